What follows belongs to an exercise in optimizing a design on an open flow for small area and a short achievable clock period; a production flow would make more cautious choices. At most, simulation tests tie the RTL to the original design; equivalence was not proved. The runs stand in the order in which they began. Some may have run side by side, so a run need not build on the results above it, and the first need not be the original design. Some runs may be left out. An edit can pass the tests and still lose a function that they never use. Function not checked in runs 6 to 8, 10, 11, 22, 33 and 34: the RTL went through the layout flow alone. The flow treats the clock pin as an ideal source. Dropping or thinning the clock tree relies on that and would not hold on a real chip. Power and IR drop assume default switching activity.

--- flow/design.v ---
`timescale 1ns / 1ps
module BMU(
    input cx0,
    input cx1,
    output reg [1:0] bm0,
    output reg [1:0] bm1,
    output reg [1:0] bm2,
    output reg [1:0] bm3,
    output reg [1:0] bm4,
    output reg [1:0] bm5,
    output reg [1:0] bm6,
    output reg [1:0] bm7
    );
	 always@ (cx0 or cx1)
	 begin
	    if (cx0==0 && cx1==0)
		 begin
			bm0 <= 2'd0;  
			bm1 <= 2'd2;  
	   	bm2 <= 2'd2;  
	    	bm3 <= 2'd0;  
	    	bm4 <= 2'd1;  
	    	bm5 <= 2'd1;  
	    	bm6 <= 2'd1;  
	    	bm7 <= 2'd1;  
	    end
	    else if (cx0==0 && cx1==1)
	    begin
	      bm0 <= 2'd1;  
	    	bm1 <= 2'd1;  
	   	bm2 <= 2'd1;  
	    	bm3 <= 2'd1;  
	    	bm4 <= 2'd2;  
	    	bm5 <= 2'd0;  
	    	bm6 <= 2'd0;  
	    	bm7 <= 2'd2;  
	    end
	    else if (cx0==1 && cx1==0)
	    begin
	      bm0 <= 2'd1;  
	    	bm1 <= 2'd1;  
	   	bm2 <= 2'd1;  
	    	bm3 <= 2'd1;  
	    	bm4 <= 2'd0;  
	    	bm5 <= 2'd2;  
	    	bm6 <= 2'd2;  
	    	bm7 <= 2'd0;  
	    end
	    else  
	    begin
	      bm0 <= 2'd2;  
	    	bm1 <= 2'd0;  
	   	bm2 <= 2'd0;  
	    	bm3 <= 2'd2;  
	    	bm4 <= 2'd1;  
	    	bm5 <= 2'd1;  
	    	bm6 <= 2'd1;  
	    	bm7 <= 2'd1;  
	    end
	 end
endmodule
`timescale 1ns / 1ps
module ACS(
    input [3:0] pm1,		 
    input [1:0] bm1,		 
    input [3:0] pm2,		 
    input [1:0] bm2,		 
    output reg [3:0] npm,	 
    output reg d				 
    );
	 reg [3:0] sum1;		 
	 reg [3:0] sum2;		 
	 reg [4:0] temp1;		 
	 reg [4:0] temp2;		 
	 parameter max_value = 4'd15;
	 always @ (pm1 or bm1)
	 begin
		temp1 = pm1 + bm1;
		if(temp1 > max_value)
		begin
			sum1 = max_value;
		end
		else
		begin
			sum1 = pm1 + bm1;
		end
	end
	always @ (pm2 or bm2)
	 begin
		temp2 = pm2 + bm2;
		if(temp2 > max_value)
		begin
			sum2 = max_value;
		end
		else
		begin
			sum2 = pm2 + bm2;
		end
	end
	always @ (sum1 or sum2)
	begin
		if(sum1 <= sum2)
		begin
			d = 1'b0;		 
		end
		else
		begin
			d = 1'b1;		 
		end
	end
	always @ (d or sum1 or sum2)
	begin
		if(d)
		begin
			npm = sum2;		 
		end
		else
		begin
			npm = sum1;		 
		end
	end
endmodule
`timescale 1ns / 1ps
module PMSM(
    input [3:0] npm0,
    input [3:0] npm1,
    input [3:0] npm2,
    input [3:0]npm3,
    input clk,
    input reset,
    output reg [3:0] pm0,
    output reg [3:0] pm1,
    output reg [3:0] pm2,
    output reg [3:0] pm3
    );
	 reg [3:0] 	npm0norm, npm1norm, npm2norm, npm3norm;
	 parameter saturating_value = 4'd15;
	 always @ (npm0 or npm1 or npm2 or npm3)
	 begin
	   if ((npm0 <= npm1)&&(npm0 <= npm2)&&(npm0 <= npm3))
	     begin
	       npm0norm <= 0;
	       npm1norm <= npm1-npm0;
	       npm2norm <= npm2-npm0;
	       npm3norm <= npm3-npm0;
	     end
	   else if ((npm1 <= npm0)&&(npm1 <= npm2)&&(npm1 <= npm3))
	     begin
	       npm0norm <= npm0-npm1;
	       npm1norm <= 0;
	       npm2norm <= npm2-npm1;
	       npm3norm <= npm3-npm1;
	     end
	   else if ((npm2 <= npm0)&&(npm2 <= npm1)&&(npm2 <= npm3))
	     begin
	       npm0norm <= npm0-npm2;
	       npm1norm <= npm1-npm2;
	       npm2norm <= 0;
	       npm3norm <= npm3-npm2;
	     end
	   else  
	     begin
	       npm0norm <= npm0-npm3;
	       npm1norm <= npm1-npm3;
	       npm2norm <= npm2-npm3;
	       npm3norm <= 0;
	     end
	 end
	 always @ (posedge clk)
	 begin
		if (reset)
		  begin
		    pm0 <= 4'd0;
		    pm1 <= saturating_value;
		    pm2 <= saturating_value;
		    pm3 <= saturating_value;
		  end
		else
		  begin
		    pm0 <= npm0norm;
		    pm1 <= npm1norm;
		    pm2 <= npm2norm;
		    pm3 <= npm3norm;
		  end
	 end
endmodule
`timescale 1ns / 1ps
module SPDu(
    input in0,
    input in1,
    input in2,
    input in3,
    input d0,
    input d1,
    input d2,
    input d3,
    input clk,
    input reset,
    output reg out0,
    output reg out1,
    output reg out2,
    output reg out3
    );
	 reg   	w0, w1, w2, w3;
	 always @ (d0 or d1 or d2 or d3 or in0 or in1 or in2 or in3)
	 begin
		w0  <= d0?in1:in0;  
		w1  <= d1?in3:in2;  
		w2  <= d2?in1:in0;  
		w3  <= d3?in3:in2;  
	 end
   always @ (posedge clk)
	 begin
		if (reset)
		  begin
		    out0 <= 1'b0;
		    out1 <= 1'b0;
		    out2 <= 1'b0;
		    out3 <= 1'b0;
		  end
		else
		  begin
		    out0 <= w0;
		    out1 <= w1;
		    out2 <= w2;
		    out3 <= w3;
		  end
	 end
endmodule
`timescale 1ns / 1ps
module Selector(
    input [3:0] pm0,
    input [3:0] pm1,
    input [3:0] pm2,
    input [3:0] pm3,
    output reg d0,
    output reg d1
    );
	 reg[1:0] int0, int1;
	 reg[3:0] pm_int0, pm_int1;
	 always @ (pm0 or pm1 or pm2 or pm3)
	 begin
		int0 = (pm0<=pm1)? 2'd0 : 2'd1;  
		int1 = (pm2<=pm3)? 2'd2 : 2'd3;  
		pm_int0 = (pm0<=pm1)? pm0 : pm1;  
		pm_int1 = (pm2<=pm3)? pm2 : pm3;  
		{d1,d0} = (pm_int0<=pm_int1)? int0 : int1;  
	 end
endmodule
`timescale 1ns / 1ps
module Mux(
    input in0,
    input in1,
    input in2,
    input in3,
    input d0,
    input d1,
    output reg out
    );
	 reg temp1, temp2;
    always@(in0 or in1 or in2 or in3 or d0 or d1)
      begin
        temp1 = d0?in1:in0;
        temp2 = d0?in3:in2;
        out =  d1?temp2:temp1;     
      end
endmodule
`timescale 1ns / 1ps
module SPD(
    input d0,
    input d1,
    input d2,
    input d3,
    input [3:0] pm0,
    input [3:0] pm1,
    input [3:0] pm2,
    input [3:0] pm3,
    input clk,
    input reset,
    output wire out
    );
    wire 	Selectord0, Selectord1;
    wire 	SPDu0out0, SPDu0out1, SPDu0out2, SPDu0out3;
    wire 	SPDu1out0, SPDu1out1, SPDu1out2, SPDu1out3;
    wire 	SPDu2out0, SPDu2out1, SPDu2out2, SPDu2out3;
    wire 	SPDu3out0, SPDu3out1, SPDu3out2, SPDu3out3;
    wire 	SPDu4out0, SPDu4out1, SPDu4out2, SPDu4out3;
    wire 	SPDu5out0, SPDu5out1, SPDu5out2, SPDu5out3;
    wire 	SPDu6out0, SPDu6out1, SPDu6out2, SPDu6out3;
    wire 	SPDu7out0, SPDu7out1, SPDu7out2, SPDu7out3;
    wire 	SPDu8out0, SPDu8out1, SPDu8out2, SPDu8out3;
    wire 	SPDu9out0, SPDu9out1, SPDu9out2, SPDu9out3;
    wire 	SPDu10out0, SPDu10out1, SPDu10out2, SPDu10out3;
    wire 	SPDu11out0, SPDu11out1, SPDu11out2, SPDu11out3;
    wire 	SPDu12out0, SPDu12out1, SPDu12out2, SPDu12out3;
    wire 	SPDu13out0, SPDu13out1, SPDu13out2, SPDu13out3;
    wire 	SPDu14out0, SPDu14out1, SPDu14out2, SPDu14out3;
    SPDu SPDu0(1'b0, 
    	      1'b0, 
   	      1'b1, 
   	      1'b1, d0, d1, d2, d3, clk, reset,
    	SPDu0out0, 
    	SPDu0out1, 
    	SPDu0out2, 
    	SPDu0out3);
    SPDu SPDu1(SPDu0out0, 
   	      SPDu0out1, 
   	      SPDu0out2, 
   	      SPDu0out3, d0, d1, d2, d3, clk, reset,
    	SPDu1out0, 
    	SPDu1out1, 
    	SPDu1out2, 
    	SPDu1out3);
    SPDu SPDu2(SPDu1out0, 
    	      SPDu1out1, 
   	      SPDu1out2, 
   	      SPDu1out3, d0, d1, d2, d3, clk, reset,
    	SPDu2out0, 
    	SPDu2out1, 
    	SPDu2out2, 
    	SPDu2out3);
    SPDu SPDu3(SPDu2out0, 
   	      SPDu2out1, 
   	      SPDu2out2, 
   	      SPDu2out3, d0, d1, d2, d3, clk, reset,
    	SPDu3out0, 
    	SPDu3out1, 
    	SPDu3out2, 
    	SPDu3out3);
    SPDu SPDu4(SPDu3out0, 
   	      SPDu3out1, 
   	      SPDu3out2, 
   	      SPDu3out3, d0, d1, d2, d3, clk, reset,
    	SPDu4out0, 
    	SPDu4out1, 
    	SPDu4out2, 
    	SPDu4out3);
    SPDu SPDu5(SPDu4out0, 
   	      SPDu4out1, 
   	      SPDu4out2, 
   	      SPDu4out3, d0, d1, d2, d3, clk, reset,
    	SPDu5out0, 
    	SPDu5out1, 
    	SPDu5out2, 
    	SPDu5out3);
    SPDu SPDu6(SPDu5out0, 
   	      SPDu5out1, 
   	      SPDu5out2, 
   	      SPDu5out3, d0, d1, d2, d3, clk, reset,
    	SPDu6out0, 
    	SPDu6out1, 
    	SPDu6out2, 
    	SPDu6out3);
    SPDu SPDu7(SPDu6out0, 
   	      SPDu6out1, 
   	      SPDu6out2, 
   	      SPDu6out3, d0, d1, d2, d3, clk, reset,
    	SPDu7out0, 
    	SPDu7out1, 
    	SPDu7out2, 
    	SPDu7out3);
    SPDu SPDu8(SPDu7out0, 
   	      SPDu7out1, 
   	      SPDu7out2, 
   	      SPDu7out3, d0, d1, d2, d3, clk, reset,
    	SPDu8out0, 
    	SPDu8out1, 
    	SPDu8out2, 
    	SPDu8out3);
    SPDu SPDu9(SPDu8out0, 
   	      SPDu8out1, 
   	      SPDu8out2, 
   	      SPDu8out3, d0, d1, d2, d3, clk, reset,
    	SPDu9out0, 
    	SPDu9out1, 
    	SPDu9out2, 
    	SPDu9out3);
    SPDu SPDu10(SPDu9out0, 
   	       SPDu9out1, 
   	       SPDu9out2, 
   	       SPDu9out3, d0, d1, d2, d3, clk, reset,
    	SPDu10out0, 
    	SPDu10out1, 
    	SPDu10out2, 
    	SPDu10out3);
    SPDu SPDu11(SPDu10out0, 
   	       SPDu10out1, 
   	       SPDu10out2, 
   	       SPDu10out3, d0, d1, d2, d3, clk, reset,
    	SPDu11out0, 
    	SPDu11out1, 
    	SPDu11out2, 
    	SPDu11out3);
    SPDu SPDu12(SPDu11out0, 
   	       SPDu11out1, 
   	       SPDu11out2, 
   	       SPDu11out3, d0, d1, d2, d3, clk, reset,
    	SPDu12out0, 
    	SPDu12out1, 
    	SPDu12out2, 
    	SPDu12out3);
    SPDu SPDu13(SPDu12out0, 
    	       SPDu12out1, 
   	       SPDu12out2, 
   	       SPDu12out3, d0, d1, d2, d3, clk, reset,
    	SPDu13out0, 
    	SPDu13out1, 
    	SPDu13out2, 
    	SPDu13out3);
    SPDu SPDu14(SPDu13out0, 
   	       SPDu13out1, 
   	       SPDu13out2, 
   	       SPDu13out3, d0, d1, d2, d3, clk, reset,
    	SPDu14out0, 
    	SPDu14out1, 
    	SPDu14out2, 
    	SPDu14out3);
    Selector Selector1 (pm0, pm1, pm2, pm3, Selectord0, Selectord1);
    Mux Mux1 (SPDu14out0, SPDu14out1, SPDu14out2, SPDu14out3,
	         Selectord0, Selectord1, out);
endmodule
`timescale 1ns / 1ps
module Viterbi_Decoder(
		input [1:0] encoded_signal,
		input clk,
		input reset,
		output wire decoded_signal
	);
	wire [1:0] bm0, bm1, bm2, bm3,
				  bm4, bm5, bm6, bm7;
	wire d0, d1, d2, d3;
	wire [3:0] new_pm0, new_pm1, new_pm2, new_pm3;
	wire [3:0] pm0, pm1, pm2, pm3;
	BMU bm (encoded_signal[0], encoded_signal[1],
		bm0, bm1, bm2, bm3,
		bm4, bm5, bm6, bm7);
	ACS acs0(pm0, bm0, pm1, bm2, new_pm0, d0);
	ACS acs1(pm2, bm4, pm3, bm6, new_pm1, d1);
	ACS acs2(pm0, bm1, pm1, bm3, new_pm2, d2);
	ACS acs3(pm2, bm5, pm3, bm7, new_pm3, d3);
	PMSM path_metric_sm (new_pm0, new_pm1, new_pm2, new_pm3, clk, reset,
		pm0, pm1, pm2, pm3);
	SPD survivor_path_dec (d0, d1, d2, d3, pm0, pm1, pm2, pm3,
		clk, reset, decoded_signal);
endmodule
--- flow/run.sh ---
#!/bin/bash
# synth_recipe.tcl (not shown) runs the flow's synth.tcl, then flattens the netlist and writes it again
# the make line also repeats each setting of config.mk as NAME=value (left out here)
make -C /OpenROAD-flow-scripts/flow DESIGN_CONFIG=/design/flow/config.mk WORK_HOME=/design/flow/orfs CLKGATE_MAP_FILE= SYNTH_SCRIPT=/design/flow/synth_recipe.tcl finish
--- flow/config.mk ---
export PLATFORM = sky130hd
export DESIGN_NAME = Viterbi_Decoder
export DESIGN_NICKNAME = Viterbi_Decoder
export VERILOG_FILES = /design/flow/design.v
export SDC_FILE = /design/flow/constraint.sdc
export NUM_CORES = 4
export LEC_CHECK = 0
export CAP_MARGIN = 20
export CORE_MARGIN = 2
export CORE_UTILIZATION = 40
export SLEW_MARGIN = 20
--- flow/constraint.sdc ---
create_clock -name core_clock -period 10.0 [get_ports {clk}]
set_input_delay 2.0000 -clock core_clock [delete_from_list [all_inputs] [get_ports {clk}]]
set_output_delay 2.0000 -clock core_clock [all_outputs]
set_load 0.01 [all_outputs]
==> results.toml, run 1 <==
[critical_path]
slowest_delay_ps = 570
critPathMaxFanout = 23
crit_arrival_ps = 8400
endpoint_kind = "flop"
cp.required_ps = 10230
startpoint_type = "input pin"
criticalPathCategory = "input pin to flop"
worst_path_max_delay_cell = "clkdlybuf4s50_1"

[detailed_routing]
drt_iter0_drc = 347
wl_per_cell_microns = 16.9
drc = 0
wl_mm = 16.0
firstDrtPassIters = 6
route.antenna.remaining_nets = 0
vias = 5366
vias_per_cell = 5.64

[clock_tree]
cts_num_sinks = 73
root_buffer = "clkbuf_16"
clock_latency_ps = 340
cts-buffers-inserted = 9
clk_pin_slew_worst_paths_ps = 60
ctsHoldBuffers = 0
htree_levels = 3
cts_tree = "done"
cts_buffer_depth = 2
cts_setup_buffers = 0
post_cts_resized = 0

[grt]
grt_pass1_vias = 5243
grt_max_degree = 60
grt_pass1_wl_mm = 26.4
grt_usage_pct = 19.9
antenna_found_initial = 0
grt_overflow = 0

[die]
ios = 5
start_util_pct = 41.1
core.rowCount = 45
dieWidth_microns = 129
dieArea_sq_mm = 0.0166
core-area_sq_mm = 0.0152
chipHeight_microns = 129

[timing]
relSlewSlack_pct = 46.9
final_max_slew_viol_count = 0
finalHoldViolCount = 0
worstMarginPinSlew_ps = 792
finalCritPeriodShare_pct = 81.7
setup_violations = 0
fin_crit_ps = 8170
rsz0062_at_grt = "no"
setup_ws_ps = 1830
finClkSkew_ps = 7.96
tns_ps = 0
fmax_mhz = 122

[synth]
avgSynthCellArea_sq_um = 8.15
synth_async_sr_flop_share_pct = 0
ys_ff_latch = 73
ys_warn_count = 6
netlist_area_sq_mm = 0.00624
synth-edff-count = 0
ys_types = 73
synthCells = 766
ys_seq_area_share_pct = 23.4
syn-num-nets = 852
synth_ff_type = "dfxtp_1"

[cells_and_area]
num-nets-final = 844
final_area_sq_mm = 0.00676
layout_commonest_cell = "nor2_1"
layout_common_cells = "nor2_1, ha_1, nand2_1"
area_delta_synth_final_pct = 8.21
drive_above_1_share_pct = 8.26
n_antenna_cell = 0

[run_status]
status = "complete, no violations"

[place]
gp_congestion = 1.00
pre_cts_ws_ps = 1520
place_area_sq_mm = 0.00643
place_hpwl_mm = 12.4
port_buffers = 4

[worst_hold_path]
hold_class = "flop to flop"

[job]
maxCapViolCount = 0
[path summary, 6_finish.rpt]
| check | start | endpoint | slack, ps | cells past startpoint |
|---|---|---|---|---|
| max reg2reg | path_metric_sm.pm2[1] | path_metric_sm.pm1[2] | 4220 | 25 |
| max | encoded_signal[1] | path_metric_sm.pm1[2] | 1830 | 29 |
| min | survivor_path_dec.SPDu2.out2 | survivor_path_dec.SPDu3.out3 | 460 | 2 |
| min reg2reg | survivor_path_dec.SPDu2.out2 | survivor_path_dec.SPDu3.out3 | 460 | 2 |
[layer usage]
metal	wire [microns]	vias to the layer above	global-route usage, %
met2	7320	126	32.5
met1	7690	2541	26.4
met4	431	0	7.93
li1	-	2671	-
met3	595	28	3.16
met5	0	-	0
[per-stage QoR]
stage	utilization, %	hold slack [ps]	instances
final	44.5	457	951
after global routing	44.5	485	951
after CTS	44.5	457	951
after detailed placement	42.3	450	935
after global placement	42.3	441	935
after floorplan	-	436	766
[synth_stat cells, drive strengths merged, types with 13 or more instances]
cell type   n  share of area (%)
buf        14                1.6
clkbuf     18                1.1
a21o       13                1.6
nor2       90                5.4
o21ai      47                3.8
nand3      24                2.0
a21oi      54                4.4
xor2       16                2.2
mux2i      59                9.5
dfxtp      73                 23
xnor2      23                3.2
inv        47                2.8
ha         77                 15
nand2      74                4.4
[flip-flops by register name (all words and copies together) (netlist names), 4 cells and up]
name / count
path_metric_sm.pm3: 4
path_metric_sm.pm2: 4
path_metric_sm.pm0: 4
path_metric_sm.pm1: 4
[final cells by class]
cell class	count	area (sq um)
inverter	49	189
tap	188	235
fill	1502	8440
clock buffer	9	225
timing repair buffer	13	103
clock inverter	7	103
sequential	73	1460
multi-input combinational	612	4440
[critical path: cells and delay by family]
family                     cells  cell delay [ps]
AOI/OAI and AO/OA             11             2380
adders and majority gates      6             1780
buffers and inverters          8             1500
muxes                          2              410
and+or+nand+nor                2              290
[logic make-up (layout without fill, tap and decap cells)]
group	count (synthesis)	in the layout	share of synthesized area [%]
simple gates	236	236	16.9
compound gates	181	181	19.3
fa+ha+maj	87	87	17.8
buf+inv	81	78	5.73
flops	73	73	23.4
mux	69	69	11.3
xor+xnor	39	39	5.47
Power of run 1 is left out: the tool's default activity adds up to more than one toggle a clock period on the data nets, which glitch-free logic cannot reach.
==> run 2: changes to the inputs <==
==> flow/design.v (replaced) <==
module Viterbi_Decoder(
    input [1:0] encoded_signal,
    input clk,
    input reset,
    output wire decoded_signal
);
  reg  [11:0] pm;
  reg  [3:0]  dr;
  reg  [1:0]  qr;
  reg  [3:0]  cnt;
  reg  [3:0]  b1;
  reg  [47:0] re;       
  wire [11:0] pmn;
  wire [3:0]  dn;
  wire [1:0]  qn;
  alogic L (.z(pm), .s(encoded_signal), .zn(pmn), .d(dn), .q(qn));
  function [3:0] sel(input [3:0] d, input [3:0] c);
    sel = {d[3] ? c[3] : c[2], d[2] ? c[1] : c[0], d[1] ? c[3] : c[2], d[0] ? c[1] : c[0]};
  endfunction
  always @(posedge clk) begin
    if (reset) begin
      pm  <= {3'd7, 3'd7, 3'd7, 3'd0};
      cnt <= 4'd0;
    end else begin
      pm  <= pmn;
      if (cnt != 4'd15) cnt <= cnt + 4'd1;
    end
    dr <= dn;
    qr <= qn;
    b1 <= dr;
    re <= {sel(dr, re[43:40]), sel(dr, re[39:36]), sel(dr, re[35:32]), sel(dr, re[31:28]),
           sel(dr, re[27:24]), sel(dr, re[23:20]), sel(dr, re[19:16]), sel(dr, re[15:12]),
           sel(dr, re[11:8]),  sel(dr, re[7:4]),   sel(dr, re[3:0]),   sel(dr, b1)};
  end
  wire [3:0] last = re[47:44];
  assign decoded_signal = (cnt == 4'd15) & last[qr];
endmodule
module alogic(input [11:0] z, input [1:0] s, output [11:0] zn, output [3:0] d, output [1:0] q);
  wire [2:0] p0=z[2:0], p1=z[5:3], p2=z[8:6], p3=z[11:9];
  wire c0=s[0], c1=s[1];
  wire [1:0] b00 = {c0&c1, c0^c1};
  wire [1:0] b11 = {~c0&~c1, c0^c1};
  wire [1:0] b10 = {~c0&c1, ~(c0^c1)};
  wire [1:0] b01 = {c0&~c1, ~(c0^c1)};
  function [2:0] sadd(input [2:0] p, input [1:0] b);
    reg [3:0] t; begin t = p + b; sadd = t[3] ? 3'd7 : t[2:0]; end
  endfunction
  wire [2:0] s00=sadd(p0,b00), s01=sadd(p1,b11);  
  wire [2:0] s20=sadd(p0,b11), s21=sadd(p1,b00);  
  wire [2:0] s10=sadd(p2,b10), s11=sadd(p3,b01);  
  wire [2:0] s30=sadd(p2,b01), s31=sadd(p3,b10);  
  assign d[0] = s00 > s01; assign d[2] = s20 > s21; assign d[1] = s10 > s11; assign d[3] = s30 > s31;
  wire [2:0] n0 = d[0]?s01:s00, n1 = d[1]?s11:s10, n2 = d[2]?s21:s20, n3 = d[3]?s31:s30;
  wire l01 = n0<=n1, l23 = n2<=n3;
  wire [2:0] m01 = l01?n0:n1, m23 = l23?n2:n3;
  wire lo = m01<=m23;
  wire [2:0] m = lo?m01:m23;
  wire [1:0] amin = lo ? {1'b0, ~l01} : {1'b1, ~l23};
  assign zn = {n3-m, n2-m, n1-m, n0-m};
  assign q = {amin[0], d[amin]};
endmodule
==> results.toml, run 2 <==
[die]
ios = 5
dieArea_sq_mm = 0.0114
core.rowCount = 37
chipHeight_microns = 107
start_util_pct = 41.1
core-area_sq_mm = 0.0103
dieWidth_microns = 107

[synth]
synth_ff_type = "dfxtp_1"
netlist_area_sq_mm = 0.00422
synth_async_sr_flop_share_pct = 0
synth_most_common_cell = "dfxtp_1"
syn-num-nets = 451
synth_area_leaders = "dfxtp_1, mux2_2, ha_1, xnor2_1, inv_1"
synthCells = 401
synth_commonest_cells = "dfxtp_1, mux2_2, ha_1"
yosysTopAreaCellShare_pct = 35.1
ys_warn_count = 2
ys_seq_area_share_pct = 35.1
ys_types = 60
synth.largest_area_cell = "dfxtp_1"
ys_ff_latch = 74
avgSynthCellArea_sq_um = 10.5
synth-edff-count = 0

[grt]
grt_overflow = 0
grt_max_degree = 15
grt_pass1_wl_mm = 13.1
antenna_found_initial = 0
grt_pass1_vias = 2763
grt_usage_pct = 14.6

[place]
place_area_sq_mm = 0.00437
gp_congestion = 0.886
port_buffers = 4
placed_cells = 529
place_hpwl_mm = 5.91

[detailed_routing]
vias = 2770
wl_per_cell_microns = 14.1
firstDrtPassIters = 4
vias_per_cell = 5.08
wl_mm = 7.71
drc = 0
drt_iter0_drc = 50
route.antenna.remaining_nets = 0

[timing]
final_max_slew_viol_count = 0
relSlewSlack_pct = 53.9
fin_crit_ps = 9150
tns_ps = 0
finClkSkew_ps = 9.10
finalHoldViolCount = 0
rsz0062_at_grt = "no"
setup_violations = 0
worstMarginPinSlew_ps = 691
finalCritPeriodShare_pct = 91.5
fmax_mhz = 109

[run_status]
status = "complete, no violations"

[critical_path]
criticalPathCategory = "input pin to flop"
critPathMaxFanout = 13
reg2reg_slack_ps = 3400
crit_arrival_ps = 9370
worst_path_max_delay_cell = "ha_1"
cpMostUsedCell = "ha_1"
cp.required_ps = 10230
endpoint_kind = "flop"
slowest_delay_ps = 600
startpoint_type = "input pin"
reg2reg_depth = 28

[clock_tree]
clk_pin_slew_worst_paths_ps = 80
ctsHoldBuffers = 0
cts-buffers-inserted = 9
cts_num_sinks = 74
post_cts_resized = 0
cts_setup_buffers = 0
cts_buffer_depth = 2
clock_latency_ps = 350
root_buffer = "clkbuf_8"
htree_levels = 3
cts_tree = "done"

[cells_and_area]
final_area_sq_mm = 0.00460
layout_commonest_cell = "dfxtp_1"
final_util_pct = 44.8
n_antenna_cell = 0
drive_above_1_share_pct = 24.0
reg_top3 = "re x48, pm x12"
fillers = 998
top_register = "re"
area_delta_synth_final_pct = 9.05
largest_reg_flops = 48
layout_common_cells = "dfxtp_1, mux2_2, ha_1"
num-nets-final = 454
layout.cells.non_filler = 545

[worst_hold_path]
holdPathStages = 1
hold_class = "flop to flop"

[job]
maxCapViolCount = 0
[run 2: metal layers]
| layer | wire, microns | vias up | global-route usage (%) |
|---|---|---|---|
| li1 | - | 1412 | - |
| met1 | 3930 | 1316 | 19.3 |
| met2 | 3490 | 28 | 23.2 |
| met3 | 174 | 14 | 3.77 |
| met4 | 113 | 0 | 4.92 |
| met5 | 0 | - | 0 |
[run 2: final cells by class]
cell class | count | area [sq um] | share of cell area (%)
flip-flops and latches | 74 | 1480 | 32.2
repair buffers | 4 | 40.0 | 0.870
clock buffers | 10 | 138 | 2.99
clock inverters | 6 | 95.1 | 2.07
multi-input cells | 279 | 2540 | 55.2
well taps | 136 | 170 | 3.70
inverters | 36 | 135 | 2.94
[run 2: cell families after synthesis]
| group | after synthesis | synth area share [%] |
|---|---|---|
| AOI/OAI and AO/OA | 75 | 13.9 |
| DFF | 74 | 35.1 |
| and+or+nand+nor | 70 | 8.54 |
| muxes | 63 | 17.4 |
| buffers and inverters | 48 | 4.66 |
| adders and majority gates | 46 | 14.4 |
| xor gates and xnor gates | 25 | 5.99 |
[run 2: per-stage QoR]
| step | setup slack [ps] | hold slack (ps) |
|---|---|---|
| after floorplan | 2320 | 372 |
| after global placement | 782 | 457 |
| after detailed placement | 568 | 463 |
| after CTS | 876 | 482 |
| after global routing | 108 | 497 |
| final | 851 | 483 |
[run 2: final timing paths]
kind                                   startpoint     end
worst max-delay path            encoded_signal[0]   pm[5]
worst min-delay path                       re[13]  re[16]
worst max register to register              pm[7]   pm[5]
worst min register to register             re[13]  re[16]
[run 2: worst max-delay path: cells and delay by family]
kind	cells	cell delay, ps
adders and majority gates	7	2440
AOI/OAI and AO/OA	12	2430
buffers and inverters	6	1150
and+or+nand+nor	5	740
muxes	1	390
xor gates and xnor gates	1	220
Power of run 2 is left out for the same reason.
==> run 3: changes to the inputs <==
==> flow/design.v (replaced) <==
module Viterbi_Decoder(
    input [1:0] encoded_signal,
    input clk,
    input reset,
    output wire decoded_signal
);
  reg  [6:0]  pm;       
  reg  [3:0]  dr;
  reg  [1:0]  qr;
  reg  [3:0]  cnt;
  reg  [3:0]  b1;
  reg  [47:0] re;       
  wire [6:0]  pmn;
  wire [3:0]  dn;
  wire [1:0]  qn;
  pmlogic L (.t(pm[0]), .e(pm[3:1]), .f(pm[6:4]), .c0(encoded_signal[0]), .c1(encoded_signal[1]),
             .tn(pmn[0]), .en(pmn[3:1]), .fn(pmn[6:4]), .d(dn), .q(qn));
  function [3:0] sel(input [3:0] d, input [3:0] c);
    sel = {d[3] ? c[3] : c[2], d[2] ? c[1] : c[0], d[1] ? c[3] : c[2], d[0] ? c[1] : c[0]};
  endfunction
  always @(posedge clk) begin
    if (reset) begin
      pm  <= {3'd0, 3'b101, 1'b0};    
      cnt <= 4'd0;
    end else begin
      pm  <= pmn;
      if (cnt != 4'd15) cnt <= cnt + 4'd1;
    end
    dr <= dn;
    qr <= qn;
    b1 <= dr;
    re <= {sel(dr, re[43:40]), sel(dr, re[39:36]), sel(dr, re[35:32]), sel(dr, re[31:28]),
           sel(dr, re[27:24]), sel(dr, re[23:20]), sel(dr, re[19:16]), sel(dr, re[15:12]),
           sel(dr, re[11:8]),  sel(dr, re[7:4]),   sel(dr, re[3:0]),   sel(dr, b1)};
  end
  wire [3:0] last = re[47:44];
  assign decoded_signal = (cnt == 4'd15) & last[qr];
endmodule
module pmlogic(
    input t,
    input signed [2:0] e,
    input signed [2:0] f,
    input c0,
    input c1,
    output tn,
    output signed [2:0] en,
    output signed [2:0] fn,
    output [3:0] d,
    output [1:0] q
);
  wire xact = ~(c0 ^ c1);
  wire signed [2:0] act = xact ? e : f;
  wire signed [2:0] pas = xact ? f : e;
  wire signed [2:0] Pv = (act == 3'sd3) ? 3'sd2 : act;
  wire signed [2:0] Qv = (act < -3'sd1) ? act + 3'sd2 : 3'sd0;
  wire signed [2:0] Mv = pas[2] ? pas : 3'sd0;
  wire dA = t ? (act < -3'sd2) : (act == 3'sd3);
  wire dB = t ? (act < 3'sd2) : (act > -3'sd2);
  wire dm = t ? pas[2] : (pas > 3'sd0);
  wire signed [2:0] A = t ? Qv : Pv;
  wire signed [2:0] B = t ? Pv : Qv;
  wire signed [2:0] u = c1 ? B : A;
  wire signed [2:0] v = c1 ? A : B;
  wire du = c1 ? dB : dA;
  wire dv = c1 ? dA : dB;
  wire signed [2:0] cn = Mv + 3'sd1;
  assign en = u - cn;
  assign fn = v - cn;
  assign tn = c0 ^ c1;
  assign d = xact ? {dm, dv, dm, du} : {dv, dm, du, dm};
  reg [1:0] am;
  always @* begin
    if (!tn) am = (!(en > 3'sd0) && !(en > fn)) ? 2'd0 : (!fn[2] ? 2'd1 : 2'd2);
    else     am = (!en[2] && !fn[2]) ? 2'd0 : (!(en > fn) ? 2'd1 : 2'd3);
  end
  assign q = {am[0], d[am]};
endmodule
==> results.toml, run 3 <==
[timing]
worstMarginPinSlew_ps = 630
setup_violations = 0
finalCritPeriodShare_pct = 71.7
fmax_mhz = 139
finalHoldViolCount = 0
relSlewSlack_pct = 57.9
fin_crit_ps = 7170
rsz0062_at_grt = "no"
setup_ws_ps = 2830
tns_ps = 0
final_max_slew_viol_count = 0
finClkSkew_ps = 8.18

[synth]
synth-edff-count = 0
synth_commonest_cells = "dfxtp_1, mux2_2, nor2_1"
synth_ff_type = "dfxtp_1"
ys_seq_area_share_pct = 47.3
synth_area_leaders = "dfxtp_1, mux2_2, ha_1, nor2_1, mux2i_1"
netlist_area_sq_mm = 0.00292
yosysTopAreaCellShare_pct = 47.3
ys_types = 47
synth.largest_area_cell = "dfxtp_1"
synth_most_common_cell = "dfxtp_1"
synth_async_sr_flop_share_pct = 0
ys_ff_latch = 69
ys_warn_count = 2
avgSynthCellArea_sq_um = 11.2
synthCells = 261
syn-num-nets = 276

[worst_hold_path]
hold_class = "flop to flop"
holdPathStages = 1
min_from = "re[8]"
hold_end = "re[12]"

[detailed_routing]
drc = 0
wl_mm = 4.67
vias_per_cell = 4.86
firstDrtPassIters = 4
vias = 1788
drt_iter0_drc = 54
route.antenna.remaining_nets = 0
wl_per_cell_microns = 12.7

[clock_tree]
cts_tree = "done"
clk_pin_slew_worst_paths_ps = 70
cts_setup_buffers = 0
htree_levels = 3
cts_num_sinks = 69
cts_buffer_depth = 2
root_buffer = "clkbuf_8"
clock_latency_ps = 330
post_cts_resized = 0
cts-buffers-inserted = 9
ctsHoldBuffers = 0

[critical_path]
reg2reg_slack_ps = 5460
reg2reg_depth = 21
endpoint_kind = "flop"
criticalPathCategory = "input pin to flop"
critPathMaxFanout = 13
reg2reg_from = "pm[2]"
startpoint_type = "input pin"
r2r-end = "qr[0]"
cp.required_ps = 10250
crit_arrival_ps = 7420

[place]
gp_congestion = 0.787
place_area_sq_mm = 0.00303
place_hpwl_mm = 3.18
port_buffers = 4
pre_cts_ws_ps = 2560

[grt]
use_met1_pct = 18.0
grt_usage_pct = 13.7
grt_busiest_layer = "met2"
use_met2_pct = 20.2
grt_pass1_vias = 1679
grt_overflow = 0
use_met3_pct = 5.26
grt_pass1_wl_mm = 8.11
grt_max_degree = 15
antenna_found_initial = 0

[cells_and_area]
n_antenna_cell = 0
layout_commonest_cell = "dfxtp_1"
reg_top3 = "re x48, pm x7"
final_util_pct = 45.4
final_area_sq_mm = 0.00326
layout_common_cells = "dfxtp_1, mux2_2, nor2_1"
drive_above_1_share_pct = 28.3
largest_reg_flops = 48
num-nets-final = 279
area_delta_synth_final_pct = 11.6
top_register = "re"

[die]
core-area_sq_mm = 0.00718
dieArea_sq_mm = 0.00800
ios = 5
core.rowCount = 31
dieWidth_microns = 89.5
start_util_pct = 40.7
chipHeight_microns = 89.5

[run_status]
status = "complete, no violations"

[job]
maxCapViolCount = 0
-- run 3: changes by cell type after synthesis, moves of 4 or more --
cell,change
o21ai_0,-12
nand2_1,-24
ha_1,-33
nor2b_1,-4
inv_1,-21
nor2_1,+11
dfxtp_1,-5
a21oi_1,-8
xnor2_1,-10
-- run 3: worst max-delay path: stages --
cell,delay (ps)
clkdlybuf4s50_1,780
xor2_2,560
mux2i_1,380
nor2_1,120
ha_1,300
xnor2_1,210
nor2_1,60
a211o_1,280
ha_1,170
inv_1,60
fa_1,170
xor2_1,380
o21a_1,180
o21ai_0,70
o211ai_1,270
inv_1,120
ha_1,230
o311ai_0,330
o21ai_0,140
inv_1,110
a311o_1,210
a21oi_1,90
a211oi_2,190
-- run 3: through the flow --
| stage | instances | hold WS [ps] |
|---|---|---|
| after floorplan | 261 | 372 |
| after global placement | 352 | 459 |
| after detailed placement | 352 | 463 |
| after CTS | 368 | 482 |
| after global routing | 368 | 497 |
| final | 368 | 479 |
-- run 3: worst max-delay path by stage --
stage	end	startpoint	slack, ps
after floorplan	qr[0]	encoded_signal[0]	3870
after global placement	qr[0]	encoded_signal[1]	2700
after detailed placement	qr[0]	encoded_signal[1]	2560
after CTS	qr[0]	encoded_signal[1]	2910
after global routing	qr[0]	encoded_signal[1]	2380
final	qr[0]	encoded_signal[1]	2830
-- run 3: cell type report --
class	instances	area, sq um
clock buffer	11	151
inverter	12	45.0
fill	694	3920
timing repair buffer	4	40.0
tap	99	124
clock inverter	5	81.3
multi-input combinational	168	1440
sequential	69	1380
-- run 3: cell families (layout without fill, tap and decap cells) --
group / Yosys count / after routing / share of synthesized area, %
XOR/XNOR: 11 / 11 / 4.20
AO/OA/AOI/OAI: 35 / 35 / 8.22
buffers and inverters: 24 / 32 / 3.51
flip-flops: 69 / 69 / 47.3
multiplexers: 59 / 59 / 23.0
adder cells (fa/ha/maj): 12 / 12 / 5.57
AND/OR/NAND/NOR: 51 / 51 / 8.18
-- run 3: per-layer routing --
metal,vias to the layer above,part of all wire [%]
li1,914,-
met1,842,49
met2,21,45
met3,11,4.0
met4,0,2.2
met5,-,0
Power of run 3 is not shown: the default activity estimate is doubtful for this run.
==> run 4: changes to the inputs <==
==> flow/design.v (replaced) <==
module Viterbi_Decoder(
    input [1:0] encoded_signal,
    input clk,
    input reset,
    output wire decoded_signal
);
  reg        t;
  reg [2:0]  e, f;
  reg [3:0]  dr;        
  reg [3:0]  b1;        
  reg [43:0] re;        
  reg [3:0]  cnt;       
  reg        dec;
  function [3:0] sel(input [3:0] d, input [3:0] c);
    sel = {d[3] ? c[3] : c[2], d[2] ? c[1] : c[0], d[1] ? c[3] : c[2], d[0] ? c[1] : c[0]};
  endfunction
  wire [12:0] X;
  assign X[0] = (t & f[2]) | (~t & ~e[2] & ~f[2]) | (t & e[2]) | (~t & ~e[2] & f[0]) | (~e[1] & ~e[0] & ~f[2]);
  assign X[1] = (f[2] & ~f[1]) | (~e[2] & f[2] & ~f[0]) | (~t & f[2] & ~f[0]) | (t & ~e[2] & e[0] & f[2]);
  assign X[2] = (t & e[2]) | (~t & ~e[2] & e[0] & ~f[2]) | (~t & ~e[2] & e[1]) | (t & f[2] & ~f[0]);
  assign X[3] = (f[2] & ~f[1]) | (~e[2] & f[2] & ~f[0]) | (t & f[2] & ~f[0]) | (~t & ~e[2] & e[0] & f[2]);
  assign X[4] = (t & f[2]) | (~t & ~f[2] & f[0]) | (~t & ~f[2] & f[1]);
  assign X[5] = (~e[2] & ~e[1]) | (e[2] & e[1] & e[0]) | (t & e[2]) | (~t & ~e[2]);
  assign X[6] = (t & e[2] & ~e[1]) | (~t & ~e[2] & e[1] & e[0]);
  assign X[7] = (~e[0] & ~f[0]) | (~t & ~e[2] & ~f[2]) | (t & e[0] & f[2] & f[0]) | (~e[0] & ~f[2]) | (~t & e[1] & ~f[2]) | (~e[2] & e[1]) | (~t & f[2] & ~f[0]) | (e[2] & ~e[1] & f[1]);
  assign X[8] = (~t & ~f[2]) | (~t & ~f[1]) | (~t & e[2] & ~e[1]) | (~e[1] & ~e[0] & ~f[2]) | (e[2] & e[0] & ~f[2]) | (t & e[1] & f[1] & f[0]);
  assign X[9] = (~t & ~f[2]) | (e[2] & ~e[1]) | (e[2] & ~f[2]) | (~e[1] & ~e[0] & ~f[2]) | (t & e[2] & f[1] & f[0]);
  assign X[10] = (t & ~f[2]) | (~e[0] & ~f[0]) | (~t & e[0] & f[2] & f[0]) | (~e[0] & ~f[2]) | (~e[2] & e[1]) | (t & ~f[0]) | (e[2] & ~e[1] & f[1]);
  assign X[11] = (t & ~f[2]) | (~e[1] & ~e[0] & ~f[1]) | (~t & e[1] & f[1] & f[0]) | (e[2] & e[1] & e[0] & ~f[2]) | (t & ~f[1]) | (t & e[2] & ~e[1]);
  assign X[12] = (t & ~f[2]) | (e[2] & ~e[1]) | (e[2] & ~f[2]) | (~e[1] & ~e[0] & ~f[2]) | (~t & e[2] & f[1] & f[0]);
  wire [12:0] Y;
  assign Y[0] = (t & f[2]) | (~t & ~e[2] & ~f[2]) | (t & ~f[1] & ~f[0]) | (t & e[2]);
  assign Y[1] = (~e[2]) | (e[1] & e[0] & f[2]);
  assign Y[2] = (t & f[2]) | (~t & ~e[2] & ~f[2] & f[0]) | (t & e[2]) | (~t & ~f[2] & f[1]);
  assign Y[3] = (~e[2]) | (e[1] & e[0] & f[2]);
  assign Y[4] = (t & e[2]) | (~t & ~e[2] & e[0]) | (~t & ~e[2] & e[1]);
  assign Y[5] = (~f[2] & ~f[1]) | (f[2] & f[1] & f[0]) | (t & f[2]) | (~t & ~f[2]);
  assign Y[6] = (t & f[2] & ~f[1]) | (~t & ~f[2] & f[1] & f[0]);
  assign Y[7] = (~t & ~e[2]) | (~e[0] & ~f[0]) | (t & e[2] & e[0] & f[0]) | (~e[2] & ~f[0]) | (~f[2] & f[1]) | (~t & ~e[0]) | (f[2] & ~f[1]);
  assign Y[8] = (~t & ~e[1]) | (~t & ~e[2]) | (~t & f[2] & ~f[1]) | (~e[1] & ~f[1] & ~f[0]) | (~e[2] & f[2] & f[0]) | (t & e[1] & e[0] & f[1]);
  assign Y[9] = (~t & ~e[2]) | (~e[2] & f[2]) | (f[2] & ~f[1]) | (~e[2] & ~f[1] & ~f[0]) | (t & e[1] & e[0] & f[2]);
  assign Y[10] = (t & ~e[2]) | (~e[0] & ~f[0]) | (~t & e[2] & e[0] & f[0]) | (~e[2] & ~f[0]) | (t & ~e[0]) | (~f[2] & f[1]) | (f[2] & ~f[1]);
  assign Y[11] = (t & ~e[2]) | (~e[1] & ~f[1] & ~f[0]) | (~e[2] & f[2] & f[0]) | (~t & e[1] & e[0] & f[1]) | (t & ~e[1]) | (t & f[2] & ~f[1]);
  assign Y[12] = (t & ~e[2]) | (~e[2] & f[2]) | (f[2] & ~f[1]) | (~e[2] & ~f[1] & ~f[0]) | (~t & e[1] & e[0] & f[2]);
  wire [3:0]  s13 = sel(dr, re[43:40]);
  wire o00 = s13[X[3:2]];
  wire o11 = s13[X[1:0]];
  wire o10 = s13[Y[3:2]];
  wire o01 = s13[Y[1:0]];
  wire c0 = encoded_signal[0];
  wire c1 = encoded_signal[1];
  reg [2:0] en, fn;
  reg [3:0] dn;
  reg       on;
  always @* begin
    case ({c1, c0})
      2'b00: begin en = X[12:10]; fn = X[9:7];   dn = {X[4], X[5], X[4], X[6]}; on = o00; end
      2'b11: begin en = X[9:7];   fn = X[12:10]; dn = {X[4], X[6], X[4], X[5]}; on = o11; end
      2'b01: begin en = Y[12:10]; fn = Y[9:7];   dn = {Y[5], Y[4], Y[6], Y[4]}; on = o10; end
      default: begin en = Y[9:7]; fn = Y[12:10]; dn = {Y[6], Y[4], Y[5], Y[4]}; on = o01; end
    endcase
  end
  always @(posedge clk) begin
    if (reset) begin
      t   <= 1'b0;
      e   <= 3'b101;    
      f   <= 3'b000;
      cnt <= 4'd0;
    end else begin
      t   <= c0 ^ c1;
      e   <= en;
      f   <= fn;
      if (cnt != 4'd15) cnt <= cnt + 4'd1;
    end
    dr  <= dn;
    b1  <= dr;
    re  <= {sel(dr, re[39:36]), sel(dr, re[35:32]), sel(dr, re[31:28]), sel(dr, re[27:24]),
            sel(dr, re[23:20]), sel(dr, re[19:16]), sel(dr, re[15:12]), sel(dr, re[11:8]),
            sel(dr, re[7:4]),   sel(dr, re[3:0]),   sel(dr, b1)};
    dec <= ~reset & (cnt[3:1] == 3'b111) & on;
  end
  assign decoded_signal = dec;
endmodule
==> results.toml, run 4 <==
[die]
core-area_sq_mm = 0.00725
core.rowCount = 31
chipHeight_microns = 90.6
dieArea_sq_mm = 0.00821
dieWidth_microns = 90.6
ios = 5
start_util_pct = 41.4

[synth]
synth.largest_area_cell = "dfxtp_1"
synthCells = 302
synth_commonest_cells = "dfxtp_1, mux2_2, nand2_1"
synth_async_sr_flop_share_pct = 0
avgSynthCellArea_sq_um = 9.94
ys_seq_area_share_pct = 42.7
yosysTopAreaCellShare_pct = 42.7
synth_area_leaders = "dfxtp_1, mux2_2, nand2_1, o21ai_0, mux2i_1"
synth-edff-count = 0
synth_ff_type = "dfxtp_1"
ys_ff_latch = 64
ys_types = 58
synth_most_common_cell = "dfxtp_1"
ys_warn_count = 1
netlist_area_sq_mm = 0.00300
syn-num-nets = 311

[grt]
grt_max_degree = 29
grt_usage_pct = 14.9
grt_pass1_wl_mm = 9.76
grt_pass1_vias = 2069
grt_overflow = 0
antenna_found_initial = 0

[worst_hold_path]
min_from = "b1[1]"
hold_class = "flop to flop"
holdPathStages = 1
hold_end = "re[0]"

[cells_and_area]
layout_commonest_cell = "dfxtp_1"
area_delta_synth_final_pct = 8.21
num-nets-final = 304
final_area_sq_mm = 0.00325
drive_above_1_share_pct = 22.7
top_register = "re"
largest_reg_flops = 44
fillers = 715
n_antenna_cell = 0
layout_common_cells = "dfxtp_1, mux2_2, nand2_1"

[timing]
finalCritPeriodShare_pct = 39.8
relSlewSlack_pct = 38.4
setup_violations = 0
setup_ws_ps = 6020
finalHoldViolCount = 0
finClkSkew_ps = 8.51
worstMarginPinSlew_ps = 922
fin_crit_ps = 3980
final_max_slew_viol_count = 0
tns_ps = 0
rsz0062_at_grt = "no"
fmax_mhz = 251

[critical_path]
cp.required_ps = 10220
endpoint_kind = "flop"
reg2reg_slack_ps = 7740
criticalPathCategory = "input pin to flop"
reg2reg_from = "t"
crit_arrival_ps = 4190
reg2reg_depth = 6
startpoint_type = "input pin"
r2r-end = "dec"
critPathMaxFanout = 17

[clock_tree]
post_cts_resized = 0
root_buffer = "clkbuf_8"
ctsHoldBuffers = 0
cts-buffers-inserted = 9
cts_num_sinks = 64
clock_latency_ps = 330
clk_pin_slew_worst_paths_ps = 70
cts_buffer_depth = 2
htree_levels = 3
cts_tree = "done"
cts_setup_buffers = 0

[detailed_routing]
wl_per_cell_microns = 14.6
drc = 0
vias = 2148
wl_mm = 5.84
drt_iter0_drc = 88
firstDrtPassIters = 5
route.antenna.remaining_nets = 0
vias_per_cell = 5.38

[place]
pre_cts_ws_ps = 5690
gp_congestion = 0.887
place_area_sq_mm = 0.00304
place_hpwl_mm = 3.88
port_buffers = 4

[job]
maxCapViolCount = 0

[run_status]
status = "complete, no violations"

[pwr]
power_leakage_nw = 1.25
power_density_mw_per_mm2 = 249
total_power_w = 0.000809
ir_drop_mv = 0.0904
==> run 4: power by group <==
group          switching (W)  leakage, nW  internal (W)
Sequential         0.0000684        0.534      0.000343
Clock              0.0000933        0.104      0.000140
Combinational      0.0000613        0.617      0.000102
==> run 4: kinds of logic after synthesis <==
group,share of synthesized area (%)
XOR/XNOR,1.17
multiplexers,19.2
AND/OR/NAND/NOR,11.7
AO/OA/AOI/OAI,17.5
adder cells (fa/ha/maj),2.08
buffers and inverters,5.71
flip-flops,42.7
==> run 4: area by class of cell <==
cell class / count / area [sq um] / area share [%]
multi-input combinational: 205 / 1550 / 47.7
sequential: 64 / 1280 / 39.4
clock buffer: 11 / 131 / 4.04
tap: 99 / 124 / 3.81
clock inverter: 5 / 81.3 / 2.50
inverter: 11 / 41.3 / 1.27
timing repair buffer: 4 / 40.0 / 1.23
==> run 4: how the worst max path moves through the flow <==
| stage | startpoint | to | cells after the start |
|---|---|---|---|
| floorplan | encoded_signal[0] | dec | 9 |
| global placement | encoded_signal[0] | dec | 9 |
| detailed placement | encoded_signal[0] | dec | 9 |
| global route | encoded_signal[0] | dec | 9 |
| finish | encoded_signal[0] | dec | 9 |
| CTS | encoded_signal[0] | dec | 9 |
==> run 4: critical path: stages <==
cell	delay (ps)
clkdlybuf4s50_1	510
inv_1	70
ha_1	390
nand2b_1	260
a211oi_2	230
a21oi_1	100
and2_4	170
mux2i_1	110
a311o_1	350
==> run 4: per-layer routing <==
metal | track usage [%] | up-vias | wire, microns
li1 | - | 1088 | -
met1 | 18.1 | 986 | 2680
met2 | 24.5 | 59 | 2740
met3 | 3.67 | 15 | 276
met4 | 7.82 | 0 | 145
met5 | 0 | - | 0
==> run 4: metrics by stage <==
stage               cells  hold slack [ps]  util (%)
finish                399              476      44.8
floorplan             302              379         -
CTS                   399              476      44.8
global placement      383              458      41.8
detailed placement    383              464      41.8
global route          399              489      44.8
==> run 5: changes to the inputs <==
--- a/flow/design.v
+++ b/flow/design.v
@@ -4,16 +4,12 @@
     input reset,
     output wire decoded_signal
 );
-  reg        t;
+  reg        t, tp;
   reg [2:0]  e, f;
   reg [3:0]  dr;        
-  reg [3:0]  b1;        
-  reg [43:0] re;        
+  reg [35:0] re;        
   reg [3:0]  cnt;       
   reg        dec;
-  function [3:0] sel(input [3:0] d, input [3:0] c);
-    sel = {d[3] ? c[3] : c[2], d[2] ? c[1] : c[0], d[1] ? c[3] : c[2], d[0] ? c[1] : c[0]};
-  endfunction
   wire [12:0] X;
   assign X[0] = (t & f[2]) | (~t & ~e[2] & ~f[2]) | (t & e[2]) | (~t & ~e[2] & f[0]) | (~e[1] & ~e[0] & ~f[2]);
   assign X[1] = (f[2] & ~f[1]) | (~e[2] & f[2] & ~f[0]) | (~t & f[2] & ~f[0]) | (t & ~e[2] & e[0] & f[2]);
@@ -42,24 +38,39 @@
   assign Y[10] = (t & ~e[2]) | (~e[0] & ~f[0]) | (~t & e[2] & e[0] & f[0]) | (~e[2] & ~f[0]) | (t & ~e[0]) | (~f[2] & f[1]) | (f[2] & ~f[1]);
   assign Y[11] = (t & ~e[2]) | (~e[1] & ~f[1] & ~f[0]) | (~e[2] & f[2] & f[0]) | (~t & e[1] & e[0] & f[1]) | (t & ~e[1]) | (t & f[2] & ~f[1]);
   assign Y[12] = (t & ~e[2]) | (~e[2] & f[2]) | (f[2] & ~f[1]) | (~e[2] & ~f[1] & ~f[0]) | (~t & e[1] & e[0] & f[2]);
-  wire [3:0]  s13 = sel(dr, re[43:40]);
+  wire g10 = ~dr[1] & tp;
+  wire g11 = dr[1] & ~tp;
+  wire g12 = ~(g10 | g11);
+  wire g20 = t ? (~dr[3] & tp) : ~dr[2];
+  wire g21 = t ? (dr[3] & ~tp) : dr[2];
+  wire g22 = ~(g20 | g21);
+  wire [32:0] ren;
+  genvar k;
+  generate
+    for (k = 0; k < 11; k = k + 1) begin : st
+      wire [2:0] s = re[3*k +: 3];
+      assign ren[3*k]     = ~(dr[0] ? s[1] : s[0]);
+      assign ren[3*k + 1] = ~((g10 & s[0]) | (g11 & s[1]) | (g12 & s[2]));
+      assign ren[3*k + 2] = ~((g20 & s[0]) | (g21 & s[1]) | (g22 & s[2]));
+    end
+  endgenerate
+  wire [2:0] s12 = ~re[35:33];
+  wire c2o = tp ? s12[0] : s12[2];    
+  wire c3o = tp ? s12[2] : s12[1];    
+  wire [3:0] s13 = {dr[3] ? c3o : c2o, dr[2] ? s12[1] : s12[0],
+                    dr[1] ? c3o : c2o, dr[0] ? s12[1] : s12[0]};
   wire o00 = s13[X[3:2]];
   wire o11 = s13[X[1:0]];
   wire o10 = s13[Y[3:2]];
   wire o01 = s13[Y[1:0]];
   wire c0 = encoded_signal[0];
   wire c1 = encoded_signal[1];
-  reg [2:0] en, fn;
-  reg [3:0] dn;
-  reg       on;
-  always @* begin
-    case ({c1, c0})
-      2'b00: begin en = X[12:10]; fn = X[9:7];   dn = {X[4], X[5], X[4], X[6]}; on = o00; end
-      2'b11: begin en = X[9:7];   fn = X[12:10]; dn = {X[4], X[6], X[4], X[5]}; on = o11; end
-      2'b01: begin en = Y[12:10]; fn = Y[9:7];   dn = {Y[5], Y[4], Y[6], Y[4]}; on = o10; end
-      default: begin en = Y[9:7]; fn = Y[12:10]; dn = {Y[6], Y[4], Y[5], Y[4]}; on = o01; end
-    endcase
-  end
+  wire [2:0] en = c1 ? (c0 ? X[9:7]   : Y[9:7])   : (c0 ? Y[12:10] : X[12:10]);
+  wire [2:0] fn = c1 ? (c0 ? X[12:10] : Y[12:10]) : (c0 ? Y[9:7]   : X[9:7]);
+  wire [3:0] dn = c1 ? (c0 ? {X[4], X[6], X[4], X[5]} : {Y[6], Y[4], Y[5], Y[4]})
+                     : (c0 ? {Y[5], Y[4], Y[6], Y[4]} : {X[4], X[5], X[4], X[6]});
+  wire       on = c1 ? (c0 ? o11 : o01) : (c0 ? o10 : o00);
+  wire [2:0] s1n = {t ? dr[3] : dr[2], dr[1], dr[0]};
   always @(posedge clk) begin
     if (reset) begin
       t   <= 1'b0;
@@ -72,11 +83,9 @@
       f   <= fn;
       if (cnt != 4'd15) cnt <= cnt + 4'd1;
     end
+    tp  <= t;
     dr  <= dn;
-    b1  <= dr;
-    re  <= {sel(dr, re[39:36]), sel(dr, re[35:32]), sel(dr, re[31:28]), sel(dr, re[27:24]),
-            sel(dr, re[23:20]), sel(dr, re[19:16]), sel(dr, re[15:12]), sel(dr, re[11:8]),
-            sel(dr, re[7:4]),   sel(dr, re[3:0]),   sel(dr, b1)};
+    re  <= {ren, s1n};
     dec <= ~reset & (cnt[3:1] == 3'b111) & on;
   end
   assign decoded_signal = dec;
==> results.toml, run 5 <==
[detailed_routing]
wl_mm = 5.60
firstDrtPassIters = 7
route.antenna.remaining_nets = 0
vias_per_cell = 6.07
wl_per_cell_microns = 15.4
drt_iter0_drc = 163
vias = 2210
drc = 0

[clock_tree]
ctsHoldBuffers = 0
cts-buffers-inserted = 5
cts_buffer_depth = 2
post_cts_resized = 0
cts_num_sinks = 53
root_buffer = "clkbuf_8"
clock_latency_ps = 300
cts_setup_buffers = 0
cts_tree = "done"
clk_pin_slew_worst_paths_ps = 90
htree_levels = 2

[cells_and_area]
drive_above_1_share_pct = 7.04
area_delta_synth_final_pct = 1.50
layout_commonest_cell = "dfxtp_1"
layout_common_cells = "dfxtp_1, nor2_1, a21oi_1"
reg_top3 = "re x36, cnt x4, dr x4"
top_register = "re"
largest_reg_flops = 36
layout.cells.non_filler = 364
n_antenna_cell = 0
num-nets-final = 290

[synth]
synth_compound_area_share_pct = 23.3
yosysTopAreaCellShare_pct = 38.5
synth_fa_ha_area_share_pct = 1.36
synth_most_common_cell = "dfxtp_1"
synth_async_sr_flop_share_pct = 0
yosys.area_share.simple_pct = 14.6
synth_commonest_cells = "dfxtp_1, nor2_1, a21oi_1"
syn-num-nets = 305
ys_ff_latch = 53
synth_top_family_by_area = "compound AO/OA/AOI/OAI gates"
netlist_area_sq_mm = 0.00276
synthCells = 298
ys_warn_count = 1
synth_xor_area_share_pct = 2.86
synth_ff_type = "dfxtp_1"
ys_seq_area_share_pct = 38.5
synth-edff-count = 0
avgSynthCellArea_sq_um = 9.25
synth.area.mux_share_pct = 11.5
ys_types = 53
synth.largest_area_cell = "dfxtp_1"
synth_area_leaders = "dfxtp_1, mux2i_1, nor2_1, mux4_2, a21oi_1"

[pwr]
total_power_w = 0.000810
power_leakage_nw = 1.09
ir_drop_mv = 0.0761
power_density_mw_per_mm2 = 289

[timing]
worstMarginPinSlew_ps = 898
rsz0062_at_grt = "no"
finClkSkew_ps = 3.07
finalCritPeriodShare_pct = 39.8
setup_violations = 0
final_max_slew_viol_count = 0
tns_ps = 0
relSlewSlack_pct = 40.0
fin_crit_ps = 3980
fmax_mhz = 251
finalHoldViolCount = 0

[worst_hold_path]
hold_class = "flop to flop"

[grt]
grt_usage_pct = 15.3
grt_max_degree = 27
grt_busiest_layer = "met2"
grt_pass1_wl_mm = 9.34
antenna_found_initial = 0
grt_pass1_vias = 1919
use_met3_pct = 3.03
grt_overflow = 0
use_met1_pct = 22.2
use_met2_pct = 22.6

[die]
dieWidth_microns = 87.0
core.rowCount = 30
core-area_sq_mm = 0.00672
chipHeight_microns = 87.0
ios = 5
start_util_pct = 41.0
dieArea_sq_mm = 0.00757

[place]
place_hpwl_mm = 3.56
gp_congestion = 0.805
placed_cells = 356
port_buffers = 4

[critical_path]
startpoint_type = "input pin"
cp.required_ps = 10190
crit_arrival_ps = 4170
endpoint_kind = "flop"
criticalPathCategory = "input pin to flop"
critPathMaxFanout = 20

[job]
maxCapViolCount = 0

[run_status]
status = "complete, no violations"
-- run 5: cell families after synthesis --
logic type / count (synthesis)
buffers and inverters: 34
AO/OA/AOI/OAI: 88
multiplexers: 24
XOR/XNOR: 9
flip-flops: 53
AND/OR/NAND/NOR: 87
adder cells (fa/ha/maj): 3
-- run 5: path summary, 6_finish.rpt --
| check | start | end | slack [ps] | cells past startpoint |
|---|---|---|---|---|
| setup reg to reg | t | re[32] | 7570 | 6 |
| hold / removal | dr[1] | re[1] | 430 | 0 |
| hold reg to reg | dr[1] | re[1] | 430 | 0 |
| setup / recovery | encoded_signal[1] | dec | 6020 | 7 |
-- run 5: critical path: stages --
cell and delay, ps:
clkdlybuf4s50_1 940, inv_1 320, a311o_1 390, o21ai_0 170, a21oi_1 60, a211oi_1 210, a211oi_1 70
-- run 5: cell type report --
class                   instances  area [sq um]
fillers                       679          3920
multi-input cells             211          1480
flip-flops and latches         53          1060
well taps                      80           100
clock buffers                   6          72.6
repair buffers                  5          47.5
inverters                       7          26.3
clock inverters                 2          13.8
-- run 5: per-layer routing --
metal	vias up	routed length, microns
li1	1079	-
met1	1072	2780
met2	54	2540
met3	5	226
met4	0	65
met5	-	0
-- run 5: report_power, final --
group | total (W) | switching (W) | internal (W)
combinational | 0.000280 | 0.000132 | 0.000148
clock | 0.000119 | 0.0000694 | 0.0000500
sequential | 0.000410 | 0.000105 | 0.000305
total | 0.000810 | 0.000307 | 0.000503
-- run 5: stage by stage --
step | worst slack, ps | utilization [%] | hold WS, ps | area (sq um)
2_1_floorplan | 6840 | - | 387 | 2760
3_3_place_gp | 5740 | 40.4 | 418 | 2710
3_5_place_dp | 5690 | 40.4 | 417 | 2710
4_1_cts | 6010 | 41.7 | 434 | 2800
5_1_grt | 5770 | 41.7 | 448 | 2800
6_report | 6020 | 41.7 | 432 | 2800
==> run 6: changes to the inputs <==
--- a/flow/design.v
+++ b/flow/design.v
@@ -75,7 +75,7 @@
     if (reset) begin
       t   <= 1'b0;
       e   <= 3'b101;    
-      f   <= 3'b000;
+      f   <= 3'b000;    
       cnt <= 4'd0;
     end else begin
       t   <= c0 ^ c1;
==> flow/flow/run.sh (new file) <==
#!/bin/bash
# The standard layout (standard.sh, unchanged synthesis), with two
# optimisation knobs: port buffers of a normal buffer cell instead of the
# delay cell buffer_ports picks by default, and a setup margin so that the
# resizer's repair works towards a shorter period than the 10 ns constraint.
# The constraints (constraint.sdc) are not changed.
set -euo pipefail
bash standard.sh \
  "BUFFER_PORTS_ARGS=-buffer_cell sky130_fd_sc_hd__buf_2" \
  SETUP_SLACK_MARGIN=${MARGIN:-7.0} \
  finish > make_finish.log 2>&1
==> flow/standard.sh (new file) <==
#!/bin/bash
# synth_recipe.tcl (not shown) runs the flow's synth.tcl, then flattens the netlist and writes it again
# the make line also repeats each setting of config.mk as NAME=value (left out here)
make -C /OpenROAD-flow-scripts/flow DESIGN_CONFIG=/design/flow/config.mk WORK_HOME=/design/flow/orfs CLKGATE_MAP_FILE= SYNTH_SCRIPT=/design/flow/synth_recipe.tcl "${@:-finish}"
removed: flow/run.sh
==> results.toml, run 6 <==
[synth]
netlist_area_sq_mm = 0.00276
synth-edff-count = 0
synth_area_leaders = "dfxtp_1, mux2i_1, nor2_1, mux4_2, a21oi_1"
synth_commonest_cells = "dfxtp_1, nor2_1, a21oi_1"
ys_seq_area_share_pct = 38.5
syn-num-nets = 305
ys_types = 53
synth_async_sr_flop_share_pct = 0
ys_ff_latch = 53
synth_ff_type = "dfxtp_1"
yosysTopAreaCellShare_pct = 38.5
synth_most_common_cell = "dfxtp_1"
synth.largest_area_cell = "dfxtp_1"
synthCells = 298
avgSynthCellArea_sq_um = 9.25
ys_warn_count = 1

[timing]
final_max_slew_viol_count = 0
finalHoldViolCount = 0
setup_ws_ps = 6990
worstMarginPinSlew_ps = 926
finClkSkew_ps = 7.85
setup_violations = 0
fin_crit_ps = 3010
finalCritPeriodShare_pct = 30.1
relSlewSlack_pct = 38.2
hold_ws_ps = 433
fmax_mhz = 332
rsz0062_at_grt = "yes"
tns_ps = 0

[pwr]
power_leakage_nw = 1.12
ir_drop_mv = 0.0831
power_density_mw_per_mm2 = 295

[job]
maxCapViolCount = 0

[cells_and_area]
num-nets-final = 290
drive_above_1_share_pct = 10.6
regArea_sq_mm = 0.00106
n_antenna_cell = 0
layout_commonest_cell = "dfxtp_1"
top_register = "re"
layout_common_cells = "dfxtp_1, nor2_1, a21oi_1"
largest_reg_flops = 36
final_area_sq_mm = 0.00286
fillers = 643
multi_input_area_sq_mm = 0.00150
area_delta_synth_final_pct = 3.68
reg_top3 = "re x36, cnt x4, dr x4"

[detailed_routing]
route.antenna.remaining_nets = 0
wl_per_cell_microns = 15.9
wl_mm = 5.77
drc = 0
vias = 2187
drt_iter0_drc = 165
vias_per_cell = 6.01
firstDrtPassIters = 6

[grt]
grt_pass1_vias = 1969
grt_max_degree = 27
grt_overflow = 0
antenna_found_initial = 0
grt_pass1_wl_mm = 9.73
grt_usage_pct = 16.0

[critical_path]
crit_arrival_ps = 3230
reg2reg_slack_ps = 7560
criticalPathCategory = "input pin to flop"
reg2reg_depth = 5
reg2reg_from = "t"
r2r-end = "re[8]"
critPathMaxFanout = 24
cp.required_ps = 10220
endpoint_kind = "flop"
startpoint_type = "input pin"

[place]
gp_congestion = 0.786
place_area_sq_mm = 0.00269
place_hpwl_mm = 3.66
port_buffers = 4
pre_cts_ws_ps = 6280

[worst_hold_path]
hold_end = "re[14]"
min_from = "re[11]"
hold_class = "flop to flop"
holdPathStages = 1

[clock_tree]
htree_levels = 2
cts_num_sinks = 53
cts-buffers-inserted = 5
cts_tree = "done"
root_buffer = "clkbuf_8"
clk_pin_slew_worst_paths_ps = 100
cts_buffer_depth = 2
clock_latency_ps = 300

[die]
dieWidth_microns = 87.0
core-area_sq_mm = 0.00672
ios = 5
core.rowCount = 30
chipHeight_microns = 87.0
dieArea_sq_mm = 0.00757
start_util_pct = 41.0

[run_status]
status = "complete, no violations"
-- run 6: how the worst max path moves through the flow --
stage	startpoint	endpoint	slack [ps]	cells after the start
6_report	encoded_signal[0]	dec	6990	6
2_1_floorplan	encoded_signal[1]	dec	6840	6
5_1_grt	encoded_signal[0]	dec	6930	6
3_3_place_gp	encoded_signal[1]	dec	6390	6
4_1_cts	encoded_signal[0]	dec	7000	6
3_5_place_dp	encoded_signal[1]	dec	6280	6
-- run 6: where the power goes --
group	leakage [nW]	internal (W)	switching, W	total, W
Clock	0.0585	0.0000751	0.0000709	0.000146
Combinational	0.611	0.000150	0.000136	0.000286
Sequential	0.445	0.000305	0.000107	0.000412
Total	1.12	0.000531	0.000313	0.000844
-- run 6: repair_timing --
action / CTS / global route
resized for setup: 4 / 8
endpoints found under the setup margin: 3 / 12
endpoints found under the hold margin: 0 / 0
buffers inserted: 1 / 0
hold buffers: 0 / 0
gates cloned: 0 / 0
pin swaps: 0 / 1
-- run 6: cells by family after synthesis --
logic type | after synthesis | synth area share, %
mux | 24 | 11.5
compound gates | 88 | 23.3
fa+ha+maj | 3 | 1.36
flops | 53 | 38.5
xor+xnor | 9 | 2.86
simple gates | 87 | 14.6
buf+inv | 34 | 7.94
-- run 6: layout make-up --
cell class | instances | share of cell area [%]
Multi-Input combinational cell | 211 | 52.5
Timing Repair Buffer | 5 | 1.84
Inverter | 7 | 1.05
Clock buffer | 5 | 2.41
Sequential cell | 53 | 37.2
Clock inverter | 3 | 1.53
Tap cell | 80 | 3.50
-- run 6: metal layers --
metal / GRT usage [%] / up-vias / share of wire [%]
met2: 23.9 / 54 / 46
met5: 0 / - / 0
li1: - / 1073 / -
met3: 3.13 / 2 / 4.6
met4: 4.83 / 0 / 0.62
met1: 23.1 / 1058 / 49
-- run 6: critical path: stages --
cell	delay, ps
buf_12	130
or3_4	330
o221a_4	270
o2bb2ai_2	130
mux2i_1	130
a211oi_1	230
-- run 6: through the flow --
step	util (%)	instances	power, W
2_1_floorplan	-	298	0.000647
3_3_place_gp	40.0	355	0.000693
3_5_place_dp	40.0	355	0.000693
4_1_cts	42.0	364	0.000842
5_1_grt	42.6	364	0.000902
6_report	42.6	364	0.000844
==> run 7: changes to the inputs <==
--- a/flow/flow/run.sh
+++ b/flow/flow/run.sh
@@ -7,5 +7,5 @@
 set -euo pipefail
 bash standard.sh \
   "BUFFER_PORTS_ARGS=-buffer_cell sky130_fd_sc_hd__buf_2" \
-  SETUP_SLACK_MARGIN=${MARGIN:-7.0} \
+  SETUP_SLACK_MARGIN=${MARGIN:-7.5} \
   finish > make_finish.log 2>&1
==> results.toml, run 7 <==
[grt]
antenna_found_initial = 0
grt_pass1_vias = 1974
grt_max_degree = 27
grt_pass1_wl_mm = 9.83
grt_usage_pct = 16.3
grt_overflow = 0

[clock_tree]
htree_levels = 2
cts_tree = "done"
cts_num_sinks = 53
root_buffer = "clkbuf_8"
clock_latency_ps = 310
clk_pin_slew_worst_paths_ps = 100
cts-buffers-inserted = 5
cts_buffer_depth = 2

[pwr]
total_power_w = 0.000830
power_leakage_nw = 1.17
ir_drop_mv = 0.128
power_density_mw_per_mm2 = 279

[detailed_routing]
drc = 0
wl_per_cell_microns = 16.0
vias_per_cell = 6.01
firstDrtPassIters = 9
wl_mm = 5.97
vias = 2249
route.antenna.remaining_nets = 0
drt_iter0_drc = 268

[synth]
synthCells = 298
synth_most_common_cell = "dfxtp_1"
synth_ff_type = "dfxtp_1"
netlist_area_sq_mm = 0.00276
synth_area_leaders = "dfxtp_1, mux2i_1, nor2_1, mux4_2, a21oi_1"
avgSynthCellArea_sq_um = 9.25
synth_async_sr_flop_share_pct = 0
ys_ff_latch = 53
ys_seq_area_share_pct = 38.5
synth-edff-count = 0
synth_commonest_cells = "dfxtp_1, nor2_1, a21oi_1"
ys_warn_count = 1
ys_types = 53
yosysTopAreaCellShare_pct = 38.5
synth.largest_area_cell = "dfxtp_1"
syn-num-nets = 305

[cells_and_area]
area_delta_synth_final_pct = 7.76
layout_common_cells = "dfxtp_1, nor2_1, a21oi_1"
n_antenna_cell = 0
multi_input_area_sq_mm = 0.00150
largest_reg_flops = 36
layout.cells.non_filler = 374
layout_commonest_cell = "dfxtp_1"
num-nets-final = 300
final_area_sq_mm = 0.00297
top_register = "re"
drive_above_1_share_pct = 14.3
fillers = 654
regArea_sq_mm = 0.00106
reg_top3 = "re x36, cnt x4, dr x4"

[place]
pre_cts_ws_ps = 6340
gp_congestion = 0.817
place_area_sq_mm = 0.00269
placed_cells = 355
port_buffers = 4
place_hpwl_mm = 3.62

[job]
maxCapViolCount = 0

[critical_path]
startpoint_type = "input pin"
reg2reg_depth = 6
r2r-end = "e[0]"
reg2reg_from = "e[2]"
reg2reg_slack_ps = 7770
crit_arrival_ps = 3190
critPathMaxFanout = 24
cp.required_ps = 10230
endpoint_kind = "flop"
criticalPathCategory = "input pin to flop"

[die]
dieWidth_microns = 87.0
chipHeight_microns = 87.0
dieArea_sq_mm = 0.00757
ios = 5
start_util_pct = 41.0
core-area_sq_mm = 0.00672
core.rowCount = 30

[timing]
fin_crit_ps = 2960
rsz0062_at_grt = "yes"
setup_violations = 0
relSlewSlack_pct = 40.2
worstMarginPinSlew_ps = 895
fmax_mhz = 338
finalHoldViolCount = 0
finClkSkew_ps = 9.46
finalCritPeriodShare_pct = 29.6
tns_ps = 0
setup_ws_ps = 7040
final_max_slew_viol_count = 0

[worst_hold_path]
holdPathStages = 1
min_from = "re[11]"
hold_class = "flop to flop"
hold_end = "re[14]"

[run_status]
status = "complete, no violations"
==> run 7: cell counts after synthesis <==
No cell type changed its count.
==> run 7: metrics by stage <==
step | hold slack [ps] | util, %
floorplan | 387 | -
global placement | 414 | 40.0
detailed placement | 419 | 40.0
CTS | 433 | 43.4
global route | 446 | 44.2
finish | 431 | 44.2
==> run 7: power by group <==
part / switching (W) / total [W] / internal [W]
sequential: 0.000108 / 0.000414 / 0.000305
combinational: 0.000137 / 0.000292 / 0.000156
clock: 0.0000732 / 0.000124 / 0.0000510
==> run 7: worst max path at each step <==
stage	start	endpoint	slack, ps	depth (start not counted)
2_1_floorplan	encoded_signal[1]	dec	6840	6
3_3_place_gp	encoded_signal[1]	dec	6380	6
3_5_place_dp	encoded_signal[1]	dec	6340	6
4_1_cts	encoded_signal[0]	dec	7030	6
5_1_grt	encoded_signal[0]	dec	6980	6
6_report	encoded_signal[0]	dec	7040	6
==> run 7: repair_timing <==
item,4_1_cts,5_1_grt
pin swaps,5,5
gates resized for setup,15,8
cloned,1,0
hold buffers,0,0
endpoints found under the hold margin,0,0
buffers inserted,6,4
endpoints found under the setup margin,24,21
==> run 7: worst max-delay path: stages <==
cell       delay, ps
buf_8            140
or3_1            320
o221a_4          270
o2bb2ai_2        130
mux2i_1          120
a211oi_1         190
==> run 7: cells by family after synthesis <==
kind of cell | after synthesis | synth area share, %
adders and majority gates | 3 | 1.36
xor gates and xnor gates | 9 | 2.86
muxes | 24 | 11.5
buffers and inverters | 34 | 7.94
and+or+nand+nor | 87 | 14.6
AOI/OAI and AO/OA | 88 | 23.3
DFF | 53 | 38.5
==> run 7: cell type report <==
type / count / area share (%)
multi-input cells: 211 / 50.4
flip-flops and latches: 53 / 35.7
inverters: 7 / 1.14
repair buffers: 15 / 6.15
clock inverters: 3 / 0.884
clock buffers: 5 / 2.32
well taps: 80 / 3.37
==> run 7: metal layers <==
metal	wire length, microns	vias up	track usage [%]
met5	0	-	0
met1	2870	1083	23.5
met3	297	4	3.22
met2	2760	72	24.8
met4	42	0	3.98
li1	-	1090	-
==> run 8: changes to the inputs <==
--- a/flow/flow/run.sh
+++ b/flow/flow/run.sh
@@ -7,5 +7,5 @@
 set -euo pipefail
 bash standard.sh \
   "BUFFER_PORTS_ARGS=-buffer_cell sky130_fd_sc_hd__buf_2" \
-  SETUP_SLACK_MARGIN=${MARGIN:-7.5} \
+  SETUP_SLACK_MARGIN=${MARGIN:-8.0} \
   finish > make_finish.log 2>&1
==> results.toml, run 8 <==
[synth]
ys_ff_latch = 53
synth.largest_area_cell = "dfxtp_1"
ys_seq_area_share_pct = 38.5
synth-edff-count = 0
synth_most_common_cell = "dfxtp_1"
netlist_area_sq_mm = 0.00276
yosysTopAreaCellShare_pct = 38.5
synth_area_leaders = "dfxtp_1, mux2i_1, nor2_1, mux4_2, a21oi_1"
yosys.area_share.simple_pct = 14.6
avgSynthCellArea_sq_um = 9.25
synth_async_sr_flop_share_pct = 0
synth_xor_area_share_pct = 2.86
synth_top_family_by_area = "compound AO/OA/AOI/OAI gates"
syn-num-nets = 305
synth_commonest_cells = "dfxtp_1, nor2_1, a21oi_1"
synth.area.mux_share_pct = 11.5
synth_ff_type = "dfxtp_1"
synthCells = 298
synth_compound_area_share_pct = 23.3
ys_types = 53
ys_warn_count = 1
synth_fa_ha_area_share_pct = 1.36

[cells_and_area]
largest_reg_flops = 36
reg_top3 = "re x36, cnt x4, dr x4"
final_area_sq_mm = 0.00315
top_register = "re"
fillers = 615
area_delta_synth_final_pct = 14.1
layout_commonest_cell = "dfxtp_1"
drive_above_1_share_pct = 19.4
num-nets-final = 305
n_antenna_cell = 0
layout_common_cells = "dfxtp_1, nor2_1, a21oi_1"

[pwr]
power_density_mw_per_mm2 = 271
total_power_w = 0.000853
power_leakage_nw = 1.23
p_sw_share_pct = 38.7
ir_drop_mv = 0.109
p_clk_share_pct = 14.6
pwr-share-seq_pct = 48.2
p_comb_share_pct = 37.2
power_switching_w = 0.000330
power.internal_w = 0.000523

[timing]
worstMarginPinSlew_ps = 896
relSlewSlack_pct = 40.2
rsz0062_at_grt = "yes"
setup_ws_ps = 7060
finalCritPeriodShare_pct = 29.4
fmax_mhz = 340
finalHoldViolCount = 0
hold_ws_ps = 431
finClkSkew_ps = 4.58
tns_ps = 0
setup_violations = 0
final_max_slew_viol_count = 0
fin_crit_ps = 2940

[critical_path]
slowest_delay_ps = 320
crit_arrival_ps = 3170
crit_cells = 6
crit_chain = "buf_16 -> or3_4 -> o221a_4 -> o2bb2ai_2 -> mux2i_1 -> a211oi_1"
reg2reg_depth = 6
reg2reg_from = "f[2]"
path_buf_inv = 1
r2r-end = "e[0]"
critPathMaxFanout = 12
critPathTopFamily = "compound AO/OA/AOI/OAI gates"
endpoint_kind = "flop"
startpoint_type = "input pin"
reg2reg_slack_ps = 7730
cp.required_ps = 10230
worst_path_max_delay_cell = "or3_4"
criticalPathCategory = "input pin to flop"

[grt]
grt_overflow = 0
grt_pass1_vias = 2047
grt_busiest_layer = "met2"
grt_pass1_wl_mm = 10.3
antenna_found_initial = 0
grt_usage_pct = 16.7
use_met3_pct = 3.03
use_met1_pct = 24.4
grt_max_degree = 27
use_met2_pct = 25.7

[clock_tree]
cts_num_sinks = 53
clk_pin_slew_worst_paths_ps = 100
cts-buffers-inserted = 5
cts_tree = "done"
cts_buffer_depth = 2
root_buffer = "clkbuf_8"
ctsHoldBuffers = 0
htree_levels = 2
clock_latency_ps = 310

[die]
ios = 5
start_util_pct = 41.0
dieWidth_microns = 87.0
dieArea_sq_mm = 0.00757
core-area_sq_mm = 0.00672
core.rowCount = 30
chipHeight_microns = 87.0

[worst_hold_path]
holdPathStages = 1
hold_class = "flop to flop"
hold_end = "re[26]"
min_from = "re[23]"

[detailed_routing]
vias = 2268
firstDrtPassIters = 7
route.antenna.remaining_nets = 0
vias_per_cell = 5.98
wl_mm = 6.21
drc = 0
wl_per_cell_microns = 16.4
drt_iter0_drc = 242

[place]
gp_congestion = 0.834
pre_cts_ws_ps = 6360
place_area_sq_mm = 0.00271
place_hpwl_mm = 3.76
port_buffers = 4

[run_status]
status = "complete, no violations"

[job]
maxCapViolCount = 0
-- run 8: cell counts after synthesis --
No cell type changed its count.
-- run 8: worst max path at each step --
stage | from | end | slack, ps
floorplan | encoded_signal[1] | dec | 6840
global placement | encoded_signal[1] | dec | 6380
detailed placement | encoded_signal[1] | dec | 6360
CTS | encoded_signal[0] | dec | 7060
global route | encoded_signal[0] | dec | 7020
finish | encoded_signal[0] | dec | 7060
-- run 8: final cells by class --
type                    count  area, sq um  area share [%]
flip-flops and latches     53         1060            33.7
inverters                   7         33.8            1.07
clock buffers               5         68.8            2.19
repair buffers             20          272            8.63
multi-input cells         211         1580            50.4
clock inverters             3         26.3           0.835
well taps                  80          100            3.18
-- run 8: logic make-up after synthesis --
family,Yosys count
xor gates and xnor gates,9
DFF,53
buffers and inverters,34
muxes,24
and+or+nand+nor,87
AOI/OAI and AO/OA,88
adders and majority gates,3
-- run 8: power groups by stage --
| stage | clock network, W | registers, W | logic (W) |
|---|---|---|---|
| 2_1_floorplan | 0 | 0.000359 | 0.000290 |
| 3_3_place_gp | 0 | 0.000412 | 0.000283 |
| 3_5_place_dp | 0 | 0.000412 | 0.000284 |
| 4_1_cts | 0.000128 | 0.000407 | 0.000300 |
| 5_1_grt | 0.000136 | 0.000427 | 0.000353 |
| 6_report | 0.000125 | 0.000411 | 0.000317 |
-- run 8: timing repair --
action                     4_1_cts  5_1_grt
cloned                           2        0
setup buffers                    4        9
setup endpoints to repair       28       24
pin swaps                        5        6
gates resized for setup         27       15
-- run 8: metal layers --
metal | wire, microns | part of all wire (%) | up-vias
met5 | 0 | 0 | -
met3 | 344 | 5.5 | 6
met2 | 2890 | 47 | 82
met1 | 2920 | 47 | 1071
li1 | - | - | 1109
met4 | 59 | 0.95 | 0
-- run 8: stage by stage --
step                utilization [%]  instances
CTS                            44.6        370
global placement               40.3        356
floorplan                         -        298
finish                         46.8        379
global route                   46.8        379
detailed placement             40.3        356
==> run 9: changes to the inputs <==
==> flow/design.v (replaced) <==
module Viterbi_Decoder(
    input [1:0] encoded_signal,
    input clk,
    input reset,
    output wire decoded_signal
);
  reg        t, tp;
  reg [2:0]  e, f;
  reg [2:0]  dr;        
  reg [35:0] re;        
  reg [3:0]  cnt;       
  reg        dec;
  wire [12:0] X, Y;
  vd_tables tables (.t(t), .e(e), .f(f), .X(X), .Y(Y));
  wire d0 = dr[0];
  wire d1 = dr[1];
  wire g10 = ~d1 & tp;
  wire g11 = d1 & ~tp;
  wire g12 = ~(g10 | g11);
  wire g20 = ~dr[2] & (tp | ~t);
  wire g21 = dr[2] & ~(tp & t);
  wire g22 = ~(g20 | g21);
  wire [35:0] ren;
  genvar k;
  generate
    for (k = 0; k < 12; k = k + 1) begin : st
      vd_col col (.s(re[3*k +: 3]), .d0(d0), .g10(g10), .g11(g11), .g12(g12),
                  .g20(g20), .g21(g21), .g22(g22), .n(ren[3*k +: 3]));
    end
  endgenerate
  wire [2:0] s13 = ren[35:33];
  wire o00, o11, o10, o01;
  vd_out outs (.s(s13), .i00(X[3:2]), .i11(X[1:0]), .i10(Y[3:2]), .i01(Y[1:0]),
               .o00(o00), .o11(o11), .o10(o10), .o01(o01));
  wire c0 = encoded_signal[0];
  wire c1 = encoded_signal[1];
  wire [2:0] en, fn, dn;
  wire       decn;
  vd_sel sel (.c0(c0), .c1(c1), .reset(reset), .v14(cnt[3:1] == 3'b111), .X(X), .Y(Y),
              .o00(o00), .o11(o11), .o10(o10), .o01(o01), .en(en), .fn(fn), .dn(dn), .decn(decn));
  always @(posedge clk) begin
    if (reset) begin
      t   <= 1'b0;
      e   <= 3'b101;    
      f   <= 3'b000;    
      cnt <= 4'd0;
    end else begin
      t   <= c0 ^ c1;
      e   <= en;
      f   <= fn;
      if (cnt != 4'd15) cnt <= cnt + 4'd1;
    end
    tp  <= t;
    dr  <= dn;
    re  <= {ren[32:0], dr};
    dec <= decn;
  end
  assign decoded_signal = dec;
endmodule
module vd_tables(
    input t,
    input [2:0] e,
    input [2:0] f,
    output [12:0] X,
    output [12:0] Y
);
  assign X[0] = (~t & ~e[2] & ~f[2]) | (t & e[2] & f[1]) | (t & e[2] & ~f[2]) | (~e[1] & ~e[0] & f[0]) | (~t & ~e[2] & f[0]) | (~e[1] & ~e[0] & ~f[2]);
  assign X[1] = (f[2] & ~f[1]) | (~e[2] & f[2] & ~f[0]) | (~t & f[2] & ~f[0]) | (t & ~e[2] & e[0] & f[2]);
  assign X[2] = (~t & ~e[2] & e[0] & ~f[2]) | (t & e[2] & ~f[2]) | (t & e[2] & f[1] & f[0]) | (~t & ~e[2] & e[1]);
  assign X[3] = (f[2] & ~f[1]) | (~e[2] & f[2] & ~f[0]) | (t & f[2] & ~f[0]) | (~t & ~e[2] & e[0] & f[2]);
  assign X[4] = (t & f[2]) | (~t & ~f[2] & f[0]) | (~t & ~f[2] & f[1]);
  assign X[5] = (~e[2] & ~e[1]) | (e[2] & e[1] & e[0]) | (t & e[2]) | (~t & ~e[2]);
  assign X[6] = (t & e[2] & ~e[1]) | (~t & ~e[2] & e[1] & e[0]);
  assign X[7] = (~e[0] & ~f[0]) | (~t & ~e[2] & ~f[2]) | (t & e[0] & f[2] & f[0]) | (~e[0] & ~f[2]) | (~t & e[1] & ~f[2]) | (~e[2] & e[1]) | (~t & f[2] & ~f[0]) | (e[2] & ~e[1] & f[1]);
  assign X[8] = (~t & ~f[2]) | (~t & ~f[1]) | (~t & e[2] & ~e[1]) | (~e[1] & ~e[0] & ~f[2]) | (e[2] & e[0] & ~f[2]) | (t & e[1] & f[1] & f[0]);
  assign X[9] = (~t & ~f[2]) | (e[2] & ~e[1]) | (e[2] & ~f[2]) | (~e[1] & ~e[0] & ~f[2]) | (t & e[2] & f[1] & f[0]);
  assign X[10] = (t & ~f[2]) | (~e[0] & ~f[0]) | (~t & e[0] & f[2] & f[0]) | (~e[0] & ~f[2]) | (~e[2] & e[1]) | (t & ~f[0]) | (e[2] & ~e[1] & f[1]);
  assign X[11] = (t & ~f[2]) | (~e[1] & ~e[0] & ~f[1]) | (~t & e[1] & f[1] & f[0]) | (e[2] & e[1] & e[0] & ~f[2]) | (t & ~f[1]) | (t & e[2] & ~e[1]);
  assign X[12] = (t & ~f[2]) | (e[2] & ~e[1]) | (e[2] & ~f[2]) | (~e[1] & ~e[0] & ~f[2]) | (~t & e[2] & f[1] & f[0]);
  assign Y[0] = (~t & ~e[2] & ~f[2]) | (t & e[2] & ~f[2]) | (t & e[2] & ~e[1]) | (t & e[2] & ~e[0]);
  assign Y[1] = (~e[2] & f[2]) | (e[1] & e[0] & f[2]) | (t & ~e[1] & ~f[1] & ~f[0]);
  assign Y[2] = (~t & ~e[2] & ~f[2] & f[0]) | (t & e[2] & ~f[2]) | (~t & ~f[2] & f[1]) | (t & e[2] & ~e[1]) | (t & e[2] & ~e[0]);
  assign Y[3] = (~e[2] & f[2]) | (e[1] & e[0] & f[2]) | (~t & ~e[2] & ~f[1] & ~f[0]);
  assign Y[4] = (t & e[2]) | (~t & ~e[2] & e[0]) | (~t & ~e[2] & e[1]);
  assign Y[5] = (~f[2] & ~f[1]) | (f[2] & f[1] & f[0]) | (t & f[2]) | (~t & ~f[2]);
  assign Y[6] = (t & f[2] & ~f[1]) | (~t & ~f[2] & f[1] & f[0]);
  assign Y[7] = (~t & ~e[2]) | (~e[0] & ~f[0]) | (t & e[2] & e[0] & f[0]) | (~e[2] & ~f[0]) | (~f[2] & f[1]) | (~t & ~e[0]) | (f[2] & ~f[1]);
  assign Y[8] = (~t & ~e[1]) | (~t & ~e[2]) | (~t & f[2] & ~f[1]) | (~e[1] & ~f[1] & ~f[0]) | (~e[2] & f[2] & f[0]) | (t & e[1] & e[0] & f[1]);
  assign Y[9] = (~t & ~e[2]) | (~e[2] & f[2]) | (f[2] & ~f[1]) | (~e[2] & ~f[1] & ~f[0]) | (t & e[1] & e[0] & f[2]);
  assign Y[10] = (t & ~e[2]) | (~e[0] & ~f[0]) | (~t & e[2] & e[0] & f[0]) | (~e[2] & ~f[0]) | (t & ~e[0]) | (~f[2] & f[1]) | (f[2] & ~f[1]);
  assign Y[11] = (t & ~e[2]) | (~e[1] & ~f[1] & ~f[0]) | (~e[2] & f[2] & f[0]) | (~t & e[1] & e[0] & f[1]) | (t & ~e[1]) | (t & f[2] & ~f[1]);
  assign Y[12] = (t & ~e[2]) | (~e[2] & f[2]) | (f[2] & ~f[1]) | (~e[2] & ~f[1] & ~f[0]) | (~t & e[1] & e[0] & f[2]);
endmodule
module vd_col(
    input [2:0] s,
    input d0, g10, g11, g12, g20, g21, g22,
    output [2:0] n
);
  assign n[0] = ~(d0 ? s[1] : s[0]);
  assign n[1] = ~((g10 & s[0]) | (g11 & s[1]) | (g12 & s[2]));
  assign n[2] = ~((g20 & s[0]) | (g21 & s[1]) | (g22 & s[2]));
endmodule
module vd_out(
    input [2:0] s,
    input [1:0] i00, i11, i10, i01,
    output o00, o11, o10, o01
);
  function pick(input [2:0] v, input [1:0] i);
    pick = i[1] ? v[2] : (i[0] ? v[1] : v[0]);
  endfunction
  assign o00 = pick(s, i00);
  assign o11 = pick(s, i11);
  assign o10 = pick(s, i10);
  assign o01 = pick(s, i01);
endmodule
module vd_sel(
    input c0, c1, reset, v14,
    input [12:0] X,
    input [12:0] Y,
    input o00, o11, o10, o01,
    output [2:0] en,
    output [2:0] fn,
    output [2:0] dn,
    output decn
);
  assign en = c1 ? (c0 ? X[9:7]   : Y[9:7])   : (c0 ? Y[12:10] : X[12:10]);
  assign fn = c1 ? (c0 ? X[12:10] : Y[12:10]) : (c0 ? Y[9:7]   : X[9:7]);
  assign dn = c1 ? (c0 ? {X[6], X[4], X[5]} : {Y[6], Y[5], Y[4]})
                 : (c0 ? {Y[5], Y[6], Y[4]} : {X[5], X[4], X[6]});
  wire on = c1 ? (c0 ? o11 : o01) : (c0 ? o10 : o00);
  assign decn = ~reset & v14 & on;
endmodule
--- a/flow/flow/run.sh
+++ b/flow/flow/run.sh
@@ -7,5 +7,5 @@
 set -euo pipefail
 bash standard.sh \
   "BUFFER_PORTS_ARGS=-buffer_cell sky130_fd_sc_hd__buf_2" \
-  SETUP_SLACK_MARGIN=${MARGIN:-8.0} \
+  SETUP_SLACK_MARGIN=${MARGIN:-7.0} \
   finish > make_finish.log 2>&1
--- a/flow/config.mk
+++ b/flow/config.mk
@@ -9,3 +9,5 @@
 export CORE_MARGIN = 2
 export CORE_UTILIZATION = 40
 export SLEW_MARGIN = 20
+export SYNTH_HIERARCHICAL = 1
+export SYNTH_MINIMUM_KEEP_SIZE = 0
==> results.toml, run 9 <==
[critical_path]
critPathTopFamily = "multiplexers"
criticalPathCategory = "input pin to flop"
critPathMaxFanout = 13
crit_arrival_ps = 3070
slowest_delay_ps = 520
endpoint_kind = "flop"
reg2reg_slack_ps = 7340
worst_path_max_delay_cell = "mux4_2"
startpoint_type = "input pin"
cp.required_ps = 10200
crit_chain = "clkbuf_4 -> mux4_2 -> or2_2"
path_buf_inv = 1

[die]
chipHeight_microns = 84.5
dieArea_sq_mm = 0.00713
core-area_sq_mm = 0.00631
core.rowCount = 29
ios = 5
start_util_pct = 41.0
dieWidth_microns = 84.5

[synth]
synth_most_common_cell = "dfxtp_1"
ys_ff_latch = 52
synth-edff-count = 0
synth.largest_area_cell = "dfxtp_1"
ys_warn_count = 8
netlist_area_sq_mm = 0.00259
synthCells = 254
synth_async_sr_flop_share_pct = 0
avgSynthCellArea_sq_um = 10.2
synth_ff_type = "dfxtp_1"
synth_commonest_cells = "dfxtp_1, a222oi_1, mux2i_1"
synth_area_leaders = "dfxtp_1, a222oi_1, mux2i_1, mux4_2, nand2_1"
syn-num-nets = 261
yosysTopAreaCellShare_pct = 40.2
ys_seq_area_share_pct = 40.2
ys_types = 51

[place]
gp_congestion = 0.844
port_buffers = 4
place_hpwl_mm = 3.51

[timing]
relSlewSlack_pct = 33.7
setup_violations = 0
finClkSkew_ps = 2.00
finalHoldViolCount = 0
tns_ps = 0
finalCritPeriodShare_pct = 28.7
fmax_mhz = 349
fin_crit_ps = 2870
hold_ws_ps = 382
rsz0062_at_grt = "no"
worstMarginPinSlew_ps = 994
final_max_slew_viol_count = 0

[pwr]
pwr-share-seq_pct = 48.8
power_density_mw_per_mm2 = 295
power_switching_w = 0.000302
p_comb_share_pct = 36.1
ir_drop_mv = 0.115
power_leakage_nw = 1.02
power.internal_w = 0.000501
p_clk_share_pct = 15.1
p_sw_share_pct = 37.6

[detailed_routing]
route.antenna.remaining_nets = 0
wl_per_cell_microns = 16.6
drt_iter0_drc = 255
drc = 0
vias = 2064
wl_mm = 5.50
firstDrtPassIters = 7
vias_per_cell = 6.24

[run_status]
status = "complete, no violations"

[clock_tree]
htree_levels = 2
cts_buffer_depth = 2
cts-buffers-inserted = 5
ctsHoldBuffers = 0
cts_num_sinks = 52
clock_latency_ps = 300
clk_pin_slew_worst_paths_ps = 100
root_buffer = "clkbuf_8"
cts_tree = "done"

[worst_hold_path]
hold_class = "flop to flop"

[job]
maxCapViolCount = 0

[grt]
grt_overflow = 0
grt_pass1_wl_mm = 9.67
antenna_found_initial = 0
grt_usage_pct = 16.3
grt_pass1_vias = 1981
grt_max_degree = 32

[cells_and_area]
area_delta_synth_final_pct = 4.83
largest_reg_flops = 36
drive_above_1_share_pct = 11.4
top_register = "re"
layout_common_cells = "dfxtp_1, a222oi_1, mux2i_1"
fillers = 642
layout_commonest_cell = "dfxtp_1"
reg_top3 = "re x36, cnt x4"
num-nets-final = 260
n_antenna_cell = 0
[run 9: cell types whose count changed after synthesis, sizes merged, moves of 5 or more]
cell    previous run  this run
a22o              12         3
nor2b              1         7
a21oi             24        11
a222oi            11        24
clkbuf             7         0
o21ai             10        15
nor2              36        12
nand2             24        19
buf               20        14
[run 9: modules after synthesis, one instance, submodules excluded]
module / cells / flip-flops and latches / area, sq um
vd_sel: 19 / 0 / 274
vd_col: 3 / 0 / 30.0
vd_out: 12 / 0 / 75.1
Viterbi_Decoder: 84 / 52 / 1270
vd_tables: 103 / 0 / 612
[run 9: cell families (layout without fill, tap and decap cells)]
| kind of cell | after synthesis | in the layout | share of synthesized area, % |
|---|---|---|---|
| compound gates | 79 | 79 | 23.7 |
| simple gates | 64 | 64 | 12.8 |
| flops | 52 | 52 | 40.2 |
| mux | 28 | 28 | 14.8 |
| buf+inv | 22 | 22 | 4.98 |
| xor+xnor | 6 | 6 | 2.03 |
| fa+ha+maj | 3 | 3 | 1.45 |
[run 9: final cells by class]
cell class                      instances  area (sq um)  share of cell area, %
Clock buffer                            5          68.8                   2.53
Clock inverter                          3          21.3                  0.783
Inverter                                8          30.0                   1.11
Multi-Input combinational cell        180          1420                   52.3
Sequential cell                        52          1040                   38.3
Tap cell                               77          96.3                   3.55
Timing Repair Buffer                    6          37.5                   1.38
[run 9: repair_timing]
action	in CTS	in global routing
hold endpoints to repair	0	0
setup buffers	0	0
resized for setup	0	1
endpoints found under the setup margin	0	2
[run 9: power by group through the flow]
stage	combinational (W)	sequential (W)	clock, W
detailed placement	0.000286	0.000394	0
CTS	0.000289	0.000390	0.000126
global route	0.000327	0.000408	0.000134
global placement	0.000284	0.000393	0
finish	0.000290	0.000391	0.000121
floorplan	0.000267	0.000351	0
[run 9: path summary, 6_finish.rpt]
kind | from | depth (start not counted) | to
setup / recovery | encoded_signal[0] | 3 | e[0]
setup reg to reg | t | 7 | dec
hold reg to reg | dr[1] | 0 | re[1]
hold / removal | dr[1] | 0 | re[1]
[run 9: worst reg2reg max path, delay by kind of cell (launching register included)]
kind	cells	cell delay, ps
flops	1	310
mux	1	450
simple gates	2	300
buf+inv	1	220
compound gates	3	1290
[run 9: through the flow]
stage	util, %	std cells	area [sq um]	total power (W)	setup slack, ps
after CTS	43.0	331	2710	0.000804	7040
after detailed placement	41.5	323	2620	0.000680	6700
after floorplan	-	254	2590	0.000618	7010
after global placement	41.5	323	2620	0.000677	6730
final	43.0	331	2720	0.000802	7130
after global routing	43.0	331	2720	0.000868	7100
[run 9: routing by layer]
metal	vias up	GRT usage (%)	part of all wire (%)	wire (microns)
met2	73	23.3	43	2350
met1	984	24.5	50	2750
li1	1000	-	-	-
met5	-	0	0	0
met4	0	5.05	1.2	66
met3	7	3.74	6.2	340
==> run 10: changes to the inputs <==
==> flow/design.v (replaced) <==
module Viterbi_Decoder(
    input [1:0] encoded_signal,
    input clk,
    input reset,
    output wire decoded_signal
);
  reg        t, tp;
  reg [2:0]  e, f;
  reg [2:0]  dr;        
  reg [35:0] re;        
  reg [3:0]  cnt;       
  reg        dec;
  wire [12:0] X, Y;
  vd_tables tables (.t(t), .e(e), .f(f), .X(X), .Y(Y));
  wire d0 = dr[0];
  wire d1 = dr[1];
  wire g10 = ~d1 & tp;
  wire g11 = d1 & ~tp;
  wire g12 = ~(g10 | g11);
  wire g20 = ~dr[2] & (tp | ~t);
  wire g21 = dr[2] & ~(tp & t);
  wire g22 = ~(g20 | g21);
  wire [35:0] ren;
  genvar k;
  generate
    for (k = 0; k < 12; k = k + 1) begin : st
      vd_col col (.s(re[3*k +: 3]), .d0(d0), .g10(g10), .g11(g11), .g12(g12),
                  .g20(g20), .g21(g21), .g22(g22), .n(ren[3*k +: 3]));
    end
  endgenerate
  wire [2:0] s13 = ren[35:33];
  wire o00, o11, o10, o01;
  vd_out outs (.s(s13), .i00(X[3:2]), .i11(X[1:0]), .i10(Y[3:2]), .i01(Y[1:0]),
               .o00(o00), .o11(o11), .o10(o10), .o01(o01));
  wire c0 = encoded_signal[0];
  wire c1 = encoded_signal[1];
  wire [2:0] en, fn, dn;
  wire       decn;
  vd_sel sel (.c0(c0), .c1(c1), .reset(reset), .v14(cnt[3:1] == 3'b111), .X(X), .Y(Y),
              .o00(o00), .o11(o11), .o10(o10), .o01(o01), .en(en), .fn(fn), .dn(dn), .decn(decn));
  always @(posedge clk) begin
    if (reset) begin
      t   <= 1'b0;
      e   <= 3'b101;    
      f   <= 3'b000;    
      cnt <= 4'd0;
    end else begin
      t   <= c0 ^ c1;
      e   <= en;
      f   <= fn;
      if (cnt != 4'd15) cnt <= cnt + 4'd1;
    end
    tp  <= t;
    dr  <= dn;
    re  <= {ren[32:0], dr};
    dec <= decn;
  end
  assign decoded_signal = dec;
endmodule
module vd_tables(
    input t,
    input [2:0] e,
    input [2:0] f,
    output [12:0] X,
    output [12:0] Y
);
  wire g_new_n34, g_new_n35, g_new_n36, g_new_n37, g_new_n38, g_new_n39, g_new_n40, g_new_n41, g_new_n42, g_new_n43, g_new_n44, g_new_n45, g_new_n46, g_new_n47, g_new_n49, g_new_n50, g_new_n51, g_new_n52, g_new_n53, g_new_n54, g_new_n56, g_new_n57, g_new_n58, g_new_n59, g_new_n60, g_new_n61, g_new_n63, g_new_n64, g_new_n65, g_new_n66, g_new_n68, g_new_n70, g_new_n71, g_new_n73, g_new_n74, g_new_n75, g_new_n76, g_new_n77, g_new_n80, g_new_n81, g_new_n82, g_new_n83, g_new_n85, g_new_n86, g_new_n87, g_new_n88, g_new_n89, g_new_n90, g_new_n92, g_new_n95, g_new_n96, g_new_n97, g_new_n98, g_new_n99, g_new_n100, g_new_n104, g_new_n105, g_new_n106, g_new_n108, g_new_n111, g_new_n112, g_new_n115, g_new_n116, g_new_n117, g_new_n119, g_new_n120, g_new_n121, g_new_n122, g_new_n124, g_new_n126, g_new_n127, g_new_n129;
  vc_inv_1 gg00 (.A(f[0]), .Y(g_new_n34));
  vc_inv_1 gg01 (.A(f[2]), .Y(g_new_n35));
  vc_nor2_1 gg02 (.A(f[1]), .B(g_new_n35), .Y(g_new_n36));
  vc_inv_1 gg03 (.A(g_new_n36), .Y(g_new_n37));
  vc_inv_1 gg04 (.A(t), .Y(g_new_n38));
  vc_inv_1 gg05 (.A(e[2]), .Y(g_new_n39));
  vc_nor2_1 gg06 (.A(g_new_n38), .B(g_new_n39), .Y(g_new_n40));
  vc_nand2_1 gg07 (.A(g_new_n37), .B(g_new_n40), .Y(g_new_n41));
  vc_nor2_1 gg08 (.A(e[0]), .B(e[1]), .Y(g_new_n42));
  vc_inv_1 gg09 (.A(g_new_n42), .Y(g_new_n43));
  vc_nor2_1 gg10 (.A(t), .B(e[2]), .Y(g_new_n44));
  vc_inv_1 gg11 (.A(g_new_n44), .Y(g_new_n45));
  vc_nand2_1 gg12 (.A(g_new_n41), .B(f[2]), .Y(g_new_n46));
  vc_inv_1 gg13 (.A(g_new_n46), .Y(g_new_n47));
  vc_a32oi_1 gg14 (.A1(g_new_n41), .A2(g_new_n43), .A3(g_new_n45), .B1(g_new_n47), .B2(g_new_n34), .Y(X[0]));
  vc_inv_1 gg15 (.A(e[0]), .Y(g_new_n49));
  vc_nor2_1 gg16 (.A(g_new_n38), .B(g_new_n49), .Y(g_new_n50));
  vc_inv_1 gg17 (.A(f[1]), .Y(g_new_n51));
  vc_nor2_1 gg18 (.A(g_new_n34), .B(g_new_n51), .Y(g_new_n52));
  vc_inv_1 gg19 (.A(g_new_n52), .Y(g_new_n53));
  vc_o21ai_0 gg20 (.A1(g_new_n50), .A2(g_new_n53), .B1(g_new_n47), .Y(g_new_n54));
  vc_inv_1 gg21 (.A(g_new_n54), .Y(X[1]));
  vc_nor2_1 gg22 (.A(g_new_n38), .B(g_new_n35), .Y(g_new_n56));
  vc_nor2_1 gg23 (.A(g_new_n39), .B(g_new_n51), .Y(g_new_n57));
  vc_nor2_1 gg24 (.A(g_new_n35), .B(g_new_n57), .Y(g_new_n58));
  vc_nor2_1 gg25 (.A(g_new_n56), .B(g_new_n58), .Y(g_new_n59));
  vc_nor2_1 gg26 (.A(t), .B(g_new_n49), .Y(g_new_n60));
  vc_nor2_1 gg27 (.A(g_new_n60), .B(g_new_n53), .Y(g_new_n61));
  vc_nor2_1 gg28 (.A(g_new_n61), .B(g_new_n59), .Y(X[3]));
  vc_inv_1 gg29 (.A(e[1]), .Y(g_new_n63));
  vc_nor2_1 gg30 (.A(e[2]), .B(g_new_n63), .Y(g_new_n64));
  vc_inv_1 gg31 (.A(g_new_n64), .Y(g_new_n65));
  vc_inv_1 gg32 (.A(g_new_n40), .Y(g_new_n66));
  vc_o21ai_0 gg33 (.A1(g_new_n42), .A2(g_new_n45), .B1(g_new_n66), .Y(Y[4]));
  vc_inv_1 gg34 (.A(Y[4]), .Y(g_new_n68));
  vc_a21oi_1 gg35 (.A1(X[3]), .A2(g_new_n65), .B1(g_new_n68), .Y(X[2]));
  vc_nor2_1 gg36 (.A(t), .B(f[2]), .Y(g_new_n70));
  vc_o21ai_0 gg37 (.A1(f[0]), .A2(f[1]), .B1(g_new_n70), .Y(g_new_n71));
  vc_o21ai_0 gg38 (.A1(g_new_n38), .A2(g_new_n35), .B1(g_new_n71), .Y(X[4]));
  vc_nor2_1 gg39 (.A(g_new_n44), .B(g_new_n40), .Y(g_new_n73));
  vc_nor2_1 gg40 (.A(g_new_n38), .B(g_new_n63), .Y(g_new_n74));
  vc_inv_1 gg41 (.A(g_new_n74), .Y(g_new_n75));
  vc_nor2_1 gg42 (.A(g_new_n49), .B(g_new_n63), .Y(g_new_n76));
  vc_o21ai_0 gg43 (.A1(t), .A2(g_new_n76), .B1(g_new_n75), .Y(g_new_n77));
  vc_nand2_1 gg44 (.A(g_new_n77), .B(g_new_n73), .Y(X[5]));
  vc_nor2_1 gg45 (.A(g_new_n77), .B(g_new_n68), .Y(X[6]));
  vc_nor2_1 gg46 (.A(g_new_n34), .B(g_new_n35), .Y(g_new_n80));
  vc_xor2_1 gg47 (.A(g_new_n60), .B(g_new_n80), .X(g_new_n81));
  vc_o211ai_1 gg48 (.A1(f[2]), .A2(X[5]), .B1(e[0]), .C1(g_new_n81), .Y(g_new_n82));
  vc_a21oi_1 gg49 (.A1(g_new_n57), .A2(g_new_n63), .B1(g_new_n64), .Y(g_new_n83));
  vc_o211ai_1 gg50 (.A1(e[0]), .A2(g_new_n80), .B1(g_new_n83), .C1(g_new_n82), .Y(X[7]));
  vc_inv_1 gg51 (.A(g_new_n76), .Y(g_new_n85));
  vc_a21oi_1 gg52 (.A1(g_new_n85), .A2(e[2]), .B1(g_new_n35), .Y(g_new_n86));
  vc_nor2_1 gg53 (.A(g_new_n49), .B(g_new_n39), .Y(g_new_n87));
  vc_inv_1 gg54 (.A(g_new_n87), .Y(g_new_n88));
  vc_a21oi_1 gg55 (.A1(g_new_n43), .A2(g_new_n88), .B1(g_new_n86), .Y(g_new_n89));
  vc_nor3_1 gg56 (.A(g_new_n36), .B(g_new_n70), .C(g_new_n89), .Y(g_new_n90));
  vc_o22ai_1 gg57 (.A1(g_new_n53), .A2(g_new_n75), .B1(g_new_n56), .B2(g_new_n90), .Y(X[8]));
  vc_nor2_1 gg58 (.A(g_new_n70), .B(g_new_n40), .Y(g_new_n92));
  vc_o21bai_1 gg59 (.A1(X[3]), .A2(g_new_n92), .B1_N(g_new_n89), .Y(X[9]));
  vc_nand2_1 gg60 (.A(g_new_n81), .B(g_new_n83), .Y(X[10]));
  vc_nor2_1 gg61 (.A(t), .B(g_new_n76), .Y(g_new_n95));
  vc_nor2_1 gg62 (.A(t), .B(g_new_n63), .Y(g_new_n96));
  vc_nor2_1 gg63 (.A(g_new_n51), .B(g_new_n96), .Y(g_new_n97));
  vc_nor3_1 gg64 (.A(t), .B(g_new_n42), .C(g_new_n52), .Y(g_new_n98));
  vc_nor2_1 gg65 (.A(g_new_n44), .B(g_new_n56), .Y(g_new_n99));
  vc_a21oi_1 gg66 (.A1(g_new_n54), .A2(g_new_n99), .B1(g_new_n89), .Y(g_new_n100));
  vc_o22ai_1 gg67 (.A1(g_new_n97), .A2(g_new_n98), .B1(g_new_n95), .B2(g_new_n100), .Y(X[11]));
  vc_inv_1 gg68 (.A(g_new_n100), .Y(X[12]));
  vc_nor2_1 gg69 (.A(g_new_n73), .B(g_new_n86), .Y(Y[0]));
  vc_inv_1 gg70 (.A(g_new_n86), .Y(g_new_n104));
  vc_nor3_1 gg71 (.A(e[1]), .B(f[0]), .C(f[1]), .Y(g_new_n105));
  vc_nand2_1 gg72 (.A(g_new_n105), .B(t), .Y(g_new_n106));
  vc_nand2_1 gg73 (.A(g_new_n104), .B(g_new_n106), .Y(Y[1]));
  vc_inv_1 gg74 (.A(g_new_n70), .Y(g_new_n108));
  vc_o41ai_1 gg75 (.A1(t), .A2(e[2]), .A3(f[0]), .A4(f[1]), .B1(g_new_n104), .Y(Y[3]));
  vc_o22ai_1 gg76 (.A1(g_new_n51), .A2(g_new_n108), .B1(g_new_n73), .B2(Y[3]), .Y(Y[2]));
  vc_nor2_1 gg77 (.A(t), .B(g_new_n52), .Y(g_new_n111));
  vc_nor2_1 gg78 (.A(f[2]), .B(g_new_n51), .Y(g_new_n112));
  vc_o21ai_0 gg79 (.A1(g_new_n112), .A2(g_new_n111), .B1(g_new_n108), .Y(Y[5]));
  vc_a21oi_1 gg80 (.A1(g_new_n108), .A2(g_new_n37), .B1(g_new_n111), .Y(Y[6]));
  vc_nor2_1 gg81 (.A(g_new_n36), .B(g_new_n112), .Y(g_new_n115));
  vc_nand3_1 gg82 (.A(g_new_n87), .B(t), .C(f[0]), .Y(g_new_n116));
  vc_o21ai_0 gg83 (.A1(g_new_n38), .A2(g_new_n34), .B1(g_new_n88), .Y(g_new_n117));
  vc_nand3_1 gg84 (.A(g_new_n117), .B(g_new_n115), .C(g_new_n116), .Y(Y[7]));
  vc_nor2_1 gg85 (.A(g_new_n51), .B(g_new_n85), .Y(g_new_n119));
  vc_a21oi_1 gg86 (.A1(g_new_n80), .A2(g_new_n39), .B1(g_new_n105), .Y(g_new_n120));
  vc_nand2_1 gg87 (.A(g_new_n120), .B(t), .Y(g_new_n121));
  vc_nor2_1 gg88 (.A(g_new_n119), .B(g_new_n121), .Y(g_new_n122));
  vc_a31oi_1 gg89 (.A1(e[2]), .A2(g_new_n37), .A3(g_new_n96), .B1(g_new_n122), .Y(Y[8]));
  vc_a31oi_1 gg90 (.A1(g_new_n39), .A2(g_new_n34), .A3(g_new_n51), .B1(g_new_n58), .Y(g_new_n124));
  vc_o21ai_0 gg91 (.A1(g_new_n99), .A2(g_new_n122), .B1(g_new_n124), .Y(Y[9]));
  vc_o21ai_0 gg92 (.A1(t), .A2(g_new_n34), .B1(g_new_n88), .Y(g_new_n126));
  vc_nand3_1 gg93 (.A(g_new_n87), .B(g_new_n38), .C(f[0]), .Y(g_new_n127));
  vc_nand3_1 gg94 (.A(g_new_n126), .B(g_new_n115), .C(g_new_n127), .Y(Y[10]));
  vc_nor2_1 gg95 (.A(t), .B(g_new_n119), .Y(g_new_n129));
  vc_a22oi_1 gg96 (.A1(g_new_n120), .A2(g_new_n129), .B1(X[0]), .B2(g_new_n74), .Y(Y[11]));
  vc_o31ai_1 gg97 (.A1(g_new_n40), .A2(g_new_n70), .A3(g_new_n95), .B1(g_new_n124), .Y(Y[12]));
endmodule
module vd_col(
    input [2:0] s,
    input d0, g10, g11, g12, g20, g21, g22,
    output [2:0] n
);
  assign n[0] = ~(d0 ? s[1] : s[0]);
  assign n[1] = ~((g10 & s[0]) | (g11 & s[1]) | (g12 & s[2]));
  assign n[2] = ~((g20 & s[0]) | (g21 & s[1]) | (g22 & s[2]));
endmodule
module vd_out(
    input [2:0] s,
    input [1:0] i00, i11, i10, i01,
    output o00, o11, o10, o01
);
  function pick(input [2:0] v, input [1:0] i);
    pick = i[1] ? v[2] : (i[0] ? v[1] : v[0]);
  endfunction
  assign o00 = pick(s, i00);
  assign o11 = pick(s, i11);
  assign o10 = pick(s, i10);
  assign o01 = pick(s, i01);
endmodule
module vd_sel(
    input c0, c1, reset, v14,
    input [12:0] X,
    input [12:0] Y,
    input o00, o11, o10, o01,
    output [2:0] en,
    output [2:0] fn,
    output [2:0] dn,
    output decn
);
  assign en = c1 ? (c0 ? X[9:7]   : Y[9:7])   : (c0 ? Y[12:10] : X[12:10]);
  assign fn = c1 ? (c0 ? X[12:10] : Y[12:10]) : (c0 ? Y[9:7]   : X[9:7]);
  assign dn = c1 ? (c0 ? {X[6], X[4], X[5]} : {Y[6], Y[5], Y[4]})
                 : (c0 ? {Y[5], Y[6], Y[4]} : {X[5], X[4], X[6]});
  wire on = c1 ? (c0 ? o11 : o01) : (c0 ? o10 : o00);
  assign decn = ~reset & v14 & on;
endmodule
module vc_a21oi_1(input A1, input A2, input B1, output Y);
  assign Y = (~A1&~B1) | (~A2&~B1);
endmodule
module vc_a22oi_1(input A1, input A2, input B1, input B2, output Y);
  assign Y = (~A1&~B1) | (~A1&~B2) | (~A2&~B1) | (~A2&~B2);
endmodule
module vc_a31oi_1(input A1, input A2, input A3, input B1, output Y);
  assign Y = (~A1&~B1) | (~A2&~B1) | (~A3&~B1);
endmodule
module vc_a32oi_1(input A1, input A2, input A3, input B1, input B2, output Y);
  assign Y = (~A1&~B1) | (~A1&~B2) | (~A2&~B1) | (~A3&~B1) | (~A2&~B2) | (~A3&~B2);
endmodule
module vc_inv_1(input A, output Y);
  assign Y = (~A);
endmodule
module vc_nand2_1(input A, input B, output Y);
  assign Y = (~A) | (~B);
endmodule
module vc_nand3_1(input A, input B, input C, output Y);
  assign Y = (~A) | (~B) | (~C);
endmodule
module vc_nor2_1(input A, input B, output Y);
  assign Y = (~A&~B);
endmodule
module vc_nor3_1(input A, input B, input C, output Y);
  assign Y = (~A&~B&~C);
endmodule
module vc_o211ai_1(input A1, input A2, input B1, input C1, output Y);
  assign Y = (~A1&~A2) | (~B1) | (~C1);
endmodule
module vc_o21ai_0(input A1, input A2, input B1, output Y);
  assign Y = (~A1&~A2) | (~B1);
endmodule
module vc_o21bai_1(input A1, input A2, input B1_N, output Y);
  assign Y = (~A1&~A2) | (B1_N);
endmodule
module vc_o22ai_1(input A1, input A2, input B1, input B2, output Y);
  assign Y = (~B1&~B2) | (~A1&~A2);
endmodule
module vc_o31ai_1(input A1, input A2, input A3, input B1, output Y);
  assign Y = (~A1&~A2&~A3) | (~B1);
endmodule
module vc_o41ai_1(input A1, input A2, input A3, input A4, input B1, output Y);
  assign Y = (~A1&~A2&~A3&~A4) | (~B1);
endmodule
module vc_xor2_1(input A, input B, output X);
  assign X = (A&~B) | (~A&B);
endmodule
--- a/flow/flow/run.sh
+++ b/flow/flow/run.sh
@@ -8,4 +8,5 @@
 bash standard.sh \
   "BUFFER_PORTS_ARGS=-buffer_cell sky130_fd_sc_hd__buf_2" \
   SETUP_SLACK_MARGIN=${MARGIN:-7.0} \
+  ABC_LOAD_IN_FF=1 \
   finish > make_finish.log 2>&1
--- a/flow/config.mk
+++ b/flow/config.mk
@@ -8,6 +8,8 @@
 export CAP_MARGIN = 20
 export CORE_MARGIN = 2
 export CORE_UTILIZATION = 40
+export CTS_CLUSTER_DIAMETER = 200
+export CTS_CLUSTER_SIZE = 64
 export SLEW_MARGIN = 20
 export SYNTH_HIERARCHICAL = 1
 export SYNTH_MINIMUM_KEEP_SIZE = 0
==> results.toml, run 10 <==
[clock_tree]
clock_latency_ps = 290
clk_pin_slew_worst_paths_ps = 80
ctsHoldBuffers = 0
cts_num_sinks = 52
htree_levels = 2
cts-buffers-inserted = 5
root_buffer = "clkbuf_8"
cts_tree = "done"
cts_buffer_depth = 2
cts_setup_buffers = 0

[cells_and_area]
fillers = 580
regArea_sq_mm = 0.00104
largest_reg_flops = 36
n_antenna_cell = 0
layout_commonest_cell = "dfxtp_1"
drive_above_1_share_pct = 8.91
top_register = "re"
reg_top3 = "re x36, cnt x4"
area_delta_synth_final_pct = 7.51
layout_common_cells = "dfxtp_1, nor2_1, inv_1"
num-nets-final = 265
multi_input_area_sq_mm = 0.00126

[synth]
ys_seq_area_share_pct = 43.1
ys_types = 38
syn-num-nets = 256
synth_ff_type = "dfxtp_1"
synth_most_common_cell = "dfxtp_1"
ys_warn_count = 8
netlist_area_sq_mm = 0.00242
synth-edff-count = 0
synth_async_sr_flop_share_pct = 0
ys_ff_latch = 52
synth_commonest_cells = "dfxtp_1, nor2_1, inv_1"
synthCells = 249
avgSynthCellArea_sq_um = 9.71
yosysTopAreaCellShare_pct = 43.1
synth_area_leaders = "dfxtp_1, a222oi_1, mux2i_1, mux4_2, nor2_1"
synth.largest_area_cell = "dfxtp_1"

[timing]
finClkSkew_ps = 5.52
fmax_mhz = 351
worstMarginPinSlew_ps = 1010
hold_ws_ps = 380
finalHoldViolCount = 0
final_max_slew_viol_count = 0
rsz0062_at_grt = "no"
tns_ps = 0
finalCritPeriodShare_pct = 28.5
fin_crit_ps = 2850
setup_violations = 0
relSlewSlack_pct = 32.4

[grt]
antenna_found_initial = 0
grt_max_degree = 20
grt_pass1_wl_mm = 8.54
grt_usage_pct = 16.5
grt_pass1_vias = 1750
grt_overflow = 0

[pwr]
ir_drop_mv = 0.110
power_density_mw_per_mm2 = 342
total_power_w = 0.000888
power_leakage_nw = 1.05

[detailed_routing]
met1_length_mm = 2.45
vias_per_cell = 5.95
wl_per_cell_microns = 15.5
wl_met2_mm = 2.34
dr_wl_met3_microns = 335
drc = 0
wl_mm = 5.17
vias = 1983
drt_iter0_drc = 205
route.antenna.remaining_nets = 0
firstDrtPassIters = 8
maxUsedRoutingLayer = "met4"

[place]
place_hpwl_mm = 3.70
gp_congestion = 0.958
port_buffers = 4

[run_status]
status = "complete, no violations"

[die]
start_util_pct = 41.1
core.rowCount = 28
core-area_sq_mm = 0.00589
dieWidth_microns = 81.7
ios = 5
chipHeight_microns = 81.7
dieArea_sq_mm = 0.00668

[critical_path]
criticalPathCategory = "input pin to flop"
endpoint_kind = "flop"
critPathMaxFanout = 13
crit_arrival_ps = 3030
startpoint_type = "input pin"
cp.required_ps = 10180

[job]
maxCapViolCount = 0

[worst_hold_path]
hold_class = "flop to flop"
==> run 10: metrics by stage <==
| step | util [%] | cells | setup WS (ps) | cell area [sq um] |
|---|---|---|---|---|
| floorplan | - | 249 | 7010 | 2420 |
| global placement | 42.8 | 326 | 6750 | 2520 |
| detailed placement | 42.8 | 326 | 6740 | 2520 |
| CTS | 44.1 | 333 | 7060 | 2590 |
| global route | 44.2 | 333 | 7100 | 2600 |
| finish | 44.2 | 333 | 7150 | 2600 |
==> run 10: what timing repair did <==
action | CTS | global route
setup endpoints to repair | 0 | 4
endpoints found under the hold margin | 0 | 0
resized for setup | 0 | 2
==> run 10: modules after synthesis (local to each module, per instance), excerpt <==
module / cells / cell area [sq um] / times used / flip-flops and latches
vc_a31oi_1: 1 / 6.26 / 2 / 0
vc_a32oi_1: 1 / 8.76 / 1 / 0
vc_nor2_1: 1 / 3.75 / 33 / 0
vc_nor3_1: 1 / 5.00 / 3 / 0
vd_out: 12 / 75.1 / 1 / 0
vd_sel: 19 / 274 / 1 / 0
==> run 10: kinds of logic (layout without fill, tap and decap cells) <==
kind of cell | after synthesis | after routing | synth area share [%]
xor+xnor | 4 | 4 | 1.45
compound gates | 63 | 63 | 19.6
flops | 52 | 52 | 43.1
mux | 28 | 28 | 15.9
buf+inv | 28 | 37 | 4.76
simple gates | 71 | 71 | 13.7
fa+ha+maj | 3 | 3 | 1.55
==> run 10: final timing paths <==
kind	from	end	slack, ps	cells after the start
worst min-delay path	dr[1]	re[1]	380	0
worst max register to register	t	dec	7300	10
worst min register to register	dr[1]	re[1]	380	0
worst max-delay path	encoded_signal[0]	e[2]	7150	3
==> run 10: layout make-up <==
class                      count  share of cell area (%)
timing repair buffer           5                    1.16
inverter                      25                    3.61
clock buffer                   6                    2.79
tap                           75                    3.61
clock inverter                 1                   0.193
sequential                    52                    40.1
multi-input combinational    169                    48.5
==> run 10: worst max-delay path, stage by stage <==
cell and delay (ps):
clkbuf_4 250, mux4_2 510, or2_2 270
==> run 10: power by group <==
part           switching, W  internal (W)  leakage, nW
logic              0.000206      0.000186        0.568
registers         0.0000835      0.000305        0.437
clock network     0.0000608     0.0000477       0.0410
==> run 10: routing by layer <==
layer  vias to the layer above  global-route usage (%)
met2                        72                    25.3
met1                       936                    23.8
met5                         -                       0
li1                        967                       -
met4                         0                    4.00
met3                         8                    3.52
==> run 11: changes to the inputs <==
--- a/flow/config.mk
+++ b/flow/config.mk
@@ -8,8 +8,6 @@
 export CAP_MARGIN = 20
 export CORE_MARGIN = 2
 export CORE_UTILIZATION = 40
-export CTS_CLUSTER_DIAMETER = 200
-export CTS_CLUSTER_SIZE = 64
 export SLEW_MARGIN = 20
 export SYNTH_HIERARCHICAL = 1
 export SYNTH_MINIMUM_KEEP_SIZE = 0
==> results.toml, run 11 <==
[run_status]
status = "complete, no violations"

[synth]
synth_compound_area_share_pct = 19.6
synth_fa_ha_area_share_pct = 1.55
synth_async_sr_flop_share_pct = 0
synth_xor_area_share_pct = 1.45
yosysTopAreaCellShare_pct = 43.1
ys_seq_area_share_pct = 43.1
synthCells = 249
synth.area.mux_share_pct = 15.9
synth_top_family_by_area = "compound AO/OA/AOI/OAI gates"
synth_area_leaders = "dfxtp_1, a222oi_1, mux2i_1, mux4_2, nor2_1"
syn-num-nets = 256
synth-edff-count = 0
synth.largest_area_cell = "dfxtp_1"
netlist_area_sq_mm = 0.00242
synth_ff_type = "dfxtp_1"
avgSynthCellArea_sq_um = 9.71
ys_types = 38
ys_ff_latch = 52
synth_commonest_cells = "dfxtp_1, nor2_1, inv_1"
synth_most_common_cell = "dfxtp_1"
yosys.area_share.simple_pct = 13.7
ys_warn_count = 8

[cells_and_area]
layout_common_cells = "dfxtp_1, nor2_1, inv_1"
largest_reg_flops = 36
layout.cells.non_filler = 333
num-nets-final = 265
drive_above_1_share_pct = 8.91
reg_top3 = "re x36, cnt x4"
n_antenna_cell = 0
area_delta_synth_final_pct = 7.51
layout_commonest_cell = "dfxtp_1"
top_register = "re"

[timing]
finClkSkew_ps = 5.52
setup_violations = 0
relSlewSlack_pct = 32.4
final_max_slew_viol_count = 0
worstMarginPinSlew_ps = 1010
hold_ws_ps = 380
tns_ps = 0
finalHoldViolCount = 0
finalCritPeriodShare_pct = 28.5
fin_crit_ps = 2850
rsz0062_at_grt = "no"
fmax_mhz = 351

[detailed_routing]
vias = 1983
drc = 0
vias_per_cell = 5.95
firstDrtPassIters = 8
drt_iter0_drc = 205
route.antenna.remaining_nets = 0
wl_mm = 5.17
wl_per_cell_microns = 15.5

[critical_path]
endpoint_kind = "flop"
worst_path_max_delay_cell = "mux4_2"
critPathTopFamily = "multiplexers"
startpoint_type = "input pin"
crit_arrival_ps = 3030
criticalPathCategory = "input pin to flop"
slowest_delay_ps = 510
cp.required_ps = 10180
crit_chain = "clkbuf_4 -> mux4_2 -> or2_2"
path_buf_inv = 1
critPathMaxFanout = 13

[die]
chipHeight_microns = 81.7
dieArea_sq_mm = 0.00668
ios = 5
core-area_sq_mm = 0.00589
core.rowCount = 28
start_util_pct = 41.1
dieWidth_microns = 81.7

[grt]
grt_max_degree = 20
grt_pass1_vias = 1750
grt_pass1_wl_mm = 8.54
antenna_found_initial = 0
grt_usage_pct = 16.5
grt_overflow = 0

[clock_tree]
cts_buffer_depth = 2
clock_latency_ps = 290
cts_num_sinks = 52
root_buffer = "clkbuf_8"
cts_tree = "done"
cts_setup_buffers = 0
cts-buffers-inserted = 5
clk_pin_slew_worst_paths_ps = 80
ctsHoldBuffers = 0
htree_levels = 2

[place]
place_hpwl_mm = 3.70
port_buffers = 4
placed_cells = 326
gp_congestion = 0.958

[worst_hold_path]
hold_class = "flop to flop"

[pwr]
total_power_w = 0.000888
ir_drop_mv = 0.110
power_leakage_nw = 1.05
power_density_mw_per_mm2 = 342

[job]
maxCapViolCount = 0
-- run 11: power by group --
group / internal (W) / switching (W) / leakage (nW)
Combinational: 0.000186 / 0.000206 / 0.568
Clock: 0.0000477 / 0.0000608 / 0.0410
Sequential: 0.000305 / 0.0000835 / 0.437
Total: 0.000538 / 0.000350 / 1.05
-- run 11: cell type report --
cell class,count,area [sq um]
clock buffer,6,72.6
clock inverter,1,5.00
fill,580,3290
inverter,25,93.8
multi-input combinational,169,1260
sequential,52,1040
tap,75,93.8
timing repair buffer,5,30.0
-- run 11: what timing repair did --
action / in CTS / in global routing
endpoints found under the setup margin: 0 / 4
gates resized for setup: 0 / 2
endpoints found under the hold margin: 0 / 0
-- run 11: cells by family after synthesis --
| logic type | after synthesis |
|---|---|
| and+or+nand+nor | 71 |
| AOI/OAI and AO/OA | 63 |
| DFF | 52 |
| buffers and inverters | 28 |
| muxes | 28 |
| xor gates and xnor gates | 4 |
| adders and majority gates | 3 |
-- run 11: worst paths after layout --
path                      from    end  slack, ps  depth (start not counted)
min reg2reg              dr[1]  re[1]        380                          0
min                      dr[1]  re[1]        380                          0
max          encoded_signal[0]   e[2]       7150                          3
max reg2reg                  t    dec       7300                         10
-- run 11: routing by layer --
layer | track usage (%) | up-vias | routed length [microns] | share of wire, %
met3 | 3.52 | 8 | 335 | 6.5
met5 | 0 | - | 0 | 0
met1 | 23.8 | 936 | 2450 | 47
li1 | - | 967 | - | -
met4 | 4.00 | 0 | 48 | 0.93
met2 | 25.3 | 72 | 2340 | 45
-- run 11: per-module statistics from Yosys, one instance, submodules excluded, a selection --
module	cell area, sq um	flip-flops and latches	copies in the design	cells inside
vd_col	30.0	0	12	3
vc_nor3_1	5.00	0	3	1
vc_o31ai_1	7.51	0	1	1
vc_o21bai_1	7.51	0	1	1
vc_o41ai_1	8.76	0	1	1
vc_a31oi_1	6.26	0	2	1
vc_o211ai_1	7.51	0	2	1
vc_o22ai_1	6.26	0	3	1
vc_a32oi_1	8.76	0	1	1
Viterbi_Decoder	1260	52	1	84
vd_out	75.1	0	1	12
vc_nor2_1	3.75	0	33	1
-- run 11: through the flow --
step	util (%)	setup slack [ps]	area, sq um
after CTS	44.1	7060	2590
after detailed placement	42.8	6740	2520
final	44.2	7150	2600
after global placement	42.8	6750	2520
after global routing	44.2	7100	2600
after floorplan	-	7010	2420
==> run 12: changes to the inputs <==
==> flow/design.v (replaced) <==
module Viterbi_Decoder(
    input [1:0] encoded_signal,
    input clk,
    input reset,
    output wire decoded_signal
);
  reg        t, tp;
  reg [2:0]  e, f;
  reg [2:0]  dr;        
  reg [35:0] re;        
  reg [3:0]  cnt;       
  reg        dec;
  wire [12:0] X, Y;
  vd_tables tables (.t(t), .e(e), .f(f), .X(X), .Y(Y));
  wire [3:0] cntn;
  wire nv14, g10, g11, g12, g20, g21, g22;
  vd_ctl ctl (.reset(reset), .cnt(cnt), .dr(dr), .t(t), .tp(tp), .cntn(cntn), .nv14(nv14),
              .g10(g10), .g11(g11), .g12(g12), .g20(g20), .g21(g21), .g22(g22));
  wire [35:0] ren;
  genvar k;
  generate
    for (k = 0; k < 12; k = k + 1) begin : st
      vd_col col (.s(re[3*k +: 3]), .d0(dr[0]), .g10(g10), .g11(g11), .g12(g12),
                  .g20(g20), .g21(g21), .g22(g22), .n(ren[3*k +: 3]));
    end
  endgenerate
  wire o00, o11, o10, o01;
  vd_out outs (.s(ren[35:33]), .i00(X[3:2]), .i11(X[1:0]), .i10(Y[3:2]), .i01(Y[1:0]),
               .o00(o00), .o11(o11), .o10(o10), .o01(o01));
  wire       tn, decn;
  wire [2:0] en, fn, dn;
  vd_sel sel (.c0(encoded_signal[0]), .c1(encoded_signal[1]), .reset(reset), .nv14(nv14),
              .X(X), .Y(Y), .o00(o00), .o11(o11), .o10(o10), .o01(o01),
              .tn(tn), .en(en), .fn(fn), .dn(dn), .decn(decn));
  always @(posedge clk) begin
    t   <= tn;     
    e   <= en;
    f   <= fn;
    cnt <= cntn;
    tp  <= t;
    dr  <= dn;
    re  <= {ren[32:0], dr};
    dec <= decn;
  end
  assign decoded_signal = dec;
endmodule
module vd_tables(
    input t,
    input [2:0] e,
    input [2:0] f,
    output [12:0] X,
    output [12:0] Y
);
  wire tb_new_n34, tb_new_n35, tb_new_n36, tb_new_n37, tb_new_n38, tb_new_n39, tb_new_n40, tb_new_n41, tb_new_n42, tb_new_n43, tb_new_n44, tb_new_n45, tb_new_n47, tb_new_n48, tb_new_n49, tb_new_n50, tb_new_n51, tb_new_n52, tb_new_n54, tb_new_n55, tb_new_n56, tb_new_n57, tb_new_n58, tb_new_n59, tb_new_n60, tb_new_n61, tb_new_n62, tb_new_n64, tb_new_n65, tb_new_n66, tb_new_n67, tb_new_n68, tb_new_n70, tb_new_n71, tb_new_n72, tb_new_n73, tb_new_n75, tb_new_n76, tb_new_n78, tb_new_n79, tb_new_n81, tb_new_n82, tb_new_n83, tb_new_n84, tb_new_n86, tb_new_n87, tb_new_n88, tb_new_n89, tb_new_n90, tb_new_n91, tb_new_n93, tb_new_n95, tb_new_n97, tb_new_n98, tb_new_n99, tb_new_n100, tb_new_n103, tb_new_n104, tb_new_n106, tb_new_n107, tb_new_n108, tb_new_n110, tb_new_n114, tb_new_n115, tb_new_n116, tb_new_n119, tb_new_n120, tb_new_n121, tb_new_n123, tb_new_n124, tb_new_n125;
  vc_inv_1 tbg00 (.A(f[0]), .Y(tb_new_n34));
  vc_inv_1 tbg01 (.A(f[2]), .Y(tb_new_n35));
  vc_nor2_1 tbg02 (.A(f[1]), .B(tb_new_n35), .Y(tb_new_n36));
  vc_inv_1 tbg03 (.A(t), .Y(tb_new_n37));
  vc_inv_1 tbg04 (.A(e[2]), .Y(tb_new_n38));
  vc_nor2_1 tbg05 (.A(tb_new_n37), .B(tb_new_n38), .Y(tb_new_n39));
  vc_inv_1 tbg06 (.A(tb_new_n39), .Y(tb_new_n40));
  vc_nor2_1 tbg07 (.A(tb_new_n36), .B(tb_new_n40), .Y(tb_new_n41));
  vc_nor2_1 tbg08 (.A(tb_new_n35), .B(tb_new_n41), .Y(tb_new_n42));
  vc_nor2_1 tbg09 (.A(t), .B(e[2]), .Y(tb_new_n43));
  vc_nor2_1 tbg10 (.A(e[0]), .B(e[1]), .Y(tb_new_n44));
  vc_nor3_1 tbg11 (.A(tb_new_n43), .B(tb_new_n44), .C(tb_new_n41), .Y(tb_new_n45));
  vc_a21oi_1 tbg12 (.A1(tb_new_n42), .A2(tb_new_n34), .B1(tb_new_n45), .Y(X[0]));
  vc_inv_1 tbg13 (.A(e[0]), .Y(tb_new_n47));
  vc_nor2_1 tbg14 (.A(tb_new_n37), .B(tb_new_n47), .Y(tb_new_n48));
  vc_inv_1 tbg15 (.A(f[1]), .Y(tb_new_n49));
  vc_nor2_1 tbg16 (.A(tb_new_n34), .B(tb_new_n49), .Y(tb_new_n50));
  vc_inv_1 tbg17 (.A(tb_new_n50), .Y(tb_new_n51));
  vc_o21ai_0 tbg18 (.A1(tb_new_n48), .A2(tb_new_n51), .B1(tb_new_n42), .Y(tb_new_n52));
  vc_inv_1 tbg19 (.A(tb_new_n52), .Y(X[1]));
  vc_inv_1 tbg20 (.A(tb_new_n36), .Y(tb_new_n54));
  vc_nor2_1 tbg21 (.A(t), .B(tb_new_n47), .Y(tb_new_n55));
  vc_nor2_1 tbg22 (.A(tb_new_n34), .B(tb_new_n35), .Y(tb_new_n56));
  vc_inv_1 tbg23 (.A(tb_new_n56), .Y(tb_new_n57));
  vc_nor2_1 tbg24 (.A(tb_new_n55), .B(tb_new_n57), .Y(tb_new_n58));
  vc_inv_1 tbg25 (.A(tb_new_n43), .Y(tb_new_n59));
  vc_nand2_1 tbg26 (.A(t), .B(f[2]), .Y(tb_new_n60));
  vc_nand2_1 tbg27 (.A(tb_new_n59), .B(tb_new_n60), .Y(tb_new_n61));
  vc_inv_1 tbg28 (.A(tb_new_n61), .Y(tb_new_n62));
  vc_o31ai_1 tbg29 (.A1(tb_new_n35), .A2(tb_new_n62), .A3(tb_new_n58), .B1(tb_new_n54), .Y(X[3]));
  vc_inv_1 tbg30 (.A(e[1]), .Y(tb_new_n64));
  vc_nor2_1 tbg31 (.A(e[2]), .B(tb_new_n64), .Y(tb_new_n65));
  vc_inv_1 tbg32 (.A(tb_new_n65), .Y(tb_new_n66));
  vc_inv_1 tbg33 (.A(tb_new_n44), .Y(tb_new_n67));
  vc_a21oi_1 tbg34 (.A1(tb_new_n67), .A2(tb_new_n43), .B1(tb_new_n39), .Y(tb_new_n68));
  vc_a21oi_1 tbg35 (.A1(X[3]), .A2(tb_new_n66), .B1(tb_new_n68), .Y(X[2]));
  vc_nor2_1 tbg36 (.A(f[0]), .B(f[1]), .Y(tb_new_n70));
  vc_inv_1 tbg37 (.A(tb_new_n70), .Y(tb_new_n71));
  vc_nor2_1 tbg38 (.A(t), .B(f[2]), .Y(tb_new_n72));
  vc_nand2_1 tbg39 (.A(tb_new_n71), .B(tb_new_n72), .Y(tb_new_n73));
  vc_nand2_1 tbg40 (.A(tb_new_n73), .B(tb_new_n60), .Y(X[4]));
  vc_nor2_1 tbg41 (.A(tb_new_n47), .B(tb_new_n64), .Y(tb_new_n75));
  vc_nor2_1 tbg42 (.A(t), .B(tb_new_n75), .Y(tb_new_n76));
  vc_o21ai_0 tbg43 (.A1(tb_new_n65), .A2(tb_new_n76), .B1(tb_new_n59), .Y(X[5]));
  vc_nor2_1 tbg44 (.A(e[1]), .B(tb_new_n38), .Y(tb_new_n78));
  vc_nor2_1 tbg45 (.A(tb_new_n43), .B(tb_new_n78), .Y(tb_new_n79));
  vc_nor2_1 tbg46 (.A(tb_new_n79), .B(tb_new_n76), .Y(X[6]));
  vc_inv_1 tbg47 (.A(tb_new_n48), .Y(tb_new_n81));
  vc_a21oi_1 tbg48 (.A1(tb_new_n78), .A2(f[1]), .B1(tb_new_n65), .Y(tb_new_n82));
  vc_nand2_1 tbg49 (.A(e[0]), .B(e[2]), .Y(tb_new_n83));
  vc_o311ai_0 tbg50 (.A1(e[1]), .A2(f[2]), .A3(tb_new_n83), .B1(tb_new_n81), .C1(tb_new_n57), .Y(tb_new_n84));
  vc_o211ai_1 tbg51 (.A1(tb_new_n81), .A2(tb_new_n57), .B1(tb_new_n82), .C1(tb_new_n84), .Y(X[7]));
  vc_a21oi_1 tbg52 (.A1(tb_new_n35), .A2(tb_new_n44), .B1(tb_new_n78), .Y(tb_new_n86));
  vc_inv_1 tbg53 (.A(tb_new_n86), .Y(tb_new_n87));
  vc_nand2_1 tbg54 (.A(tb_new_n83), .B(t), .Y(tb_new_n88));
  vc_inv_1 tbg55 (.A(tb_new_n88), .Y(tb_new_n89));
  vc_a21oi_1 tbg56 (.A1(f[1]), .A2(f[2]), .B1(tb_new_n89), .Y(tb_new_n90));
  vc_o21ai_0 tbg57 (.A1(tb_new_n87), .A2(tb_new_n90), .B1(tb_new_n60), .Y(tb_new_n91));
  vc_o31ai_1 tbg58 (.A1(tb_new_n37), .A2(tb_new_n64), .A3(tb_new_n51), .B1(tb_new_n91), .Y(X[8]));
  vc_nor2_1 tbg59 (.A(tb_new_n72), .B(tb_new_n39), .Y(tb_new_n93));
  vc_o21ai_0 tbg60 (.A1(tb_new_n93), .A2(X[3]), .B1(tb_new_n86), .Y(X[9]));
  vc_nor3_1 tbg61 (.A(t), .B(tb_new_n47), .C(tb_new_n56), .Y(tb_new_n95));
  vc_o21ai_0 tbg62 (.A1(tb_new_n95), .A2(tb_new_n58), .B1(tb_new_n82), .Y(X[10]));
  vc_nor3_1 tbg63 (.A(t), .B(tb_new_n44), .C(tb_new_n50), .Y(tb_new_n97));
  vc_nor2_1 tbg64 (.A(t), .B(tb_new_n64), .Y(tb_new_n98));
  vc_nor2_1 tbg65 (.A(tb_new_n49), .B(tb_new_n98), .Y(tb_new_n99));
  vc_a21oi_1 tbg66 (.A1(tb_new_n52), .A2(tb_new_n62), .B1(tb_new_n87), .Y(tb_new_n100));
  vc_o22ai_1 tbg67 (.A1(tb_new_n97), .A2(tb_new_n99), .B1(tb_new_n76), .B2(tb_new_n100), .Y(X[11]));
  vc_inv_1 tbg68 (.A(tb_new_n100), .Y(X[12]));
  vc_nor2_1 tbg69 (.A(tb_new_n38), .B(tb_new_n75), .Y(tb_new_n103));
  vc_nor2_1 tbg70 (.A(tb_new_n35), .B(tb_new_n103), .Y(tb_new_n104));
  vc_a21oi_1 tbg71 (.A1(tb_new_n40), .A2(tb_new_n59), .B1(tb_new_n104), .Y(Y[0]));
  vc_inv_1 tbg72 (.A(tb_new_n104), .Y(tb_new_n106));
  vc_nor2_1 tbg73 (.A(e[1]), .B(tb_new_n71), .Y(tb_new_n107));
  vc_nand2_1 tbg74 (.A(tb_new_n107), .B(t), .Y(tb_new_n108));
  vc_nand2_1 tbg75 (.A(tb_new_n106), .B(tb_new_n108), .Y(Y[1]));
  vc_nor2_1 tbg76 (.A(f[1]), .B(tb_new_n38), .Y(tb_new_n110));
  vc_o22ai_1 tbg77 (.A1(tb_new_n110), .A2(tb_new_n73), .B1(tb_new_n40), .B2(tb_new_n104), .Y(Y[2]));
  vc_o21ai_0 tbg78 (.A1(tb_new_n59), .A2(tb_new_n71), .B1(tb_new_n106), .Y(Y[3]));
  vc_inv_1 tbg79 (.A(tb_new_n68), .Y(Y[4]));
  vc_inv_1 tbg80 (.A(tb_new_n72), .Y(tb_new_n114));
  vc_nor2_1 tbg81 (.A(t), .B(tb_new_n50), .Y(tb_new_n115));
  vc_nor2_1 tbg82 (.A(f[2]), .B(tb_new_n49), .Y(tb_new_n116));
  vc_o21ai_0 tbg83 (.A1(tb_new_n116), .A2(tb_new_n115), .B1(tb_new_n114), .Y(Y[5]));
  vc_a21oi_1 tbg84 (.A1(tb_new_n114), .A2(tb_new_n54), .B1(tb_new_n115), .Y(Y[6]));
  vc_a31oi_1 tbg85 (.A1(tb_new_n55), .A2(e[2]), .A3(f[0]), .B1(tb_new_n89), .Y(tb_new_n119));
  vc_nand2_1 tbg86 (.A(tb_new_n119), .B(f[0]), .Y(tb_new_n120));
  vc_a211oi_1 tbg87 (.A1(tb_new_n34), .A2(tb_new_n83), .B1(tb_new_n36), .C1(tb_new_n116), .Y(tb_new_n121));
  vc_nand2_1 tbg88 (.A(tb_new_n120), .B(tb_new_n121), .Y(Y[7]));
  vc_o21ai_0 tbg89 (.A1(tb_new_n38), .A2(tb_new_n75), .B1(tb_new_n61), .Y(tb_new_n123));
  vc_a21oi_1 tbg90 (.A1(tb_new_n38), .A2(tb_new_n70), .B1(tb_new_n36), .Y(tb_new_n124));
  vc_a221oi_1 tbg91 (.A1(tb_new_n56), .A2(tb_new_n38), .B1(f[1]), .B2(tb_new_n75), .C1(tb_new_n107), .Y(tb_new_n125));
  vc_a32oi_1 tbg92 (.A1(tb_new_n98), .A2(tb_new_n123), .A3(tb_new_n124), .B1(tb_new_n125), .B2(t), .Y(Y[8]));
  vc_nand2_1 tbg93 (.A(tb_new_n123), .B(tb_new_n124), .Y(Y[9]));
  vc_nand2_1 tbg94 (.A(tb_new_n119), .B(tb_new_n121), .Y(Y[10]));
  vc_a22oi_1 tbg95 (.A1(e[1]), .A2(tb_new_n41), .B1(tb_new_n125), .B2(tb_new_n37), .Y(Y[11]));
  vc_o31ai_1 tbg96 (.A1(tb_new_n39), .A2(tb_new_n72), .A3(tb_new_n103), .B1(tb_new_n124), .Y(Y[12]));
endmodule
module vd_ctl(
    input reset,
    input [3:0] cnt,
    input [2:0] dr,
    input t, tp,
    output [3:0] cntn,
    output nv14,
    output g10, g11, g12, g20, g21, g22
);
  wire ct_new_n24, ct_new_n25, ct_new_n26, ct_new_n27, ct_new_n28, ct_new_n30, ct_new_n31, ct_new_n33, ct_new_n35, ct_new_n37;
  vc_nand3_1 ctg00 (.A(cnt[1]), .B(cnt[2]), .C(cnt[3]), .Y(nv14));
  vc_a21oi_1 ctg01 (.A1(nv14), .A2(cnt[0]), .B1(reset), .Y(cntn[0]));
  vc_nand2_1 ctg02 (.A(cnt[2]), .B(cnt[3]), .Y(ct_new_n24));
  vc_nand2_1 ctg03 (.A(cnt[0]), .B(cnt[1]), .Y(ct_new_n25));
  vc_inv_1 ctg04 (.A(ct_new_n25), .Y(ct_new_n26));
  vc_inv_1 ctg05 (.A(reset), .Y(ct_new_n27));
  vc_o21ai_0 ctg06 (.A1(cnt[0]), .A2(cnt[1]), .B1(ct_new_n27), .Y(ct_new_n28));
  vc_a21oi_1 ctg07 (.A1(ct_new_n26), .A2(ct_new_n24), .B1(ct_new_n28), .Y(cntn[1]));
  vc_inv_1 ctg08 (.A(cnt[3]), .Y(ct_new_n30));
  vc_o21ai_0 ctg09 (.A1(cnt[2]), .A2(ct_new_n26), .B1(ct_new_n27), .Y(ct_new_n31));
  vc_a31oi_1 ctg10 (.A1(cnt[2]), .A2(ct_new_n30), .A3(ct_new_n26), .B1(ct_new_n31), .Y(cntn[2]));
  vc_nand2_1 ctg11 (.A(ct_new_n26), .B(cnt[2]), .Y(ct_new_n33));
  vc_a21oi_1 ctg12 (.A1(ct_new_n33), .A2(ct_new_n30), .B1(reset), .Y(cntn[3]));
  vc_inv_1 ctg13 (.A(tp), .Y(ct_new_n35));
  vc_nor2_1 ctg14 (.A(dr[1]), .B(ct_new_n35), .Y(g10));
  vc_inv_1 ctg15 (.A(dr[1]), .Y(ct_new_n37));
  vc_nor2_1 ctg16 (.A(tp), .B(ct_new_n37), .Y(g11));
  vc_nor2_1 ctg17 (.A(g10), .B(g11), .Y(g12));
  vc_a21oi_1 ctg18 (.A1(ct_new_n35), .A2(t), .B1(dr[2]), .Y(g20));
  vc_a21boi_0 ctg19 (.A1(t), .A2(tp), .B1_N(dr[2]), .Y(g21));
  vc_nor2_1 ctg20 (.A(g21), .B(g20), .Y(g22));
endmodule
module vd_col(
    input [2:0] s,
    input d0, g10, g11, g12, g20, g21, g22,
    output [2:0] n
);
  assign n[0] = ~(d0 ? s[1] : s[0]);
  assign n[1] = ~((g10 & s[0]) | (g11 & s[1]) | (g12 & s[2]));
  assign n[2] = ~((g20 & s[0]) | (g21 & s[1]) | (g22 & s[2]));
endmodule
module vd_out(
    input [2:0] s,
    input [1:0] i00, i11, i10, i01,
    output o00, o11, o10, o01
);
  function pick(input [2:0] v, input [1:0] i);
    pick = i[1] ? v[2] : (i[0] ? v[1] : v[0]);
  endfunction
  assign o00 = pick(s, i00);
  assign o11 = pick(s, i11);
  assign o10 = pick(s, i10);
  assign o01 = pick(s, i01);
endmodule
module vd_sel(
    input c0, c1, reset, nv14,
    input [12:0] X,
    input [12:0] Y,
    input o00, o11, o10, o01,
    output tn,
    output [2:0] en,
    output [2:0] fn,
    output [2:0] dn,
    output decn
);
  wire s00, s01, s10, s11, nrst;    
  vc_nor3_1   u_s00 (.A(c0), .B(c1), .C(reset), .Y(s00));
  vc_nor3b_1  u_s01 (.A(c1), .B(reset), .C_N(c0), .Y(s01));
  vc_nor3b_1  u_s10 (.A(c0), .B(reset), .C_N(c1), .Y(s10));
  vc_and3b_1  u_s11 (.A_N(reset), .B(c0), .C(c1), .X(s11));
  vc_inv_1    u_nr (.A(reset), .Y(nrst));
  vc_or2_1    u_t (.A(s01), .B(s10), .X(tn));
  vd_sel4 #(.R(1)) u_e2 (s00, s01, s10, s11, nrst, {X[9],  Y[9],  Y[12], X[12]}, en[2]);
  vd_sel4 #(.R(0)) u_e1 (s00, s01, s10, s11, nrst, {X[8],  Y[8],  Y[11], X[11]}, en[1]);
  vd_sel4 #(.R(1)) u_e0 (s00, s01, s10, s11, nrst, {X[7],  Y[7],  Y[10], X[10]}, en[0]);
  vd_sel4 #(.R(0)) u_f2 (s00, s01, s10, s11, nrst, {X[12], Y[12], Y[9],  X[9]},  fn[2]);
  vd_sel4 #(.R(0)) u_f1 (s00, s01, s10, s11, nrst, {X[11], Y[11], Y[8],  X[8]},  fn[1]);
  vd_sel4 #(.R(0)) u_f0 (s00, s01, s10, s11, nrst, {X[10], Y[10], Y[7],  X[7]},  fn[0]);
  vd_sel4 #(.R(0))     u_d2 (s00, s01, s10, s11, nrst, {X[6],  Y[6],  Y[5],  X[5]},  dn[2]);
  vd_sel4 #(.R(0))     u_d1 (s00, s01, s10, s11, nrst, {X[4],  Y[5],  Y[6],  X[4]},  dn[1]);
  vd_sel4 #(.R(0))     u_d0 (s00, s01, s10, s11, nrst, {X[5],  Y[4],  Y[4],  X[6]},  dn[0]);
  wire p1, p2;
  vc_a22oi_1  u_o1 (.A1(s00), .A2(o00), .B1(s01), .B2(o10), .Y(p1));
  vc_a22oi_1  u_o2 (.A1(s10), .A2(o01), .B1(s11), .B2(o11), .Y(p2));
  vc_a21oi_1  u_dec (.A1(p1), .A2(p2), .B1(nv14), .Y(decn));
endmodule
module vd_sel4 #(parameter R = 0) (
    input s00, s01, s10, s11, nrst,
    input [3:0] d,
    output y
);
  wire p1, p2;
  vc_a22oi_1 u_p1 (.A1(s00), .A2(d[0]), .B1(s01), .B2(d[1]), .Y(p1));
  vc_a22oi_1 u_p2 (.A1(s10), .A2(d[2]), .B1(s11), .B2(d[3]), .Y(p2));
  generate
    if (R) begin : one
      vc_nand3_1 u_y (.A(p1), .B(p2), .C(nrst), .Y(y));
    end else begin : zero
      vc_nand2_1 u_y (.A(p1), .B(p2), .Y(y));
    end
  endgenerate
endmodule
module vc_a211oi_1(input A1, input A2, input B1, input C1, output Y);
  assign Y = (~A1&~B1&~C1) | (~A2&~B1&~C1);
endmodule
module vc_a21boi_0(input A1, input A2, input B1_N, output Y);
  assign Y = (~A1&B1_N) | (~A2&B1_N);
endmodule
module vc_a21oi_1(input A1, input A2, input B1, output Y);
  assign Y = (~A1&~B1) | (~A2&~B1);
endmodule
module vc_a221oi_1(input A1, input A2, input B1, input B2, input C1, output Y);
  assign Y = (~A1&~B1&~C1) | (~A1&~B2&~C1) | (~A2&~B1&~C1) | (~A2&~B2&~C1);
endmodule
module vc_a22oi_1(input A1, input A2, input B1, input B2, output Y);
  assign Y = (~A1&~B1) | (~A1&~B2) | (~A2&~B1) | (~A2&~B2);
endmodule
module vc_a31oi_1(input A1, input A2, input A3, input B1, output Y);
  assign Y = (~A1&~B1) | (~A2&~B1) | (~A3&~B1);
endmodule
module vc_a32oi_1(input A1, input A2, input A3, input B1, input B2, output Y);
  assign Y = (~A1&~B1) | (~A1&~B2) | (~A2&~B1) | (~A3&~B1) | (~A2&~B2) | (~A3&~B2);
endmodule
module vc_and3b_1(input A_N, input B, input C, output X);
  assign X = (~A_N&B&C);
endmodule
module vc_inv_1(input A, output Y);
  assign Y = (~A);
endmodule
module vc_nand2_1(input A, input B, output Y);
  assign Y = (~A) | (~B);
endmodule
module vc_nand3_1(input A, input B, input C, output Y);
  assign Y = (~A) | (~B) | (~C);
endmodule
module vc_nor2_1(input A, input B, output Y);
  assign Y = (~A&~B);
endmodule
module vc_nor3_1(input A, input B, input C, output Y);
  assign Y = (~A&~B&~C);
endmodule
module vc_nor3b_1(input A, input B, input C_N, output Y);
  assign Y = (~A&~B&C_N);
endmodule
module vc_o211ai_1(input A1, input A2, input B1, input C1, output Y);
  assign Y = (~A1&~A2) | (~B1) | (~C1);
endmodule
module vc_o21ai_0(input A1, input A2, input B1, output Y);
  assign Y = (~A1&~A2) | (~B1);
endmodule
module vc_o22ai_1(input A1, input A2, input B1, input B2, output Y);
  assign Y = (~B1&~B2) | (~A1&~A2);
endmodule
module vc_o311ai_0(input A1, input A2, input A3, input B1, input C1, output Y);
  assign Y = (~A1&~A2&~A3) | (~B1) | (~C1);
endmodule
module vc_o31ai_1(input A1, input A2, input A3, input B1, output Y);
  assign Y = (~A1&~A2&~A3) | (~B1);
endmodule
module vc_or2_1(input A, input B, output X);
  assign X = (A) | (B);
endmodule
==> results.toml, run 12 <==
[run_status]
status = "complete, no violations"

[critical_path]
endpoint_kind = "flop"
criticalPathCategory = "input pin to flop"
startpoint_type = "input pin"
slowest_delay_ps = 630
worst_path_max_delay_cell = "nor3b_2"
critPathMaxFanout = 11
cp.required_ps = 10250
crit_chain = "buf_2 -> nor3b_2 -> a22oi_1 -> a21oi_1"
reg2reg_depth = 10
crit_arrival_ps = 3150

[die]
chipHeight_microns = 78.8
core.rowCount = 27
dieArea_sq_mm = 0.00620
start_util_pct = 41.1
dieWidth_microns = 78.8
ios = 5
core-area_sq_mm = 0.00544

[clock_tree]
htree_levels = 2
clock_latency_ps = 310
cts_num_sinks = 52
ctsHoldBuffers = 0
cts_buffer_depth = 2
clk_pin_slew_worst_paths_ps = 100
cts-buffers-inserted = 5
cts_tree = "done"
root_buffer = "clkbuf_8"

[detailed_routing]
wl_per_cell_microns = 16.0
drt_iter0_drc = 194
maxUsedRoutingLayer = "met4"
met1_length_mm = 2.59
vias_per_cell = 6.02
dr_wl_met3_microns = 308
wl_mm = 5.52
firstDrtPassIters = 6
drc = 0
vias = 2071
wl_met2_mm = 2.57
route.antenna.remaining_nets = 0

[timing]
fmax_mhz = 345
finalHoldViolCount = 0
worstMarginPinSlew_ps = 749
fin_crit_ps = 2900
finClkSkew_ps = 5.47
tns_ps = 0
setup_violations = 0
final_max_slew_viol_count = 0
finalCritPeriodShare_pct = 29.0
rsz0062_at_grt = "no"
relSlewSlack_pct = 50.0

[grt]
grt_overflow = 0
antenna_found_initial = 0
grt_usage_pct = 19.5
grt_pass1_wl_mm = 9.54
grt_pass1_vias = 1973
grt_max_degree = 18

[pwr]
power_density_mw_per_mm2 = 250
pwr-share-seq_pct = 52.1
ir_drop_mv = 0.0870
power.internal_w = 0.000397
power_leakage_nw = 1.02
p_comb_share_pct = 28.0
p_clk_share_pct = 19.9
p_sw_share_pct = 36.3
power_switching_w = 0.000226

[worst_hold_path]
hold_class = "flop to flop"
holdPathStages = 0

[synth]
ys_types = 23
synth.largest_area_cell = "dfxtp_1"
synth_most_common_cell = "dfxtp_1"
synth-edff-count = 0
synth_ff_type = "dfxtp_1"
ys_warn_count = 8
ys_seq_area_share_pct = 46.6
netlist_area_sq_mm = 0.00224
syn-num-nets = 258
synth_async_sr_flop_share_pct = 0
synth_commonest_cells = "dfxtp_1, nor2_1, inv_1"
avgSynthCellArea_sq_um = 8.80
yosysTopAreaCellShare_pct = 46.6
synth_area_leaders = "dfxtp_1, a222oi_1, mux2i_1, a22oi_1, nor2_1"
ys_ff_latch = 52
synthCells = 254

[cells_and_area]
layout.cells.non_filler = 344
num-nets-final = 275
reg_top3 = "re x36, cnt x4"
area_delta_synth_final_pct = 11.6
layout_common_cells = "dfxtp_1, nor2_1, inv_1"
layout_commonest_cell = "dfxtp_1"
largest_reg_flops = 36
n_antenna_cell = 0
drive_above_1_share_pct = 7.72
top_register = "re"

[place]
port_buffers = 4
gp_congestion = 0.955
placed_cells = 336
place_hpwl_mm = 3.87

[job]
maxCapViolCount = 0
[run 12: cell count changes after synthesis, sizes merged, moves of 3 or more]
cell and delta:
nand2 +15, inv +5, xnor2 -3, mux2i -4
buf -3, ha -3, nor2 -3, a21oi +6
mux4 -8, nor2b -4, a22oi +20
[run 12: final timing paths]
path,start,to,slack [ps]
worst max-delay path,reset,dec,7100
worst min-delay path,dr[1],re[1],370
worst max register to register,t,dec,7510
worst min register to register,dr[1],re[1],370
[run 12: worst max-delay path: cells and delay by family]
family / cells / cell delay (ps)
AO/OA/AOI/OAI: 2 / 370
buffers and inverters: 1 / 150
AND/OR/NAND/NOR: 1 / 630
[run 12: cell type report]
cell class	instances	area, sq um
Tap cell	72	90.1
Inverter	30	113
Timing Repair Buffer	10	65.1
Clock inverter	3	21.3
Clock buffer	5	68.8
Multi-Input combinational cell	172	1100
Sequential cell	52	1040
Fill cell	528	2940
[run 12: stage by stage]
step                      utilization, %  power [W]  setup WS (ps)  area, sq um  hold slack, ps
after global placement              44.1   0.000500           6570         2400             363
final                               45.9   0.000624           7100         2500             375
after floorplan                        -   0.000445           7020         2250             346
after global routing                45.9   0.000665           7050         2500             391
after CTS                           45.9   0.000626           7110         2500             374
after detailed placement            44.1   0.000499           6550         2400             360
[run 12: per-layer routing]
metal,global-route usage (%),up-vias
met5,0,-
met4,5.09,0
met2,32.5,71
li1,-,992
met3,4.77,10
met1,25.2,998
[run 12: logic make-up (layout without fill, tap and decap cells)]
| logic type | Yosys count | after routing | share of synthesized area [%] |
|---|---|---|---|
| AND/OR/NAND/NOR | 69 | 69 | 12.6 |
| buffers and inverters | 30 | 48 | 5.04 |
| flip-flops | 52 | 52 | 46.6 |
| multiplexers | 16 | 16 | 7.16 |
| AO/OA/AOI/OAI | 87 | 87 | 28.6 |
[run 12: per-module statistics from Yosys (local to each module, per instance), a selection]
module           times used  cells  flops+latches
vc_a211oi_1               1      1              0
vc_a22oi_1               21      1              0
vc_inv_1                 30      1              0
vc_nand3_1                3      1              0
vc_a21boi_0               1      1              0
vd_out                    1     12              0
vc_o21ai_0               10      1              0
vc_nor3_1                 4      1              0
vc_o311ai_0               1      1              0
Viterbi_Decoder           1     52             52
vc_o31ai_1                3      1              0
vd_col                   12      3              0
vc_a31oi_1                2      1              0
vc_o22ai_1                2      1              0
vc_and3b_1                1      1              0
[run 12: what timing repair did]
action	in CTS	in global routing
resized for setup	1	0
setup buffers	0	0
hold endpoints to repair	0	0
endpoints found under the setup margin	10	0
[run 12: power groups by stage]
stage / sequential, W / clock [W] / combinational, W
after floorplan: 0.000313 / 0 / 0.000132
after global placement: 0.000328 / 0 / 0.000172
after detailed placement: 0.000327 / 0 / 0.000172
after CTS: 0.000324 / 0.000130 / 0.000173
after global routing: 0.000334 / 0.000136 / 0.000195
final: 0.000325 / 0.000124 / 0.000175
==> run 13: changes to the inputs <==
--- a/flow/flow/run.sh
+++ b/flow/flow/run.sh
@@ -9,4 +9,5 @@
   "BUFFER_PORTS_ARGS=-buffer_cell sky130_fd_sc_hd__buf_2" \
   SETUP_SLACK_MARGIN=${MARGIN:-7.0} \
   ABC_LOAD_IN_FF=1 \
+  "CTS_ARGS=-sink_clustering_enable -sink_clustering_size 60 -sink_clustering_max_diameter 500 -repair_clock_nets -buf_list sky130_fd_sc_hd__clkbuf_16 -root_buf sky130_fd_sc_hd__clkbuf_16" \
   finish > make_finish.log 2>&1
==> results.toml, run 13 <==
[clock_tree]
ctsHoldBuffers = 0
cts_setup_buffers = 0
cts_num_sinks = 52
post_cts_resized = 1
htree_levels = 2
cts_buffer_depth = 2
clk_pin_slew_worst_paths_ps = 70
cts_tree = "done"
root_buffer = "clkbuf_16"
clock_latency_ps = 290
cts-buffers-inserted = 5

[grt]
grt_max_degree = 18
grt_pass1_wl_mm = 9.55
grt_usage_pct = 19.6
antenna_found_initial = 0
grt_pass1_vias = 1970
grt_overflow = 0

[place]
place_hpwl_mm = 3.87
gp_congestion = 0.955
port_buffers = 4
placed_cells = 336
pre_cts_ws_ps = 6550

[synth]
ys_types = 23
synth_commonest_cells = "dfxtp_1, nor2_1, inv_1"
avgSynthCellArea_sq_um = 8.80
synth_ff_type = "dfxtp_1"
ys_warn_count = 8
ys_ff_latch = 52
synth_area_leaders = "dfxtp_1, a222oi_1, mux2i_1, a22oi_1, nor2_1"
yosysTopAreaCellShare_pct = 46.6
ys_seq_area_share_pct = 46.6
synth_most_common_cell = "dfxtp_1"
syn-num-nets = 258
synthCells = 254
synth_async_sr_flop_share_pct = 0
synth-edff-count = 0
netlist_area_sq_mm = 0.00224
synth.largest_area_cell = "dfxtp_1"

[timing]
rsz0062_at_grt = "no"
tns_ps = 0
finalCritPeriodShare_pct = 29.1
final_max_slew_viol_count = 0
setup_ws_ps = 7090
fin_crit_ps = 2910
finalHoldViolCount = 0
worstMarginPinSlew_ps = 748
setup_violations = 0
relSlewSlack_pct = 50.1
fmax_mhz = 343
finClkSkew_ps = 3.26

[detailed_routing]
wl_per_cell_microns = 16.1
wl_mm = 5.53
route.antenna.remaining_nets = 0
drc = 0
vias_per_cell = 6.03
firstDrtPassIters = 6
drt_iter0_drc = 192
met1_length_mm = 2.57
vias = 2076
maxUsedRoutingLayer = "met4"
dr_wl_met3_microns = 318
wl_met2_mm = 2.57

[die]
core.rowCount = 27
start_util_pct = 41.1
core-area_sq_mm = 0.00544
ios = 5
dieArea_sq_mm = 0.00620
dieWidth_microns = 78.8
chipHeight_microns = 78.8

[critical_path]
worst_path_max_delay_cell = "nor3b_2"
crit_cells = 4
crit_path_start = "reset"
startpoint_type = "input pin"
crit_chain = "buf_2 -> nor3b_2 -> a22oi_1 -> a21oi_1"
crit_arrival_ps = 3140
critPathMaxFanout = 11
slowest_delay_ps = 620
critPathTopFamily = "simple AND/OR/NAND/NOR gates"
reg2reg_depth = 10
crit_end = "dec"
reg2reg_slack_ps = 7510
criticalPathCategory = "input pin to flop"
path_buf_inv = 1
r2r-end = "dec"
reg2reg_from = "t"
endpoint_kind = "flop"
cp.required_ps = 10230

[cells_and_area]
regArea_sq_mm = 0.00104
num-nets-final = 275
multi_input_area_sq_mm = 0.00110
largest_reg_flops = 36
reg_top3 = "re x36, cnt x4"
area_delta_synth_final_pct = 14.2
layout_commonest_cell = "dfxtp_1"
fillers = 526
layout_common_cells = "dfxtp_1, nor2_1, inv_1"
final_util_pct = 46.9
drive_above_1_share_pct = 7.72
top_register = "re"
n_antenna_cell = 0
layout.cells.non_filler = 344

[pwr]
power_density_mw_per_mm2 = 263
power_leakage_nw = 1.04
ir_drop_mv = 0.108

[run_status]
status = "complete, no violations"

[worst_hold_path]
hold_class = "flop to flop"

[job]
maxCapViolCount = 0
-- run 13: cell count changes in the layout (fill, tap and decap cells not counted) --
cell	delta
clkbuf_16	+5
clkbuf_8	-5
-- run 13: metrics by stage --
step / area [sq um] / total power, W / hold slack (ps)
finish: 2550 / 0.000672 / 367
global placement: 2400 / 0.000500 / 363
detailed placement: 2400 / 0.000499 / 360
global route: 2550 / 0.000714 / 386
floorplan: 2250 / 0.000445 / 346
CTS: 2550 / 0.000675 / 370
-- run 13: layout make-up --
| class | instances | share of cell area, % |
|---|---|---|
| flip-flops and latches | 52 | 40.8 |
| clock buffers | 5 | 4.90 |
| repair buffers | 10 | 2.55 |
| multi-input cells | 172 | 43.0 |
| clock inverters | 3 | 0.833 |
| well taps | 72 | 3.53 |
| inverters | 30 | 4.41 |
-- run 13: how the worst min path moves through the flow --
stage / startpoint / cells after the start / end
detailed placement: dr[1] / 0 / re[1]
global route: dr[1] / 0 / re[1]
CTS: dr[1] / 0 / re[1]
global placement: dr[2] / 0 / re[2]
floorplan: dr[2] / 0 / re[2]
finish: dr[1] / 0 / re[1]
-- run 13: logic make-up (layout without fill, tap and decap cells) --
family | count (synthesis) | count (layout) | share of synthesized area (%)
flip-flops | 52 | 52 | 46.6
AO/OA/AOI/OAI | 87 | 87 | 28.6
multiplexers | 16 | 16 | 7.16
AND/OR/NAND/NOR | 69 | 69 | 12.6
buffers and inverters | 30 | 48 | 5.04
-- run 13: per-layer routing --
metal  track usage, %  vias to the layer above
met2             32.5                       73
met1             25.2                      992
li1                 -                      997
met4             5.61                        0
met5                0                        -
met3             4.77                       14
-- run 13: modules after synthesis (local to each module, per instance), a selection --
module | cells inside | area [sq um] | flops+latches | times used
Viterbi_Decoder | 52 | 1040 | 52 | 1
vc_a221oi_1 | 1 | 8.76 | 0 | 1
vc_o311ai_0 | 1 | 8.76 | 0 | 1
vc_a32oi_1 | 1 | 8.76 | 0 | 1
vc_a211oi_1 | 1 | 7.51 | 0 | 1
vc_o31ai_1 | 1 | 7.51 | 0 | 3
vc_o211ai_1 | 1 | 7.51 | 0 | 1
vc_a21boi_0 | 1 | 7.51 | 0 | 1
vc_nor3b_1 | 1 | 7.51 | 0 | 2
vc_o22ai_1 | 1 | 6.26 | 0 | 2
vc_or2_1 | 1 | 6.26 | 0 | 1
vc_nor3_1 | 1 | 5.00 | 0 | 4
vc_a21oi_1 | 1 | 5.00 | 0 | 15
vc_nand2_1 | 1 | 3.75 | 0 | 22
-- run 13: power breakdown --
part	switching [W]	total (W)	internal [W]
registers	0.0000522	0.000325	0.000273
clock network	0.0000784	0.000172	0.0000933
logic	0.000100	0.000175	0.0000751
==> run 14: changes to the inputs <==
--- a/flow/flow/run.sh
+++ b/flow/flow/run.sh
@@ -7,7 +7,6 @@
 set -euo pipefail
 bash standard.sh \
   "BUFFER_PORTS_ARGS=-buffer_cell sky130_fd_sc_hd__buf_2" \
-  SETUP_SLACK_MARGIN=${MARGIN:-7.0} \
+  SETUP_SLACK_MARGIN=${MARGIN:-7.2} \
   ABC_LOAD_IN_FF=1 \
-  "CTS_ARGS=-sink_clustering_enable -sink_clustering_size 60 -sink_clustering_max_diameter 500 -repair_clock_nets -buf_list sky130_fd_sc_hd__clkbuf_16 -root_buf sky130_fd_sc_hd__clkbuf_16" \
   finish > make_finish.log 2>&1
==> results.toml, run 14 <==
[cells_and_area]
largest_reg_flops = 36
area_delta_synth_final_pct = 12.1
layout_commonest_cell = "dfxtp_1"
n_antenna_cell = 0
top_register = "re"
layout_common_cells = "dfxtp_1, inv_1, nor2_1"
num-nets-final = 272
drive_above_1_share_pct = 8.18
final_area_sq_mm = 0.00251
reg_top3 = "re x36, cnt x4"
final_util_pct = 46.1

[timing]
finalCritPeriodShare_pct = 27.3
setup_ws_ps = 7270
rsz0062_at_grt = "no"
finalHoldViolCount = 0
fmax_mhz = 367
tns_ps = 0
finClkSkew_ps = 9.71
final_max_slew_viol_count = 0
setup_violations = 0
fin_crit_ps = 2730
relSlewSlack_pct = 43.3
hold_ws_ps = 380
worstMarginPinSlew_ps = 848

[die]
core-area_sq_mm = 0.00544
dieArea_sq_mm = 0.00620
start_util_pct = 41.1
core.rowCount = 27
dieWidth_microns = 78.8
chipHeight_microns = 78.8
ios = 5

[synth]
netlist_area_sq_mm = 0.00224
avgSynthCellArea_sq_um = 8.80
synth_area_leaders = "dfxtp_1, a222oi_1, mux2i_1, a22oi_1, nor2_1"
synth-edff-count = 0
synth_async_sr_flop_share_pct = 0
ys_types = 23
syn-num-nets = 258
ys_warn_count = 8
ys_seq_area_share_pct = 46.6
synth.largest_area_cell = "dfxtp_1"
yosysTopAreaCellShare_pct = 46.6
synthCells = 254
synth_most_common_cell = "dfxtp_1"
synth_commonest_cells = "dfxtp_1, nor2_1, inv_1"
synth_ff_type = "dfxtp_1"
ys_ff_latch = 52

[worst_hold_path]
hold_end = "re[2]"
min_from = "dr[2]"
hold_class = "flop to flop"
holdPathStages = 0

[critical_path]
reg2reg_slack_ps = 7530
slowest_delay_ps = 310
worst_path_max_delay_cell = "dfxtp_1"
critPathMaxFanout = 1
path_buf_inv = 1
r2r-end = "dec"
reg2reg_depth = 10
crit_chain = "buf_2"
criticalPathCategory = "flop to primary output"
endpoint_kind = "primary output"
startpoint_type = "flop"
critPathTopFamily = "flip-flops"
reg2reg_from = "t"
crit_arrival_ps = 730
cp.required_ps = 8000

[clock_tree]
cts-buffers-inserted = 5
cts_buffer_depth = 2
htree_levels = 2
cts_tree = "done"
ctsHoldBuffers = 0
clk_pin_slew_worst_paths_ps = 90
cts_num_sinks = 52
root_buffer = "clkbuf_8"
clock_latency_ps = 300

[detailed_routing]
vias = 2031
wl_mm = 5.22
wl_per_cell_microns = 15.3
firstDrtPassIters = 8
drc = 0
vias_per_cell = 5.96
drt_iter0_drc = 268
route.antenna.remaining_nets = 0

[grt]
grt_max_degree = 17
grt_overflow = 0
grt_usage_pct = 18.4
grt_pass1_vias = 1973
grt_pass1_wl_mm = 9.18
antenna_found_initial = 0

[pwr]
ir_drop_mv = 0.111
power_density_mw_per_mm2 = 246
power_leakage_nw = 1.01

[place]
port_buffers = 4
pre_cts_ws_ps = 6850
place_area_sq_mm = 0.00236
gp_congestion = 0.972
place_hpwl_mm = 3.69

[run_status]
status = "complete, no violations"

[job]
maxCapViolCount = 0
run 14: kinds of logic (layout without fill, tap and decap cells):
group	after synthesis	count (layout)	share of synthesized area, %
DFF	52	52	46.6
buffers and inverters	30	45	5.04
muxes	16	16	7.16
AOI/OAI and AO/OA	87	87	28.6
and+or+nand+nor	69	69	12.6
run 14: final cells by class:
class / instances / area, sq um
clock inverter: 2 / 16.3
tap: 72 / 90.1
sequential: 52 / 1040
multi-input combinational: 172 / 1130
inverter: 30 / 113
timing repair buffer: 7 / 42.5
fill: 531 / 2930
clock buffer: 6 / 72.6
run 14: Yosys stat by module (local to each module, per instance), excerpt:
module	times used	cell area, sq um	flops+latches	cells
vc_o21ai_0	10	5.00	0	1
vc_o31ai_1	3	7.51	0	1
vc_a32oi_1	1	8.76	0	1
vc_nor2_1	32	3.75	0	1
vc_nand2_1	22	3.75	0	1
vd_out	1	75.1	0	12
vc_nand3_1	3	5.00	0	1
vc_nor3_1	4	5.00	0	1
vc_a21oi_1	15	5.00	0	1
run 14: metal layers:
metal / vias up / track usage [%] / share of wire (%)
li1: 994 / - / -
met1: 954 / 23.9 / 44
met2: 73 / 31.0 / 47
met3: 10 / 3.41 / 6.1
met4: 0 / 5.61 / 2.0
met5: - / 0 / 0
run 14: metrics by stage:
| step | power (W) | std cells |
|---|---|---|
| 2_1_floorplan | 0.000445 | 254 |
| 5_1_grt | 0.000657 | 341 |
| 6_report | 0.000616 | 341 |
| 3_5_place_dp | 0.000494 | 330 |
| 4_1_cts | 0.000612 | 338 |
| 3_3_place_gp | 0.000493 | 330 |
run 14: timing repair:
action                     in CTS  in global routing
gates resized for setup         5                  3
buffers inserted                0                  3
setup endpoints to repair       1                  3
pin swaps                       0                  2
run 14: worst max-delay path by stage:
| stage | cells past startpoint | to | start |
|---|---|---|---|
| finish | 1 | decoded_signal | dec |
| global route | 1 | decoded_signal | dec |
| CTS | 8 | dec | dr[1] |
| detailed placement | 4 | dec | reset |
| global placement | 4 | dec | reset |
| floorplan | 3 | dec | reset |
run 14: power breakdown:
group          leakage, nW  total, W  switching, W  internal [W]
Combinational        0.532  0.000175      0.000101     0.0000745
Sequential           0.434  0.000324     0.0000512      0.000273
Clock               0.0414  0.000116     0.0000665     0.0000499
==> run 15: changes to the inputs <==
--- a/flow/flow/run.sh
+++ b/flow/flow/run.sh
@@ -7,6 +7,6 @@
 set -euo pipefail
 bash standard.sh \
   "BUFFER_PORTS_ARGS=-buffer_cell sky130_fd_sc_hd__buf_2" \
-  SETUP_SLACK_MARGIN=${MARGIN:-7.2} \
+  SETUP_SLACK_MARGIN=${MARGIN:-7.3} \
   ABC_LOAD_IN_FF=1 \
   finish > make_finish.log 2>&1
==> results.toml, run 15 <==
[clock_tree]
clock_latency_ps = 300
cts_tree = "done"
cts-buffers-inserted = 5
cts_buffer_depth = 2
ctsHoldBuffers = 0
htree_levels = 2
clk_pin_slew_worst_paths_ps = 90
root_buffer = "clkbuf_8"
cts_num_sinks = 52

[grt]
use_met3_pct = 3.07
grt_max_degree = 19
grt_overflow = 0
use_met2_pct = 29.5
grt_pass1_vias = 1951
use_met1_pct = 25.2
grt_pass1_wl_mm = 9.08
antenna_found_initial = 0
grt_busiest_layer = "met2"
grt_usage_pct = 18.2

[die]
core-area_sq_mm = 0.00544
chipHeight_microns = 78.8
start_util_pct = 41.1
core.rowCount = 27
ios = 5
dieArea_sq_mm = 0.00620
dieWidth_microns = 78.8

[synth]
ys_seq_area_share_pct = 46.6
ys_ff_latch = 52
synth_async_sr_flop_share_pct = 0
synth.area.mux_share_pct = 7.16
synth_fa_ha_area_share_pct = 0
avgSynthCellArea_sq_um = 8.80
synth_commonest_cells = "dfxtp_1, nor2_1, inv_1"
synth_xor_area_share_pct = 0
synth_compound_area_share_pct = 28.6
synthCells = 254
synth_area_leaders = "dfxtp_1, a222oi_1, mux2i_1, a22oi_1, nor2_1"
syn-num-nets = 258
synth.largest_area_cell = "dfxtp_1"
synth_ff_type = "dfxtp_1"
synth_most_common_cell = "dfxtp_1"
yosysTopAreaCellShare_pct = 46.6
synth-edff-count = 0
synth_top_family_by_area = "compound AO/OA/AOI/OAI gates"
ys_types = 23
yosys.area_share.simple_pct = 12.6
ys_warn_count = 8
netlist_area_sq_mm = 0.00224

[timing]
fmax_mhz = 367
finClkSkew_ps = 14.4
finalHoldViolCount = 0
worstMarginPinSlew_ps = 880
setup_violations = 0
hold_ws_ps = 390
tns_ps = 0
fin_crit_ps = 2730
relSlewSlack_pct = 41.1
rsz0062_at_grt = "yes"
final_max_slew_viol_count = 0
finalCritPeriodShare_pct = 27.3

[place]
port_buffers = 4
place_hpwl_mm = 3.71
placed_cells = 330
gp_congestion = 0.958

[detailed_routing]
vias_per_cell = 6.13
wl_per_cell_microns = 15.7
wl_mm = 5.36
drt_iter0_drc = 318
firstDrtPassIters = 7
drc = 0
vias = 2092
route.antenna.remaining_nets = 0

[cells_and_area]
reg_top3 = "re x36, cnt x4"
area_delta_synth_final_pct = 12.9
drive_above_1_share_pct = 9.67
largest_reg_flops = 36
layout.cells.non_filler = 341
layout_commonest_cell = "dfxtp_1"
n_antenna_cell = 0
layout_common_cells = "dfxtp_1, inv_1, nor2_1"
top_register = "re"
final_util_pct = 46.4
num-nets-final = 272

[pwr]
pwr-share-seq_pct = 52.2
p_clk_share_pct = 19.6
p_sw_share_pct = 36.1
power_switching_w = 0.000225
p_comb_share_pct = 28.3
power_leakage_nw = 1.01
power.internal_w = 0.000399
ir_drop_mv = 0.108
power_density_mw_per_mm2 = 247
total_power_w = 0.000623

[critical_path]
critPathMaxFanout = 1
cp.required_ps = 8000
critPathTopFamily = "flip-flops"
reg2reg_depth = 10
crit_path_start = "dec"
path_buf_inv = 1
startpoint_type = "flop"
reg2reg_slack_ps = 7580
r2r-end = "dec"
crit_end = "decoded_signal"
crit_cells = 1
reg2reg_from = "t"
crit_chain = "buf_6"
worst_path_max_delay_cell = "dfxtp_2"
criticalPathCategory = "flop to primary output"
slowest_delay_ps = 320
crit_arrival_ps = 730
endpoint_kind = "primary output"

[job]
maxCapViolCount = 0

[run_status]
status = "complete, no violations"

[worst_hold_path]
hold_class = "flop to flop"
==> run 15: cell types whose count changed in the layout (fill, tap and decap cells not counted) <==
cell / previous run / this run
buf_2: 4 / 3
dfxtp_1: 52 / 50
inv_8: 0 / 1
and3b_2: 0 / 1
dfxtp_2: 0 / 2
clkbuf_1: 1 / 0
and3b_1: 1 / 0
buf_6: 0 / 1
==> run 15: final cells by class <==
class,count,area (sq um)
Fill cell,539,2920
Multi-Input combinational cell,172,1130
Sequential cell,52,1040
Inverter,30,113
Tap cell,72,90.1
Clock buffer,5,68.8
Timing Repair Buffer,7,48.8
Clock inverter,3,27.5
==> run 15: timing repair <==
item | 4_1_cts | 5_1_grt
pin swaps | 0 | 3
cloned | 0 | 0
buffers inserted | 0 | 3
endpoints found under the setup margin | 2 | 3
resized for setup | 6 | 3
==> run 15: worst register-to-register path, stage by stage (launching register included) <==
cell,delay [ps]
dfxtp_2,430
nor2_1,260
inv_1,130
nand2_1,130
inv_1,60
o31ai_1,550
a21oi_1,180
mux2i_1,190
o21ai_1,80
a22oi_1,210
a21oi_1,90
==> run 15: worst min-delay path by stage <==
| stage | start | end | slack [ps] | cells after the start |
|---|---|---|---|---|
| after floorplan | dr[2] | re[2] | 350 | 0 |
| after global placement | dr[1] | re[1] | 360 | 0 |
| after detailed placement | dr[1] | re[1] | 370 | 0 |
| after CTS | dr[1] | re[1] | 390 | 0 |
| after global routing | dr[1] | re[1] | 400 | 0 |
| final | dr[1] | re[1] | 390 | 0 |
==> run 15: Yosys stat by module, one instance, submodules excluded, excerpt <==
module	flops+latches	copies in the design	area, sq um
vc_nor2_1	0	32	3.75
vc_a21boi_0	0	1	7.51
vc_a21oi_1	0	15	5.00
Viterbi_Decoder	52	1	1040
vd_col	0	12	30.0
vc_o21ai_0	0	10	5.00
vc_nor3b_1	0	2	7.51
vc_o211ai_1	0	1	7.51
vc_o31ai_1	0	3	7.51
==> run 15: through the flow <==
step           setup slack, ps  area, sq um
6_report                  7270         2520
4_1_cts                   7250         2500
2_1_floorplan             7330         2270
5_1_grt                   7220         2520
3_3_place_gp              7020         2380
3_5_place_dp              6990         2380
==> run 15: cell families (layout without fill, tap and decap cells) <==
| group | Yosys count | in the layout |
|---|---|---|
| compound gates | 87 | 87 |
| mux | 16 | 16 |
| flops | 52 | 52 |
| simple gates | 69 | 69 |
| buf+inv | 30 | 45 |
==> run 15: power groups by stage <==
stage / combinational [W] / clock, W / sequential (W)
floorplan: 0.000132 / 0 / 0.000313
global placement: 0.000169 / 0 / 0.000327
detailed placement: 0.000167 / 0 / 0.000327
CTS: 0.000169 / 0.000125 / 0.000323
global route: 0.000197 / 0.000137 / 0.000335
finish: 0.000176 / 0.000122 / 0.000325
==> run 15: per-layer routing <==
layer	share of wire (%)	up-vias
li1	-	990
met1	45	1006
met2	47	86
met3	6.0	10
met4	1.7	0
met5	0	-
==> run 16: changes to the inputs <==
==> flow/design.v (replaced) <==
module Viterbi_Decoder(
    input [1:0] encoded_signal,
    input clk,
    input reset,
    output wire decoded_signal
);
  reg        t, tp;
  reg [2:0]  e, f;
  reg [2:0]  dr;        
  reg [35:0] re;        
  reg [3:0]  cnt;       
  reg        dec;
  wire [12:0] X, Y;
  vd_tables tables (.t(t), .e(e), .f(f), .X(X), .Y(Y));
  wire [3:0] cntn;
  wire nv14, g10, g11, g12, g20, g21, g22;
  vd_ctl ctl (.reset(reset), .cnt(cnt), .dr(dr), .t(t), .tp(tp), .cntn(cntn), .nv14(nv14),
              .g10(g10), .g11(g11), .g12(g12), .g20(g20), .g21(g21), .g22(g22));
  wire [35:0] ren;
  genvar k;
  generate
    for (k = 0; k < 12; k = k + 1) begin : st
      vd_col col (.s(re[3*k +: 3]), .d0(dr[0]), .g10(g10), .g11(g11), .g12(g12),
                  .g20(g20), .g21(g21), .g22(g22), .n(ren[3*k +: 3]));
    end
  endgenerate
  wire o00, o11, o10, o01;
  vd_out outs (.s(ren[35:33]), .i00(X[3:2]), .i11(X[1:0]), .i10(Y[3:2]), .i01(Y[1:0]),
               .o00(o00), .o11(o11), .o10(o10), .o01(o01));
  wire       tn, decn;
  wire [2:0] en, fn, dn;
  vd_sel sel (.c0(encoded_signal[0]), .c1(encoded_signal[1]), .reset(reset), .nv14(nv14),
              .X(X), .Y(Y), .o00(o00), .o11(o11), .o10(o10), .o01(o01),
              .tn(tn), .en(en), .fn(fn), .dn(dn), .decn(decn));
  always @(posedge clk) begin
    t   <= tn;     
    e   <= en;
    f   <= fn;
    cnt <= cntn;
    tp  <= t;
    dr  <= dn;
    re  <= {ren[32:0], dr};
    dec <= decn;
  end
  assign decoded_signal = dec;
endmodule
module vd_tables(
    input t,
    input [2:0] e,
    input [2:0] f,
    output [12:0] X,
    output [12:0] Y
);
  wire tb_new_n34, tb_new_n35, tb_new_n36, tb_new_n37, tb_new_n38, tb_new_n39, tb_new_n40, tb_new_n41, tb_new_n42, tb_new_n43, tb_new_n44, tb_new_n45, tb_new_n47, tb_new_n48, tb_new_n49, tb_new_n51, tb_new_n52, tb_new_n54, tb_new_n55, tb_new_n56, tb_new_n57, tb_new_n58, tb_new_n59, tb_new_n60, tb_new_n61, tb_new_n63, tb_new_n64, tb_new_n66, tb_new_n67, tb_new_n69, tb_new_n71, tb_new_n72, tb_new_n73, tb_new_n75, tb_new_n76, tb_new_n77, tb_new_n78, tb_new_n79, tb_new_n80, tb_new_n81, tb_new_n83, tb_new_n84, tb_new_n86, tb_new_n87, tb_new_n88, tb_new_n90, tb_new_n91, tb_new_n92, tb_new_n93, tb_new_n94, tb_new_n95, tb_new_n97, tb_new_n100, tb_new_n102, tb_new_n103, tb_new_n108, tb_new_n110, tb_new_n111, tb_new_n112, tb_new_n113, tb_new_n116, tb_new_n118, tb_new_n120;
  vc_inv_1 tbg00 (.A(t), .Y(tb_new_n34));
  vc_inv_1 tbg01 (.A(e[2]), .Y(tb_new_n35));
  vc_nor3_1 tbg02 (.A(f[1]), .B(tb_new_n34), .C(tb_new_n35), .Y(tb_new_n36));
  vc_inv_1 tbg03 (.A(tb_new_n36), .Y(tb_new_n37));
  vc_inv_1 tbg04 (.A(e[0]), .Y(tb_new_n38));
  vc_inv_1 tbg05 (.A(f[2]), .Y(tb_new_n39));
  vc_nor2_1 tbg06 (.A(f[0]), .B(tb_new_n39), .Y(tb_new_n40));
  vc_inv_1 tbg07 (.A(tb_new_n40), .Y(tb_new_n41));
  vc_a21oi_1 tbg08 (.A1(tb_new_n41), .A2(tb_new_n35), .B1(tb_new_n38), .Y(tb_new_n42));
  vc_nor2_1 tbg09 (.A(e[0]), .B(tb_new_n35), .Y(tb_new_n43));
  vc_nor2_1 tbg10 (.A(t), .B(tb_new_n35), .Y(tb_new_n44));
  vc_nor2_1 tbg11 (.A(f[0]), .B(tb_new_n34), .Y(tb_new_n45));
  vc_o22ai_1 tbg12 (.A1(e[1]), .A2(tb_new_n43), .B1(tb_new_n44), .B2(tb_new_n45), .Y(X[5]));
  vc_nor2_1 tbg13 (.A(e[0]), .B(tb_new_n34), .Y(tb_new_n47));
  vc_inv_1 tbg14 (.A(tb_new_n47), .Y(tb_new_n48));
  vc_nand2_1 tbg15 (.A(X[5]), .B(tb_new_n48), .Y(tb_new_n49));
  vc_o21ai_0 tbg16 (.A1(tb_new_n42), .A2(tb_new_n49), .B1(tb_new_n37), .Y(X[0]));
  vc_inv_1 tbg17 (.A(f[0]), .Y(tb_new_n51));
  vc_nor2_1 tbg18 (.A(f[1]), .B(tb_new_n51), .Y(tb_new_n52));
  vc_a211oi_1 tbg19 (.A1(tb_new_n48), .A2(tb_new_n52), .B1(tb_new_n39), .C1(tb_new_n36), .Y(X[1]));
  vc_nor2_1 tbg20 (.A(t), .B(tb_new_n39), .Y(tb_new_n54));
  vc_inv_1 tbg21 (.A(tb_new_n54), .Y(tb_new_n55));
  vc_nor2_1 tbg22 (.A(e[0]), .B(tb_new_n55), .Y(tb_new_n56));
  vc_nor2_1 tbg23 (.A(tb_new_n40), .B(tb_new_n56), .Y(tb_new_n57));
  vc_inv_1 tbg24 (.A(tb_new_n44), .Y(tb_new_n58));
  vc_nand2_1 tbg25 (.A(tb_new_n35), .B(t), .Y(tb_new_n59));
  vc_nand2_1 tbg26 (.A(tb_new_n58), .B(tb_new_n59), .Y(tb_new_n60));
  vc_nor3_1 tbg27 (.A(t), .B(e[1]), .C(tb_new_n38), .Y(tb_new_n61));
  vc_nor2_1 tbg28 (.A(tb_new_n61), .B(tb_new_n60), .Y(Y[4]));
  vc_nand2_1 tbg29 (.A(tb_new_n57), .B(Y[4]), .Y(tb_new_n63));
  vc_nand3_1 tbg30 (.A(tb_new_n34), .B(e[0]), .C(e[1]), .Y(tb_new_n64));
  vc_nand2_1 tbg31 (.A(tb_new_n63), .B(tb_new_n64), .Y(X[2]));
  vc_inv_1 tbg32 (.A(f[1]), .Y(tb_new_n66));
  vc_nor2_1 tbg33 (.A(f[1]), .B(tb_new_n58), .Y(tb_new_n67));
  vc_o22ai_1 tbg34 (.A1(tb_new_n66), .A2(tb_new_n39), .B1(tb_new_n67), .B2(tb_new_n57), .Y(X[3]));
  vc_nor2_1 tbg35 (.A(f[2]), .B(tb_new_n34), .Y(tb_new_n69));
  vc_a211oi_1 tbg36 (.A1(tb_new_n52), .A2(tb_new_n34), .B1(tb_new_n54), .C1(tb_new_n69), .Y(X[4]));
  vc_inv_1 tbg37 (.A(e[1]), .Y(tb_new_n71));
  vc_nor2_1 tbg38 (.A(tb_new_n71), .B(tb_new_n39), .Y(tb_new_n72));
  vc_nand2_1 tbg39 (.A(tb_new_n72), .B(t), .Y(tb_new_n73));
  vc_o21ai_0 tbg40 (.A1(e[2]), .A2(tb_new_n64), .B1(tb_new_n73), .Y(X[6]));
  vc_nand2_1 tbg41 (.A(tb_new_n34), .B(e[1]), .Y(tb_new_n75));
  vc_inv_1 tbg42 (.A(tb_new_n69), .Y(tb_new_n76));
  vc_o21ai_0 tbg43 (.A1(tb_new_n36), .A2(tb_new_n41), .B1(tb_new_n76), .Y(tb_new_n77));
  vc_nor2_1 tbg44 (.A(e[2]), .B(f[2]), .Y(tb_new_n78));
  vc_inv_1 tbg45 (.A(tb_new_n78), .Y(tb_new_n79));
  vc_o21ai_0 tbg46 (.A1(t), .A2(tb_new_n51), .B1(tb_new_n79), .Y(tb_new_n80));
  vc_a21oi_1 tbg47 (.A1(tb_new_n80), .A2(tb_new_n71), .B1(tb_new_n56), .Y(tb_new_n81));
  vc_o221ai_1 tbg48 (.A1(f[0]), .A2(tb_new_n75), .B1(tb_new_n38), .B2(tb_new_n77), .C1(tb_new_n81), .Y(X[7]));
  vc_inv_1 tbg49 (.A(tb_new_n43), .Y(tb_new_n83));
  vc_a22oi_1 tbg50 (.A1(tb_new_n54), .A2(f[1]), .B1(tb_new_n72), .B2(t), .Y(tb_new_n84));
  vc_o21ai_0 tbg51 (.A1(tb_new_n83), .A2(tb_new_n76), .B1(tb_new_n84), .Y(X[8]));
  vc_nor2_1 tbg52 (.A(e[1]), .B(f[2]), .Y(tb_new_n86));
  vc_a21oi_1 tbg53 (.A1(e[0]), .A2(tb_new_n86), .B1(tb_new_n72), .Y(tb_new_n87));
  vc_nand2_1 tbg54 (.A(tb_new_n55), .B(tb_new_n59), .Y(tb_new_n88));
  vc_o21ai_0 tbg55 (.A1(tb_new_n45), .A2(tb_new_n88), .B1(tb_new_n87), .Y(X[9]));
  vc_inv_1 tbg56 (.A(tb_new_n67), .Y(tb_new_n90));
  vc_nand2_1 tbg57 (.A(tb_new_n61), .B(f[2]), .Y(tb_new_n91));
  vc_nor2_1 tbg58 (.A(tb_new_n78), .B(tb_new_n86), .Y(tb_new_n92));
  vc_a21oi_1 tbg59 (.A1(tb_new_n58), .A2(tb_new_n75), .B1(tb_new_n92), .Y(tb_new_n93));
  vc_inv_1 tbg60 (.A(tb_new_n93), .Y(tb_new_n94));
  vc_nand2_1 tbg61 (.A(tb_new_n57), .B(tb_new_n94), .Y(tb_new_n95));
  vc_o21ai_0 tbg62 (.A1(tb_new_n90), .A2(tb_new_n91), .B1(tb_new_n95), .Y(X[10]));
  vc_o211ai_1 tbg63 (.A1(t), .A2(e[1]), .B1(e[2]), .C1(tb_new_n37), .Y(tb_new_n97));
  vc_o21ai_0 tbg64 (.A1(tb_new_n83), .A2(tb_new_n94), .B1(tb_new_n97), .Y(X[11]));
  vc_o211ai_1 tbg65 (.A1(tb_new_n51), .A2(tb_new_n90), .B1(tb_new_n76), .C1(tb_new_n87), .Y(X[12]));
  vc_nor2_1 tbg66 (.A(tb_new_n39), .B(tb_new_n43), .Y(tb_new_n100));
  vc_nor2_1 tbg67 (.A(tb_new_n100), .B(tb_new_n60), .Y(Y[0]));
  vc_inv_1 tbg68 (.A(tb_new_n100), .Y(tb_new_n102));
  vc_nand2_1 tbg69 (.A(tb_new_n52), .B(tb_new_n35), .Y(tb_new_n103));
  vc_o21ai_0 tbg70 (.A1(tb_new_n34), .A2(tb_new_n103), .B1(tb_new_n102), .Y(Y[1]));
  vc_o21ai_0 tbg71 (.A1(t), .A2(tb_new_n103), .B1(tb_new_n102), .Y(Y[3]));
  vc_nor3_1 tbg72 (.A(tb_new_n67), .B(tb_new_n88), .C(Y[3]), .Y(Y[2]));
  vc_o22ai_1 tbg73 (.A1(f[1]), .A2(tb_new_n40), .B1(tb_new_n54), .B2(tb_new_n69), .Y(Y[5]));
  vc_nor2_1 tbg74 (.A(e[2]), .B(f[0]), .Y(tb_new_n108));
  vc_nor3_1 tbg75 (.A(tb_new_n66), .B(tb_new_n108), .C(tb_new_n60), .Y(Y[6]));
  vc_nor2_1 tbg76 (.A(e[0]), .B(tb_new_n90), .Y(tb_new_n110));
  vc_inv_1 tbg77 (.A(tb_new_n110), .Y(tb_new_n111));
  vc_o22ai_1 tbg78 (.A1(tb_new_n35), .A2(tb_new_n51), .B1(f[1]), .B2(tb_new_n79), .Y(tb_new_n112));
  vc_o21ai_0 tbg79 (.A1(tb_new_n34), .A2(tb_new_n112), .B1(tb_new_n111), .Y(tb_new_n113));
  vc_a21oi_1 tbg80 (.A1(tb_new_n47), .A2(X[8]), .B1(tb_new_n113), .Y(Y[7]));
  vc_o21ai_0 tbg81 (.A1(tb_new_n41), .A2(tb_new_n59), .B1(tb_new_n97), .Y(Y[8]));
  vc_a22oi_1 tbg82 (.A1(f[1]), .A2(f[2]), .B1(tb_new_n52), .B2(tb_new_n35), .Y(tb_new_n116));
  vc_o31ai_1 tbg83 (.A1(tb_new_n44), .A2(tb_new_n47), .A3(tb_new_n69), .B1(tb_new_n116), .Y(Y[9]));
  vc_o21ai_0 tbg84 (.A1(t), .A2(tb_new_n112), .B1(tb_new_n83), .Y(tb_new_n118));
  vc_o21ai_0 tbg85 (.A1(X[11]), .A2(tb_new_n111), .B1(tb_new_n118), .Y(Y[10]));
  vc_a21oi_1 tbg86 (.A1(tb_new_n108), .A2(tb_new_n34), .B1(tb_new_n39), .Y(tb_new_n120));
  vc_o31ai_1 tbg87 (.A1(tb_new_n78), .A2(tb_new_n86), .A3(tb_new_n120), .B1(tb_new_n84), .Y(Y[11]));
  vc_nand3_1 tbg88 (.A(tb_new_n116), .B(tb_new_n59), .C(tb_new_n91), .Y(Y[12]));
endmodule
module vd_ctl(
    input reset,
    input [3:0] cnt,
    input [2:0] dr,
    input t, tp,
    output [3:0] cntn,
    output nv14,
    output g10, g11, g12, g20, g21, g22
);
  wire ct_new_n24, ct_new_n25, ct_new_n26, ct_new_n27, ct_new_n28, ct_new_n30, ct_new_n31, ct_new_n33, ct_new_n35, ct_new_n37;
  vc_nand3_1 ctg00 (.A(cnt[1]), .B(cnt[2]), .C(cnt[3]), .Y(nv14));
  vc_a21oi_1 ctg01 (.A1(nv14), .A2(cnt[0]), .B1(reset), .Y(cntn[0]));
  vc_nand2_1 ctg02 (.A(cnt[2]), .B(cnt[3]), .Y(ct_new_n24));
  vc_nand2_1 ctg03 (.A(cnt[0]), .B(cnt[1]), .Y(ct_new_n25));
  vc_inv_1 ctg04 (.A(ct_new_n25), .Y(ct_new_n26));
  vc_inv_1 ctg05 (.A(reset), .Y(ct_new_n27));
  vc_o21ai_0 ctg06 (.A1(cnt[0]), .A2(cnt[1]), .B1(ct_new_n27), .Y(ct_new_n28));
  vc_a21oi_1 ctg07 (.A1(ct_new_n26), .A2(ct_new_n24), .B1(ct_new_n28), .Y(cntn[1]));
  vc_inv_1 ctg08 (.A(cnt[3]), .Y(ct_new_n30));
  vc_o21ai_0 ctg09 (.A1(cnt[2]), .A2(ct_new_n26), .B1(ct_new_n27), .Y(ct_new_n31));
  vc_a31oi_1 ctg10 (.A1(cnt[2]), .A2(ct_new_n30), .A3(ct_new_n26), .B1(ct_new_n31), .Y(cntn[2]));
  vc_nand2_1 ctg11 (.A(ct_new_n26), .B(cnt[2]), .Y(ct_new_n33));
  vc_a21oi_1 ctg12 (.A1(ct_new_n33), .A2(ct_new_n30), .B1(reset), .Y(cntn[3]));
  vc_inv_1 ctg13 (.A(tp), .Y(ct_new_n35));
  vc_nor2_1 ctg14 (.A(dr[1]), .B(ct_new_n35), .Y(g10));
  vc_inv_1 ctg15 (.A(dr[1]), .Y(ct_new_n37));
  vc_nor2_1 ctg16 (.A(tp), .B(ct_new_n37), .Y(g11));
  vc_nor2_1 ctg17 (.A(g10), .B(g11), .Y(g12));
  vc_a21oi_1 ctg18 (.A1(ct_new_n35), .A2(t), .B1(dr[2]), .Y(g20));
  vc_a21boi_0 ctg19 (.A1(t), .A2(tp), .B1_N(dr[2]), .Y(g21));
  vc_nor2_1 ctg20 (.A(g21), .B(g20), .Y(g22));
endmodule
module vd_col(
    input [2:0] s,
    input d0, g10, g11, g12, g20, g21, g22,
    output [2:0] n
);
  assign n[0] = ~(d0 ? s[1] : s[0]);
  assign n[1] = ~((g10 & s[0]) | (g11 & s[1]) | (g12 & s[2]));
  assign n[2] = ~((g20 & s[0]) | (g21 & s[1]) | (g22 & s[2]));
endmodule
module vd_out(
    input [2:0] s,
    input [1:0] i00, i11, i10, i01,
    output o00, o11, o10, o01
);
  function pick(input [2:0] v, input [1:0] i);
    pick = i[1] ? v[2] : (i[0] ? v[1] : v[0]);
  endfunction
  assign o00 = pick(s, i00);
  assign o11 = pick(s, i11);
  assign o10 = pick(s, i10);
  assign o01 = pick(s, i01);
endmodule
module vd_sel(
    input c0, c1, reset, nv14,
    input [12:0] X,
    input [12:0] Y,
    input o00, o11, o10, o01,
    output tn,
    output [2:0] en,
    output [2:0] fn,
    output [2:0] dn,
    output decn
);
  wire s00, s01, s10, s11, nrst;    
  vc_nor3_1   u_s00 (.A(c0), .B(c1), .C(reset), .Y(s00));
  vc_nor3b_1  u_s01 (.A(c1), .B(reset), .C_N(c0), .Y(s01));
  vc_nor3b_1  u_s10 (.A(c0), .B(reset), .C_N(c1), .Y(s10));
  vc_and3b_1  u_s11 (.A_N(reset), .B(c0), .C(c1), .X(s11));
  vc_inv_1    u_nr (.A(reset), .Y(nrst));
  vc_or2_1    u_t (.A(s01), .B(s10), .X(tn));
  vd_sel4 #(.R(1)) u_e2 (s00, s01, s10, s11, nrst, {X[9],  Y[9],  Y[12], X[12]}, en[2]);
  vd_sel4 #(.R(1)) u_e1 (s00, s01, s10, s11, nrst, {X[8],  Y[8],  Y[11], X[11]}, en[1]);
  vd_sel4 #(.R(0)) u_e0 (s00, s01, s10, s11, nrst, {X[7],  Y[7],  Y[10], X[10]}, en[0]);
  vd_sel4 #(.R(0)) u_f2 (s00, s01, s10, s11, nrst, {X[12], Y[12], Y[9],  X[9]},  fn[2]);
  vd_sel4 #(.R(0)) u_f1 (s00, s01, s10, s11, nrst, {X[11], Y[11], Y[8],  X[8]},  fn[1]);
  vd_sel4 #(.R(1)) u_f0 (s00, s01, s10, s11, nrst, {X[10], Y[10], Y[7],  X[7]},  fn[0]);
  vd_sel4 #(.R(0))     u_d2 (s00, s01, s10, s11, nrst, {X[6],  Y[6],  Y[5],  X[5]},  dn[2]);
  vd_sel4 #(.R(0))     u_d1 (s00, s01, s10, s11, nrst, {X[4],  Y[5],  Y[6],  X[4]},  dn[1]);
  vd_sel4 #(.R(0))     u_d0 (s00, s01, s10, s11, nrst, {X[5],  Y[4],  Y[4],  X[6]},  dn[0]);
  wire p1, p2;
  vc_a22oi_1  u_o1 (.A1(s00), .A2(o00), .B1(s01), .B2(o10), .Y(p1));
  vc_a22oi_1  u_o2 (.A1(s10), .A2(o01), .B1(s11), .B2(o11), .Y(p2));
  vc_a21oi_1  u_dec (.A1(p1), .A2(p2), .B1(nv14), .Y(decn));
endmodule
module vd_sel4 #(parameter R = 0) (
    input s00, s01, s10, s11, nrst,
    input [3:0] d,
    output y
);
  wire p1, p2;
  vc_a22oi_1 u_p1 (.A1(s00), .A2(d[0]), .B1(s01), .B2(d[1]), .Y(p1));
  vc_a22oi_1 u_p2 (.A1(s10), .A2(d[2]), .B1(s11), .B2(d[3]), .Y(p2));
  generate
    if (R) begin : one
      vc_nand3_1 u_y (.A(p1), .B(p2), .C(nrst), .Y(y));
    end else begin : zero
      vc_nand2_1 u_y (.A(p1), .B(p2), .Y(y));
    end
  endgenerate
endmodule
module vc_a211oi_1(input A1, input A2, input B1, input C1, output Y);
  assign Y = (~A1&~B1&~C1) | (~A2&~B1&~C1);
endmodule
module vc_a21boi_0(input A1, input A2, input B1_N, output Y);
  assign Y = (~A1&B1_N) | (~A2&B1_N);
endmodule
module vc_a21oi_1(input A1, input A2, input B1, output Y);
  assign Y = (~A1&~B1) | (~A2&~B1);
endmodule
module vc_a22oi_1(input A1, input A2, input B1, input B2, output Y);
  assign Y = (~A1&~B1) | (~A1&~B2) | (~A2&~B1) | (~A2&~B2);
endmodule
module vc_a31oi_1(input A1, input A2, input A3, input B1, output Y);
  assign Y = (~A1&~B1) | (~A2&~B1) | (~A3&~B1);
endmodule
module vc_and3b_1(input A_N, input B, input C, output X);
  assign X = (~A_N&B&C);
endmodule
module vc_inv_1(input A, output Y);
  assign Y = (~A);
endmodule
module vc_nand2_1(input A, input B, output Y);
  assign Y = (~A) | (~B);
endmodule
module vc_nand3_1(input A, input B, input C, output Y);
  assign Y = (~A) | (~B) | (~C);
endmodule
module vc_nor2_1(input A, input B, output Y);
  assign Y = (~A&~B);
endmodule
module vc_nor3_1(input A, input B, input C, output Y);
  assign Y = (~A&~B&~C);
endmodule
module vc_nor3b_1(input A, input B, input C_N, output Y);
  assign Y = (~A&~B&C_N);
endmodule
module vc_o211ai_1(input A1, input A2, input B1, input C1, output Y);
  assign Y = (~A1&~A2) | (~B1) | (~C1);
endmodule
module vc_o21ai_0(input A1, input A2, input B1, output Y);
  assign Y = (~A1&~A2) | (~B1);
endmodule
module vc_o221ai_1(input A1, input A2, input B1, input B2, input C1, output Y);
  assign Y = (~B1&~B2) | (~A1&~A2) | (~C1);
endmodule
module vc_o22ai_1(input A1, input A2, input B1, input B2, output Y);
  assign Y = (~B1&~B2) | (~A1&~A2);
endmodule
module vc_o31ai_1(input A1, input A2, input A3, input B1, output Y);
  assign Y = (~A1&~A2&~A3) | (~B1);
endmodule
module vc_or2_1(input A, input B, output X);
  assign X = (A) | (B);
endmodule
--- a/flow/flow/run.sh
+++ b/flow/flow/run.sh
@@ -7,6 +7,6 @@
 set -euo pipefail
 bash standard.sh \
   "BUFFER_PORTS_ARGS=-buffer_cell sky130_fd_sc_hd__buf_2" \
-  SETUP_SLACK_MARGIN=${MARGIN:-7.3} \
+  SETUP_SLACK_MARGIN=${MARGIN:-7.2} \
   ABC_LOAD_IN_FF=1 \
   finish > make_finish.log 2>&1
==> results.toml, run 16 <==
[cells_and_area]
n_antenna_cell = 0
reg_top3 = "re x36, cnt x4"
layout_commonest_cell = "dfxtp_1"
layout_common_cells = "dfxtp_1, inv_1, nand2_1, a222oi_1, a22oi_1"
top_register = "re"
num-nets-final = 263
final_util_pct = 46.4
area_delta_synth_final_pct = 13.9
largest_reg_flops = 36
drive_above_1_share_pct = 8.08

[critical_path]
path_buf_inv = 1
critPathTopFamily = "flip-flops"
worst_path_max_delay_cell = "dfxtp_1"
crit_cells = 1
crit_chain = "buf_2"
r2r-end = "dec"
slowest_delay_ps = 330
endpoint_kind = "primary output"
reg2reg_slack_ps = 7570
crit_arrival_ps = 750
critPathMaxFanout = 1
criticalPathCategory = "flop to primary output"
crit_path_start = "dec"
cp.required_ps = 8000
startpoint_type = "flop"
crit_end = "decoded_signal"
reg2reg_from = "t"
reg2reg_depth = 7

[synth]
synth_ff_type = "dfxtp_1"
netlist_area_sq_mm = 0.00221
ys_ff_latch = 52
synth_area_leaders = "dfxtp_1, a222oi_1, a22oi_1, mux2i_1, o21ai_1"
avgSynthCellArea_sq_um = 9.00
ys_seq_area_share_pct = 47.0
synthCells = 246
synth-edff-count = 0
synth_most_common_cell = "dfxtp_1"
synth.largest_area_cell = "dfxtp_1"
ys_warn_count = 8
synth_commonest_cells = "dfxtp_1, inv_1, a222oi_1, nand2_1, nor2_1"
ys_types = 21
synth_async_sr_flop_share_pct = 0
syn-num-nets = 250
yosysTopAreaCellShare_pct = 47.0

[run_status]
status = "complete, no violations"

[detailed_routing]
maxUsedRoutingLayer = "met4"
drc = 0
firstDrtPassIters = 7
met1_length_mm = 2.47
dr_wl_met3_microns = 372
route.antenna.remaining_nets = 0
vias = 2020
wl_met2_mm = 2.51
drt_iter0_drc = 236
wl_per_cell_microns = 16.5
vias_per_cell = 6.08
wl_mm = 5.47

[timing]
finalCritPeriodShare_pct = 27.5
relSlewSlack_pct = 38.7
worstMarginPinSlew_ps = 917
setup_violations = 0
finalHoldViolCount = 0
finClkSkew_ps = 10.3
fin_crit_ps = 2750
tns_ps = 0
final_max_slew_viol_count = 0
rsz0062_at_grt = "no"
fmax_mhz = 364

[job]
maxCapViolCount = 0

[die]
core.rowCount = 27
core-area_sq_mm = 0.00544
ios = 5
chipHeight_microns = 78.4
dieArea_sq_mm = 0.00614
start_util_pct = 40.7
dieWidth_microns = 78.4

[clock_tree]
ctsHoldBuffers = 0
cts_buffer_depth = 2
cts_tree = "done"
clock_latency_ps = 300
htree_levels = 2
clk_pin_slew_worst_paths_ps = 90
cts-buffers-inserted = 5
root_buffer = "clkbuf_8"
cts_num_sinks = 52

[pwr]
power_leakage_nw = 0.989
power_density_mw_per_mm2 = 257
ir_drop_mv = 0.112
total_power_w = 0.000649

[grt]
grt_pass1_wl_mm = 9.42
grt_usage_pct = 19.3
grt_pass1_vias = 1971
grt_overflow = 0
grt_max_degree = 18
antenna_found_initial = 0

[place]
gp_congestion = 0.974
place_hpwl_mm = 3.82
port_buffers = 4

[worst_hold_path]
hold_class = "flop to flop"
==> run 16: cell types whose count changed after synthesis, moves of 2 or more <==
cell     change
nor2_1       -8
o21ai_1      +6
inv_1        -5
a21oi_1      -4
nand3_1      +3
nand2_1      -2
o22ai_1      +2
==> run 16: layer usage <==
metal	vias up	GRT usage, %
met1	933	25.6
met5	-	0
met3	14	4.71
met2	100	30.4
met4	0	7.37
li1	973	-
==> run 16: worst min-delay path by stage <==
stage,depth (start not counted),end,start,slack (ps)
finish,0,re[2],dr[2],380
global route,0,re[2],dr[2],390
CTS,0,re[2],dr[2],380
detailed placement,0,re[2],dr[2],360
global placement,0,re[2],dr[2],360
floorplan,0,re[2],dr[2],350
==> run 16: per-module statistics from Yosys, one instance, submodules excluded, a selection <==
module	copies in the design	cells inside	flops+latches
vc_a211oi_1	2	1	0
vc_o221ai_1	1	1	0
Viterbi_Decoder	1	52	52
vc_nand2_1	20	1	0
vd_col	12	3	0
vc_nor3_1	5	1	0
vc_nand3_1	6	1	0
vc_o21ai_0	16	1	0
==> run 16: cells by family (layout without fill, tap and decap cells) <==
| logic type | after synthesis | in the layout | synth area share (%) |
|---|---|---|---|
| AO/OA/AOI/OAI | 90 | 90 | 29.5 |
| AND/OR/NAND/NOR | 63 | 63 | 12.0 |
| flip-flops | 52 | 52 | 47.0 |
| buffers and inverters | 25 | 39 | 4.24 |
| multiplexers | 16 | 16 | 7.24 |
==> run 16: where the power goes <==
group	switching, W	total (W)	internal [W]	leakage, nW
Clock	0.0000681	0.000169	0.000101	0.0687
Sequential	0.0000495	0.000319	0.000270	0.434
Combinational	0.0000919	0.000161	0.0000693	0.487
==> run 16: cell type report <==
| cell class | count | area, sq um |
|---|---|---|
| fill | 523 | 2920 |
| multi-input combinational | 169 | 1120 |
| sequential | 52 | 1040 |
| inverter | 25 | 93.8 |
| tap | 72 | 90.1 |
| clock buffer | 5 | 68.8 |
| clock inverter | 3 | 68.8 |
| timing repair buffer | 6 | 35.0 |
==> run 16: metrics by stage <==
step | hold slack (ps) | instance area, sq um | instances | setup slack (ps)
floorplan | 346 | 2230 | 246 | 7230
global placement | 356 | 2350 | 323 | 6890
detailed placement | 356 | 2350 | 323 | 6860
CTS | 379 | 2500 | 331 | 7210
global route | 391 | 2520 | 332 | 7220
finish | 378 | 2520 | 332 | 7250
==> run 16: what timing repair did <==
item	in CTS	in global routing
gates resized for setup	5	2
pin swaps	0	1
buffers inserted	0	1
cloned	0	0
setup endpoints to repair	1	10
==> run 17: changes to the inputs <==
--- a/flow/flow/run.sh
+++ b/flow/flow/run.sh
@@ -9,4 +9,5 @@
   "BUFFER_PORTS_ARGS=-buffer_cell sky130_fd_sc_hd__buf_2" \
   SETUP_SLACK_MARGIN=${MARGIN:-7.2} \
   ABC_LOAD_IN_FF=1 \
+  "CTS_ARGS=-sink_clustering_enable -sink_clustering_size 60 -sink_clustering_max_diameter 500 -sink_clustering_levels 1 -buf_list sky130_fd_sc_hd__clkbuf_8 -root_buf sky130_fd_sc_hd__clkbuf_8 -sink_buffer_max_cap_derate 1.0 -repair_clock_nets" \
   finish > make_finish.log 2>&1
==> results.toml, run 17 <==
[job]
maxCapViolCount = 0

[detailed_routing]
route.antenna.remaining_nets = 0
met1_length_mm = 2.47
vias_per_cell = 6.08
wl_mm = 5.47
firstDrtPassIters = 7
drc = 0
vias = 2020
wl_per_cell_microns = 16.5
drt_iter0_drc = 236
wl_met2_mm = 2.51
maxUsedRoutingLayer = "met4"
dr_wl_met3_microns = 372

[synth]
ys_warn_count = 8
synth_commonest_cells = "dfxtp_1, inv_1, a222oi_1, nand2_1, nor2_1"
avgSynthCellArea_sq_um = 9.00
synth_async_sr_flop_share_pct = 0
ys_seq_area_share_pct = 47.0
synth_most_common_cell = "dfxtp_1"
ys_ff_latch = 52
synth-edff-count = 0
synth_area_leaders = "dfxtp_1, a222oi_1, a22oi_1, mux2i_1, o21ai_1"
yosysTopAreaCellShare_pct = 47.0
syn-num-nets = 250
synth.largest_area_cell = "dfxtp_1"
synth_ff_type = "dfxtp_1"
netlist_area_sq_mm = 0.00221
synthCells = 246
ys_types = 21

[pwr]
p_clk_share_pct = 26.0
power_density_mw_per_mm2 = 257
power.internal_w = 0.000440
p_comb_share_pct = 24.8
total_power_w = 0.000649
ir_drop_mv = 0.112
p_sw_share_pct = 32.3
power_switching_w = 0.000210
pwr-share-seq_pct = 49.2
power_leakage_nw = 0.989

[clock_tree]
cts-buffers-inserted = 5
cts_tree = "done"
clk_pin_slew_worst_paths_ps = 90
cts_num_sinks = 52
root_buffer = "clkbuf_8"
cts_buffer_depth = 2
clock_latency_ps = 300
htree_levels = 2

[die]
dieArea_sq_mm = 0.00614
dieWidth_microns = 78.4
ios = 5
core.rowCount = 27
core-area_sq_mm = 0.00544
chipHeight_microns = 78.4
start_util_pct = 40.7

[timing]
rsz0062_at_grt = "no"
finalCritPeriodShare_pct = 27.5
fin_crit_ps = 2750
tns_ps = 0
fmax_mhz = 364
relSlewSlack_pct = 38.7
finalHoldViolCount = 0
finClkSkew_ps = 10.3
worstMarginPinSlew_ps = 917
setup_violations = 0
final_max_slew_viol_count = 0
hold_ws_ps = 378

[critical_path]
criticalPathCategory = "flop to primary output"
path_buf_inv = 1
startpoint_type = "flop"
slowest_delay_ps = 330
crit_arrival_ps = 750
critPathMaxFanout = 1
critPathTopFamily = "flip-flops"
endpoint_kind = "primary output"
crit_chain = "buf_2"
worst_path_max_delay_cell = "dfxtp_1"
cp.required_ps = 8000

[cells_and_area]
layout_commonest_cell = "dfxtp_1"
drive_above_1_share_pct = 8.08
n_antenna_cell = 0
num-nets-final = 263
reg_top3 = "re x36, cnt x4"
layout_common_cells = "dfxtp_1, inv_1, nand2_1, a222oi_1, a22oi_1"
largest_reg_flops = 36
area_delta_synth_final_pct = 13.9
top_register = "re"
final_area_sq_mm = 0.00252

[grt]
grt_overflow = 0
grt_pass1_vias = 1971
antenna_found_initial = 0
grt_max_degree = 18
grt_usage_pct = 19.3
grt_pass1_wl_mm = 9.42

[run_status]
status = "complete, no violations"

[place]
place_area_sq_mm = 0.00235
gp_congestion = 0.974
port_buffers = 4
place_hpwl_mm = 3.82

[worst_hold_path]
hold_class = "flop to flop"
run 17: cell counts after synthesis:
Identical to the previous run, type by type.
run 17: final cells by class:
class                   instances  area (sq um)
inverters                      25          93.8
repair buffers                  6          35.0
fillers                       523          2920
well taps                      72          90.1
clock inverters                 3          68.8
clock buffers                   5          68.8
multi-input cells             169          1120
flip-flops and latches         52          1040
run 17: final timing paths:
kind	from	end	depth (start not counted)	slack, ps
max	dec	decoded_signal	1	7250
min	dr[2]	re[2]	0	380
min reg2reg	dr[2]	re[2]	0	380
max reg2reg	t	dec	7	7570
run 17: repair_timing:
action | CTS | global route
buffers inserted | 0 | 1
gates cloned | 0 | 0
hold buffers | 0 | 0
pin swaps | 0 | 1
endpoints found under the setup margin | 1 | 10
gates resized for setup | 5 | 2
run 17: per-stage QoR:
| step | cells | util [%] | worst slack (ps) |
|---|---|---|---|
| after floorplan | 246 | - | 7230 |
| after global placement | 323 | 43.1 | 6890 |
| after detailed placement | 323 | 43.1 | 6860 |
| after CTS | 331 | 46.1 | 7210 |
| after global routing | 332 | 46.4 | 7220 |
| final | 332 | 46.4 | 7250 |
run 17: logic make-up (layout without fill, tap and decap cells):
kind of cell / after synthesis / count (layout) / synth area share [%]
AO/OA/AOI/OAI: 90 / 90 / 29.5
AND/OR/NAND/NOR: 63 / 63 / 12.0
flip-flops: 52 / 52 / 47.0
buffers and inverters: 25 / 39 / 4.24
multiplexers: 16 / 16 / 7.24
run 17: per-layer routing:
| metal | up-vias | global-route usage, % |
|---|---|---|
| met5 | - | 0 |
| met4 | 0 | 7.37 |
| met3 | 14 | 4.71 |
| met2 | 100 | 30.4 |
| met1 | 933 | 25.6 |
| li1 | 973 | - |
run 17: power by group through the flow:
stage | logic (W) | clock network, W | registers [W]
finish | 0.000161 | 0.000169 | 0.000319
global placement | 0.000157 | 0 | 0.000322
floorplan | 0.000119 | 0 | 0.000309
global route | 0.000179 | 0.000183 | 0.000327
detailed placement | 0.000153 | 0 | 0.000322
CTS | 0.000156 | 0.000172 | 0.000318
run 17: modules after synthesis, one instance, submodules excluded, a selection:
module           cells  flip-flops and latches  cell area [sq um]
Viterbi_Decoder     52                      52               1040
vc_a22oi_1           1                       0               7.51
vc_a31oi_1           1                       0               6.26
vc_inv_1             1                       0               3.75
vc_nand2_1           1                       0               3.75
vc_nor2_1            1                       0               3.75
vc_nor3_1            1                       0               5.00
vc_o211ai_1          1                       0               7.51
vc_o21ai_0           1                       0               5.00
vc_o22ai_1           1                       0               6.26
vc_o31ai_1           1                       0               7.51
vd_col               3                       0               30.0
vd_out              12                       0               75.1
run 17: worst register-to-register path: cells and delay by family, from the launching register on:
family / cells / cell delay, ps
AOI/OAI and AO/OA: 5 / 1530
and+or+nand+nor: 2 / 340
DFF: 1 / 480
==> run 18: changes to the inputs <==
--- a/flow/flow/run.sh
+++ b/flow/flow/run.sh
@@ -9,5 +9,5 @@
   "BUFFER_PORTS_ARGS=-buffer_cell sky130_fd_sc_hd__buf_2" \
   SETUP_SLACK_MARGIN=${MARGIN:-7.2} \
   ABC_LOAD_IN_FF=1 \
-  "CTS_ARGS=-sink_clustering_enable -sink_clustering_size 60 -sink_clustering_max_diameter 500 -sink_clustering_levels 1 -buf_list sky130_fd_sc_hd__clkbuf_8 -root_buf sky130_fd_sc_hd__clkbuf_8 -sink_buffer_max_cap_derate 1.0 -repair_clock_nets" \
+  "CTS_ARGS=-buf_list sky130_fd_sc_hd__clkbuf_16 -root_buf sky130_fd_sc_hd__clkbuf_16 -sink_buffer_max_cap_derate 1.0 -repair_clock_nets" \
   finish > make_finish.log 2>&1
==> results.toml, run 18 <==
[run_status]
status = "complete, no violations"

[clock_tree]
htree_levels = 2
clock_latency_ps = 280
ctsHoldBuffers = 0
cts_num_sinks = 52
clk_pin_slew_worst_paths_ps = 70
cts_buffer_depth = 2
root_buffer = "clkbuf_16"
cts-buffers-inserted = 5
cts_tree = "done"

[detailed_routing]
vias_per_cell = 6.08
vias = 2017
drc = 0
wl_mm = 5.43
drt_iter0_drc = 229
wl_per_cell_microns = 16.4
firstDrtPassIters = 8
route.antenna.remaining_nets = 0

[critical_path]
crit_cells = 1
endpoint_kind = "primary output"
worst_path_max_delay_cell = "dfxtp_1"
reg2reg_slack_ps = 7530
crit_chain = "buf_2"
startpoint_type = "flop"
critPathTopFamily = "flip-flops"
crit_arrival_ps = 720
reg2reg_depth = 7
slowest_delay_ps = 320
criticalPathCategory = "flop to primary output"
cp.required_ps = 8000
path_buf_inv = 1
reg2reg_from = "t"
critPathMaxFanout = 1
r2r-end = "dec"

[cells_and_area]
num-nets-final = 263
final_util_pct = 47.4
area_delta_synth_final_pct = 16.4
n_antenna_cell = 0
fillers = 518
layout.cells.non_filler = 332
reg_top3 = "re x36, cnt x4"
layout_common_cells = "dfxtp_1, inv_1, nand2_1, a222oi_1, a22oi_1"
drive_above_1_share_pct = 8.08
top_register = "re"
layout_commonest_cell = "dfxtp_1"
largest_reg_flops = 36

[place]
gp_congestion = 0.974
placed_cells = 323
place_hpwl_mm = 3.82
port_buffers = 4
pre_cts_ws_ps = 6860

[pwr]
power_leakage_nw = 1.01
p_comb_share_pct = 23.2
power_density_mw_per_mm2 = 270
power.internal_w = 0.000483
p_sw_share_pct = 30.6
pwr-share-seq_pct = 45.9
ir_drop_mv = 0.117
p_clk_share_pct = 30.9
power_switching_w = 0.000213

[synth]
yosysTopAreaCellShare_pct = 47.0
ys_seq_area_share_pct = 47.0
netlist_area_sq_mm = 0.00221
synth_ff_type = "dfxtp_1"
ys_types = 21
ys_warn_count = 8
avgSynthCellArea_sq_um = 9.00
synth_async_sr_flop_share_pct = 0
ys_ff_latch = 52
synthCells = 246
synth_commonest_cells = "dfxtp_1, inv_1, a222oi_1, nand2_1, nor2_1"
synth_area_leaders = "dfxtp_1, a222oi_1, a22oi_1, mux2i_1, o21ai_1"
synth_most_common_cell = "dfxtp_1"
synth.largest_area_cell = "dfxtp_1"
synth-edff-count = 0
syn-num-nets = 250

[die]
start_util_pct = 40.7
core.rowCount = 27
core-area_sq_mm = 0.00544
chipHeight_microns = 78.4
dieArea_sq_mm = 0.00614
dieWidth_microns = 78.4
ios = 5

[timing]
setup_violations = 0
setup_ws_ps = 7280
rsz0062_at_grt = "no"
finClkSkew_ps = 5.65
finalHoldViolCount = 0
finalCritPeriodShare_pct = 27.2
fmax_mhz = 368
relSlewSlack_pct = 40.8
final_max_slew_viol_count = 0
worstMarginPinSlew_ps = 885
tns_ps = 0
fin_crit_ps = 2720

[grt]
antenna_found_initial = 0
grt_pass1_wl_mm = 9.36
grt_busiest_layer = "met2"
use_met2_pct = 30.3
use_met1_pct = 25.7
grt_pass1_vias = 1943
grt_max_degree = 18
use_met3_pct = 4.60
grt_usage_pct = 19.0
grt_overflow = 0

[job]
maxCapViolCount = 0

[worst_hold_path]
hold_class = "flop to flop"
min_from = "dr[2]"
hold_end = "re[2]"
holdPathStages = 0
-- run 18: layout make-up --
class	instances	area (sq um)	area share (%)
multi-input combinational	169	1120	43.6
sequential	52	1040	40.4
clock buffer	5	125	4.85
inverter	25	93.8	3.64
tap	72	90.1	3.50
clock inverter	3	68.8	2.67
timing repair buffer	6	35.0	1.36
-- run 18: worst reg2reg max path, cell delays in order (launching register included) --
cell      delay [ps]
dfxtp_1          470
a21boi_2         620
nor2_2           250
a222oi_1         580
nand2_1          100
o21ai_1          120
a22oi_1          100
a21oi_1          160
-- run 18: worst max path at each step --
stage | slack [ps] | start | endpoint
after floorplan | 7230 | reset | dec
after global placement | 6890 | reset | dec
after detailed placement | 6860 | reset | dec
after CTS | 7270 | dec | decoded_signal
after global routing | 7210 | reset | dec
final | 7280 | dec | decoded_signal
-- run 18: what timing repair did --
item,in CTS,in global routing
setup endpoints to repair,1,1
pin swaps,0,1
gates resized for setup,6,1
buffers inserted,0,1
-- run 18: modules after synthesis, one instance, submodules excluded, a selection --
| module | flip-flops and latches | copies in the design | cell area [sq um] |
|---|---|---|---|
| vc_or2_1 | 0 | 1 | 6.26 |
| vc_nand2_1 | 0 | 20 | 3.75 |
| Viterbi_Decoder | 52 | 1 | 1040 |
| vc_and3b_1 | 0 | 1 | 8.76 |
| vc_o31ai_1 | 0 | 2 | 7.51 |
| vc_inv_1 | 0 | 25 | 3.75 |
| vc_a211oi_1 | 0 | 2 | 7.51 |
| vc_o211ai_1 | 0 | 2 | 7.51 |
| vc_o221ai_1 | 0 | 1 | 8.76 |
-- run 18: kinds of logic (layout without fill, tap and decap cells) --
kind of cell           Yosys count  count (layout)  synth area share [%]
muxes                           16              16                  7.24
and+or+nand+nor                 63              63                  12.0
buffers and inverters           25              39                  4.24
DFF                             52              52                  47.0
AOI/OAI and AO/OA               90              90                  29.5
-- run 18: power groups by stage --
stage,combinational [W],clock (W),sequential [W]
4_1_cts,0.000156,0.000219,0.000318
5_1_grt,0.000179,0.000232,0.000327
6_report,0.000161,0.000215,0.000319
2_1_floorplan,0.000119,0,0.000309
3_3_place_gp,0.000157,0,0.000322
3_5_place_dp,0.000153,0,0.000322
-- run 18: metrics by stage --
stage | hold slack, ps | area (sq um) | power, W
after floorplan | 346 | 2230 | 0.000428
after global placement | 356 | 2350 | 0.000479
after detailed placement | 356 | 2350 | 0.000476
after CTS | 365 | 2570 | 0.000694
after global routing | 376 | 2580 | 0.000737
final | 364 | 2580 | 0.000696
-- run 18: metal layers --
layer	wire (microns)	part of all wire [%]
met5	0	0
met4	135	2.5
met3	357	6.6
met2	2520	46
met1	2420	45
==> run 19: changes to the inputs <==
--- a/flow/flow/run.sh
+++ b/flow/flow/run.sh
@@ -7,7 +7,7 @@
 set -euo pipefail
 bash standard.sh \
   "BUFFER_PORTS_ARGS=-buffer_cell sky130_fd_sc_hd__buf_2" \
-  SETUP_SLACK_MARGIN=${MARGIN:-7.2} \
+  SETUP_SLACK_MARGIN=${MARGIN:-7.3} \
   ABC_LOAD_IN_FF=1 \
-  "CTS_ARGS=-buf_list sky130_fd_sc_hd__clkbuf_16 -root_buf sky130_fd_sc_hd__clkbuf_16 -sink_buffer_max_cap_derate 1.0 -repair_clock_nets" \
+  "CTS_ARGS=-sink_clustering_enable -repair_clock_nets -dont_use_dummy_load" \
   finish > make_finish.log 2>&1
==> results.toml, run 19 <==
[cells_and_area]
largest_reg_flops = 36
final_util_pct = 45.5
layout_commonest_cell = "dfxtp_1"
top_register = "re"
drive_above_1_share_pct = 8.11
area_delta_synth_final_pct = 11.8
reg_top3 = "re x36, cnt x4"
final_area_sq_mm = 0.00247
layout_common_cells = "dfxtp_1, inv_1, nand2_1, a222oi_1, a22oi_1"
num-nets-final = 265
n_antenna_cell = 0
fillers = 535

[detailed_routing]
vias = 2033
vias_per_cell = 6.14
wl_mm = 5.32
firstDrtPassIters = 6
drc = 0
route.antenna.remaining_nets = 0
wl_per_cell_microns = 16.1
drt_iter0_drc = 236

[job]
maxCapViolCount = 0

[pwr]
pwr-share-seq_pct = 55.0
p_sw_share_pct = 34.2
power.internal_w = 0.000383
p_comb_share_pct = 27.0
power_leakage_nw = 0.968
power_switching_w = 0.000199
p_clk_share_pct = 18.0
power_density_mw_per_mm2 = 235
ir_drop_mv = 0.0882

[place]
port_buffers = 4
place_area_sq_mm = 0.00237
gp_congestion = 0.967
place_hpwl_mm = 3.70

[clock_tree]
cts-buffers-inserted = 5
cts_tree = "done"
clk_pin_slew_worst_paths_ps = 80
clock_latency_ps = 300
htree_levels = 2
cts_num_sinks = 52
cts_buffer_depth = 2
root_buffer = "clkbuf_8"

[synth]
synth_compound_area_share_pct = 29.5
synth_fa_ha_area_share_pct = 0
synth.largest_area_cell = "dfxtp_1"
syn-num-nets = 250
synth_most_common_cell = "dfxtp_1"
avgSynthCellArea_sq_um = 9.00
netlist_area_sq_mm = 0.00221
synth_ff_type = "dfxtp_1"
synth_xor_area_share_pct = 0
synth.area.mux_share_pct = 7.24
ys_ff_latch = 52
synthCells = 246
synth_async_sr_flop_share_pct = 0
synth_area_leaders = "dfxtp_1, a222oi_1, a22oi_1, mux2i_1, o21ai_1"
synth-edff-count = 0
ys_types = 21
yosysTopAreaCellShare_pct = 47.0
synth_top_family_by_area = "compound AO/OA/AOI/OAI gates"
synth_commonest_cells = "dfxtp_1, inv_1, a222oi_1, nand2_1, nor2_1"
ys_seq_area_share_pct = 47.0
ys_warn_count = 8
yosys.area_share.simple_pct = 12.0

[grt]
grt_overflow = 0
antenna_found_initial = 0
grt_max_degree = 17
grt_pass1_wl_mm = 8.94
grt_pass1_vias = 1828
grt_usage_pct = 18.2

[die]
chipHeight_microns = 78.4
dieWidth_microns = 78.4
start_util_pct = 40.7
core-area_sq_mm = 0.00544
core.rowCount = 27
dieArea_sq_mm = 0.00614
ios = 5

[timing]
fin_crit_ps = 2720
finClkSkew_ps = 28.5
relSlewSlack_pct = 43.7
rsz0062_at_grt = "yes"
worstMarginPinSlew_ps = 841
hold_ws_ps = 351
final_max_slew_viol_count = 0
finalCritPeriodShare_pct = 27.2
fmax_mhz = 367
finalHoldViolCount = 0
tns_ps = 0
setup_violations = 0

[critical_path]
criticalPathCategory = "flop to primary output"
endpoint_kind = "primary output"
slowest_delay_ps = 330
crit_chain = "buf_6"
path_buf_inv = 1
worst_path_max_delay_cell = "dfxtp_2"
cp.required_ps = 8000
startpoint_type = "flop"
critPathTopFamily = "flip-flops"
crit_arrival_ps = 720
critPathMaxFanout = 1

[worst_hold_path]
hold_class = "flop to flop"

[run_status]
status = "complete, no violations"
run 19: layout make-up:
class / instances / area [sq um] / area share, %
Multi-Input combinational cell: 169 / 1120 / 45.3
Timing Repair Buffer: 8 / 58.8 / 2.38
Inverter: 25 / 93.8 / 3.79
Clock buffer: 5 / 68.8 / 2.78
Sequential cell: 52 / 1040 / 42.1
Tap cell: 72 / 90.1 / 3.64
run 19: per-stage QoR:
step                      worst slack, ps  total power (W)  cells
after floorplan                      7330         0.000428    246
after global placement               7000         0.000477    324
after detailed placement             6970         0.000476    324
after CTS                            7260         0.000583    331
after global routing                 7240         0.000620    331
final                                7280         0.000581    331
run 19: power by group through the flow:
stage / clock, W / combinational (W) / sequential (W)
5_1_grt: 0.000117 / 0.000175 / 0.000327
3_5_place_dp: 0 / 0.000153 / 0.000322
6_report: 0.000105 / 0.000157 / 0.000320
4_1_cts: 0.000109 / 0.000155 / 0.000318
2_1_floorplan: 0 / 0.000119 / 0.000309
3_3_place_gp: 0 / 0.000155 / 0.000322
run 19: Yosys stat by module, one instance, submodules excluded, excerpt:
module           copies in the design  cells inside
Viterbi_Decoder                     1            52
vc_o221ai_1                         1             1
vc_o211ai_1                         2             1
vc_a22oi_1                         22             1
vc_nor3b_1                          2             1
vc_a21boi_0                         1             1
vc_or2_1                            1             1
vc_o22ai_1                          4             1
vc_o21ai_0                         16             1
vc_nor3_1                           5             1
vc_inv_1                           25             1
vc_nand2_1                         20             1
run 19: kinds of logic (layout without fill, tap and decap cells):
logic type / after synthesis / in the layout
DFF: 52 / 52
and+or+nand+nor: 63 / 63
AOI/OAI and AO/OA: 90 / 90
muxes: 16 / 16
buffers and inverters: 25 / 38
run 19: routing by layer:
layer  vias to the layer above  wire length, microns  GRT usage [%]
li1                        978                     -              -
met1                       952                  2380           25.5
met2                        94                  2470           27.8
met3                         9                   394           4.37
met4                         0                    72           5.61
met5                         -                     0              0
run 19: what timing repair did:
item	4_1_cts	5_1_grt
hold buffers	0	0
setup buffers	2	0
setup endpoints to repair	2	6
pin swaps	1	1
gates resized for setup	4	3
run 19: path summary, 6_finish.rpt:
check,cells after the start,endpoint,from,slack [ps]
min,0,re[2],dr[2],350
max,1,decoded_signal,dec,7280
min reg2reg,0,re[2],dr[2],350
max reg2reg,8,dec,tp,7580
==> run 20: changes to the inputs <==
--- a/flow/flow/run.sh
+++ b/flow/flow/run.sh
@@ -7,7 +7,7 @@
 set -euo pipefail
 bash standard.sh \
   "BUFFER_PORTS_ARGS=-buffer_cell sky130_fd_sc_hd__buf_2" \
-  SETUP_SLACK_MARGIN=${MARGIN:-7.3} \
+  SETUP_SLACK_MARGIN=${MARGIN:-7.2} \
   ABC_LOAD_IN_FF=1 \
   "CTS_ARGS=-sink_clustering_enable -repair_clock_nets -dont_use_dummy_load" \
   finish > make_finish.log 2>&1
==> results.toml, run 20 <==
[timing]
setup_violations = 0
finClkSkew_ps = 29.5
tns_ps = 0
finalHoldViolCount = 0
final_max_slew_viol_count = 0
relSlewSlack_pct = 41.4
fin_crit_ps = 2720
rsz0062_at_grt = "no"
fmax_mhz = 368
finalCritPeriodShare_pct = 27.2
worstMarginPinSlew_ps = 875

[clock_tree]
clock_latency_ps = 300
ctsHoldBuffers = 0
cts_num_sinks = 52
htree_levels = 2
cts_tree = "done"
clk_pin_slew_worst_paths_ps = 80
cts-buffers-inserted = 5
cts_buffer_depth = 2
root_buffer = "clkbuf_8"

[synth]
netlist_area_sq_mm = 0.00221
ys_ff_latch = 52
ys_seq_area_share_pct = 47.0
synth_commonest_cells = "dfxtp_1, inv_1, a222oi_1, nand2_1, nor2_1"
yosysTopAreaCellShare_pct = 47.0
synth.largest_area_cell = "dfxtp_1"
syn-num-nets = 250
ys_types = 21
synth-edff-count = 0
synth_most_common_cell = "dfxtp_1"
synthCells = 246
ys_warn_count = 8
synth_area_leaders = "dfxtp_1, a222oi_1, a22oi_1, mux2i_1, o21ai_1"
avgSynthCellArea_sq_um = 9.00
synth_ff_type = "dfxtp_1"
synth_async_sr_flop_share_pct = 0

[pwr]
power_density_mw_per_mm2 = 237
ir_drop_mv = 0.0947
power_leakage_nw = 0.957

[critical_path]
cp.required_ps = 8000
startpoint_type = "flop"
crit_arrival_ps = 720
crit_chain = "buf_2"
critPathMaxFanout = 1
endpoint_kind = "primary output"
worst_path_max_delay_cell = "dfxtp_1"
critPathTopFamily = "flip-flops"
path_buf_inv = 1
criticalPathCategory = "flop to primary output"
slowest_delay_ps = 320

[place]
port_buffers = 4
place_area_sq_mm = 0.00235
gp_congestion = 0.974
place_hpwl_mm = 3.82

[grt]
grt_pass1_wl_mm = 9.23
grt_pass1_vias = 1935
grt_max_degree = 18
grt_overflow = 0
grt_usage_pct = 18.9
antenna_found_initial = 0

[detailed_routing]
vias_per_cell = 6.06
drt_iter0_drc = 229
wl_mm = 5.37
vias = 1994
wl_per_cell_microns = 16.3
firstDrtPassIters = 7
drc = 0
route.antenna.remaining_nets = 0

[die]
core-area_sq_mm = 0.00544
dieWidth_microns = 78.4
core.rowCount = 27
ios = 5
start_util_pct = 40.7
dieArea_sq_mm = 0.00614
chipHeight_microns = 78.4

[cells_and_area]
top_register = "re"
multi_input_area_sq_mm = 0.00112
final_area_sq_mm = 0.00245
regArea_sq_mm = 0.00104
num-nets-final = 263
layout_commonest_cell = "dfxtp_1"
drive_above_1_share_pct = 7.00
n_antenna_cell = 0
final_util_pct = 45.1
layout_common_cells = "dfxtp_1, inv_1, nand2_1, a222oi_1, a22oi_1"
reg_top3 = "re x36, cnt x4"
largest_reg_flops = 36
area_delta_synth_final_pct = 10.8
fillers = 532

[worst_hold_path]
hold_class = "flop to flop"

[run_status]
status = "complete, no violations"

[job]
maxCapViolCount = 0
==> run 20: cell counts after synthesis <==
Identical to the previous run, type by type.
==> run 20: worst paths after layout <==
path | start | endpoint | slack (ps) | depth (start not counted)
worst max register to register | t | dec | 7580 | 7
worst min-delay path | dr[2] | re[2] | 360 | 0
worst min register to register | dr[2] | re[2] | 360 | 0
worst max-delay path | dec | decoded_signal | 7280 | 1
==> run 20: final cells by class <==
class | count | area share, %
timing repair buffer | 6 | 1.43
inverter | 25 | 3.83
sequential | 52 | 42.4
clock buffer | 5 | 2.81
tap | 72 | 3.67
multi-input combinational | 169 | 45.8
==> run 20: cell families after synthesis <==
group                  synth area share, %
AOI/OAI and AO/OA                     29.5
and+or+nand+nor                       12.0
DFF                                   47.0
muxes                                 7.24
buffers and inverters                 4.24
==> run 20: modules after synthesis, one instance, submodules excluded, excerpt <==
module / copies in the design / area (sq um) / flip-flops and latches / cells inside
vc_nand3_1: 6 / 5.00 / 0 / 1
vd_out: 1 / 75.1 / 0 / 12
vc_o221ai_1: 1 / 8.76 / 0 / 1
Viterbi_Decoder: 1 / 1040 / 52 / 52
vc_a22oi_1: 22 / 7.51 / 0 / 1
vc_inv_1: 25 / 3.75 / 0 / 1
vc_o21ai_0: 16 / 5.00 / 0 / 1
vc_nor3_1: 5 / 5.00 / 0 / 1
vc_o22ai_1: 4 / 6.26 / 0 / 1
vc_o211ai_1: 2 / 7.51 / 0 / 1
vc_nand2_1: 20 / 3.75 / 0 / 1
vc_nor2_1: 24 / 3.75 / 0 / 1
vc_and3b_1: 1 / 8.76 / 0 / 1
vc_nor3b_1: 2 / 7.51 / 0 / 1
vd_col: 12 / 30.0 / 0 / 3
vc_a21oi_1: 11 / 5.00 / 0 / 1
==> run 20: where the power goes <==
group          switching (W)  leakage [nW]  total [W]  internal [W]
clock              0.0000580        0.0359   0.000103     0.0000452
combinational      0.0000910         0.487   0.000160     0.0000694
sequential         0.0000491         0.434   0.000319      0.000270
==> run 20: layer usage <==
metal  GRT usage (%)  routed length [microns]  vias to the layer above
li1                -                        -                      973
met5               0                        0                        -
met4            7.37                      108                        0
met1            25.1                     2430                      929
met2            29.6                     2490                       80
met3            4.71                      345                       12
==> run 20: through the flow <==
stage	worst slack, ps	cells	hold WS, ps	power, W
after detailed placement	6860	323	356	0.000476
final	7280	329	365	0.000582
after CTS	7260	328	367	0.000581
after global placement	6890	323	356	0.000479
after global routing	7210	329	378	0.000622
after floorplan	7230	246	346	0.000428
==> run 20: worst register-to-register path: stages (launching register included) <==
cell	delay [ps]
dfxtp_1	470
a21boi_2	620
nor2_2	250
a222oi_1	530
nand2_1	90
o21ai_1	120
a22oi_1	100
a21oi_1	160
==> run 20: timing repair <==
action / CTS / global route
resized for setup: 6 / 1
pin swaps: 0 / 1
buffers inserted: 0 / 1
setup endpoints to repair: 1 / 1
==> run 21: changes to the inputs <==
--- a/flow/flow/run.sh
+++ b/flow/flow/run.sh
@@ -6,6 +6,7 @@
 # The constraints (constraint.sdc) are not changed.
 set -euo pipefail
 bash standard.sh \
+  "POST_CTS_TCL=$PWD/flow/flat_clock.tcl" \
   "BUFFER_PORTS_ARGS=-buffer_cell sky130_fd_sc_hd__buf_2" \
   SETUP_SLACK_MARGIN=${MARGIN:-7.2} \
   ABC_LOAD_IN_FF=1 \
==> flow/flow/flat_clock.tcl (new file) <==
set block [ord::get_db_block]
set clkport_net [$block findNet clk]
set root ""
foreach it [$clkport_net getITerms] {
  if {[$it isInputSignal]} { set root [$it getInst] }
}
if {$root eq ""} { error "flat_clock: no root clock buffer" }
set rootin ""; set rootout ""
foreach it [$root getITerms] {
  if {[$it isInputSignal]} { set rootin $it }
  if {[$it isOutputSignal]} { set rootout [$it getNet] }
}
set leaves {}
set other 0
foreach it [$rootout getITerms] {
  set inst [$it getInst]
  if {$inst eq $root} continue
  if {[string match "sky130_fd_sc_hd__clkbuf*" [[$inst getMaster] getName]]} {
    lappend leaves $it
  } else {
    incr other
  }
}
puts "flat_clock: root [$root getName], [llength $leaves] leaf buffers, $other other sinks"
if {$other == 0 && [llength $leaves] > 0 && [llength $leaves] <= 4} {
  foreach it $leaves {
    $it disconnect
    $it connect $clkport_net
  }
  $rootin disconnect
  foreach it [$root getITerms] { if {[$it isOutputSignal]} { $it disconnect } }
  odb::dbInst_destroy $root
  odb::dbNet_destroy $rootout
  detailed_placement
  estimate_parasitics -placement
} else {
  puts "flat_clock: tree left as it is"
}
==> results.toml, run 21 <==
[critical_path]
critPathMaxFanout = 5
startpoint_type = "input pin"
crit_chain = "clkbuf_4 -> nor3b_4 -> buf_4 -> buf_4 -> a22oi_2 -> nand2_1"
cp.required_ps = 10030
slowest_delay_ps = 160
criticalPathCategory = "input pin to flop"
crit_arrival_ps = 2810
endpoint_kind = "flop"
cpMostUsedCell = "buf_4"
worst_path_max_delay_cell = "nor3b_4"

[synth]
netlist_area_sq_mm = 0.00221
ys_seq_area_share_pct = 47.0
synth.largest_area_cell = "dfxtp_1"
synth_ff_type = "dfxtp_1"
ys_types = 21
synth_async_sr_flop_share_pct = 0
synth_commonest_cells = "dfxtp_1, inv_1, a222oi_1, nand2_1, nor2_1"
ys_ff_latch = 52
synth_area_leaders = "dfxtp_1, a222oi_1, a22oi_1, mux2i_1, o21ai_1"
yosysTopAreaCellShare_pct = 47.0
avgSynthCellArea_sq_um = 9.00
synthCells = 246
synth-edff-count = 0
synth_most_common_cell = "dfxtp_1"
syn-num-nets = 250
ys_warn_count = 8

[timing]
relSlewSlack_pct = 39.8
rsz0062_at_grt = "no"
fin_crit_ps = 2780
hold_ws_ps = 365
setup_violations = 0
tns_ps = 0
finalCritPeriodShare_pct = 27.8
setup_ws_ps = 7220
finClkSkew_ps = 27.0
finalHoldViolCount = 0
worstMarginPinSlew_ps = 899
final_max_slew_viol_count = 0
fmax_mhz = 360

[detailed_routing]
drc = 0
wl_met2_mm = 2.66
vias = 2050
met1_length_mm = 2.46
drt_iter0_drc = 252
vias_per_cell = 6.10
firstDrtPassIters = 5
wl_per_cell_microns = 16.6
dr_wl_met3_microns = 332
wl_mm = 5.57
maxUsedRoutingLayer = "met4"
route.antenna.remaining_nets = 0

[grt]
grt_max_degree = 18
grt_pass1_vias = 1916
antenna_found_initial = 0
grt_pass1_wl_mm = 9.17
grt_usage_pct = 18.5
grt_overflow = 0

[place]
place_hpwl_mm = 3.82
placed_cells = 323
pre_cts_ws_ps = 6860
port_buffers = 4
gp_congestion = 0.974

[job]
maxCapViolCount = 0

[cells_and_area]
layout_common_cells = "dfxtp_1, inv_1, nand2_1, a222oi_1, nor2_1"
multi_input_area_sq_mm = 0.00114
layout.cells.non_filler = 336
num-nets-final = 270
n_antenna_cell = 0
reg_top3 = "re x36, cnt x4"
drive_above_1_share_pct = 10.2
layout_commonest_cell = "dfxtp_1"
regArea_sq_mm = 0.00104
fillers = 536
area_delta_synth_final_pct = 14.2
final_util_pct = 46.5
largest_reg_flops = 36
top_register = "re"

[pwr]
ir_drop_mv = 0.0977
power_leakage_nw = 0.999
p_clk_share_pct = 15.0
pwr-share-seq_pct = 56.3
power_switching_w = 0.000190
power.internal_w = 0.000376
p_sw_share_pct = 33.6
p_comb_share_pct = 28.7
power_density_mw_per_mm2 = 224

[die]
start_util_pct = 40.7
ios = 5
dieWidth_microns = 78.4
core.rowCount = 27
dieArea_sq_mm = 0.00614
core-area_sq_mm = 0.00544
chipHeight_microns = 78.4

[run_status]
status = "complete, no violations"

[worst_hold_path]
hold_class = "flop to flop"

[clock_tree]
clk_pin_slew_worst_paths_ps = 80
clock_latency_ps = 150
cts_num_sinks = 52
## run 21: per-stage QoR
| stage | power, W | cell area (sq um) |
|---|---|---|
| finish | 0.000566 | 2530 |
| global route | 0.000604 | 2530 |
| detailed placement | 0.000476 | 2350 |
| global placement | 0.000479 | 2350 |
| floorplan | 0.000428 | 2230 |
## run 21: layout make-up
class,instances,area share (%)
multi-input combinational,170,45.2
sequential,52,41.2
timing repair buffer,13,4.16
inverter,25,3.71
tap,72,3.56
clock buffer,4,2.18
## run 21: critical path: cells and delay by family
family | cells | cell delay (ps)
AO/OA/AOI/OAI | 1 | 140
buffers and inverters | 3 | 440
AND/OR/NAND/NOR | 2 | 230
## run 21: cells by family after synthesis
family	count (synthesis)	share of synthesized area, %
buffers and inverters	25	4.24
multiplexers	16	7.24
AO/OA/AOI/OAI	90	29.5
flip-flops	52	47.0
AND/OR/NAND/NOR	63	12.0
## run 21: per-module statistics from Yosys (local to each module, per instance), a selection
module           copies in the design  flops+latches
vc_o31ai_1                          2              0
vc_and3b_1                          1              0
vc_o22ai_1                          4              0
Viterbi_Decoder                     1             52
vc_inv_1                           25              0
vc_o21ai_0                         16              0
vc_a22oi_1                         22              0
vc_a211oi_1                         2              0
vc_a21oi_1                         11              0
vd_col                             12              0
vc_a31oi_1                          1              0
vc_o211ai_1                         2              0
vc_or2_1                            1              0
vc_nor3b_1                          2              0
vc_a21boi_0                         1              0
## run 21: path summary, 6_finish.rpt
check / start / to / slack (ps) / cells after the start
max: encoded_signal[0] / dr[2] / 7220 / 6
min reg2reg: dr[2] / re[2] / 360 / 0
min: dr[2] / re[2] / 360 / 0
max reg2reg: tp / dec / 7460 / 8
## run 21: layer usage
layer | vias up | track usage [%]
met5 | - | 0
met4 | 0 | 5.79
met3 | 15 | 4.02
met2 | 77 | 29.6
met1 | 971 | 25.1
li1 | 987 | -
## run 21: power by group through the flow
stage / logic (W) / clock network, W / registers, W
6_report: 0.000162 / 0.0000851 / 0.000319
3_3_place_gp: 0.000157 / 0 / 0.000322
2_1_floorplan: 0.000119 / 0 / 0.000309
3_5_place_dp: 0.000153 / 0 / 0.000322
5_1_grt: 0.000180 / 0.0000974 / 0.000326
==> run 22: changes to the inputs <==
==> flow/design.v (replaced) <==
module Viterbi_Decoder(
    input [1:0] encoded_signal,
    input clk,
    input reset,
    output wire decoded_signal
);
  reg        t, tp;
  reg [2:0]  e, f;
  reg [2:0]  dr;        
  reg [35:0] re;        
  reg [3:0]  cnt;       
  reg        dec;
  reg        rp;        
  wire [12:0] X, Y;
  vd_tables tables (.rp(rp), .t(t), .e(e), .f(f), .X(X), .Y(Y));
  wire [3:0] cntn;
  wire v14, g10, g11, g12, g20, g21, g22;
  vd_ctl ctl (.reset(reset), .cnt(cnt), .dr(dr), .t(t), .tp(tp), .cntn(cntn), .v14(v14),
              .g10(g10), .g11(g11), .g12(g12), .g20(g20), .g21(g21), .g22(g22));
  wire [35:0] ren;
  genvar k;
  generate
    for (k = 0; k < 12; k = k + 1) begin : st
      vd_col col (.s(re[3*k +: 3]), .d0(dr[0]), .g10(g10), .g11(g11), .g12(g12),
                  .g20(g20), .g21(g21), .g22(g22), .n(ren[3*k +: 3]));
    end
  endgenerate
  wire o00, o11, o10, o01;
  vd_out outs (.s(ren[35:33]), .i00(X[3:2]), .i11(X[1:0]), .i10(Y[3:2]), .i01(Y[1:0]),
               .o00(o00), .o11(o11), .o10(o10), .o01(o01));
  wire       tn, decn;
  wire [2:0] en, fn, dn;
  vd_sel sel (.c0(encoded_signal[0]), .c1(encoded_signal[1]), .reset(reset), .v14(v14),
              .X(X), .Y(Y), .o00(o00), .o11(o11), .o10(o10), .o01(o01),
              .tn(tn), .en(en), .fn(fn), .dn(dn), .decn(decn));
  always @(posedge clk) begin
    rp  <= reset;
    t   <= tn;     
    e   <= en;
    f   <= fn;
    cnt <= cntn;
    tp  <= t;
    dr  <= dn;
    re  <= {ren[32:0], dr};
    dec <= decn;
  end
  assign decoded_signal = dec;
endmodule
module vd_tables(
    input rp,
    input t,
    input [2:0] e,
    input [2:0] f,
    output [12:0] X,
    output [12:0] Y
);
  wire tb_new_n35, tb_new_n36, tb_new_n37, tb_new_n38, tb_new_n39, tb_new_n40, tb_new_n41, tb_new_n42, tb_new_n43, tb_new_n44, tb_new_n45, tb_new_n46, tb_new_n47, tb_new_n49, tb_new_n50, tb_new_n51, tb_new_n52, tb_new_n53, tb_new_n55, tb_new_n56, tb_new_n57, tb_new_n58, tb_new_n59, tb_new_n60, tb_new_n61, tb_new_n62, tb_new_n63, tb_new_n65, tb_new_n66, tb_new_n67, tb_new_n69, tb_new_n70, tb_new_n71, tb_new_n72, tb_new_n74, tb_new_n75, tb_new_n78, tb_new_n79, tb_new_n80, tb_new_n81, tb_new_n83, tb_new_n84, tb_new_n85, tb_new_n87, tb_new_n88, tb_new_n89, tb_new_n90, tb_new_n92, tb_new_n93, tb_new_n94, tb_new_n95, tb_new_n97, tb_new_n98, tb_new_n99, tb_new_n100, tb_new_n102, tb_new_n104, tb_new_n106, tb_new_n107, tb_new_n109, tb_new_n111, tb_new_n116, tb_new_n117, tb_new_n118, tb_new_n119, tb_new_n121, tb_new_n123, tb_new_n124, tb_new_n126, tb_new_n127, tb_new_n129;
  vc_inv_1 tbg00 (.A(t), .Y(tb_new_n35));
  vc_inv_1 tbg01 (.A(e[2]), .Y(tb_new_n36));
  vc_nor2_1 tbg02 (.A(tb_new_n35), .B(tb_new_n36), .Y(tb_new_n37));
  vc_inv_1 tbg03 (.A(tb_new_n37), .Y(tb_new_n38));
  vc_nor2_1 tbg04 (.A(f[1]), .B(tb_new_n38), .Y(tb_new_n39));
  vc_inv_1 tbg05 (.A(tb_new_n39), .Y(tb_new_n40));
  vc_inv_1 tbg06 (.A(e[0]), .Y(tb_new_n41));
  vc_inv_1 tbg07 (.A(f[2]), .Y(tb_new_n42));
  vc_nor2_1 tbg08 (.A(tb_new_n41), .B(tb_new_n42), .Y(tb_new_n43));
  vc_inv_1 tbg09 (.A(tb_new_n43), .Y(tb_new_n44));
  vc_nand2_1 tbg10 (.A(t), .B(e[1]), .Y(tb_new_n45));
  vc_a21oi_1 tbg11 (.A1(tb_new_n44), .A2(tb_new_n45), .B1(f[0]), .Y(tb_new_n46));
  vc_o21ai_0 tbg12 (.A1(e[0]), .A2(tb_new_n35), .B1(tb_new_n36), .Y(tb_new_n47));
  vc_o21ai_0 tbg13 (.A1(tb_new_n47), .A2(tb_new_n46), .B1(tb_new_n40), .Y(X[0]));
  vc_inv_1 tbg14 (.A(f[0]), .Y(tb_new_n49));
  vc_nor2_1 tbg15 (.A(f[1]), .B(tb_new_n49), .Y(tb_new_n50));
  vc_inv_1 tbg16 (.A(tb_new_n50), .Y(tb_new_n51));
  vc_nor2_1 tbg17 (.A(tb_new_n35), .B(tb_new_n43), .Y(tb_new_n52));
  vc_o21ai_0 tbg18 (.A1(tb_new_n51), .A2(tb_new_n52), .B1(f[2]), .Y(tb_new_n53));
  vc_nor2_1 tbg19 (.A(tb_new_n39), .B(tb_new_n53), .Y(X[1]));
  vc_nor2_1 tbg20 (.A(f[0]), .B(tb_new_n42), .Y(tb_new_n55));
  vc_nor2_1 tbg21 (.A(t), .B(tb_new_n43), .Y(tb_new_n56));
  vc_nor2_1 tbg22 (.A(tb_new_n55), .B(tb_new_n56), .Y(tb_new_n57));
  vc_nor2_1 tbg23 (.A(tb_new_n42), .B(tb_new_n57), .Y(tb_new_n58));
  vc_nor2_1 tbg24 (.A(t), .B(tb_new_n36), .Y(tb_new_n59));
  vc_nor2_1 tbg25 (.A(e[2]), .B(tb_new_n35), .Y(tb_new_n60));
  vc_nor2_1 tbg26 (.A(tb_new_n59), .B(tb_new_n60), .Y(tb_new_n61));
  vc_o21ai_0 tbg27 (.A1(t), .A2(tb_new_n41), .B1(tb_new_n61), .Y(tb_new_n62));
  vc_nand3_1 tbg28 (.A(tb_new_n35), .B(e[0]), .C(e[1]), .Y(tb_new_n63));
  vc_o21ai_0 tbg29 (.A1(tb_new_n62), .A2(tb_new_n58), .B1(tb_new_n63), .Y(X[2]));
  vc_inv_1 tbg30 (.A(f[1]), .Y(tb_new_n65));
  vc_inv_1 tbg31 (.A(tb_new_n59), .Y(tb_new_n66));
  vc_nand2_1 tbg32 (.A(tb_new_n58), .B(tb_new_n66), .Y(tb_new_n67));
  vc_o21ai_0 tbg33 (.A1(tb_new_n65), .A2(tb_new_n42), .B1(tb_new_n67), .Y(X[3]));
  vc_nor2_1 tbg34 (.A(t), .B(tb_new_n42), .Y(tb_new_n69));
  vc_inv_1 tbg35 (.A(tb_new_n69), .Y(tb_new_n70));
  vc_nor2_1 tbg36 (.A(t), .B(tb_new_n50), .Y(tb_new_n71));
  vc_o21ai_0 tbg37 (.A1(f[2]), .A2(tb_new_n71), .B1(tb_new_n70), .Y(tb_new_n72));
  vc_inv_1 tbg38 (.A(tb_new_n72), .Y(X[4]));
  vc_inv_1 tbg39 (.A(tb_new_n61), .Y(tb_new_n74));
  vc_nor2_1 tbg40 (.A(e[0]), .B(tb_new_n36), .Y(tb_new_n75));
  vc_o21ai_0 tbg41 (.A1(e[1]), .A2(tb_new_n75), .B1(tb_new_n74), .Y(X[5]));
  vc_o22ai_1 tbg42 (.A1(tb_new_n42), .A2(tb_new_n45), .B1(e[2]), .B2(tb_new_n63), .Y(X[6]));
  vc_a21oi_1 tbg43 (.A1(tb_new_n40), .A2(tb_new_n49), .B1(tb_new_n52), .Y(tb_new_n78));
  vc_inv_1 tbg44 (.A(e[1]), .Y(tb_new_n79));
  vc_nand2_1 tbg45 (.A(tb_new_n79), .B(f[2]), .Y(tb_new_n80));
  vc_a31oi_1 tbg46 (.A1(tb_new_n38), .A2(tb_new_n45), .A3(tb_new_n80), .B1(tb_new_n78), .Y(tb_new_n81));
  vc_nor2_1 tbg47 (.A(rp), .B(tb_new_n81), .Y(X[7]));
  vc_nor2_1 tbg48 (.A(tb_new_n42), .B(tb_new_n45), .Y(tb_new_n83));
  vc_a21oi_1 tbg49 (.A1(tb_new_n69), .A2(f[1]), .B1(tb_new_n83), .Y(tb_new_n84));
  vc_nand4_1 tbg50 (.A(tb_new_n80), .B(t), .C(tb_new_n41), .D(e[2]), .Y(tb_new_n85));
  vc_a21oi_1 tbg51 (.A1(tb_new_n84), .A2(tb_new_n85), .B1(rp), .Y(X[8]));
  vc_nand2_1 tbg52 (.A(tb_new_n36), .B(e[1]), .Y(tb_new_n87));
  vc_o21ai_0 tbg53 (.A1(f[2]), .A2(tb_new_n41), .B1(tb_new_n79), .Y(tb_new_n88));
  vc_a21oi_1 tbg54 (.A1(tb_new_n88), .A2(tb_new_n87), .B1(rp), .Y(tb_new_n89));
  vc_a21oi_1 tbg55 (.A1(e[2]), .A2(f[0]), .B1(tb_new_n35), .Y(tb_new_n90));
  vc_o21ai_0 tbg56 (.A1(tb_new_n69), .A2(tb_new_n90), .B1(tb_new_n89), .Y(X[9]));
  vc_nor2_1 tbg57 (.A(e[2]), .B(f[2]), .Y(tb_new_n92));
  vc_nor3_1 tbg58 (.A(f[1]), .B(tb_new_n66), .C(tb_new_n44), .Y(tb_new_n93));
  vc_o21ai_0 tbg59 (.A1(tb_new_n92), .A2(tb_new_n93), .B1(tb_new_n79), .Y(tb_new_n94));
  vc_nor2_1 tbg60 (.A(rp), .B(tb_new_n57), .Y(tb_new_n95));
  vc_nand2_1 tbg61 (.A(tb_new_n94), .B(tb_new_n95), .Y(X[10]));
  vc_inv_1 tbg62 (.A(rp), .Y(tb_new_n97));
  vc_o21ai_0 tbg63 (.A1(tb_new_n79), .A2(tb_new_n70), .B1(tb_new_n97), .Y(tb_new_n98));
  vc_a21oi_1 tbg64 (.A1(f[1]), .A2(tb_new_n37), .B1(tb_new_n98), .Y(tb_new_n99));
  vc_nand2_1 tbg65 (.A(tb_new_n35), .B(tb_new_n42), .Y(tb_new_n100));
  vc_o31ai_1 tbg66 (.A1(e[0]), .A2(tb_new_n36), .A3(tb_new_n100), .B1(tb_new_n99), .Y(X[11]));
  vc_nor2_1 tbg67 (.A(t), .B(e[2]), .Y(tb_new_n102));
  vc_o31ai_1 tbg68 (.A1(tb_new_n71), .A2(tb_new_n102), .A3(X[4]), .B1(tb_new_n89), .Y(X[12]));
  vc_nor2_1 tbg69 (.A(tb_new_n42), .B(tb_new_n75), .Y(tb_new_n104));
  vc_nor2_1 tbg70 (.A(tb_new_n104), .B(tb_new_n74), .Y(Y[0]));
  vc_inv_1 tbg71 (.A(tb_new_n104), .Y(tb_new_n106));
  vc_nand2_1 tbg72 (.A(tb_new_n50), .B(tb_new_n60), .Y(tb_new_n107));
  vc_nand2_1 tbg73 (.A(tb_new_n106), .B(tb_new_n107), .Y(Y[1]));
  vc_nand3_1 tbg74 (.A(tb_new_n35), .B(tb_new_n42), .C(f[1]), .Y(tb_new_n109));
  vc_o31ai_1 tbg75 (.A1(tb_new_n74), .A2(tb_new_n104), .A3(tb_new_n78), .B1(tb_new_n109), .Y(Y[2]));
  vc_nand2_1 tbg76 (.A(tb_new_n50), .B(tb_new_n102), .Y(tb_new_n111));
  vc_nand2_1 tbg77 (.A(tb_new_n106), .B(tb_new_n111), .Y(Y[3]));
  vc_o21ai_0 tbg78 (.A1(tb_new_n79), .A2(tb_new_n100), .B1(tb_new_n62), .Y(Y[4]));
  vc_o21ai_0 tbg79 (.A1(f[1]), .A2(tb_new_n55), .B1(tb_new_n72), .Y(Y[5]));
  vc_o22ai_1 tbg80 (.A1(tb_new_n49), .A2(tb_new_n109), .B1(tb_new_n65), .B2(tb_new_n38), .Y(Y[6]));
  vc_nand2_1 tbg81 (.A(tb_new_n92), .B(tb_new_n65), .Y(tb_new_n116));
  vc_nand3_1 tbg82 (.A(tb_new_n59), .B(tb_new_n41), .C(tb_new_n65), .Y(tb_new_n117));
  vc_a31oi_1 tbg83 (.A1(tb_new_n80), .A2(t), .A3(tb_new_n41), .B1(tb_new_n90), .Y(tb_new_n118));
  vc_nand2_1 tbg84 (.A(tb_new_n118), .B(tb_new_n117), .Y(tb_new_n119));
  vc_a21oi_1 tbg85 (.A1(tb_new_n119), .A2(tb_new_n116), .B1(rp), .Y(Y[7]));
  vc_nand2_1 tbg86 (.A(tb_new_n55), .B(tb_new_n60), .Y(tb_new_n121));
  vc_nand2_1 tbg87 (.A(tb_new_n99), .B(tb_new_n121), .Y(Y[8]));
  vc_o22ai_1 tbg88 (.A1(tb_new_n65), .A2(tb_new_n42), .B1(e[2]), .B2(tb_new_n51), .Y(tb_new_n123));
  vc_nand2_1 tbg89 (.A(tb_new_n123), .B(tb_new_n97), .Y(tb_new_n124));
  vc_o31ai_1 tbg90 (.A1(rp), .A2(tb_new_n59), .A3(tb_new_n52), .B1(tb_new_n124), .Y(Y[9]));
  vc_a21oi_1 tbg91 (.A1(e[2]), .A2(f[0]), .B1(t), .Y(tb_new_n126));
  vc_o21ai_0 tbg92 (.A1(tb_new_n126), .A2(tb_new_n75), .B1(tb_new_n116), .Y(tb_new_n127));
  vc_o2bb2ai_1 tbg93 (.A1_N(tb_new_n97), .A2_N(tb_new_n127), .B1(tb_new_n117), .B2(X[11]), .Y(Y[10]));
  vc_a21oi_1 tbg94 (.A1(tb_new_n55), .A2(tb_new_n102), .B1(rp), .Y(tb_new_n129));
  vc_nand2_1 tbg95 (.A(tb_new_n84), .B(tb_new_n129), .Y(Y[11]));
  vc_o31ai_1 tbg96 (.A1(tb_new_n37), .A2(tb_new_n56), .A3(tb_new_n98), .B1(tb_new_n124), .Y(Y[12]));
endmodule
module vd_ctl(
    input reset,
    input [3:0] cnt,
    input [2:0] dr,
    input t, tp,
    output [3:0] cntn,
    output v14,
    output g10, g11, g12, g20, g21, g22
);
  wire ct_new_n22, ct_new_n24, ct_new_n25, ct_new_n26, ct_new_n27, ct_new_n28, ct_new_n30, ct_new_n31, ct_new_n33, ct_new_n36, ct_new_n38;
  vc_nand3_1 ctg00 (.A(cnt[1]), .B(cnt[2]), .C(cnt[3]), .Y(ct_new_n22));
  vc_a21oi_1 ctg01 (.A1(ct_new_n22), .A2(cnt[0]), .B1(reset), .Y(cntn[0]));
  vc_nand2_1 ctg02 (.A(cnt[2]), .B(cnt[3]), .Y(ct_new_n24));
  vc_nand2_1 ctg03 (.A(cnt[0]), .B(cnt[1]), .Y(ct_new_n25));
  vc_inv_1 ctg04 (.A(ct_new_n25), .Y(ct_new_n26));
  vc_inv_1 ctg05 (.A(reset), .Y(ct_new_n27));
  vc_o21ai_0 ctg06 (.A1(cnt[0]), .A2(cnt[1]), .B1(ct_new_n27), .Y(ct_new_n28));
  vc_a21oi_1 ctg07 (.A1(ct_new_n26), .A2(ct_new_n24), .B1(ct_new_n28), .Y(cntn[1]));
  vc_inv_1 ctg08 (.A(cnt[3]), .Y(ct_new_n30));
  vc_o21ai_0 ctg09 (.A1(cnt[2]), .A2(ct_new_n26), .B1(ct_new_n27), .Y(ct_new_n31));
  vc_a31oi_1 ctg10 (.A1(cnt[2]), .A2(ct_new_n30), .A3(ct_new_n26), .B1(ct_new_n31), .Y(cntn[2]));
  vc_nand2_1 ctg11 (.A(ct_new_n26), .B(cnt[2]), .Y(ct_new_n33));
  vc_a21oi_1 ctg12 (.A1(ct_new_n33), .A2(ct_new_n30), .B1(reset), .Y(cntn[3]));
  vc_inv_1 ctg13 (.A(ct_new_n22), .Y(v14));
  vc_inv_1 ctg14 (.A(tp), .Y(ct_new_n36));
  vc_nor2_1 ctg15 (.A(dr[1]), .B(ct_new_n36), .Y(g10));
  vc_inv_1 ctg16 (.A(dr[1]), .Y(ct_new_n38));
  vc_nor2_1 ctg17 (.A(tp), .B(ct_new_n38), .Y(g11));
  vc_nor2_1 ctg18 (.A(g10), .B(g11), .Y(g12));
  vc_a21oi_1 ctg19 (.A1(ct_new_n36), .A2(t), .B1(dr[2]), .Y(g20));
  vc_a21boi_0 ctg20 (.A1(t), .A2(tp), .B1_N(dr[2]), .Y(g21));
  vc_nor2_1 ctg21 (.A(g21), .B(g20), .Y(g22));
endmodule
module vd_col(
    input [2:0] s,
    input d0, g10, g11, g12, g20, g21, g22,
    output [2:0] n
);
  assign n[0] = ~(d0 ? s[1] : s[0]);
  assign n[1] = ~((g10 & s[0]) | (g11 & s[1]) | (g12 & s[2]));
  assign n[2] = ~((g20 & s[0]) | (g21 & s[1]) | (g22 & s[2]));
endmodule
module vd_out(
    input [2:0] s,
    input [1:0] i00, i11, i10, i01,
    output o00, o11, o10, o01
);
  function pick(input [2:0] v, input [1:0] i);
    pick = i[1] ? v[2] : (i[0] ? v[1] : v[0]);
  endfunction
  assign o00 = pick(s, i00);
  assign o11 = pick(s, i11);
  assign o10 = pick(s, i10);
  assign o01 = pick(s, i01);
endmodule
module vd_sel(
    input c0, c1, reset, v14,
    input [12:0] X,
    input [12:0] Y,
    input o00, o11, o10, o01,
    output tn,
    output [2:0] en,
    output [2:0] fn,
    output [2:0] dn,
    output decn
);
  vc_xor2_1 u_t (.A(c0), .B(c1), .X(tn));
  vd_m4 u_e2 (c0, c1, X[12], Y[12], Y[9],  X[9],  en[2]);
  vd_m4 u_e1 (c0, c1, X[11], Y[11], Y[8],  X[8],  en[1]);
  vd_m4 u_e0 (c0, c1, X[10], Y[10], Y[7],  X[7],  en[0]);
  vd_m4 u_f2 (c0, c1, X[9],  Y[9],  Y[12], X[12], fn[2]);
  vd_m4 u_f1 (c0, c1, X[8],  Y[8],  Y[11], X[11], fn[1]);
  vd_m4 u_f0 (c0, c1, X[7],  Y[7],  Y[10], X[10], fn[0]);
  vd_m4 u_d2 (c0, c1, X[5],  Y[5],  Y[6],  X[6],  dn[2]);
  vd_m4 u_d1 (c0, c1, X[4],  Y[6],  Y[5],  X[4],  dn[1]);
  vd_m4 u_d0 (c0, c1, X[6],  Y[4],  Y[4],  X[5],  dn[0]);
  wire on;
  vd_m4 u_o  (c0, c1, o00,   o10,   o01,   o11,   on);
  vc_and3b_1 u_dec (.A_N(reset), .B(v14), .C(on), .X(decn));
endmodule
module vd_m4(input s0, input s1, input a0, input a1, input a2, input a3, output y);
  vc_mux4_2 u (.A0(a0), .A1(a1), .A2(a2), .A3(a3), .S0(s0), .S1(s1), .X(y));
endmodule
module vc_a21boi_0(input A1, input A2, input B1_N, output Y);
  assign Y = (~A1&B1_N) | (~A2&B1_N);
endmodule
module vc_a21oi_1(input A1, input A2, input B1, output Y);
  assign Y = (~A1&~B1) | (~A2&~B1);
endmodule
module vc_a31oi_1(input A1, input A2, input A3, input B1, output Y);
  assign Y = (~A1&~B1) | (~A2&~B1) | (~A3&~B1);
endmodule
module vc_and3b_1(input A_N, input B, input C, output X);
  assign X = (~A_N&B&C);
endmodule
module vc_inv_1(input A, output Y);
  assign Y = (~A);
endmodule
module vc_mux4_2(input A0, input A1, input A2, input A3, input S0, input S1, output X);
  assign X = (A0&~S0&~S1) | (A1&S0&~S1) | (A2&~S0&S1) | (A3&S0&S1);
endmodule
module vc_nand2_1(input A, input B, output Y);
  assign Y = (~A) | (~B);
endmodule
module vc_nand3_1(input A, input B, input C, output Y);
  assign Y = (~A) | (~B) | (~C);
endmodule
module vc_nand4_1(input A, input B, input C, input D, output Y);
  assign Y = (~A) | (~B) | (~C) | (~D);
endmodule
module vc_nor2_1(input A, input B, output Y);
  assign Y = (~A&~B);
endmodule
module vc_nor3_1(input A, input B, input C, output Y);
  assign Y = (~A&~B&~C);
endmodule
module vc_o21ai_0(input A1, input A2, input B1, output Y);
  assign Y = (~A1&~A2) | (~B1);
endmodule
module vc_o22ai_1(input A1, input A2, input B1, input B2, output Y);
  assign Y = (~B1&~B2) | (~A1&~A2);
endmodule
module vc_o2bb2ai_1(input A1_N, input A2_N, input B1, input B2, output Y);
  assign Y = (~B1&~B2) | (A1_N&A2_N);
endmodule
module vc_o31ai_1(input A1, input A2, input A3, input B1, output Y);
  assign Y = (~A1&~A2&~A3) | (~B1);
endmodule
module vc_xor2_1(input A, input B, output X);
  assign X = (A&~B) | (~A&B);
endmodule
==> results.toml, run 22 <==
[synth]
ys_types = 19
synth_most_common_cell = "dfxtp_1"
avgSynthCellArea_sq_um = 9.81
synthCells = 232
synth.area.mux_share_pct = 16.9
yosys.area_share.simple_pct = 10.0
ys_seq_area_share_pct = 46.6
netlist_area_sq_mm = 0.00228
synth_compound_area_share_pct = 22.3
ys_warn_count = 8
synth_top_family_by_area = "compound AO/OA/AOI/OAI gates"
syn-num-nets = 236
synth_async_sr_flop_share_pct = 0
synth_commonest_cells = "dfxtp_1, nor2_1, a222oi_1"
synth-edff-count = 0
synth_xor_area_share_pct = 0.385
synth_ff_type = "dfxtp_1"
ys_ff_latch = 53
synth.largest_area_cell = "dfxtp_1"
synth_area_leaders = "dfxtp_1, a222oi_1, mux4_2, mux2i_1, o21ai_1"
synth_fa_ha_area_share_pct = 0
yosysTopAreaCellShare_pct = 46.6

[place]
gp_congestion = 0.998
placed_cells = 308
pre_cts_ws_ps = 6790
port_buffers = 4
place_hpwl_mm = 3.41

[clock_tree]
clock_latency_ps = 150
cts_num_sinks = 53
clk_pin_slew_worst_paths_ps = 90

[detailed_routing]
wl_mm = 5.00
drt_iter0_drc = 238
drc = 0
route.antenna.remaining_nets = 0
vias_per_cell = 6.02
vias = 1877
wl_per_cell_microns = 16.0
firstDrtPassIters = 7

[pwr]
total_power_w = 0.000811
power_leakage_nw = 1.01
power_density_mw_per_mm2 = 328
ir_drop_mv = 0.112

[critical_path]
critPathTopFamily = "multiplexers"
critPathMaxFanout = 11
cp.required_ps = 10050
worst_path_max_delay_cell = "mux4_2"
reg2reg_depth = 11
path_buf_inv = 1
crit_arrival_ps = 2800
endpoint_kind = "flop"
slowest_delay_ps = 490
startpoint_type = "input pin"
crit_cells = 3
crit_chain = "buf_12 -> mux4_2 -> and3b_1"
criticalPathCategory = "input pin to flop"
reg2reg_slack_ps = 7430

[grt]
grt_overflow = 0
grt_pass1_wl_mm = 8.36
grt_pass1_vias = 1710
antenna_found_initial = 0
grt_max_degree = 17
grt_usage_pct = 16.7

[worst_hold_path]
holdPathStages = 0
hold_class = "flop to flop"

[timing]
finalHoldViolCount = 0
finalCritPeriodShare_pct = 27.5
relSlewSlack_pct = 44.7
finClkSkew_ps = 17.7
final_max_slew_viol_count = 0
fmax_mhz = 363
fin_crit_ps = 2750
worstMarginPinSlew_ps = 826
rsz0062_at_grt = "no"
setup_ws_ps = 7250
tns_ps = 0
setup_violations = 0

[cells_and_area]
layout_common_cells = "dfxtp_1, nor2_1, a222oi_1"
n_antenna_cell = 0
top_register = "re"
largest_reg_flops = 36
reg_top3 = "re x36, cnt x4"
layout.cells.non_filler = 312
num-nets-final = 246
drive_above_1_share_pct = 10.0
layout_commonest_cell = "dfxtp_1"
area_delta_synth_final_pct = 8.63

[die]
core-area_sq_mm = 0.00551
start_util_pct = 41.3
core.rowCount = 27
ios = 5
dieArea_sq_mm = 0.00631
dieWidth_microns = 79.4
chipHeight_microns = 79.4

[job]
maxCapViolCount = 0

[run_status]
status = "complete, no violations"
==> run 22: cell count changes after synthesis, moves of 2 or more <==
| cell | delta |
|---|---|
| o211ai_1 | -2 |
| a21oi_1 | +3 |
| nand3_1 | -2 |
| o31ai_1 | +3 |
| inv_1 | -2 |
| nor3b_1 | -2 |
| a22oi_1 | -22 |
| nor3_1 | -4 |
| a31oi_1 | +2 |
| mux4_2 | +10 |
| a211oi_1 | -2 |
| nor2_1 | +3 |
==> run 22: layout make-up <==
cell class / instances / area, sq um
multi-input cells: 156 / 1140
clock buffers: 4 / 55.1
well taps: 72 / 90.1
inverters: 23 / 86.3
repair buffers: 4 / 35.0
flip-flops and latches: 53 / 1060
fillers: 528 / 3030
==> run 22: power breakdown <==
part | switching [W] | internal [W] | leakage [nW] | total (W)
clock network | 0.0000539 | 0.0000368 | 0.0288 | 0.0000907
logic | 0.000171 | 0.000150 | 0.531 | 0.000321
registers | 0.0000884 | 0.000311 | 0.446 | 0.000399
==> run 22: metal layers <==
layer,vias up,part of all wire [%],track usage (%)
met5,-,0,0
met4,0,1.2,3.45
met3,10,7.5,3.51
met2,88,46,26.6
met1,869,45,23.4
li1,910,-,-
==> run 22: worst register-to-register path, cell delays in order (launching register included) <==
cell and delay [ps]:
dfxtp_1 530, inv_1 200, nor2_1 260, inv_1 120, nor2_1 150, inv_1 70
a21oi_1 210, o31ai_1 120, mux2i_1 150, o21ai_1 70, mux4_2 440, and3b_1 180
==> run 22: logic make-up after synthesis <==
family,count (synthesis)
AO/OA/AOI/OAI,72
XOR/XNOR,1
buffers and inverters,23
flip-flops,53
multiplexers,26
AND/OR/NAND/NOR,57
==> run 22: Yosys stat by module (local to each module, per instance), a selection <==
module / cell area [sq um] / flops+latches / copies in the design / cells inside
vc_mux4_2: 22.5 / 0 / 10 / 1
vc_a21oi_1: 5.00 / 0 / 14 / 1
vc_nor2_1: 3.75 / 0 / 27 / 1
vc_o31ai_1: 7.51 / 0 / 5 / 1
vc_xor2_1: 8.76 / 0 / 1 / 1
vd_col: 30.0 / 0 / 12 / 3
vc_nor3_1: 5.00 / 0 / 1 / 1
vc_inv_1: 3.75 / 0 / 23 / 1
vc_nand3_1: 5.00 / 0 / 4 / 1
Viterbi_Decoder: 1060 / 53 / 1 / 53
vc_a31oi_1: 6.26 / 0 / 3 / 1
vc_a21boi_0: 7.51 / 0 / 1 / 1
vd_out: 75.1 / 0 / 1 / 12
vc_nand4_1: 6.26 / 0 / 1 / 1
==> run 22: worst paths after layout <==
kind / start / to
worst max register to register: e[2] / dec
worst min-delay path: dr[2] / re[2]
worst max-delay path: encoded_signal[0] / dec
worst min register to register: dr[2] / re[2]
==> run 22: stage by stage <==
stage          hold WS [ps]  util (%)  area, sq um
5_1_grt                 387      44.9         2470
3_5_place_dp            354      43.3         2390
3_3_place_gp            354      43.3         2390
2_1_floorplan           346         -         2280
6_report                377      44.9         2470
==> run 23: changes to the inputs <==
==> flow/design.v (replaced) <==
module Viterbi_Decoder(
    input [1:0] encoded_signal,
    input clk,
    input reset,
    output wire decoded_signal
);
  reg        t, tp;      
  reg [2:0]  e, f;
  reg [2:0]  dr;        
  reg [35:0] re;        
  reg [3:0]  cnt;       
  reg        dec;
  wire [12:0] X, Y;
  vd_tables tables (.t(t), .e(e), .f(f), .X(X), .Y(Y));
  wire [3:0] cntn;
  wire nv14, g10, g11, g12, g20, g21, g22;
  vd_ctl ctl (.reset(reset), .cnt(cnt), .dr(dr), .t_s(t), .tp_s(tp), .cntn(cntn), .nv14(nv14),
              .g10(g10), .g11(g11), .g12(g12), .g20(g20), .g21(g21), .g22(g22));
  wire [35:0] ren;
  genvar k;
  generate
    for (k = 0; k < 12; k = k + 1) begin : st
      vd_col col (.s(re[3*k +: 3]), .d0(dr[0]), .g10(g10), .g11(g11), .g12(g12),
                  .g20(g20), .g21(g21), .g22(g22), .n(ren[3*k +: 3]));
    end
  endgenerate
  wire o00, o11, o10, o01;
  vd_out outs (.s(ren[35:33]), .i00(X[3:2]), .i11(X[1:0]), .i10(Y[3:2]), .i01(Y[1:0]),
               .o00(o00), .o11(o11), .o10(o10), .o01(o01));
  wire       tn, decn;
  wire [2:0] en, fn, dn;
  vd_sel sel (.c0(encoded_signal[0]), .c1(encoded_signal[1]), .reset(reset), .nv14(nv14),
              .X(X), .Y(Y), .o00(o00), .o11(o11), .o10(o10), .o01(o01),
              .tn(tn), .en(en), .fn(fn), .dn(dn), .decn(decn));
  always @(posedge clk) begin
    t   <= tn;     
    e   <= en;
    f   <= fn;
    cnt <= cntn;
    tp  <= t;
    dr  <= dn;
    re  <= {ren[32:0], dr};
    dec <= decn;
  end
  assign decoded_signal = dec;
endmodule
module vd_tables(
    input t,
    input [2:0] e,
    input [2:0] f,
    output [12:0] X,
    output [12:0] Y
);
  wire tb_new_n34, tb_new_n35, tb_new_n36, tb_new_n37, tb_new_n38, tb_new_n39, tb_new_n40, tb_new_n41, tb_new_n42, tb_new_n43, tb_new_n44, tb_new_n45, tb_new_n46, tb_new_n47, tb_new_n48, tb_new_n49, tb_new_n50, tb_new_n51, tb_new_n52, tb_new_n53, tb_new_n56, tb_new_n57, tb_new_n58, tb_new_n59, tb_new_n60, tb_new_n62, tb_new_n63, tb_new_n64, tb_new_n65, tb_new_n66, tb_new_n68, tb_new_n69, tb_new_n71, tb_new_n73, tb_new_n74, tb_new_n75, tb_new_n76, tb_new_n78, tb_new_n79, tb_new_n80, tb_new_n81, tb_new_n82, tb_new_n84, tb_new_n85, tb_new_n86, tb_new_n87, tb_new_n90, tb_new_n91, tb_new_n94, tb_new_n97, tb_new_n98, tb_new_n100, tb_new_n101, tb_new_n107, tb_new_n108, tb_new_n111, tb_new_n113, tb_new_n116;
  vc_inv_1 tbg00 (.A(e[2]), .Y(tb_new_n34));
  vc_nor2_1 tbg01 (.A(t), .B(tb_new_n34), .Y(tb_new_n35));
  vc_inv_1 tbg02 (.A(e[1]), .Y(tb_new_n36));
  vc_nor2_1 tbg03 (.A(t), .B(tb_new_n36), .Y(tb_new_n37));
  vc_inv_1 tbg04 (.A(f[1]), .Y(tb_new_n38));
  vc_nor2_1 tbg05 (.A(t), .B(e[2]), .Y(tb_new_n39));
  vc_inv_1 tbg06 (.A(t), .Y(tb_new_n40));
  vc_nor2_1 tbg07 (.A(tb_new_n40), .B(tb_new_n34), .Y(tb_new_n41));
  vc_nor2_1 tbg08 (.A(tb_new_n39), .B(tb_new_n41), .Y(tb_new_n42));
  vc_nor2_1 tbg09 (.A(tb_new_n38), .B(tb_new_n42), .Y(tb_new_n43));
  vc_o21ai_0 tbg10 (.A1(tb_new_n37), .A2(tb_new_n43), .B1(e[2]), .Y(tb_new_n44));
  vc_inv_1 tbg11 (.A(tb_new_n41), .Y(tb_new_n45));
  vc_inv_1 tbg12 (.A(e[0]), .Y(tb_new_n46));
  vc_inv_1 tbg13 (.A(f[0]), .Y(tb_new_n47));
  vc_o21ai_0 tbg14 (.A1(tb_new_n40), .A2(tb_new_n46), .B1(tb_new_n47), .Y(tb_new_n48));
  vc_nand2_1 tbg15 (.A(tb_new_n45), .B(tb_new_n48), .Y(tb_new_n49));
  vc_nand2_1 tbg16 (.A(tb_new_n44), .B(tb_new_n49), .Y(tb_new_n50));
  vc_inv_1 tbg17 (.A(f[2]), .Y(tb_new_n51));
  vc_nor2_1 tbg18 (.A(e[0]), .B(e[1]), .Y(tb_new_n52));
  vc_o21ai_0 tbg19 (.A1(tb_new_n40), .A2(tb_new_n52), .B1(tb_new_n51), .Y(tb_new_n53));
  vc_a21oi_1 tbg20 (.A1(tb_new_n50), .A2(tb_new_n53), .B1(tb_new_n35), .Y(X[0]));
  vc_o22ai_1 tbg21 (.A1(e[0]), .A2(tb_new_n38), .B1(tb_new_n51), .B2(tb_new_n49), .Y(X[1]));
  vc_nor2_1 tbg22 (.A(t), .B(tb_new_n46), .Y(tb_new_n56));
  vc_nor2_1 tbg23 (.A(e[2]), .B(f[2]), .Y(tb_new_n57));
  vc_nand2_1 tbg24 (.A(tb_new_n56), .B(tb_new_n57), .Y(tb_new_n58));
  vc_nand2_1 tbg25 (.A(tb_new_n37), .B(f[0]), .Y(tb_new_n59));
  vc_nor2_1 tbg26 (.A(tb_new_n47), .B(tb_new_n51), .Y(tb_new_n60));
  vc_o211ai_1 tbg27 (.A1(tb_new_n60), .A2(tb_new_n45), .B1(tb_new_n58), .C1(tb_new_n59), .Y(X[2]));
  vc_inv_1 tbg28 (.A(tb_new_n60), .Y(tb_new_n62));
  vc_o22ai_1 tbg29 (.A1(e[0]), .A2(tb_new_n38), .B1(tb_new_n35), .B2(tb_new_n62), .Y(tb_new_n63));
  vc_a21oi_1 tbg30 (.A1(f[2]), .A2(tb_new_n56), .B1(tb_new_n63), .Y(tb_new_n64));
  vc_nor2_1 tbg31 (.A(tb_new_n46), .B(tb_new_n34), .Y(tb_new_n65));
  vc_nand2_1 tbg32 (.A(t), .B(f[2]), .Y(tb_new_n66));
  vc_a21oi_1 tbg33 (.A1(tb_new_n65), .A2(tb_new_n66), .B1(tb_new_n64), .Y(X[3]));
  vc_nand2_1 tbg34 (.A(tb_new_n40), .B(tb_new_n51), .Y(tb_new_n68));
  vc_nor2_1 tbg35 (.A(f[0]), .B(f[1]), .Y(tb_new_n69));
  vc_o21ai_0 tbg36 (.A1(tb_new_n69), .A2(tb_new_n68), .B1(tb_new_n66), .Y(X[4]));
  vc_inv_1 tbg37 (.A(tb_new_n39), .Y(tb_new_n71));
  vc_o221ai_1 tbg38 (.A1(tb_new_n40), .A2(f[0]), .B1(e[1]), .B2(tb_new_n65), .C1(tb_new_n71), .Y(X[5]));
  vc_nor2_1 tbg39 (.A(t), .B(tb_new_n51), .Y(tb_new_n73));
  vc_nor2_1 tbg40 (.A(tb_new_n36), .B(tb_new_n73), .Y(tb_new_n74));
  vc_inv_1 tbg41 (.A(tb_new_n74), .Y(tb_new_n75));
  vc_nor3_1 tbg42 (.A(f[2]), .B(tb_new_n37), .C(tb_new_n56), .Y(tb_new_n76));
  vc_nor3_1 tbg43 (.A(tb_new_n56), .B(tb_new_n76), .C(tb_new_n75), .Y(X[6]));
  vc_o21ai_0 tbg44 (.A1(tb_new_n36), .A2(tb_new_n63), .B1(X[1]), .Y(tb_new_n78));
  vc_nand2_1 tbg45 (.A(tb_new_n74), .B(tb_new_n59), .Y(tb_new_n79));
  vc_nor2_1 tbg46 (.A(tb_new_n51), .B(tb_new_n65), .Y(tb_new_n80));
  vc_inv_1 tbg47 (.A(tb_new_n80), .Y(tb_new_n81));
  vc_nand2_1 tbg48 (.A(tb_new_n81), .B(tb_new_n41), .Y(tb_new_n82));
  vc_nand3_1 tbg49 (.A(tb_new_n78), .B(tb_new_n79), .C(tb_new_n82), .Y(X[7]));
  vc_nand2_1 tbg50 (.A(tb_new_n65), .B(tb_new_n66), .Y(tb_new_n84));
  vc_nand2_1 tbg51 (.A(e[1]), .B(f[2]), .Y(tb_new_n85));
  vc_nor2_1 tbg52 (.A(tb_new_n38), .B(tb_new_n51), .Y(tb_new_n86));
  vc_nor2_1 tbg53 (.A(t), .B(tb_new_n86), .Y(tb_new_n87));
  vc_a31oi_1 tbg54 (.A1(tb_new_n84), .A2(t), .A3(tb_new_n85), .B1(tb_new_n87), .Y(X[8]));
  vc_o211ai_1 tbg55 (.A1(f[0]), .A2(tb_new_n45), .B1(tb_new_n53), .C1(tb_new_n85), .Y(X[9]));
  vc_a21oi_1 tbg56 (.A1(e[1]), .A2(e[2]), .B1(f[2]), .Y(tb_new_n90));
  vc_nand2_1 tbg57 (.A(tb_new_n35), .B(tb_new_n90), .Y(tb_new_n91));
  vc_nand3_1 tbg58 (.A(tb_new_n64), .B(tb_new_n59), .C(tb_new_n91), .Y(X[10]));
  vc_o31ai_1 tbg59 (.A1(tb_new_n46), .A2(tb_new_n34), .A3(tb_new_n68), .B1(tb_new_n44), .Y(X[11]));
  vc_nand2_1 tbg60 (.A(tb_new_n35), .B(tb_new_n69), .Y(tb_new_n94));
  vc_nand3b_1 tbg61 (.A_N(tb_new_n76), .B(tb_new_n85), .C(tb_new_n94), .Y(X[12]));
  vc_nor2_1 tbg62 (.A(tb_new_n42), .B(tb_new_n80), .Y(Y[0]));
  vc_inv_1 tbg63 (.A(tb_new_n69), .Y(tb_new_n97));
  vc_nand2_1 tbg64 (.A(tb_new_n34), .B(t), .Y(tb_new_n98));
  vc_o21ai_0 tbg65 (.A1(tb_new_n98), .A2(tb_new_n97), .B1(tb_new_n81), .Y(Y[1]));
  vc_nor2_1 tbg66 (.A(e[2]), .B(tb_new_n47), .Y(tb_new_n100));
  vc_o21ai_0 tbg67 (.A1(f[1]), .A2(tb_new_n100), .B1(tb_new_n40), .Y(tb_new_n101));
  vc_o21ai_0 tbg68 (.A1(f[2]), .A2(tb_new_n101), .B1(tb_new_n82), .Y(Y[2]));
  vc_o21ai_0 tbg69 (.A1(tb_new_n71), .A2(tb_new_n97), .B1(tb_new_n81), .Y(Y[3]));
  vc_o21ai_0 tbg70 (.A1(tb_new_n52), .A2(tb_new_n71), .B1(tb_new_n45), .Y(Y[4]));
  vc_o21bai_1 tbg71 (.A1(f[1]), .A2(tb_new_n60), .B1_N(X[4]), .Y(Y[5]));
  vc_nor3_1 tbg72 (.A(tb_new_n38), .B(tb_new_n100), .C(tb_new_n42), .Y(Y[6]));
  vc_a22oi_1 tbg73 (.A1(tb_new_n57), .A2(tb_new_n38), .B1(e[2]), .B2(tb_new_n69), .Y(tb_new_n107));
  vc_nand2_1 tbg74 (.A(tb_new_n107), .B(t), .Y(tb_new_n108));
  vc_o221ai_1 tbg75 (.A1(tb_new_n36), .A2(f[0]), .B1(tb_new_n84), .B2(tb_new_n86), .C1(tb_new_n108), .Y(Y[7]));
  vc_o21ai_0 tbg76 (.A1(tb_new_n62), .A2(tb_new_n98), .B1(tb_new_n44), .Y(Y[8]));
  vc_a21oi_1 tbg77 (.A1(tb_new_n34), .A2(tb_new_n69), .B1(tb_new_n86), .Y(tb_new_n111));
  vc_o211ai_1 tbg78 (.A1(e[0]), .A2(tb_new_n66), .B1(tb_new_n71), .C1(tb_new_n111), .Y(Y[9]));
  vc_a22oi_1 tbg79 (.A1(e[1]), .A2(e[2]), .B1(tb_new_n107), .B2(tb_new_n40), .Y(tb_new_n113));
  vc_o31ai_1 tbg80 (.A1(tb_new_n46), .A2(tb_new_n34), .A3(tb_new_n73), .B1(tb_new_n113), .Y(Y[10]));
  vc_a21oi_1 tbg81 (.A1(tb_new_n75), .A2(tb_new_n101), .B1(tb_new_n90), .Y(Y[11]));
  vc_nand2_1 tbg82 (.A(tb_new_n73), .B(tb_new_n52), .Y(tb_new_n116));
  vc_nand3_1 tbg83 (.A(tb_new_n111), .B(tb_new_n98), .C(tb_new_n116), .Y(Y[12]));
endmodule
module vd_ctl(
    input reset,
    input [3:0] cnt,
    input [2:0] dr,
    input t_s, tp_s,
    output [3:0] cntn,
    output nv14,
    output g10, g11, g12, g20, g21, g22
);
  wire ct_new_n24, ct_new_n25, ct_new_n26, ct_new_n27, ct_new_n28, ct_new_n30, ct_new_n31, ct_new_n33, ct_new_n35, ct_new_n37;
  vc_nand3_1 ctg00 (.A(cnt[1]), .B(cnt[2]), .C(cnt[3]), .Y(nv14));
  vc_a21oi_1 ctg01 (.A1(nv14), .A2(cnt[0]), .B1(reset), .Y(cntn[0]));
  vc_nand2_1 ctg02 (.A(cnt[2]), .B(cnt[3]), .Y(ct_new_n24));
  vc_nand2_1 ctg03 (.A(cnt[0]), .B(cnt[1]), .Y(ct_new_n25));
  vc_inv_1 ctg04 (.A(ct_new_n25), .Y(ct_new_n26));
  vc_inv_1 ctg05 (.A(reset), .Y(ct_new_n27));
  vc_o21ai_0 ctg06 (.A1(cnt[0]), .A2(cnt[1]), .B1(ct_new_n27), .Y(ct_new_n28));
  vc_a21oi_1 ctg07 (.A1(ct_new_n26), .A2(ct_new_n24), .B1(ct_new_n28), .Y(cntn[1]));
  vc_inv_1 ctg08 (.A(cnt[3]), .Y(ct_new_n30));
  vc_o21ai_0 ctg09 (.A1(cnt[2]), .A2(ct_new_n26), .B1(ct_new_n27), .Y(ct_new_n31));
  vc_a31oi_1 ctg10 (.A1(cnt[2]), .A2(ct_new_n30), .A3(ct_new_n26), .B1(ct_new_n31), .Y(cntn[2]));
  vc_nand2_1 ctg11 (.A(ct_new_n26), .B(cnt[2]), .Y(ct_new_n33));
  vc_a21oi_1 ctg12 (.A1(ct_new_n33), .A2(ct_new_n30), .B1(reset), .Y(cntn[3]));
  vc_inv_1 ctg13 (.A(tp_s), .Y(ct_new_n35));
  vc_nor2_1 ctg14 (.A(dr[1]), .B(ct_new_n35), .Y(g10));
  vc_inv_1 ctg15 (.A(dr[1]), .Y(ct_new_n37));
  vc_nor2_1 ctg16 (.A(tp_s), .B(ct_new_n37), .Y(g11));
  vc_nor2_1 ctg17 (.A(g10), .B(g11), .Y(g12));
  vc_a21oi_1 ctg18 (.A1(ct_new_n35), .A2(t_s), .B1(dr[2]), .Y(g20));
  vc_a21boi_0 ctg19 (.A1(t_s), .A2(tp_s), .B1_N(dr[2]), .Y(g21));
  vc_nor2_1 ctg20 (.A(g21), .B(g20), .Y(g22));
endmodule
module vd_col(
    input [2:0] s,
    input d0, g10, g11, g12, g20, g21, g22,
    output [2:0] n
);
  assign n[0] = ~(d0 ? s[1] : s[0]);
  assign n[1] = ~((g10 & s[0]) | (g11 & s[1]) | (g12 & s[2]));
  assign n[2] = ~((g20 & s[0]) | (g21 & s[1]) | (g22 & s[2]));
endmodule
module vd_out(
    input [2:0] s,
    input [1:0] i00, i11, i10, i01,
    output o00, o11, o10, o01
);
  function pick(input [2:0] v, input [1:0] i);
    pick = i[1] ? v[2] : (i[0] ? v[1] : v[0]);
  endfunction
  assign o00 = pick(s, i00);
  assign o11 = pick(s, i11);
  assign o10 = pick(s, i10);
  assign o01 = pick(s, i01);
endmodule
module vd_sel(
    input c0, c1, reset, nv14,
    input [12:0] X,
    input [12:0] Y,
    input o00, o11, o10, o01,
    output tn,
    output [2:0] en,
    output [2:0] fn,
    output [2:0] dn,
    output decn
);
  wire s00, s01, s10, s11, nrst;    
  vc_nor3_1   u_s00 (.A(c0), .B(c1), .C(reset), .Y(s00));
  vc_nor3b_1  u_s01 (.A(c1), .B(reset), .C_N(c0), .Y(s01));
  vc_nor3b_1  u_s10 (.A(c0), .B(reset), .C_N(c1), .Y(s10));
  vc_and3b_1  u_s11 (.A_N(reset), .B(c0), .C(c1), .X(s11));
  vc_inv_1    u_nr (.A(reset), .Y(nrst));
  vc_or2_1    u_t (.A(s01), .B(s10), .X(tn));
  vd_sel4 #(.R(1)) u_e2 (s00, s01, s10, s11, nrst, {X[9],  Y[9],  Y[12], X[12]}, en[2]);
  vd_sel4 #(.R(1)) u_e1 (s00, s01, s10, s11, nrst, {X[8],  Y[8],  Y[11], X[11]}, en[1]);
  vd_sel4 #(.R(1)) u_e0 (s00, s01, s10, s11, nrst, {X[7],  Y[7],  Y[10], X[10]}, en[0]);
  vd_sel4 #(.R(0)) u_f2 (s00, s01, s10, s11, nrst, {X[12], Y[12], Y[9],  X[9]},  fn[2]);
  vd_sel4 #(.R(0)) u_f1 (s00, s01, s10, s11, nrst, {X[11], Y[11], Y[8],  X[8]},  fn[1]);
  vd_sel4 #(.R(0)) u_f0 (s00, s01, s10, s11, nrst, {X[10], Y[10], Y[7],  X[7]},  fn[0]);
  vd_sel4 #(.R(0))     u_d2 (s00, s01, s10, s11, nrst, {X[6],  Y[6],  Y[5],  X[5]},  dn[2]);
  vd_sel4 #(.R(0))     u_d1 (s00, s01, s10, s11, nrst, {X[4],  Y[5],  Y[6],  X[4]},  dn[1]);
  vd_sel4 #(.R(0))     u_d0 (s00, s01, s10, s11, nrst, {X[5],  Y[4],  Y[4],  X[6]},  dn[0]);
  wire p1, p2;
  vc_a22oi_1  u_o1 (.A1(s00), .A2(o00), .B1(s01), .B2(o10), .Y(p1));
  vc_a22oi_1  u_o2 (.A1(s10), .A2(o01), .B1(s11), .B2(o11), .Y(p2));
  vc_a21oi_1  u_dec (.A1(p1), .A2(p2), .B1(nv14), .Y(decn));
endmodule
module vd_sel4 #(parameter R = 0) (
    input s00, s01, s10, s11, nrst,
    input [3:0] d,
    output y
);
  wire p1, p2;
  vc_a22oi_1 u_p1 (.A1(s00), .A2(d[0]), .B1(s01), .B2(d[1]), .Y(p1));
  vc_a22oi_1 u_p2 (.A1(s10), .A2(d[2]), .B1(s11), .B2(d[3]), .Y(p2));
  generate
    if (R) begin : one
      vc_nand3_1 u_y (.A(p1), .B(p2), .C(nrst), .Y(y));
    end else begin : zero
      vc_nand2_1 u_y (.A(p1), .B(p2), .Y(y));
    end
  endgenerate
endmodule
module vc_a21boi_0(input A1, input A2, input B1_N, output Y);
  assign Y = (~A1&B1_N) | (~A2&B1_N);
endmodule
module vc_a21oi_1(input A1, input A2, input B1, output Y);
  assign Y = (~A1&~B1) | (~A2&~B1);
endmodule
module vc_a22oi_1(input A1, input A2, input B1, input B2, output Y);
  assign Y = (~A1&~B1) | (~A1&~B2) | (~A2&~B1) | (~A2&~B2);
endmodule
module vc_a31oi_1(input A1, input A2, input A3, input B1, output Y);
  assign Y = (~A1&~B1) | (~A2&~B1) | (~A3&~B1);
endmodule
module vc_and3b_1(input A_N, input B, input C, output X);
  assign X = (~A_N&B&C);
endmodule
module vc_inv_1(input A, output Y);
  assign Y = (~A);
endmodule
module vc_nand2_1(input A, input B, output Y);
  assign Y = (~A) | (~B);
endmodule
module vc_nand3_1(input A, input B, input C, output Y);
  assign Y = (~A) | (~B) | (~C);
endmodule
module vc_nand3b_1(input A_N, input B, input C, output Y);
  assign Y = (A_N) | (~B) | (~C);
endmodule
module vc_nor2_1(input A, input B, output Y);
  assign Y = (~A&~B);
endmodule
module vc_nor3_1(input A, input B, input C, output Y);
  assign Y = (~A&~B&~C);
endmodule
module vc_nor3b_1(input A, input B, input C_N, output Y);
  assign Y = (~A&~B&C_N);
endmodule
module vc_o211ai_1(input A1, input A2, input B1, input C1, output Y);
  assign Y = (~A1&~A2) | (~B1) | (~C1);
endmodule
module vc_o21ai_0(input A1, input A2, input B1, output Y);
  assign Y = (~A1&~A2) | (~B1);
endmodule
module vc_o21bai_1(input A1, input A2, input B1_N, output Y);
  assign Y = (~A1&~A2) | (B1_N);
endmodule
module vc_o221ai_1(input A1, input A2, input B1, input B2, input C1, output Y);
  assign Y = (~B1&~B2) | (~A1&~A2) | (~C1);
endmodule
module vc_o22ai_1(input A1, input A2, input B1, input B2, output Y);
  assign Y = (~B1&~B2) | (~A1&~A2);
endmodule
module vc_o31ai_1(input A1, input A2, input A3, input B1, output Y);
  assign Y = (~A1&~A2&~A3) | (~B1);
endmodule
module vc_or2_1(input A, input B, output X);
  assign X = (A) | (B);
endmodule
--- a/flow/flow/run.sh
+++ b/flow/flow/run.sh
@@ -6,7 +6,6 @@
 # The constraints (constraint.sdc) are not changed.
 set -euo pipefail
 bash standard.sh \
-  "POST_CTS_TCL=$PWD/flow/flat_clock.tcl" \
   "BUFFER_PORTS_ARGS=-buffer_cell sky130_fd_sc_hd__buf_2" \
   SETUP_SLACK_MARGIN=${MARGIN:-7.2} \
   ABC_LOAD_IN_FF=1 \
removed: flow/flow/flat_clock.tcl
==> results.toml, run 23 <==
[detailed_routing]
drc = 0
route.antenna.remaining_nets = 0
wl_per_cell_microns = 16.3
vias_per_cell = 6.13
wl_mm = 5.33
vias = 2004
drt_iter0_drc = 231
firstDrtPassIters = 8

[cells_and_area]
n_antenna_cell = 0
reg_top3 = "re x36, cnt x4"
layout_commonest_cell = "dfxtp_1"
regArea_sq_mm = 0.00104
largest_reg_flops = 36
num-nets-final = 263
layout_common_cells = "dfxtp_1, nand2_1, a222oi_1"
final_area_sq_mm = 0.00246
area_delta_synth_final_pct = 12.0
multi_input_area_sq_mm = 0.00112
fillers = 509
top_register = "re"
drive_above_1_share_pct = 7.39

[clock_tree]
clk_pin_slew_worst_paths_ps = 80
cts_setup_buffers = 0
cts_buffer_depth = 2
ctsHoldBuffers = 0
clock_latency_ps = 300
cts_tree = "done"
root_buffer = "clkbuf_8"
htree_levels = 2
cts_num_sinks = 52
cts-buffers-inserted = 5

[job]
maxCapViolCount = 0

[pwr]
p_sw_share_pct = 33.8
power_leakage_nw = 0.971
power_switching_w = 0.000196
power.internal_w = 0.000383
p_comb_share_pct = 27.2
power_density_mw_per_mm2 = 235
ir_drop_mv = 0.0855
pwr-share-seq_pct = 54.5
p_clk_share_pct = 18.3

[synth]
synth_commonest_cells = "dfxtp_1, nand2_1, a222oi_1"
yosys.area_share.simple_pct = 12.9
synth_most_common_cell = "dfxtp_1"
synth_fa_ha_area_share_pct = 0
synth_area_leaders = "dfxtp_1, a222oi_1, a22oi_1, mux2i_1, nand2_1"
synth_xor_area_share_pct = 0
synth.largest_area_cell = "dfxtp_1"
synth.area.mux_share_pct = 7.29
synth_async_sr_flop_share_pct = 0
synthCells = 241
syn-num-nets = 245
yosysTopAreaCellShare_pct = 47.4
synth_ff_type = "dfxtp_1"
ys_seq_area_share_pct = 47.4
ys_types = 22
synth-edff-count = 0
avgSynthCellArea_sq_um = 9.12
ys_ff_latch = 52
netlist_area_sq_mm = 0.00220
ys_warn_count = 8
synth_compound_area_share_pct = 29.2
synth_top_family_by_area = "compound AO/OA/AOI/OAI gates"

[timing]
finClkSkew_ps = 20.7
relSlewSlack_pct = 61.7
final_max_slew_viol_count = 0
finalCritPeriodShare_pct = 27.3
finalHoldViolCount = 0
tns_ps = 0
setup_violations = 0
fmax_mhz = 366
fin_crit_ps = 2730
rsz0062_at_grt = "no"
worstMarginPinSlew_ps = 575

[grt]
grt_pass1_wl_mm = 9.23
grt_usage_pct = 19.0
antenna_found_initial = 0
grt_max_degree = 17
grt_overflow = 0
grt_pass1_vias = 1900

[place]
gp_congestion = 0.982
place_area_sq_mm = 0.00237
place_hpwl_mm = 3.79
port_buffers = 4

[die]
core.rowCount = 26
dieWidth_microns = 78.1
core-area_sq_mm = 0.00520
chipHeight_microns = 78.1
dieArea_sq_mm = 0.00610
start_util_pct = 42.2
ios = 5

[critical_path]
cp.required_ps = 8000
path_buf_inv = 1
criticalPathCategory = "flop to primary output"
crit_chain = "buf_2"
endpoint_kind = "primary output"
reg2reg_from = "t"
critPathTopFamily = "flip-flops"
critPathMaxFanout = 1
crit_path_start = "dec"
startpoint_type = "flop"
slowest_delay_ps = 310
worst_path_max_delay_cell = "dfxtp_1"
crit_arrival_ps = 730

[run_status]
status = "complete, no violations"

[worst_hold_path]
min_from = "dr[2]"
hold_class = "flop to flop"
[run 23: changes by cell type after synthesis, moves of 4 or more]
cell,delta
a22oi_1,+22
nor2_1,-4
nand2_1,+5
inv_1,-4
o21ai_1,-4
mux4_2,-10
[run 23: cell families (layout without fill, tap and decap cells)]
logic type             count (synthesis)  after routing
AND/OR/NAND/NOR                       67             67
flip-flops                            52             52
buffers and inverters                 19             35
AO/OA/AOI/OAI                         87             87
multiplexers                          16             16
[run 23: cell type report]
type                    instances  share of cell area [%]
multi-input cells             170                    45.5
flip-flops and latches         52                    42.3
well taps                      70                    3.56
repair buffers                 11                    2.95
inverters                      19                    2.90
clock buffers                   5                    2.80
[run 23: final timing paths]
kind	end	slack, ps	depth (start not counted)
worst max-delay path	decoded_signal	7270	1
worst min-delay path	re[2]	370	0
worst max register to register	dec	7730	11
worst min register to register	re[2]	370	0
[run 23: per-module statistics from Yosys, one instance, submodules excluded, a selection]
module,area [sq um],flops+latches,cells
vc_a21oi_1,5.00,0,1
vc_o21ai_0,5.00,0,1
vc_o22ai_1,6.26,0,1
vc_o21bai_1,7.51,0,1
Viterbi_Decoder,1040,52,52
vd_col,30.0,0,3
vc_nand3b_1,7.51,0,1
vc_a21boi_0,7.51,0,1
vc_nor3_1,5.00,0,1
vc_nand3_1,5.00,0,1
vc_nor2_1,3.75,0,1
[run 23: repair_timing]
item / in CTS / in global routing
resized for setup: 1 / 2
endpoints found under the setup margin: 2 / 10
pin swaps: 0 / 0
[run 23: power groups by stage]
stage               clock (W)  combinational (W)  sequential, W
floorplan                   0           0.000115       0.000308
global placement            0           0.000155       0.000318
detailed placement          0           0.000155       0.000318
CTS                  0.000110           0.000156       0.000314
global route         0.000119           0.000175       0.000325
finish               0.000106           0.000157       0.000315
[run 23: metrics by stage]
stage          power, W  util, %  hold slack [ps]  worst slack [ps]  cells
2_1_floorplan  0.000424        -              346              7230    241
3_3_place_gp   0.000473     45.6              362              6880    322
3_5_place_dp   0.000473     45.6              366              6820    322
4_1_cts        0.000580     47.0              376              7210    327
5_1_grt        0.000618     47.3              379              7200    327
6_report       0.000579     47.3              374              7270    327
[run 23: routing by layer]
metal	share of wire, %	track usage [%]	vias up	routed length (microns)
met4	1.7	7.72	0	91
met2	46	31.6	100	2450
li1	-	-	975	-
met5	0	0	-	0
met1	45	24.7	920	2410
met3	7.1	3.10	9	377
==> run 24: changes to the inputs <==
--- a/flow/config.mk
+++ b/flow/config.mk
@@ -7,7 +7,7 @@
 export LEC_CHECK = 0
 export CAP_MARGIN = 20
 export CORE_MARGIN = 2
-export CORE_UTILIZATION = 40
+export CORE_UTILIZATION = 50
 export SLEW_MARGIN = 20
 export SYNTH_HIERARCHICAL = 1
 export SYNTH_MINIMUM_KEEP_SIZE = 0
==> results.toml, run 24 <==
[grt]
grt_overflow = 0
grt_pass1_vias = 1956
grt_max_degree = 18
use_met3_pct = 4.76
grt_usage_pct = 23.2
grt_busiest_layer = "met2"
use_met1_pct = 26.5
antenna_found_initial = 0
grt_pass1_wl_mm = 9.07
use_met2_pct = 38.4

[place]
place_hpwl_mm = 3.99
gp_congestion = 0.959
port_buffers = 4

[cells_and_area]
drive_above_1_share_pct = 7.03
area_delta_synth_final_pct = 10.6
num-nets-final = 262
n_antenna_cell = 0
layout_common_cells = "dfxtp_1, nand2_1, a222oi_1"
regArea_sq_mm = 0.00104
reg_top3 = "re x36, cnt x4"
layout_commonest_cell = "dfxtp_1"
top_register = "re"
largest_reg_flops = 36
multi_input_area_sq_mm = 0.00112
fillers = 376

[timing]
finClkSkew_ps = 29.4
finalHoldViolCount = 0
relSlewSlack_pct = 50.3
setup_violations = 0
finalCritPeriodShare_pct = 27.3
fmax_mhz = 367
fin_crit_ps = 2730
tns_ps = 0
final_max_slew_viol_count = 0
worstMarginPinSlew_ps = 744
rsz0062_at_grt = "no"

[detailed_routing]
route.antenna.remaining_nets = 0
vias_per_cell = 6.74
firstDrtPassIters = 6
wl_mm = 5.49
drt_iter0_drc = 289
vias = 2077
drc = 0
wl_per_cell_microns = 17.8

[run_status]
status = "complete, no violations"

[critical_path]
reg2reg_slack_ps = 7620
cp.required_ps = 8000
crit_chain = "buf_2"
worst_path_max_delay_cell = "dfxtp_1"
crit_arrival_ps = 730
startpoint_type = "flop"
criticalPathCategory = "flop to primary output"
path_buf_inv = 1
r2r-end = "dec"
reg2reg_depth = 11
critPathMaxFanout = 1
reg2reg_from = "t"
endpoint_kind = "primary output"
critPathTopFamily = "flip-flops"
slowest_delay_ps = 300

[synth]
avgSynthCellArea_sq_um = 9.12
ys_seq_area_share_pct = 47.4
synth.largest_area_cell = "dfxtp_1"
synth_area_leaders = "dfxtp_1, a222oi_1, a22oi_1, mux2i_1, nand2_1"
synth-edff-count = 0
synth_commonest_cells = "dfxtp_1, nand2_1, a222oi_1"
synthCells = 241
ys_ff_latch = 52
ys_types = 22
netlist_area_sq_mm = 0.00220
syn-num-nets = 245
synth_most_common_cell = "dfxtp_1"
synth_async_sr_flop_share_pct = 0
ys_warn_count = 8
yosysTopAreaCellShare_pct = 47.4
synth_ff_type = "dfxtp_1"

[die]
core-area_sq_mm = 0.00429
start_util_pct = 51.2
ios = 5
chipHeight_microns = 70.3
dieArea_sq_mm = 0.00494
dieWidth_microns = 70.3
core.rowCount = 24

[clock_tree]
clk_pin_slew_worst_paths_ps = 90
clock_latency_ps = 300
cts_num_sinks = 52
cts-buffers-inserted = 5
cts_tree = "done"
cts_setup_buffers = 0
htree_levels = 2
root_buffer = "clkbuf_8"
ctsHoldBuffers = 0
cts_buffer_depth = 2

[pwr]
power_density_mw_per_mm2 = 239
ir_drop_mv = 0.0915
power_leakage_nw = 0.966
total_power_w = 0.000580

[worst_hold_path]
min_from = "dr[2]"
hold_class = "flop to flop"
hold_end = "re[2]"
holdPathStages = 0

[job]
maxCapViolCount = 0
[run 24: changes by cell type in the layout (fill, tap and decap cells not counted), sizes merged]
cell	previous run	this run
buf	11	10
[run 24: per-stage QoR]
step	area [sq um]	std cells	setup WS, ps	hold slack (ps)	utilization (%)
3_3_place_gp	2340	303	6940	368	54.5
2_1_floorplan	2210	241	7230	346	-
5_1_grt	2430	308	7200	429	56.6
6_report	2430	308	7270	409	56.6
3_5_place_dp	2340	303	6870	374	54.5
4_1_cts	2420	308	7210	411	56.3
[run 24: final cells by class]
cell class	instances	area share [%]
Inverter	19	2.94
Multi-Input combinational cell	170	46.0
Tap cell	52	2.68
Timing Repair Buffer	10	2.68
Clock buffer	5	2.83
Sequential cell	52	42.8
[run 24: worst max-delay path by stage]
stage / startpoint / to / slack, ps / depth (start not counted)
after CTS: reset / dec / 7210 / 4
after detailed placement: reset / dec / 6870 / 4
final: dec / decoded_signal / 7270 / 1
after global routing: encoded_signal[1] / dec / 7200 / 4
after floorplan: reset / dec / 7230 / 3
after global placement: reset / dec / 6940 / 4
[run 24: logic make-up after synthesis]
kind of cell | count (synthesis) | synth area share (%)
AO/OA/AOI/OAI | 87 | 29.2
buffers and inverters | 19 | 3.25
flip-flops | 52 | 47.4
multiplexers | 16 | 7.29
AND/OR/NAND/NOR | 67 | 12.9
[run 24: Yosys stat by module, one instance, submodules excluded, a selection]
module | flops+latches | times used | cells inside | cell area, sq um
vc_a21boi_0 | 0 | 1 | 1 | 7.51
vc_a21oi_1 | 0 | 11 | 1 | 5.00
vc_a22oi_1 | 0 | 22 | 1 | 7.51
vc_a31oi_1 | 0 | 2 | 1 | 6.26
vc_inv_1 | 0 | 19 | 1 | 3.75
vc_nand2_1 | 0 | 24 | 1 | 3.75
vc_nand3_1 | 0 | 7 | 1 | 5.00
vc_nand3b_1 | 0 | 1 | 1 | 7.51
vc_nor2_1 | 0 | 23 | 1 | 3.75
vc_nor3b_1 | 0 | 2 | 1 | 7.51
vc_o211ai_1 | 0 | 3 | 1 | 7.51
vc_o21ai_0 | 0 | 13 | 1 | 5.00
vc_o21bai_1 | 0 | 1 | 1 | 7.51
vc_o22ai_1 | 0 | 2 | 1 | 6.26
vd_col | 0 | 12 | 3 | 30.0
vd_out | 0 | 1 | 12 | 75.1
[run 24: layer usage]
layer  share of wire, %  routed length, microns  up-vias
met5                  0                       0        -
met4                6.2                     339        0
met3                7.0                     384       33
met2                 48                    2650      133
met1                 39                    2110      944
li1                   -                       -      967
[run 24: repair_timing]
item | CTS | global route
hold endpoints to repair | 0 | 0
setup endpoints to repair | 1 | 10
pin swaps | 0 | 1
gates resized for setup | 1 | 2
[run 24: power breakdown]
part	switching, W	internal [W]	total (W)	leakage (nW)
Sequential	0.0000510	0.000270	0.000321	0.434
Combinational	0.0000882	0.0000680	0.000156	0.496
Clock	0.0000576	0.0000452	0.000103	0.0359
Total	0.000197	0.000383	0.000580	0.966
==> run 25: changes to the inputs <==
--- a/flow/config.mk
+++ b/flow/config.mk
@@ -7,7 +7,8 @@
 export LEC_CHECK = 0
 export CAP_MARGIN = 20
 export CORE_MARGIN = 2
-export CORE_UTILIZATION = 50
+export CORE_UTILIZATION = 40
+export PLACE_DENSITY = 0.7
 export SLEW_MARGIN = 20
 export SYNTH_HIERARCHICAL = 1
 export SYNTH_MINIMUM_KEEP_SIZE = 0
==> results.toml, run 25 <==
[timing]
final_max_slew_viol_count = 0
finalCritPeriodShare_pct = 27.2
rsz0062_at_grt = "no"
setup_violations = 0
finClkSkew_ps = 23.5
tns_ps = 0
fin_crit_ps = 2720
relSlewSlack_pct = 42.0
worstMarginPinSlew_ps = 867
finalHoldViolCount = 0
fmax_mhz = 368

[cells_and_area]
multi_input_area_sq_mm = 0.00113
drive_above_1_share_pct = 6.40
regArea_sq_mm = 0.00104
num-nets-final = 256
final_area_sq_mm = 0.00242
fillers = 523
reg_top3 = "re x36, cnt x4"
top_register = "re"
layout_commonest_cell = "dfxtp_1"
n_antenna_cell = 0
layout_common_cells = "dfxtp_1, nand2_1, a222oi_1"
largest_reg_flops = 36
area_delta_synth_final_pct = 10.1

[pwr]
ir_drop_mv = 0.106
power_leakage_nw = 0.936
power_density_mw_per_mm2 = 236

[synth]
ys_ff_latch = 52
syn-num-nets = 245
synth_async_sr_flop_share_pct = 0
synth_commonest_cells = "dfxtp_1, nand2_1, a222oi_1"
ys_seq_area_share_pct = 47.4
synth_compound_area_share_pct = 29.2
ys_warn_count = 8
synth_fa_ha_area_share_pct = 0
synth_area_leaders = "dfxtp_1, a222oi_1, a22oi_1, mux2i_1, nand2_1"
yosysTopAreaCellShare_pct = 47.4
ys_types = 22
synth_ff_type = "dfxtp_1"
synth-edff-count = 0
synth_most_common_cell = "dfxtp_1"
synth_xor_area_share_pct = 0
netlist_area_sq_mm = 0.00220
synth_top_family_by_area = "compound AO/OA/AOI/OAI gates"
synthCells = 241
synth.area.mux_share_pct = 7.29
avgSynthCellArea_sq_um = 9.12
yosys.area_share.simple_pct = 12.9
synth.largest_area_cell = "dfxtp_1"

[critical_path]
reg2reg_slack_ps = 7490
r2r-end = "dec"
endpoint_kind = "flop"
startpoint_type = "input pin"
critPathMaxFanout = 11
criticalPathCategory = "input pin to flop"
reg2reg_from = "tp"
reg2reg_depth = 8
crit_arrival_ps = 2940
cp.required_ps = 10220

[run_status]
status = "complete, no violations"

[worst_hold_path]
min_from = "dr[2]"
hold_class = "flop to flop"
hold_end = "re[2]"
holdPathStages = 0

[grt]
antenna_found_initial = 0
grt_pass1_wl_mm = 8.20
grt_usage_pct = 16.3
grt_overflow = 0
grt_pass1_vias = 1745
grt_max_degree = 17

[die]
ios = 5
dieArea_sq_mm = 0.00610
dieWidth_microns = 78.1
start_util_pct = 42.2
chipHeight_microns = 78.1
core.rowCount = 26
core-area_sq_mm = 0.00520

[detailed_routing]
vias_per_cell = 6.34
drc = 0
drt_iter0_drc = 280
vias = 2030
firstDrtPassIters = 7
wl_per_cell_microns = 15.5
wl_mm = 4.97
route.antenna.remaining_nets = 0

[place]
place_hpwl_mm = 3.45
place_area_sq_mm = 0.00232
gp_congestion = 1.02
port_buffers = 4

[clock_tree]
cts_buffer_depth = 2
clk_pin_slew_worst_paths_ps = 90
htree_levels = 2
root_buffer = "clkbuf_8"
cts-buffers-inserted = 5
cts_num_sinks = 52
cts_setup_buffers = 0
clock_latency_ps = 300
ctsHoldBuffers = 0
cts_tree = "done"

[job]
maxCapViolCount = 0
-- run 25: cell counts after synthesis --
No cell type changed its count.
-- run 25: power by group --
group / switching [W] / internal [W]
logic: 0.0000835 / 0.0000644
registers: 0.0000491 / 0.000270
clock network: 0.0000585 / 0.0000452
-- run 25: how the worst max path moves through the flow --
stage	from	to	slack, ps	cells after the start
6_report	reset	dec	7280	4
5_1_grt	reset	dec	7210	4
4_1_cts	reset	dec	7210	4
3_5_place_dp	reset	dec	6840	4
3_3_place_gp	reset	dec	6910	4
2_1_floorplan	reset	dec	7230	3
-- run 25: through the flow --
step / hold WS (ps) / total power [W] / worst slack [ps] / instances / util, %
after floorplan: 346 / 0.000424 / 7230 / 241 / -
after global placement: 358 / 0.000465 / 6910 / 315 / 44.6
after detailed placement: 357 / 0.000465 / 6840 / 315 / 44.6
after CTS: 389 / 0.000568 / 7210 / 320 / 46.1
after global routing: 399 / 0.000607 / 7210 / 320 / 46.5
final: 387 / 0.000571 / 7280 / 320 / 46.5
-- run 25: per-module statistics from Yosys (local to each module, per instance), excerpt --
module	cell area (sq um)	copies in the design	cells inside
vd_out	75.1	1	12
vd_col	30.0	12	3
vc_o221ai_1	8.76	2	1
vc_and3b_1	8.76	1	1
vc_o21bai_1	7.51	1	1
vc_a21boi_0	7.51	1	1
vc_o211ai_1	7.51	3	1
vc_nor3b_1	7.51	2	1
vc_nand3b_1	7.51	1	1
vc_or2_1	6.26	1	1
vc_a21oi_1	5.00	11	1
vc_nor3_1	5.00	4	1
vc_nand3_1	5.00	7	1
vc_nor2_1	3.75	23	1
-- run 25: cells by family after synthesis --
group	Yosys count
simple gates	67
buf+inv	19
compound gates	87
flops	52
mux	16
-- run 25: final cells by class --
class	count	share of cell area (%)
inverters	19	2.95
flip-flops and latches	52	43.0
multi-input cells	170	46.7
clock buffers	5	2.84
repair buffers	4	0.827
well taps	70	3.62
-- run 25: worst max-delay path: stages --
cell and delay [ps]:
buf_2 170, nor3b_4 440, a22oi_1 170, a21oi_1 160
-- run 25: what timing repair did --
item	4_1_cts	5_1_grt
gates cloned	0	0
hold endpoints to repair	0	0
endpoints found under the setup margin	1	10
resized for setup	2	5
-- run 25: layer usage --
metal	vias up	wire (microns)	share of wire [%]	track usage, %
met3	8	438	8.8	2.76
met4	0	45	0.90	3.16
met5	-	0	0	0
met1	941	2260	45	23.1
li1	960	-	-	-
met2	121	2230	45	26.4
==> run 26: changes to the inputs <==
--- a/flow/config.mk
+++ b/flow/config.mk
@@ -8,7 +8,7 @@
 export CAP_MARGIN = 20
 export CORE_MARGIN = 2
 export CORE_UTILIZATION = 40
-export PLACE_DENSITY = 0.7
+export GPL_TIMING_DRIVEN = 0
 export SLEW_MARGIN = 20
 export SYNTH_HIERARCHICAL = 1
 export SYNTH_MINIMUM_KEEP_SIZE = 0
==> results.toml, run 26 <==
[synth]
yosysTopAreaCellShare_pct = 47.4
synth-edff-count = 0
synth_commonest_cells = "dfxtp_1, nand2_1, a222oi_1"
synth.largest_area_cell = "dfxtp_1"
synth_async_sr_flop_share_pct = 0
synth_most_common_cell = "dfxtp_1"
avgSynthCellArea_sq_um = 9.12
synth_area_leaders = "dfxtp_1, a222oi_1, a22oi_1, mux2i_1, nand2_1"
ys_types = 22
ys_seq_area_share_pct = 47.4
netlist_area_sq_mm = 0.00220
synthCells = 241
ys_warn_count = 8
ys_ff_latch = 52
synth_ff_type = "dfxtp_1"
syn-num-nets = 245

[timing]
relSlewSlack_pct = 43.2
finClkSkew_ps = 19.4
tns_ps = 0
final_max_slew_viol_count = 0
fin_crit_ps = 2740
fmax_mhz = 365
finalCritPeriodShare_pct = 27.4
setup_violations = 0
finalHoldViolCount = 0
rsz0062_at_grt = "no"
worstMarginPinSlew_ps = 849

[grt]
grt_usage_pct = 17.6
grt_max_degree = 17
grt_pass1_wl_mm = 8.73
use_met2_pct = 29.4
grt_pass1_vias = 1811
grt_overflow = 0
use_met3_pct = 3.22
use_met1_pct = 22.9
grt_busiest_layer = "met2"
antenna_found_initial = 0

[die]
start_util_pct = 42.2
dieArea_sq_mm = 0.00610
ios = 5
core-area_sq_mm = 0.00520
core.rowCount = 26
dieWidth_microns = 78.1
chipHeight_microns = 78.1

[detailed_routing]
drc = 0
drt_iter0_drc = 195
vias_per_cell = 6.29
wl_mm = 5.26
wl_per_cell_microns = 16.4
firstDrtPassIters = 5
route.antenna.remaining_nets = 0
vias = 2012

[cells_and_area]
area_delta_synth_final_pct = 10.1
top_register = "re"
num-nets-final = 256
layout_commonest_cell = "dfxtp_1"
reg_top3 = "re x36, cnt x4"
final_area_sq_mm = 0.00242
drive_above_1_share_pct = 6.40
layout_common_cells = "dfxtp_1, nand2_1, a222oi_1"
n_antenna_cell = 0
largest_reg_flops = 36

[pwr]
power_density_mw_per_mm2 = 236
ir_drop_mv = 0.0792
power_leakage_nw = 0.936

[job]
maxCapViolCount = 0

[critical_path]
crit_chain = "buf_2 -> nor3b_4 -> a22oi_1 -> a21oi_1"
startpoint_type = "input pin"
cp.required_ps = 10230
crit_path_start = "reset"
worst_path_max_delay_cell = "nor3b_4"
crit_arrival_ps = 2980
reg2reg_depth = 7
reg2reg_slack_ps = 7460
slowest_delay_ps = 470
r2r-end = "dec"
endpoint_kind = "flop"
criticalPathCategory = "input pin to flop"
crit_end = "dec"
critPathMaxFanout = 11
reg2reg_from = "t"

[place]
place_area_sq_mm = 0.00232
place_hpwl_mm = 3.57
gp_congestion = 1.00
port_buffers = 4

[clock_tree]
clk_pin_slew_worst_paths_ps = 90
htree_levels = 2
cts-buffers-inserted = 5
clock_latency_ps = 300
root_buffer = "clkbuf_8"
cts_num_sinks = 52
cts_tree = "done"
cts_setup_buffers = 0
cts_buffer_depth = 2

[worst_hold_path]
hold_class = "flop to flop"
holdPathStages = 0

[run_status]
status = "complete, no violations"
run 26: layer usage:
layer	part of all wire (%)	vias to the layer above	wire length, microns
met1	45	939	2370
met2	46	101	2400
met4	1.8	0	95
met3	7.4	16	390
met5	0	-	0
li1	-	956	-
run 26: how the worst min path moves through the flow:
stage,startpoint,endpoint,slack (ps)
3_3_place_gp,dr[2],re[2],360
4_1_cts,dr[2],re[2],360
2_1_floorplan,dr[2],re[2],350
5_1_grt,dr[1],re[1],370
6_report,dr[2],re[2],360
3_5_place_dp,dr[2],re[2],360
run 26: kinds of logic after synthesis:
group | synth area share (%)
simple gates | 12.9
compound gates | 29.2
buf+inv | 3.25
flops | 47.4
mux | 7.29
run 26: what timing repair did:
action / 4_1_cts / 5_1_grt
hold buffers: 0 / 0
setup endpoints to repair: 10 / 1
pin swaps: 0 / 1
gates resized for setup: 5 / 2
run 26: cell type report:
class	count	area [sq um]
tap	70	87.6
inverter	19	71.3
timing repair buffer	4	20.0
clock buffer	5	68.8
fill	509	2790
sequential	52	1040
multi-input combinational	170	1130
run 26: critical path, delay by kind of cell:
family | cells | cell delay [ps]
AND/OR/NAND/NOR | 1 | 470
AO/OA/AOI/OAI | 2 | 330
buffers and inverters | 1 | 170
run 26: through the flow:
| step | total power [W] | instances | worst slack, ps | utilization (%) | hold WS [ps] |
|---|---|---|---|---|---|
| final | 0.000571 | 320 | 7260 | 46.5 | 357 |
| after CTS | 0.000573 | 320 | 7240 | 46.4 | 357 |
| after detailed placement | 0.000465 | 315 | 6740 | 44.6 | 361 |
| after global placement | 0.000466 | 315 | 6770 | 44.6 | 361 |
| after floorplan | 0.000424 | 241 | 7230 | - | 346 |
| after global routing | 0.000610 | 320 | 7210 | 46.5 | 375 |
run 26: per-module statistics from Yosys, one instance, submodules excluded, a selection:
module	flops+latches	area, sq um
vc_or2_1	0	6.26
vc_inv_1	0	3.75
Viterbi_Decoder	52	1040
vc_nor3_1	0	5.00
vd_out	0	75.1
vc_nor2_1	0	3.75
vc_o211ai_1	0	7.51
vd_col	0	30.0
vc_o21bai_1	0	7.51
run 26: report_power, final:
group	internal, W	switching [W]
Combinational	0.0000644	0.0000834
Sequential	0.000270	0.0000484
Clock	0.0000452	0.0000603
==> run 27: changes to the inputs <==
--- a/flow/config.mk
+++ b/flow/config.mk
@@ -7,8 +7,8 @@
 export LEC_CHECK = 0
 export CAP_MARGIN = 20
 export CORE_MARGIN = 2
-export CORE_UTILIZATION = 40
-export GPL_TIMING_DRIVEN = 0
+export CORE_UTILIZATION = 50
+export PLACE_DENSITY = 0.7
 export SLEW_MARGIN = 20
 export SYNTH_HIERARCHICAL = 1
 export SYNTH_MINIMUM_KEEP_SIZE = 0
==> results.toml, run 27 <==
[run_status]
status = "complete, no violations"

[synth]
synth_area_leaders = "dfxtp_1, a222oi_1, a22oi_1, mux2i_1, nand2_1"
yosysTopAreaCellShare_pct = 47.4
synth-edff-count = 0
synth_most_common_cell = "dfxtp_1"
synth.largest_area_cell = "dfxtp_1"
ys_warn_count = 8
syn-num-nets = 245
ys_ff_latch = 52
synth_ff_type = "dfxtp_1"
synth_async_sr_flop_share_pct = 0
synth_commonest_cells = "dfxtp_1, nand2_1, a222oi_1"
ys_seq_area_share_pct = 47.4
avgSynthCellArea_sq_um = 9.12
synthCells = 241
netlist_area_sq_mm = 0.00220
ys_types = 22

[place]
pre_cts_ws_ps = 6830
place_hpwl_mm = 3.62
placed_cells = 297
port_buffers = 4
gp_congestion = 0.947
place_area_sq_mm = 0.00230

[cells_and_area]
layout_common_cells = "dfxtp_1, nand2_1, a222oi_1"
fillers = 367
layout.cells.non_filler = 304
layout_commonest_cell = "dfxtp_1"
drive_above_1_share_pct = 7.54
area_delta_synth_final_pct = 9.91
n_antenna_cell = 0
multi_input_area_sq_mm = 0.00113
regArea_sq_mm = 0.00104
largest_reg_flops = 36
reg_top3 = "re x36, cnt x4"
num-nets-final = 258
final_area_sq_mm = 0.00241
top_register = "re"

[timing]
finalCritPeriodShare_pct = 27.5
setup_ws_ps = 7250
worstMarginPinSlew_ps = 891
fmax_mhz = 364
finalHoldViolCount = 0
setup_violations = 0
hold_ws_ps = 374
finClkSkew_ps = 16.0
final_max_slew_viol_count = 0
fin_crit_ps = 2750
tns_ps = 0
relSlewSlack_pct = 40.4
rsz0062_at_grt = "no"

[critical_path]
crit_arrival_ps = 750
reg2reg_from = "tp"
worst_path_max_delay_cell = "dfxtp_1"
critPathTopFamily = "flip-flops"
crit_chain = "buf_2"
path_buf_inv = 1
criticalPathCategory = "flop to primary output"
startpoint_type = "flop"
slowest_delay_ps = 330
critPathMaxFanout = 1
cp.required_ps = 8000
crit_path_start = "dec"
endpoint_kind = "primary output"

[detailed_routing]
wl_per_cell_microns = 17.4
wl_mm = 5.28
firstDrtPassIters = 8
drc = 0
route.antenna.remaining_nets = 0
drt_iter0_drc = 360
vias_per_cell = 6.70
vias = 2037

[grt]
grt_pass1_wl_mm = 8.98
grt_overflow = 0
antenna_found_initial = 0
grt_max_degree = 16
grt_pass1_vias = 1981
grt_usage_pct = 22.5

[die]
chipHeight_microns = 70.3
ios = 5
dieArea_sq_mm = 0.00494
core-area_sq_mm = 0.00429
dieWidth_microns = 70.3
core.rowCount = 24
start_util_pct = 51.2

[pwr]
power_density_mw_per_mm2 = 239
power_leakage_nw = 0.947
ir_drop_mv = 0.129

[clock_tree]
ctsHoldBuffers = 0
cts_tree = "done"
cts_buffer_depth = 2
cts-buffers-inserted = 5
clk_pin_slew_worst_paths_ps = 80
root_buffer = "clkbuf_8"
htree_levels = 2
cts_num_sinks = 52
clock_latency_ps = 310

[worst_hold_path]
hold_class = "flop to flop"
min_from = "dr[2]"

[job]
maxCapViolCount = 0
==> run 27: cell counts after synthesis <==
Identical to the previous run, type by type.
==> run 27: logic make-up after synthesis <==
family / after synthesis / share of synthesized area, %
AO/OA/AOI/OAI: 87 / 29.2
flip-flops: 52 / 47.4
buffers and inverters: 19 / 3.25
AND/OR/NAND/NOR: 67 / 12.9
multiplexers: 16 / 7.29
==> run 27: per-stage QoR <==
step / utilization, % / power (W)
5_1_grt: 56.2 / 0.000611
3_3_place_gp: 53.5 / 0.000468
2_1_floorplan: - / 0.000424
4_1_cts: 55.5 / 0.000574
3_5_place_dp: 53.5 / 0.000467
6_report: 56.2 / 0.000577
==> run 27: per-module statistics from Yosys (local to each module, per instance), excerpt <==
module | copies in the design | cells inside | flip-flops and latches
vd_col | 12 | 3 | 0
vc_a22oi_1 | 22 | 1 | 0
vc_a21boi_0 | 1 | 1 | 0
vc_nand3b_1 | 1 | 1 | 0
vc_nor3b_1 | 2 | 1 | 0
Viterbi_Decoder | 1 | 52 | 52
vc_o31ai_1 | 2 | 1 | 0
vc_nor2_1 | 23 | 1 | 0
vc_o21ai_0 | 13 | 1 | 0
vc_o22ai_1 | 2 | 1 | 0
vc_nand2_1 | 24 | 1 | 0
vc_a31oi_1 | 2 | 1 | 0
==> run 27: area by class of cell <==
| cell class | instances | share of cell area, % |
|---|---|---|
| clock buffer | 5 | 2.85 |
| multi-input combinational | 170 | 46.9 |
| sequential | 52 | 43.1 |
| inverter | 19 | 2.95 |
| timing repair buffer | 6 | 1.45 |
| tap | 52 | 2.69 |
==> run 27: what timing repair did <==
action	CTS	global route
endpoints found under the setup margin	1	10
pin swaps	0	2
gates resized for setup	5	3
setup buffers	0	2
==> run 27: worst paths after layout <==
check        slack (ps)  depth (start not counted)             end
min reg2reg         370                          0           re[2]
max reg2reg        7450                          8             dec
max                7250                          1  decoded_signal
min                 370                          0           re[2]
==> run 27: report_power, final <==
group | internal (W) | switching, W
Combinational | 0.0000649 | 0.0000874
Clock | 0.0000452 | 0.0000599
Sequential | 0.000270 | 0.0000495
Total | 0.000380 | 0.000197
==> run 27: layer usage <==
metal	global-route usage, %	up-vias	routed length [microns]	share of wire (%)
met2	35.5	125	2450	46
li1	-	961	-	-
met4	11.1	0	130	2.5
met5	0	-	0	0
met3	5.34	23	515	9.8
met1	28.7	928	2180	41
==> run 28: changes to the inputs <==
==> flow/flow/run.sh (replaced) <==
#!/bin/bash
# The standard layout (standard.sh: the standard synthesis and ORFS
# flow, unchanged constraints), with these knobs passed to ORFS:
# - port buffers of a normal buffer cell instead of the delay cell that
#   buffer_ports picks by default (every port still gets its buffer);
# - a setup margin, so that the resizer's repair works towards a shorter
#   period than the 10 ns constraint;
# - ABC's output load for the per-module mapping set to 1 fF, so that the
#   small gate-sized modules keep their x1 cells;
# - clock tree synthesis with the default options plus -dont_use_dummy_load.
# All tool output goes to make_finish.log and ORFS's own logs under orfs/.
set -euo pipefail
bash standard.sh \
  "BUFFER_PORTS_ARGS=-buffer_cell sky130_fd_sc_hd__buf_2" \
  SETUP_SLACK_MARGIN=${MARGIN:-7.2} \
  ABC_LOAD_IN_FF=1 \
  "CTS_ARGS=-sink_clustering_enable -repair_clock_nets -dont_use_dummy_load" \
  finish > make_finish.log 2>&1
--- a/flow/config.mk
+++ b/flow/config.mk
@@ -7,7 +7,7 @@
 export LEC_CHECK = 0
 export CAP_MARGIN = 20
 export CORE_MARGIN = 2
-export CORE_UTILIZATION = 50
+export CORE_UTILIZATION = 40
 export PLACE_DENSITY = 0.7
 export SLEW_MARGIN = 20
 export SYNTH_HIERARCHICAL = 1
==> results.toml, run 28 <==
[run_status]
status = "complete, no violations"

[timing]
tns_ps = 0
worstMarginPinSlew_ps = 867
finClkSkew_ps = 23.5
finalHoldViolCount = 0
fin_crit_ps = 2720
rsz0062_at_grt = "no"
fmax_mhz = 368
final_max_slew_viol_count = 0
setup_violations = 0
relSlewSlack_pct = 42.0
hold_ws_ps = 387
finalCritPeriodShare_pct = 27.2

[synth]
synth_async_sr_flop_share_pct = 0
synth_commonest_cells = "dfxtp_1, nand2_1, a222oi_1"
synth-edff-count = 0
synth_area_leaders = "dfxtp_1, a222oi_1, a22oi_1, mux2i_1, nand2_1"
synth_most_common_cell = "dfxtp_1"
synth.largest_area_cell = "dfxtp_1"
ys_seq_area_share_pct = 47.4
ys_warn_count = 8
syn-num-nets = 245
ys_ff_latch = 52
ys_types = 22
synth_ff_type = "dfxtp_1"
yosysTopAreaCellShare_pct = 47.4
synthCells = 241
avgSynthCellArea_sq_um = 9.12
netlist_area_sq_mm = 0.00220

[clock_tree]
cts_num_sinks = 52
clk_pin_slew_worst_paths_ps = 90
htree_levels = 2
root_buffer = "clkbuf_8"
cts_buffer_depth = 2
cts_tree = "done"
cts_setup_buffers = 0
ctsHoldBuffers = 0
clock_latency_ps = 300
cts-buffers-inserted = 5
post_cts_resized = 2

[worst_hold_path]
hold_class = "flop to flop"

[detailed_routing]
wl_per_cell_microns = 15.5
vias = 2030
vias_per_cell = 6.34
wl_mm = 4.97
route.antenna.remaining_nets = 0
firstDrtPassIters = 7
drc = 0
drt_iter0_drc = 280

[cells_and_area]
largest_reg_flops = 36
n_antenna_cell = 0
area_delta_synth_final_pct = 10.1
layout_commonest_cell = "dfxtp_1"
layout_common_cells = "dfxtp_1, nand2_1, a222oi_1"
reg_top3 = "re x36, cnt x4"
final_area_sq_mm = 0.00242
num-nets-final = 256
layout.cells.non_filler = 320
drive_above_1_share_pct = 6.40
top_register = "re"

[pwr]
ir_drop_mv = 0.106
power_density_mw_per_mm2 = 236
power_leakage_nw = 0.936

[grt]
use_met1_pct = 23.1
grt_busiest_layer = "met2"
grt_overflow = 0
use_met3_pct = 2.76
grt_usage_pct = 16.3
grt_max_degree = 17
use_met2_pct = 26.4
grt_pass1_wl_mm = 8.20
grt_pass1_vias = 1745
antenna_found_initial = 0

[critical_path]
cp.required_ps = 10220
endpoint_kind = "flop"
critPathMaxFanout = 11
crit_arrival_ps = 2940
criticalPathCategory = "input pin to flop"
startpoint_type = "input pin"

[die]
start_util_pct = 42.2
chipHeight_microns = 78.1
dieWidth_microns = 78.1
core-area_sq_mm = 0.00520
dieArea_sq_mm = 0.00610
core.rowCount = 26
ios = 5

[place]
gp_congestion = 1.02
place_hpwl_mm = 3.45
port_buffers = 4
place_area_sq_mm = 0.00232
placed_cells = 315

[job]
maxCapViolCount = 0
==> run 28: changes by cell type in the layout (fill, tap and decap cells not counted), sizes merged <==
cell,change
buf,-2
==> run 28: layer usage <==
layer	wire length [microns]	part of all wire (%)
met4	45	0.90
met3	438	8.8
met2	2230	45
met1	2260	45
met5	0	0
==> run 28: kinds of logic after synthesis <==
family	synth area share, %
AO/OA/AOI/OAI	29.2
buffers and inverters	3.25
flip-flops	47.4
multiplexers	7.29
AND/OR/NAND/NOR	12.9
==> run 28: critical path, stage by stage <==
cell	delay [ps]
buf_2	170
nor3b_4	440
a22oi_1	170
a21oi_1	160
==> run 28: layout make-up <==
class                      count  area [sq um]
fill                         523          2790
multi-input combinational    170          1130
sequential                    52          1040
tap                           70          87.6
inverter                      19          71.3
clock buffer                   5          68.8
timing repair buffer           4          20.0
==> run 28: worst paths after layout <==
path,from,to,slack [ps],cells past startpoint
setup / recovery,reset,dec,7280,4
hold / removal,dr[2],re[2],390,0
setup reg to reg,tp,dec,7490,8
hold reg to reg,dr[2],re[2],390,0
==> run 28: report_power, final <==
group	internal [W]	total (W)	leakage (nW)	switching (W)
logic	0.0000644	0.000148	0.466	0.0000835
registers	0.000270	0.000319	0.434	0.0000491
clock network	0.0000452	0.000104	0.0359	0.0000585
==> run 28: per-module statistics from Yosys, one instance, submodules excluded, a selection <==
module           area, sq um  times used  flip-flops and latches  cells
Viterbi_Decoder         1040           1                      52     52
vd_out                  75.1           1                       0     12
vc_o211ai_1             7.51           3                       0      1
vc_o22ai_1              6.26           2                       0      1
vc_a21oi_1              5.00          11                       0      1
vc_nand2_1              3.75          24                       0      1
==> run 28: metrics by stage <==
step                total power [W]  setup slack [ps]  utilization, %
floorplan                  0.000424              7230               -
global placement           0.000465              6910            44.6
detailed placement         0.000465              6840            44.6
CTS                        0.000568              7210            46.1
global route               0.000607              7210            46.5
finish                     0.000571              7280            46.5
==> run 29: changes to the inputs <==
--- a/flow/flow/run.sh
+++ b/flow/flow/run.sh
@@ -11,8 +11,9 @@
 # All tool output goes to make_finish.log and ORFS's own logs under orfs/.
 set -euo pipefail
 bash standard.sh \
+  "POST_CTS_TCL=$PWD/flow/flat_clock.tcl" \
   "BUFFER_PORTS_ARGS=-buffer_cell sky130_fd_sc_hd__buf_2" \
-  SETUP_SLACK_MARGIN=${MARGIN:-7.2} \
+  SETUP_SLACK_MARGIN=${MARGIN:-7.35} \
   ABC_LOAD_IN_FF=1 \
   "CTS_ARGS=-sink_clustering_enable -repair_clock_nets -dont_use_dummy_load" \
   finish > make_finish.log 2>&1
==> flow/flow/flat_clock.tcl (new file) <==
set block [ord::get_db_block]
set clkport_net [$block findNet clk]
set root ""
foreach it [$clkport_net getITerms] {
  if {[$it isInputSignal]} { set root [$it getInst] }
}
if {$root eq ""} { error "flat_clock: no root clock buffer" }
set rootin ""; set rootout ""
foreach it [$root getITerms] {
  if {[$it isInputSignal]} { set rootin $it }
  if {[$it isOutputSignal]} { set rootout [$it getNet] }
}
set leaves {}
set other 0
foreach it [$rootout getITerms] {
  set inst [$it getInst]
  if {$inst eq $root} continue
  if {[string match "sky130_fd_sc_hd__clkbuf*" [[$inst getMaster] getName]]} {
    lappend leaves $it
  } else {
    incr other
  }
}
puts "flat_clock: root [$root getName], [llength $leaves] leaf buffers, $other other sinks"
if {$other == 0 && [llength $leaves] > 0 && [llength $leaves] <= 4} {
  foreach it $leaves {
    $it disconnect
    $it connect $clkport_net
  }
  $rootin disconnect
  foreach it [$root getITerms] { if {[$it isOutputSignal]} { $it disconnect } }
  odb::dbInst_destroy $root
  odb::dbNet_destroy $rootout
  detailed_placement
  estimate_parasitics -placement
} else {
  puts "flat_clock: tree left as it is"
}
==> results.toml, run 29 <==
[timing]
finalHoldViolCount = 0
final_max_slew_viol_count = 0
finalCritPeriodShare_pct = 27.1
fin_crit_ps = 2710
relSlewSlack_pct = 40.0
rsz0062_at_grt = "yes"
setup_violations = 0
finClkSkew_ps = 16.4
worstMarginPinSlew_ps = 896
tns_ps = 0
fmax_mhz = 370
hold_ws_ps = 388

[critical_path]
crit_arrival_ps = 2790
startpoint_type = "input pin"
endpoint_kind = "flop"
critPathMaxFanout = 5
cp.required_ps = 10080
criticalPathCategory = "input pin to flop"

[cells_and_area]
largest_reg_flops = 36
layout_common_cells = "dfxtp_1, nand2_1, a222oi_1"
layout_commonest_cell = "dfxtp_1"
n_antenna_cell = 0
area_delta_synth_final_pct = 18.7
reg_top3 = "re x36, cnt x4"
top_register = "re"
num-nets-final = 266
drive_above_1_share_pct = 14.6

[synth]
synth_area_leaders = "dfxtp_1, a222oi_1, a22oi_1, mux2i_1, nand2_1"
synthCells = 241
synth_async_sr_flop_share_pct = 0
yosysTopAreaCellShare_pct = 47.4
ys_warn_count = 8
ys_ff_latch = 52
syn-num-nets = 245
ys_seq_area_share_pct = 47.4
synth_ff_type = "dfxtp_1"
ys_types = 22
avgSynthCellArea_sq_um = 9.12
netlist_area_sq_mm = 0.00220
synth_commonest_cells = "dfxtp_1, nand2_1, a222oi_1"
synth-edff-count = 0
synth_most_common_cell = "dfxtp_1"
synth.largest_area_cell = "dfxtp_1"

[grt]
grt_overflow = 0
antenna_found_initial = 0
grt_usage_pct = 16.7
grt_max_degree = 16
grt_pass1_wl_mm = 8.38
grt_pass1_vias = 1821

[die]
core-area_sq_mm = 0.00520
dieArea_sq_mm = 0.00610
core.rowCount = 26
chipHeight_microns = 78.1
start_util_pct = 42.2
dieWidth_microns = 78.1
ios = 5

[worst_hold_path]
hold_class = "flop to flop"

[detailed_routing]
vias = 2078
vias_per_cell = 6.30
wl_per_cell_microns = 16.7
firstDrtPassIters = 5
drt_iter0_drc = 364
drc = 0
wl_mm = 5.50
route.antenna.remaining_nets = 0

[pwr]
ir_drop_mv = 0.114
power_leakage_nw = 1.01
total_power_w = 0.000572
power_density_mw_per_mm2 = 219

[place]
gp_congestion = 1.00
port_buffers = 4
place_hpwl_mm = 3.59

[job]
maxCapViolCount = 0

[run_status]
status = "complete, no violations"

[clock_tree]
clk_pin_slew_worst_paths_ps = 90
clock_latency_ps = 150
cts_num_sinks = 52
## run 29: metrics by stage
stage | cells | worst slack [ps] | util (%) | area, sq um
after global placement | 315 | 7070 | 44.9 | 2340
after floorplan | 241 | 7350 | - | 2230
after detailed placement | 315 | 7000 | 44.9 | 2340
final | 330 | 7290 | 50.1 | 2610
after global routing | 330 | 7280 | 50.1 | 2610
## run 29: power by group
part,total [W],switching (W),internal [W]
clock network,0.0000873,0.0000506,0.0000367
logic,0.000166,0.0000932,0.0000728
registers,0.000319,0.0000490,0.000270
## run 29: cell type report
| type | instances | area (sq um) |
|---|---|---|
| Clock buffer | 4 | 55.1 |
| Fill cell | 481 | 2600 |
| Inverter | 19 | 71.3 |
| Multi-Input combinational cell | 171 | 1200 |
| Sequential cell | 52 | 1040 |
| Tap cell | 70 | 87.6 |
| Timing Repair Buffer | 14 | 155 |
## run 29: logic make-up after synthesis
logic type             after synthesis  share of synthesized area, %
buffers and inverters               19                          3.25
AO/OA/AOI/OAI                       87                          29.2
multiplexers                        16                          7.29
flip-flops                          52                          47.4
AND/OR/NAND/NOR                     67                          12.9
## run 29: critical path: stages
cell and delay, ps:
buf_12 110, nor3b_4 300, buf_6 180, a22oi_2 80, nand2_1 110
## run 29: worst paths after layout
| path | from | endpoint | slack (ps) | cells after the start |
|---|---|---|---|---|
| setup / recovery | reset | f[1] | 7290 | 5 |
| hold / removal | dr[2] | re[2] | 390 | 0 |
| setup reg to reg | t | dec | 7600 | 7 |
| hold reg to reg | dr[2] | re[2] | 390 | 0 |
## run 29: modules after synthesis (local to each module, per instance), excerpt
module,area [sq um],times used,flip-flops and latches,cells
Viterbi_Decoder,1040,1,52,52
vd_col,30.0,12,0,3
vc_o221ai_1,8.76,2,0,1
vc_nor3b_1,7.51,2,0,1
vc_nand3b_1,7.51,1,0,1
vc_o211ai_1,7.51,3,0,1
vc_a22oi_1,7.51,22,0,1
vc_o21bai_1,7.51,1,0,1
vc_or2_1,6.26,1,0,1
vc_o22ai_1,6.26,2,0,1
vc_nand3_1,5.00,7,0,1
vc_nor3_1,5.00,4,0,1
vc_o21ai_0,5.00,13,0,1
vc_inv_1,3.75,19,0,1
vc_nor2_1,3.75,23,0,1
vc_nand2_1,3.75,24,0,1
## run 29: metal layers
| metal | track usage, % | vias up | share of wire, % |
|---|---|---|---|
| met3 | 2.30 | 15 | 8.9 |
| met5 | 0 | - | 0 |
| met1 | 24.1 | 959 | 44 |
| met4 | 5.61 | 0 | 2.5 |
| li1 | - | 980 | - |
| met2 | 25.8 | 124 | 44 |
==> run 30: changes to the inputs <==
--- a/flow/flow/run.sh
+++ b/flow/flow/run.sh
@@ -13,7 +13,7 @@
 bash standard.sh \
   "POST_CTS_TCL=$PWD/flow/flat_clock.tcl" \
   "BUFFER_PORTS_ARGS=-buffer_cell sky130_fd_sc_hd__buf_2" \
-  SETUP_SLACK_MARGIN=${MARGIN:-7.35} \
+  SETUP_SLACK_MARGIN=${MARGIN:-7.30} \
   ABC_LOAD_IN_FF=1 \
   "CTS_ARGS=-sink_clustering_enable -repair_clock_nets -dont_use_dummy_load" \
   finish > make_finish.log 2>&1
==> results.toml, run 30 <==
[timing]
finalHoldViolCount = 0
finClkSkew_ps = 17.2
final_max_slew_viol_count = 0
fin_crit_ps = 2680
relSlewSlack_pct = 38.2
tns_ps = 0
hold_ws_ps = 399
rsz0062_at_grt = "yes"
setup_violations = 0
worstMarginPinSlew_ps = 923
finalCritPeriodShare_pct = 26.8
fmax_mhz = 372

[place]
place_hpwl_mm = 3.45
port_buffers = 4
place_area_sq_mm = 0.00234
gp_congestion = 0.976

[synth]
synthCells = 241
synth.area.mux_share_pct = 7.29
synth_async_sr_flop_share_pct = 0
ys_ff_latch = 52
avgSynthCellArea_sq_um = 9.12
yosys.area_share.simple_pct = 12.9
ys_seq_area_share_pct = 47.4
ys_warn_count = 8
synth_top_family_by_area = "compound AO/OA/AOI/OAI gates"
synth-edff-count = 0
syn-num-nets = 245
synth_ff_type = "dfxtp_1"
netlist_area_sq_mm = 0.00220
ys_types = 22
synth.largest_area_cell = "dfxtp_1"
yosysTopAreaCellShare_pct = 47.4
synth_area_leaders = "dfxtp_1, a222oi_1, a22oi_1, mux2i_1, nand2_1"
synth_most_common_cell = "dfxtp_1"
synth_xor_area_share_pct = 0
synth_commonest_cells = "dfxtp_1, nand2_1, a222oi_1"
synth_compound_area_share_pct = 29.2
synth_fa_ha_area_share_pct = 0

[detailed_routing]
firstDrtPassIters = 6
route.antenna.remaining_nets = 0
vias_per_cell = 6.20
drt_iter0_drc = 246
vias = 2015
wl_mm = 5.37
drc = 0
wl_per_cell_microns = 16.5

[cells_and_area]
n_antenna_cell = 0
multi_input_area_sq_mm = 0.00120
layout_common_cells = "dfxtp_1, nand2_1, a222oi_1"
reg_top3 = "re x36, cnt x4"
largest_reg_flops = 36
top_register = "re"
fillers = 495
final_area_sq_mm = 0.00253
drive_above_1_share_pct = 10.6
regArea_sq_mm = 0.00104
num-nets-final = 261
layout_commonest_cell = "dfxtp_1"
area_delta_synth_final_pct = 15.2

[critical_path]
critPathMaxFanout = 9
crit_arrival_ps = 2710
cp.required_ps = 10030
startpoint_type = "input pin"
endpoint_kind = "flop"
criticalPathCategory = "input pin to flop"

[grt]
grt_usage_pct = 16.6
grt_overflow = 0
grt_max_degree = 16
grt_pass1_wl_mm = 8.42
antenna_found_initial = 0
grt_pass1_vias = 1836

[die]
dieWidth_microns = 78.1
core-area_sq_mm = 0.00520
ios = 5
start_util_pct = 42.2
core.rowCount = 26
dieArea_sq_mm = 0.00610
chipHeight_microns = 78.1

[job]
maxCapViolCount = 0

[pwr]
power_leakage_nw = 0.976
ir_drop_mv = 0.133
power_density_mw_per_mm2 = 223

[clock_tree]
clk_pin_slew_worst_paths_ps = 90
clock_latency_ps = 150
cts_num_sinks = 52

[worst_hold_path]
hold_class = "flop to flop"

[run_status]
status = "complete, no violations"
-- run 30: final cells by class --
class	count	share of cell area, %
Sequential cell	52	41.1
Inverter	19	2.82
Multi-Input combinational cell	171	47.3
Timing Repair Buffer	9	3.16
Tap cell	70	3.46
Clock buffer	4	2.17
-- run 30: kinds of logic (layout without fill, tap and decap cells) --
| kind of cell | Yosys count | in the layout |
|---|---|---|
| compound gates | 87 | 87 |
| simple gates | 67 | 68 |
| flops | 52 | 52 |
| buf+inv | 19 | 32 |
| mux | 16 | 16 |
-- run 30: metrics by stage --
| stage | cells | utilization [%] | setup WS (ps) | power [W] |
|---|---|---|---|---|
| 6_report | 325 | 48.6 | 7320 | 0.000565 |
| 5_1_grt | 325 | 48.6 | 7270 | 0.000600 |
| 3_5_place_dp | 315 | 44.9 | 7010 | 0.000468 |
| 3_3_place_gp | 315 | 44.9 | 7040 | 0.000465 |
| 2_1_floorplan | 241 | - | 7330 | 0.000424 |
-- run 30: report_power, final --
part           switching, W  internal, W  leakage (nW)  total (W)
sequential        0.0000489     0.000270         0.434   0.000319
combinational     0.0000904    0.0000684         0.513   0.000159
clock             0.0000509    0.0000367        0.0288  0.0000876
total              0.000190     0.000375         0.976   0.000565
-- run 30: worst max-delay path, stage by stage --
cell     delay [ps]
buf_4           140
nor3b_4         160
buf_6           140
a22oi_1         190
nand2_1          90
-- run 30: path summary, 6_finish.rpt --
path	start	to	depth (start not counted)	slack, ps
max	encoded_signal[0]	dr[2]	5	7320
min	dr[2]	re[2]	0	400
min reg2reg	dr[2]	re[2]	0	400
max reg2reg	t	dec	7	7460
-- run 30: modules after synthesis, one instance, submodules excluded, excerpt --
module | cells | area, sq um | times used
vc_nand3b_1 | 1 | 7.51 | 1
Viterbi_Decoder | 52 | 1040 | 1
vc_or2_1 | 1 | 6.26 | 1
vc_o21ai_0 | 1 | 5.00 | 13
vc_nand2_1 | 1 | 3.75 | 24
vc_nand3_1 | 1 | 5.00 | 7
vc_o221ai_1 | 1 | 8.76 | 2
vc_a21boi_0 | 1 | 7.51 | 1
-- run 30: per-layer routing --
| layer | wire length, microns | up-vias | track usage (%) |
|---|---|---|---|
| li1 | - | 969 | - |
| met1 | 2370 | 923 | 23.4 |
| met2 | 2550 | 117 | 27.4 |
| met3 | 411 | 6 | 2.41 |
| met4 | 46 | 0 | 2.98 |
| met5 | 0 | - | 0 |
==> run 31: changes to the inputs <==
--- a/flow/flow/run.sh
+++ b/flow/flow/run.sh
@@ -11,9 +11,8 @@
 # All tool output goes to make_finish.log and ORFS's own logs under orfs/.
 set -euo pipefail
 bash standard.sh \
-  "POST_CTS_TCL=$PWD/flow/flat_clock.tcl" \
   "BUFFER_PORTS_ARGS=-buffer_cell sky130_fd_sc_hd__buf_2" \
-  SETUP_SLACK_MARGIN=${MARGIN:-7.30} \
+  SETUP_SLACK_MARGIN=${MARGIN:-7.25} \
   ABC_LOAD_IN_FF=1 \
   "CTS_ARGS=-sink_clustering_enable -repair_clock_nets -dont_use_dummy_load" \
   finish > make_finish.log 2>&1
removed: flow/flow/flat_clock.tcl
==> results.toml, run 31 <==
[detailed_routing]
route.antenna.remaining_nets = 0
drc = 0
vias_per_cell = 6.29
wl_mm = 5.14
vias = 2031
firstDrtPassIters = 6
drt_iter0_drc = 261
wl_per_cell_microns = 15.9

[critical_path]
slowest_delay_ps = 320
criticalPathCategory = "flop to primary output"
path_buf_inv = 1
crit_chain = "buf_6"
cp.required_ps = 8000
startpoint_type = "flop"
crit_arrival_ps = 710
worst_path_max_delay_cell = "dfxtp_2"
critPathMaxFanout = 1
endpoint_kind = "primary output"
critPathTopFamily = "flip-flops"

[cells_and_area]
area_delta_synth_final_pct = 12.2
largest_reg_flops = 36
drive_above_1_share_pct = 8.30
multi_input_area_sq_mm = 0.00115
fillers = 510
n_antenna_cell = 0
num-nets-final = 259
regArea_sq_mm = 0.00104
reg_top3 = "re x36, cnt x4"
layout_common_cells = "dfxtp_1, nand2_1, a222oi_1"
layout_commonest_cell = "dfxtp_1"
top_register = "re"
final_util_pct = 47.4

[synth]
synth_commonest_cells = "dfxtp_1, nand2_1, a222oi_1"
netlist_area_sq_mm = 0.00220
synth_ff_type = "dfxtp_1"
yosysTopAreaCellShare_pct = 47.4
synth_most_common_cell = "dfxtp_1"
ys_types = 22
synth_fa_ha_area_share_pct = 0
avgSynthCellArea_sq_um = 9.12
synth_async_sr_flop_share_pct = 0
ys_warn_count = 8
syn-num-nets = 245
synth-edff-count = 0
synth_area_leaders = "dfxtp_1, a222oi_1, a22oi_1, mux2i_1, nand2_1"
synth.area.mux_share_pct = 7.29
synthCells = 241
yosys.area_share.simple_pct = 12.9
synth_xor_area_share_pct = 0
synth_top_family_by_area = "compound AO/OA/AOI/OAI gates"
synth.largest_area_cell = "dfxtp_1"
synth_compound_area_share_pct = 29.2
ys_seq_area_share_pct = 47.4
ys_ff_latch = 52

[clock_tree]
cts_num_sinks = 52
htree_levels = 2
cts_tree = "done"
ctsHoldBuffers = 0
cts-buffers-inserted = 5
clk_pin_slew_worst_paths_ps = 90
root_buffer = "clkbuf_8"
cts_buffer_depth = 2
clock_latency_ps = 290

[die]
ios = 5
start_util_pct = 42.2
chipHeight_microns = 78.1
dieWidth_microns = 78.1
core-area_sq_mm = 0.00520
dieArea_sq_mm = 0.00610
core.rowCount = 26

[worst_hold_path]
hold_class = "flop to flop"

[pwr]
ir_drop_mv = 0.130
power_leakage_nw = 0.956
power_density_mw_per_mm2 = 234

[grt]
antenna_found_initial = 0
grt_overflow = 0
grt_pass1_wl_mm = 8.51
grt_usage_pct = 17.2
grt_pass1_vias = 1825
grt_max_degree = 16

[timing]
fin_crit_ps = 2710
rsz0062_at_grt = "no"
finalHoldViolCount = 0
setup_violations = 0
relSlewSlack_pct = 39.6
finalCritPeriodShare_pct = 27.1
finClkSkew_ps = 14.8
final_max_slew_viol_count = 0
worstMarginPinSlew_ps = 902
fmax_mhz = 369
tns_ps = 0
setup_ws_ps = 7290

[place]
port_buffers = 4
gp_congestion = 1.00
place_hpwl_mm = 3.50
pre_cts_ws_ps = 6930

[job]
maxCapViolCount = 0

[run_status]
status = "complete, no violations"
[run 31: cell counts after synthesis]
Identical to the previous run, type by type.
[run 31: cells by family after synthesis]
logic type / after synthesis
flops: 52
mux: 16
compound gates: 87
simple gates: 67
buf+inv: 19
[run 31: final timing paths]
check,startpoint,end,slack (ps),depth (start not counted)
setup reg to reg,t,dec,7490,7
hold reg to reg,dr[2],re[2],400,0
setup / recovery,dec,decoded_signal,7290,1
hold / removal,dr[2],re[2],400,0
[run 31: metrics by stage]
step	area [sq um]	power, W	std cells	hold WS, ps
3_5_place_dp	2330	0.000467	315	355
4_1_cts	2420	0.000571	320	364
6_report	2470	0.000577	323	396
5_1_grt	2470	0.000614	323	406
2_1_floorplan	2220	0.000424	241	346
3_3_place_gp	2330	0.000465	315	361
[run 31: where the power goes]
group,internal [W],switching [W]
clock network,0.0000452,0.0000580
logic,0.0000679,0.0000865
registers,0.000270,0.0000497
[run 31: modules after synthesis (local to each module, per instance), excerpt]
| module | area [sq um] | flops+latches | cells |
|---|---|---|---|
| vc_a21boi_0 | 7.51 | 0 | 1 |
| vc_inv_1 | 3.75 | 0 | 1 |
| vc_a21oi_1 | 5.00 | 0 | 1 |
| vc_and3b_1 | 8.76 | 0 | 1 |
| vc_nand3_1 | 5.00 | 0 | 1 |
| vd_col | 30.0 | 0 | 3 |
[run 31: final cells by class]
| cell class | count | share of cell area (%) |
|---|---|---|
| Timing Repair Buffer | 7 | 1.98 |
| Tap cell | 70 | 3.55 |
| Inverter | 19 | 2.89 |
| Clock buffer | 5 | 2.79 |
| Multi-Input combinational cell | 170 | 46.5 |
| Sequential cell | 52 | 42.3 |
[run 31: routing by layer]
metal / vias to the layer above / part of all wire, % / GRT usage (%)
li1: 959 / - / -
met1: 949 / 47 / 24.1
met2: 113 / 43 / 26.3
met3: 10 / 7.9 / 3.22
met4: 0 / 1.8 / 6.84
met5: - / 0 / 0
[run 31: timing repair]
item,4_1_cts,5_1_grt
buffers inserted,0,3
endpoints found under the setup margin,1,2
pin swaps,0,2
resized for setup,5,6
==> run 32: changes to the inputs <==
--- a/flow/flow/run.sh
+++ b/flow/flow/run.sh
@@ -12,7 +12,7 @@
 set -euo pipefail
 bash standard.sh \
   "BUFFER_PORTS_ARGS=-buffer_cell sky130_fd_sc_hd__buf_2" \
-  SETUP_SLACK_MARGIN=${MARGIN:-7.25} \
+  SETUP_SLACK_MARGIN=${MARGIN:-7.15} \
   ABC_LOAD_IN_FF=1 \
   "CTS_ARGS=-sink_clustering_enable -repair_clock_nets -dont_use_dummy_load" \
   finish > make_finish.log 2>&1
==> results.toml, run 32 <==
[run_status]
status = "complete, no violations"

[detailed_routing]
drt_iter0_drc = 291
route.antenna.remaining_nets = 0
vias_per_cell = 6.30
firstDrtPassIters = 8
wl_mm = 4.95
vias = 2017
wl_per_cell_microns = 15.5
drc = 0

[pwr]
power.internal_w = 0.000379
ir_drop_mv = 0.106
power_density_mw_per_mm2 = 235
p_comb_share_pct = 25.9
power_switching_w = 0.000190
pwr-share-seq_pct = 56.0
power_leakage_nw = 0.936
p_sw_share_pct = 33.4
p_clk_share_pct = 18.1

[die]
dieWidth_microns = 78.1
chipHeight_microns = 78.1
core.rowCount = 26
start_util_pct = 42.2
ios = 5
dieArea_sq_mm = 0.00610
core-area_sq_mm = 0.00520

[clock_tree]
root_buffer = "clkbuf_8"
cts-buffers-inserted = 5
cts_setup_buffers = 0
cts_num_sinks = 52
clk_pin_slew_worst_paths_ps = 90
cts_tree = "done"
clock_latency_ps = 290
cts_buffer_depth = 2
htree_levels = 2
ctsHoldBuffers = 0

[critical_path]
path_buf_inv = 1
startpoint_type = "input pin"
worst_path_max_delay_cell = "nor3b_4"
critPathTopFamily = "simple AND/OR/NAND/NOR gates"
crit_chain = "buf_2 -> nor3b_4 -> a22oi_1 -> a21oi_1"
slowest_delay_ps = 440
criticalPathCategory = "input pin to flop"
crit_arrival_ps = 2940
endpoint_kind = "flop"
cp.required_ps = 10220
critPathMaxFanout = 11

[cells_and_area]
layout_commonest_cell = "dfxtp_1"
drive_above_1_share_pct = 6.40
largest_reg_flops = 36
top_register = "re"
num-nets-final = 256
reg_top3 = "re x36, cnt x4"
n_antenna_cell = 0
final_util_pct = 46.5
fillers = 523
layout_common_cells = "dfxtp_1, nand2_1, a222oi_1"
area_delta_synth_final_pct = 10.1

[timing]
tns_ps = 0
finalHoldViolCount = 0
fmax_mhz = 368
setup_violations = 0
finalCritPeriodShare_pct = 27.2
fin_crit_ps = 2720
rsz0062_at_grt = "no"
worstMarginPinSlew_ps = 872
final_max_slew_viol_count = 0
relSlewSlack_pct = 41.7
finClkSkew_ps = 22.0

[grt]
antenna_found_initial = 0
grt_pass1_wl_mm = 8.15
grt_max_degree = 17
grt_usage_pct = 16.2
grt_pass1_vias = 1740
grt_overflow = 0

[synth]
ys_warn_count = 8
synth_xor_area_share_pct = 0
synth-edff-count = 0
synth_compound_area_share_pct = 29.2
ys_types = 22
yosys.area_share.simple_pct = 12.9
syn-num-nets = 245
netlist_area_sq_mm = 0.00220
synth_area_leaders = "dfxtp_1, a222oi_1, a22oi_1, mux2i_1, nand2_1"
synth_commonest_cells = "dfxtp_1, nand2_1, a222oi_1"
synth_most_common_cell = "dfxtp_1"
avgSynthCellArea_sq_um = 9.12
synth_fa_ha_area_share_pct = 0
synth_async_sr_flop_share_pct = 0
synth_top_family_by_area = "compound AO/OA/AOI/OAI gates"
yosysTopAreaCellShare_pct = 47.4
synth.area.mux_share_pct = 7.29
ys_ff_latch = 52
synth_ff_type = "dfxtp_1"
synth.largest_area_cell = "dfxtp_1"
synthCells = 241
ys_seq_area_share_pct = 47.4

[worst_hold_path]
hold_class = "flop to flop"

[place]
place_hpwl_mm = 3.45
gp_congestion = 1.02
port_buffers = 4

[job]
maxCapViolCount = 0
run 32: what timing repair did:
item	in CTS	in global routing
pin swaps	0	0
gates resized for setup	1	6
setup endpoints to repair	1	3
run 32: final timing paths:
| check | startpoint | to | slack [ps] | cells past startpoint |
|---|---|---|---|---|
| setup / recovery | reset | dec | 7280 | 4 |
| setup reg to reg | tp | dec | 7490 | 8 |
| hold / removal | dr[2] | re[2] | 390 | 0 |
| hold reg to reg | dr[2] | re[2] | 390 | 0 |
run 32: stage by stage:
stage          setup slack [ps]  cell area [sq um]  std cells  hold WS (ps)  total power, W
6_report                   7280               2420        320           385        0.000569
5_1_grt                    7210               2420        320           399        0.000607
4_1_cts                    7190               2390        320           374        0.000568
3_5_place_dp               6840               2320        315           357        0.000465
3_3_place_gp               6910               2320        315           358        0.000465
2_1_floorplan              7230               2210        241           346        0.000424
run 32: metal layers:
layer  vias up  GRT usage (%)  part of all wire (%)
li1        957              -                     -
met1       916           22.9                    44
met2       136           26.2                    46
met3         8           2.76                   9.6
met4         0           3.16                  0.89
met5         -              0                     0
run 32: power by group through the flow:
stage / Combinational (W) / Sequential, W / Clock (W)
after global routing: 0.000164 / 0.000326 / 0.000117
final: 0.000148 / 0.000319 / 0.000103
after CTS: 0.000145 / 0.000317 / 0.000106
after floorplan: 0.000115 / 0.000308 / 0
after detailed placement: 0.000143 / 0.000322 / 0
after global placement: 0.000144 / 0.000320 / 0
run 32: per-module statistics from Yosys (local to each module, per instance), a selection:
| module | copies in the design | flops+latches |
|---|---|---|
| vc_inv_1 | 19 | 0 |
| vd_out | 1 | 0 |
| vc_o21bai_1 | 1 | 0 |
| vc_o31ai_1 | 2 | 0 |
| vc_nand3_1 | 7 | 0 |
| vc_a31oi_1 | 2 | 0 |
| vc_a22oi_1 | 22 | 0 |
| vc_nand3b_1 | 1 | 0 |
| vd_col | 12 | 0 |
| vc_o221ai_1 | 2 | 0 |
| vc_nor3b_1 | 2 | 0 |
| vc_o21ai_0 | 13 | 0 |
run 32: final cells by class:
cell class	instances	area, sq um	area share [%]
Multi-Input combinational cell	170	1130	46.7
Sequential cell	52	1040	43.0
Tap cell	70	87.6	3.62
Timing Repair Buffer	4	20.0	0.827
Clock buffer	5	68.8	2.84
Inverter	19	71.3	2.95
run 32: cell families (layout without fill, tap and decap cells):
| group | after synthesis | count (layout) |
|---|---|---|
| AOI/OAI and AO/OA | 87 | 87 |
| and+or+nand+nor | 67 | 67 |
| DFF | 52 | 52 |
| buffers and inverters | 19 | 28 |
| muxes | 16 | 16 |
==> run 33: changes to the inputs <==
==> flow/design.v (replaced) <==
module Viterbi_Decoder(
    input [1:0] encoded_signal,
    input clk,
    input reset,
    output wire decoded_signal
);
  reg        t, tp;      
  reg [2:0]  e, f;
  reg [2:0]  dr;        
  reg [35:0] re;        
  reg [3:0]  cnt;       
  reg        dec;
  reg        rp;        
  wire [12:0] X, Y;
  vd_tables tables (.rp(rp), .t(t), .e(e), .f(f), .X(X), .Y(Y));
  wire [3:0] cntn;
  wire nv14, g10, g11, g12, g20, g21, g22;
  vd_ctl ctl (.reset(reset), .cnt(cnt), .dr(dr), .t_s(t), .tp_s(tp), .cntn(cntn), .nv14(nv14),
              .g10(g10), .g11(g11), .g12(g12), .g20(g20), .g21(g21), .g22(g22));
  wire [35:0] ren;
  genvar k;
  generate
    for (k = 0; k < 12; k = k + 1) begin : st
      vd_col col (.s(re[3*k +: 3]), .d0(dr[0]), .g10(g10), .g11(g11), .g12(g12),
                  .g20(g20), .g21(g21), .g22(g22), .n(ren[3*k +: 3]));
    end
  endgenerate
  wire o00, o11, o10, o01;
  vd_out outs (.s(ren[35:33]), .i00(X[3:2]), .i11(X[1:0]), .i10(Y[3:2]), .i01(Y[1:0]),
               .o00(o00), .o11(o11), .o10(o10), .o01(o01));
  wire       tn, decn;
  wire [2:0] en, fn, dn;
  vd_sel sel (.c0(encoded_signal[0]), .c1(encoded_signal[1]), .reset(reset), .nv14(nv14),
              .X(X), .Y(Y), .o00(o00), .o11(o11), .o10(o10), .o01(o01),
              .tn(tn), .en(en), .fn(fn), .dn(dn), .decn(decn));
  always @(posedge clk) begin
    rp  <= reset;
    t   <= tn;     
    e   <= en;
    f   <= fn;
    cnt <= cntn;
    tp  <= t;
    dr  <= dn;
    re  <= {ren[32:0], dr};
    dec <= decn;
  end
  assign decoded_signal = dec;
endmodule
module vd_tables(
    input rp,
    input t,
    input [2:0] e,
    input [2:0] f,
    output [12:0] X,
    output [12:0] Y
);
  wire tb_new_n35, tb_new_n36, tb_new_n37, tb_new_n38, tb_new_n39, tb_new_n40, tb_new_n41, tb_new_n42, tb_new_n43, tb_new_n45, tb_new_n46, tb_new_n47, tb_new_n48, tb_new_n49, tb_new_n50, tb_new_n51, tb_new_n52, tb_new_n53, tb_new_n54, tb_new_n55, tb_new_n56, tb_new_n58, tb_new_n59, tb_new_n60, tb_new_n61, tb_new_n62, tb_new_n64, tb_new_n65, tb_new_n66, tb_new_n68, tb_new_n69, tb_new_n70, tb_new_n71, tb_new_n73, tb_new_n74, tb_new_n75, tb_new_n77, tb_new_n78, tb_new_n79, tb_new_n81, tb_new_n82, tb_new_n83, tb_new_n84, tb_new_n86, tb_new_n87, tb_new_n88, tb_new_n90, tb_new_n91, tb_new_n93, tb_new_n94, tb_new_n95, tb_new_n96, tb_new_n98, tb_new_n99, tb_new_n101, tb_new_n102, tb_new_n103, tb_new_n105, tb_new_n107, tb_new_n108, tb_new_n115, tb_new_n116, tb_new_n119, tb_new_n120, tb_new_n124;
  vc_inv_1 tbg00 (.A(e[2]), .Y(tb_new_n35));
  vc_nor2_1 tbg01 (.A(f[1]), .B(tb_new_n35), .Y(tb_new_n36));
  vc_nor3_1 tbg02 (.A(e[0]), .B(e[1]), .C(f[2]), .Y(tb_new_n37));
  vc_o21ai_0 tbg03 (.A1(tb_new_n36), .A2(tb_new_n37), .B1(t), .Y(tb_new_n38));
  vc_inv_1 tbg04 (.A(t), .Y(tb_new_n39));
  vc_inv_1 tbg05 (.A(e[0]), .Y(tb_new_n40));
  vc_inv_1 tbg06 (.A(f[0]), .Y(tb_new_n41));
  vc_nor2_1 tbg07 (.A(t), .B(f[2]), .Y(tb_new_n42));
  vc_o22ai_1 tbg08 (.A1(tb_new_n39), .A2(tb_new_n40), .B1(tb_new_n41), .B2(tb_new_n42), .Y(tb_new_n43));
  vc_o21ai_0 tbg09 (.A1(e[2]), .A2(tb_new_n43), .B1(tb_new_n38), .Y(X[0]));
  vc_inv_1 tbg10 (.A(f[1]), .Y(tb_new_n45));
  vc_nor2_1 tbg11 (.A(e[0]), .B(tb_new_n45), .Y(tb_new_n46));
  vc_inv_1 tbg12 (.A(tb_new_n46), .Y(tb_new_n47));
  vc_inv_1 tbg13 (.A(f[2]), .Y(tb_new_n48));
  vc_nor2_1 tbg14 (.A(e[0]), .B(tb_new_n48), .Y(tb_new_n49));
  vc_nor2_1 tbg15 (.A(e[2]), .B(f[2]), .Y(tb_new_n50));
  vc_nor2_1 tbg16 (.A(tb_new_n50), .B(tb_new_n49), .Y(tb_new_n51));
  vc_nor2_1 tbg17 (.A(tb_new_n39), .B(tb_new_n35), .Y(tb_new_n52));
  vc_nor2_1 tbg18 (.A(tb_new_n41), .B(tb_new_n48), .Y(tb_new_n53));
  vc_inv_1 tbg19 (.A(tb_new_n53), .Y(tb_new_n54));
  vc_nor2_1 tbg20 (.A(tb_new_n52), .B(tb_new_n54), .Y(tb_new_n55));
  vc_a31oi_1 tbg21 (.A1(t), .A2(tb_new_n35), .A3(tb_new_n51), .B1(tb_new_n55), .Y(tb_new_n56));
  vc_nand2_1 tbg22 (.A(tb_new_n56), .B(tb_new_n47), .Y(X[1]));
  vc_nor2_1 tbg23 (.A(t), .B(e[2]), .Y(tb_new_n58));
  vc_a21oi_1 tbg24 (.A1(e[0]), .A2(tb_new_n58), .B1(tb_new_n52), .Y(tb_new_n59));
  vc_nor2_1 tbg25 (.A(f[0]), .B(tb_new_n35), .Y(tb_new_n60));
  vc_nand2_1 tbg26 (.A(tb_new_n60), .B(t), .Y(tb_new_n61));
  vc_nand3_1 tbg27 (.A(tb_new_n39), .B(e[1]), .C(f[0]), .Y(tb_new_n62));
  vc_o211ai_1 tbg28 (.A1(f[2]), .A2(tb_new_n59), .B1(tb_new_n61), .C1(tb_new_n62), .Y(X[2]));
  vc_nor2_1 tbg29 (.A(tb_new_n39), .B(tb_new_n48), .Y(tb_new_n64));
  vc_nor2_1 tbg30 (.A(tb_new_n58), .B(tb_new_n64), .Y(tb_new_n65));
  vc_a31oi_1 tbg31 (.A1(e[0]), .A2(tb_new_n58), .A3(f[2]), .B1(tb_new_n46), .Y(tb_new_n66));
  vc_o21ai_0 tbg32 (.A1(tb_new_n54), .A2(tb_new_n65), .B1(tb_new_n66), .Y(X[3]));
  vc_inv_1 tbg33 (.A(tb_new_n64), .Y(tb_new_n68));
  vc_nor2_1 tbg34 (.A(f[0]), .B(f[1]), .Y(tb_new_n69));
  vc_inv_1 tbg35 (.A(tb_new_n69), .Y(tb_new_n70));
  vc_nand2_1 tbg36 (.A(tb_new_n70), .B(tb_new_n42), .Y(tb_new_n71));
  vc_nand2_1 tbg37 (.A(tb_new_n71), .B(tb_new_n68), .Y(X[4]));
  vc_inv_1 tbg38 (.A(tb_new_n52), .Y(tb_new_n73));
  vc_inv_1 tbg39 (.A(tb_new_n58), .Y(tb_new_n74));
  vc_nor2_1 tbg40 (.A(tb_new_n40), .B(tb_new_n35), .Y(tb_new_n75));
  vc_o211ai_1 tbg41 (.A1(e[1]), .A2(tb_new_n75), .B1(tb_new_n74), .C1(tb_new_n73), .Y(X[5]));
  vc_inv_1 tbg42 (.A(e[1]), .Y(tb_new_n77));
  vc_inv_1 tbg43 (.A(tb_new_n42), .Y(tb_new_n78));
  vc_nand2_1 tbg44 (.A(tb_new_n64), .B(e[1]), .Y(tb_new_n79));
  vc_o31ai_1 tbg45 (.A1(e[0]), .A2(tb_new_n77), .A3(tb_new_n78), .B1(tb_new_n79), .Y(X[6]));
  vc_inv_1 tbg46 (.A(rp), .Y(tb_new_n81));
  vc_nand2_1 tbg47 (.A(e[1]), .B(e[2]), .Y(tb_new_n82));
  vc_a21oi_1 tbg48 (.A1(tb_new_n55), .A2(tb_new_n82), .B1(tb_new_n46), .Y(tb_new_n83));
  vc_o21ai_0 tbg49 (.A1(e[1]), .A2(tb_new_n51), .B1(t), .Y(tb_new_n84));
  vc_nand3_1 tbg50 (.A(tb_new_n83), .B(tb_new_n81), .C(tb_new_n84), .Y(X[7]));
  vc_nand3_1 tbg51 (.A(tb_new_n75), .B(t), .C(tb_new_n48), .Y(tb_new_n86));
  vc_nor2_1 tbg52 (.A(t), .B(tb_new_n48), .Y(tb_new_n87));
  vc_nand2_1 tbg53 (.A(tb_new_n87), .B(f[1]), .Y(tb_new_n88));
  vc_a31oi_1 tbg54 (.A1(tb_new_n86), .A2(tb_new_n79), .A3(tb_new_n88), .B1(rp), .Y(X[8]));
  vc_nand2_1 tbg55 (.A(tb_new_n82), .B(tb_new_n81), .Y(tb_new_n90));
  vc_nor2_1 tbg56 (.A(tb_new_n90), .B(tb_new_n37), .Y(tb_new_n91));
  vc_nand3_1 tbg57 (.A(tb_new_n91), .B(tb_new_n78), .C(tb_new_n61), .Y(X[9]));
  vc_nor2_1 tbg58 (.A(tb_new_n54), .B(tb_new_n65), .Y(tb_new_n93));
  vc_nor2_1 tbg59 (.A(tb_new_n45), .B(tb_new_n48), .Y(tb_new_n94));
  vc_nor2_1 tbg60 (.A(tb_new_n94), .B(tb_new_n93), .Y(tb_new_n95));
  vc_o21ai_0 tbg61 (.A1(e[1]), .A2(tb_new_n51), .B1(tb_new_n39), .Y(tb_new_n96));
  vc_a21oi_1 tbg62 (.A1(tb_new_n95), .A2(tb_new_n96), .B1(rp), .Y(X[10]));
  vc_inv_1 tbg63 (.A(tb_new_n75), .Y(tb_new_n98));
  vc_a221oi_1 tbg64 (.A1(tb_new_n46), .A2(t), .B1(e[1]), .B2(tb_new_n87), .C1(rp), .Y(tb_new_n99));
  vc_o21ai_0 tbg65 (.A1(tb_new_n78), .A2(tb_new_n98), .B1(tb_new_n99), .Y(X[11]));
  vc_o21ai_0 tbg66 (.A1(tb_new_n50), .A2(tb_new_n60), .B1(tb_new_n45), .Y(tb_new_n101));
  vc_nand2_1 tbg67 (.A(tb_new_n101), .B(tb_new_n39), .Y(tb_new_n102));
  vc_nand2_1 tbg68 (.A(tb_new_n102), .B(tb_new_n65), .Y(tb_new_n103));
  vc_nand2_1 tbg69 (.A(tb_new_n103), .B(tb_new_n91), .Y(X[12]));
  vc_nor2_1 tbg70 (.A(tb_new_n48), .B(tb_new_n75), .Y(tb_new_n105));
  vc_a21oi_1 tbg71 (.A1(tb_new_n73), .A2(tb_new_n74), .B1(tb_new_n105), .Y(Y[0]));
  vc_nand2_1 tbg72 (.A(tb_new_n35), .B(t), .Y(tb_new_n107));
  vc_inv_1 tbg73 (.A(tb_new_n105), .Y(tb_new_n108));
  vc_o21ai_0 tbg74 (.A1(tb_new_n107), .A2(tb_new_n70), .B1(tb_new_n108), .Y(Y[1]));
  vc_o22ai_1 tbg75 (.A1(tb_new_n49), .A2(tb_new_n73), .B1(tb_new_n36), .B2(tb_new_n71), .Y(Y[2]));
  vc_o21ai_0 tbg76 (.A1(tb_new_n74), .A2(tb_new_n70), .B1(tb_new_n108), .Y(Y[3]));
  vc_o21ai_0 tbg77 (.A1(tb_new_n77), .A2(tb_new_n78), .B1(tb_new_n59), .Y(Y[4]));
  vc_o211ai_1 tbg78 (.A1(f[1]), .A2(tb_new_n53), .B1(tb_new_n68), .C1(tb_new_n71), .Y(Y[5]));
  vc_o22ai_1 tbg79 (.A1(tb_new_n39), .A2(tb_new_n47), .B1(f[0]), .B2(tb_new_n71), .Y(Y[6]));
  vc_nand2_1 tbg80 (.A(tb_new_n101), .B(t), .Y(tb_new_n115));
  vc_a21oi_1 tbg81 (.A1(tb_new_n41), .A2(e[1]), .B1(rp), .Y(tb_new_n116));
  vc_o311ai_0 tbg82 (.A1(tb_new_n64), .A2(tb_new_n94), .A3(tb_new_n98), .B1(tb_new_n116), .C1(tb_new_n115), .Y(Y[7]));
  vc_o21ai_0 tbg83 (.A1(tb_new_n107), .A2(tb_new_n54), .B1(tb_new_n99), .Y(Y[8]));
  vc_o22ai_1 tbg84 (.A1(tb_new_n39), .A2(tb_new_n40), .B1(tb_new_n58), .B2(tb_new_n64), .Y(tb_new_n119));
  vc_a21oi_1 tbg85 (.A1(tb_new_n35), .A2(tb_new_n69), .B1(tb_new_n94), .Y(tb_new_n120));
  vc_a21oi_1 tbg86 (.A1(tb_new_n119), .A2(tb_new_n120), .B1(rp), .Y(Y[9]));
  vc_o2111ai_1 tbg87 (.A1(tb_new_n98), .A2(tb_new_n87), .B1(tb_new_n81), .C1(tb_new_n82), .D1(tb_new_n102), .Y(Y[10]));
  vc_o211ai_1 tbg88 (.A1(t), .A2(tb_new_n95), .B1(tb_new_n81), .C1(tb_new_n79), .Y(Y[11]));
  vc_nand3_1 tbg89 (.A(tb_new_n87), .B(tb_new_n40), .C(tb_new_n77), .Y(tb_new_n124));
  vc_a31oi_1 tbg90 (.A1(tb_new_n120), .A2(tb_new_n107), .A3(tb_new_n124), .B1(rp), .Y(Y[12]));
endmodule
module vd_ctl(
    input reset,
    input [3:0] cnt,
    input [2:0] dr,
    input t_s, tp_s,
    output [3:0] cntn,
    output nv14,
    output g10, g11, g12, g20, g21, g22
);
  wire ct_new_n24, ct_new_n25, ct_new_n26, ct_new_n27, ct_new_n28, ct_new_n30, ct_new_n31, ct_new_n33, ct_new_n35, ct_new_n37;
  vc_nand3_1 ctg00 (.A(cnt[1]), .B(cnt[2]), .C(cnt[3]), .Y(nv14));
  vc_a21oi_1 ctg01 (.A1(nv14), .A2(cnt[0]), .B1(reset), .Y(cntn[0]));
  vc_nand2_1 ctg02 (.A(cnt[2]), .B(cnt[3]), .Y(ct_new_n24));
  vc_nand2_1 ctg03 (.A(cnt[0]), .B(cnt[1]), .Y(ct_new_n25));
  vc_inv_1 ctg04 (.A(ct_new_n25), .Y(ct_new_n26));
  vc_inv_1 ctg05 (.A(reset), .Y(ct_new_n27));
  vc_o21ai_0 ctg06 (.A1(cnt[0]), .A2(cnt[1]), .B1(ct_new_n27), .Y(ct_new_n28));
  vc_a21oi_1 ctg07 (.A1(ct_new_n26), .A2(ct_new_n24), .B1(ct_new_n28), .Y(cntn[1]));
  vc_inv_1 ctg08 (.A(cnt[3]), .Y(ct_new_n30));
  vc_o21ai_0 ctg09 (.A1(cnt[2]), .A2(ct_new_n26), .B1(ct_new_n27), .Y(ct_new_n31));
  vc_a31oi_1 ctg10 (.A1(cnt[2]), .A2(ct_new_n30), .A3(ct_new_n26), .B1(ct_new_n31), .Y(cntn[2]));
  vc_nand2_1 ctg11 (.A(ct_new_n26), .B(cnt[2]), .Y(ct_new_n33));
  vc_a21oi_1 ctg12 (.A1(ct_new_n33), .A2(ct_new_n30), .B1(reset), .Y(cntn[3]));
  vc_inv_1 ctg13 (.A(tp_s), .Y(ct_new_n35));
  vc_nor2_1 ctg14 (.A(dr[1]), .B(ct_new_n35), .Y(g10));
  vc_inv_1 ctg15 (.A(dr[1]), .Y(ct_new_n37));
  vc_nor2_1 ctg16 (.A(tp_s), .B(ct_new_n37), .Y(g11));
  vc_nor2_1 ctg17 (.A(g10), .B(g11), .Y(g12));
  vc_a21oi_1 ctg18 (.A1(ct_new_n35), .A2(t_s), .B1(dr[2]), .Y(g20));
  vc_a21boi_0 ctg19 (.A1(t_s), .A2(tp_s), .B1_N(dr[2]), .Y(g21));
  vc_nor2_1 ctg20 (.A(g21), .B(g20), .Y(g22));
endmodule
module vd_col(
    input [2:0] s,
    input d0, g10, g11, g12, g20, g21, g22,
    output [2:0] n
);
  assign n[0] = ~(d0 ? s[1] : s[0]);
  assign n[1] = ~((g10 & s[0]) | (g11 & s[1]) | (g12 & s[2]));
  assign n[2] = ~((g20 & s[0]) | (g21 & s[1]) | (g22 & s[2]));
endmodule
module vd_out(
    input [2:0] s,
    input [1:0] i00, i11, i10, i01,
    output o00, o11, o10, o01
);
  function pick(input [2:0] v, input [1:0] i);
    pick = i[1] ? v[2] : (i[0] ? v[1] : v[0]);
  endfunction
  assign o00 = pick(s, i00);
  assign o11 = pick(s, i11);
  assign o10 = pick(s, i10);
  assign o01 = pick(s, i01);
endmodule
module vd_sel(
    input c0, c1, reset, nv14,
    input [12:0] X,
    input [12:0] Y,
    input o00, o11, o10, o01,
    output tn,
    output [2:0] en,
    output [2:0] fn,
    output [2:0] dn,
    output decn
);
  wire s00, s01, s10, s11;    
  vc_nor2_1   u_s00 (.A(c0), .B(c1), .Y(s00));
  vc_nor2b_1  u_s01 (.A(c1), .B_N(c0), .Y(s01));
  vc_nor2b_1  u_s10 (.A(c0), .B_N(c1), .Y(s10));
  vc_and2_1   u_s11 (.A(c0), .B(c1), .X(s11));
  vc_xor2_1   u_t (.A(c0), .B(c1), .X(tn));
  vd_sel4 u_e2 (s00, s01, s10, s11, {X[9],  Y[9],  Y[12], X[12]}, en[2]);
  vd_sel4 u_e1 (s00, s01, s10, s11, {X[8],  Y[8],  Y[11], X[11]}, en[1]);
  vd_sel4 u_e0 (s00, s01, s10, s11, {X[7],  Y[7],  Y[10], X[10]}, en[0]);
  vd_sel4 u_f2 (s00, s01, s10, s11, {X[12], Y[12], Y[9],  X[9]},  fn[2]);
  vd_sel4 u_f1 (s00, s01, s10, s11, {X[11], Y[11], Y[8],  X[8]},  fn[1]);
  vd_sel4 u_f0 (s00, s01, s10, s11, {X[10], Y[10], Y[7],  X[7]},  fn[0]);
  vd_sel4 u_d2 (s00, s01, s10, s11, {X[6],  Y[6],  Y[5],  X[5]},  dn[2]);
  vd_sel4 u_d1 (s00, s01, s10, s11, {X[4],  Y[5],  Y[6],  X[4]},  dn[1]);
  vd_sel4 u_d0 (s00, s01, s10, s11, {X[5],  Y[4],  Y[4],  X[6]},  dn[0]);
  wire p1, p2;
  vc_a22oi_1  u_o1 (.A1(s00), .A2(o00), .B1(s01), .B2(o10), .Y(p1));
  vc_a22oi_1  u_o2 (.A1(s10), .A2(o01), .B1(s11), .B2(o11), .Y(p2));
  vc_a211oi_1 u_dec (.A1(p1), .A2(p2), .B1(nv14), .C1(reset), .Y(decn));
endmodule
module vd_sel4(
    input s00, s01, s10, s11,
    input [3:0] d,
    output y
);
  wire p1, p2;
  vc_a22oi_1 u_p1 (.A1(s00), .A2(d[0]), .B1(s01), .B2(d[1]), .Y(p1));
  vc_a22oi_1 u_p2 (.A1(s10), .A2(d[2]), .B1(s11), .B2(d[3]), .Y(p2));
  vc_nand2_1 u_y (.A(p1), .B(p2), .Y(y));
endmodule
module vc_a211oi_1(input A1, input A2, input B1, input C1, output Y);
  assign Y = (~A1&~B1&~C1) | (~A2&~B1&~C1);
endmodule
module vc_a21boi_0(input A1, input A2, input B1_N, output Y);
  assign Y = (~A1&B1_N) | (~A2&B1_N);
endmodule
module vc_a21oi_1(input A1, input A2, input B1, output Y);
  assign Y = (~A1&~B1) | (~A2&~B1);
endmodule
module vc_a221oi_1(input A1, input A2, input B1, input B2, input C1, output Y);
  assign Y = (~A1&~B1&~C1) | (~A1&~B2&~C1) | (~A2&~B1&~C1) | (~A2&~B2&~C1);
endmodule
module vc_a22oi_1(input A1, input A2, input B1, input B2, output Y);
  assign Y = (~A1&~B1) | (~A1&~B2) | (~A2&~B1) | (~A2&~B2);
endmodule
module vc_a31oi_1(input A1, input A2, input A3, input B1, output Y);
  assign Y = (~A1&~B1) | (~A2&~B1) | (~A3&~B1);
endmodule
module vc_and2_1(input A, input B, output X);
  assign X = (A&B);
endmodule
module vc_inv_1(input A, output Y);
  assign Y = (~A);
endmodule
module vc_nand2_1(input A, input B, output Y);
  assign Y = (~A) | (~B);
endmodule
module vc_nand3_1(input A, input B, input C, output Y);
  assign Y = (~A) | (~B) | (~C);
endmodule
module vc_nor2_1(input A, input B, output Y);
  assign Y = (~A&~B);
endmodule
module vc_nor2b_1(input A, input B_N, output Y);
  assign Y = (~A&B_N);
endmodule
module vc_nor3_1(input A, input B, input C, output Y);
  assign Y = (~A&~B&~C);
endmodule
module vc_o2111ai_1(input A1, input A2, input B1, input C1, input D1, output Y);
  assign Y = (~A1&~A2) | (~B1) | (~C1) | (~D1);
endmodule
module vc_o211ai_1(input A1, input A2, input B1, input C1, output Y);
  assign Y = (~A1&~A2) | (~B1) | (~C1);
endmodule
module vc_o21ai_0(input A1, input A2, input B1, output Y);
  assign Y = (~A1&~A2) | (~B1);
endmodule
module vc_o22ai_1(input A1, input A2, input B1, input B2, output Y);
  assign Y = (~B1&~B2) | (~A1&~A2);
endmodule
module vc_o311ai_0(input A1, input A2, input A3, input B1, input C1, output Y);
  assign Y = (~A1&~A2&~A3) | (~B1) | (~C1);
endmodule
module vc_o31ai_1(input A1, input A2, input A3, input B1, output Y);
  assign Y = (~A1&~A2&~A3) | (~B1);
endmodule
module vc_xor2_1(input A, input B, output X);
  assign X = (A&~B) | (~A&B);
endmodule
--- a/flow/flow/run.sh
+++ b/flow/flow/run.sh
@@ -12,7 +12,7 @@
 set -euo pipefail
 bash standard.sh \
   "BUFFER_PORTS_ARGS=-buffer_cell sky130_fd_sc_hd__buf_2" \
-  SETUP_SLACK_MARGIN=${MARGIN:-7.15} \
+  SETUP_SLACK_MARGIN=${MARGIN:-7.2} \
   ABC_LOAD_IN_FF=1 \
   "CTS_ARGS=-sink_clustering_enable -repair_clock_nets -dont_use_dummy_load" \
   finish > make_finish.log 2>&1
==> results.toml, run 33 <==
[run_status]
status = "complete, no violations"

[critical_path]
worst_path_max_delay_cell = "dfxtp_1"
cp.required_ps = 8000
endpoint_kind = "primary output"
crit_arrival_ps = 730
path_buf_inv = 1
startpoint_type = "flop"
critPathTopFamily = "flip-flops"
critPathMaxFanout = 1
criticalPathCategory = "flop to primary output"
slowest_delay_ps = 330
crit_chain = "buf_2"

[clock_tree]
cts_setup_buffers = 0
cts_buffer_depth = 2
ctsHoldBuffers = 0
cts_num_sinks = 53
htree_levels = 2
clock_latency_ps = 300
clk_pin_slew_worst_paths_ps = 70
cts_tree = "done"
root_buffer = "clkbuf_8"
post_cts_resized = 6
cts-buffers-inserted = 5

[detailed_routing]
wl_per_cell_microns = 15.7
vias_per_cell = 6.27
route.antenna.remaining_nets = 0
wl_mm = 5.17
firstDrtPassIters = 7
vias = 2062
drc = 0
drt_iter0_drc = 302

[timing]
finalCritPeriodShare_pct = 27.3
rsz0062_at_grt = "no"
final_max_slew_viol_count = 0
fmax_mhz = 366
finClkSkew_ps = 23.9
relSlewSlack_pct = 43.8
finalHoldViolCount = 0
tns_ps = 0
fin_crit_ps = 2730
worstMarginPinSlew_ps = 840
setup_violations = 0

[cells_and_area]
multi_input_area_sq_mm = 0.00114
layout.cells.non_filler = 329
largest_reg_flops = 36
layout_commonest_cell = "dfxtp_1"
regArea_sq_mm = 0.00106
layout_common_cells = "dfxtp_1, nand2_1, a222oi_1"
n_antenna_cell = 0
drive_above_1_share_pct = 6.61
final_area_sq_mm = 0.00246
area_delta_synth_final_pct = 9.89
fillers = 526
reg_top3 = "re x36, cnt x4"
num-nets-final = 263
top_register = "re"

[place]
place_hpwl_mm = 3.56
port_buffers = 4
place_area_sq_mm = 0.00235
gp_congestion = 0.931
placed_cells = 324

[pwr]
power_density_mw_per_mm2 = 272
power.internal_w = 0.000428
power_switching_w = 0.000240
pwr-share-seq_pct = 54.2
p_clk_share_pct = 15.7
p_comb_share_pct = 30.1
power_leakage_nw = 0.983
p_sw_share_pct = 35.9
ir_drop_mv = 0.104

[synth]
syn-num-nets = 252
synth.largest_area_cell = "dfxtp_1"
avgSynthCellArea_sq_um = 9.03
yosysTopAreaCellShare_pct = 47.4
ys_types = 23
ys_warn_count = 8
netlist_area_sq_mm = 0.00224
synth-edff-count = 0
ys_seq_area_share_pct = 47.4
synth_area_leaders = "dfxtp_1, a222oi_1, mux2i_1, a22oi_1, nand2_1"
synth_async_sr_flop_share_pct = 0
synth_commonest_cells = "dfxtp_1, nand2_1, nor2_1"
synth_ff_type = "dfxtp_1"
synth_most_common_cell = "dfxtp_1"
ys_ff_latch = 53
synthCells = 248

[die]
start_util_pct = 41.2
dieArea_sq_mm = 0.00621
core-area_sq_mm = 0.00544
chipHeight_microns = 78.8
dieWidth_microns = 78.8
core.rowCount = 27
ios = 5

[grt]
grt_max_degree = 17
antenna_found_initial = 0
grt_pass1_vias = 1886
grt_overflow = 0
grt_usage_pct = 17.5
grt_pass1_wl_mm = 8.73

[worst_hold_path]
hold_class = "flop to flop"

[job]
maxCapViolCount = 0
[run 33: changes by cell type after synthesis, moves of 2 or more]
cell      change
a31oi_1       +3
nor3b_1       -2
nor2b_1       +2
inv_1         +3
a22oi_1       -2
nor2_1        +3
nor3_1        -3
o22ai_1       +2
o221ai_1      -2
[run 33: area by class of cell]
class | instances | share of cell area, %
sequential | 53 | 43.1
multi-input combinational | 173 | 46.2
clock buffer | 5 | 2.80
tap | 72 | 3.66
inverter | 22 | 3.36
timing repair buffer | 4 | 0.814
[run 33: cell families after synthesis]
group / count (synthesis) / share of synthesized area (%)
compound gates: 91 / 29.7
buf+inv: 22 / 3.69
mux: 16 / 7.15
simple gates: 65 / 11.6
flops: 53 / 47.4
xor+xnor: 1 / 0.391
[run 33: final timing paths]
check	cells after the start	slack (ps)	from	to
min reg2reg	0	390	dr[2]	re[2]
min	0	390	dr[2]	re[2]
max reg2reg	8	7380	tp	dec
max	1	7270	dec	decoded_signal
[run 33: power groups by stage]
stage,Clock [W],Combinational [W],Sequential (W)
final,0.000105,0.000201,0.000362
after floorplan,0,0.000156,0.000345
after CTS,0.000109,0.000196,0.000360
after global placement,0,0.000192,0.000362
after detailed placement,0,0.000194,0.000364
after global routing,0.000119,0.000221,0.000370
[run 33: stage by stage]
step	util (%)	total power, W	hold slack, ps	setup slack [ps]
after global placement	43.2	0.000555	357	6940
after global routing	45.2	0.000710	405	7200
after CTS	44.8	0.000665	372	7250
after detailed placement	43.2	0.000558	360	6860
after floorplan	-	0.000501	346	7210
final	45.2	0.000668	390	7270
[run 33: worst register-to-register path, stage by stage, from the launching register on]
cell	delay, ps
dfxtp_1	410
inv_1	120
nor2_2	450
nor2_1	330
a222oi_1	580
mux2i_1	160
o21ai_1	160
a22oi_1	100
a211oi_1	230
[run 33: modules after synthesis (local to each module, per instance), a selection]
module | flip-flops and latches | area (sq um) | times used | cells inside
vc_nor2_1 | 0 | 3.75 | 26 | 1
vc_o21ai_0 | 0 | 5.00 | 13 | 1
vc_a21boi_0 | 0 | 7.51 | 1 | 1
vc_a22oi_1 | 0 | 7.51 | 20 | 1
vc_o311ai_0 | 0 | 8.76 | 1 | 1
vc_o31ai_1 | 0 | 7.51 | 1 | 1
vc_a31oi_1 | 0 | 6.26 | 5 | 1
vc_and2_1 | 0 | 6.26 | 1 | 1
Viterbi_Decoder | 53 | 1060 | 1 | 53
vc_o2111ai_1 | 0 | 8.76 | 1 | 1
[run 33: per-layer routing]
layer,part of all wire [%],global-route usage (%),up-vias,wire [microns]
met2,47,28.3,93,2440
met4,2.1,7.37,0,107
met3,5.9,3.98,14,304
met1,45,22.4,974,2320
li1,-,-,981,-
met5,0,0,-,0
==> run 34: changes to the inputs <==
--- a/flow/flow/run.sh
+++ b/flow/flow/run.sh
@@ -11,8 +11,9 @@
 # All tool output goes to make_finish.log and ORFS's own logs under orfs/.
 set -euo pipefail
 bash standard.sh \
+  "POST_CTS_TCL=$PWD/flow/flat_clock.tcl" \
   "BUFFER_PORTS_ARGS=-buffer_cell sky130_fd_sc_hd__buf_2" \
-  SETUP_SLACK_MARGIN=${MARGIN:-7.2} \
+  SETUP_SLACK_MARGIN=${MARGIN:-7.3} \
   ABC_LOAD_IN_FF=1 \
   "CTS_ARGS=-sink_clustering_enable -repair_clock_nets -dont_use_dummy_load" \
   finish > make_finish.log 2>&1
==> flow/flow/flat_clock.tcl (new file) <==
set block [ord::get_db_block]
set clkport_net [$block findNet clk]
set root ""
foreach it [$clkport_net getITerms] {
  if {[$it isInputSignal]} { set root [$it getInst] }
}
if {$root eq ""} { error "flat_clock: no root clock buffer" }
set rootin ""; set rootout ""
foreach it [$root getITerms] {
  if {[$it isInputSignal]} { set rootin $it }
  if {[$it isOutputSignal]} { set rootout [$it getNet] }
}
set leaves {}
set other 0
foreach it [$rootout getITerms] {
  set inst [$it getInst]
  if {$inst eq $root} continue
  if {[string match "sky130_fd_sc_hd__clkbuf*" [[$inst getMaster] getName]]} {
    lappend leaves $it
  } else {
    incr other
  }
}
puts "flat_clock: root [$root getName], [llength $leaves] leaf buffers, $other other sinks"
if {$other == 0 && [llength $leaves] > 0 && [llength $leaves] <= 4} {
  foreach it $leaves {
    $it disconnect
    $it connect $clkport_net
  }
  $rootin disconnect
  foreach it [$root getITerms] { if {[$it isOutputSignal]} { $it disconnect } }
  odb::dbInst_destroy $root
  odb::dbNet_destroy $rootout
  detailed_placement
  estimate_parasitics -placement
} else {
  puts "flat_clock: tree left as it is"
}
==> results.toml, run 34 <==
[run_status]
status = "complete, no violations"

[timing]
relSlewSlack_pct = 42.0
hold_ws_ps = 403
finalHoldViolCount = 0
rsz0062_at_grt = "no"
setup_violations = 0
final_max_slew_viol_count = 0
fin_crit_ps = 2700
worstMarginPinSlew_ps = 867
fmax_mhz = 370
finClkSkew_ps = 25.1
finalCritPeriodShare_pct = 27.0
tns_ps = 0

[die]
core-area_sq_mm = 0.00544
dieArea_sq_mm = 0.00621
ios = 5
core.rowCount = 27
start_util_pct = 41.2
chipHeight_microns = 78.8
dieWidth_microns = 78.8

[synth]
ys_warn_count = 8
synth.area.mux_share_pct = 7.15
synth_area_leaders = "dfxtp_1, a222oi_1, mux2i_1, a22oi_1, nand2_1"
yosysTopAreaCellShare_pct = 47.4
synth_top_family_by_area = "compound AO/OA/AOI/OAI gates"
avgSynthCellArea_sq_um = 9.03
netlist_area_sq_mm = 0.00224
synthCells = 248
synth_xor_area_share_pct = 0.391
ys_types = 23
synth.largest_area_cell = "dfxtp_1"
syn-num-nets = 252
yosys.area_share.simple_pct = 11.6
synth_ff_type = "dfxtp_1"
synth_fa_ha_area_share_pct = 0
ys_ff_latch = 53
synth-edff-count = 0
synth_commonest_cells = "dfxtp_1, nand2_1, nor2_1"
synth_async_sr_flop_share_pct = 0
ys_seq_area_share_pct = 47.4
synth_most_common_cell = "dfxtp_1"
synth_compound_area_share_pct = 29.7

[critical_path]
crit_arrival_ps = 2750
crit_path_start = "encoded_signal[1]"
endpoint_kind = "flop"
critPathMaxFanout = 6
reg2reg_depth = 7
criticalPathCategory = "input pin to flop"
reg2reg_from = "t"
startpoint_type = "input pin"
cp.required_ps = 10040

[detailed_routing]
drt_iter0_drc = 350
vias = 2113
vias_per_cell = 6.25
wl_mm = 5.32
firstDrtPassIters = 7
wl_per_cell_microns = 15.7
drc = 0
route.antenna.remaining_nets = 0

[clock_tree]
clock_latency_ps = 160
cts_num_sinks = 53
clk_pin_slew_worst_paths_ps = 80

[place]
gp_congestion = 1.00
place_hpwl_mm = 3.55
port_buffers = 4
placed_cells = 324

[grt]
grt_overflow = 0
grt_pass1_vias = 1928
grt_pass1_wl_mm = 8.68
grt_max_degree = 19
grt_usage_pct = 17.2
antenna_found_initial = 0

[cells_and_area]
area_delta_synth_final_pct = 13.8
largest_reg_flops = 36
layout_commonest_cell = "dfxtp_1"
num-nets-final = 272
reg_top3 = "re x36, cnt x4"
layout.cells.non_filler = 338
n_antenna_cell = 0
top_register = "re"
layout_common_cells = "dfxtp_1, nand2_1, a222oi_1"
drive_above_1_share_pct = 10.2

[worst_hold_path]
min_from = "dr[1]"
hold_class = "flop to flop"
holdPathStages = 0

[pwr]
p_comb_share_pct = 31.3
p_clk_share_pct = 13.3
power_switching_w = 0.000231
power.internal_w = 0.000425
power_leakage_nw = 1.04
p_sw_share_pct = 35.2
ir_drop_mv = 0.0887
pwr-share-seq_pct = 55.4
power_density_mw_per_mm2 = 257

[job]
maxCapViolCount = 0
==> run 34: routing by layer <==
layer  part of all wire (%)  GRT usage, %  wire (microns)
met3                    8.5          4.09             450
met2                     48          26.8            2560
met1                     42          23.2            2220
met5                      0             0               0
met4                    1.7          5.96              93
==> run 34: power groups by stage <==
stage	registers (W)	clock network (W)	logic, W
final	0.000364	0.0000872	0.000205
after global routing	0.000375	0.0000987	0.000230
after detailed placement	0.000364	0	0.000191
after global placement	0.000367	0	0.000190
after floorplan	0.000345	0	0.000156
==> run 34: worst max-delay path, stage by stage <==
cell	delay (ps)
clkbuf_4	160
nor2b_4	220
a22oi_1	110
a211oi_1	240
==> run 34: worst paths after layout <==
path / slack (ps) / endpoint
setup reg to reg: 7510 / dec
hold reg to reg: 400 / re[1]
hold / removal: 400 / re[1]
setup / recovery: 7300 / dec
==> run 34: layout make-up <==
| class | instances | area (sq um) |
|---|---|---|
| fillers | 504 | 2890 |
| multi-input cells | 173 | 1150 |
| flip-flops and latches | 53 | 1060 |
| repair buffers | 14 | 110 |
| well taps | 72 | 90.1 |
| inverters | 22 | 82.6 |
| clock buffers | 4 | 55.1 |
==> run 34: modules after synthesis (local to each module, per instance), a selection <==
module | area (sq um) | times used | cells inside
Viterbi_Decoder | 1060 | 1 | 53
vc_o2111ai_1 | 8.76 | 1 | 1
vc_o22ai_1 | 6.26 | 4 | 1
vd_col | 30.0 | 12 | 3
vc_a221oi_1 | 8.76 | 1 | 1
vc_o311ai_0 | 8.76 | 1 | 1
vc_o211ai_1 | 7.51 | 4 | 1
vc_a31oi_1 | 6.26 | 5 | 1
vc_a211oi_1 | 7.51 | 1 | 1
vd_out | 75.1 | 1 | 12
vc_nor2b_1 | 6.26 | 2 | 1
==> run 34: logic make-up (layout without fill, tap and decap cells) <==
family | count (synthesis) | count (layout)
AOI/OAI and AO/OA | 91 | 91
xor gates and xnor gates | 1 | 1
buffers and inverters | 22 | 40
DFF | 53 | 53
muxes | 16 | 16
and+or+nand+nor | 65 | 65
==> run 34: through the flow <==
step                      power [W]  instance area, sq um  worst slack, ps  util [%]
after global routing       0.000703                  2550             7280      46.8
after detailed placement   0.000555                  2360             7000      43.3
after floorplan            0.000501                  2250             7300         -
final                      0.000656                  2550             7300      46.8
after global placement     0.000557                  2360             7050      43.3

==> afterwards: timing with drivers on the ports <==
Ports are ideal in the flow. The routed layouts listed here were re-timed in OpenROAD. Step 1 (the two cells are an assumption about what drives the block):
set clk [get_ports {clk}]
set_driving_cell -lib_cell sky130_fd_sc_hd__clkbuf_16 $clk
set_driving_cell -lib_cell sky130_fd_sc_hd__buf_2 [delete_from_list [all_inputs] $clk]
Step 2, shift: input delay + t, output delay - t, t = (earliest + latest rising clock arrival at the registers) / 2. This alone moves slack from input paths to output paths. a / b / c = no drivers / after step 1 / after step 2; a / b = the first two.
run	shift t [ns]	slack for setup (ns)	worst setup path at the end	latest minus earliest clock arrival (ns)
run 1	0.374	1.829 / 1.842 / 1.467	input to register	0.009 / 0.009
run 2	0.373	0.851 / 0.857 / 0.484	input to register	0.011 / 0.010
run 3	0.357	2.831 / 2.839 / 2.482	input to register	0.009 / 0.009
run 4	0.351	6.023 / 6.030 / 5.678	input to register	0.009 / 0.009
run 5	0.333	6.022 / 6.027 / 5.694	input to register	0.003 / 0.003
run 6	0.328	6.990 / 6.972 / 6.644	input to register	0.008 / 0.008
run 7	0.328	7.040 / 7.030 / 6.702	input to register	0.009 / 0.010
run 8	0.330	7.061 / 7.002 / 6.672	input to register	0.006 / 0.006
run 9	0.330	7.131 / 7.137 / 6.807	input to register	0.003 / 0.003
run 10	0.316	7.150 / 7.153 / 6.837	input to register	0.006 / 0.006
run 11	0.316	7.150 / 7.153 / 6.837	input to register	0.006 / 0.006
run 12	0.340	7.099 / 7.109 / 6.769	input to register	0.006 / 0.006
run 13	0.322	7.086 / 7.100 / 6.778	input to register	0.004 / 0.004
run 14	0.319	7.273 / 7.246 / 6.998	input to register	0.010 / 0.010
run 15	0.323	7.273 / 7.248 / 7.035	input to register	0.014 / 0.014
run 16	0.323	7.252 / 7.226 / 6.999	input to register	0.010 / 0.010
run 17	0.323	7.252 / 7.226 / 6.999	input to register	0.010 / 0.010
run 18	0.307	7.279 / 7.248 / 6.998	input to register	0.006 / 0.006
run 19	0.318	7.275 / 7.249 / 7.046	input to register	0.029 / 0.029
run 20	0.315	7.282 / 7.255 / 6.984	input to register	0.029 / 0.030
run 21	0.189	7.222 / 7.250 / 7.062	input to register	0.028 / 0.027
run 22	0.198	7.248 / 7.242 / 7.044	input to register	0.018 / 0.018
run 23	0.325	7.271 / 7.238 / 6.971	input to register	0.021 / 0.021
run 24	0.317	7.275 / 7.247 / 6.998	input to register	0.029 / 0.030
run 25	0.309	7.280 / 7.257 / 6.978	input to register	0.024 / 0.023
run 26	0.321	7.258 / 7.253 / 6.947	input to register	0.019 / 0.019
run 27	0.321	7.249 / 7.226 / 7.004	input to register	0.016 / 0.016
run 28	0.309	7.280 / 7.257 / 6.978	input to register	0.024 / 0.023
run 29	0.187	7.295 / 7.269 / 7.082	input to register	0.017 / 0.016
run 30	0.184	7.315 / 7.339 / 7.154	input to register	0.018 / 0.017
run 31	0.315	7.288 / 7.259 / 7.027	input to register	0.015 / 0.015
run 32	0.309	7.281 / 7.258 / 6.979	input to register	0.022 / 0.022
run 33	0.319	7.269 / 7.241 / 7.014	input to register	0.024 / 0.024
run 34	0.201	7.296 / 7.332 / 7.131	input to register	0.025 / 0.026
After both steps every run listed still meets setup and hold. The setup slack of run 8, which loses most, moves by -0.059 ns with the drivers and by -0.389 ns with both steps.
